Context: an optimization exercise on an open-source flow, tuned for small area, a short achievable clock period and few clock cycles per item. The choices shown serve that exercise and are no tape-out recipe. RTL that was checked went through simulation tests only; none was proved equivalent to the original. The runs stand in the order in which they began. Some may have run side by side, so a run need not build on the results above it, and the first need not be the original design. Not every run is shown, and edits may drop behaviour that the tests do not exercise. Function not checked in runs 1 to 6, 9, 10, 13 and 15: the RTL went through the layout flow alone. Power is estimated from default activity; no workload was simulated.

## design/flow/config.mk

```make
export PLATFORM = sky130hd
export DESIGN_NAME = fbindct_8bit
export DESIGN_NICKNAME = fbindct_8bit
export VERILOG_FILES = /design/flow/design.v
export SDC_FILE = /design/flow/constraint.sdc
export NUM_CORES = 4
export LEC_CHECK = 0
export CAP_MARGIN = 20
export CORE_MARGIN = 2
export CORE_UTILIZATION = 40
export SLEW_MARGIN = 20
```

## design/flow/constraint.sdc

```tcl
create_clock -name core_clock -period 10.0 [get_ports {clk}]
set_input_delay 2.0000 -clock core_clock [delete_from_list [all_inputs] [get_ports {clk}]]
set_output_delay 2.0000 -clock core_clock [all_outputs]
set_load 0.01 [all_outputs]
```

## design/flow/design.v

```verilog
`timescale 1ns / 1ps
module fbindct_8bit #(
  parameter IN_WIDTH = 8,                                  
  parameter INT_BITS = 6,                                  
  parameter FRAC_BITS = 6,                                 
  parameter INTER_WIDTH = IN_WIDTH + INT_BITS + FRAC_BITS, 
  parameter OUT_WIDTH = 20                                 
)(
  input                                        clk,
  input                                        rst,
  input signed [8*IN_WIDTH-1:0]                x_in,         
  input                                        ready_in,     
  input                                        load,         
  output                                       valid_out,    
  output signed [8*OUT_WIDTH-1:0]              y_out         
);
parameter [1:0] IDLE = 2'b00;
parameter [1:0] WAIT = 2'b01;
parameter [1:0] SEND = 2'b10;
reg [1:0] state;
parameter [1:0] STAGE1 = 2'b00;
parameter [1:0] STAGE2 = 2'b01;
parameter [1:0] STAGE3 = 2'b10;
parameter [1:0] STAGE4 = 2'b11;
reg [1:0] stage;
reg signed [IN_WIDTH-1:0] x_reg_0, x_reg_1, x_reg_2, x_reg_3, x_reg_4, x_reg_5, x_reg_6, x_reg_7;
reg done;
assign valid_out = done;
always @(posedge clk) begin : state_machine
  if (rst) begin
    state <= IDLE;
    stage <= STAGE1;
    done <= 1'b0;
    x_reg_0 <= 0;
    x_reg_1 <= 0;
    x_reg_2 <= 0;
    x_reg_3 <= 0;
    x_reg_4 <= 0;
    x_reg_5 <= 0;
    x_reg_6 <= 0;
    x_reg_7 <= 0;
  end else begin
    case (state)
      IDLE: begin
        if(load) begin
          x_reg_0 <= x_in[1*IN_WIDTH-1:0*IN_WIDTH];
          x_reg_1 <= x_in[2*IN_WIDTH-1:1*IN_WIDTH];
          x_reg_2 <= x_in[3*IN_WIDTH-1:2*IN_WIDTH];
          x_reg_3 <= x_in[4*IN_WIDTH-1:3*IN_WIDTH];
          x_reg_4 <= x_in[5*IN_WIDTH-1:4*IN_WIDTH];
          x_reg_5 <= x_in[6*IN_WIDTH-1:5*IN_WIDTH];
          x_reg_6 <= x_in[7*IN_WIDTH-1:6*IN_WIDTH];
          x_reg_7 <= x_in[8*IN_WIDTH-1:7*IN_WIDTH];
          state <= WAIT;
        end
      end
      WAIT: begin
        case (stage)
          STAGE1: begin 
            stage <= STAGE2;
            done <= 1'b0;
          end
          STAGE2: stage <= STAGE3;
          STAGE3: stage <= STAGE4;
          STAGE4: begin 
            state <= SEND;
            stage <= STAGE1;
            done <= 1'b1;
          end
          default : begin 
            stage <= STAGE1;
          end
        endcase
      end
      SEND: begin
        if(ready_in) begin
          state <= IDLE;
          done <= 1'b0;
        end
      end
      default: state <= IDLE;
    endcase
  end
end
reg signed [INTER_WIDTH-1:0] a_reg_0, a_reg_1, a_reg_2, a_reg_3, a_reg_4, a_reg_5, a_reg_6, a_reg_7;
wire signed [INTER_WIDTH-1:0] a_wire_0, a_wire_1, a_wire_2, a_wire_3, a_wire_4, a_wire_5, a_wire_6, a_wire_7;
assign a_wire_0 = (x_reg_0 + x_reg_7) << FRAC_BITS;
assign a_wire_1 = (x_reg_1 + x_reg_6) << FRAC_BITS;
assign a_wire_2 = (x_reg_2 + x_reg_5) << FRAC_BITS;
assign a_wire_3 = (x_reg_3 + x_reg_4) << FRAC_BITS;
assign a_wire_4 = (x_reg_3 - x_reg_4) << FRAC_BITS;
assign a_wire_5 = (x_reg_2 - x_reg_5) << FRAC_BITS;
assign a_wire_6 = (x_reg_1 - x_reg_6) << FRAC_BITS;
assign a_wire_7 = (x_reg_0 - x_reg_7) << FRAC_BITS;
always @(posedge clk) begin : stage1
  if(rst) begin
    a_reg_0 <= 0;
    a_reg_1 <= 0;
    a_reg_2 <= 0;
    a_reg_3 <= 0;
    a_reg_4 <= 0;
    a_reg_5 <= 0;
    a_reg_6 <= 0;
    a_reg_7 <= 0;
  end else if(stage == STAGE1) begin
    a_reg_0 <= a_wire_0;
    a_reg_1 <= a_wire_1;
    a_reg_2 <= a_wire_2;
    a_reg_3 <= a_wire_3;
    a_reg_4 <= a_wire_4;
    a_reg_5 <= a_wire_5;
    a_reg_6 <= a_wire_6;
    a_reg_7 <= a_wire_7;
  end
end
reg signed [INTER_WIDTH-1:0] b_reg_0, b_reg_1;
wire signed [INTER_WIDTH-1:0] b_wire_0, b_wire_1;
assign b_wire_0 = (a_reg_5>>>2) + (a_reg_5>>>3) + a_reg_6;             
assign b_wire_1 = (b_wire_0>>>1) + (b_wire_0>>>3) - a_reg_5;           
always @(posedge clk) begin : stage2
  if(rst) begin
    b_reg_0 <= 0;
    b_reg_1 <= 0;
  end else if(stage == STAGE2) begin
    b_reg_0 <= b_wire_0;
    b_reg_1 <= b_wire_1;
  end
end
reg signed [INTER_WIDTH-1:0] c_reg_0, c_reg_1, c_reg_2, c_reg_3, c_reg_4, c_reg_5, c_reg_6, c_reg_7;
wire signed [INTER_WIDTH-1:0] c_wire_0, c_wire_1, c_wire_2, c_wire_3, c_wire_4, c_wire_5, c_wire_6, c_wire_7;
assign c_wire_0 = a_reg_0 + a_reg_3;
assign c_wire_1 = a_reg_2 + a_reg_1;
assign c_wire_2 = a_reg_1 - a_reg_2;
assign c_wire_3 = a_reg_0 - a_reg_3;
assign c_wire_4 = a_reg_4 + b_reg_1;
assign c_wire_5 = a_reg_4 - b_reg_1;
assign c_wire_6 = a_reg_7 - b_reg_0;
assign c_wire_7 = b_reg_0 + a_reg_7;
always @(posedge clk) begin : stage3 
  if(rst) begin
    c_reg_0 <= 0;
    c_reg_1 <= 0;
    c_reg_2 <= 0;
    c_reg_3 <= 0;
    c_reg_4 <= 0;
    c_reg_5 <= 0;
    c_reg_6 <= 0;
    c_reg_7 <= 0;
  end else if(stage == STAGE3) begin
    c_reg_0 <= c_wire_0;
    c_reg_1 <= c_wire_1;
    c_reg_2 <= c_wire_2;
    c_reg_3 <= c_wire_3;
    c_reg_4 <= c_wire_4;
    c_reg_5 <= c_wire_5;
    c_reg_6 <= c_wire_6;
    c_reg_7 <= c_wire_7;
  end
end
reg signed [INTER_WIDTH-1:0] d_reg_0, d_reg_1, d_reg_2, d_reg_3, d_reg_4, d_reg_5, d_reg_6;
wire signed [INTER_WIDTH-1:0] d_wire_0, d_wire_1, d_wire_2, d_wire_3, d_wire_4, d_wire_5, d_wire_6;
assign d_wire_0 = c_reg_0 + c_reg_1;                                          
assign d_wire_1 = (d_wire_0>>>1) - c_reg_1;                                   
assign d_wire_2 = c_reg_2 - ((c_reg_3>>>2) + (c_reg_3>>>3));                 
assign d_wire_3 = c_reg_3 + (d_wire_2>>>2) + (d_wire_2>>>3);                 
assign d_wire_4 = c_reg_4 - (c_reg_7>>>3);                                    
assign d_wire_5 = c_reg_5 + (c_reg_6>>>1) + (c_reg_6>>>2) + (c_reg_6>>>3);  
assign d_wire_6 = c_reg_6 - (d_wire_5>>>1);                                   
always @(posedge clk) begin : stage4 
  if(rst) begin
    d_reg_0 <= 0;
    d_reg_1 <= 0;
    d_reg_2 <= 0;
    d_reg_3 <= 0;
    d_reg_4 <= 0;
    d_reg_5 <= 0;
    d_reg_6 <= 0;
  end else if(stage == STAGE4) begin
    d_reg_0 <= d_wire_0;
    d_reg_1 <= d_wire_1;
    d_reg_2 <= d_wire_2;
    d_reg_3 <= d_wire_3;
    d_reg_4 <= d_wire_4;
    d_reg_5 <= d_wire_5;
    d_reg_6 <= d_wire_6;
  end
end
reg [INTER_WIDTH-1:0] c_reg7_delay;
always @(posedge clk) begin : delay_c_reg
  if (rst) begin
    c_reg7_delay <= 1'b0;
  end else begin
    c_reg7_delay <= c_reg_7;
  end
end
assign y_out[1*OUT_WIDTH-1:0*OUT_WIDTH] = d_reg_0;
assign y_out[2*OUT_WIDTH-1:1*OUT_WIDTH] = c_reg7_delay;
assign y_out[3*OUT_WIDTH-1:2*OUT_WIDTH] = d_reg_3;
assign y_out[4*OUT_WIDTH-1:3*OUT_WIDTH] = d_reg_6;
assign y_out[5*OUT_WIDTH-1:4*OUT_WIDTH] = d_reg_1;
assign y_out[6*OUT_WIDTH-1:5*OUT_WIDTH] = d_reg_5;
assign y_out[7*OUT_WIDTH-1:6*OUT_WIDTH] = d_reg_2;
assign y_out[8*OUT_WIDTH-1:7*OUT_WIDTH] = d_reg_4;
endmodule
```

## design/flow/run.sh

```bash
#!/bin/bash
# synth_recipe.tcl (not shown) runs the flow's synth.tcl, then flattens the netlist and writes it again
# the make line also repeats each setting of config.mk as NAME=value (left out here)
make -C /OpenROAD-flow-scripts/flow DESIGN_CONFIG=/design/flow/config.mk WORK_HOME=/design/flow/orfs CLKGATE_MAP_FILE= SYNTH_SCRIPT=/design/flow/synth_recipe.tcl finish
```

==> metrics.cfg, run 1 <==
[synthesis]
ys_warn_count=1
synth_common_cells=nor2_1, dfxtp_1, inv_1
syn_inst=3451
synth_ff_type=dfxtp_1
synth_top_area_cell=dfxtp_1
yosys_register_bits=432
synth_edf_count=0
synth.top_cell.area_share=0.299
ys_types=67
synth_area_mm2=0.0290
avgSynthCellArea_um2=8.39
yosysSeqAreaShare=0.299
yosys-top-cells-area=dfxtp_1, ha_1, nor2_1
async_flop_share=0
synth.most_common_cell=nor2_1

[routing]
via_count=22800
totalWireLength_um=74200
ant_nets=0
drtPass1Iterations=7
viasPerCell=4.98
drc=0
wl_per_cell_um=16.2
drt_iter0_markers=1219

[critical_path]
r2r_end=d_reg_6[18]$_SDFFE_PP0P_
arrival_ns=6.61
endpoint_kind=register
regToRegStartpoint=c_reg_5[1]$_SDFFE_PP0P_
reg2regPathDepth=22
worst-r2r-setup-slack_ns=3.89
crit_slowest_cell=dfxtp_1
crit_type=reg -> reg
crit_required_ns=10.51
cpPeakStageDelay_ns=0.51
cp_common_cell=o21ai_0
path_cells=inv_1, fa_1, fa_1, inv_1, ha_1, o21ai_0, nor2_1, o21ai_0, and2_1, xor2_1, ha_1, o21a_1, o21ai_0, a22oi_1, a31o_2, maj3_1, maj3_1, nand3b_1, and2_1, a2111oi_0, o21ai_0, a311oi_1
startpoint_type=register
path_max_fanout=7

[floorplan]
initial_utilization=0.404
rows=98
dieArea_mm2=0.0746
ioPinCount=229
core_mm2=0.0716
die_w_um=273
die_y_um=273

[timing]
tightest_slew_ns=1.09
slew_viol_final=0
skew_ns=0.0285
rsz0062_at_grt=false
max_freq_mhz=164
fin_tns_setup_ns=0
fin_crit_sh=0.611
min_period_ns=6.11
hold_viol_final=0
maxSlewHeadroom=0.277
setup_viol=0

[hold_path]
min_path_type=reg -> reg
hold-path-endpoint=c_reg7_delay[4]$_SDFF_PP0_
hp-start=c_reg_7[4]$_SDFFE_PP0P_
hold_depth=1

[grt]
track_usage=0.196
grt_overflow=0
antenna_found_initial=0
grt_pass1_vias=21300
grt_max_degree=221
grt_first_pass_wirelength_um=117000

[layout]
fin_nets=4049
fin_util=0.467
drive_gt1_frac=0.0345
area_growth_pct=15.6
n_antenna_cell=0

[clock_network]
clock_sinks=432
htree_levels=2
numCtsBuffers=49
postCtsHoldBufs=0
clkLatencyLatePin_ns=0.60
path_clk_slew_ns=0.06
cts_tree=yes
root_buffer=clkbuf_16
post-cts-setup-buffer-count=0
cts_buffer_depth=3
cts_resized=0

[pwr]
ir_drop_v=0.000214
p_per_area_mw_per_mm2=265
power_leakage_nw=13.7

[placed_design]
routabilityCongestion=0.865
io_buffers=208
hpwl_um=57600

[outcome]
status=finished clean

[run]
cap_viol_max_count=0

registers in the layout (all words and copies together) (netlist names), 9 cells and up:
register,cells
c_reg_1,14
c_reg_7,17
a_reg_1,9
c_reg_0,14
d_reg_4,18
a_reg_2,9
d_reg_1,14
a_reg_0,9
c_reg_5,19
d_reg_2,17
a_reg_3,9
d_reg_3,19
c_reg_3,13
c_reg_4,18
d_reg_6,19
b_reg_1,20
d_reg_5,19
c_reg7_delay,17
c_reg_6,15
d_reg_0,14
c_reg_2,13
b_reg_0,15
cells in the final DEF (no fill, tap or decap), types with 89 or more instances in the layout:
cell type	synthesis	final
dfxtp_1	432	432
fa_1	89	89
xnor2_1	178	178
a21oi_1	263	263
o21ai_0	117	117
inv_1	361	360
clkdlybuf4s50_1	0	207
nor2_1	475	474
mux2i_1	144	144
nand2_1	238	238
a211oi_1	113	113
ha_1	311	307
final cells by class:
| class | instances | area (µm²) |
|---|---|---|
| Timing Repair Buffer | 219 | 2180 |
| Clock inverter | 30 | 405 |
| Clock buffer | 60 | 1320 |
| Inverter | 361 | 1360 |
| Multi-Input combinational cell | 2518 | 18400 |
| Sequential cell | 432 | 8650 |
| Tap cell | 950 | 1190 |
| Fill cell | 7151 | 38100 |
layer usage:
| layer | track usage | vias to the layer above | share of wire |
|---|---|---|---|
| met2 | 0.298 | 412 | 0.42 |
| li1 | - | 11900 | - |
| met5 | 0 | - | 0 |
| met1 | 0.292 | 10400 | 0.52 |
| met4 | 0.0476 | 0 | 0.021 |
| met3 | 0.0257 | 82 | 0.041 |
power by group:
part           switching (mW)  internal, mW  leakage [nW]
sequential              0.159          1.85          3.51
combinational            2.79          2.13          9.39
clock                   0.774          1.15         0.827
total                    3.73          5.13          13.7
metrics by stage:
stage	instance area (µm²)	power, mW	hold WS, ns	setup WS [ns]	instances
final	33500	8.86	0.459	3.89	4570
after global placement	31700	6.92	0.453	4.05	4480
after global routing	33500	9.59	0.495	3.50	4570
after CTS	33500	8.91	0.458	3.90	4570
after detailed placement	31700	6.95	0.460	3.95	4480
after floorplan	29000	5.84	0.429	4.36	3470
how the worst max path moves through the flow:
stage / start / depth (start not counted) / slack, ns / endpoint
finish: c_reg_5[1]$_SDFFE_PP0P_ / 22 / 3.89 / d_reg_6[18]$_SDFFE_PP0P_
global route: c_reg_5[1]$_SDFFE_PP0P_ / 22 / 3.50 / d_reg_6[18]$_SDFFE_PP0P_
CTS: c_reg_5[1]$_SDFFE_PP0P_ / 22 / 3.90 / d_reg_6[18]$_SDFFE_PP0P_
detailed placement: c_reg_5[1]$_SDFFE_PP0P_ / 22 / 3.95 / d_reg_6[18]$_SDFFE_PP0P_
global placement: c_reg_5[1]$_SDFFE_PP0P_ / 22 / 4.05 / d_reg_6[15]$_SDFFE_PP0P_
floorplan: c_reg_5[1]$_SDFFE_PP0P_ / 22 / 4.36 / d_reg_6[15]$_SDFFE_PP0P_
cells by family after synthesis:
| family | share of synthesized area |
|---|---|
| AO/OA/AOI/OAI | 0.168 |
| XOR/XNOR | 0.0726 |
| adder cells (fa/ha/maj) | 0.200 |
| buffers and inverters | 0.0709 |
| flip-flops | 0.299 |
| multiplexers | 0.0510 |
| other | 0.000130 |
| AND/OR/NAND/NOR | 0.139 |
worst max-delay path, delay by kind of cell (launching register included):
kind / cells / cell delay (ns)
adders and majority gates: 6 / 2.42
xor gates and xnor gates: 1 / 0.23
buffers and inverters: 2 / 0.15
AOI/OAI and AO/OA: 9 / 2.04
DFF: 1 / 0.51
and+or+nand+nor: 4 / 0.64
==> inputs of run 2 (changes only) <==
==> design/flow/design.v (replaced) <==
`timescale 1ns / 1ps
module fbindct_8bit #(
  parameter IN_WIDTH = 8,
  parameter INT_BITS = 6,
  parameter FRAC_BITS = 6,
  parameter INTER_WIDTH = IN_WIDTH + INT_BITS + FRAC_BITS,
  parameter OUT_WIDTH = 20
)(
  input                                        clk,
  input                                        rst,
  input signed [8*IN_WIDTH-1:0]                x_in,
  input                                        ready_in,
  input                                        load,
  output                                       valid_out,
  output signed [8*OUT_WIDTH-1:0]              y_out
);
  wire signed [7:0] x0 = x_in[ 7: 0];
  wire signed [7:0] x1 = x_in[15: 8];
  wire signed [7:0] x2 = x_in[23:16];
  wire signed [7:0] x3 = x_in[31:24];
  wire signed [7:0] x4 = x_in[39:32];
  wire signed [7:0] x5 = x_in[47:40];
  wire signed [7:0] x6 = x_in[55:48];
  wire signed [7:0] x7 = x_in[63:56];
  reg signed [8:0] s0, s1, s2, s3, s4, s5, s6, s7;
  reg              vld;
  always @(posedge clk) begin
    if (load) begin
      s0 <= x0 + x7;  s7 <= x0 - x7;
      s1 <= x1 + x6;  s6 <= x1 - x6;
      s2 <= x2 + x5;  s5 <= x2 - x5;
      s3 <= x3 + x4;  s4 <= x3 - x4;
    end
  end
  always @(posedge clk) begin
    if (rst)
      vld <= 1'b0;
    else if (load)
      vld <= 1'b1;
    else if (ready_in)
      vld <= 1'b0;
  end
  assign valid_out = vld;
  wire signed [9:0]  t0 = s0 + s3;
  wire signed [9:0]  t1 = s1 + s2;
  wire signed [9:0]  c3 = s0 - s3;
  wire signed [9:0]  c2 = s1 - s2;
  wire signed [10:0] e0 = t0 + t1;
  wire signed [10:0] e4 = t0 - t1;
  wire signed [11:0] h3 = (c3 <<< 1) + c3;
  wire signed [13:0] e6 = (c2 <<< 3) - h3;
  wire signed [16:0] e2 = (c3 <<< 6) + (e6 <<< 1) + e6;
  wire signed [12:0] u  = (s5 <<< 1) + s5 + (s6 <<< 3);
  wire signed [9:0]  p  = s4 + s5;
  wire signed [9:0]  z  = s4 - s5;
  wire signed [13:0] o1 = u + (s7 <<< 3);
  wire signed [14:0] o7 = (z <<< 4) + u - (s7 <<< 1);
  wire signed [14:0] o5 = (p <<< 4) - (u <<< 1) - u + (s7 <<< 4) - (s7 <<< 1);
  wire signed [14:0] o3 = (s7 <<< 4) + (s7 <<< 1) - (p <<< 4) - u;
  assign y_out[ 19:  0] = {{3{e0[10]}}, e0, 6'b0};
  assign y_out[ 39: 20] = {{3{o1[13]}}, o1, 3'b0};
  assign y_out[ 59: 40] = {{3{e2[16]}}, e2};
  assign y_out[ 79: 60] = {{4{o3[14]}}, o3, 1'b0};
  assign y_out[ 99: 80] = {{4{e4[10]}}, e4, 5'b0};
  assign y_out[119:100] = {{3{o5[14]}}, o5, 2'b0};
  assign y_out[139:120] = {{3{e6[13]}}, e6, 3'b0};
  assign y_out[159:140] = {{3{o7[14]}}, o7, 2'b0};
endmodule
==> metrics.cfg, run 2 <==
[outcome]
status=finished clean

[synthesis]
avgSynthCellArea_um2=8.76
synth_ff_type=edfxtp_1
synth_common_cells=inv_1, ha_1, xnor2_1
synth_edf_count=68
synth.top_cell.area_share=0.226
ys_warn_count=1
yosys_register_bits=69
yosys-top-cells-area=ha_1, edfxtp_1, fa_1
syn_inst=1586
async_flop_share=0
yosysSeqAreaShare=0.148
synth_top_area_cell=ha_1
synth_area_mm2=0.0139
synth.most_common_cell=inv_1
ys_types=69

[clock_network]
path_clk_slew_ns=0.06
root_buffer=clkbuf_16
cts_resized=0
clkLatencyLatePin_ns=0.34
clock_sinks=69
cts_buffer_depth=2
cts_tree=yes
htree_levels=3
numCtsBuffers=9

[floorplan]
ioPinCount=229
rows=68
die_y_um=190
initial_utilization=0.404
dieArea_mm2=0.0362
core_mm2=0.0344
die_w_um=190

[timing]
hold_viol_final=0
skew_ns=0
maxSlewHeadroom=0.360
slew_viol_final=0
min_period_ns=9.44
holdWs_ns=0.507
layout_setup_ws_ns=0.556
tightest_slew_ns=0.960
setup_viol=0
fin_tns_setup_ns=0
fin_crit_sh=0.944
rsz0062_at_grt=false
max_freq_mhz=106

[critical_path]
arrival_ns=7.44
path_max_fanout=7
startpoint_type=register
crit_type=reg -> out
cpPeakStageDelay_ns=0.60
endpoint_kind=primary output
crit_slowest_cell=clkdlybuf4s50_1
cp_common_cell=o21ai_0
crit_required_ns=8.00

[routing]
via_count=11000
wl_per_cell_um=15.3
ant_nets=0
viasPerCell=4.96
totalWireLength_um=33900
drtPass1Iterations=7
drt_iter0_markers=570
drc=0

[placed_design]
routabilityCongestion=0.868
preCtsSetupSlack_ns=0.766
dp.cells=2197
io_buffers=206
hpwl_um=29100

[layout]
area_growth_pct=18.3
regArea_mm2=0.00206
n_fill_cell=3322
drive_gt1_frac=0.0193
stdcell_count=2215
fin_nets=2168
final_cell_mix=inv_1, ha_1, clkdlybuf4s50_1, xnor2_1, nor2_1
n_antenna_cell=0
final_common_cell=inv_1
multiInputGateArea_mm2=0.0104

[grt]
grt_first_pass_wirelength_um=53800
grt_pass1_vias=10600
grt_max_degree=66
track_usage=0.187
grt_overflow=0
antenna_found_initial=0

[hold_path]
min_path_type=reg -> reg

[run]
cap_viol_max_count=0

## run 2: path summary, 6_finish.rpt
path | start | endpoint | slack, ns | cells past startpoint
setup reg to reg | vld$_SDFFE_PP0P_ | vld$_SDFFE_PP0P_ | 9.41 | 2
setup / recovery | s0[0]$_DFFE_PP_ | y_out[58] | 0.56 | 26
hold / removal | vld$_SDFFE_PP0P_ | vld$_SDFFE_PP0P_ | 0.51 | 2
hold reg to reg | vld$_SDFFE_PP0P_ | vld$_SDFFE_PP0P_ | 0.51 | 2
## run 2: what timing repair did
item / 4_1_cts / 5_1_grt
hold buffers: 0 / 0
buffers inserted: 0 / 2
endpoints found under the setup margin: 0 / 4
## run 2: final cells by class
type	instances	area share
Inverter	266	0.0607
Clock inverter	5	0.00312
Timing Repair Buffer	210	0.127
Sequential cell	69	0.125
Tap cell	455	0.0346
Clock buffer	11	0.0142
Multi-Input combinational cell	1199	0.635
## run 2: kinds of logic after synthesis
| family | count (synthesis) | synth area share |
|---|---|---|
| and+or+nand+nor | 308 | 0.109 |
| muxes | 5 | 0.00360 |
| DFF | 69 | 0.148 |
| buffers and inverters | 339 | 0.106 |
| other | 1 | 0.000270 |
| xor gates and xnor gates | 177 | 0.113 |
| AOI/OAI and AO/OA | 342 | 0.159 |
| adders and majority gates | 345 | 0.361 |
## run 2: routing by layer
| layer | track usage | part of all wire | vias up |
|---|---|---|---|
| met5 | 0 | 0 | - |
| met1 | 0.251 | 0.46 | 5125 |
| met2 | 0.322 | 0.48 | 247 |
| met4 | 0.0405 | 0.017 | 0 |
| li1 | - | - | 5583 |
| met3 | 0.0212 | 0.038 | 31 |
## run 2: through the flow
step	instance area, µm²	util
2_1_floorplan	14000	-
3_3_place_gp	16100	0.469
3_5_place_dp	16100	0.469
4_1_cts	16400	0.478
5_1_grt	16400	0.478
6_report	16400	0.478
## run 2: critical path: cells and delay by family (launching register included)
kind,cells,cell delay [ns]
fa+ha+maj,6,2.18
xor+xnor,3,0.76
flops,1,0.40
simple gates,4,0.74
compound gates,9,2.15
buf+inv,4,0.86
Power of run 2 is left out: the tool's default activity adds up to more than one toggle a clock period on the data nets, which glitch-free logic cannot reach.
==> inputs of run 3 (changes only) <==
--- a/design/flow/config.mk
+++ b/design/flow/config.mk
@@ -8,4 +8,5 @@
 export CAP_MARGIN = 20
 export CORE_MARGIN = 2
 export CORE_UTILIZATION = 40
+export SETUP_SLACK_MARGIN = 5
 export SLEW_MARGIN = 20
==> metrics.cfg, run 3 <==
[outcome]
status=finished clean

[critical_path]
critPathBufInv=2
crit_required_ns=8.00
cpPeakStageDelay_ns=0.56
startpoint_type=register
crit_type=reg -> out
cp_common_cell=ha_4
crit_family=adder cells
path_cells=ha_4, fa_2, or2b_1, a21oi_2, o31ai_2, a21oi_2, xnor2_2, inv_1, fa_1, ha_4, a21o_1, a21oi_1, o21ai_1, or3b_4, xor2_4, xor2_1, ha_2, ha_4, or3_1, o221a_4, o21ai_4, xor2_2, buf_2
endpoint_kind=primary output
arrival_ns=6.01
path_max_fanout=6
crit_slowest_cell=fa_1

[synthesis]
synth_edf_count=68
async_flop_share=0
yosysSeqAreaShare=0.148
synth.most_common_cell=inv_1
synth_common_cells=inv_1, ha_1, xnor2_1
ys_types=69
avgSynthCellArea_um2=8.76
synth_area_mm2=0.0139
synth.top_cell.area_share=0.226
yosys-top-cells-area=ha_1, edfxtp_1, fa_1
syn_inst=1586
synth_ff_type=edfxtp_1
ys_warn_count=1
yosys_register_bits=69
synth_top_area_cell=ha_1

[clock_network]
htree_levels=3
clock_sinks=69
path_clk_slew_ns=0.06
root_buffer=clkbuf_16
postCtsHoldBufs=0
clkLatencyLatePin_ns=0.34
numCtsBuffers=9
cts_buffer_depth=2
cts_tree=yes

[run]
cap_viol_max_count=0

[layout]
drive_gt1_frac=0.354
final_common_cell=inv_1
n_fill_cell=2876
regArea_mm2=0.00206
fin_util=0.595
multiInputGateArea_mm2=0.0131
final_cell_mix=inv_1, ha_1, buf_4, buf_6, fa_1
stdcell_count=2415
area_growth_pct=47.2
fin_nets=2366

[timing]
min_period_ns=8.01
max_freq_mhz=125
hold_viol_final=0
tightest_slew_ns=0.923
fin_tns_setup_ns=0
skew_ns=0
layout_setup_ws_ns=1.99
fin_crit_sh=0.801
slew_viol_final=0
setup_viol=0
rsz0062_at_grt=true
maxSlewHeadroom=0.385

[hold_path]
min_path_type=reg -> reg

[floorplan]
dieArea_mm2=0.0362
rows=68
die_y_um=190
die_w_um=190
ioPinCount=229
core_mm2=0.0344
initial_utilization=0.404

[placed_design]
preCtsSetupSlack_ns=1.20
io_buffers=206
routabilityCongestion=0.848
hpwl_um=29800
dp.cells=2197

[routing]
drtPass1Iterations=6
totalWireLength_um=39600
drc=0
ant_nets=0
via_count=12000
wl_per_cell_um=16.4
drt_iter0_markers=446
viasPerCell=4.98

[grt]
grt_first_pass_wirelength_um=61300
grt_pass1_vias=12100
antenna_found_initial=3
grt_max_degree=70
track_usage=0.212
grt_overflow=0

run 3: logic make-up after synthesis:
logic type,synth area share
compound gates,0.159
fa+ha+maj,0.361
xor+xnor,0.113
buf+inv,0.106
flops,0.148
mux,0.00360
other cells,0.000270
simple gates,0.109
run 3: worst register-to-register path, stage by stage (launching register included):
cell	delay (ns)
dfxtp_1	0.31
a21oi_1	0.11
nor2_1	0.05
run 3: area by class of cell:
cell class,instances,share of cell area
repair buffers,408,0.167
well taps,455,0.0278
clock buffers,9,0.0110
clock inverters,7,0.00514
inverters,266,0.0493
flip-flops and latches,69,0.101
diodes,2,0.000245
multi-input cells,1199,0.638
run 3: repair_timing:
item,4_1_cts,5_1_grt
resized for setup,702,159
setup endpoints to repair,122,118
buffers inserted,150,50
pin swaps,178,158
run 3: metal layers:
metal	GRT usage	share of wire
met3	0.0274	0.037
met4	0.0423	0.021
met5	0	0.00023
met1	0.273	0.44
met2	0.379	0.50
run 3: path summary, 6_finish.rpt:
check	startpoint	end	slack, ns	cells past startpoint
min reg2reg	vld$_SDFFE_PP0P_	vld$_SDFFE_PP0P_	0.49	2
max	s4[0]$_DFFE_PP_	y_out[59]	1.99	23
min	vld$_SDFFE_PP0P_	vld$_SDFFE_PP0P_	0.49	2
max reg2reg	vld$_SDFFE_PP0P_	vld$_SDFFE_PP0P_	9.42	2
run 3: per-stage QoR:
step	area (µm²)	hold WS [ns]
4_1_cts	19400	0.500
2_1_floorplan	14900	0.521
3_5_place_dp	17100	0.489
5_1_grt	20500	0.543
3_3_place_gp	17100	0.475
6_report	20500	0.492
Power of run 3 is left out for the same reason.
==> inputs of run 4 (changes only) <==
==> design/flow/design.v (replaced) <==
`timescale 1ns / 1ps
module fbindct_8bit #(
  parameter IN_WIDTH = 8,
  parameter INT_BITS = 6,
  parameter FRAC_BITS = 6,
  parameter INTER_WIDTH = IN_WIDTH + INT_BITS + FRAC_BITS,
  parameter OUT_WIDTH = 20
)(
  input                                        clk,
  input                                        rst,
  input signed [8*IN_WIDTH-1:0]                x_in,
  input                                        ready_in,
  input                                        load,
  output                                       valid_out,
  output signed [8*OUT_WIDTH-1:0]              y_out
);
  wire signed [7:0] x0 = x_in[ 7: 0];
  wire signed [7:0] x1 = x_in[15: 8];
  wire signed [7:0] x2 = x_in[23:16];
  wire signed [7:0] x3 = x_in[31:24];
  wire signed [7:0] x4 = x_in[39:32];
  wire signed [7:0] x5 = x_in[47:40];
  wire signed [7:0] x6 = x_in[55:48];
  wire signed [7:0] x7 = x_in[63:56];
  reg vld;
  always @(posedge clk) begin
    if (rst)
      vld <= 1'b0;
    else if (load)
      vld <= 1'b1;
    else if (ready_in)
      vld <= 1'b0;
  end
  assign valid_out = vld;
  reg [8:0] s0, s1, s2, s3;
  reg [8:1] s4h, s5h, s6h, s7h;
  wire [8:0] n0 = x0 + x7, n1 = x1 + x6, n2 = x2 + x5, n3 = x3 + x4;
  wire [8:0] n4 = x3 - x4, n5 = x2 - x5, n6 = x1 - x6, n7 = x0 - x7;
  always @(posedge clk) begin
    if (load) begin
      s0 <= n0; s1 <= n1; s2 <= n2; s3 <= n3;
      s4h <= n4[8:1]; s5h <= n5[8:1]; s6h <= n6[8:1]; s7h <= n7[8:1];
    end
  end
  wire [8:0] s4 = {s4h, s3[0]}, s5 = {s5h, s2[0]}, s6 = {s6h, s1[0]}, s7 = {s7h, s0[0]};
  wire w1 = s0[0] ^ s1[0];
  wire w2 = s0[0] & s1[0];
  wire w3s, w3c;
  fbd_fa u3 (.a(s0[1]), .b(s1[1]), .c(s2[1]), .s(w3s), .co(w3c));
  wire w4s, w4c;
  fbd_fa u4 (.a(s0[2]), .b(s1[2]), .c(s2[2]), .s(w4s), .co(w4c));
  wire w5s, w5c;
  fbd_fa u5 (.a(s0[3]), .b(s1[3]), .c(s2[3]), .s(w5s), .co(w5c));
  wire w6s, w6c;
  fbd_fa u6 (.a(s0[4]), .b(s1[4]), .c(s2[4]), .s(w6s), .co(w6c));
  wire w7s, w7c;
  fbd_fa u7 (.a(s0[5]), .b(s1[5]), .c(s2[5]), .s(w7s), .co(w7c));
  wire w8s, w8c;
  fbd_fa u8 (.a(s0[6]), .b(s1[6]), .c(s2[6]), .s(w8s), .co(w8c));
  wire w9s, w9c;
  fbd_fa u9 (.a(s0[7]), .b(s1[7]), .c(s2[7]), .s(w9s), .co(w9c));
  wire w10s, w10c;
  fbd_fa u10 (.a(s0[8]), .b(s1[8]), .c(s2[8]), .s(w10s), .co(w10c));
  wire w11 = s2[0] ^ s3[0];
  wire w12 = s2[0] & s3[0];
  wire w13s, w13c;
  fbd_fa u13 (.a(s3[1]), .b(w2), .c(w3s), .s(w13s), .co(w13c));
  wire w14s, w14c;
  fbd_fa u14 (.a(s3[2]), .b(w3c), .c(w4s), .s(w14s), .co(w14c));
  wire w15s, w15c;
  fbd_fa u15 (.a(s3[3]), .b(w4c), .c(w5s), .s(w15s), .co(w15c));
  wire w16s, w16c;
  fbd_fa u16 (.a(s3[4]), .b(w5c), .c(w6s), .s(w16s), .co(w16c));
  wire w17s, w17c;
  fbd_fa u17 (.a(s3[5]), .b(w6c), .c(w7s), .s(w17s), .co(w17c));
  wire w18s, w18c;
  fbd_fa u18 (.a(s3[6]), .b(w7c), .c(w8s), .s(w18s), .co(w18c));
  wire w19s, w19c;
  fbd_fa u19 (.a(s3[7]), .b(w8c), .c(w9s), .s(w19s), .co(w19c));
  wire w20s, w20c;
  fbd_fa u20 (.a(s3[8]), .b(~w9c), .c(w10s), .s(w20s), .co(w20c));
  wire [10:0] e0_a = {1'b1, ~w20c, w19c, w18c, w17c, w16c, w15c, w14c, w13c, w12, w11};
  wire [10:0] e0_b = {1'b0, ~w10c, ~w20s, w19s, w18s, w17s, w16s, w15s, w14s, w13s, w1};
  wire [10:0] e0 = e0_a + e0_b;
  wire w21 = 1'b1 ^ s0[1];
  wire w22 = 1'b1 & s0[1];
  wire w23 = s0[2] ^ ~s1[2];
  wire w24 = s0[2] & ~s1[2];
  wire w25 = s0[3] ^ ~s1[3];
  wire w26 = s0[3] & ~s1[3];
  wire w27 = s0[4] ^ ~s1[4];
  wire w28 = s0[4] & ~s1[4];
  wire w29 = s0[5] ^ ~s1[5];
  wire w30 = s0[5] & ~s1[5];
  wire w31 = s0[6] ^ ~s1[6];
  wire w32 = s0[6] & ~s1[6];
  wire w33 = s0[7] ^ ~s1[7];
  wire w34 = s0[7] & ~s1[7];
  wire w35 = ~s0[8] ^ s1[8];
  wire w36 = ~s0[8] & s1[8];
  wire w37 = s0[0] ^ ~s1[0];
  wire w38 = s0[0] & ~s1[0];
  wire w39s, w39c;
  fbd_fa u39 (.a(s1[1]), .b(s2[1]), .c(~s3[1]), .s(w39s), .co(w39c));
  wire w40s, w40c;
  fbd_fa u40 (.a(~s2[2]), .b(s3[2]), .c(w22), .s(w40s), .co(w40c));
  wire w41s, w41c;
  fbd_fa u41 (.a(~s2[3]), .b(s3[3]), .c(w24), .s(w41s), .co(w41c));
  wire w42s, w42c;
  fbd_fa u42 (.a(~s2[4]), .b(s3[4]), .c(w26), .s(w42s), .co(w42c));
  wire w43s, w43c;
  fbd_fa u43 (.a(~s2[5]), .b(s3[5]), .c(w28), .s(w43s), .co(w43c));
  wire w44s, w44c;
  fbd_fa u44 (.a(~s2[6]), .b(s3[6]), .c(w30), .s(w44s), .co(w44c));
  wire w45s, w45c;
  fbd_fa u45 (.a(~s2[7]), .b(s3[7]), .c(w32), .s(w45s), .co(w45c));
  wire w46s, w46c;
  fbd_fa u46 (.a(s2[8]), .b(w34), .c(w35), .s(w46s), .co(w46c));
  wire w47 = ~s2[0] ^ s3[0];
  wire w48 = ~s2[0] & s3[0];
  wire w49s, w49c;
  fbd_fa u49 (.a(w38), .b(w21), .c(~w39s), .s(w49s), .co(w49c));
  wire w50s, w50c;
  fbd_fa u50 (.a(w23), .b(~w39c), .c(w40s), .s(w50s), .co(w50c));
  wire w51s, w51c;
  fbd_fa u51 (.a(w25), .b(w40c), .c(w41s), .s(w51s), .co(w51c));
  wire w52s, w52c;
  fbd_fa u52 (.a(w27), .b(w41c), .c(w42s), .s(w52s), .co(w52c));
  wire w53s, w53c;
  fbd_fa u53 (.a(w29), .b(w42c), .c(w43s), .s(w53s), .co(w53c));
  wire w54s, w54c;
  fbd_fa u54 (.a(w31), .b(w43c), .c(w44s), .s(w54s), .co(w54c));
  wire w55s, w55c;
  fbd_fa u55 (.a(w33), .b(w44c), .c(w45s), .s(w55s), .co(w55c));
  wire w56s, w56c;
  fbd_fa u56 (.a(~s3[8]), .b(w45c), .c(w46s), .s(w56s), .co(w56c));
  wire w57 = w36 ^ w46c;
  wire w58 = w36 & w46c;
  wire [10:0] e4_a = {w58, w56c, w55c, w54c, w53c, w52c, w51c, w50c, w49c, w48, w47};
  wire [10:0] e4_b = {1'b1, w57, w56s, w55s, w54s, w53s, w52s, w51s, w50s, w49s, w37};
  wire [10:0] e4 = e4_a + e4_b;
  wire w59 = 1'b1 ^ s1[0];
  wire w60 = 1'b1 & s1[0];
  wire w61 = s1[1] ^ ~s2[1];
  wire w62 = s1[1] & ~s2[1];
  wire w63 = s1[2] ^ ~s2[2];
  wire w64 = s1[2] & ~s2[2];
  wire w65 = s1[3] ^ ~s2[3];
  wire w66 = s1[3] & ~s2[3];
  wire w67 = s1[4] ^ ~s2[4];
  wire w68 = s1[4] & ~s2[4];
  wire w69 = s1[5] ^ ~s2[5];
  wire w70 = s1[5] & ~s2[5];
  wire w71 = 1'b1 ^ ~s0[0];
  wire w72 = 1'b1 & ~s0[0];
  wire w73 = ~s0[1] ^ ~s0[2];
  wire w74 = ~s0[1] & ~s0[2];
  wire w75s, w75c;
  fbd_fa u75 (.a(s2[0]), .b(s0[2]), .c(s0[3]), .s(w75s), .co(w75c));
  wire w76 = s3[2] ^ s3[3];
  wire w77 = s3[2] & s3[3];
  wire w78s, w78c;
  fbd_fa u78 (.a(s0[3]), .b(s0[4]), .c(~s3[3]), .s(w78s), .co(w78c));
  wire w79s, w79c;
  fbd_fa u79 (.a(s3[4]), .b(w60), .c(w61), .s(w79s), .co(w79c));
  wire w80s, w80c;
  fbd_fa u80 (.a(s0[4]), .b(s0[5]), .c(~s3[4]), .s(w80s), .co(w80c));
  wire w81s, w81c;
  fbd_fa u81 (.a(s3[5]), .b(w62), .c(w63), .s(w81s), .co(w81c));
  wire w82s, w82c;
  fbd_fa u82 (.a(s0[5]), .b(s0[6]), .c(~s3[5]), .s(w82s), .co(w82c));
  wire w83s, w83c;
  fbd_fa u83 (.a(s3[6]), .b(w64), .c(w65), .s(w83s), .co(w83c));
  wire w84s, w84c;
  fbd_fa u84 (.a(s0[6]), .b(s0[7]), .c(~s3[6]), .s(w84s), .co(w84c));
  wire w85s, w85c;
  fbd_fa u85 (.a(s3[7]), .b(w66), .c(w67), .s(w85s), .co(w85c));
  wire w86s, w86c;
  fbd_fa u86 (.a(~s0[7]), .b(s0[8]), .c(s3[7]), .s(w86s), .co(w86c));
  wire w87s, w87c;
  fbd_fa u87 (.a(~s3[8]), .b(w68), .c(w69), .s(w87s), .co(w87c));
  wire w88 = 1'b1 ^ s1[6] ^ ~s2[6];
  wire w89 = (1'b1 & s1[6]) | (1'b1 & ~s2[6]) | (s1[6] & ~s2[6]);
  wire w90s, w90c;
  fbd_fa u90 (.a(s0[8]), .b(~s3[8]), .c(w70), .s(w90s), .co(w90c));
  wire w91 = ~s0[1] ^ s3[0];
  wire w92 = ~s0[1] & s3[0];
  wire w93s, w93c;
  fbd_fa u93 (.a(s3[1]), .b(s3[2]), .c(w72), .s(w93s), .co(w93c));
  wire w94s, w94c;
  fbd_fa u94 (.a(w74), .b(w76), .c(w59), .s(w94s), .co(w94c));
  wire w95s, w95c;
  fbd_fa u95 (.a(~w77), .b(w75c), .c(w78s), .s(w95s), .co(w95c));
  wire w96s, w96c;
  fbd_fa u96 (.a(w78c), .b(w80s), .c(~w79c), .s(w96s), .co(w96c));
  wire w97s, w97c;
  fbd_fa u97 (.a(w80c), .b(w82s), .c(~w81c), .s(w97s), .co(w97c));
  wire w98s, w98c;
  fbd_fa u98 (.a(w82c), .b(w84s), .c(~w83c), .s(w98s), .co(w98c));
  wire w99s, w99c;
  fbd_fa u99 (.a(~w84c), .b(w86s), .c(w85c), .s(w99s), .co(w99c));
  wire w100s, w100c;
  fbd_fa u100 (.a(w86c), .b(w88), .c(w87c), .s(w100s), .co(w100c));
  wire w101s, w101c;
  fbd_fa u101 (.a(s1[7]), .b(~s2[7]), .c(w89), .s(w101s), .co(w101c));
  wire w102 = 1'b1 ^ ~s1[8];
  wire w103 = 1'b1 & ~s1[8];
  wire w104 = 1'b1 ^ ~s0[0];
  wire w105 = 1'b1 & ~s0[0];
  wire w106s, w106c;
  fbd_fa u106 (.a(s3[1]), .b(w91), .c(w71), .s(w106s), .co(w106c));
  wire w107s, w107c;
  fbd_fa u107 (.a(w92), .b(w73), .c(w93s), .s(w107s), .co(w107c));
  wire w108s, w108c;
  fbd_fa u108 (.a(~w75s), .b(w93c), .c(w94s), .s(w108s), .co(w108c));
  wire w109s, w109c;
  fbd_fa u109 (.a(w94c), .b(w79s), .c(~w95s), .s(w109s), .co(w109c));
  wire w110s, w110c;
  fbd_fa u110 (.a(~w81s), .b(w95c), .c(w96s), .s(w110s), .co(w110c));
  wire w111s, w111c;
  fbd_fa u111 (.a(~w83s), .b(w96c), .c(w97s), .s(w111s), .co(w111c));
  wire w112s, w112c;
  fbd_fa u112 (.a(~w85s), .b(w97c), .c(w98s), .s(w112s), .co(w112c));
  wire w113s, w113c;
  fbd_fa u113 (.a(w87s), .b(~w98c), .c(w99s), .s(w113s), .co(w113c));
  wire w114s, w114c;
  fbd_fa u114 (.a(w90s), .b(w99c), .c(w100s), .s(w114s), .co(w114c));
  wire w115s, w115c;
  fbd_fa u115 (.a(w90c), .b(w101s), .c(w100c), .s(w115s), .co(w115c));
  wire w116s, w116c;
  fbd_fa u116 (.a(s2[8]), .b(w102), .c(w101c), .s(w116s), .co(w116c));
  wire [13:0] e6_a = {1'b1, w116c, w115c, w114c, w113c, ~w112c, ~w111c, ~w110c, w109c, w108c, w107c, w106c, w105, w104};
  wire [13:0] e6_b = {1'b0, w103, w116s, w115s, w114s, w113s, ~w112s, ~w111s, ~w110s, w109s, w108s, w107s, w106s, s3[0]};
  wire [13:0] e6 = e6_a + e6_b;
  wire w117 = 1'b1 ^ s0[0] ^ ~s0[3];
  wire w118 = (1'b1 & s0[0]) | (1'b1 & ~s0[3]) | (s0[0] & ~s0[3]);
  wire w119s, w119c;
  fbd_fa u119 (.a(s0[1]), .b(s3[4]), .c(s3[7]), .s(w119s), .co(w119c));
  wire w120s, w120c;
  fbd_fa u120 (.a(s0[2]), .b(s0[8]), .c(s3[5]), .s(w120s), .co(w120c));
  wire w121 = 1'b1 ^ s0[3];
  wire w122 = 1'b1 & s0[3];
  wire w123 = 1'b1 ^ s0[4];
  wire w124 = 1'b1 & s0[4];
  wire w125 = 1'b1 ^ s0[5];
  wire w126 = 1'b1 & s0[5];
  wire w127s, w127c;
  fbd_fa u127 (.a(s0[1]), .b(s0[4]), .c(s2[0]), .s(w127s), .co(w127c));
  wire w128 = 1'b0 ^ s0[2] ^ s0[5];
  wire w129 = (1'b0 & s0[2]) | (1'b0 & s0[5]) | (s0[2] & s0[5]);
  wire w130s, w130c;
  fbd_fa u130 (.a(s3[2]), .b(s3[5]), .c(s1[1]), .s(w130s), .co(w130c));
  wire w131s, w131c;
  fbd_fa u131 (.a(s0[6]), .b(s3[0]), .c(s2[2]), .s(w131s), .co(w131c));
  wire w132s, w132c;
  fbd_fa u132 (.a(s3[3]), .b(s3[6]), .c(s1[2]), .s(w132s), .co(w132c));
  wire w133 = s1[3] ^ ~s2[3];
  wire w134 = s1[3] & ~s2[3];
  wire w135s, w135c;
  fbd_fa u135 (.a(s0[4]), .b(s0[7]), .c(s3[1]), .s(w135s), .co(w135c));
  wire w136s, w136c;
  fbd_fa u136 (.a(s1[3]), .b(s1[4]), .c(~s2[3]), .s(w136s), .co(w136c));
  wire w137s, w137c;
  fbd_fa u137 (.a(~s2[4]), .b(w119s), .c(w118), .s(w137s), .co(w137c));
  wire w138s, w138c;
  fbd_fa u138 (.a(s0[5]), .b(s3[2]), .c(s3[8]), .s(w138s), .co(w138c));
  wire w139s, w139c;
  fbd_fa u139 (.a(s1[4]), .b(s1[5]), .c(~s2[4]), .s(w139s), .co(w139c));
  wire w140s, w140c;
  fbd_fa u140 (.a(~s2[5]), .b(w119c), .c(w120s), .s(w140s), .co(w140c));
  wire w141s, w141c;
  fbd_fa u141 (.a(s0[6]), .b(s3[3]), .c(s2[5]), .s(w141s), .co(w141c));
  wire w142s, w142c;
  fbd_fa u142 (.a(s3[6]), .b(s1[5]), .c(s1[6]), .s(w142s), .co(w142c));
  wire w143s, w143c;
  fbd_fa u143 (.a(~s2[6]), .b(w121), .c(w120c), .s(w143s), .co(w143c));
  wire w144s, w144c;
  fbd_fa u144 (.a(s0[7]), .b(s3[4]), .c(s2[6]), .s(w144s), .co(w144c));
  wire w145s, w145c;
  fbd_fa u145 (.a(s3[7]), .b(s1[6]), .c(s1[7]), .s(w145s), .co(w145c));
  wire w146s, w146c;
  fbd_fa u146 (.a(~s2[7]), .b(w122), .c(w123), .s(w146s), .co(w146c));
  wire w147s, w147c;
  fbd_fa u147 (.a(s0[8]), .b(s1[7]), .c(s2[8]), .s(w147s), .co(w147c));
  wire w148s, w148c;
  fbd_fa u148 (.a(s3[5]), .b(s3[8]), .c(s1[8]), .s(w148s), .co(w148c));
  wire w149s, w149c;
  fbd_fa u149 (.a(~s2[7]), .b(w124), .c(w125), .s(w149s), .co(w149c));
  wire w150 = 1'b1 ^ s0[6] ^ ~s3[6];
  wire w151 = (1'b1 & s0[6]) | (1'b1 & ~s3[6]) | (s0[6] & ~s3[6]);
  wire w152 = ~s1[8] ^ s2[8];
  wire w153 = ~s1[8] & s2[8];
  wire w154s, w154c;
  fbd_fa u154 (.a(s0[0]), .b(s0[3]), .c(s2[0]), .s(w154s), .co(w154c));
  wire w155s, w155c;
  fbd_fa u155 (.a(s3[1]), .b(s3[4]), .c(s1[0]), .s(w155s), .co(w155c));
  wire w156 = s1[1] ^ ~s2[1];
  wire w157 = s1[1] & ~s2[1];
  wire w158s, w158c;
  fbd_fa u158 (.a(~s1[2]), .b(s2[1]), .c(s2[2]), .s(w158s), .co(w158c));
  wire w159s, w159c;
  fbd_fa u159 (.a(w127c), .b(w128), .c(~w130s), .s(w159s), .co(w159c));
  wire w160s, w160c;
  fbd_fa u160 (.a(w133), .b(w130c), .c(w132s), .s(w160s), .co(w160c));
  wire w161s, w161c;
  fbd_fa u161 (.a(w129), .b(w131s), .c(~w117), .s(w161s), .co(w161c));
  wire w162s, w162c;
  fbd_fa u162 (.a(w134), .b(w132c), .c(w136s), .s(w162s), .co(w162c));
  wire w163s, w163c;
  fbd_fa u163 (.a(w131c), .b(w135s), .c(~w137s), .s(w163s), .co(w163c));
  wire w164s, w164c;
  fbd_fa u164 (.a(w135c), .b(w138s), .c(~w136c), .s(w164s), .co(w164c));
  wire w165s, w165c;
  fbd_fa u165 (.a(w139s), .b(w137c), .c(w140s), .s(w165s), .co(w165c));
  wire w166s, w166c;
  fbd_fa u166 (.a(w138c), .b(w141s), .c(~w142s), .s(w166s), .co(w166c));
  wire w167s, w167c;
  fbd_fa u167 (.a(w139c), .b(w140c), .c(w143s), .s(w167s), .co(w167c));
  wire w168s, w168c;
  fbd_fa u168 (.a(w141c), .b(~w142c), .c(w144s), .s(w168s), .co(w168c));
  wire w169s, w169c;
  fbd_fa u169 (.a(w145s), .b(w146s), .c(w143c), .s(w169s), .co(w169c));
  wire w170s, w170c;
  fbd_fa u170 (.a(~w144c), .b(w145c), .c(w147s), .s(w170s), .co(w170c));
  wire w171s, w171c;
  fbd_fa u171 (.a(~w148s), .b(w146c), .c(w149s), .s(w171s), .co(w171c));
  wire w172s, w172c;
  fbd_fa u172 (.a(w126), .b(w152), .c(w147c), .s(w172s), .co(w172c));
  wire w173s, w173c;
  fbd_fa u173 (.a(~w148c), .b(w150), .c(w149c), .s(w173s), .co(w173c));
  wire w174 = 1'b1 ^ s0[7] ^ ~s3[7];
  wire w175 = (1'b1 & s0[7]) | (1'b1 & ~s3[7]) | (s0[7] & ~s3[7]);
  wire w176 = w153 ^ w151;
  wire w177 = w153 & w151;
  wire w178 = s3[0] ^ s3[3];
  wire w179 = s3[0] & s3[3];
  wire w180s, w180c;
  fbd_fa u180 (.a(w156), .b(~w154c), .c(w155s), .s(w180s), .co(w180c));
  wire w181s, w181c;
  fbd_fa u181 (.a(w157), .b(w155c), .c(~w158s), .s(w181s), .co(w181c));
  wire w182s, w182c;
  fbd_fa u182 (.a(w158c), .b(w159c), .c(w161s), .s(w182s), .co(w182c));
  wire w183s, w183c;
  fbd_fa u183 (.a(w160c), .b(w162s), .c(~w161c), .s(w183s), .co(w183c));
  wire w184s, w184c;
  fbd_fa u184 (.a(w162c), .b(~w164s), .c(w165s), .s(w184s), .co(w184c));
  wire w185s, w185c;
  fbd_fa u185 (.a(w164c), .b(w166s), .c(~w165c), .s(w185s), .co(w185c));
  wire w186s, w186c;
  fbd_fa u186 (.a(w166c), .b(w168s), .c(~w167c), .s(w186s), .co(w186c));
  wire w187s, w187c;
  fbd_fa u187 (.a(~w168c), .b(w170s), .c(w169c), .s(w187s), .co(w187c));
  wire w188s, w188c;
  fbd_fa u188 (.a(w172s), .b(w170c), .c(w171c), .s(w188s), .co(w188c));
  wire w189s, w189c;
  fbd_fa u189 (.a(w174), .b(w176), .c(w172c), .s(w189s), .co(w189c));
  wire w190s, w190c;
  fbd_fa u190 (.a(~s0[8]), .b(s3[8]), .c(w175), .s(w190s), .co(w190c));
  wire w191 = 1'b1 ^ ~s0[0];
  wire w192 = 1'b1 & ~s0[0];
  wire w193 = ~s0[1] ^ s3[1];
  wire w194 = ~s0[1] & s3[1];
  wire w195 = ~s0[2] ^ s3[2];
  wire w196 = ~s0[2] & s3[2];
  wire w197s, w197c;
  fbd_fa u197 (.a(s1[0]), .b(w178), .c(~w154s), .s(w197s), .co(w197c));
  wire w198s, w198c;
  fbd_fa u198 (.a(w179), .b(~w127s), .c(w180s), .s(w198s), .co(w198c));
  wire w199s, w199c;
  fbd_fa u199 (.a(w180c), .b(~w159s), .c(w181s), .s(w199s), .co(w199c));
  wire w200s, w200c;
  fbd_fa u200 (.a(w160s), .b(w181c), .c(~w182s), .s(w200s), .co(w200c));
  wire w201s, w201c;
  fbd_fa u201 (.a(w182c), .b(~w183s), .c(w163s), .s(w201s), .co(w201c));
  wire w202s, w202c;
  fbd_fa u202 (.a(w183c), .b(~w163c), .c(w184s), .s(w202s), .co(w202c));
  wire w203s, w203c;
  fbd_fa u203 (.a(w167s), .b(~w185s), .c(w184c), .s(w203s), .co(w203c));
  wire w204s, w204c;
  fbd_fa u204 (.a(~w169s), .b(w185c), .c(w186s), .s(w204s), .co(w204c));
  wire w205s, w205c;
  fbd_fa u205 (.a(w171s), .b(~w186c), .c(w187s), .s(w205s), .co(w205c));
  wire w206s, w206c;
  fbd_fa u206 (.a(w173s), .b(w188s), .c(w187c), .s(w206s), .co(w206c));
  wire w207s, w207c;
  fbd_fa u207 (.a(w189s), .b(w173c), .c(w188c), .s(w207s), .co(w207c));
  wire w208s, w208c;
  fbd_fa u208 (.a(w177), .b(w190s), .c(w189c), .s(w208s), .co(w208c));
  wire [16:0] e2_a = {1'b1, w208c, w207c, w206c, w205c, ~w204c, w203c, w202c, ~w201c, w200c, w199c, w198c, w197c, w196, w194, w192, w191};
  wire [16:0] e2_b = {1'b0, w190c, w208s, w207s, w206s, w205s, ~w204s, w203s, w202s, ~w201s, w200s, w199s, w198s, w197s, w195, w193, s3[0]};
  wire [16:0] e2 = e2_a + e2_b;
  wire w209 = 1'b1 ^ s5[7];
  wire w210 = 1'b1 & s5[7];
  wire w211 = s5[2] ^ s5[3];
  wire w212 = s5[2] & s5[3];
  wire w213s, w213c;
  fbd_fa u213 (.a(s5[3]), .b(s5[4]), .c(s6[1]), .s(w213s), .co(w213c));
  wire w214s, w214c;
  fbd_fa u214 (.a(s5[4]), .b(s5[5]), .c(s6[2]), .s(w214s), .co(w214c));
  wire w215s, w215c;
  fbd_fa u215 (.a(s5[5]), .b(s5[6]), .c(s6[3]), .s(w215s), .co(w215c));
  wire w216s, w216c;
  fbd_fa u216 (.a(s5[6]), .b(s5[7]), .c(s6[4]), .s(w216s), .co(w216c));
  wire w217s, w217c;
  fbd_fa u217 (.a(~s5[8]), .b(s6[5]), .c(s7[5]), .s(w217s), .co(w217c));
  wire w218s, w218c;
  fbd_fa u218 (.a(~s5[8]), .b(s6[6]), .c(s7[6]), .s(w218s), .co(w218c));
  wire w219 = 1'b1 ^ s6[7];
  wire w220 = 1'b1 & s6[7];
  wire w221 = 1'b1 ^ ~s6[8];
  wire w222 = 1'b1 & ~s6[8];
  wire w223 = s6[0] ^ s7[0];
  wire w224 = s6[0] & s7[0];
  wire w225s, w225c;
  fbd_fa u225 (.a(s7[1]), .b(w212), .c(w213s), .s(w225s), .co(w225c));
  wire w226s, w226c;
  fbd_fa u226 (.a(s7[2]), .b(w213c), .c(w214s), .s(w226s), .co(w226c));
  wire w227s, w227c;
  fbd_fa u227 (.a(s7[3]), .b(w214c), .c(w215s), .s(w227s), .co(w227c));
  wire w228s, w228c;
  fbd_fa u228 (.a(s7[4]), .b(w215c), .c(w216s), .s(w228s), .co(w228c));
  wire w229s, w229c;
  fbd_fa u229 (.a(w209), .b(w216c), .c(w217s), .s(w229s), .co(w229c));
  wire w230s, w230c;
  fbd_fa u230 (.a(w210), .b(w217c), .c(w218s), .s(w230s), .co(w230c));
  wire w231s, w231c;
  fbd_fa u231 (.a(s7[7]), .b(w219), .c(w218c), .s(w231s), .co(w231c));
  wire w232s, w232c;
  fbd_fa u232 (.a(~s7[8]), .b(w220), .c(w221), .s(w232s), .co(w232c));
  wire [13:0] o1_a = {1'b1, w232c, w231c, w230c, w229c, w228c, w227c, w226c, w225c, w224, w223, s5[1], s5[0], s5[0]};
  wire [13:0] o1_b = {1'b0, w222, w232s, w231s, w230s, w229s, w228s, w227s, w226s, w225s, w211, s5[2], s5[1], 1'b0};
  wire [13:0] o1 = o1_a + o1_b;
  wire w233 = 1'b1 ^ s4[0];
  wire w234 = 1'b1 & s4[0];
  wire w235 = s4[1] ^ ~s5[1];
  wire w236 = s4[1] & ~s5[1];
  wire w237 = s4[2] ^ ~s5[2];
  wire w238 = s4[2] & ~s5[2];
  wire w239 = s4[3] ^ ~s5[3];
  wire w240 = s4[3] & ~s5[3];
  wire w241 = 1'b1 ^ s4[4] ^ ~s5[4];
  wire w242 = (1'b1 & s4[4]) | (1'b1 & ~s5[4]) | (s4[4] & ~s5[4]);
  wire w243s, w243c;
  fbd_fa u243 (.a(s5[0]), .b(s5[4]), .c(s7[3]), .s(w243s), .co(w243c));
  wire w244s, w244c;
  fbd_fa u244 (.a(s5[3]), .b(~s5[5]), .c(s6[2]), .s(w244s), .co(w244c));
  wire w245 = ~s7[4] ^ w234;
  wire w246 = ~s7[4] & w234;
  wire w247s, w247c;
  fbd_fa u247 (.a(s5[4]), .b(~s5[6]), .c(s6[3]), .s(w247s), .co(w247c));
  wire w248s, w248c;
  fbd_fa u248 (.a(~s7[5]), .b(w236), .c(w237), .s(w248s), .co(w248c));
  wire w249s, w249c;
  fbd_fa u249 (.a(s5[5]), .b(~s5[7]), .c(s6[4]), .s(w249s), .co(w249c));
  wire w250s, w250c;
  fbd_fa u250 (.a(~s7[6]), .b(w238), .c(w239), .s(w250s), .co(w250c));
  wire w251s, w251c;
  fbd_fa u251 (.a(s5[6]), .b(s5[8]), .c(s6[5]), .s(w251s), .co(w251c));
  wire w252s, w252c;
  fbd_fa u252 (.a(~s7[7]), .b(w240), .c(w241), .s(w252s), .co(w252c));
  wire w253s, w253c;
  fbd_fa u253 (.a(s4[5]), .b(s5[7]), .c(s6[6]), .s(w253s), .co(w253c));
  wire w254s, w254c;
  fbd_fa u254 (.a(~s5[5]), .b(s7[8]), .c(w242), .s(w254s), .co(w254c));
  wire w255s, w255c;
  fbd_fa u255 (.a(~s4[6]), .b(s5[6]), .c(s5[8]), .s(w255s), .co(w255c));
  wire w256 = s5[1] ^ ~s5[3];
  wire w257 = s5[1] & ~s5[3];
  wire w258s, w258c;
  fbd_fa u258 (.a(s5[2]), .b(s6[1]), .c(w233), .s(w258s), .co(w258c));
  wire w259s, w259c;
  fbd_fa u259 (.a(w235), .b(w244s), .c(w245), .s(w259s), .co(w259c));
  wire w260s, w260c;
  fbd_fa u260 (.a(w244c), .b(w246), .c(w247s), .s(w260s), .co(w260c));
  wire w261s, w261c;
  fbd_fa u261 (.a(w247c), .b(w249s), .c(w248c), .s(w261s), .co(w261c));
  wire w262s, w262c;
  fbd_fa u262 (.a(w251s), .b(w249c), .c(w250c), .s(w262s), .co(w262c));
  wire w263s, w263c;
  fbd_fa u263 (.a(w251c), .b(w253s), .c(w252c), .s(w263s), .co(w263c));
  wire w264s, w264c;
  fbd_fa u264 (.a(s6[7]), .b(w253c), .c(~w255s), .s(w264s), .co(w264c));
  wire w265s, w265c;
  fbd_fa u265 (.a(~s4[7]), .b(s5[7]), .c(s6[8]), .s(w265s), .co(w265c));
  wire w266 = 1'b1 ^ ~s4[8];
  wire w267 = 1'b1 & ~s4[8];
  wire w268 = 1'b1 ^ ~s5[1];
  wire w269 = 1'b1 & ~s5[1];
  wire w270s, w270c;
  fbd_fa u270 (.a(~s5[0]), .b(s5[2]), .c(s7[1]), .s(w270s), .co(w270c));
  wire w271s, w271c;
  fbd_fa u271 (.a(s6[0]), .b(~s7[2]), .c(w256), .s(w271s), .co(w271c));
  wire w272s, w272c;
  fbd_fa u272 (.a(w257), .b(~w243s), .c(w258s), .s(w272s), .co(w272c));
  wire w273s, w273c;
  fbd_fa u273 (.a(~w243c), .b(w258c), .c(w259s), .s(w273s), .co(w273c));
  wire w274s, w274c;
  fbd_fa u274 (.a(w248s), .b(w259c), .c(w260s), .s(w274s), .co(w274c));
  wire w275s, w275c;
  fbd_fa u275 (.a(w250s), .b(w260c), .c(w261s), .s(w275s), .co(w275c));
  wire w276s, w276c;
  fbd_fa u276 (.a(w252s), .b(w261c), .c(w262s), .s(w276s), .co(w276c));
  wire w277s, w277c;
  fbd_fa u277 (.a(w254s), .b(w262c), .c(w263s), .s(w277s), .co(w277c));
  wire w278s, w278c;
  fbd_fa u278 (.a(w254c), .b(w264s), .c(w263c), .s(w278s), .co(w278c));
  wire w279s, w279c;
  fbd_fa u279 (.a(w255c), .b(w265s), .c(~w264c), .s(w279s), .co(w279c));
  wire w280s, w280c;
  fbd_fa u280 (.a(s5[8]), .b(w266), .c(~w265c), .s(w280s), .co(w280c));
  wire [14:0] o7_a = {1'b1, w280c, ~w279c, w278c, w277c, w276c, w275c, w274c, w273c, w272c, w271c, ~w270c, w269, w268, 1'b1};
  wire [14:0] o7_b = {1'b0, w267, w280s, ~w279s, w278s, w277s, w276s, w275s, w274s, w273s, w272s, w271s, ~w270s, ~s7[0], ~s5[0]};
  wire [14:0] o7 = o7_a + o7_b;
  wire w281 = 1'b1 ^ s4[1] ^ s5[2];
  wire w282 = (1'b1 & s4[1]) | (1'b1 & s5[2]) | (s4[1] & s5[2]);
  wire w283s, w283c;
  fbd_fa u283 (.a(s4[2]), .b(s5[3]), .c(s6[3]), .s(w283s), .co(w283c));
  wire w284s, w284c;
  fbd_fa u284 (.a(s4[3]), .b(s5[4]), .c(s6[4]), .s(w284s), .co(w284c));
  wire w285 = 1'b1 ^ s4[4] ^ s5[5];
  wire w286 = (1'b1 & s4[4]) | (1'b1 & s5[5]) | (s4[4] & s5[5]);
  wire w287 = s5[8] ^ ~s6[3];
  wire w288 = s5[8] & ~s6[3];
  wire w289s, w289c;
  fbd_fa u289 (.a(s4[5]), .b(s5[6]), .c(s6[6]), .s(w289s), .co(w289c));
  wire w290 = 1'b1 ^ s4[6];
  wire w291 = 1'b1 & s4[6];
  wire w292 = 1'b1 ^ s4[7];
  wire w293 = 1'b1 & s4[7];
  wire w294s, w294c;
  fbd_fa u294 (.a(s4[0]), .b(s5[1]), .c(s6[1]), .s(w294s), .co(w294c));
  wire w295s, w295c;
  fbd_fa u295 (.a(s5[5]), .b(s6[0]), .c(s7[4]), .s(w295s), .co(w295c));
  wire w296 = s6[2] ^ s7[1];
  wire w297 = s6[2] & s7[1];
  wire w298s, w298c;
  fbd_fa u298 (.a(s5[6]), .b(s6[1]), .c(s7[5]), .s(w298s), .co(w298c));
  wire w299s, w299c;
  fbd_fa u299 (.a(s7[2]), .b(w282), .c(w283s), .s(w299s), .co(w299c));
  wire w300s, w300c;
  fbd_fa u300 (.a(s5[7]), .b(s6[2]), .c(s7[6]), .s(w300s), .co(w300c));
  wire w301s, w301c;
  fbd_fa u301 (.a(s7[3]), .b(w283c), .c(w284s), .s(w301s), .co(w301c));
  wire w302s, w302c;
  fbd_fa u302 (.a(s6[5]), .b(s7[4]), .c(~s7[7]), .s(w302s), .co(w302c));
  wire w303s, w303c;
  fbd_fa u303 (.a(w287), .b(w284c), .c(w285), .s(w303s), .co(w303c));
  wire w304s, w304c;
  fbd_fa u304 (.a(~s6[4]), .b(s7[5]), .c(s7[8]), .s(w304s), .co(w304c));
  wire w305s, w305c;
  fbd_fa u305 (.a(w288), .b(w286), .c(w289s), .s(w305s), .co(w305c));
  wire w306s, w306c;
  fbd_fa u306 (.a(s5[7]), .b(s6[7]), .c(s7[6]), .s(w306s), .co(w306c));
  wire w307s, w307c;
  fbd_fa u307 (.a(~s6[5]), .b(w290), .c(w289c), .s(w307s), .co(w307c));
  wire w308s, w308c;
  fbd_fa u308 (.a(s5[8]), .b(s6[6]), .c(s6[8]), .s(w308s), .co(w308c));
  wire w309s, w309c;
  fbd_fa u309 (.a(s7[7]), .b(w291), .c(w292), .s(w309s), .co(w309c));
  wire w310s, w310c;
  fbd_fa u310 (.a(s4[8]), .b(s6[7]), .c(s7[8]), .s(w310s), .co(w310c));
  wire w311 = s5[0] ^ ~s5[3];
  wire w312 = s5[0] & ~s5[3];
  wire w313s, w313c;
  fbd_fa u313 (.a(s5[4]), .b(~s7[0]), .c(s7[3]), .s(w313s), .co(w313c));
  wire w314s, w314c;
  fbd_fa u314 (.a(w296), .b(w294c), .c(w281), .s(w314s), .co(w314c));
  wire w315s, w315c;
  fbd_fa u315 (.a(~w297), .b(w295c), .c(w298s), .s(w315s), .co(w315c));
  wire w316s, w316c;
  fbd_fa u316 (.a(w298c), .b(w300s), .c(~w299c), .s(w316s), .co(w316c));
  wire w317s, w317c;
  fbd_fa u317 (.a(~w300c), .b(w302s), .c(w301c), .s(w317s), .co(w317c));
  wire w318s, w318c;
  fbd_fa u318 (.a(w302c), .b(w304s), .c(w303c), .s(w318s), .co(w318c));
  wire w319s, w319c;
  fbd_fa u319 (.a(w306s), .b(w304c), .c(w305c), .s(w319s), .co(w319c));
  wire w320s, w320c;
  fbd_fa u320 (.a(w306c), .b(w309s), .c(w307c), .s(w320s), .co(w320c));
  wire w321s, w321c;
  fbd_fa u321 (.a(~w293), .b(w308c), .c(w310s), .s(w321s), .co(w321c));
  wire w322 = 1'b1 ^ s6[8];
  wire w323 = 1'b1 & s6[8];
  wire w324 = 1'b1 ^ ~s5[1];
  wire w325 = 1'b1 & ~s5[1];
  wire w326 = ~s5[2] ^ ~s7[1];
  wire w327 = ~s5[2] & ~s7[1];
  wire w328s, w328c;
  fbd_fa u328 (.a(s6[0]), .b(~s7[2]), .c(w311), .s(w328s), .co(w328c));
  wire w329s, w329c;
  fbd_fa u329 (.a(w312), .b(w294s), .c(~w313s), .s(w329s), .co(w329c));
  wire w330s, w330c;
  fbd_fa u330 (.a(w295s), .b(w313c), .c(~w314s), .s(w330s), .co(w330c));
  wire w331s, w331c;
  fbd_fa u331 (.a(w314c), .b(w299s), .c(~w315s), .s(w331s), .co(w331c));
  wire w332s, w332c;
  fbd_fa u332 (.a(~w301s), .b(w315c), .c(w316s), .s(w332s), .co(w332c));
  wire w333s, w333c;
  fbd_fa u333 (.a(w303s), .b(~w316c), .c(w317s), .s(w333s), .co(w333c));
  wire w334s, w334c;
  fbd_fa u334 (.a(w305s), .b(w318s), .c(w317c), .s(w334s), .co(w334c));
  wire w335s, w335c;
  fbd_fa u335 (.a(w307s), .b(w318c), .c(w319s), .s(w335s), .co(w335c));
  wire w336s, w336c;
  fbd_fa u336 (.a(~w308s), .b(w319c), .c(w320s), .s(w336s), .co(w336c));
  wire w337s, w337c;
  fbd_fa u337 (.a(w309c), .b(~w321s), .c(w320c), .s(w337s), .co(w337c));
  wire w338s, w338c;
  fbd_fa u338 (.a(~w322), .b(w310c), .c(w321c), .s(w338s), .co(w338c));
  wire [14:0] o5_a = {~w338c, w337c, w336c, w335c, w334c, w333c, ~w332c, w331c, ~w330c, w329c, w328c, w327, w325, w324, 1'b1};
  wire [14:0] o5_b = {w323, ~w338s, w337s, w336s, w335s, w334s, w333s, ~w332s, w331s, ~w330s, w329s, w328s, w326, ~s7[0], ~s5[0]};
  wire [14:0] o5 = o5_a + o5_b;
  wire w339 = ~s4[0] ^ ~s5[0];
  wire w340 = ~s4[0] & ~s5[0];
  wire w341 = 1'b0 ^ s4[1] ^ s5[1];
  wire w342 = (1'b0 & s4[1]) | (1'b0 & s5[1]) | (s4[1] & s5[1]);
  wire w343 = ~s5[4] ^ ~s5[5];
  wire w344 = ~s5[4] & ~s5[5];
  wire w345s, w345c;
  fbd_fa u345 (.a(s4[2]), .b(s5[2]), .c(s5[5]), .s(w345s), .co(w345c));
  wire w346 = ~s5[6] ^ ~s6[3];
  wire w347 = ~s5[6] & ~s6[3];
  wire w348s, w348c;
  fbd_fa u348 (.a(s4[3]), .b(s5[3]), .c(s5[6]), .s(w348s), .co(w348c));
  wire w349 = ~s5[7] ^ ~s6[4];
  wire w350 = ~s5[7] & ~s6[4];
  wire w351 = 1'b0 ^ s4[4] ^ s5[4];
  wire w352 = (1'b0 & s4[4]) | (1'b0 & s5[4]) | (s4[4] & s5[4]);
  wire w353s, w353c;
  fbd_fa u353 (.a(s5[7]), .b(~s5[8]), .c(s6[5]), .s(w353s), .co(w353c));
  wire w354 = 1'b0 ^ s4[5] ^ s5[5];
  wire w355 = (1'b0 & s4[5]) | (1'b0 & s5[5]) | (s4[5] & s5[5]);
  wire w356 = s5[8] ^ ~s6[6];
  wire w357 = s5[8] & ~s6[6];
  wire w358 = 1'b1 ^ ~s5[2];
  wire w359 = 1'b1 & ~s5[2];
  wire w360s, w360c;
  fbd_fa u360 (.a(s5[3]), .b(s5[4]), .c(s6[1]), .s(w360s), .co(w360c));
  wire w361 = s7[0] ^ s7[3];
  wire w362 = s7[0] & s7[3];
  wire w363s, w363c;
  fbd_fa u363 (.a(~s6[2]), .b(s7[1]), .c(s7[4]), .s(w363s), .co(w363c));
  wire w364s, w364c;
  fbd_fa u364 (.a(w340), .b(w343), .c(~w341), .s(w364s), .co(w364c));
  wire w365s, w365c;
  fbd_fa u365 (.a(s7[2]), .b(s7[5]), .c(w344), .s(w365s), .co(w365c));
  wire w366s, w366c;
  fbd_fa u366 (.a(~w346), .b(w342), .c(w345s), .s(w366s), .co(w366c));
  wire w367s, w367c;
  fbd_fa u367 (.a(s7[3]), .b(s7[6]), .c(w347), .s(w367s), .co(w367c));
  wire w368s, w368c;
  fbd_fa u368 (.a(~w349), .b(w345c), .c(w348s), .s(w368s), .co(w368c));
  wire w369s, w369c;
  fbd_fa u369 (.a(s7[4]), .b(s7[7]), .c(w350), .s(w369s), .co(w369c));
  wire w370s, w370c;
  fbd_fa u370 (.a(w348c), .b(w351), .c(w353s), .s(w370s), .co(w370c));
  wire w371s, w371c;
  fbd_fa u371 (.a(s7[5]), .b(~s7[8]), .c(w356), .s(w371s), .co(w371c));
  wire w372s, w372c;
  fbd_fa u372 (.a(w352), .b(w354), .c(w353c), .s(w372s), .co(w372c));
  wire w373s, w373c;
  fbd_fa u373 (.a(s4[6]), .b(s5[6]), .c(s6[7]), .s(w373s), .co(w373c));
  wire w374s, w374c;
  fbd_fa u374 (.a(s7[6]), .b(w357), .c(~w355), .s(w374s), .co(w374c));
  wire w375s, w375c;
  fbd_fa u375 (.a(s4[7]), .b(s5[7]), .c(~s6[8]), .s(w375s), .co(w375c));
  wire w376 = 1'b1 ^ ~s5[0];
  wire w377 = 1'b1 & ~s5[0];
  wire w378 = ~s5[1] ^ ~s5[2];
  wire w379 = ~s5[1] & ~s5[2];
  wire w380s, w380c;
  fbd_fa u380 (.a(s5[3]), .b(s6[0]), .c(~s7[2]), .s(w380s), .co(w380c));
  wire w381s, w381c;
  fbd_fa u381 (.a(w359), .b(w361), .c(w339), .s(w381s), .co(w381c));
  wire w382s, w382c;
  fbd_fa u382 (.a(w362), .b(~w360c), .c(w363s), .s(w382s), .co(w382c));
  wire w383s, w383c;
  fbd_fa u383 (.a(w363c), .b(w365s), .c(w364c), .s(w383s), .co(w383c));
  wire w384s, w384c;
  fbd_fa u384 (.a(w365c), .b(w367s), .c(~w366c), .s(w384s), .co(w384c));
  wire w385s, w385c;
  fbd_fa u385 (.a(w367c), .b(w369s), .c(~w368c), .s(w385s), .co(w385c));
  wire w386s, w386c;
  fbd_fa u386 (.a(w369c), .b(w371s), .c(~w370c), .s(w386s), .co(w386c));
  wire w387s, w387c;
  fbd_fa u387 (.a(w373s), .b(~w371c), .c(w372c), .s(w387s), .co(w387c));
  wire w388s, w388c;
  fbd_fa u388 (.a(~s7[7]), .b(w373c), .c(w375s), .s(w388s), .co(w388c));
  wire w389s, w389c;
  fbd_fa u389 (.a(s4[8]), .b(s5[8]), .c(~s7[8]), .s(w389s), .co(w389c));
  wire w390 = ~s5[1] ^ s7[0];
  wire w391 = ~s5[1] & s7[0];
  wire w392s, w392c;
  fbd_fa u392 (.a(s7[1]), .b(w377), .c(w378), .s(w392s), .co(w392c));
  wire w393s, w393c;
  fbd_fa u393 (.a(w379), .b(w358), .c(~w380s), .s(w393s), .co(w393c));
  wire w394s, w394c;
  fbd_fa u394 (.a(w360s), .b(w380c), .c(~w381s), .s(w394s), .co(w394c));
  wire w395s, w395c;
  fbd_fa u395 (.a(w381c), .b(w364s), .c(w382s), .s(w395s), .co(w395c));
  wire w396s, w396c;
  fbd_fa u396 (.a(~w366s), .b(w382c), .c(w383s), .s(w396s), .co(w396c));
  wire w397s, w397c;
  fbd_fa u397 (.a(~w368s), .b(w383c), .c(w384s), .s(w397s), .co(w397c));
  wire w398s, w398c;
  fbd_fa u398 (.a(~w370s), .b(w384c), .c(w385s), .s(w398s), .co(w398c));
  wire w399s, w399c;
  fbd_fa u399 (.a(~w372s), .b(w385c), .c(w386s), .s(w399s), .co(w399c));
  wire w400s, w400c;
  fbd_fa u400 (.a(w374s), .b(w386c), .c(~w387s), .s(w400s), .co(w400c));
  wire w401s, w401c;
  fbd_fa u401 (.a(~w374c), .b(w388s), .c(w387c), .s(w401s), .co(w401c));
  wire w402s, w402c;
  fbd_fa u402 (.a(w375c), .b(~w389s), .c(w388c), .s(w402s), .co(w402c));
  wire [14:0] o3_a = {1'b1, ~w402c, ~w401c, w400c, w399c, w398c, w397c, w396c, w395c, ~w394c, w393c, w392c, w391, w390, 1'b1};
  wire [14:0] o3_b = {1'b0, w389c, ~w402s, ~w401s, w400s, w399s, w398s, w397s, w396s, w395s, ~w394s, w393s, w392s, w376, ~s5[0]};
  wire [14:0] o3 = o3_a + o3_b;
  assign y_out[19:0] = {{3{e0[10]}}, e0, 6'b0};
  assign y_out[39:20] = {{3{o1[13]}}, o1, 3'b0};
  assign y_out[59:40] = {{3{e2[16]}}, e2};
  assign y_out[79:60] = {{4{o3[14]}}, o3, 1'b0};
  assign y_out[99:80] = {{4{e4[10]}}, e4, 5'b0};
  assign y_out[119:100] = {{3{o5[14]}}, o5, 2'b0};
  assign y_out[139:120] = {{3{e6[13]}}, e6, 3'b0};
  assign y_out[159:140] = {{3{o7[14]}}, o7, 2'b0};
endmodule
module fbd_fa (
  input  a,
  input  b,
  input  c,
  output s,
  output co
);
  assign s  = a ^ b ^ c;
  assign co = (a & b) | (a & c) | (b & c);
endmodule
==> design/flow/flow/run.sh (new file) <==
#!/bin/bash
# The standard layout, with plain buf_1 cells as the port buffers instead of the
# delay buffers buffer_ports picks by default. Every port still gets its buffer.
set -euo pipefail
bash standard.sh "BUFFER_PORTS_ARGS=-buffer_cell sky130_fd_sc_hd__buf_1" finish > standard_flow.log 2>&1
==> design/flow/standard.sh (new file) <==
#!/bin/bash
# synth_recipe.tcl (not shown) runs the flow's synth.tcl, then flattens the netlist and writes it again
# the make line also repeats each setting of config.mk as NAME=value (left out here)
make -C /OpenROAD-flow-scripts/flow DESIGN_CONFIG=/design/flow/config.mk WORK_HOME=/design/flow/orfs CLKGATE_MAP_FILE= SYNTH_SCRIPT=/design/flow/synth_recipe.tcl "${@:-finish}"
--- a/design/flow/config.mk
+++ b/design/flow/config.mk
@@ -8,5 +8,5 @@
 export CAP_MARGIN = 20
 export CORE_MARGIN = 2
 export CORE_UTILIZATION = 40
-export SETUP_SLACK_MARGIN = 5
 export SLEW_MARGIN = 20
+export SYNTH_HIERARCHICAL = 1
removed: design/flow/run.sh
==> metrics.cfg, run 4 <==
[outcome]
status=finished clean

[clock_network]
clkLatencyLatePin_ns=0.33
cts_resized=0
root_buffer=clkbuf_16
cts_buffer_depth=2
htree_levels=3
post-cts-setup-buffer-count=0
path_clk_slew_ns=0.06
postCtsHoldBufs=0
cts_tree=yes
numCtsBuffers=9
clock_sinks=69

[floorplan]
rows=72
die_w_um=202
core_mm2=0.0387
ioPinCount=229
die_y_um=202
initial_utilization=0.407
dieArea_mm2=0.0410

[critical_path]
crit_required_ns=8.00
arrival_ns=5.38
startpoint_type=register
crit_type=reg -> out
path_max_fanout=10
endpoint_kind=primary output

[layout]
final_cell_mix=inv_1, fa_1, ha_1, buf_1, nor2_1
stdcell_count=2260
drive_gt1_frac=0.0195
fin_util=0.443
fin_nets=2280
area_growth_pct=8.80
final_common_cell=inv_1
n_antenna_cell=0

[routing]
via_count=11400
drt_iter0_markers=687
drc=0
ant_nets=0
drtPass1Iterations=5
viasPerCell=5.05
totalWireLength_um=40700
wl_per_cell_um=18.0

[synthesis]
yosys_register_bits=69
ys_types=69
synth_top_area_cell=fa_1
synth_ff_type=edfxtp_1
synth_area_mm2=0.0158
async_flop_share=0
synth.top_cell.area_share=0.330
yosysSeqAreaShare=0.131
synth_edf_count=68
avgSynthCellArea_um2=10.1
ys_warn_count=7
synth_common_cells=inv_1, fa_1, ha_1
syn_inst=1561
synth.most_common_cell=inv_1
yosys-top-cells-area=fa_1, ha_1, edfxtp_1

[timing]
skew_ns=0
layout_setup_ws_ns=2.62
maxSlewHeadroom=0.380
hold_viol_final=0
tightest_slew_ns=0.929
rsz0062_at_grt=false
fin_tns_setup_ns=0
slew_viol_final=0
min_period_ns=7.38
setup_viol=0
max_freq_mhz=135
fin_crit_sh=0.738

[placed_design]
routabilityCongestion=0.873
dp.cells=2244
io_buffers=206
hpwl_um=35200
preCtsSetupSlack_ns=2.98

[run]
cap_viol_max_count=0

[grt]
grt_pass1_vias=11700
antenna_found_initial=0
grt_first_pass_wirelength_um=64500
grt_max_degree=70
track_usage=0.203
grt_overflow=0

[hold_path]
min_path_type=reg -> reg

## run 4: changes by cell type after synthesis, sizes merged, moves of 8 or more
| cell | delta |
|---|---|
| fa | +166 |
| nor2 | -24 |
| a21oi | -23 |
| ha | -36 |
| a221oi | +10 |
| o21ai | -11 |
| xnor2 | -41 |
| nor2b | +8 |
| nand2 | -10 |
| xor2 | -23 |
| o21bai | -19 |
| nand3 | +15 |
| nor3 | -11 |
## run 4: per-module statistics from Yosys, one instance, submodules excluded
module	cells inside	copies in the design	area, µm²	flip-flops and latches
fbindct_8bit	1315	1	10800	69
fbd_fa	1	246	20.0	0
## run 4: stage by stage
| step | hold WS [ns] | instance area (µm²) |
|---|---|---|
| after detailed placement | 0.500 | 16800 |
| after floorplan | 0.521 | 15800 |
| after global placement | 0.468 | 16800 |
| final | 0.501 | 17100 |
| after global routing | 0.548 | 17100 |
| after CTS | 0.515 | 17100 |
## run 4: path summary, 6_finish.rpt
check | from | to | slack (ns) | cells after the start
max reg2reg | vld$_SDFFE_PP0P_ | vld$_SDFFE_PP0P_ | 9.41 | 2
min reg2reg | vld$_SDFFE_PP0P_ | vld$_SDFFE_PP0P_ | 0.50 | 2
max | s0[0]$_DFFE_PP_ | y_out[55] | 2.62 | 17
min | vld$_SDFFE_PP0P_ | vld$_SDFFE_PP0P_ | 0.50 | 2
## run 4: critical path, cell delays in order (launching register included)
cell and delay (ns):
edfxtp_1 0.65, inv_1 0.42, ha_1 0.23, inv_1 0.06
fa_1 0.39, fa_1 0.39, inv_1 0.08, fa_1 0.40
inv_1 0.09, fa_1 0.43, ha_1 0.40, nand4_1 0.25
nor2_1 0.19, a311oi_2 0.15, and2b_1 0.20, o2111ai_1 0.20
or3b_1 0.37, buf_1 0.13
## run 4: cells by family (layout without fill, tap and decap cells)
group	count (synthesis)	after routing	synth area share
AND/OR/NAND/NOR	280	280	0.0892
AO/OA/AOI/OAI	279	279	0.118
adder cells (fa/ha/maj)	475	475	0.501
multiplexers	8	8	0.00516
other	1	22	0.000238
buffers and inverters	336	496	0.0930
flip-flops	69	69	0.131
XOR/XNOR	113	113	0.0628
## run 4: final cells by class
cell class | count | area, µm²
inverters | 272 | 1020
well taps | 518 | 648
flip-flops and latches | 69 | 2060
multi-input cells | 1177 | 12300
clock buffers | 9 | 225
fillers | 3781 | 21600
repair buffers | 208 | 790
clock inverters | 7 | 88.8
## run 4: metal layers
| layer | GRT usage | routed length [µm] |
|---|---|---|
| met5 | 0 | 0 |
| met4 | 0.0284 | 449 |
| met3 | 0.0260 | 1930 |
| met2 | 0.326 | 18700 |
| met1 | 0.300 | 19600 |
Power of run 4 is left out for the same reason.
==> inputs of run 5 (changes only) <==
==> design/flow/run.sh (new file) <==
#!/bin/bash
# synth_recipe.tcl (not shown) runs the flow's synth.tcl, then flattens the netlist and writes it again
# the make line also repeats each setting of config.mk as NAME=value (left out here)
make -C /OpenROAD-flow-scripts/flow DESIGN_CONFIG=/design/flow/config.mk WORK_HOME=/design/flow/orfs CLKGATE_MAP_FILE= SYNTH_SCRIPT=/design/flow/synth_recipe.tcl finish
removed: design/flow/flow/run.sh
removed: design/flow/standard.sh
==> metrics.cfg, run 5 <==
[floorplan]
ioPinCount=229
die_y_um=202
initial_utilization=0.407
core_mm2=0.0387
rows=72
dieArea_mm2=0.0410
die_w_um=202

[synthesis]
ys_warn_count=7
synth_ff_type=edfxtp_1
ys_types=69
synth_edf_count=68
syn_inst=1561
yosysSeqAreaShare=0.131
yosys_register_bits=69
synth_top_area_cell=fa_1
synth_area_mm2=0.0158
async_flop_share=0
yosys-top-cells-area=fa_1, ha_1, edfxtp_1
synth_common_cells=inv_1, fa_1, ha_1
synth.top_cell.area_share=0.330
avgSynthCellArea_um2=10.1
synth.most_common_cell=inv_1

[layout]
regArea_mm2=0.00206
fin_util=0.476
n_antenna_cell=0
n_fill_cell=3676
drive_gt1_frac=0.0195
multiInputGateArea_mm2=0.0123
fin_nets=2280
final_cell_mix=inv_1, fa_1, ha_1, clkdlybuf4s50_1, nor2_1
area_growth_pct=17.1
final_common_cell=inv_1

[clock_network]
clkLatencyLatePin_ns=0.33
clock_sinks=69
cts_buffer_depth=2
cts_tree=yes
post-cts-setup-buffer-count=0
numCtsBuffers=9
cts_resized=0
path_clk_slew_ns=0.06
htree_levels=3
postCtsHoldBufs=0
root_buffer=clkbuf_16

[timing]
rsz0062_at_grt=false
hold_viol_final=0
slew_viol_final=0
min_period_ns=7.70
fin_tns_setup_ns=0
skew_ns=0
fin_crit_sh=0.770
holdWs_ns=0.495
max_freq_mhz=130
setup_viol=0
tightest_slew_ns=0.897
maxSlewHeadroom=0.402

[routing]
drtPass1Iterations=5
drc=0
via_count=11500
drt_iter0_markers=704
wl_per_cell_um=17.9
viasPerCell=5.07
ant_nets=0
totalWireLength_um=40500

[critical_path]
cpPeakStageDelay_ns=0.64
crit_slowest_cell=edfxtp_1
worst-r2r-setup-slack_ns=9.42
crit_type=reg -> out
arrival_ns=5.70
path_cells=inv_1, ha_1, inv_1, fa_1, fa_1, inv_1, fa_1, inv_1, fa_1, ha_1, nand4_1, nor2_1, a311oi_2, and2b_1, o2111ai_1, or3b_1, clkdlybuf4s50_1
endpoint_kind=primary output
path_max_fanout=10
startpoint_type=register
crit_required_ns=8.00

[grt]
antenna_found_initial=0
grt_overflow=0
grt_first_pass_wirelength_um=64900
grt_pass1_vias=11700
grt_max_degree=70
track_usage=0.203

[placed_design]
routabilityCongestion=0.895
hpwl_um=35100
io_buffers=206

[run]
cap_viol_max_count=0

[hold_path]
min_path_type=reg -> reg

[outcome]
status=finished clean

run 5: cell counts after synthesis:
Identical to the previous run, type by type.
run 5: cell families after synthesis:
logic type | after synthesis | synth area share
xor+xnor | 113 | 0.0628
flops | 69 | 0.131
fa+ha+maj | 475 | 0.501
mux | 8 | 0.00516
buf+inv | 336 | 0.0930
simple gates | 280 | 0.0892
other cells | 1 | 0.000238
compound gates | 279 | 0.118
run 5: worst paths after layout:
check,from,endpoint,cells after the start
setup reg to reg,vld$_SDFFE_PP0P_,vld$_SDFFE_PP0P_,2
hold reg to reg,vld$_SDFFE_PP0P_,vld$_SDFFE_PP0P_,2
hold / removal,vld$_SDFFE_PP0P_,vld$_SDFFE_PP0P_,2
setup / recovery,s0[0]$_DFFE_PP_,y_out[55],17
run 5: metrics by stage:
step	instances	area (µm²)	worst slack (ns)
6_report	2260	18500	2.30
5_1_grt	2260	18500	1.93
4_1_cts	2260	18500	2.27
3_5_place_dp	2244	18100	2.65
3_3_place_gp	2244	18100	2.75
2_1_floorplan	1582	15800	3.65
run 5: metal layers:
metal,up-vias,track usage,part of all wire
met2,323,0.321,0.45
met3,20,0.0300,0.057
li1,5451,-,-
met4,0,0.0240,0.011
met1,5662,0.305,0.48
met5,-,0,0
run 5: per-module statistics from Yosys (local to each module, per instance):
module | flops+latches | cell area [µm²] | cells
fbd_fa | 0 | 20.0 | 1
fbindct_8bit | 69 | 10800 | 1315
run 5: worst max-delay path: cells and delay by family, from the launching register on:
kind	cells	cell delay, ns
flops	1	0.64
fa+ha+maj	6	2.23
compound gates	2	0.32
buf+inv	5	1.13
simple gates	4	1.04
run 5: final cells by class:
cell class | count | area share
Timing Repair Buffer | 208 | 0.112
Clock buffer | 9 | 0.0122
Inverter | 272 | 0.0553
Multi-Input combinational cell | 1177 | 0.667
Tap cell | 518 | 0.0351
Clock inverter | 7 | 0.00617
Sequential cell | 69 | 0.112
Power of run 5 is left out for the same reason.
==> inputs of run 6 (changes only) <==
==> design/flow/design.v (replaced) <==
`timescale 1ns / 1ps
module fbindct_8bit #(
  parameter IN_WIDTH = 8,
  parameter INT_BITS = 6,
  parameter FRAC_BITS = 6,
  parameter INTER_WIDTH = IN_WIDTH + INT_BITS + FRAC_BITS,
  parameter OUT_WIDTH = 20
)(
  input                                        clk,
  input                                        rst,
  input signed [8*IN_WIDTH-1:0]                x_in,
  input                                        ready_in,
  input                                        load,
  output                                       valid_out,
  output signed [8*OUT_WIDTH-1:0]              y_out
);
  wire signed [7:0] x0 = x_in[ 7: 0];
  wire signed [7:0] x1 = x_in[15: 8];
  wire signed [7:0] x2 = x_in[23:16];
  wire signed [7:0] x3 = x_in[31:24];
  wire signed [7:0] x4 = x_in[39:32];
  wire signed [7:0] x5 = x_in[47:40];
  wire signed [7:0] x6 = x_in[55:48];
  wire signed [7:0] x7 = x_in[63:56];
  reg vld;
  always @(posedge clk) begin
    if (rst)
      vld <= 1'b0;
    else if (load)
      vld <= 1'b1;
    else if (ready_in)
      vld <= 1'b0;
  end
  assign valid_out = vld;
  wire signed [8:0] n0 = x0 + x7, n1 = x1 + x6, n2 = x2 + x5, n3 = x3 + x4;
  wire signed [8:0] n4 = x3 - x4, n5 = x2 - x5, n6 = x1 - x6, n7 = x0 - x7;
  wire signed [9:0] nt0 = n0 + n3, nt1 = n1 + n2, nc3 = n0 - n3, nc2 = n1 - n2;
  wire signed [9:0] np = n4 + n5, nz = n4 - n5;
  wire signed [12:0] nu = (n5 <<< 1) + n5 + (n6 <<< 3);
  reg [9:0] t0, t1, p;
  reg [9:1] c3h, c2h, zh;
  reg [12:0] u;
  reg [8:0] s7;
  always @(posedge clk) begin
    if (load) begin
      t0 <= nt0; t1 <= nt1; c3h <= nc3[9:1]; c2h <= nc2[9:1];
      p <= np; zh <= nz[9:1]; u <= nu; s7 <= n7;
    end
  end
  wire [9:0] c3 = {c3h, t0[0]}, c2 = {c2h, t1[0]}, z = {zh, p[0]};
  wire signed [10:0] e0 = + $signed(t0) + $signed(t1);
  wire signed [10:0] e4 = + $signed(t0) - $signed(t1);
  wire w1 = 1'b1 ^ c2[6];
  wire w2 = 1'b1 & c2[6];
  wire w3 = 1'b1 ^ ~c3[0];
  wire w4 = 1'b1 & ~c3[0];
  wire w5 = ~c3[1] ^ ~c3[2];
  wire w6 = ~c3[1] & ~c3[2];
  wire w7s, w7c;
  fbd_fa u7 (.a(~c2[0]), .b(c3[2]), .c(c3[3]), .s(w7s), .co(w7c));
  wire w8s, w8c;
  fbd_fa u8 (.a(~c2[1]), .b(c3[3]), .c(c3[4]), .s(w8s), .co(w8c));
  wire w9s, w9c;
  fbd_fa u9 (.a(~c2[2]), .b(c3[4]), .c(c3[5]), .s(w9s), .co(w9c));
  wire w10s, w10c;
  fbd_fa u10 (.a(~c2[3]), .b(c3[5]), .c(c3[6]), .s(w10s), .co(w10c));
  wire w11s, w11c;
  fbd_fa u11 (.a(~c2[4]), .b(c3[6]), .c(c3[7]), .s(w11s), .co(w11c));
  wire w12s, w12c;
  fbd_fa u12 (.a(~c2[5]), .b(c3[7]), .c(c3[8]), .s(w12s), .co(w12c));
  wire w13s, w13c;
  fbd_fa u13 (.a(~c3[8]), .b(c3[9]), .c(w1), .s(w13s), .co(w13c));
  wire w14s, w14c;
  fbd_fa u14 (.a(c2[7]), .b(c3[9]), .c(w2), .s(w14s), .co(w14c));
  wire w15 = 1'b1 ^ c2[8];
  wire w16 = 1'b1 & c2[8];
  wire [13:0] e6_a = {1'b1, w16, w14c, w13c, ~w12c, ~w11c, ~w10c, ~w9c, ~w8c, ~w7c, w6, w4, w3, 1'b1};
  wire [13:0] e6_b = {1'b0, ~c2[9], w15, w14s, w13s, ~w12s, ~w11s, ~w10s, ~w9s, ~w8s, ~w7s, w5, ~c3[1], ~c3[0]};
  wire [13:0] e6 = e6_a + e6_b;
  wire w17 = c3[0] ^ ~c3[3];
  wire w18 = c3[0] & ~c3[3];
  wire w19s, w19c;
  fbd_fa u19 (.a(c3[1]), .b(c2[3]), .c(c2[4]), .s(w19s), .co(w19c));
  wire w20s, w20c;
  fbd_fa u20 (.a(c3[2]), .b(c2[4]), .c(c2[5]), .s(w20s), .co(w20c));
  wire w21 = 1'b1 ^ c3[3] ^ ~c3[6];
  wire w22 = (1'b1 & c3[3]) | (1'b1 & ~c3[6]) | (c3[3] & ~c3[6]);
  wire w23 = c3[9] ^ c2[5];
  wire w24 = c3[9] & c2[5];
  wire w25 = 1'b1 ^ c3[4] ^ ~c3[7];
  wire w26 = (1'b1 & c3[4]) | (1'b1 & ~c3[7]) | (c3[4] & ~c3[7]);
  wire w27 = c2[6] ^ c2[7];
  wire w28 = c2[6] & c2[7];
  wire w29 = 1'b1 ^ c3[5] ^ ~c3[8];
  wire w30 = (1'b1 & c3[5]) | (1'b1 & ~c3[8]) | (c3[5] & ~c3[8]);
  wire w31 = c2[7] ^ c2[8];
  wire w32 = c2[7] & c2[8];
  wire w33 = 1'b1 ^ c3[6] ^ c3[9];
  wire w34 = (1'b1 & c3[6]) | (1'b1 & c3[9]) | (c3[6] & c3[9]);
  wire w35 = c2[8] ^ ~c2[9];
  wire w36 = c2[8] & ~c2[9];
  wire w37 = 1'b1 ^ c3[7];
  wire w38 = 1'b1 & c3[7];
  wire w39 = 1'b1 ^ ~c3[0];
  wire w40 = 1'b1 & ~c3[0];
  wire w41s, w41c;
  fbd_fa u41 (.a(c3[1]), .b(c3[4]), .c(~c2[0]), .s(w41s), .co(w41c));
  wire w42s, w42c;
  fbd_fa u42 (.a(c3[2]), .b(c3[5]), .c(~c2[1]), .s(w42s), .co(w42c));
  wire w43s, w43c;
  fbd_fa u43 (.a(~c3[6]), .b(c2[2]), .c(c2[3]), .s(w43s), .co(w43c));
  wire w44s, w44c;
  fbd_fa u44 (.a(c3[4]), .b(c3[7]), .c(~w18), .s(w44s), .co(w44c));
  wire w45s, w45c;
  fbd_fa u45 (.a(c3[5]), .b(c3[8]), .c(~w19c), .s(w45s), .co(w45c));
  wire w46s, w46c;
  fbd_fa u46 (.a(c2[6]), .b(w23), .c(w20c), .s(w46s), .co(w46c));
  wire w47s, w47c;
  fbd_fa u47 (.a(w24), .b(w27), .c(w22), .s(w47s), .co(w47c));
  wire w48s, w48c;
  fbd_fa u48 (.a(w28), .b(w31), .c(w26), .s(w48s), .co(w48c));
  wire w49s, w49c;
  fbd_fa u49 (.a(w32), .b(w35), .c(w33), .s(w49s), .co(w49c));
  wire w50s, w50c;
  fbd_fa u50 (.a(~c2[9]), .b(w36), .c(w37), .s(w50s), .co(w50c));
  wire w51 = ~c3[3] ^ c2[0];
  wire w52 = ~c3[3] & c2[0];
  wire w53s, w53c;
  fbd_fa u53 (.a(c2[1]), .b(w40), .c(~w41s), .s(w53s), .co(w53c));
  wire w54s, w54c;
  fbd_fa u54 (.a(~c2[2]), .b(w41c), .c(w42s), .s(w54s), .co(w54c));
  wire w55s, w55c;
  fbd_fa u55 (.a(w17), .b(~w42c), .c(w43s), .s(w55s), .co(w55c));
  wire w56s, w56c;
  fbd_fa u56 (.a(w19s), .b(w43c), .c(~w44s), .s(w56s), .co(w56c));
  wire w57s, w57c;
  fbd_fa u57 (.a(~w20s), .b(w44c), .c(w45s), .s(w57s), .co(w57c));
  wire w58s, w58c;
  fbd_fa u58 (.a(w21), .b(w46s), .c(~w45c), .s(w58s), .co(w58c));
  wire w59s, w59c;
  fbd_fa u59 (.a(w25), .b(w46c), .c(w47s), .s(w59s), .co(w59c));
  wire w60s, w60c;
  fbd_fa u60 (.a(w29), .b(w47c), .c(w48s), .s(w60s), .co(w60c));
  wire w61s, w61c;
  fbd_fa u61 (.a(w30), .b(w48c), .c(w49s), .s(w61s), .co(w61c));
  wire w62s, w62c;
  fbd_fa u62 (.a(w34), .b(w50s), .c(w49c), .s(w62s), .co(w62c));
  wire w63s, w63c;
  fbd_fa u63 (.a(c3[8]), .b(w38), .c(w50c), .s(w63s), .co(w63c));
  wire [16:0] e2_a = {1'b1, w63c, w62c, w61c, w60c, w59c, w58c, ~w57c, w56c, w55c, ~w54c, w53c, w52, w51, ~c3[2], ~c3[1], 1'b1};
  wire [16:0] e2_b = {1'b0, ~c3[9], w63s, w62s, w61s, w60s, w59s, w58s, ~w57s, w56s, w55s, ~w54s, w53s, w39, 1'b0, 1'b0, ~c3[0]};
  wire [16:0] e2 = e2_a + e2_b;
  wire signed [13:0] o1 = + $signed(u) + ($signed(s7) <<< 3);
  wire w64 = 1'b1 ^ z[5];
  wire w65 = 1'b1 & z[5];
  wire w66 = 1'b1 ^ z[6];
  wire w67 = 1'b1 & z[6];
  wire w68 = 1'b1 ^ z[7];
  wire w69 = 1'b1 & z[7];
  wire w70 = 1'b1 ^ u[1];
  wire w71 = 1'b1 & u[1];
  wire w72 = u[2] ^ ~s7[1];
  wire w73 = u[2] & ~s7[1];
  wire w74 = u[3] ^ ~s7[2];
  wire w75 = u[3] & ~s7[2];
  wire w76s, w76c;
  fbd_fa u76 (.a(z[0]), .b(u[4]), .c(~s7[3]), .s(w76s), .co(w76c));
  wire w77s, w77c;
  fbd_fa u77 (.a(z[1]), .b(u[5]), .c(~s7[4]), .s(w77s), .co(w77c));
  wire w78s, w78c;
  fbd_fa u78 (.a(z[2]), .b(u[6]), .c(~s7[5]), .s(w78s), .co(w78c));
  wire w79s, w79c;
  fbd_fa u79 (.a(z[3]), .b(u[7]), .c(~s7[6]), .s(w79s), .co(w79c));
  wire w80s, w80c;
  fbd_fa u80 (.a(z[4]), .b(u[8]), .c(~s7[7]), .s(w80s), .co(w80c));
  wire w81s, w81c;
  fbd_fa u81 (.a(u[9]), .b(s7[8]), .c(w64), .s(w81s), .co(w81c));
  wire w82s, w82c;
  fbd_fa u82 (.a(u[10]), .b(w65), .c(w66), .s(w82s), .co(w82c));
  wire w83s, w83c;
  fbd_fa u83 (.a(u[11]), .b(w67), .c(w68), .s(w83s), .co(w83c));
  wire w84s, w84c;
  fbd_fa u84 (.a(z[8]), .b(~u[12]), .c(w69), .s(w84s), .co(w84c));
  wire [14:0] o7_a = {1'b1, w84c, w83c, w82c, w81c, w80c, w79c, w78c, w77c, w76c, w75, w73, w71, w70, u[0]};
  wire [14:0] o7_b = {1'b0, ~z[9], w84s, w83s, w82s, w81s, w80s, w79s, w78s, w77s, w76s, w74, w72, ~s7[0], 1'b0};
  wire [14:0] o7 = o7_a + o7_b;
  wire w85 = p[0] ^ ~u[3];
  wire w86 = p[0] & ~u[3];
  wire w87s, w87c;
  fbd_fa u87 (.a(~p[1]), .b(u[4]), .c(u[5]), .s(w87s), .co(w87c));
  wire w88s, w88c;
  fbd_fa u88 (.a(~p[2]), .b(u[5]), .c(u[6]), .s(w88s), .co(w88c));
  wire w89s, w89c;
  fbd_fa u89 (.a(~p[3]), .b(u[6]), .c(u[7]), .s(w89s), .co(w89c));
  wire w90s, w90c;
  fbd_fa u90 (.a(~p[4]), .b(u[7]), .c(u[8]), .s(w90s), .co(w90c));
  wire w91 = 1'b1 ^ p[5] ^ ~u[8];
  wire w92 = (1'b1 & p[5]) | (1'b1 & ~u[8]) | (p[5] & ~u[8]);
  wire w93 = ~u[9] ^ s7[5];
  wire w94 = ~u[9] & s7[5];
  wire w95 = 1'b1 ^ p[6] ^ ~u[9];
  wire w96 = (1'b1 & p[6]) | (1'b1 & ~u[9]) | (p[6] & ~u[9]);
  wire w97 = ~u[10] ^ s7[6];
  wire w98 = ~u[10] & s7[6];
  wire w99 = 1'b1 ^ p[7] ^ ~u[10];
  wire w100 = (1'b1 & p[7]) | (1'b1 & ~u[10]) | (p[7] & ~u[10]);
  wire w101 = ~u[11] ^ s7[7];
  wire w102 = ~u[11] & s7[7];
  wire w103 = 1'b1 ^ p[8] ^ ~u[11];
  wire w104 = (1'b1 & p[8]) | (1'b1 & ~u[11]) | (p[8] & ~u[11]);
  wire w105 = u[12] ^ ~s7[8];
  wire w106 = u[12] & ~s7[8];
  wire w107 = 1'b1 ^ ~u[1];
  wire w108 = 1'b1 & ~u[1];
  wire w109 = ~u[2] ^ ~u[3];
  wire w110 = ~u[2] & ~u[3];
  wire w111s, w111c;
  fbd_fa u111 (.a(u[4]), .b(~s7[0]), .c(s7[3]), .s(w111s), .co(w111c));
  wire w112s, w112c;
  fbd_fa u112 (.a(s7[1]), .b(~s7[4]), .c(w86), .s(w112s), .co(w112c));
  wire w113s, w113c;
  fbd_fa u113 (.a(~s7[2]), .b(s7[5]), .c(w87c), .s(w113s), .co(w113c));
  wire w114s, w114c;
  fbd_fa u114 (.a(~s7[3]), .b(s7[6]), .c(w88c), .s(w114s), .co(w114c));
  wire w115s, w115c;
  fbd_fa u115 (.a(~s7[4]), .b(s7[7]), .c(w89c), .s(w115s), .co(w115c));
  wire w116s, w116c;
  fbd_fa u116 (.a(s7[8]), .b(w93), .c(w91), .s(w116s), .co(w116c));
  wire w117s, w117c;
  fbd_fa u117 (.a(w94), .b(w97), .c(w92), .s(w117s), .co(w117c));
  wire w118s, w118c;
  fbd_fa u118 (.a(w98), .b(w101), .c(w96), .s(w118s), .co(w118c));
  wire w119s, w119c;
  fbd_fa u119 (.a(w102), .b(w105), .c(w100), .s(w119s), .co(w119c));
  wire w120s, w120c;
  fbd_fa u120 (.a(~p[9]), .b(u[12]), .c(w106), .s(w120s), .co(w120c));
  wire w121 = ~u[0] ^ ~u[1];
  wire w122 = ~u[0] & ~u[1];
  wire w123s, w123c;
  fbd_fa u123 (.a(u[2]), .b(s7[1]), .c(~w107), .s(w123s), .co(w123c));
  wire w124s, w124c;
  fbd_fa u124 (.a(~s7[2]), .b(w108), .c(w109), .s(w124s), .co(w124c));
  wire w125s, w125c;
  fbd_fa u125 (.a(w110), .b(w85), .c(~w111s), .s(w125s), .co(w125c));
  wire w126s, w126c;
  fbd_fa u126 (.a(w111c), .b(w87s), .c(~w112s), .s(w126s), .co(w126c));
  wire w127s, w127c;
  fbd_fa u127 (.a(w88s), .b(~w112c), .c(w113s), .s(w127s), .co(w127c));
  wire w128s, w128c;
  fbd_fa u128 (.a(w89s), .b(w113c), .c(w114s), .s(w128s), .co(w128c));
  wire w129s, w129c;
  fbd_fa u129 (.a(w90s), .b(w114c), .c(w115s), .s(w129s), .co(w129c));
  wire w130s, w130c;
  fbd_fa u130 (.a(w90c), .b(w115c), .c(~w116s), .s(w130s), .co(w130c));
  wire w131s, w131c;
  fbd_fa u131 (.a(w95), .b(w116c), .c(w117s), .s(w131s), .co(w131c));
  wire w132s, w132c;
  fbd_fa u132 (.a(w99), .b(w117c), .c(w118s), .s(w132s), .co(w132c));
  wire w133s, w133c;
  fbd_fa u133 (.a(w103), .b(w118c), .c(w119s), .s(w133s), .co(w133c));
  wire w134s, w134c;
  fbd_fa u134 (.a(w104), .b(w120s), .c(w119c), .s(w134s), .co(w134c));
  wire [14:0] o5_a = {w134c, w133c, w132c, w131c, ~w130c, ~w129c, ~w128c, ~w127c, ~w126c, w125c, w124c, ~w123c, w122, w121, 1'b1};
  wire [14:0] o5_b = {w120c, w134s, w133s, w132s, w131s, ~w130s, ~w129s, ~w128s, ~w127s, ~w126s, w125s, w124s, ~w123s, ~s7[0], ~u[0]};
  wire [14:0] o5 = o5_a + o5_b;
  wire w135 = 1'b1 ^ ~p[0];
  wire w136 = 1'b1 & ~p[0];
  wire w137 = ~p[1] ^ ~u[5];
  wire w138 = ~p[1] & ~u[5];
  wire w139 = ~p[2] ^ ~u[6];
  wire w140 = ~p[2] & ~u[6];
  wire w141 = ~p[3] ^ ~u[7];
  wire w142 = ~p[3] & ~u[7];
  wire w143 = ~p[4] ^ ~u[8];
  wire w144 = ~p[4] & ~u[8];
  wire w145 = 1'b0 ^ p[5] ^ u[9];
  wire w146 = (1'b0 & p[5]) | (1'b0 & u[9]) | (p[5] & u[9]);
  wire w147 = 1'b1 ^ ~p[6];
  wire w148 = 1'b1 & ~p[6];
  wire w149 = 1'b1 ^ ~p[7];
  wire w150 = 1'b1 & ~p[7];
  wire w151 = 1'b1 ^ ~p[8];
  wire w152 = 1'b1 & ~p[8];
  wire w153 = ~u[4] ^ s7[0];
  wire w154 = ~u[4] & s7[0];
  wire w155s, w155c;
  fbd_fa u155 (.a(s7[1]), .b(s7[4]), .c(w136), .s(w155s), .co(w155c));
  wire w156s, w156c;
  fbd_fa u156 (.a(s7[2]), .b(s7[5]), .c(w138), .s(w156s), .co(w156c));
  wire w157s, w157c;
  fbd_fa u157 (.a(s7[3]), .b(s7[6]), .c(w140), .s(w157s), .co(w157c));
  wire w158s, w158c;
  fbd_fa u158 (.a(s7[4]), .b(s7[7]), .c(w142), .s(w158s), .co(w158c));
  wire w159s, w159c;
  fbd_fa u159 (.a(s7[5]), .b(~s7[8]), .c(w144), .s(w159s), .co(w159c));
  wire w160s, w160c;
  fbd_fa u160 (.a(~u[10]), .b(s7[6]), .c(w147), .s(w160s), .co(w160c));
  wire w161s, w161c;
  fbd_fa u161 (.a(~u[11]), .b(s7[7]), .c(w148), .s(w161s), .co(w161c));
  wire w162s, w162c;
  fbd_fa u162 (.a(u[12]), .b(w150), .c(w151), .s(w162s), .co(w162c));
  wire w163 = 1'b1 ^ p[9];
  wire w164 = 1'b1 & p[9];
  wire w165 = s7[3] ^ w153;
  wire w166 = s7[3] & w153;
  wire w167s, w167c;
  fbd_fa u167 (.a(w154), .b(w137), .c(w155s), .s(w167s), .co(w167c));
  wire w168s, w168c;
  fbd_fa u168 (.a(w139), .b(w155c), .c(w156s), .s(w168s), .co(w168c));
  wire w169s, w169c;
  fbd_fa u169 (.a(w141), .b(w156c), .c(w157s), .s(w169s), .co(w169c));
  wire w170s, w170c;
  fbd_fa u170 (.a(w143), .b(w157c), .c(w158s), .s(w170s), .co(w170c));
  wire w171s, w171c;
  fbd_fa u171 (.a(~w145), .b(w158c), .c(w159s), .s(w171s), .co(w171c));
  wire w172s, w172c;
  fbd_fa u172 (.a(~w146), .b(w159c), .c(w160s), .s(w172s), .co(w172c));
  wire w173s, w173c;
  fbd_fa u173 (.a(w149), .b(w160c), .c(w161s), .s(w173s), .co(w173c));
  wire w174s, w174c;
  fbd_fa u174 (.a(~s7[8]), .b(w161c), .c(w162s), .s(w174s), .co(w174c));
  wire w175s, w175c;
  fbd_fa u175 (.a(w152), .b(w163), .c(w162c), .s(w175s), .co(w175c));
  wire [14:0] o3_a = {w175c, w174c, w173c, w172c, w171c, w170c, w169c, w168c, w167c, w166, w165, ~u[3], ~u[2], ~u[1], 1'b1};
  wire [14:0] o3_b = {w164, w175s, w174s, w173s, w172s, w171s, w170s, w169s, w168s, w167s, w135, s7[2], s7[1], s7[0], ~u[0]};
  wire [14:0] o3 = o3_a + o3_b;
  assign y_out[19:0] = {{3{e0[10]}}, e0, 6'b0};
  assign y_out[39:20] = {{3{o1[13]}}, o1, 3'b0};
  assign y_out[59:40] = {{3{e2[16]}}, e2};
  assign y_out[79:60] = {{4{o3[14]}}, o3, 1'b0};
  assign y_out[99:80] = {{4{e4[10]}}, e4, 5'b0};
  assign y_out[119:100] = {{3{o5[14]}}, o5, 2'b0};
  assign y_out[139:120] = {{3{e6[13]}}, e6, 3'b0};
  assign y_out[159:140] = {{3{o7[14]}}, o7, 2'b0};
endmodule
module fbd_fa (
  input  a,
  input  b,
  input  c,
  output s,
  output co
);
  assign s  = a ^ b ^ c;
  assign co = (a & b) | (a & c) | (b & c);
endmodule
==> design/flow/flow/run.sh (new file) <==
#!/bin/bash
# The standard layout, with plain buf_1 cells as the port buffers instead of the
# delay buffers buffer_ports picks by default. Every port still gets its buffer.
set -euo pipefail
bash standard.sh "BUFFER_PORTS_ARGS=-buffer_cell sky130_fd_sc_hd__buf_1" finish > standard_flow.log 2>&1
==> design/flow/standard.sh (new file) <==
#!/bin/bash
# synth_recipe.tcl (not shown) runs the flow's synth.tcl, then flattens the netlist and writes it again
# the make line also repeats each setting of config.mk as NAME=value (left out here)
make -C /OpenROAD-flow-scripts/flow DESIGN_CONFIG=/design/flow/config.mk WORK_HOME=/design/flow/orfs CLKGATE_MAP_FILE= SYNTH_SCRIPT=/design/flow/synth_recipe.tcl "${@:-finish}"
removed: design/flow/run.sh
==> metrics.cfg, run 6 <==
[outcome]
status=finished clean

[timing]
holdWs_ns=0.500
fin_crit_sh=0.622
setup_viol=0
fin_tns_setup_ns=0
skew_ns=0
slew_viol_final=0
max_freq_mhz=161
maxSlewHeadroom=0.345
tightest_slew_ns=0.982
hold_viol_final=0
min_period_ns=6.22
rsz0062_at_grt=false

[routing]
drtPass1Iterations=5
wl_per_cell_um=15.7
drc=0
drt_iter0_markers=609
totalWireLength_um=35500
via_count=11200
viasPerCell=4.98
ant_nets=0

[synthesis]
synth_edf_count=79
synth_common_cells=inv_1, ha_1, xnor2_1
ys_types=74
synth_top_area_cell=ha_1
syn_inst=1619
yosys-top-cells-area=ha_1, edfxtp_1, fa_1
yosys_register_bits=80
synth.top_cell.area_share=0.219
avgSynthCellArea_um2=9.05
yosysSeqAreaShare=0.163
synth_area_mm2=0.0146
synth.most_common_cell=inv_1
ys_warn_count=7
async_flop_share=0
synth_ff_type=edfxtp_1

[floorplan]
die_w_um=195
ioPinCount=229
die_y_um=195
dieArea_mm2=0.0382
core_mm2=0.0363
initial_utilization=0.403
rows=70

[run]
cap_viol_max_count=0

[hold_path]
hold_depth=2
min_path_type=reg -> reg

[clock_network]
path_clk_slew_ns=0.07
cts_buffer_depth=2
root_buffer=clkbuf_16
numCtsBuffers=9
clock_sinks=80
cts_tree=yes
htree_levels=3
cts_resized=0
clkLatencyLatePin_ns=0.34
post-cts-setup-buffer-count=0
postCtsHoldBufs=0

[grt]
grt_first_pass_wirelength_um=57500
grt_busiest_layer=met2
antenna_found_initial=1
met1_usage=0.263
grtUsageMet2=0.320
met3_usage=0.0235
track_usage=0.189
grt_max_degree=73
grt_pass1_vias=11300
grt_overflow=0

[layout]
n_fill_cell=3642
area_growth_pct=8.41
final_common_cell=inv_1
final_cell_mix=inv_1, ha_1, buf_1, xnor2_1, a21oi_1
regArea_mm2=0.00239
largest_register_ffs=13
multiInputGateArea_mm2=0.0107
fin_nets=2213
drive_gt1_frac=0.0224
largest-register=u

[placed_design]
routabilityCongestion=0.898
io_buffers=206
hpwl_um=30700

[critical_path]
crit_slowest_cell=edfxtp_1
arrival_ns=4.22
crit_required_ns=8.00
cpPeakStageDelay_ns=0.56
endpoint_kind=primary output
crit_type=reg -> out
reg2regPathDepth=2
path_max_fanout=7
startpoint_type=register
path_cells=fa_1, fa_1, fa_1, ha_1, a21o_1, a21o_1, or4_1, a21oi_1, o31ai_1, a21oi_1, buf_1
cp_common_cell=fa_1

[run 6: cell types whose count changed after synthesis, sizes merged, moves of 9 or more]
cell    before  now
xnor2       74  121
nand2b      29   19
edfxtp      68   79
a21o        23   50
nand2       42   57
o31ai        3   17
fa         260  107
nor2b       37   26
a21oi       76  120
o21ai       68   52
o21bai      11   32
nor2        80   71
ha         215  256
inv        272  288
[run 6: modules after synthesis, one instance, submodules excluded]
module	area, µm²	flops+latches
fbindct_8bit	13000	80
fbd_fa	20.0	0
[run 6: cell type report]
class                   count  area share
clock inverters             5     0.00355
inverters                 288      0.0681
repair buffers            207      0.0494
multi-input cells        1196       0.677
clock buffers              11      0.0147
flip-flops and latches     80       0.151
diodes                      1    0.000158
well taps                 468      0.0369
[run 6: per-layer routing]
metal | part of all wire | vias to the layer above | routed length [µm]
met3 | 0.031 | 20 | 1120
met4 | 0.011 | 0 | 399
met2 | 0.47 | 195 | 16800
met5 | 0 | - | 0
met1 | 0.48 | 5337 | 17200
li1 | - | 5692 | -
[run 6: final timing paths]
kind,slack [ns],endpoint,from
setup / recovery,3.78,y_out[57],c3h[2]$_DFFE_PP_
setup reg to reg,9.41,vld$_SDFFE_PP0P_,vld$_SDFFE_PP0P_
hold / removal,0.50,vld$_SDFFE_PP0P_,vld$_SDFFE_PP0P_
hold reg to reg,0.50,vld$_SDFFE_PP0P_,vld$_SDFFE_PP0P_
[run 6: logic make-up after synthesis]
group	synth area share
mux	0.00478
buf+inv	0.109
flops	0.163
compound gates	0.163
xor+xnor	0.0987
other cells	0.000256
fa+ha+maj	0.365
simple gates	0.0962
[run 6: stage by stage]
step | std cells | utilization | worst slack [ns] | area [µm²]
after floorplan | 1640 | - | 4.26 | 14700
after global placement | 2239 | 0.429 | 4.13 | 15600
after detailed placement | 2239 | 0.429 | 4.04 | 15600
after global routing | 2255 | 0.437 | 3.51 | 15900
final | 2256 | 0.437 | 3.78 | 15900
after CTS | 2255 | 0.437 | 3.76 | 15900
[run 6: worst max-delay path: cells and delay by family, from the launching register on]
kind / cells / cell delay, ns
DFF: 1 / 0.56
and+or+nand+nor: 1 / 0.39
adders and majority gates: 4 / 1.81
buffers and inverters: 1 / 0.19
AOI/OAI and AO/OA: 5 / 0.93
Power of run 6 is left out for the same reason.
==> inputs of run 7 (changes only) <==
==> design/flow/design.v (replaced) <==
`timescale 1ns / 1ps
module fbindct_8bit #(
  parameter IN_WIDTH = 8,
  parameter INT_BITS = 6,
  parameter FRAC_BITS = 6,
  parameter INTER_WIDTH = IN_WIDTH + INT_BITS + FRAC_BITS,
  parameter OUT_WIDTH = 20
)(
  input                                        clk,
  input                                        rst,
  input signed [8*IN_WIDTH-1:0]                x_in,
  input                                        ready_in,
  input                                        load,
  output                                       valid_out,
  output signed [8*OUT_WIDTH-1:0]              y_out
);
  wire signed [7:0] x0 = x_in[ 7: 0];
  wire signed [7:0] x1 = x_in[15: 8];
  wire signed [7:0] x2 = x_in[23:16];
  wire signed [7:0] x3 = x_in[31:24];
  wire signed [7:0] x4 = x_in[39:32];
  wire signed [7:0] x5 = x_in[47:40];
  wire signed [7:0] x6 = x_in[55:48];
  wire signed [7:0] x7 = x_in[63:56];
  reg vld;
  always @(posedge clk) begin
    if (rst)
      vld <= 1'b0;
    else if (load)
      vld <= 1'b1;
    else if (ready_in)
      vld <= 1'b0;
  end
  assign valid_out = vld;
  wire signed [8:0] n0 = x0 + x7, n1 = x1 + x6, n2 = x2 + x5, n3 = x3 + x4;
  wire signed [8:0] n4 = x3 - x4, n5 = x2 - x5, n6 = x1 - x6, n7 = x0 - x7;
  wire signed [9:0] nt0 = n0 + n3, nt1 = n1 + n2, nc3 = n0 - n3, nc2 = n1 - n2;
  wire signed [9:0] np = n4 + n5, nz = n4 - n5;
  wire signed [12:0] nu = (n5 <<< 1) + n5 + (n6 <<< 3);
  reg [9:0] t0, t1, p;
  reg [9:1] c3h, c2h, zh;
  reg [12:0] u_n;
  reg [8:0] s7;
  always @(posedge clk) begin
    if (load) begin
      t0 <= nt0; t1 <= nt1; c3h <= ~nc3[9:1]; c2h <= nc2[9:1];
      p <= np; zh <= nz[9:1]; u_n <= ~nu; s7 <= n7;
    end
  end
  wire [9:0] c3_n = {c3h, ~t0[0]}, c2 = {c2h, t1[0]}, z = {zh, p[0]};
  wire [10:0] e0 = + {{1{t0[9]}}, t0} + {{1{t1[9]}}, t1};
  wire [10:0] e4 = + {{1{t0[9]}}, t0} - {{1{t1[9]}}, t1};
  wire w1 = 1'b1 ^ c2[6];
  wire w2 = 1'b1 & c2[6];
  wire w3 = 1'b1 ^ c3_n[0];
  wire w4 = 1'b1 & c3_n[0];
  wire w5 = c3_n[1] ^ c3_n[2];
  wire w6 = c3_n[1] & c3_n[2];
  wire w7s, w7c;
  fbd_fa u7 (.a(c2[0]), .b(c3_n[2]), .c(c3_n[3]), .s(w7s), .co(w7c));
  wire w8s, w8c;
  fbd_fa u8 (.a(c2[1]), .b(c3_n[3]), .c(c3_n[4]), .s(w8s), .co(w8c));
  wire w9s, w9c;
  fbd_fa u9 (.a(c2[2]), .b(c3_n[4]), .c(c3_n[5]), .s(w9s), .co(w9c));
  wire w10s, w10c;
  fbd_fa u10 (.a(c2[3]), .b(c3_n[5]), .c(c3_n[6]), .s(w10s), .co(w10c));
  wire w11s, w11c;
  fbd_fa u11 (.a(c2[4]), .b(c3_n[6]), .c(c3_n[7]), .s(w11s), .co(w11c));
  wire w12s, w12c;
  fbd_fa u12 (.a(c2[5]), .b(c3_n[7]), .c(c3_n[8]), .s(w12s), .co(w12c));
  wire w13s, w13c;
  fbd_fa u13 (.a(c3_n[8]), .b(~c3_n[9]), .c(w1), .s(w13s), .co(w13c));
  wire w14s, w14c;
  fbd_fa u14 (.a(c2[7]), .b(~c3_n[9]), .c(w2), .s(w14s), .co(w14c));
  wire w15 = 1'b1 ^ c2[8];
  wire w16 = 1'b1 & c2[8];
  wire [13:0] e6_a = {1'b1, w16, w14c, w13c, w12c, w11c, w10c, w9c, w8c, w7c, w6, w4, w3, 1'b1};
  wire [13:0] e6_b = {1'b0, ~c2[9], w15, w14s, w13s, w12s, w11s, w10s, w9s, w8s, w7s, w5, c3_n[1], c3_n[0]};
  wire [13:0] e6 = e6_a + e6_b;
  wire w17 = ~c3_n[0] ^ c3_n[3];
  wire w18 = ~c3_n[0] & c3_n[3];
  wire w19s, w19c;
  fbd_fa u19 (.a(~c3_n[1]), .b(c3_n[4]), .c(c3_n[7]), .s(w19s), .co(w19c));
  wire w20s, w20c;
  fbd_fa u20 (.a(~c3_n[2]), .b(c3_n[5]), .c(c3_n[8]), .s(w20s), .co(w20c));
  wire w21 = 1'b1 ^ ~c3_n[3] ^ c3_n[6];
  wire w22 = (1'b1 & ~c3_n[3]) | (1'b1 & c3_n[6]) | (~c3_n[3] & c3_n[6]);
  wire w23 = ~c3_n[9] ^ c2[5];
  wire w24 = ~c3_n[9] & c2[5];
  wire w25 = 1'b1 ^ ~c3_n[4] ^ c3_n[7];
  wire w26 = (1'b1 & ~c3_n[4]) | (1'b1 & c3_n[7]) | (~c3_n[4] & c3_n[7]);
  wire w27 = c2[6] ^ c2[7];
  wire w28 = c2[6] & c2[7];
  wire w29 = 1'b1 ^ ~c3_n[5] ^ c3_n[8];
  wire w30 = (1'b1 & ~c3_n[5]) | (1'b1 & c3_n[8]) | (~c3_n[5] & c3_n[8]);
  wire w31 = c2[7] ^ c2[8];
  wire w32 = c2[7] & c2[8];
  wire w33 = 1'b0 ^ c3_n[6] ^ c3_n[9];
  wire w34 = (1'b0 & c3_n[6]) | (1'b0 & c3_n[9]) | (c3_n[6] & c3_n[9]);
  wire w35 = c2[8] ^ ~c2[9];
  wire w36 = c2[8] & ~c2[9];
  wire w37 = 1'b1 ^ ~c3_n[7];
  wire w38 = 1'b1 & ~c3_n[7];
  wire w39 = 1'b1 ^ c3_n[0];
  wire w40 = 1'b1 & c3_n[0];
  wire w41s, w41c;
  fbd_fa u41 (.a(c3_n[1]), .b(c3_n[4]), .c(c2[0]), .s(w41s), .co(w41c));
  wire w42s, w42c;
  fbd_fa u42 (.a(c3_n[2]), .b(c3_n[5]), .c(c2[1]), .s(w42s), .co(w42c));
  wire w43s, w43c;
  fbd_fa u43 (.a(c3_n[6]), .b(c2[2]), .c(c2[3]), .s(w43s), .co(w43c));
  wire w44s, w44c;
  fbd_fa u44 (.a(c2[3]), .b(c2[4]), .c(w18), .s(w44s), .co(w44c));
  wire w45s, w45c;
  fbd_fa u45 (.a(c2[4]), .b(c2[5]), .c(w19c), .s(w45s), .co(w45c));
  wire w46s, w46c;
  fbd_fa u46 (.a(c2[6]), .b(w23), .c(w20c), .s(w46s), .co(w46c));
  wire w47s, w47c;
  fbd_fa u47 (.a(w24), .b(w27), .c(w22), .s(w47s), .co(w47c));
  wire w48s, w48c;
  fbd_fa u48 (.a(w28), .b(w31), .c(w26), .s(w48s), .co(w48c));
  wire w49s, w49c;
  fbd_fa u49 (.a(w32), .b(w35), .c(w30), .s(w49s), .co(w49c));
  wire w50s, w50c;
  fbd_fa u50 (.a(~c2[9]), .b(w36), .c(w37), .s(w50s), .co(w50c));
  wire w51 = c3_n[3] ^ c2[0];
  wire w52 = c3_n[3] & c2[0];
  wire w53s, w53c;
  fbd_fa u53 (.a(c2[1]), .b(w40), .c(w41s), .s(w53s), .co(w53c));
  wire w54s, w54c;
  fbd_fa u54 (.a(c2[2]), .b(w41c), .c(w42s), .s(w54s), .co(w54c));
  wire w55s, w55c;
  fbd_fa u55 (.a(w17), .b(w42c), .c(w43s), .s(w55s), .co(w55c));
  wire w56s, w56c;
  fbd_fa u56 (.a(w43c), .b(w19s), .c(w44s), .s(w56s), .co(w56c));
  wire w57s, w57c;
  fbd_fa u57 (.a(w20s), .b(w44c), .c(w45s), .s(w57s), .co(w57c));
  wire w58s, w58c;
  fbd_fa u58 (.a(w21), .b(w45c), .c(w46s), .s(w58s), .co(w58c));
  wire w59s, w59c;
  fbd_fa u59 (.a(w25), .b(w46c), .c(w47s), .s(w59s), .co(w59c));
  wire w60s, w60c;
  fbd_fa u60 (.a(w29), .b(w47c), .c(w48s), .s(w60s), .co(w60c));
  wire w61s, w61c;
  fbd_fa u61 (.a(~w33), .b(w48c), .c(w49s), .s(w61s), .co(w61c));
  wire w62s, w62c;
  fbd_fa u62 (.a(~w34), .b(w50s), .c(w49c), .s(w62s), .co(w62c));
  wire w63s, w63c;
  fbd_fa u63 (.a(~c3_n[8]), .b(w38), .c(w50c), .s(w63s), .co(w63c));
  wire [16:0] e2_a = {1'b1, w63c, w62c, w61c, w60c, w59c, w58c, w57c, w56c, w55c, w54c, w53c, w52, w51, c3_n[2], c3_n[1], 1'b1};
  wire [16:0] e2_b = {1'b0, c3_n[9], w63s, w62s, w61s, w60s, w59s, w58s, w57s, w56s, w55s, w54s, w53s, w39, 1'b0, 1'b0, c3_n[0]};
  wire [16:0] e2 = e2_a + e2_b;
  wire w64 = 1'b1 ^ ~u_n[11];
  wire w65 = 1'b1 & ~u_n[11];
  wire [13:0] o1_a = {1'b1, w65, w64, ~u_n[10], ~u_n[9], ~u_n[8], ~u_n[7], ~u_n[6], ~u_n[5], ~u_n[4], ~u_n[3], ~u_n[2], ~u_n[1], ~u_n[0]};
  wire [13:0] o1_b = {1'b0, u_n[12], ~s7[8], s7[7], s7[6], s7[5], s7[4], s7[3], s7[2], s7[1], s7[0], 1'b0, 1'b0, 1'b0};
  wire [13:0] o1 = o1_a + o1_b;
  wire w66 = 1'b1 ^ z[5];
  wire w67 = 1'b1 & z[5];
  wire w68 = 1'b1 ^ z[6];
  wire w69 = 1'b1 & z[6];
  wire w70 = 1'b1 ^ z[7];
  wire w71 = 1'b1 & z[7];
  wire w72 = 1'b1 ^ ~u_n[1];
  wire w73 = 1'b1 & ~u_n[1];
  wire w74 = ~u_n[2] ^ ~s7[1];
  wire w75 = ~u_n[2] & ~s7[1];
  wire w76 = ~u_n[3] ^ ~s7[2];
  wire w77 = ~u_n[3] & ~s7[2];
  wire w78s, w78c;
  fbd_fa u78 (.a(~z[0]), .b(u_n[4]), .c(s7[3]), .s(w78s), .co(w78c));
  wire w79s, w79c;
  fbd_fa u79 (.a(~z[1]), .b(u_n[5]), .c(s7[4]), .s(w79s), .co(w79c));
  wire w80s, w80c;
  fbd_fa u80 (.a(~z[2]), .b(u_n[6]), .c(s7[5]), .s(w80s), .co(w80c));
  wire w81s, w81c;
  fbd_fa u81 (.a(~z[3]), .b(u_n[7]), .c(s7[6]), .s(w81s), .co(w81c));
  wire w82s, w82c;
  fbd_fa u82 (.a(~z[4]), .b(u_n[8]), .c(s7[7]), .s(w82s), .co(w82c));
  wire w83s, w83c;
  fbd_fa u83 (.a(~u_n[9]), .b(s7[8]), .c(w66), .s(w83s), .co(w83c));
  wire w84s, w84c;
  fbd_fa u84 (.a(~u_n[10]), .b(w67), .c(w68), .s(w84s), .co(w84c));
  wire w85s, w85c;
  fbd_fa u85 (.a(~u_n[11]), .b(w69), .c(w70), .s(w85s), .co(w85c));
  wire w86s, w86c;
  fbd_fa u86 (.a(z[8]), .b(u_n[12]), .c(w71), .s(w86s), .co(w86c));
  wire [14:0] o7_a = {1'b1, w86c, w85c, w84c, w83c, ~w82c, ~w81c, ~w80c, ~w79c, ~w78c, w77, w75, w73, w72, ~u_n[0]};
  wire [14:0] o7_b = {1'b0, ~z[9], w86s, w85s, w84s, w83s, ~w82s, ~w81s, ~w80s, ~w79s, ~w78s, w76, w74, ~s7[0], 1'b0};
  wire [14:0] o7 = o7_a + o7_b;
  wire w87 = p[0] ^ u_n[3];
  wire w88 = p[0] & u_n[3];
  wire w89s, w89c;
  fbd_fa u89 (.a(p[1]), .b(u_n[4]), .c(u_n[5]), .s(w89s), .co(w89c));
  wire w90s, w90c;
  fbd_fa u90 (.a(p[2]), .b(u_n[5]), .c(u_n[6]), .s(w90s), .co(w90c));
  wire w91s, w91c;
  fbd_fa u91 (.a(p[3]), .b(u_n[6]), .c(u_n[7]), .s(w91s), .co(w91c));
  wire w92s, w92c;
  fbd_fa u92 (.a(p[4]), .b(u_n[7]), .c(u_n[8]), .s(w92s), .co(w92c));
  wire w93 = 1'b1 ^ p[5] ^ u_n[8];
  wire w94 = (1'b1 & p[5]) | (1'b1 & u_n[8]) | (p[5] & u_n[8]);
  wire w95 = u_n[9] ^ s7[5];
  wire w96 = u_n[9] & s7[5];
  wire w97 = 1'b1 ^ p[6] ^ u_n[9];
  wire w98 = (1'b1 & p[6]) | (1'b1 & u_n[9]) | (p[6] & u_n[9]);
  wire w99 = u_n[10] ^ s7[6];
  wire w100 = u_n[10] & s7[6];
  wire w101 = 1'b1 ^ p[7] ^ u_n[10];
  wire w102 = (1'b1 & p[7]) | (1'b1 & u_n[10]) | (p[7] & u_n[10]);
  wire w103 = u_n[11] ^ s7[7];
  wire w104 = u_n[11] & s7[7];
  wire w105 = 1'b1 ^ p[8] ^ u_n[11];
  wire w106 = (1'b1 & p[8]) | (1'b1 & u_n[11]) | (p[8] & u_n[11]);
  wire w107 = ~u_n[12] ^ ~s7[8];
  wire w108 = ~u_n[12] & ~s7[8];
  wire w109 = 1'b1 ^ u_n[1];
  wire w110 = 1'b1 & u_n[1];
  wire w111 = u_n[2] ^ u_n[3];
  wire w112 = u_n[2] & u_n[3];
  wire w113s, w113c;
  fbd_fa u113 (.a(u_n[4]), .b(s7[0]), .c(~s7[3]), .s(w113s), .co(w113c));
  wire w114s, w114c;
  fbd_fa u114 (.a(s7[1]), .b(w88), .c(w89s), .s(w114s), .co(w114c));
  wire w115s, w115c;
  fbd_fa u115 (.a(s7[2]), .b(w89c), .c(w90s), .s(w115s), .co(w115c));
  wire w116s, w116c;
  fbd_fa u116 (.a(s7[3]), .b(w90c), .c(w91s), .s(w116s), .co(w116c));
  wire w117s, w117c;
  fbd_fa u117 (.a(s7[4]), .b(w91c), .c(w92s), .s(w117s), .co(w117c));
  wire w118s, w118c;
  fbd_fa u118 (.a(s7[8]), .b(w95), .c(w92c), .s(w118s), .co(w118c));
  wire w119s, w119c;
  fbd_fa u119 (.a(w96), .b(w99), .c(w94), .s(w119s), .co(w119c));
  wire w120s, w120c;
  fbd_fa u120 (.a(w100), .b(w103), .c(w98), .s(w120s), .co(w120c));
  wire w121s, w121c;
  fbd_fa u121 (.a(w104), .b(w107), .c(w102), .s(w121s), .co(w121c));
  wire w122s, w122c;
  fbd_fa u122 (.a(p[9]), .b(u_n[12]), .c(~w108), .s(w122s), .co(w122c));
  wire w123 = u_n[0] ^ u_n[1];
  wire w124 = u_n[0] & u_n[1];
  wire w125s, w125c;
  fbd_fa u125 (.a(u_n[2]), .b(~s7[1]), .c(w109), .s(w125s), .co(w125c));
  wire w126s, w126c;
  fbd_fa u126 (.a(~s7[2]), .b(w110), .c(w111), .s(w126s), .co(w126c));
  wire w127s, w127c;
  fbd_fa u127 (.a(w112), .b(w87), .c(w113s), .s(w127s), .co(w127c));
  wire w128s, w128c;
  fbd_fa u128 (.a(~s7[4]), .b(w113c), .c(w114s), .s(w128s), .co(w128c));
  wire w129s, w129c;
  fbd_fa u129 (.a(~s7[5]), .b(w114c), .c(w115s), .s(w129s), .co(w129c));
  wire w130s, w130c;
  fbd_fa u130 (.a(~s7[6]), .b(w115c), .c(w116s), .s(w130s), .co(w130c));
  wire w131s, w131c;
  fbd_fa u131 (.a(~s7[7]), .b(w116c), .c(w117s), .s(w131s), .co(w131c));
  wire w132s, w132c;
  fbd_fa u132 (.a(w93), .b(w117c), .c(w118s), .s(w132s), .co(w132c));
  wire w133s, w133c;
  fbd_fa u133 (.a(w97), .b(w118c), .c(w119s), .s(w133s), .co(w133c));
  wire w134s, w134c;
  fbd_fa u134 (.a(w101), .b(w119c), .c(w120s), .s(w134s), .co(w134c));
  wire w135s, w135c;
  fbd_fa u135 (.a(w105), .b(w120c), .c(w121s), .s(w135s), .co(w135c));
  wire w136s, w136c;
  fbd_fa u136 (.a(w106), .b(~w122s), .c(w121c), .s(w136s), .co(w136c));
  wire [14:0] o5_a = {w136c, w135c, w134c, w133c, w132c, w131c, w130c, w129c, w128c, w127c, w126c, w125c, w124, w123, 1'b1};
  wire [14:0] o5_b = {~w122c, w136s, w135s, w134s, w133s, w132s, w131s, w130s, w129s, w128s, w127s, w126s, w125s, ~s7[0], u_n[0]};
  wire [14:0] o5 = o5_a + o5_b;
  wire w137 = 1'b1 ^ ~p[0];
  wire w138 = 1'b1 & ~p[0];
  wire w139 = ~p[1] ^ u_n[5];
  wire w140 = ~p[1] & u_n[5];
  wire w141 = ~p[2] ^ u_n[6];
  wire w142 = ~p[2] & u_n[6];
  wire w143 = ~p[3] ^ u_n[7];
  wire w144 = ~p[3] & u_n[7];
  wire w145 = ~p[4] ^ u_n[8];
  wire w146 = ~p[4] & u_n[8];
  wire w147 = 1'b1 ^ ~p[5] ^ u_n[9];
  wire w148 = (1'b1 & ~p[5]) | (1'b1 & u_n[9]) | (~p[5] & u_n[9]);
  wire w149 = 1'b1 ^ ~p[6];
  wire w150 = 1'b1 & ~p[6];
  wire w151 = 1'b1 ^ ~p[7];
  wire w152 = 1'b1 & ~p[7];
  wire w153 = 1'b1 ^ ~p[8];
  wire w154 = 1'b1 & ~p[8];
  wire w155 = u_n[4] ^ s7[0];
  wire w156 = u_n[4] & s7[0];
  wire w157s, w157c;
  fbd_fa u157 (.a(s7[1]), .b(s7[4]), .c(w138), .s(w157s), .co(w157c));
  wire w158s, w158c;
  fbd_fa u158 (.a(s7[2]), .b(s7[5]), .c(w140), .s(w158s), .co(w158c));
  wire w159s, w159c;
  fbd_fa u159 (.a(s7[3]), .b(s7[6]), .c(w142), .s(w159s), .co(w159c));
  wire w160s, w160c;
  fbd_fa u160 (.a(s7[4]), .b(s7[7]), .c(w144), .s(w160s), .co(w160c));
  wire w161s, w161c;
  fbd_fa u161 (.a(s7[5]), .b(~s7[8]), .c(w146), .s(w161s), .co(w161c));
  wire w162s, w162c;
  fbd_fa u162 (.a(u_n[10]), .b(s7[6]), .c(w149), .s(w162s), .co(w162c));
  wire w163s, w163c;
  fbd_fa u163 (.a(u_n[11]), .b(s7[7]), .c(w150), .s(w163s), .co(w163c));
  wire w164s, w164c;
  fbd_fa u164 (.a(u_n[12]), .b(s7[8]), .c(~w152), .s(w164s), .co(w164c));
  wire w165 = 1'b1 ^ p[9];
  wire w166 = 1'b1 & p[9];
  wire w167 = s7[3] ^ w155;
  wire w168 = s7[3] & w155;
  wire w169s, w169c;
  fbd_fa u169 (.a(w156), .b(w139), .c(w157s), .s(w169s), .co(w169c));
  wire w170s, w170c;
  fbd_fa u170 (.a(w141), .b(w157c), .c(w158s), .s(w170s), .co(w170c));
  wire w171s, w171c;
  fbd_fa u171 (.a(w143), .b(w158c), .c(w159s), .s(w171s), .co(w171c));
  wire w172s, w172c;
  fbd_fa u172 (.a(w145), .b(w159c), .c(w160s), .s(w172s), .co(w172c));
  wire w173s, w173c;
  fbd_fa u173 (.a(w147), .b(w160c), .c(w161s), .s(w173s), .co(w173c));
  wire w174s, w174c;
  fbd_fa u174 (.a(w148), .b(w161c), .c(w162s), .s(w174s), .co(w174c));
  wire w175s, w175c;
  fbd_fa u175 (.a(w151), .b(w162c), .c(w163s), .s(w175s), .co(w175c));
  wire w176s, w176c;
  fbd_fa u176 (.a(w153), .b(w163c), .c(~w164s), .s(w176s), .co(w176c));
  wire w177s, w177c;
  fbd_fa u177 (.a(w154), .b(w165), .c(~w164c), .s(w177s), .co(w177c));
  wire [14:0] o3_a = {w177c, w176c, w175c, w174c, w173c, w172c, w171c, w170c, w169c, w168, w167, u_n[3], u_n[2], u_n[1], 1'b1};
  wire [14:0] o3_b = {w166, w177s, w176s, w175s, w174s, w173s, w172s, w171s, w170s, w169s, w137, s7[2], s7[1], s7[0], u_n[0]};
  wire [14:0] o3 = o3_a + o3_b;
  assign y_out[19:0] = {{3{e0[10]}}, e0, 6'b0};
  assign y_out[39:20] = {{3{o1[13]}}, o1, 3'b0};
  assign y_out[59:40] = {{3{e2[16]}}, e2};
  assign y_out[79:60] = {{4{o3[14]}}, o3, 1'b0};
  assign y_out[99:80] = {{4{e4[10]}}, e4, 5'b0};
  assign y_out[119:100] = {{3{o5[14]}}, o5, 2'b0};
  assign y_out[139:120] = {{3{e6[13]}}, e6, 3'b0};
  assign y_out[159:140] = {{3{o7[14]}}, o7, 2'b0};
endmodule
module fbd_fa (
  input  a,
  input  b,
  input  c,
  output s,
  output co
);
  assign s  = a ^ b ^ c;
  assign co = (a & b) | (a & c) | (b & c);
endmodule
==> metrics.cfg, run 7 <==
[clock_network]
postCtsHoldBufs=0
post-cts-setup-buffer-count=0
clkLatencyLatePin_ns=0.34
root_buffer=clkbuf_16
clock_sinks=80
cts_buffer_depth=2
cts_tree=yes
numCtsBuffers=9
path_clk_slew_ns=0.07
htree_levels=3
cts_resized=0

[hold_path]
hp-start=vld$_SDFFE_PP0P_
hold_depth=2
min_path_type=reg -> reg

[grt]
grt_busiest_layer=met2
grtUsageMet2=0.318
grt_pass1_vias=10800
antenna_found_initial=3
grt_first_pass_wirelength_um=55900
track_usage=0.186
met3_usage=0.0204
grt_overflow=0
met1_usage=0.252
grt_max_degree=59

[synthesis]
ys_types=70
synth_ff_type=edfxtp_1
yosysSeqAreaShare=0.166
synth_area_mm2=0.0144
yosys_register_bits=80
synth.top_cell.area_share=0.222
ys_warn_count=7
yosys-top-cells-area=ha_1, edfxtp_1, fa_1
synth_common_cells=inv_1, ha_1, xnor2_1
avgSynthCellArea_um2=9.13
synth_top_area_cell=ha_1
synth.most_common_cell=inv_1
async_flop_share=0
syn_inst=1581
synth_edf_count=79

[critical_path]
startpoint=c3h[4]$_DFFE_PP_
regToRegStartpoint=vld$_SDFFE_PP0P_
reg2regPathDepth=2
startpoint_type=register
cp_common_cell=fa_1
path_cells=fa_1, fa_1, fa_1, ha_1, inv_1, o22ai_1, a21oi_1, o21ai_0, a21oi_1, o21ai_0, a31oi_1, buf_1
endpoint_kind=primary output
crit_required_ns=8.00
cpPeakStageDelay_ns=0.57
crit_slowest_cell=edfxtp_1
arrival_ns=4.25
path_max_fanout=5
crit_type=reg -> out

[routing]
drtPass1Iterations=5
wl_per_cell_um=15.8
drt_iter0_markers=456
drc=0
ant_nets=0
viasPerCell=5.03
via_count=11100
totalWireLength_um=35000

[outcome]
status=finished clean

[layout]
fin_nets=2177
largest_register_ffs=13
final_common_cell=inv_1
area_growth_pct=8.69
final_cell_mix=inv_1, ha_1, buf_1, xnor2_1, a21oi_1
largest-register=u_n
drive_gt1_frac=0.0234

[timing]
skew_ns=0
fin_crit_sh=0.625
setup_viol=0
max_freq_mhz=160
hold_viol_final=0
min_period_ns=6.25
slew_viol_final=0
rsz0062_at_grt=false
tightest_slew_ns=0.756
maxSlewHeadroom=0.496
fin_tns_setup_ns=0

[floorplan]
die_y_um=194
ioPinCount=229
dieArea_mm2=0.0376
initial_utilization=0.406
rows=69
core_mm2=0.0356
die_w_um=194

[placed_design]
hpwl_um=30500
io_buffers=206
routabilityCongestion=0.873

[run]
cap_viol_max_count=0

## run 7: changes by cell type after synthesis, moves of 3 or more
cell	before	now
inv_1	288	270
o21ai_1	0	11
o21ai_0	52	42
a31oi_1	4	10
a21o_1	48	43
nor2_1	71	66
a21boi_0	8	4
mux2i_1	7	3
nand3_1	17	13
a211oi_1	5	8
a21boi_1	0	3
a21oi_2	0	3
nand4_1	6	9
xor2_1	44	47
## run 7: path summary, 6_finish.rpt
kind	endpoint	slack [ns]
worst max-delay path	y_out[59]	3.75
worst min register to register	vld$_SDFFE_PP0P_	0.49
worst min-delay path	vld$_SDFFE_PP0P_	0.49
worst max register to register	vld$_SDFFE_PP0P_	9.42
## run 7: area by class of cell
cell class	instances	area, µm²
fill	3566	19900
multi-input combinational	1178	10600
sequential	80	2390
inverter	270	1010
timing repair buffer	207	785
tap	461	577
clock buffer	9	225
clock inverter	7	88.8
antenna	2	5.00
## run 7: logic make-up (layout without fill, tap and decap cells)
| kind of cell | Yosys count | in the layout | share of synthesized area |
|---|---|---|---|
| buffers and inverters | 344 | 493 | 0.105 |
| and+or+nand+nor | 257 | 257 | 0.0885 |
| DFF | 80 | 80 | 0.166 |
| AOI/OAI and AO/OA | 365 | 365 | 0.166 |
| xor gates and xnor gates | 168 | 168 | 0.102 |
| adders and majority gates | 363 | 363 | 0.370 |
| muxes | 3 | 3 | 0.00208 |
| other | 1 | 24 | 0.000260 |
## run 7: metrics by stage
step	cell area (µm²)	cells	setup WS, ns	utilization	hold slack [ns]
after floorplan	14500	1602	4.32	-	0.521
after global placement	15400	2196	3.91	0.432	0.468
after detailed placement	15400	2196	3.85	0.432	0.488
after CTS	15700	2212	3.72	0.441	0.495
after global routing	15700	2213	3.42	0.441	0.566
final	15700	2214	3.75	0.441	0.490
## run 7: critical path: cells and delay by family (launching register included)
| family | cells | cell delay (ns) |
|---|---|---|
| AOI/OAI and AO/OA | 6 | 1.24 |
| buffers and inverters | 2 | 0.32 |
| DFF | 1 | 0.57 |
| adders and majority gates | 4 | 1.77 |
## run 7: metal layers
| layer | part of all wire | routed length (µm) | vias to the layer above |
|---|---|---|---|
| li1 | - | - | 5591 |
| met5 | 0 | 0 | - |
| met4 | 0.017 | 608 | 0 |
| met1 | 0.47 | 16600 | 5328 |
| met2 | 0.48 | 16700 | 195 |
| met3 | 0.032 | 1110 | 28 |
## run 7: Yosys stat by module (local to each module, per instance)
| module | cells inside | times used |
|---|---|---|
| fbindct_8bit | 1498 | 1 |
| fbd_fa | 1 | 83 |
Testbench counts for the RTL of run 7, summed over its fixed seeds: cycles 4,096, rows 2,048.
Power of run 7 is left out for the same reason.
==> inputs of run 8 (changes only) <==
==> design/flow/design.v (replaced) <==
`timescale 1ns / 1ps
module fbindct_8bit #(
  parameter IN_WIDTH = 8,
  parameter INT_BITS = 6,
  parameter FRAC_BITS = 6,
  parameter INTER_WIDTH = IN_WIDTH + INT_BITS + FRAC_BITS,
  parameter OUT_WIDTH = 20
)(
  input                                        clk,
  input                                        rst,
  input signed [8*IN_WIDTH-1:0]                x_in,
  input                                        ready_in,
  input                                        load,
  output                                       valid_out,
  output signed [8*OUT_WIDTH-1:0]              y_out
);
  wire signed [7:0] x0 = x_in[ 7: 0];
  wire signed [7:0] x1 = x_in[15: 8];
  wire signed [7:0] x2 = x_in[23:16];
  wire signed [7:0] x3 = x_in[31:24];
  wire signed [7:0] x4 = x_in[39:32];
  wire signed [7:0] x5 = x_in[47:40];
  wire signed [7:0] x6 = x_in[55:48];
  wire signed [7:0] x7 = x_in[63:56];
  reg vld;
  always @(posedge clk) begin
    if (rst)
      vld <= 1'b0;
    else if (load)
      vld <= 1'b1;
    else if (ready_in)
      vld <= 1'b0;
  end
  assign valid_out = vld;
  wire [8:0] n0_a = {{1{x0[7]}}, x0};
  wire [8:0] n0_b = {{1{x7[7]}}, x7};
  wire [8:0] n0_p = n0_a ^ n0_b;
  wire [8:0] n0_g = n0_a & n0_b;
  wire n0_G1 = n0_g[1] | (n0_p[1] & n0_g[0]);
  wire n0_P1 = n0_p[1] & n0_p[0];
  wire n0_G2 = n0_g[3] | (n0_p[3] & n0_g[2]);
  wire n0_P2 = n0_p[3] & n0_p[2];
  wire n0_G3 = n0_g[5] | (n0_p[5] & n0_g[4]);
  wire n0_P3 = n0_p[5] & n0_p[4];
  wire n0_G4 = n0_g[7] | (n0_p[7] & n0_g[6]);
  wire n0_P4 = n0_p[7] & n0_p[6];
  wire n0_G5 = n0_G2 | (n0_P2 & n0_G1);
  wire n0_P5 = n0_P2 & n0_P1;
  wire n0_G6 = n0_G4 | (n0_P4 & n0_G3);
  wire n0_P6 = n0_P4 & n0_P3;
  wire n0_G7 = n0_G6 | (n0_P6 & n0_G5);
  wire n0_P7 = n0_P6 & n0_P5;
  wire n0_G8 = n0_G3 | (n0_P3 & n0_G5);
  wire n0_P8 = n0_P3 & n0_P5;
  wire n0_G9 = n0_g[2] | (n0_p[2] & n0_G1);
  wire n0_P9 = n0_p[2] & n0_P1;
  wire n0_G10 = n0_g[4] | (n0_p[4] & n0_G5);
  wire n0_P10 = n0_p[4] & n0_P5;
  wire n0_G11 = n0_g[6] | (n0_p[6] & n0_G8);
  wire n0_P11 = n0_p[6] & n0_P8;
  wire n0_G12 = n0_g[8] | (n0_p[8] & n0_G7);
  wire n0_P12 = n0_p[8] & n0_P7;
  wire [8:0] n0 = {n0_p[8] ^ n0_G7, n0_p[7] ^ n0_G11, n0_p[6] ^ n0_G8, n0_p[5] ^ n0_G10, n0_p[4] ^ n0_G5, n0_p[3] ^ n0_G9, n0_p[2] ^ n0_G1, n0_p[1] ^ n0_g[0], n0_p[0]};
  wire [8:0] n7_a = {{1{x0[7]}}, x0};
  wire [8:0] n7_b = ~{{1{x7[7]}}, x7};
  wire [8:0] n7_p = n7_a ^ n7_b;
  wire [8:0] n7_g = n7_a & n7_b;
  wire n7_g0 = n7_a[0] | n7_b[0];
  wire n7_G1 = n7_g[1] | (n7_p[1] & n7_g0);
  wire n7_P1 = n7_p[1] & n7_p[0];
  wire n7_G2 = n7_g[3] | (n7_p[3] & n7_g[2]);
  wire n7_P2 = n7_p[3] & n7_p[2];
  wire n7_G3 = n7_g[5] | (n7_p[5] & n7_g[4]);
  wire n7_P3 = n7_p[5] & n7_p[4];
  wire n7_G4 = n7_g[7] | (n7_p[7] & n7_g[6]);
  wire n7_P4 = n7_p[7] & n7_p[6];
  wire n7_G5 = n7_G2 | (n7_P2 & n7_G1);
  wire n7_P5 = n7_P2 & n7_P1;
  wire n7_G6 = n7_G4 | (n7_P4 & n7_G3);
  wire n7_P6 = n7_P4 & n7_P3;
  wire n7_G7 = n7_G6 | (n7_P6 & n7_G5);
  wire n7_P7 = n7_P6 & n7_P5;
  wire n7_G8 = n7_G3 | (n7_P3 & n7_G5);
  wire n7_P8 = n7_P3 & n7_P5;
  wire n7_G9 = n7_g[2] | (n7_p[2] & n7_G1);
  wire n7_P9 = n7_p[2] & n7_P1;
  wire n7_G10 = n7_g[4] | (n7_p[4] & n7_G5);
  wire n7_P10 = n7_p[4] & n7_P5;
  wire n7_G11 = n7_g[6] | (n7_p[6] & n7_G8);
  wire n7_P11 = n7_p[6] & n7_P8;
  wire n7_G12 = n7_g[8] | (n7_p[8] & n7_G7);
  wire n7_P12 = n7_p[8] & n7_P7;
  wire [8:0] n7 = {n7_p[8] ^ n7_G7, n7_p[7] ^ n7_G11, n7_p[6] ^ n7_G8, n7_p[5] ^ n7_G10, n7_p[4] ^ n7_G5, n7_p[3] ^ n7_G9, n7_p[2] ^ n7_G1, n7_p[1] ^ n7_g0, ~n7_p[0]};
  wire [8:0] n1_a = {{1{x1[7]}}, x1};
  wire [8:0] n1_b = {{1{x6[7]}}, x6};
  wire [8:0] n1_p = n1_a ^ n1_b;
  wire [8:0] n1_g = n1_a & n1_b;
  wire n1_G1 = n1_g[1] | (n1_p[1] & n1_g[0]);
  wire n1_P1 = n1_p[1] & n1_p[0];
  wire n1_G2 = n1_g[3] | (n1_p[3] & n1_g[2]);
  wire n1_P2 = n1_p[3] & n1_p[2];
  wire n1_G3 = n1_g[5] | (n1_p[5] & n1_g[4]);
  wire n1_P3 = n1_p[5] & n1_p[4];
  wire n1_G4 = n1_g[7] | (n1_p[7] & n1_g[6]);
  wire n1_P4 = n1_p[7] & n1_p[6];
  wire n1_G5 = n1_G2 | (n1_P2 & n1_G1);
  wire n1_P5 = n1_P2 & n1_P1;
  wire n1_G6 = n1_G4 | (n1_P4 & n1_G3);
  wire n1_P6 = n1_P4 & n1_P3;
  wire n1_G7 = n1_G6 | (n1_P6 & n1_G5);
  wire n1_P7 = n1_P6 & n1_P5;
  wire n1_G8 = n1_G3 | (n1_P3 & n1_G5);
  wire n1_P8 = n1_P3 & n1_P5;
  wire n1_G9 = n1_g[2] | (n1_p[2] & n1_G1);
  wire n1_P9 = n1_p[2] & n1_P1;
  wire n1_G10 = n1_g[4] | (n1_p[4] & n1_G5);
  wire n1_P10 = n1_p[4] & n1_P5;
  wire n1_G11 = n1_g[6] | (n1_p[6] & n1_G8);
  wire n1_P11 = n1_p[6] & n1_P8;
  wire n1_G12 = n1_g[8] | (n1_p[8] & n1_G7);
  wire n1_P12 = n1_p[8] & n1_P7;
  wire [8:0] n1 = {n1_p[8] ^ n1_G7, n1_p[7] ^ n1_G11, n1_p[6] ^ n1_G8, n1_p[5] ^ n1_G10, n1_p[4] ^ n1_G5, n1_p[3] ^ n1_G9, n1_p[2] ^ n1_G1, n1_p[1] ^ n1_g[0], n1_p[0]};
  wire [8:0] n6_a = {{1{x1[7]}}, x1};
  wire [8:0] n6_b = ~{{1{x6[7]}}, x6};
  wire [8:0] n6_p = n6_a ^ n6_b;
  wire [8:0] n6_g = n6_a & n6_b;
  wire n6_g0 = n6_a[0] | n6_b[0];
  wire n6_G1 = n6_g[1] | (n6_p[1] & n6_g0);
  wire n6_P1 = n6_p[1] & n6_p[0];
  wire n6_G2 = n6_g[3] | (n6_p[3] & n6_g[2]);
  wire n6_P2 = n6_p[3] & n6_p[2];
  wire n6_G3 = n6_g[5] | (n6_p[5] & n6_g[4]);
  wire n6_P3 = n6_p[5] & n6_p[4];
  wire n6_G4 = n6_g[7] | (n6_p[7] & n6_g[6]);
  wire n6_P4 = n6_p[7] & n6_p[6];
  wire n6_G5 = n6_G2 | (n6_P2 & n6_G1);
  wire n6_P5 = n6_P2 & n6_P1;
  wire n6_G6 = n6_G4 | (n6_P4 & n6_G3);
  wire n6_P6 = n6_P4 & n6_P3;
  wire n6_G7 = n6_G6 | (n6_P6 & n6_G5);
  wire n6_P7 = n6_P6 & n6_P5;
  wire n6_G8 = n6_G3 | (n6_P3 & n6_G5);
  wire n6_P8 = n6_P3 & n6_P5;
  wire n6_G9 = n6_g[2] | (n6_p[2] & n6_G1);
  wire n6_P9 = n6_p[2] & n6_P1;
  wire n6_G10 = n6_g[4] | (n6_p[4] & n6_G5);
  wire n6_P10 = n6_p[4] & n6_P5;
  wire n6_G11 = n6_g[6] | (n6_p[6] & n6_G8);
  wire n6_P11 = n6_p[6] & n6_P8;
  wire n6_G12 = n6_g[8] | (n6_p[8] & n6_G7);
  wire n6_P12 = n6_p[8] & n6_P7;
  wire [8:0] n6 = {n6_p[8] ^ n6_G7, n6_p[7] ^ n6_G11, n6_p[6] ^ n6_G8, n6_p[5] ^ n6_G10, n6_p[4] ^ n6_G5, n6_p[3] ^ n6_G9, n6_p[2] ^ n6_G1, n6_p[1] ^ n6_g0, ~n6_p[0]};
  wire [8:0] n2_a = {{1{x2[7]}}, x2};
  wire [8:0] n2_b = {{1{x5[7]}}, x5};
  wire [8:0] n2_p = n2_a ^ n2_b;
  wire [8:0] n2_g = n2_a & n2_b;
  wire n2_G1 = n2_g[1] | (n2_p[1] & n2_g[0]);
  wire n2_P1 = n2_p[1] & n2_p[0];
  wire n2_G2 = n2_g[3] | (n2_p[3] & n2_g[2]);
  wire n2_P2 = n2_p[3] & n2_p[2];
  wire n2_G3 = n2_g[5] | (n2_p[5] & n2_g[4]);
  wire n2_P3 = n2_p[5] & n2_p[4];
  wire n2_G4 = n2_g[7] | (n2_p[7] & n2_g[6]);
  wire n2_P4 = n2_p[7] & n2_p[6];
  wire n2_G5 = n2_G2 | (n2_P2 & n2_G1);
  wire n2_P5 = n2_P2 & n2_P1;
  wire n2_G6 = n2_G4 | (n2_P4 & n2_G3);
  wire n2_P6 = n2_P4 & n2_P3;
  wire n2_G7 = n2_G6 | (n2_P6 & n2_G5);
  wire n2_P7 = n2_P6 & n2_P5;
  wire n2_G8 = n2_G3 | (n2_P3 & n2_G5);
  wire n2_P8 = n2_P3 & n2_P5;
  wire n2_G9 = n2_g[2] | (n2_p[2] & n2_G1);
  wire n2_P9 = n2_p[2] & n2_P1;
  wire n2_G10 = n2_g[4] | (n2_p[4] & n2_G5);
  wire n2_P10 = n2_p[4] & n2_P5;
  wire n2_G11 = n2_g[6] | (n2_p[6] & n2_G8);
  wire n2_P11 = n2_p[6] & n2_P8;
  wire n2_G12 = n2_g[8] | (n2_p[8] & n2_G7);
  wire n2_P12 = n2_p[8] & n2_P7;
  wire [8:0] n2 = {n2_p[8] ^ n2_G7, n2_p[7] ^ n2_G11, n2_p[6] ^ n2_G8, n2_p[5] ^ n2_G10, n2_p[4] ^ n2_G5, n2_p[3] ^ n2_G9, n2_p[2] ^ n2_G1, n2_p[1] ^ n2_g[0], n2_p[0]};
  wire [8:0] n5_a = {{1{x2[7]}}, x2};
  wire [8:0] n5_b = ~{{1{x5[7]}}, x5};
  wire [8:0] n5_p = n5_a ^ n5_b;
  wire [8:0] n5_g = n5_a & n5_b;
  wire n5_g0 = n5_a[0] | n5_b[0];
  wire n5_G1 = n5_g[1] | (n5_p[1] & n5_g0);
  wire n5_P1 = n5_p[1] & n5_p[0];
  wire n5_G2 = n5_g[3] | (n5_p[3] & n5_g[2]);
  wire n5_P2 = n5_p[3] & n5_p[2];
  wire n5_G3 = n5_g[5] | (n5_p[5] & n5_g[4]);
  wire n5_P3 = n5_p[5] & n5_p[4];
  wire n5_G4 = n5_g[7] | (n5_p[7] & n5_g[6]);
  wire n5_P4 = n5_p[7] & n5_p[6];
  wire n5_G5 = n5_G2 | (n5_P2 & n5_G1);
  wire n5_P5 = n5_P2 & n5_P1;
  wire n5_G6 = n5_G4 | (n5_P4 & n5_G3);
  wire n5_P6 = n5_P4 & n5_P3;
  wire n5_G7 = n5_G6 | (n5_P6 & n5_G5);
  wire n5_P7 = n5_P6 & n5_P5;
  wire n5_G8 = n5_G3 | (n5_P3 & n5_G5);
  wire n5_P8 = n5_P3 & n5_P5;
  wire n5_G9 = n5_g[2] | (n5_p[2] & n5_G1);
  wire n5_P9 = n5_p[2] & n5_P1;
  wire n5_G10 = n5_g[4] | (n5_p[4] & n5_G5);
  wire n5_P10 = n5_p[4] & n5_P5;
  wire n5_G11 = n5_g[6] | (n5_p[6] & n5_G8);
  wire n5_P11 = n5_p[6] & n5_P8;
  wire n5_G12 = n5_g[8] | (n5_p[8] & n5_G7);
  wire n5_P12 = n5_p[8] & n5_P7;
  wire [8:0] n5 = {n5_p[8] ^ n5_G7, n5_p[7] ^ n5_G11, n5_p[6] ^ n5_G8, n5_p[5] ^ n5_G10, n5_p[4] ^ n5_G5, n5_p[3] ^ n5_G9, n5_p[2] ^ n5_G1, n5_p[1] ^ n5_g0, ~n5_p[0]};
  wire [8:0] n3_a = {{1{x3[7]}}, x3};
  wire [8:0] n3_b = {{1{x4[7]}}, x4};
  wire [8:0] n3_p = n3_a ^ n3_b;
  wire [8:0] n3_g = n3_a & n3_b;
  wire n3_G1 = n3_g[1] | (n3_p[1] & n3_g[0]);
  wire n3_P1 = n3_p[1] & n3_p[0];
  wire n3_G2 = n3_g[3] | (n3_p[3] & n3_g[2]);
  wire n3_P2 = n3_p[3] & n3_p[2];
  wire n3_G3 = n3_g[5] | (n3_p[5] & n3_g[4]);
  wire n3_P3 = n3_p[5] & n3_p[4];
  wire n3_G4 = n3_g[7] | (n3_p[7] & n3_g[6]);
  wire n3_P4 = n3_p[7] & n3_p[6];
  wire n3_G5 = n3_G2 | (n3_P2 & n3_G1);
  wire n3_P5 = n3_P2 & n3_P1;
  wire n3_G6 = n3_G4 | (n3_P4 & n3_G3);
  wire n3_P6 = n3_P4 & n3_P3;
  wire n3_G7 = n3_G6 | (n3_P6 & n3_G5);
  wire n3_P7 = n3_P6 & n3_P5;
  wire n3_G8 = n3_G3 | (n3_P3 & n3_G5);
  wire n3_P8 = n3_P3 & n3_P5;
  wire n3_G9 = n3_g[2] | (n3_p[2] & n3_G1);
  wire n3_P9 = n3_p[2] & n3_P1;
  wire n3_G10 = n3_g[4] | (n3_p[4] & n3_G5);
  wire n3_P10 = n3_p[4] & n3_P5;
  wire n3_G11 = n3_g[6] | (n3_p[6] & n3_G8);
  wire n3_P11 = n3_p[6] & n3_P8;
  wire n3_G12 = n3_g[8] | (n3_p[8] & n3_G7);
  wire n3_P12 = n3_p[8] & n3_P7;
  wire [8:0] n3 = {n3_p[8] ^ n3_G7, n3_p[7] ^ n3_G11, n3_p[6] ^ n3_G8, n3_p[5] ^ n3_G10, n3_p[4] ^ n3_G5, n3_p[3] ^ n3_G9, n3_p[2] ^ n3_G1, n3_p[1] ^ n3_g[0], n3_p[0]};
  wire [8:0] n4_a = {{1{x3[7]}}, x3};
  wire [8:0] n4_b = ~{{1{x4[7]}}, x4};
  wire [8:0] n4_p = n4_a ^ n4_b;
  wire [8:0] n4_g = n4_a & n4_b;
  wire n4_g0 = n4_a[0] | n4_b[0];
  wire n4_G1 = n4_g[1] | (n4_p[1] & n4_g0);
  wire n4_P1 = n4_p[1] & n4_p[0];
  wire n4_G2 = n4_g[3] | (n4_p[3] & n4_g[2]);
  wire n4_P2 = n4_p[3] & n4_p[2];
  wire n4_G3 = n4_g[5] | (n4_p[5] & n4_g[4]);
  wire n4_P3 = n4_p[5] & n4_p[4];
  wire n4_G4 = n4_g[7] | (n4_p[7] & n4_g[6]);
  wire n4_P4 = n4_p[7] & n4_p[6];
  wire n4_G5 = n4_G2 | (n4_P2 & n4_G1);
  wire n4_P5 = n4_P2 & n4_P1;
  wire n4_G6 = n4_G4 | (n4_P4 & n4_G3);
  wire n4_P6 = n4_P4 & n4_P3;
  wire n4_G7 = n4_G6 | (n4_P6 & n4_G5);
  wire n4_P7 = n4_P6 & n4_P5;
  wire n4_G8 = n4_G3 | (n4_P3 & n4_G5);
  wire n4_P8 = n4_P3 & n4_P5;
  wire n4_G9 = n4_g[2] | (n4_p[2] & n4_G1);
  wire n4_P9 = n4_p[2] & n4_P1;
  wire n4_G10 = n4_g[4] | (n4_p[4] & n4_G5);
  wire n4_P10 = n4_p[4] & n4_P5;
  wire n4_G11 = n4_g[6] | (n4_p[6] & n4_G8);
  wire n4_P11 = n4_p[6] & n4_P8;
  wire n4_G12 = n4_g[8] | (n4_p[8] & n4_G7);
  wire n4_P12 = n4_p[8] & n4_P7;
  wire [8:0] n4 = {n4_p[8] ^ n4_G7, n4_p[7] ^ n4_G11, n4_p[6] ^ n4_G8, n4_p[5] ^ n4_G10, n4_p[4] ^ n4_G5, n4_p[3] ^ n4_G9, n4_p[2] ^ n4_G1, n4_p[1] ^ n4_g0, ~n4_p[0]};
  wire [9:0] nt0_a = {{1{n0[8]}}, n0};
  wire [9:0] nt0_b = {{1{n3[8]}}, n3};
  wire [9:0] nt0_p = nt0_a ^ nt0_b;
  wire [9:0] nt0_g = nt0_a & nt0_b;
  wire nt0_G1 = nt0_g[1] | (nt0_p[1] & nt0_g[0]);
  wire nt0_P1 = nt0_p[1] & nt0_p[0];
  wire nt0_G2 = nt0_g[3] | (nt0_p[3] & nt0_g[2]);
  wire nt0_P2 = nt0_p[3] & nt0_p[2];
  wire nt0_G3 = nt0_g[5] | (nt0_p[5] & nt0_g[4]);
  wire nt0_P3 = nt0_p[5] & nt0_p[4];
  wire nt0_G4 = nt0_g[7] | (nt0_p[7] & nt0_g[6]);
  wire nt0_P4 = nt0_p[7] & nt0_p[6];
  wire nt0_G5 = nt0_g[9] | (nt0_p[9] & nt0_g[8]);
  wire nt0_P5 = nt0_p[9] & nt0_p[8];
  wire nt0_G6 = nt0_G2 | (nt0_P2 & nt0_G1);
  wire nt0_P6 = nt0_P2 & nt0_P1;
  wire nt0_G7 = nt0_G4 | (nt0_P4 & nt0_G3);
  wire nt0_P7 = nt0_P4 & nt0_P3;
  wire nt0_G8 = nt0_G7 | (nt0_P7 & nt0_G6);
  wire nt0_P8 = nt0_P7 & nt0_P6;
  wire nt0_G9 = nt0_G3 | (nt0_P3 & nt0_G6);
  wire nt0_P9 = nt0_P3 & nt0_P6;
  wire nt0_G10 = nt0_G5 | (nt0_P5 & nt0_G8);
  wire nt0_P10 = nt0_P5 & nt0_P8;
  wire nt0_G11 = nt0_g[2] | (nt0_p[2] & nt0_G1);
  wire nt0_P11 = nt0_p[2] & nt0_P1;
  wire nt0_G12 = nt0_g[4] | (nt0_p[4] & nt0_G6);
  wire nt0_P12 = nt0_p[4] & nt0_P6;
  wire nt0_G13 = nt0_g[6] | (nt0_p[6] & nt0_G9);
  wire nt0_P13 = nt0_p[6] & nt0_P9;
  wire nt0_G14 = nt0_g[8] | (nt0_p[8] & nt0_G8);
  wire nt0_P14 = nt0_p[8] & nt0_P8;
  wire [9:0] nt0 = {nt0_p[9] ^ nt0_G14, nt0_p[8] ^ nt0_G8, nt0_p[7] ^ nt0_G13, nt0_p[6] ^ nt0_G9, nt0_p[5] ^ nt0_G12, nt0_p[4] ^ nt0_G6, nt0_p[3] ^ nt0_G11, nt0_p[2] ^ nt0_G1, nt0_p[1] ^ nt0_g[0], nt0_p[0]};
  wire [9:0] nt1_a = {{1{n1[8]}}, n1};
  wire [9:0] nt1_b = {{1{n2[8]}}, n2};
  wire [9:0] nt1_p = nt1_a ^ nt1_b;
  wire [9:0] nt1_g = nt1_a & nt1_b;
  wire nt1_G1 = nt1_g[1] | (nt1_p[1] & nt1_g[0]);
  wire nt1_P1 = nt1_p[1] & nt1_p[0];
  wire nt1_G2 = nt1_g[3] | (nt1_p[3] & nt1_g[2]);
  wire nt1_P2 = nt1_p[3] & nt1_p[2];
  wire nt1_G3 = nt1_g[5] | (nt1_p[5] & nt1_g[4]);
  wire nt1_P3 = nt1_p[5] & nt1_p[4];
  wire nt1_G4 = nt1_g[7] | (nt1_p[7] & nt1_g[6]);
  wire nt1_P4 = nt1_p[7] & nt1_p[6];
  wire nt1_G5 = nt1_g[9] | (nt1_p[9] & nt1_g[8]);
  wire nt1_P5 = nt1_p[9] & nt1_p[8];
  wire nt1_G6 = nt1_G2 | (nt1_P2 & nt1_G1);
  wire nt1_P6 = nt1_P2 & nt1_P1;
  wire nt1_G7 = nt1_G4 | (nt1_P4 & nt1_G3);
  wire nt1_P7 = nt1_P4 & nt1_P3;
  wire nt1_G8 = nt1_G7 | (nt1_P7 & nt1_G6);
  wire nt1_P8 = nt1_P7 & nt1_P6;
  wire nt1_G9 = nt1_G3 | (nt1_P3 & nt1_G6);
  wire nt1_P9 = nt1_P3 & nt1_P6;
  wire nt1_G10 = nt1_G5 | (nt1_P5 & nt1_G8);
  wire nt1_P10 = nt1_P5 & nt1_P8;
  wire nt1_G11 = nt1_g[2] | (nt1_p[2] & nt1_G1);
  wire nt1_P11 = nt1_p[2] & nt1_P1;
  wire nt1_G12 = nt1_g[4] | (nt1_p[4] & nt1_G6);
  wire nt1_P12 = nt1_p[4] & nt1_P6;
  wire nt1_G13 = nt1_g[6] | (nt1_p[6] & nt1_G9);
  wire nt1_P13 = nt1_p[6] & nt1_P9;
  wire nt1_G14 = nt1_g[8] | (nt1_p[8] & nt1_G8);
  wire nt1_P14 = nt1_p[8] & nt1_P8;
  wire [9:0] nt1 = {nt1_p[9] ^ nt1_G14, nt1_p[8] ^ nt1_G8, nt1_p[7] ^ nt1_G13, nt1_p[6] ^ nt1_G9, nt1_p[5] ^ nt1_G12, nt1_p[4] ^ nt1_G6, nt1_p[3] ^ nt1_G11, nt1_p[2] ^ nt1_G1, nt1_p[1] ^ nt1_g[0], nt1_p[0]};
  wire [9:0] nc3_a = {{1{n0[8]}}, n0};
  wire [9:0] nc3_b = ~{{1{n3[8]}}, n3};
  wire [9:0] nc3_p = nc3_a ^ nc3_b;
  wire [9:0] nc3_g = nc3_a & nc3_b;
  wire nc3_g0 = nc3_a[0] | nc3_b[0];
  wire nc3_G1 = nc3_g[1] | (nc3_p[1] & nc3_g0);
  wire nc3_P1 = nc3_p[1] & nc3_p[0];
  wire nc3_G2 = nc3_g[3] | (nc3_p[3] & nc3_g[2]);
  wire nc3_P2 = nc3_p[3] & nc3_p[2];
  wire nc3_G3 = nc3_g[5] | (nc3_p[5] & nc3_g[4]);
  wire nc3_P3 = nc3_p[5] & nc3_p[4];
  wire nc3_G4 = nc3_g[7] | (nc3_p[7] & nc3_g[6]);
  wire nc3_P4 = nc3_p[7] & nc3_p[6];
  wire nc3_G5 = nc3_g[9] | (nc3_p[9] & nc3_g[8]);
  wire nc3_P5 = nc3_p[9] & nc3_p[8];
  wire nc3_G6 = nc3_G2 | (nc3_P2 & nc3_G1);
  wire nc3_P6 = nc3_P2 & nc3_P1;
  wire nc3_G7 = nc3_G4 | (nc3_P4 & nc3_G3);
  wire nc3_P7 = nc3_P4 & nc3_P3;
  wire nc3_G8 = nc3_G7 | (nc3_P7 & nc3_G6);
  wire nc3_P8 = nc3_P7 & nc3_P6;
  wire nc3_G9 = nc3_G3 | (nc3_P3 & nc3_G6);
  wire nc3_P9 = nc3_P3 & nc3_P6;
  wire nc3_G10 = nc3_G5 | (nc3_P5 & nc3_G8);
  wire nc3_P10 = nc3_P5 & nc3_P8;
  wire nc3_G11 = nc3_g[2] | (nc3_p[2] & nc3_G1);
  wire nc3_P11 = nc3_p[2] & nc3_P1;
  wire nc3_G12 = nc3_g[4] | (nc3_p[4] & nc3_G6);
  wire nc3_P12 = nc3_p[4] & nc3_P6;
  wire nc3_G13 = nc3_g[6] | (nc3_p[6] & nc3_G9);
  wire nc3_P13 = nc3_p[6] & nc3_P9;
  wire nc3_G14 = nc3_g[8] | (nc3_p[8] & nc3_G8);
  wire nc3_P14 = nc3_p[8] & nc3_P8;
  wire [9:0] nc3 = {nc3_p[9] ^ nc3_G14, nc3_p[8] ^ nc3_G8, nc3_p[7] ^ nc3_G13, nc3_p[6] ^ nc3_G9, nc3_p[5] ^ nc3_G12, nc3_p[4] ^ nc3_G6, nc3_p[3] ^ nc3_G11, nc3_p[2] ^ nc3_G1, nc3_p[1] ^ nc3_g0, ~nc3_p[0]};
  wire [9:0] nc2_a = {{1{n1[8]}}, n1};
  wire [9:0] nc2_b = ~{{1{n2[8]}}, n2};
  wire [9:0] nc2_p = nc2_a ^ nc2_b;
  wire [9:0] nc2_g = nc2_a & nc2_b;
  wire nc2_g0 = nc2_a[0] | nc2_b[0];
  wire nc2_G1 = nc2_g[1] | (nc2_p[1] & nc2_g0);
  wire nc2_P1 = nc2_p[1] & nc2_p[0];
  wire nc2_G2 = nc2_g[3] | (nc2_p[3] & nc2_g[2]);
  wire nc2_P2 = nc2_p[3] & nc2_p[2];
  wire nc2_G3 = nc2_g[5] | (nc2_p[5] & nc2_g[4]);
  wire nc2_P3 = nc2_p[5] & nc2_p[4];
  wire nc2_G4 = nc2_g[7] | (nc2_p[7] & nc2_g[6]);
  wire nc2_P4 = nc2_p[7] & nc2_p[6];
  wire nc2_G5 = nc2_g[9] | (nc2_p[9] & nc2_g[8]);
  wire nc2_P5 = nc2_p[9] & nc2_p[8];
  wire nc2_G6 = nc2_G2 | (nc2_P2 & nc2_G1);
  wire nc2_P6 = nc2_P2 & nc2_P1;
  wire nc2_G7 = nc2_G4 | (nc2_P4 & nc2_G3);
  wire nc2_P7 = nc2_P4 & nc2_P3;
  wire nc2_G8 = nc2_G7 | (nc2_P7 & nc2_G6);
  wire nc2_P8 = nc2_P7 & nc2_P6;
  wire nc2_G9 = nc2_G3 | (nc2_P3 & nc2_G6);
  wire nc2_P9 = nc2_P3 & nc2_P6;
  wire nc2_G10 = nc2_G5 | (nc2_P5 & nc2_G8);
  wire nc2_P10 = nc2_P5 & nc2_P8;
  wire nc2_G11 = nc2_g[2] | (nc2_p[2] & nc2_G1);
  wire nc2_P11 = nc2_p[2] & nc2_P1;
  wire nc2_G12 = nc2_g[4] | (nc2_p[4] & nc2_G6);
  wire nc2_P12 = nc2_p[4] & nc2_P6;
  wire nc2_G13 = nc2_g[6] | (nc2_p[6] & nc2_G9);
  wire nc2_P13 = nc2_p[6] & nc2_P9;
  wire nc2_G14 = nc2_g[8] | (nc2_p[8] & nc2_G8);
  wire nc2_P14 = nc2_p[8] & nc2_P8;
  wire [9:0] nc2 = {nc2_p[9] ^ nc2_G14, nc2_p[8] ^ nc2_G8, nc2_p[7] ^ nc2_G13, nc2_p[6] ^ nc2_G9, nc2_p[5] ^ nc2_G12, nc2_p[4] ^ nc2_G6, nc2_p[3] ^ nc2_G11, nc2_p[2] ^ nc2_G1, nc2_p[1] ^ nc2_g0, ~nc2_p[0]};
  wire [9:0] np_a = {{1{n4[8]}}, n4};
  wire [9:0] np_b = {{1{n5[8]}}, n5};
  wire [9:0] np_p = np_a ^ np_b;
  wire [9:0] np_g = np_a & np_b;
  wire np_G1 = np_g[1] | (np_p[1] & np_g[0]);
  wire np_P1 = np_p[1] & np_p[0];
  wire np_G2 = np_g[3] | (np_p[3] & np_g[2]);
  wire np_P2 = np_p[3] & np_p[2];
  wire np_G3 = np_g[5] | (np_p[5] & np_g[4]);
  wire np_P3 = np_p[5] & np_p[4];
  wire np_G4 = np_g[7] | (np_p[7] & np_g[6]);
  wire np_P4 = np_p[7] & np_p[6];
  wire np_G5 = np_g[9] | (np_p[9] & np_g[8]);
  wire np_P5 = np_p[9] & np_p[8];
  wire np_G6 = np_G2 | (np_P2 & np_G1);
  wire np_P6 = np_P2 & np_P1;
  wire np_G7 = np_G4 | (np_P4 & np_G3);
  wire np_P7 = np_P4 & np_P3;
  wire np_G8 = np_G7 | (np_P7 & np_G6);
  wire np_P8 = np_P7 & np_P6;
  wire np_G9 = np_G3 | (np_P3 & np_G6);
  wire np_P9 = np_P3 & np_P6;
  wire np_G10 = np_G5 | (np_P5 & np_G8);
  wire np_P10 = np_P5 & np_P8;
  wire np_G11 = np_g[2] | (np_p[2] & np_G1);
  wire np_P11 = np_p[2] & np_P1;
  wire np_G12 = np_g[4] | (np_p[4] & np_G6);
  wire np_P12 = np_p[4] & np_P6;
  wire np_G13 = np_g[6] | (np_p[6] & np_G9);
  wire np_P13 = np_p[6] & np_P9;
  wire np_G14 = np_g[8] | (np_p[8] & np_G8);
  wire np_P14 = np_p[8] & np_P8;
  wire [9:0] np = {np_p[9] ^ np_G14, np_p[8] ^ np_G8, np_p[7] ^ np_G13, np_p[6] ^ np_G9, np_p[5] ^ np_G12, np_p[4] ^ np_G6, np_p[3] ^ np_G11, np_p[2] ^ np_G1, np_p[1] ^ np_g[0], np_p[0]};
  wire [9:0] nz_a = {{1{n4[8]}}, n4};
  wire [9:0] nz_b = ~{{1{n5[8]}}, n5};
  wire [9:0] nz_p = nz_a ^ nz_b;
  wire [9:0] nz_g = nz_a & nz_b;
  wire nz_g0 = nz_a[0] | nz_b[0];
  wire nz_G1 = nz_g[1] | (nz_p[1] & nz_g0);
  wire nz_P1 = nz_p[1] & nz_p[0];
  wire nz_G2 = nz_g[3] | (nz_p[3] & nz_g[2]);
  wire nz_P2 = nz_p[3] & nz_p[2];
  wire nz_G3 = nz_g[5] | (nz_p[5] & nz_g[4]);
  wire nz_P3 = nz_p[5] & nz_p[4];
  wire nz_G4 = nz_g[7] | (nz_p[7] & nz_g[6]);
  wire nz_P4 = nz_p[7] & nz_p[6];
  wire nz_G5 = nz_g[9] | (nz_p[9] & nz_g[8]);
  wire nz_P5 = nz_p[9] & nz_p[8];
  wire nz_G6 = nz_G2 | (nz_P2 & nz_G1);
  wire nz_P6 = nz_P2 & nz_P1;
  wire nz_G7 = nz_G4 | (nz_P4 & nz_G3);
  wire nz_P7 = nz_P4 & nz_P3;
  wire nz_G8 = nz_G7 | (nz_P7 & nz_G6);
  wire nz_P8 = nz_P7 & nz_P6;
  wire nz_G9 = nz_G3 | (nz_P3 & nz_G6);
  wire nz_P9 = nz_P3 & nz_P6;
  wire nz_G10 = nz_G5 | (nz_P5 & nz_G8);
  wire nz_P10 = nz_P5 & nz_P8;
  wire nz_G11 = nz_g[2] | (nz_p[2] & nz_G1);
  wire nz_P11 = nz_p[2] & nz_P1;
  wire nz_G12 = nz_g[4] | (nz_p[4] & nz_G6);
  wire nz_P12 = nz_p[4] & nz_P6;
  wire nz_G13 = nz_g[6] | (nz_p[6] & nz_G9);
  wire nz_P13 = nz_p[6] & nz_P9;
  wire nz_G14 = nz_g[8] | (nz_p[8] & nz_G8);
  wire nz_P14 = nz_p[8] & nz_P8;
  wire [9:0] nz = {nz_p[9] ^ nz_G14, nz_p[8] ^ nz_G8, nz_p[7] ^ nz_G13, nz_p[6] ^ nz_G9, nz_p[5] ^ nz_G12, nz_p[4] ^ nz_G6, nz_p[3] ^ nz_G11, nz_p[2] ^ nz_G1, nz_p[1] ^ nz_g0, ~nz_p[0]};
  wire w10001 = 1'b1 ^ n5[7];
  wire w10002 = 1'b1 & n5[7];
  wire w10003 = n5[2] ^ n5[3];
  wire w10004 = n5[2] & n5[3];
  wire w10005s, w10005c;
  fbd_fa u10005 (.a(n5[3]), .b(n5[4]), .c(n6[1]), .s(w10005s), .co(w10005c));
  wire w10006s, w10006c;
  fbd_fa u10006 (.a(n5[4]), .b(n5[5]), .c(n6[2]), .s(w10006s), .co(w10006c));
  wire w10007s, w10007c;
  fbd_fa u10007 (.a(n5[5]), .b(n5[6]), .c(n6[3]), .s(w10007s), .co(w10007c));
  wire w10008s, w10008c;
  fbd_fa u10008 (.a(n5[6]), .b(n5[7]), .c(n6[4]), .s(w10008s), .co(w10008c));
  wire w10009s, w10009c;
  fbd_fa u10009 (.a(~n5[8]), .b(n6[5]), .c(w10001), .s(w10009s), .co(w10009c));
  wire w10010s, w10010c;
  fbd_fa u10010 (.a(~n5[8]), .b(n6[6]), .c(w10002), .s(w10010s), .co(w10010c));
  wire w10011 = 1'b1 ^ n6[7];
  wire w10012 = 1'b1 & n6[7];
  wire [12:0] nu_a = {1'b1, w10012, w10010c, w10009c, w10008c, w10007c, w10006c, w10005c, w10004, w10003, n5[1], n5[0], n5[0]};
  wire [12:0] nu_b = {1'b0, ~n6[8], w10011, w10010s, w10009s, w10008s, w10007s, w10006s, w10005s, n6[0], n5[2], n5[1], 1'b0};
  wire [12:0] nu_p = nu_a ^ nu_b;
  wire [12:0] nu_g = nu_a & nu_b;
  wire nu_G1 = nu_g[1] | (nu_p[1] & nu_g[0]);
  wire nu_P1 = nu_p[1] & nu_p[0];
  wire nu_G2 = nu_g[3] | (nu_p[3] & nu_g[2]);
  wire nu_P2 = nu_p[3] & nu_p[2];
  wire nu_G3 = nu_g[5] | (nu_p[5] & nu_g[4]);
  wire nu_P3 = nu_p[5] & nu_p[4];
  wire nu_G4 = nu_g[7] | (nu_p[7] & nu_g[6]);
  wire nu_P4 = nu_p[7] & nu_p[6];
  wire nu_G5 = nu_g[9] | (nu_p[9] & nu_g[8]);
  wire nu_P5 = nu_p[9] & nu_p[8];
  wire nu_G6 = nu_g[11] | (nu_p[11] & nu_g[10]);
  wire nu_P6 = nu_p[11] & nu_p[10];
  wire nu_G7 = nu_G2 | (nu_P2 & nu_G1);
  wire nu_P7 = nu_P2 & nu_P1;
  wire nu_G8 = nu_G4 | (nu_P4 & nu_G3);
  wire nu_P8 = nu_P4 & nu_P3;
  wire nu_G9 = nu_G6 | (nu_P6 & nu_G5);
  wire nu_P9 = nu_P6 & nu_P5;
  wire nu_G10 = nu_G8 | (nu_P8 & nu_G7);
  wire nu_P10 = nu_P8 & nu_P7;
  wire nu_G11 = nu_G9 | (nu_P9 & nu_G10);
  wire nu_P11 = nu_P9 & nu_P10;
  wire nu_G12 = nu_G3 | (nu_P3 & nu_G7);
  wire nu_P12 = nu_P3 & nu_P7;
  wire nu_G13 = nu_G5 | (nu_P5 & nu_G10);
  wire nu_P13 = nu_P5 & nu_P10;
  wire nu_G14 = nu_g[2] | (nu_p[2] & nu_G1);
  wire nu_P14 = nu_p[2] & nu_P1;
  wire nu_G15 = nu_g[4] | (nu_p[4] & nu_G7);
  wire nu_P15 = nu_p[4] & nu_P7;
  wire nu_G16 = nu_g[6] | (nu_p[6] & nu_G12);
  wire nu_P16 = nu_p[6] & nu_P12;
  wire nu_G17 = nu_g[8] | (nu_p[8] & nu_G10);
  wire nu_P17 = nu_p[8] & nu_P10;
  wire nu_G18 = nu_g[10] | (nu_p[10] & nu_G13);
  wire nu_P18 = nu_p[10] & nu_P13;
  wire nu_G19 = nu_g[12] | (nu_p[12] & nu_G11);
  wire nu_P19 = nu_p[12] & nu_P11;
  wire [12:0] nu = {nu_p[12] ^ nu_G11, nu_p[11] ^ nu_G18, nu_p[10] ^ nu_G13, nu_p[9] ^ nu_G17, nu_p[8] ^ nu_G10, nu_p[7] ^ nu_G16, nu_p[6] ^ nu_G12, nu_p[5] ^ nu_G15, nu_p[4] ^ nu_G7, nu_p[3] ^ nu_G14, nu_p[2] ^ nu_G1, nu_p[1] ^ nu_g[0], nu_p[0]};
  reg [9:0] t0, t1, p;
  reg [9:1] c3h, c2h, zh;
  reg [12:0] u_n;
  reg [8:0] s7;
  always @(posedge clk) begin
    if (load) begin
      t0 <= nt0; t1 <= nt1; c3h <= ~nc3[9:1]; c2h <= nc2[9:1];
      p <= np; zh <= nz[9:1]; u_n <= ~nu; s7 <= n7;
    end
  end
  wire [9:0] c3_n = {c3h, ~t0[0]}, c2 = {c2h, t1[0]}, z = {zh, p[0]};
  wire [10:0] e0_a = {{1{t0[9]}}, t0};
  wire [10:0] e0_b = {{1{t1[9]}}, t1};
  wire [10:0] e0_p = e0_a ^ e0_b;
  wire [10:0] e0_g = e0_a & e0_b;
  wire e0_G1 = e0_g[1] | (e0_p[1] & e0_g[0]);
  wire e0_P1 = e0_p[1] & e0_p[0];
  wire e0_G2 = e0_g[3] | (e0_p[3] & e0_g[2]);
  wire e0_P2 = e0_p[3] & e0_p[2];
  wire e0_G3 = e0_g[5] | (e0_p[5] & e0_g[4]);
  wire e0_P3 = e0_p[5] & e0_p[4];
  wire e0_G4 = e0_g[7] | (e0_p[7] & e0_g[6]);
  wire e0_P4 = e0_p[7] & e0_p[6];
  wire e0_G5 = e0_g[9] | (e0_p[9] & e0_g[8]);
  wire e0_P5 = e0_p[9] & e0_p[8];
  wire e0_G6 = e0_G2 | (e0_P2 & e0_G1);
  wire e0_P6 = e0_P2 & e0_P1;
  wire e0_G7 = e0_G4 | (e0_P4 & e0_G3);
  wire e0_P7 = e0_P4 & e0_P3;
  wire e0_G8 = e0_G7 | (e0_P7 & e0_G6);
  wire e0_P8 = e0_P7 & e0_P6;
  wire e0_G9 = e0_G3 | (e0_P3 & e0_G6);
  wire e0_P9 = e0_P3 & e0_P6;
  wire e0_G10 = e0_G5 | (e0_P5 & e0_G8);
  wire e0_P10 = e0_P5 & e0_P8;
  wire e0_G11 = e0_g[2] | (e0_p[2] & e0_G1);
  wire e0_P11 = e0_p[2] & e0_P1;
  wire e0_G12 = e0_g[4] | (e0_p[4] & e0_G6);
  wire e0_P12 = e0_p[4] & e0_P6;
  wire e0_G13 = e0_g[6] | (e0_p[6] & e0_G9);
  wire e0_P13 = e0_p[6] & e0_P9;
  wire e0_G14 = e0_g[8] | (e0_p[8] & e0_G8);
  wire e0_P14 = e0_p[8] & e0_P8;
  wire e0_G15 = e0_g[10] | (e0_p[10] & e0_G10);
  wire e0_P15 = e0_p[10] & e0_P10;
  wire [10:0] e0 = {e0_p[10] ^ e0_G10, e0_p[9] ^ e0_G14, e0_p[8] ^ e0_G8, e0_p[7] ^ e0_G13, e0_p[6] ^ e0_G9, e0_p[5] ^ e0_G12, e0_p[4] ^ e0_G6, e0_p[3] ^ e0_G11, e0_p[2] ^ e0_G1, e0_p[1] ^ e0_g[0], e0_p[0]};
  wire [10:0] e4_a = {{1{t0[9]}}, t0};
  wire [10:0] e4_b = ~{{1{t1[9]}}, t1};
  wire [10:0] e4_p = e4_a ^ e4_b;
  wire [10:0] e4_g = e4_a & e4_b;
  wire e4_g0 = e4_a[0] | e4_b[0];
  wire e4_G1 = e4_g[1] | (e4_p[1] & e4_g0);
  wire e4_P1 = e4_p[1] & e4_p[0];
  wire e4_G2 = e4_g[3] | (e4_p[3] & e4_g[2]);
  wire e4_P2 = e4_p[3] & e4_p[2];
  wire e4_G3 = e4_g[5] | (e4_p[5] & e4_g[4]);
  wire e4_P3 = e4_p[5] & e4_p[4];
  wire e4_G4 = e4_g[7] | (e4_p[7] & e4_g[6]);
  wire e4_P4 = e4_p[7] & e4_p[6];
  wire e4_G5 = e4_g[9] | (e4_p[9] & e4_g[8]);
  wire e4_P5 = e4_p[9] & e4_p[8];
  wire e4_G6 = e4_G2 | (e4_P2 & e4_G1);
  wire e4_P6 = e4_P2 & e4_P1;
  wire e4_G7 = e4_G4 | (e4_P4 & e4_G3);
  wire e4_P7 = e4_P4 & e4_P3;
  wire e4_G8 = e4_G7 | (e4_P7 & e4_G6);
  wire e4_P8 = e4_P7 & e4_P6;
  wire e4_G9 = e4_G3 | (e4_P3 & e4_G6);
  wire e4_P9 = e4_P3 & e4_P6;
  wire e4_G10 = e4_G5 | (e4_P5 & e4_G8);
  wire e4_P10 = e4_P5 & e4_P8;
  wire e4_G11 = e4_g[2] | (e4_p[2] & e4_G1);
  wire e4_P11 = e4_p[2] & e4_P1;
  wire e4_G12 = e4_g[4] | (e4_p[4] & e4_G6);
  wire e4_P12 = e4_p[4] & e4_P6;
  wire e4_G13 = e4_g[6] | (e4_p[6] & e4_G9);
  wire e4_P13 = e4_p[6] & e4_P9;
  wire e4_G14 = e4_g[8] | (e4_p[8] & e4_G8);
  wire e4_P14 = e4_p[8] & e4_P8;
  wire e4_G15 = e4_g[10] | (e4_p[10] & e4_G10);
  wire e4_P15 = e4_p[10] & e4_P10;
  wire [10:0] e4 = {e4_p[10] ^ e4_G10, e4_p[9] ^ e4_G14, e4_p[8] ^ e4_G8, e4_p[7] ^ e4_G13, e4_p[6] ^ e4_G9, e4_p[5] ^ e4_G12, e4_p[4] ^ e4_G6, e4_p[3] ^ e4_G11, e4_p[2] ^ e4_G1, e4_p[1] ^ e4_g0, ~e4_p[0]};
  wire w1 = 1'b1 ^ c2[6];
  wire w2 = 1'b1 & c2[6];
  wire w3 = 1'b1 ^ c3_n[0];
  wire w4 = 1'b1 & c3_n[0];
  wire w5 = c3_n[1] ^ c3_n[2];
  wire w6 = c3_n[1] & c3_n[2];
  wire w7s, w7c;
  fbd_fa u7 (.a(c2[0]), .b(c3_n[2]), .c(c3_n[3]), .s(w7s), .co(w7c));
  wire w8s, w8c;
  fbd_fa u8 (.a(c2[1]), .b(c3_n[3]), .c(c3_n[4]), .s(w8s), .co(w8c));
  wire w9s, w9c;
  fbd_fa u9 (.a(c2[2]), .b(c3_n[4]), .c(c3_n[5]), .s(w9s), .co(w9c));
  wire w10s, w10c;
  fbd_fa u10 (.a(c2[3]), .b(c3_n[5]), .c(c3_n[6]), .s(w10s), .co(w10c));
  wire w11s, w11c;
  fbd_fa u11 (.a(c2[4]), .b(c3_n[6]), .c(c3_n[7]), .s(w11s), .co(w11c));
  wire w12s, w12c;
  fbd_fa u12 (.a(c2[5]), .b(c3_n[7]), .c(c3_n[8]), .s(w12s), .co(w12c));
  wire w13s, w13c;
  fbd_fa u13 (.a(c3_n[8]), .b(~c3_n[9]), .c(w1), .s(w13s), .co(w13c));
  wire w14s, w14c;
  fbd_fa u14 (.a(c2[7]), .b(~c3_n[9]), .c(w2), .s(w14s), .co(w14c));
  wire w15 = 1'b1 ^ c2[8];
  wire w16 = 1'b1 & c2[8];
  wire [13:0] e6_a = {1'b1, w16, w14c, w13c, w12c, w11c, w10c, w9c, w8c, w7c, w6, w4, w3, 1'b1};
  wire [13:0] e6_b = {1'b0, ~c2[9], w15, w14s, w13s, w12s, w11s, w10s, w9s, w8s, w7s, w5, c3_n[1], c3_n[0]};
  wire [13:0] e6_p = e6_a ^ e6_b;
  wire [13:0] e6_g = e6_a & e6_b;
  wire e6_G1 = e6_g[1] | (e6_p[1] & e6_g[0]);
  wire e6_P1 = e6_p[1] & e6_p[0];
  wire e6_G2 = e6_g[3] | (e6_p[3] & e6_g[2]);
  wire e6_P2 = e6_p[3] & e6_p[2];
  wire e6_G3 = e6_g[5] | (e6_p[5] & e6_g[4]);
  wire e6_P3 = e6_p[5] & e6_p[4];
  wire e6_G4 = e6_g[7] | (e6_p[7] & e6_g[6]);
  wire e6_P4 = e6_p[7] & e6_p[6];
  wire e6_G5 = e6_g[9] | (e6_p[9] & e6_g[8]);
  wire e6_P5 = e6_p[9] & e6_p[8];
  wire e6_G6 = e6_g[11] | (e6_p[11] & e6_g[10]);
  wire e6_P6 = e6_p[11] & e6_p[10];
  wire e6_G7 = e6_g[13] | (e6_p[13] & e6_g[12]);
  wire e6_P7 = e6_p[13] & e6_p[12];
  wire e6_G8 = e6_G2 | (e6_P2 & e6_G1);
  wire e6_P8 = e6_P2 & e6_P1;
  wire e6_G9 = e6_G4 | (e6_P4 & e6_G3);
  wire e6_P9 = e6_P4 & e6_P3;
  wire e6_G10 = e6_G6 | (e6_P6 & e6_G5);
  wire e6_P10 = e6_P6 & e6_P5;
  wire e6_G11 = e6_G9 | (e6_P9 & e6_G8);
  wire e6_P11 = e6_P9 & e6_P8;
  wire e6_G12 = e6_G10 | (e6_P10 & e6_G11);
  wire e6_P12 = e6_P10 & e6_P11;
  wire e6_G13 = e6_G3 | (e6_P3 & e6_G8);
  wire e6_P13 = e6_P3 & e6_P8;
  wire e6_G14 = e6_G5 | (e6_P5 & e6_G11);
  wire e6_P14 = e6_P5 & e6_P11;
  wire e6_G15 = e6_G7 | (e6_P7 & e6_G12);
  wire e6_P15 = e6_P7 & e6_P12;
  wire e6_G16 = e6_g[2] | (e6_p[2] & e6_G1);
  wire e6_P16 = e6_p[2] & e6_P1;
  wire e6_G17 = e6_g[4] | (e6_p[4] & e6_G8);
  wire e6_P17 = e6_p[4] & e6_P8;
  wire e6_G18 = e6_g[6] | (e6_p[6] & e6_G13);
  wire e6_P18 = e6_p[6] & e6_P13;
  wire e6_G19 = e6_g[8] | (e6_p[8] & e6_G11);
  wire e6_P19 = e6_p[8] & e6_P11;
  wire e6_G20 = e6_g[10] | (e6_p[10] & e6_G14);
  wire e6_P20 = e6_p[10] & e6_P14;
  wire e6_G21 = e6_g[12] | (e6_p[12] & e6_G12);
  wire e6_P21 = e6_p[12] & e6_P12;
  wire [13:0] e6 = {e6_p[13] ^ e6_G21, e6_p[12] ^ e6_G12, e6_p[11] ^ e6_G20, e6_p[10] ^ e6_G14, e6_p[9] ^ e6_G19, e6_p[8] ^ e6_G11, e6_p[7] ^ e6_G18, e6_p[6] ^ e6_G13, e6_p[5] ^ e6_G17, e6_p[4] ^ e6_G8, e6_p[3] ^ e6_G16, e6_p[2] ^ e6_G1, e6_p[1] ^ e6_g[0], e6_p[0]};
  wire w17 = ~c3_n[0] ^ c3_n[3];
  wire w18 = ~c3_n[0] & c3_n[3];
  wire w19s, w19c;
  fbd_fa u19 (.a(~c3_n[1]), .b(c3_n[4]), .c(c3_n[7]), .s(w19s), .co(w19c));
  wire w20s, w20c;
  fbd_fa u20 (.a(~c3_n[2]), .b(c3_n[5]), .c(c3_n[8]), .s(w20s), .co(w20c));
  wire w21 = 1'b1 ^ ~c3_n[3] ^ c3_n[6];
  wire w22 = (1'b1 & ~c3_n[3]) | (1'b1 & c3_n[6]) | (~c3_n[3] & c3_n[6]);
  wire w23 = ~c3_n[9] ^ c2[5];
  wire w24 = ~c3_n[9] & c2[5];
  wire w25 = 1'b1 ^ ~c3_n[4] ^ c3_n[7];
  wire w26 = (1'b1 & ~c3_n[4]) | (1'b1 & c3_n[7]) | (~c3_n[4] & c3_n[7]);
  wire w27 = c2[6] ^ c2[7];
  wire w28 = c2[6] & c2[7];
  wire w29 = 1'b1 ^ ~c3_n[5] ^ c3_n[8];
  wire w30 = (1'b1 & ~c3_n[5]) | (1'b1 & c3_n[8]) | (~c3_n[5] & c3_n[8]);
  wire w31 = c2[7] ^ c2[8];
  wire w32 = c2[7] & c2[8];
  wire w33 = 1'b0 ^ c3_n[6] ^ c3_n[9];
  wire w34 = (1'b0 & c3_n[6]) | (1'b0 & c3_n[9]) | (c3_n[6] & c3_n[9]);
  wire w35 = c2[8] ^ ~c2[9];
  wire w36 = c2[8] & ~c2[9];
  wire w37 = 1'b1 ^ ~c3_n[7];
  wire w38 = 1'b1 & ~c3_n[7];
  wire w39 = 1'b1 ^ c3_n[0];
  wire w40 = 1'b1 & c3_n[0];
  wire w41s, w41c;
  fbd_fa u41 (.a(c3_n[1]), .b(c3_n[4]), .c(c2[0]), .s(w41s), .co(w41c));
  wire w42s, w42c;
  fbd_fa u42 (.a(c3_n[2]), .b(c3_n[5]), .c(c2[1]), .s(w42s), .co(w42c));
  wire w43s, w43c;
  fbd_fa u43 (.a(c3_n[6]), .b(c2[2]), .c(c2[3]), .s(w43s), .co(w43c));
  wire w44s, w44c;
  fbd_fa u44 (.a(c2[3]), .b(c2[4]), .c(w18), .s(w44s), .co(w44c));
  wire w45s, w45c;
  fbd_fa u45 (.a(c2[4]), .b(c2[5]), .c(w19c), .s(w45s), .co(w45c));
  wire w46s, w46c;
  fbd_fa u46 (.a(c2[6]), .b(w23), .c(w20c), .s(w46s), .co(w46c));
  wire w47s, w47c;
  fbd_fa u47 (.a(w24), .b(w27), .c(w22), .s(w47s), .co(w47c));
  wire w48s, w48c;
  fbd_fa u48 (.a(w28), .b(w31), .c(w26), .s(w48s), .co(w48c));
  wire w49s, w49c;
  fbd_fa u49 (.a(w32), .b(w35), .c(w30), .s(w49s), .co(w49c));
  wire w50s, w50c;
  fbd_fa u50 (.a(~c2[9]), .b(w36), .c(w37), .s(w50s), .co(w50c));
  wire w51 = c3_n[3] ^ c2[0];
  wire w52 = c3_n[3] & c2[0];
  wire w53s, w53c;
  fbd_fa u53 (.a(c2[1]), .b(w40), .c(w41s), .s(w53s), .co(w53c));
  wire w54s, w54c;
  fbd_fa u54 (.a(c2[2]), .b(w41c), .c(w42s), .s(w54s), .co(w54c));
  wire w55s, w55c;
  fbd_fa u55 (.a(w17), .b(w42c), .c(w43s), .s(w55s), .co(w55c));
  wire w56s, w56c;
  fbd_fa u56 (.a(w43c), .b(w19s), .c(w44s), .s(w56s), .co(w56c));
  wire w57s, w57c;
  fbd_fa u57 (.a(w20s), .b(w44c), .c(w45s), .s(w57s), .co(w57c));
  wire w58s, w58c;
  fbd_fa u58 (.a(w21), .b(w45c), .c(w46s), .s(w58s), .co(w58c));
  wire w59s, w59c;
  fbd_fa u59 (.a(w25), .b(w46c), .c(w47s), .s(w59s), .co(w59c));
  wire w60s, w60c;
  fbd_fa u60 (.a(w29), .b(w47c), .c(w48s), .s(w60s), .co(w60c));
  wire w61s, w61c;
  fbd_fa u61 (.a(~w33), .b(w48c), .c(w49s), .s(w61s), .co(w61c));
  wire w62s, w62c;
  fbd_fa u62 (.a(~w34), .b(w50s), .c(w49c), .s(w62s), .co(w62c));
  wire w63s, w63c;
  fbd_fa u63 (.a(~c3_n[8]), .b(w38), .c(w50c), .s(w63s), .co(w63c));
  wire [16:0] e2_a = {1'b1, w63c, w62c, w61c, w60c, w59c, w58c, w57c, w56c, w55c, w54c, w53c, w52, w51, c3_n[2], c3_n[1], 1'b1};
  wire [16:0] e2_b = {1'b0, c3_n[9], w63s, w62s, w61s, w60s, w59s, w58s, w57s, w56s, w55s, w54s, w53s, w39, 1'b0, 1'b0, c3_n[0]};
  wire [16:0] e2_p = e2_a ^ e2_b;
  wire [16:0] e2_g = e2_a & e2_b;
  wire e2_G1 = e2_g[1] | (e2_p[1] & e2_g[0]);
  wire e2_P1 = e2_p[1] & e2_p[0];
  wire e2_G2 = e2_g[3] | (e2_p[3] & e2_g[2]);
  wire e2_P2 = e2_p[3] & e2_p[2];
  wire e2_G3 = e2_g[5] | (e2_p[5] & e2_g[4]);
  wire e2_P3 = e2_p[5] & e2_p[4];
  wire e2_G4 = e2_g[7] | (e2_p[7] & e2_g[6]);
  wire e2_P4 = e2_p[7] & e2_p[6];
  wire e2_G5 = e2_g[9] | (e2_p[9] & e2_g[8]);
  wire e2_P5 = e2_p[9] & e2_p[8];
  wire e2_G6 = e2_g[11] | (e2_p[11] & e2_g[10]);
  wire e2_P6 = e2_p[11] & e2_p[10];
  wire e2_G7 = e2_g[13] | (e2_p[13] & e2_g[12]);
  wire e2_P7 = e2_p[13] & e2_p[12];
  wire e2_G8 = e2_g[15] | (e2_p[15] & e2_g[14]);
  wire e2_P8 = e2_p[15] & e2_p[14];
  wire e2_G9 = e2_G2 | (e2_P2 & e2_G1);
  wire e2_P9 = e2_P2 & e2_P1;
  wire e2_G10 = e2_G4 | (e2_P4 & e2_G3);
  wire e2_P10 = e2_P4 & e2_P3;
  wire e2_G11 = e2_G6 | (e2_P6 & e2_G5);
  wire e2_P11 = e2_P6 & e2_P5;
  wire e2_G12 = e2_G8 | (e2_P8 & e2_G7);
  wire e2_P12 = e2_P8 & e2_P7;
  wire e2_G13 = e2_G10 | (e2_P10 & e2_G9);
  wire e2_P13 = e2_P10 & e2_P9;
  wire e2_G14 = e2_G12 | (e2_P12 & e2_G11);
  wire e2_P14 = e2_P12 & e2_P11;
  wire e2_G15 = e2_G14 | (e2_P14 & e2_G13);
  wire e2_P15 = e2_P14 & e2_P13;
  wire e2_G16 = e2_G11 | (e2_P11 & e2_G13);
  wire e2_P16 = e2_P11 & e2_P13;
  wire e2_G17 = e2_G3 | (e2_P3 & e2_G9);
  wire e2_P17 = e2_P3 & e2_P9;
  wire e2_G18 = e2_G5 | (e2_P5 & e2_G13);
  wire e2_P18 = e2_P5 & e2_P13;
  wire e2_G19 = e2_G7 | (e2_P7 & e2_G16);
  wire e2_P19 = e2_P7 & e2_P16;
  wire e2_G20 = e2_g[2] | (e2_p[2] & e2_G1);
  wire e2_P20 = e2_p[2] & e2_P1;
  wire e2_G21 = e2_g[4] | (e2_p[4] & e2_G9);
  wire e2_P21 = e2_p[4] & e2_P9;
  wire e2_G22 = e2_g[6] | (e2_p[6] & e2_G17);
  wire e2_P22 = e2_p[6] & e2_P17;
  wire e2_G23 = e2_g[8] | (e2_p[8] & e2_G13);
  wire e2_P23 = e2_p[8] & e2_P13;
  wire e2_G24 = e2_g[10] | (e2_p[10] & e2_G18);
  wire e2_P24 = e2_p[10] & e2_P18;
  wire e2_G25 = e2_g[12] | (e2_p[12] & e2_G16);
  wire e2_P25 = e2_p[12] & e2_P16;
  wire e2_G26 = e2_g[14] | (e2_p[14] & e2_G19);
  wire e2_P26 = e2_p[14] & e2_P19;
  wire e2_G27 = e2_g[16] | (e2_p[16] & e2_G15);
  wire e2_P27 = e2_p[16] & e2_P15;
  wire [16:0] e2 = {e2_p[16] ^ e2_G15, e2_p[15] ^ e2_G26, e2_p[14] ^ e2_G19, e2_p[13] ^ e2_G25, e2_p[12] ^ e2_G16, e2_p[11] ^ e2_G24, e2_p[10] ^ e2_G18, e2_p[9] ^ e2_G23, e2_p[8] ^ e2_G13, e2_p[7] ^ e2_G22, e2_p[6] ^ e2_G17, e2_p[5] ^ e2_G21, e2_p[4] ^ e2_G9, e2_p[3] ^ e2_G20, e2_p[2] ^ e2_G1, e2_p[1] ^ e2_g[0], e2_p[0]};
  wire [13:0] o1_a = ~{{1{u_n[12]}}, u_n};
  wire [13:0] o1_b = {{2{s7[8]}}, s7, 3'b0};
  wire [13:0] o1_p = o1_a ^ o1_b;
  wire [13:0] o1_g = o1_a & o1_b;
  wire o1_G1 = o1_g[1] | (o1_p[1] & o1_g[0]);
  wire o1_P1 = o1_p[1] & o1_p[0];
  wire o1_G2 = o1_g[3] | (o1_p[3] & o1_g[2]);
  wire o1_P2 = o1_p[3] & o1_p[2];
  wire o1_G3 = o1_g[5] | (o1_p[5] & o1_g[4]);
  wire o1_P3 = o1_p[5] & o1_p[4];
  wire o1_G4 = o1_g[7] | (o1_p[7] & o1_g[6]);
  wire o1_P4 = o1_p[7] & o1_p[6];
  wire o1_G5 = o1_g[9] | (o1_p[9] & o1_g[8]);
  wire o1_P5 = o1_p[9] & o1_p[8];
  wire o1_G6 = o1_g[11] | (o1_p[11] & o1_g[10]);
  wire o1_P6 = o1_p[11] & o1_p[10];
  wire o1_G7 = o1_g[13] | (o1_p[13] & o1_g[12]);
  wire o1_P7 = o1_p[13] & o1_p[12];
  wire o1_G8 = o1_G2 | (o1_P2 & o1_G1);
  wire o1_P8 = o1_P2 & o1_P1;
  wire o1_G9 = o1_G4 | (o1_P4 & o1_G3);
  wire o1_P9 = o1_P4 & o1_P3;
  wire o1_G10 = o1_G6 | (o1_P6 & o1_G5);
  wire o1_P10 = o1_P6 & o1_P5;
  wire o1_G11 = o1_G9 | (o1_P9 & o1_G8);
  wire o1_P11 = o1_P9 & o1_P8;
  wire o1_G12 = o1_G10 | (o1_P10 & o1_G11);
  wire o1_P12 = o1_P10 & o1_P11;
  wire o1_G13 = o1_G3 | (o1_P3 & o1_G8);
  wire o1_P13 = o1_P3 & o1_P8;
  wire o1_G14 = o1_G5 | (o1_P5 & o1_G11);
  wire o1_P14 = o1_P5 & o1_P11;
  wire o1_G15 = o1_G7 | (o1_P7 & o1_G12);
  wire o1_P15 = o1_P7 & o1_P12;
  wire o1_G16 = o1_g[2] | (o1_p[2] & o1_G1);
  wire o1_P16 = o1_p[2] & o1_P1;
  wire o1_G17 = o1_g[4] | (o1_p[4] & o1_G8);
  wire o1_P17 = o1_p[4] & o1_P8;
  wire o1_G18 = o1_g[6] | (o1_p[6] & o1_G13);
  wire o1_P18 = o1_p[6] & o1_P13;
  wire o1_G19 = o1_g[8] | (o1_p[8] & o1_G11);
  wire o1_P19 = o1_p[8] & o1_P11;
  wire o1_G20 = o1_g[10] | (o1_p[10] & o1_G14);
  wire o1_P20 = o1_p[10] & o1_P14;
  wire o1_G21 = o1_g[12] | (o1_p[12] & o1_G12);
  wire o1_P21 = o1_p[12] & o1_P12;
  wire [13:0] o1 = {o1_p[13] ^ o1_G21, o1_p[12] ^ o1_G12, o1_p[11] ^ o1_G20, o1_p[10] ^ o1_G14, o1_p[9] ^ o1_G19, o1_p[8] ^ o1_G11, o1_p[7] ^ o1_G18, o1_p[6] ^ o1_G13, o1_p[5] ^ o1_G17, o1_p[4] ^ o1_G8, o1_p[3] ^ o1_G16, o1_p[2] ^ o1_G1, o1_p[1] ^ o1_g[0], o1_p[0]};
  wire w64 = 1'b1 ^ z[5];
  wire w65 = 1'b1 & z[5];
  wire w66 = 1'b1 ^ z[6];
  wire w67 = 1'b1 & z[6];
  wire w68 = 1'b1 ^ z[7];
  wire w69 = 1'b1 & z[7];
  wire w70 = 1'b1 ^ ~u_n[1];
  wire w71 = 1'b1 & ~u_n[1];
  wire w72 = ~u_n[2] ^ ~s7[1];
  wire w73 = ~u_n[2] & ~s7[1];
  wire w74 = ~u_n[3] ^ ~s7[2];
  wire w75 = ~u_n[3] & ~s7[2];
  wire w76s, w76c;
  fbd_fa u76 (.a(~z[0]), .b(u_n[4]), .c(s7[3]), .s(w76s), .co(w76c));
  wire w77s, w77c;
  fbd_fa u77 (.a(~z[1]), .b(u_n[5]), .c(s7[4]), .s(w77s), .co(w77c));
  wire w78s, w78c;
  fbd_fa u78 (.a(~z[2]), .b(u_n[6]), .c(s7[5]), .s(w78s), .co(w78c));
  wire w79s, w79c;
  fbd_fa u79 (.a(~z[3]), .b(u_n[7]), .c(s7[6]), .s(w79s), .co(w79c));
  wire w80s, w80c;
  fbd_fa u80 (.a(~z[4]), .b(u_n[8]), .c(s7[7]), .s(w80s), .co(w80c));
  wire w81s, w81c;
  fbd_fa u81 (.a(~u_n[9]), .b(s7[8]), .c(w64), .s(w81s), .co(w81c));
  wire w82s, w82c;
  fbd_fa u82 (.a(~u_n[10]), .b(w65), .c(w66), .s(w82s), .co(w82c));
  wire w83s, w83c;
  fbd_fa u83 (.a(~u_n[11]), .b(w67), .c(w68), .s(w83s), .co(w83c));
  wire w84s, w84c;
  fbd_fa u84 (.a(z[8]), .b(u_n[12]), .c(w69), .s(w84s), .co(w84c));
  wire [14:0] o7_a = {1'b1, w84c, w83c, w82c, w81c, ~w80c, ~w79c, ~w78c, ~w77c, ~w76c, w75, w73, w71, w70, ~u_n[0]};
  wire [14:0] o7_b = {1'b0, ~z[9], w84s, w83s, w82s, w81s, ~w80s, ~w79s, ~w78s, ~w77s, ~w76s, w74, w72, ~s7[0], 1'b0};
  wire [14:0] o7_p = o7_a ^ o7_b;
  wire [14:0] o7_g = o7_a & o7_b;
  wire o7_G1 = o7_g[1] | (o7_p[1] & o7_g[0]);
  wire o7_P1 = o7_p[1] & o7_p[0];
  wire o7_G2 = o7_g[3] | (o7_p[3] & o7_g[2]);
  wire o7_P2 = o7_p[3] & o7_p[2];
  wire o7_G3 = o7_g[5] | (o7_p[5] & o7_g[4]);
  wire o7_P3 = o7_p[5] & o7_p[4];
  wire o7_G4 = o7_g[7] | (o7_p[7] & o7_g[6]);
  wire o7_P4 = o7_p[7] & o7_p[6];
  wire o7_G5 = o7_g[9] | (o7_p[9] & o7_g[8]);
  wire o7_P5 = o7_p[9] & o7_p[8];
  wire o7_G6 = o7_g[11] | (o7_p[11] & o7_g[10]);
  wire o7_P6 = o7_p[11] & o7_p[10];
  wire o7_G7 = o7_g[13] | (o7_p[13] & o7_g[12]);
  wire o7_P7 = o7_p[13] & o7_p[12];
  wire o7_G8 = o7_G2 | (o7_P2 & o7_G1);
  wire o7_P8 = o7_P2 & o7_P1;
  wire o7_G9 = o7_G4 | (o7_P4 & o7_G3);
  wire o7_P9 = o7_P4 & o7_P3;
  wire o7_G10 = o7_G6 | (o7_P6 & o7_G5);
  wire o7_P10 = o7_P6 & o7_P5;
  wire o7_G11 = o7_G9 | (o7_P9 & o7_G8);
  wire o7_P11 = o7_P9 & o7_P8;
  wire o7_G12 = o7_G10 | (o7_P10 & o7_G11);
  wire o7_P12 = o7_P10 & o7_P11;
  wire o7_G13 = o7_G3 | (o7_P3 & o7_G8);
  wire o7_P13 = o7_P3 & o7_P8;
  wire o7_G14 = o7_G5 | (o7_P5 & o7_G11);
  wire o7_P14 = o7_P5 & o7_P11;
  wire o7_G15 = o7_G7 | (o7_P7 & o7_G12);
  wire o7_P15 = o7_P7 & o7_P12;
  wire o7_G16 = o7_g[2] | (o7_p[2] & o7_G1);
  wire o7_P16 = o7_p[2] & o7_P1;
  wire o7_G17 = o7_g[4] | (o7_p[4] & o7_G8);
  wire o7_P17 = o7_p[4] & o7_P8;
  wire o7_G18 = o7_g[6] | (o7_p[6] & o7_G13);
  wire o7_P18 = o7_p[6] & o7_P13;
  wire o7_G19 = o7_g[8] | (o7_p[8] & o7_G11);
  wire o7_P19 = o7_p[8] & o7_P11;
  wire o7_G20 = o7_g[10] | (o7_p[10] & o7_G14);
  wire o7_P20 = o7_p[10] & o7_P14;
  wire o7_G21 = o7_g[12] | (o7_p[12] & o7_G12);
  wire o7_P21 = o7_p[12] & o7_P12;
  wire o7_G22 = o7_g[14] | (o7_p[14] & o7_G15);
  wire o7_P22 = o7_p[14] & o7_P15;
  wire [14:0] o7 = {o7_p[14] ^ o7_G15, o7_p[13] ^ o7_G21, o7_p[12] ^ o7_G12, o7_p[11] ^ o7_G20, o7_p[10] ^ o7_G14, o7_p[9] ^ o7_G19, o7_p[8] ^ o7_G11, o7_p[7] ^ o7_G18, o7_p[6] ^ o7_G13, o7_p[5] ^ o7_G17, o7_p[4] ^ o7_G8, o7_p[3] ^ o7_G16, o7_p[2] ^ o7_G1, o7_p[1] ^ o7_g[0], o7_p[0]};
  wire w85 = p[0] ^ u_n[3];
  wire w86 = p[0] & u_n[3];
  wire w87s, w87c;
  fbd_fa u87 (.a(p[1]), .b(u_n[4]), .c(u_n[5]), .s(w87s), .co(w87c));
  wire w88s, w88c;
  fbd_fa u88 (.a(p[2]), .b(u_n[5]), .c(u_n[6]), .s(w88s), .co(w88c));
  wire w89s, w89c;
  fbd_fa u89 (.a(p[3]), .b(u_n[6]), .c(u_n[7]), .s(w89s), .co(w89c));
  wire w90s, w90c;
  fbd_fa u90 (.a(p[4]), .b(u_n[7]), .c(u_n[8]), .s(w90s), .co(w90c));
  wire w91 = 1'b1 ^ p[5] ^ u_n[8];
  wire w92 = (1'b1 & p[5]) | (1'b1 & u_n[8]) | (p[5] & u_n[8]);
  wire w93 = u_n[9] ^ s7[5];
  wire w94 = u_n[9] & s7[5];
  wire w95 = 1'b1 ^ p[6] ^ u_n[9];
  wire w96 = (1'b1 & p[6]) | (1'b1 & u_n[9]) | (p[6] & u_n[9]);
  wire w97 = u_n[10] ^ s7[6];
  wire w98 = u_n[10] & s7[6];
  wire w99 = 1'b1 ^ p[7] ^ u_n[10];
  wire w100 = (1'b1 & p[7]) | (1'b1 & u_n[10]) | (p[7] & u_n[10]);
  wire w101 = u_n[11] ^ s7[7];
  wire w102 = u_n[11] & s7[7];
  wire w103 = 1'b1 ^ p[8] ^ u_n[11];
  wire w104 = (1'b1 & p[8]) | (1'b1 & u_n[11]) | (p[8] & u_n[11]);
  wire w105 = ~u_n[12] ^ ~s7[8];
  wire w106 = ~u_n[12] & ~s7[8];
  wire w107 = 1'b1 ^ u_n[1];
  wire w108 = 1'b1 & u_n[1];
  wire w109 = u_n[2] ^ u_n[3];
  wire w110 = u_n[2] & u_n[3];
  wire w111s, w111c;
  fbd_fa u111 (.a(u_n[4]), .b(s7[0]), .c(~s7[3]), .s(w111s), .co(w111c));
  wire w112s, w112c;
  fbd_fa u112 (.a(s7[1]), .b(w86), .c(w87s), .s(w112s), .co(w112c));
  wire w113s, w113c;
  fbd_fa u113 (.a(s7[2]), .b(w87c), .c(w88s), .s(w113s), .co(w113c));
  wire w114s, w114c;
  fbd_fa u114 (.a(s7[3]), .b(w88c), .c(w89s), .s(w114s), .co(w114c));
  wire w115s, w115c;
  fbd_fa u115 (.a(s7[4]), .b(w89c), .c(w90s), .s(w115s), .co(w115c));
  wire w116s, w116c;
  fbd_fa u116 (.a(s7[8]), .b(w93), .c(w90c), .s(w116s), .co(w116c));
  wire w117s, w117c;
  fbd_fa u117 (.a(w94), .b(w97), .c(w92), .s(w117s), .co(w117c));
  wire w118s, w118c;
  fbd_fa u118 (.a(w98), .b(w101), .c(w96), .s(w118s), .co(w118c));
  wire w119s, w119c;
  fbd_fa u119 (.a(w102), .b(w105), .c(w100), .s(w119s), .co(w119c));
  wire w120s, w120c;
  fbd_fa u120 (.a(p[9]), .b(u_n[12]), .c(~w106), .s(w120s), .co(w120c));
  wire w121 = u_n[0] ^ u_n[1];
  wire w122 = u_n[0] & u_n[1];
  wire w123s, w123c;
  fbd_fa u123 (.a(u_n[2]), .b(~s7[1]), .c(w107), .s(w123s), .co(w123c));
  wire w124s, w124c;
  fbd_fa u124 (.a(~s7[2]), .b(w108), .c(w109), .s(w124s), .co(w124c));
  wire w125s, w125c;
  fbd_fa u125 (.a(w110), .b(w85), .c(w111s), .s(w125s), .co(w125c));
  wire w126s, w126c;
  fbd_fa u126 (.a(~s7[4]), .b(w111c), .c(w112s), .s(w126s), .co(w126c));
  wire w127s, w127c;
  fbd_fa u127 (.a(~s7[5]), .b(w112c), .c(w113s), .s(w127s), .co(w127c));
  wire w128s, w128c;
  fbd_fa u128 (.a(~s7[6]), .b(w113c), .c(w114s), .s(w128s), .co(w128c));
  wire w129s, w129c;
  fbd_fa u129 (.a(~s7[7]), .b(w114c), .c(w115s), .s(w129s), .co(w129c));
  wire w130s, w130c;
  fbd_fa u130 (.a(w91), .b(w115c), .c(w116s), .s(w130s), .co(w130c));
  wire w131s, w131c;
  fbd_fa u131 (.a(w95), .b(w116c), .c(w117s), .s(w131s), .co(w131c));
  wire w132s, w132c;
  fbd_fa u132 (.a(w99), .b(w117c), .c(w118s), .s(w132s), .co(w132c));
  wire w133s, w133c;
  fbd_fa u133 (.a(w103), .b(w118c), .c(w119s), .s(w133s), .co(w133c));
  wire w134s, w134c;
  fbd_fa u134 (.a(w104), .b(~w120s), .c(w119c), .s(w134s), .co(w134c));
  wire [14:0] o5_a = {w134c, w133c, w132c, w131c, w130c, w129c, w128c, w127c, w126c, w125c, w124c, w123c, w122, w121, 1'b1};
  wire [14:0] o5_b = {~w120c, w134s, w133s, w132s, w131s, w130s, w129s, w128s, w127s, w126s, w125s, w124s, w123s, ~s7[0], u_n[0]};
  wire [14:0] o5_p = o5_a ^ o5_b;
  wire [14:0] o5_g = o5_a & o5_b;
  wire o5_G1 = o5_g[1] | (o5_p[1] & o5_g[0]);
  wire o5_P1 = o5_p[1] & o5_p[0];
  wire o5_G2 = o5_g[3] | (o5_p[3] & o5_g[2]);
  wire o5_P2 = o5_p[3] & o5_p[2];
  wire o5_G3 = o5_g[5] | (o5_p[5] & o5_g[4]);
  wire o5_P3 = o5_p[5] & o5_p[4];
  wire o5_G4 = o5_g[7] | (o5_p[7] & o5_g[6]);
  wire o5_P4 = o5_p[7] & o5_p[6];
  wire o5_G5 = o5_g[9] | (o5_p[9] & o5_g[8]);
  wire o5_P5 = o5_p[9] & o5_p[8];
  wire o5_G6 = o5_g[11] | (o5_p[11] & o5_g[10]);
  wire o5_P6 = o5_p[11] & o5_p[10];
  wire o5_G7 = o5_g[13] | (o5_p[13] & o5_g[12]);
  wire o5_P7 = o5_p[13] & o5_p[12];
  wire o5_G8 = o5_G2 | (o5_P2 & o5_G1);
  wire o5_P8 = o5_P2 & o5_P1;
  wire o5_G9 = o5_G4 | (o5_P4 & o5_G3);
  wire o5_P9 = o5_P4 & o5_P3;
  wire o5_G10 = o5_G6 | (o5_P6 & o5_G5);
  wire o5_P10 = o5_P6 & o5_P5;
  wire o5_G11 = o5_G9 | (o5_P9 & o5_G8);
  wire o5_P11 = o5_P9 & o5_P8;
  wire o5_G12 = o5_G10 | (o5_P10 & o5_G11);
  wire o5_P12 = o5_P10 & o5_P11;
  wire o5_G13 = o5_G3 | (o5_P3 & o5_G8);
  wire o5_P13 = o5_P3 & o5_P8;
  wire o5_G14 = o5_G5 | (o5_P5 & o5_G11);
  wire o5_P14 = o5_P5 & o5_P11;
  wire o5_G15 = o5_G7 | (o5_P7 & o5_G12);
  wire o5_P15 = o5_P7 & o5_P12;
  wire o5_G16 = o5_g[2] | (o5_p[2] & o5_G1);
  wire o5_P16 = o5_p[2] & o5_P1;
  wire o5_G17 = o5_g[4] | (o5_p[4] & o5_G8);
  wire o5_P17 = o5_p[4] & o5_P8;
  wire o5_G18 = o5_g[6] | (o5_p[6] & o5_G13);
  wire o5_P18 = o5_p[6] & o5_P13;
  wire o5_G19 = o5_g[8] | (o5_p[8] & o5_G11);
  wire o5_P19 = o5_p[8] & o5_P11;
  wire o5_G20 = o5_g[10] | (o5_p[10] & o5_G14);
  wire o5_P20 = o5_p[10] & o5_P14;
  wire o5_G21 = o5_g[12] | (o5_p[12] & o5_G12);
  wire o5_P21 = o5_p[12] & o5_P12;
  wire o5_G22 = o5_g[14] | (o5_p[14] & o5_G15);
  wire o5_P22 = o5_p[14] & o5_P15;
  wire [14:0] o5 = {o5_p[14] ^ o5_G15, o5_p[13] ^ o5_G21, o5_p[12] ^ o5_G12, o5_p[11] ^ o5_G20, o5_p[10] ^ o5_G14, o5_p[9] ^ o5_G19, o5_p[8] ^ o5_G11, o5_p[7] ^ o5_G18, o5_p[6] ^ o5_G13, o5_p[5] ^ o5_G17, o5_p[4] ^ o5_G8, o5_p[3] ^ o5_G16, o5_p[2] ^ o5_G1, o5_p[1] ^ o5_g[0], o5_p[0]};
  wire w135 = 1'b1 ^ ~p[0];
  wire w136 = 1'b1 & ~p[0];
  wire w137 = ~p[1] ^ u_n[5];
  wire w138 = ~p[1] & u_n[5];
  wire w139 = ~p[2] ^ u_n[6];
  wire w140 = ~p[2] & u_n[6];
  wire w141 = ~p[3] ^ u_n[7];
  wire w142 = ~p[3] & u_n[7];
  wire w143 = ~p[4] ^ u_n[8];
  wire w144 = ~p[4] & u_n[8];
  wire w145 = 1'b1 ^ ~p[5] ^ u_n[9];
  wire w146 = (1'b1 & ~p[5]) | (1'b1 & u_n[9]) | (~p[5] & u_n[9]);
  wire w147 = 1'b1 ^ ~p[6];
  wire w148 = 1'b1 & ~p[6];
  wire w149 = 1'b1 ^ ~p[7];
  wire w150 = 1'b1 & ~p[7];
  wire w151 = 1'b1 ^ ~p[8];
  wire w152 = 1'b1 & ~p[8];
  wire w153 = u_n[4] ^ s7[0];
  wire w154 = u_n[4] & s7[0];
  wire w155s, w155c;
  fbd_fa u155 (.a(s7[1]), .b(s7[4]), .c(w136), .s(w155s), .co(w155c));
  wire w156s, w156c;
  fbd_fa u156 (.a(s7[2]), .b(s7[5]), .c(w138), .s(w156s), .co(w156c));
  wire w157s, w157c;
  fbd_fa u157 (.a(s7[3]), .b(s7[6]), .c(w140), .s(w157s), .co(w157c));
  wire w158s, w158c;
  fbd_fa u158 (.a(s7[4]), .b(s7[7]), .c(w142), .s(w158s), .co(w158c));
  wire w159s, w159c;
  fbd_fa u159 (.a(s7[5]), .b(~s7[8]), .c(w144), .s(w159s), .co(w159c));
  wire w160s, w160c;
  fbd_fa u160 (.a(u_n[10]), .b(s7[6]), .c(w147), .s(w160s), .co(w160c));
  wire w161s, w161c;
  fbd_fa u161 (.a(u_n[11]), .b(s7[7]), .c(w148), .s(w161s), .co(w161c));
  wire w162s, w162c;
  fbd_fa u162 (.a(u_n[12]), .b(s7[8]), .c(~w150), .s(w162s), .co(w162c));
  wire w163 = 1'b1 ^ p[9];
  wire w164 = 1'b1 & p[9];
  wire w165 = s7[3] ^ w153;
  wire w166 = s7[3] & w153;
  wire w167s, w167c;
  fbd_fa u167 (.a(w154), .b(w137), .c(w155s), .s(w167s), .co(w167c));
  wire w168s, w168c;
  fbd_fa u168 (.a(w139), .b(w155c), .c(w156s), .s(w168s), .co(w168c));
  wire w169s, w169c;
  fbd_fa u169 (.a(w141), .b(w156c), .c(w157s), .s(w169s), .co(w169c));
  wire w170s, w170c;
  fbd_fa u170 (.a(w143), .b(w157c), .c(w158s), .s(w170s), .co(w170c));
  wire w171s, w171c;
  fbd_fa u171 (.a(w145), .b(w158c), .c(w159s), .s(w171s), .co(w171c));
  wire w172s, w172c;
  fbd_fa u172 (.a(w146), .b(w159c), .c(w160s), .s(w172s), .co(w172c));
  wire w173s, w173c;
  fbd_fa u173 (.a(w149), .b(w160c), .c(w161s), .s(w173s), .co(w173c));
  wire w174s, w174c;
  fbd_fa u174 (.a(w151), .b(w161c), .c(~w162s), .s(w174s), .co(w174c));
  wire w175s, w175c;
  fbd_fa u175 (.a(w152), .b(w163), .c(~w162c), .s(w175s), .co(w175c));
  wire [14:0] o3_a = {w175c, w174c, w173c, w172c, w171c, w170c, w169c, w168c, w167c, w166, w165, u_n[3], u_n[2], u_n[1], 1'b1};
  wire [14:0] o3_b = {w164, w175s, w174s, w173s, w172s, w171s, w170s, w169s, w168s, w167s, w135, s7[2], s7[1], s7[0], u_n[0]};
  wire [14:0] o3_p = o3_a ^ o3_b;
  wire [14:0] o3_g = o3_a & o3_b;
  wire o3_G1 = o3_g[1] | (o3_p[1] & o3_g[0]);
  wire o3_P1 = o3_p[1] & o3_p[0];
  wire o3_G2 = o3_g[3] | (o3_p[3] & o3_g[2]);
  wire o3_P2 = o3_p[3] & o3_p[2];
  wire o3_G3 = o3_g[5] | (o3_p[5] & o3_g[4]);
  wire o3_P3 = o3_p[5] & o3_p[4];
  wire o3_G4 = o3_g[7] | (o3_p[7] & o3_g[6]);
  wire o3_P4 = o3_p[7] & o3_p[6];
  wire o3_G5 = o3_g[9] | (o3_p[9] & o3_g[8]);
  wire o3_P5 = o3_p[9] & o3_p[8];
  wire o3_G6 = o3_g[11] | (o3_p[11] & o3_g[10]);
  wire o3_P6 = o3_p[11] & o3_p[10];
  wire o3_G7 = o3_g[13] | (o3_p[13] & o3_g[12]);
  wire o3_P7 = o3_p[13] & o3_p[12];
  wire o3_G8 = o3_G2 | (o3_P2 & o3_G1);
  wire o3_P8 = o3_P2 & o3_P1;
  wire o3_G9 = o3_G4 | (o3_P4 & o3_G3);
  wire o3_P9 = o3_P4 & o3_P3;
  wire o3_G10 = o3_G6 | (o3_P6 & o3_G5);
  wire o3_P10 = o3_P6 & o3_P5;
  wire o3_G11 = o3_G9 | (o3_P9 & o3_G8);
  wire o3_P11 = o3_P9 & o3_P8;
  wire o3_G12 = o3_G10 | (o3_P10 & o3_G11);
  wire o3_P12 = o3_P10 & o3_P11;
  wire o3_G13 = o3_G3 | (o3_P3 & o3_G8);
  wire o3_P13 = o3_P3 & o3_P8;
  wire o3_G14 = o3_G5 | (o3_P5 & o3_G11);
  wire o3_P14 = o3_P5 & o3_P11;
  wire o3_G15 = o3_G7 | (o3_P7 & o3_G12);
  wire o3_P15 = o3_P7 & o3_P12;
  wire o3_G16 = o3_g[2] | (o3_p[2] & o3_G1);
  wire o3_P16 = o3_p[2] & o3_P1;
  wire o3_G17 = o3_g[4] | (o3_p[4] & o3_G8);
  wire o3_P17 = o3_p[4] & o3_P8;
  wire o3_G18 = o3_g[6] | (o3_p[6] & o3_G13);
  wire o3_P18 = o3_p[6] & o3_P13;
  wire o3_G19 = o3_g[8] | (o3_p[8] & o3_G11);
  wire o3_P19 = o3_p[8] & o3_P11;
  wire o3_G20 = o3_g[10] | (o3_p[10] & o3_G14);
  wire o3_P20 = o3_p[10] & o3_P14;
  wire o3_G21 = o3_g[12] | (o3_p[12] & o3_G12);
  wire o3_P21 = o3_p[12] & o3_P12;
  wire o3_G22 = o3_g[14] | (o3_p[14] & o3_G15);
  wire o3_P22 = o3_p[14] & o3_P15;
  wire [14:0] o3 = {o3_p[14] ^ o3_G15, o3_p[13] ^ o3_G21, o3_p[12] ^ o3_G12, o3_p[11] ^ o3_G20, o3_p[10] ^ o3_G14, o3_p[9] ^ o3_G19, o3_p[8] ^ o3_G11, o3_p[7] ^ o3_G18, o3_p[6] ^ o3_G13, o3_p[5] ^ o3_G17, o3_p[4] ^ o3_G8, o3_p[3] ^ o3_G16, o3_p[2] ^ o3_G1, o3_p[1] ^ o3_g[0], o3_p[0]};
  assign y_out[19:0] = {{3{e0[10]}}, e0, 6'b0};
  assign y_out[39:20] = {{3{o1[13]}}, o1, 3'b0};
  assign y_out[59:40] = {{3{e2[16]}}, e2};
  assign y_out[79:60] = {{4{o3[14]}}, o3, 1'b0};
  assign y_out[99:80] = {{4{e4[10]}}, e4, 5'b0};
  assign y_out[119:100] = {{3{o5[14]}}, o5, 2'b0};
  assign y_out[139:120] = {{3{e6[13]}}, e6, 3'b0};
  assign y_out[159:140] = {{3{o7[14]}}, o7, 2'b0};
endmodule
module fbd_fa (
  input  a,
  input  b,
  input  c,
  output s,
  output co
);
  assign s  = a ^ b ^ c;
  assign co = (a & b) | (a & c) | (b & c);
endmodule
==> metrics.cfg, run 8 <==
[outcome]
status=finished clean

[critical_path]
endpoint_kind=primary output
startpoint_type=register
cpPeakStageDelay_ns=0.52
critPathBufInv=1
crit_family=adder cells
path_cells=fa_1, fa_1, fa_1, ha_1, a21oi_1, nor2_1, a211oi_1, a211o_1, nand2_1, fa_1, xor2_1, buf_1
crit_type=reg -> out
path_max_fanout=5
cp_common_cell=fa_1
crit_required_ns=8.00
arrival_ns=4.33
crit_slowest_cell=edfxtp_1

[synthesis]
synth_ff_type=edfxtp_1
yosysSeqAreaShare=0.179
synth-simple-area-share=0.0296
ys_warn_count=7
async_flop_share=0
synth-xor-area-share=0.0642
yosys_register_bits=80
syn_inst=1233
synth_adder_area_share=0.519
synth_edf_count=79
synth.top_cell.area_share=0.303
synth.most_common_cell=inv_1
synth_top_area_cell=fa_1
muxShareOfSynthArea=0.00159
ys_types=47
synth_top_family_by_area=adder cells
yosys-top-cells-area=fa_1, ha_1, edfxtp_1
synth_area_mm2=0.0134
synth_compound_area_frac=0.0919
synth_common_cells=inv_1, ha_1, fa_1
avgSynthCellArea_um2=10.8

[clock_network]
clkLatencyLatePin_ns=0.34
cts_resized=0
post-cts-setup-buffer-count=0
postCtsHoldBufs=0
cts_buffer_depth=2
clock_sinks=80
path_clk_slew_ns=0.07
root_buffer=clkbuf_16
numCtsBuffers=9
htree_levels=3
cts_tree=yes

[layout]
design_area_mm2=0.0147
fin_nets=1907
largest-register=u_n
area_growth_pct=9.81
final_cell_mix=inv_1, ha_1, buf_1, fa_1, edfxtp_1
final_common_cell=inv_1
largest_register_ffs=13
drive_gt1_frac=0.0241

[grt]
grt_overflow=0
grt_max_degree=75
grt_first_pass_wirelength_um=46500
antenna_found_initial=6
track_usage=0.169
grt_pass1_vias=9138

[floorplan]
ioPinCount=229
die_w_um=187
initial_utilization=0.409
die_y_um=187
rows=66
dieArea_mm2=0.0349
core_mm2=0.0327

[timing]
skew_ns=0
hold_viol_final=0
holdWs_ns=0.495
setup_viol=0
maxSlewHeadroom=0.356
rsz0062_at_grt=false
slew_viol_final=0
fin_crit_sh=0.633
max_freq_mhz=158
fin_tns_setup_ns=0
tightest_slew_ns=0.965
min_period_ns=6.33

[hold_path]
min_path_type=reg -> reg

[routing]
totalWireLength_um=28000
wl_per_cell_um=15.1
viasPerCell=4.57
drtPass1Iterations=4
drt_iter0_markers=349
ant_nets=0
via_count=8493
drc=0

[run]
cap_viol_max_count=0

[placed_design]
placed_area_mm2=0.0143
io_buffers=206
routabilityCongestion=0.819
hpwl_um=25100

==> run 8: layer usage <==
layer,vias to the layer above,share of wire,track usage
li1,4208,-,-
met4,2,0.0057,0.0259
met1,4113,0.46,0.228
met2,159,0.48,0.287
met3,11,0.048,0.0318
met5,-,0.00039,0
==> run 8: logic make-up after synthesis <==
group           after synthesis
mux                           2
simple gates                 87
compound gates              182
xor+xnor                     98
fa+ha+maj                   433
buf+inv                     350
flops                        80
other cells                   1
==> run 8: metrics by stage <==
step	util	setup WS, ns	cells
3_3_place_gp	0.438	3.54	1837
4_1_cts	0.448	3.62	1853
6_report	0.449	3.67	1858
3_5_place_dp	0.438	3.42	1837
2_1_floorplan	-	3.96	1254
5_1_grt	0.448	3.38	1854
==> run 8: path summary, 6_finish.rpt <==
| path | start | end | slack (ns) | depth (start not counted) |
|---|---|---|---|---|
| max | u_n[4]$_DFFE_PP_ | y_out[115] | 3.67 | 12 |
| min reg2reg | vld$_SDFFE_PP0P_ | vld$_SDFFE_PP0P_ | 0.50 | 2 |
| min | vld$_SDFFE_PP0P_ | vld$_SDFFE_PP0P_ | 0.50 | 2 |
| max reg2reg | vld$_SDFFE_PP0P_ | vld$_SDFFE_PP0P_ | 9.42 | 2 |
==> run 8: final cells by class <==
class / instances / area [µm²]
multi-input cells: 824 / 9520
well taps: 442 / 553
clock inverters: 7 / 120
clock buffers: 9 / 225
fillers: 3150 / 18000
diodes: 5 / 12.5
inverters: 284 / 1070
flip-flops and latches: 80 / 2390
repair buffers: 207 / 785
==> run 8: worst reg2reg max path: cells and delay by family, from the launching register on <==
| kind | cells | cell delay, ns |
|---|---|---|
| AO/OA/AOI/OAI | 1 | 0.12 |
| AND/OR/NAND/NOR | 1 | 0.05 |
| flip-flops | 1 | 0.31 |
==> run 8: per-module statistics from Yosys (local to each module, per instance) <==
| module | times used | area [µm²] | cells inside | flops+latches |
|---|---|---|---|---|
| fbd_fa | 89 | 20.0 | 1 | 0 |
| fbindct_8bit | 1 | 11600 | 1144 | 80 |
Testbench counts for the RTL of run 8, summed over its fixed seeds: cycles 4,096, rows 2,048.
Power of run 8 is left out for the same reason.
==> inputs of run 9 (changes only) <==
--- a/design/flow/design.v
+++ b/design/flow/design.v
@@ -120,36 +120,6 @@
   wire n1_G12 = n1_g[8] | (n1_p[8] & n1_G7);
   wire n1_P12 = n1_p[8] & n1_P7;
   wire [8:0] n1 = {n1_p[8] ^ n1_G7, n1_p[7] ^ n1_G11, n1_p[6] ^ n1_G8, n1_p[5] ^ n1_G10, n1_p[4] ^ n1_G5, n1_p[3] ^ n1_G9, n1_p[2] ^ n1_G1, n1_p[1] ^ n1_g[0], n1_p[0]};
-  wire [8:0] n6_a = {{1{x1[7]}}, x1};
-  wire [8:0] n6_b = ~{{1{x6[7]}}, x6};
-  wire [8:0] n6_p = n6_a ^ n6_b;
-  wire [8:0] n6_g = n6_a & n6_b;
-  wire n6_g0 = n6_a[0] | n6_b[0];
-  wire n6_G1 = n6_g[1] | (n6_p[1] & n6_g0);
-  wire n6_P1 = n6_p[1] & n6_p[0];
-  wire n6_G2 = n6_g[3] | (n6_p[3] & n6_g[2]);
-  wire n6_P2 = n6_p[3] & n6_p[2];
-  wire n6_G3 = n6_g[5] | (n6_p[5] & n6_g[4]);
-  wire n6_P3 = n6_p[5] & n6_p[4];
-  wire n6_G4 = n6_g[7] | (n6_p[7] & n6_g[6]);
-  wire n6_P4 = n6_p[7] & n6_p[6];
-  wire n6_G5 = n6_G2 | (n6_P2 & n6_G1);
-  wire n6_P5 = n6_P2 & n6_P1;
-  wire n6_G6 = n6_G4 | (n6_P4 & n6_G3);
-  wire n6_P6 = n6_P4 & n6_P3;
-  wire n6_G7 = n6_G6 | (n6_P6 & n6_G5);
-  wire n6_P7 = n6_P6 & n6_P5;
-  wire n6_G8 = n6_G3 | (n6_P3 & n6_G5);
-  wire n6_P8 = n6_P3 & n6_P5;
-  wire n6_G9 = n6_g[2] | (n6_p[2] & n6_G1);
-  wire n6_P9 = n6_p[2] & n6_P1;
-  wire n6_G10 = n6_g[4] | (n6_p[4] & n6_G5);
-  wire n6_P10 = n6_p[4] & n6_P5;
-  wire n6_G11 = n6_g[6] | (n6_p[6] & n6_G8);
-  wire n6_P11 = n6_p[6] & n6_P8;
-  wire n6_G12 = n6_g[8] | (n6_p[8] & n6_G7);
-  wire n6_P12 = n6_p[8] & n6_P7;
-  wire [8:0] n6 = {n6_p[8] ^ n6_G7, n6_p[7] ^ n6_G11, n6_p[6] ^ n6_G8, n6_p[5] ^ n6_G10, n6_p[4] ^ n6_G5, n6_p[3] ^ n6_G9, n6_p[2] ^ n6_G1, n6_p[1] ^ n6_g0, ~n6_p[0]};
   wire [8:0] n2_a = {{1{x2[7]}}, x2};
   wire [8:0] n2_b = {{1{x5[7]}}, x5};
   wire [8:0] n2_p = n2_a ^ n2_b;
@@ -469,26 +439,88 @@
   wire nz_G14 = nz_g[8] | (nz_p[8] & nz_G8);
   wire nz_P14 = nz_p[8] & nz_P8;
   wire [9:0] nz = {nz_p[9] ^ nz_G14, nz_p[8] ^ nz_G8, nz_p[7] ^ nz_G13, nz_p[6] ^ nz_G9, nz_p[5] ^ nz_G12, nz_p[4] ^ nz_G6, nz_p[3] ^ nz_G11, nz_p[2] ^ nz_G1, nz_p[1] ^ nz_g0, ~nz_p[0]};
-  wire w10001 = 1'b1 ^ n5[7];
-  wire w10002 = 1'b1 & n5[7];
-  wire w10003 = n5[2] ^ n5[3];
-  wire w10004 = n5[2] & n5[3];
-  wire w10005s, w10005c;
-  fbd_fa u10005 (.a(n5[3]), .b(n5[4]), .c(n6[1]), .s(w10005s), .co(w10005c));
-  wire w10006s, w10006c;
-  fbd_fa u10006 (.a(n5[4]), .b(n5[5]), .c(n6[2]), .s(w10006s), .co(w10006c));
-  wire w10007s, w10007c;
-  fbd_fa u10007 (.a(n5[5]), .b(n5[6]), .c(n6[3]), .s(w10007s), .co(w10007c));
-  wire w10008s, w10008c;
-  fbd_fa u10008 (.a(n5[6]), .b(n5[7]), .c(n6[4]), .s(w10008s), .co(w10008c));
-  wire w10009s, w10009c;
-  fbd_fa u10009 (.a(~n5[8]), .b(n6[5]), .c(w10001), .s(w10009s), .co(w10009c));
-  wire w10010s, w10010c;
-  fbd_fa u10010 (.a(~n5[8]), .b(n6[6]), .c(w10002), .s(w10010s), .co(w10010c));
-  wire w10011 = 1'b1 ^ n6[7];
-  wire w10012 = 1'b1 & n6[7];
-  wire [12:0] nu_a = {1'b1, w10012, w10010c, w10009c, w10008c, w10007c, w10006c, w10005c, w10004, w10003, n5[1], n5[0], n5[0]};
-  wire [12:0] nu_b = {1'b0, ~n6[8], w10011, w10010s, w10009s, w10008s, w10007s, w10006s, w10005s, n6[0], n5[2], n5[1], 1'b0};
+  wire w10001 = 1'b1 ^ x2[2];
+  wire w10002 = 1'b1 & x2[2];
+  wire w10003 = x2[3] ^ x2[4];
+  wire w10004 = x2[3] & x2[4];
+  wire w10005 = x2[4] ^ x2[5];
+  wire w10006 = x2[4] & x2[5];
+  wire w10007 = x2[5] ^ x2[6];
+  wire w10008 = x2[5] & x2[6];
+  wire w10009 = x2[6] ^ ~x2[7];
+  wire w10010 = x2[6] & ~x2[7];
+  wire w10011 = 1'b1 ^ x2[0];
+  wire w10012 = 1'b1 & x2[0];
+  wire w10013 = x2[1] ^ x2[2];
+  wire w10014 = x2[1] & x2[2];
+  wire w10015s, w10015c;
+  fbd_fa u10015 (.a(~x2[3]), .b(x5[2]), .c(x5[3]), .s(w10015s), .co(w10015c));
+  wire w10016 = x1[0] ^ ~x6[0];
+  wire w10017 = x1[0] & ~x6[0];
+  wire w10018s, w10018c;
+  fbd_fa u10018 (.a(x5[3]), .b(x5[4]), .c(x6[1]), .s(w10018s), .co(w10018c));
+  wire w10019s, w10019c;
+  fbd_fa u10019 (.a(x1[1]), .b(w10002), .c(w10003), .s(w10019s), .co(w10019c));
+  wire w10020s, w10020c;
+  fbd_fa u10020 (.a(x5[4]), .b(x5[5]), .c(x6[2]), .s(w10020s), .co(w10020c));
+  wire w10021s, w10021c;
+  fbd_fa u10021 (.a(x1[2]), .b(w10004), .c(w10005), .s(w10021s), .co(w10021c));
+  wire w10022s, w10022c;
+  fbd_fa u10022 (.a(x5[5]), .b(x5[6]), .c(x6[3]), .s(w10022s), .co(w10022c));
+  wire w10023s, w10023c;
+  fbd_fa u10023 (.a(x1[3]), .b(w10006), .c(w10007), .s(w10023s), .co(w10023c));
+  wire w10024s, w10024c;
+  fbd_fa u10024 (.a(~x5[6]), .b(x5[7]), .c(x1[4]), .s(w10024s), .co(w10024c));
+  wire w10025s, w10025c;
+  fbd_fa u10025 (.a(~x6[4]), .b(w10008), .c(w10009), .s(w10025s), .co(w10025c));
+  wire w10026 = 1'b1 ^ ~x2[7] ^ x5[7];
+  wire w10027 = (1'b1 & ~x2[7]) | (1'b1 & x5[7]) | (~x2[7] & x5[7]);
+  wire w10028s, w10028c;
+  fbd_fa u10028 (.a(x1[5]), .b(~x6[5]), .c(w10010), .s(w10028s), .co(w10028c));
+  wire w10029 = x2[1] ^ ~x5[0];
+  wire w10030 = x2[1] & ~x5[0];
+  wire w10031s, w10031c;
+  fbd_fa u10031 (.a(x5[1]), .b(x5[2]), .c(~w10012), .s(w10031s), .co(w10031c));
+  wire w10032s, w10032c;
+  fbd_fa u10032 (.a(w10014), .b(w10016), .c(w10001), .s(w10032s), .co(w10032c));
+  wire w10033s, w10033c;
+  fbd_fa u10033 (.a(~w10017), .b(w10018s), .c(w10015c), .s(w10033s), .co(w10033c));
+  wire w10034s, w10034c;
+  fbd_fa u10034 (.a(w10018c), .b(w10020s), .c(~w10019c), .s(w10034s), .co(w10034c));
+  wire w10035s, w10035c;
+  fbd_fa u10035 (.a(w10020c), .b(w10022s), .c(~w10021c), .s(w10035s), .co(w10035c));
+  wire w10036s, w10036c;
+  fbd_fa u10036 (.a(~w10022c), .b(w10024s), .c(w10023c), .s(w10036s), .co(w10036c));
+  wire w10037s, w10037c;
+  fbd_fa u10037 (.a(w10024c), .b(w10026), .c(w10025c), .s(w10037s), .co(w10037c));
+  wire w10038s, w10038c;
+  fbd_fa u10038 (.a(x1[6]), .b(~x6[6]), .c(w10027), .s(w10038s), .co(w10038c));
+  wire w10039 = 1'b1 ^ ~x1[7];
+  wire w10040 = 1'b1 & ~x1[7];
+  wire w10041 = 1'b1 ^ x2[0];
+  wire w10042 = 1'b1 & x2[0];
+  wire w10043s, w10043c;
+  fbd_fa u10043 (.a(~x5[1]), .b(w10029), .c(w10011), .s(w10043s), .co(w10043c));
+  wire w10044s, w10044c;
+  fbd_fa u10044 (.a(w10030), .b(w10013), .c(~w10031s), .s(w10044s), .co(w10044c));
+  wire w10045s, w10045c;
+  fbd_fa u10045 (.a(w10015s), .b(w10031c), .c(~w10032s), .s(w10045s), .co(w10045c));
+  wire w10046s, w10046c;
+  fbd_fa u10046 (.a(w10032c), .b(w10019s), .c(~w10033s), .s(w10046s), .co(w10046c));
+  wire w10047s, w10047c;
+  fbd_fa u10047 (.a(~w10021s), .b(w10033c), .c(w10034s), .s(w10047s), .co(w10047c));
+  wire w10048s, w10048c;
+  fbd_fa u10048 (.a(~w10023s), .b(w10034c), .c(w10035s), .s(w10048s), .co(w10048c));
+  wire w10049s, w10049c;
+  fbd_fa u10049 (.a(w10025s), .b(~w10035c), .c(w10036s), .s(w10049s), .co(w10049c));
+  wire w10050s, w10050c;
+  fbd_fa u10050 (.a(w10028s), .b(w10036c), .c(w10037s), .s(w10050s), .co(w10050c));
+  wire w10051s, w10051c;
+  fbd_fa u10051 (.a(w10028c), .b(w10038s), .c(w10037c), .s(w10051s), .co(w10051c));
+  wire w10052s, w10052c;
+  fbd_fa u10052 (.a(x6[7]), .b(w10039), .c(w10038c), .s(w10052s), .co(w10052c));
+  wire [12:0] nu_a = {1'b1, w10052c, w10051c, w10050c, w10049c, ~w10048c, ~w10047c, w10046c, ~w10045c, w10044c, w10043c, w10042, w10041};
+  wire [12:0] nu_b = {1'b0, w10040, w10052s, w10051s, w10050s, w10049s, ~w10048s, ~w10047s, w10046s, ~w10045s, w10044s, w10043s, ~x5[0]};
   wire [12:0] nu_p = nu_a ^ nu_b;
   wire [12:0] nu_g = nu_a & nu_b;
   wire nu_G1 = nu_g[1] | (nu_p[1] & nu_g[0]);
--- a/design/flow/config.mk
+++ b/design/flow/config.mk
@@ -8,5 +8,6 @@
 export CAP_MARGIN = 20
 export CORE_MARGIN = 2
 export CORE_UTILIZATION = 40
+export SETUP_SLACK_MARGIN = 4.2
 export SLEW_MARGIN = 20
 export SYNTH_HIERARCHICAL = 1
==> metrics.cfg, run 9 <==
[routing]
ant_nets=0
met3_length_um=1490
viasPerCell=4.54
drtPass1Iterations=5
wl_per_cell_um=15.5
via_count=8734
totalWireLength_um=29900
drc=0
drt_iter0_markers=327
wl_met1_um=13600
topRoutingLayerUsed=met5
met2_length_um=14500

[grt]
grt_max_degree=80
antenna_found_initial=7
grt_pass1_vias=9431
grt_first_pass_wirelength_um=48700
track_usage=0.174
grt_overflow=0

[critical_path]
cp_common_cell=fa_1
startpoint_type=register
crit_slowest_cell=fa_1
endpoint_kind=primary output
path_cells=fa_1, fa_1, fa_1, ha_4, nand4_1, a211oi_2, o21bai_2, a211o_1, nand2_1, fa_2, buf_2
crit_required_ns=8.00
path_max_fanout=4
cpPeakStageDelay_ns=0.53
crit_type=reg -> out
arrival_ns=4.03

[synthesis]
yosysSeqAreaShare=0.175
synth.most_common_cell=inv_1
syn_inst=1253
synth_common_cells=inv_1, ha_1, fa_1
synth.top_cell.area_share=0.322
yosys-top-cells-area=fa_1, ha_1, edfxtp_1
synth_edf_count=79
ys_warn_count=7
synth_top_area_cell=fa_1
async_flop_share=0
avgSynthCellArea_um2=10.9
synth_area_mm2=0.0137
ys_types=49
yosys_register_bits=80
synth_ff_type=edfxtp_1

[layout]
drive_gt1_frac=0.106
fin_util=0.467
final_cell_mix=inv_1, ha_1, fa_1, buf_1, edfxtp_1
n_fill_cell=3183
largest_register_ffs=13
final_common_cell=inv_1
area_growth_pct=14.6
fin_nets=1982
largest-register=u_n

[clock_network]
root_buffer=clkbuf_16
cts_tree=yes
numCtsBuffers=9
htree_levels=3
cts_buffer_depth=2
path_clk_slew_ns=0.07
postCtsHoldBufs=0
clock_sinks=80
clkLatencyLatePin_ns=0.34

[timing]
slew_viol_final=0
min_period_ns=6.03
holdWs_ns=0.495
rsz0062_at_grt=true
hold_viol_final=0
setup_viol=0
max_freq_mhz=166
tightest_slew_ns=1.06
maxSlewHeadroom=0.293
fin_crit_sh=0.603
fin_tns_setup_ns=0
skew_ns=0

[floorplan]
core_mm2=0.0336
die_y_um=189
dieArea_mm2=0.0357
die_w_um=189
initial_utilization=0.407
ioPinCount=229
rows=67

[placed_design]
routabilityCongestion=0.809
io_buffers=206
hpwl_um=26000

[run]
cap_viol_max_count=0

[outcome]
status=finished clean

[hold_path]
min_path_type=reg -> reg

-- run 9: path summary, 6_finish.rpt --
path,startpoint,end,slack (ns),depth (start not counted)
worst min-delay path,vld$_SDFFE_PP0P_,vld$_SDFFE_PP0P_,0.49,2
worst max register to register,vld$_SDFFE_PP0P_,vld$_SDFFE_PP0P_,9.43,2
worst min register to register,vld$_SDFFE_PP0P_,vld$_SDFFE_PP0P_,0.49,2
worst max-delay path,u_n[5]$_DFFE_PP_,y_out[114],3.97,11
-- run 9: Yosys stat by module (local to each module, per instance) --
module	area [µm²]	copies in the design	flip-flops and latches	cells inside
fbindct_8bit	11500	1	80	1142
fbd_fa	20.0	111	0	1
-- run 9: worst max-delay path: cells and delay by family (launching register included) --
kind / cells / cell delay [ns]
AOI/OAI and AO/OA: 3 / 0.68
adders and majority gates: 5 / 2.19
DFF: 1 / 0.47
buffers and inverters: 1 / 0.15
and+or+nand+nor: 2 / 0.20
-- run 9: area by class of cell --
class,instances,area [µm²],area share
Clock buffer,9,225,0.0144
Clock inverter,7,96.3,0.00614
Timing Repair Buffer,242,1100,0.0703
Multi-Input combinational cell,828,10200,0.648
Antenna cell,5,12.5,0.000798
Tap cell,448,561,0.0357
Inverter,303,1140,0.0725
Sequential cell,80,2390,0.153
-- run 9: logic make-up (layout without fill, tap and decap cells) --
| kind of cell | Yosys count | after routing | synth area share |
|---|---|---|---|
| fa+ha+maj | 450 | 450 | 0.532 |
| buf+inv | 366 | 561 | 0.116 |
| compound gates | 177 | 177 | 0.0881 |
| xor+xnor | 95 | 95 | 0.0608 |
| simple gates | 83 | 83 | 0.0275 |
| flops | 80 | 80 | 0.175 |
| other cells | 1 | 27 | 0.000274 |
| mux | 1 | 1 | 0.000731 |
-- run 9: repair_timing --
action,in CTS,in global routing
endpoints found under the setup margin,33,31
resized for setup,52,53
pin swaps,18,22
setup buffers,28,7
gates cloned,0,0
-- run 9: metal layers --
metal,track usage,vias up
met1,0.236,4243
met3,0.0335,17
met5,0,-
met2,0.296,151
li1,-,4319
met4,0.0264,4
-- run 9: metrics by stage --
step           cell area (µm²)  worst slack, ns  std cells
3_5_place_dp             14700             4.05       1866
6_report                 15700             3.97       1922
4_1_cts                  15400             3.98       1910
2_1_floorplan            13800             4.32       1274
3_3_place_gp             14700             4.11       1866
5_1_grt                  15700             3.75       1919
Power of run 9 is left out for the same reason.
==> inputs of run 10 (changes only) <==
--- a/design/flow/config.mk
+++ b/design/flow/config.mk
@@ -8,6 +8,5 @@
 export CAP_MARGIN = 20
 export CORE_MARGIN = 2
 export CORE_UTILIZATION = 40
-export SETUP_SLACK_MARGIN = 4.2
 export SLEW_MARGIN = 20
 export SYNTH_HIERARCHICAL = 1
==> metrics.cfg, run 10 <==
[timing]
rsz0062_at_grt=false
skew_ns=0
setup_viol=0
fin_crit_sh=0.633
holdWs_ns=0.495
maxSlewHeadroom=0.286
slew_viol_final=0
fin_tns_setup_ns=0
max_freq_mhz=158
hold_viol_final=0
tightest_slew_ns=1.07
min_period_ns=6.33

[grt]
grt_pass1_vias=9242
grt_overflow=0
antenna_found_initial=7
grt_max_degree=80
track_usage=0.170
grt_first_pass_wirelength_um=47500

[floorplan]
initial_utilization=0.407
rows=67
die_y_um=189
dieArea_mm2=0.0357
ioPinCount=229
die_w_um=189
core_mm2=0.0336

[outcome]
status=finished clean

[hold_path]
hold-path-endpoint=vld$_SDFFE_PP0P_
hp-start=vld$_SDFFE_PP0P_
min_path_type=reg -> reg
hold_depth=2

[layout]
area_growth_pct=9.55
largest_register_ffs=13
n_fill_cell=3238
final_common_cell=inv_1
largest-register=u_n
fin_nets=1947
drive_gt1_frac=0.0272
final_cell_mix=inv_1, ha_1, fa_1, buf_1, edfxtp_1

[clock_network]
numCtsBuffers=9
clock_sinks=80
cts_buffer_depth=2
postCtsHoldBufs=0
htree_levels=3
cts_resized=0
root_buffer=clkbuf_16
post-cts-setup-buffer-count=0
cts_tree=yes
clkLatencyLatePin_ns=0.34
path_clk_slew_ns=0.07

[placed_design]
routabilityCongestion=0.809
io_buffers=206
hpwl_um=26000

[synthesis]
synth_common_cells=inv_1, ha_1, fa_1
synth_edf_count=79
ys_warn_count=7
synth_ff_type=edfxtp_1
synth.most_common_cell=inv_1
syn_inst=1253
yosys-top-cells-area=fa_1, ha_1, edfxtp_1
synth_compound_area_frac=0.0881
synth.top_cell.area_share=0.322
synth_top_area_cell=fa_1
async_flop_share=0
synth-simple-area-share=0.0275
yosys_register_bits=80
muxShareOfSynthArea=0.000731
synth-xor-area-share=0.0608
synth_area_mm2=0.0137
synth_top_family_by_area=adder cells
synth_adder_area_share=0.532
yosysSeqAreaShare=0.175
ys_types=49
avgSynthCellArea_um2=10.9

[routing]
drt_iter0_markers=319
drc=0
via_count=8540
totalWireLength_um=28800
drtPass1Iterations=4
wl_per_cell_um=15.3
ant_nets=0
viasPerCell=4.53

[critical_path]
r2r_end=vld$_SDFFE_PP0P_
endpoint_kind=primary output
reg2regPathDepth=2
cpPeakStageDelay_ns=0.52
cp_common_cell=fa_1
crit_type=reg -> out
crit_required_ns=8.00
path_cells=fa_1, fa_1, fa_1, ha_1, a21oi_1, nor2_1, a211oi_1, and2_1, o21ai_0, fa_1, xor2_1, buf_1
path_max_fanout=5
arrival_ns=4.33
startpoint_type=register
worst-r2r-setup-slack_ns=9.43
regToRegStartpoint=vld$_SDFFE_PP0P_
crit_slowest_cell=edfxtp_1

[run]
cap_viol_max_count=0

==> run 10: cell counts after synthesis <==
No cell type changed its count.
==> run 10: routing by layer <==
metal | GRT usage | vias up | share of wire | routed length [µm]
met3 | 0.0335 | 14 | 0.053 | 1530
met1 | 0.230 | 4129 | 0.46 | 13200
met5 | 0 | - | 0.00083 | 24
met2 | 0.287 | 146 | 0.48 | 13800
li1 | - | 4247 | - | -
met4 | 0.0264 | 4 | 0.0077 | 221
==> run 10: logic make-up after synthesis <==
logic type | count (synthesis)
muxes | 1
other | 1
DFF | 80
adders and majority gates | 450
and+or+nand+nor | 83
xor gates and xnor gates | 95
buffers and inverters | 366
AOI/OAI and AO/OA | 177
==> run 10: metrics by stage <==
stage | cell area, µm² | setup slack [ns] | util | std cells
global route | 15000 | 3.36 | 0.446 | 1884
floorplan | 13800 | 4.32 | - | 1274
CTS | 15000 | 3.66 | 0.446 | 1882
detailed placement | 14700 | 4.05 | 0.436 | 1866
finish | 15000 | 3.67 | 0.446 | 1887
global placement | 14700 | 4.11 | 0.436 | 1866
==> run 10: worst max-delay path by stage <==
stage | startpoint | endpoint | slack, ns | cells past startpoint
2_1_floorplan | u_n[4]$_DFFE_PP_ | y_out[117] | 4.32 | 11
3_3_place_gp | u_n[4]$_DFFE_PP_ | y_out[113] | 4.11 | 12
3_5_place_dp | u_n[4]$_DFFE_PP_ | y_out[113] | 4.05 | 12
4_1_cts | u_n[4]$_DFFE_PP_ | y_out[113] | 3.66 | 12
5_1_grt | u_n[4]$_DFFE_PP_ | y_out[113] | 3.36 | 12
6_report | u_n[4]$_DFFE_PP_ | y_out[113] | 3.67 | 12
==> run 10: area by class of cell <==
class | count | area (µm²) | area share
inverter | 303 | 1140 | 0.0758
clock inverter | 7 | 96.3 | 0.00642
clock buffer | 9 | 225 | 0.0150
antenna | 5 | 12.5 | 0.000834
tap | 448 | 561 | 0.0374
multi-input combinational | 828 | 9790 | 0.653
timing repair buffer | 207 | 785 | 0.0523
sequential | 80 | 2390 | 0.160
==> run 10: critical path: cells and delay by family (launching register included) <==
kind            cells  cell delay [ns]
buf+inv             1             0.16
compound gates      3             0.69
fa+ha+maj           5             2.17
flops               1             0.52
simple gates        2             0.28
xor+xnor            1             0.16
==> run 10: Yosys stat by module, one instance, submodules excluded <==
| module | times used | cells | flops+latches |
|---|---|---|---|
| fbd_fa | 111 | 1 | 0 |
| fbindct_8bit | 1 | 1142 | 80 |
Power of run 10 is left out for the same reason.
==> inputs of run 11 (changes only) <==
==> design/flow/design.v: back to that of run 8 <==
--- a/design/flow/config.mk
+++ b/design/flow/config.mk
@@ -7,6 +7,7 @@
 export LEC_CHECK = 0
 export CAP_MARGIN = 20
 export CORE_MARGIN = 2
-export CORE_UTILIZATION = 40
+export CORE_UTILIZATION = 65
+export PLACE_DENSITY = 0.8
 export SLEW_MARGIN = 20
 export SYNTH_HIERARCHICAL = 1
==> metrics.cfg, run 11 <==
[synthesis]
async_flop_share=0
yosys_register_bits=80
synth_area_mm2=0.0134
synth_edf_count=79
synth_ff_type=edfxtp_1
synth_common_cells=inv_1, ha_1, fa_1
yosys-top-cells-area=fa_1, ha_1, edfxtp_1
yosysSeqAreaShare=0.179
ys_warn_count=7
ys_types=47
synth_top_area_cell=fa_1
synth.top_cell.area_share=0.303
synth.most_common_cell=inv_1
syn_inst=1233
avgSynthCellArea_um2=10.8

[hold_path]
min_path_type=reg -> reg

[routing]
via_count=8675
drc=0
wl_per_cell_um=15.7
ant_nets=0
drtPass1Iterations=5
totalWireLength_um=26400
drt_iter0_markers=368
viasPerCell=5.16

[clock_network]
path_clk_slew_ns=0.06
clkLatencyLatePin_ns=0.34
cts_tree=yes
clock_sinks=80
cts_resized=0
cts_buffer_depth=2
numCtsBuffers=9
root_buffer=clkbuf_16
htree_levels=3
postCtsHoldBufs=0
post-cts-setup-buffer-count=0

[critical_path]
endpoint_kind=primary output
path_cells=fa_1, fa_1, fa_1, ha_1, a21oi_1, nor2_1, a211oi_1, a211o_1, nand2_1, fa_1, xor2_1, buf_1
cpPeakStageDelay_ns=0.53
crit_type=reg -> out
path_max_fanout=5
cp_common_cell=fa_1
startpoint_type=register
arrival_ns=4.36
crit_slowest_cell=fa_1
crit_required_ns=8.00

[layout]
area_growth_pct=7.42
largest_register_ffs=13
drive_gt1_frac=0.0206
largest-register=u_n
fin_nets=1906
final_cell_mix=inv_1, ha_1, buf_1, fa_1, edfxtp_1
final_common_cell=inv_1

[timing]
maxSlewHeadroom=0.303
max_freq_mhz=157
slew_viol_final=0
hold_viol_final=0
fin_tns_setup_ns=0
fin_crit_sh=0.636
setup_viol=0
rsz0062_at_grt=false
min_period_ns=6.36
tightest_slew_ns=1.05
skew_ns=0
holdWs_ns=0.512

[placed_design]
io_buffers=206
routabilityCongestion=0.891
hpwl_um=23300

[floorplan]
die_w_um=147
die_y_um=147
rows=52
core_mm2=0.0202
dieArea_mm2=0.0217
ioPinCount=229
initial_utilization=0.660

[grt]
grt_overflow=0
grt_pass1_vias=9123
track_usage=0.254
grt_first_pass_wirelength_um=43300
antenna_found_initial=2
grt_max_degree=81

[run]
cap_viol_max_count=0

[outcome]
status=finished clean

## run 11: changes by cell type after synthesis, moves of 3 or more
cell / delta
xnor2_1: -3
xor2_1: +6
a31oi_1: +3
nor2b_1: +5
fa_1: -18
inv_1: -19
o21bai_1: +3
a21o_1: +3
## run 11: logic make-up after synthesis
family | count (synthesis) | share of synthesized area
and+or+nand+nor | 87 | 0.0296
AOI/OAI and AO/OA | 182 | 0.0919
buffers and inverters | 350 | 0.114
muxes | 2 | 0.00159
adders and majority gates | 433 | 0.519
xor gates and xnor gates | 98 | 0.0642
DFF | 80 | 0.179
other | 1 | 0.000281
## run 11: path summary, 6_finish.rpt
path / from / to / slack (ns) / cells past startpoint
setup / recovery: u_n[4]$_DFFE_PP_ / y_out[115] / 3.64 / 12
setup reg to reg: vld$_SDFFE_PP0P_ / vld$_SDFFE_PP0P_ / 9.41 / 2
hold reg to reg: vld$_SDFFE_PP0P_ / vld$_SDFFE_PP0P_ / 0.51 / 2
hold / removal: vld$_SDFFE_PP0P_ / vld$_SDFFE_PP0P_ / 0.51 / 2
## run 11: area by class of cell
type,count,area [µm²]
Inverter,284,1070
Multi-Input combinational cell,824,9520
Clock inverter,4,21.3
Timing Repair Buffer,206,777
Antenna cell,1,2.50
Tap cell,270,338
Sequential cell,80,2390
Fill cell,1536,5880
Clock buffer,12,236
## run 11: critical path, delay by kind of cell, from the launching register on
kind | cells | cell delay (ns)
adders and majority gates | 5 | 2.20
AOI/OAI and AO/OA | 3 | 0.78
DFF | 1 | 0.52
xor gates and xnor gates | 1 | 0.19
buffers and inverters | 1 | 0.18
and+or+nand+nor | 2 | 0.15
## run 11: stage by stage
| stage | setup slack (ns) | area, µm² | util | instances |
|---|---|---|---|---|
| detailed placement | 3.42 | 14100 | 0.696 | 1664 |
| floorplan | 3.96 | 13400 | - | 1254 |
| global placement | 3.50 | 14100 | 0.696 | 1664 |
| CTS | 3.61 | 14400 | 0.709 | 1680 |
| global route | 3.40 | 14400 | 0.709 | 1681 |
| finish | 3.64 | 14400 | 0.709 | 1681 |
## run 11: metal layers
metal	vias to the layer above	wire length, µm	GRT usage	part of all wire
met5	-	16	0	0.00061
met4	2	439	0.0577	0.017
met3	32	1310	0.0417	0.049
met2	213	13000	0.431	0.49
met1	4239	11700	0.348	0.44
li1	4189	-	-	-
## run 11: modules after synthesis, one instance, submodules excluded
module        flops+latches  copies in the design
fbindct_8bit             80                     1
fbd_fa                    0                    89
Testbench counts for the RTL of run 11, summed over its fixed seeds: cycles 4,096, rows 2,048.
Power of run 11 is left out for the same reason.
==> inputs of run 12 (changes only) <==
--- a/design/flow/config.mk
+++ b/design/flow/config.mk
@@ -5,9 +5,9 @@
 export SDC_FILE = /design/flow/constraint.sdc
 export NUM_CORES = 4
 export LEC_CHECK = 0
+export ABC_AREA = 1
 export CAP_MARGIN = 20
 export CORE_MARGIN = 2
-export CORE_UTILIZATION = 65
-export PLACE_DENSITY = 0.8
+export CORE_UTILIZATION = 40
 export SLEW_MARGIN = 20
 export SYNTH_HIERARCHICAL = 1
==> metrics.cfg, run 12 <==
[critical_path]
r2r_end=vld$_SDFFE_PP0P_
path_max_fanout=8
worst-r2r-setup-slack_ns=9.39
crit_required_ns=8.00
regToRegStartpoint=vld$_SDFFE_PP0P_
crit_type=reg -> out
startpoint_type=register
reg2regPathDepth=2
arrival_ns=4.06
endpoint_kind=primary output

[synthesis]
synth_top_area_cell=fa_1
avgSynthCellArea_um2=10.2
yosys-top-cells-area=fa_1, ha_1, edfxtp_1
async_flop_share=0
synth_area_mm2=0.0137
synth_ff_type=edfxtp_1
synth.most_common_cell=inv_1
synth_edf_count=79
synth.top_cell.area_share=0.295
yosys_register_bits=80
ys_warn_count=7
ys_types=41
syn_inst=1350
synth_common_cells=inv_1, ha_1, fa_1
yosysSeqAreaShare=0.174

[routing]
viasPerCell=4.60
drc=0
via_count=9085
drtPass1Iterations=4
drt_iter0_markers=301
totalWireLength_um=30200
ant_nets=0
wl_per_cell_um=15.3

[grt]
antenna_found_initial=4
grt_max_degree=70
grt_overflow=0
met3_usage=0.0261
track_usage=0.178
grtUsageMet2=0.302
met1_usage=0.246
grt_busiest_layer=met2
grt_first_pass_wirelength_um=49600
grt_pass1_vias=9594

[clock_network]
root_buffer=clkbuf_16
clkLatencyLatePin_ns=0.35
post-cts-setup-buffer-count=0
clock_sinks=80
path_clk_slew_ns=0.06
postCtsHoldBufs=0
cts_tree=yes
htree_levels=3
cts_buffer_depth=2
numCtsBuffers=9
cts_resized=0

[placed_design]
hpwl_um=26800
routabilityCongestion=0.873
placed_area_mm2=0.0146
io_buffers=206
dp.cells=1957

[layout]
n_fill_cell=3259
final_common_cell=inv_1
largest_register_ffs=13
drive_gt1_frac=0.0334
area_growth_pct=8.90
final_cell_mix=inv_1, ha_1, buf_1, fa_1, nand2_1
design_area_mm2=0.0149
regArea_mm2=0.00239
stdcell_count=1975
multiInputGateArea_mm2=0.00967
fin_nets=2021
largest-register=u_n

[floorplan]
die_w_um=189
initial_utilization=0.408
rows=67
ioPinCount=229
core_mm2=0.0336
dieArea_mm2=0.0358
die_y_um=189

[hold_path]
hold-path-endpoint=vld$_SDFFE_PP0P_
min_path_type=reg -> reg
hp-start=vld$_SDFFE_PP0P_
hold_depth=2

[timing]
min_period_ns=6.06
fin_tns_setup_ns=0
maxSlewHeadroom=0.384
max_freq_mhz=165
hold_viol_final=0
setup_viol=0
slew_viol_final=0
skew_ns=0
fin_crit_sh=0.606
rsz0062_at_grt=false
tightest_slew_ns=0.924

[run]
cap_viol_max_count=0

[outcome]
status=finished clean

## run 12: cell types whose count changed in the layout (fill, tap and decap cells not counted), sizes merged, moves of 5 or more
cell and delta:
nand2 +96, inv +45, nand3 +27, o21ai -12, a21o -10, nand4 +10, nand2b -9, nor2b -7
o21bai -6, a21boi +5, o21a -5
## run 12: area by class of cell
| class | count | share of cell area |
|---|---|---|
| inverters | 329 | 0.0827 |
| multi-input cells | 893 | 0.647 |
| repair buffers | 207 | 0.0525 |
| clock buffers | 10 | 0.0153 |
| clock inverters | 6 | 0.00394 |
| diodes | 2 | 0.000335 |
| flip-flops and latches | 80 | 0.160 |
| well taps | 448 | 0.0375 |
## run 12: worst max-delay path, stage by stage, from the launching register on
cell	delay (ns)
edfxtp_1	0.58
inv_1	0.12
fa_1	0.46
fa_1	0.51
fa_1	0.41
ha_1	0.33
a21o_1	0.20
nand3_1	0.06
nand2_1	0.05
inv_1	0.05
nand2_1	0.11
nand3_1	0.09
nand2_1	0.06
fa_1	0.37
xor2_1	0.15
buf_1	0.17
## run 12: cells by family (layout without fill, tap and decap cells)
family                   Yosys count  in the layout  synth area share
adder cells (fa/ha/maj)          433            433             0.506
buffers and inverters            398            552             0.126
AND/OR/NAND/NOR                  204            204            0.0644
AO/OA/AOI/OAI                    136            136            0.0662
XOR/XNOR                          98             98            0.0626
flip-flops                        80             80             0.174
other                              1             24          0.000273
## run 12: worst max path at each step
| stage | slack, ns | endpoint | depth (start not counted) | from |
|---|---|---|---|---|
| finish | 3.94 | y_out[55] | 15 | c3h[2]$_DFFE_PP_ |
| global route | 3.68 | y_out[55] | 15 | c3h[2]$_DFFE_PP_ |
| CTS | 3.89 | y_out[55] | 15 | c3h[2]$_DFFE_PP_ |
| detailed placement | 3.79 | u_n[11]$_DFFE_PP_ | 20 | x_in[16] |
| global placement | 3.84 | u_n[11]$_DFFE_PP_ | 20 | x_in[16] |
| floorplan | 4.26 | u_n[11]$_DFFE_PP_ | 19 | x_in[16] |
## run 12: stage by stage
stage / hold slack (ns) / setup WS [ns] / util
CTS: 0.555 / 3.89 / 0.444
detailed placement: 0.537 / 3.79 / 0.435
finish: 0.532 / 3.94 / 0.444
floorplan: 0.524 / 4.26 / -
global placement: 0.478 / 3.84 / 0.435
global route: 0.601 / 3.68 / 0.444
## run 12: modules after synthesis, one instance, submodules excluded
module,flip-flops and latches,times used,cells
fbindct_8bit,80,1,1261
fbd_fa,0,89,1
## run 12: layer usage
layer	wire length (µm)	vias up
met5	27	-
met4	264	4
met3	1440	16
met2	14200	205
met1	14200	4390
li1	-	4470
Power of run 12 is left out for the same reason.
==> inputs of run 13 (changes only) <==
==> design/flow/design.v: back to that of run 9 <==
==> metrics.cfg, run 13 <==
[synthesis]
ys_types=41
avgSynthCellArea_um2=10.3
syn_inst=1364
synth.most_common_cell=inv_1
synth.top_cell.area_share=0.314
yosys-top-cells-area=fa_1, ha_1, edfxtp_1
synth_common_cells=inv_1, ha_1, fa_1
synth_edf_count=79
synth_top_area_cell=fa_1
synth_ff_type=edfxtp_1
ys_warn_count=7
synth_area_mm2=0.0140
yosys_register_bits=80
yosysSeqAreaShare=0.171
async_flop_share=0

[clock_network]
root_buffer=clkbuf_16
cts_tree=yes
clkLatencyLatePin_ns=0.34
postCtsHoldBufs=0
htree_levels=3
cts_buffer_depth=2
clock_sinks=80
cts_resized=0
path_clk_slew_ns=0.07
post-cts-setup-buffer-count=0
numCtsBuffers=9

[grt]
antenna_found_initial=5
grt_overflow=0
track_usage=0.171
grt_first_pass_wirelength_um=48200
grt_max_degree=72
grt_pass1_vias=9446

[timing]
tightest_slew_ns=0.939
min_period_ns=6.04
rsz0062_at_grt=false
setup_viol=0
fin_tns_setup_ns=0
maxSlewHeadroom=0.374
max_freq_mhz=166
slew_viol_final=0
skew_ns=0
hold_viol_final=0
fin_crit_sh=0.604

[placed_design]
hpwl_um=27400
routabilityCongestion=0.853
io_buffers=206
placed_area_mm2=0.0150
dp.cells=1981

[critical_path]
path_cells=inv_1, fa_1, fa_1, fa_1, ha_1, a21o_1, nand3_1, nand2_1, inv_1, nand2_1, nand3_1, nand2_1, fa_1, xor2_1, buf_1
reg2regPathDepth=2
endpoint_kind=primary output
arrival_ns=4.04
startpoint=c3h[2]$_DFFE_PP_
path_max_fanout=8
worst-r2r-setup-slack_ns=9.39
r2r_end=vld$_SDFFE_PP0P_
crit_slowest_cell=edfxtp_1
regToRegStartpoint=vld$_SDFFE_PP0P_
crit_required_ns=8.00
cpPeakStageDelay_ns=0.56
critPathCapture=y_out[55]
cp_common_cell=fa_1
startpoint_type=register
crit_type=reg -> out

[floorplan]
die_w_um=191
core_mm2=0.0345
rows=68
initial_utilization=0.405
dieArea_mm2=0.0365
die_y_um=191
ioPinCount=229

[routing]
viasPerCell=4.60
totalWireLength_um=30200
drc=0
drtPass1Iterations=4
via_count=9189
ant_nets=0
drt_iter0_markers=333
wl_per_cell_um=15.1

[hold_path]
min_path_type=reg -> reg

[outcome]
status=finished clean

[layout]
area_growth_pct=9.26
stdcell_count=1999
largest_register_ffs=13
drive_gt1_frac=0.0389
largest-register=u_n
final_cell_mix=inv_1, ha_1, fa_1, buf_1, nand2_1
design_area_mm2=0.0153
fin_nets=2055
fin_util=0.443
final_common_cell=inv_1

[run]
cap_viol_max_count=0

[run 13: logic make-up (layout without fill, tap and decap cells)]
kind of cell               Yosys count  count (layout)  share of synthesized area
and+or+nand+nor                    200             200                     0.0631
DFF                                 80              80                      0.171
xor gates and xnor gates            95              95                     0.0594
buffers and inverters              410             567                      0.126
other                                1              24                   0.000268
AOI/OAI and AO/OA                  128             128                     0.0602
adders and majority gates          450             450                      0.520
[run 13: metrics by stage]
stage | worst slack, ns | hold WS [ns]
2_1_floorplan | 4.62 | 0.524
3_3_place_gp | 4.36 | 0.473
3_5_place_dp | 4.27 | 0.491
4_1_cts | 3.92 | 0.506
5_1_grt | 3.71 | 0.553
6_report | 3.96 | 0.504
[run 13: cell type report]
cell class | count | area [µm²]
Antenna cell | 2 | 5.00
Clock buffer | 11 | 253
Clock inverter | 5 | 86.3
Fill cell | 3393 | 19200
Inverter | 344 | 1290
Multi-Input combinational cell | 895 | 9920
Sequential cell | 80 | 2390
Tap cell | 455 | 569
Timing Repair Buffer | 207 | 785
[run 13: metal layers]
layer | track usage | part of all wire | vias to the layer above
met5 | 0 | 0.0015 | -
met3 | 0.0226 | 0.041 | 28
met1 | 0.230 | 0.46 | 4458
met4 | 0.0361 | 0.014 | 6
li1 | - | - | 4505
met2 | 0.295 | 0.48 | 192
[run 13: worst max-delay path, delay by kind of cell (launching register included)]
kind | cells | cell delay [ns]
fa+ha+maj | 5 | 2.09
flops | 1 | 0.56
buf+inv | 3 | 0.35
simple gates | 5 | 0.34
compound gates | 1 | 0.20
xor+xnor | 1 | 0.15
[run 13: modules after synthesis, one instance, submodules excluded]
module / copies in the design / flip-flops and latches
fbd_fa: 111 / 0
fbindct_8bit: 1 / 80
[run 13: worst min-delay path by stage]
| stage | endpoint | from | cells past startpoint | slack [ns] |
|---|---|---|---|---|
| global route | vld$_SDFFE_PP0P_ | vld$_SDFFE_PP0P_ | 2 | 0.55 |
| detailed placement | vld$_SDFFE_PP0P_ | vld$_SDFFE_PP0P_ | 2 | 0.49 |
| finish | vld$_SDFFE_PP0P_ | vld$_SDFFE_PP0P_ | 2 | 0.50 |
| CTS | vld$_SDFFE_PP0P_ | vld$_SDFFE_PP0P_ | 2 | 0.51 |
| global placement | vld$_SDFFE_PP0P_ | vld$_SDFFE_PP0P_ | 2 | 0.47 |
| floorplan | vld$_SDFFE_PP0P_ | vld$_SDFFE_PP0P_ | 2 | 0.52 |
Power of run 13 is left out for the same reason.
==> inputs of run 14 (changes only) <==
==> design/flow/design.v: back to that of run 8 <==
--- a/design/flow/config.mk
+++ b/design/flow/config.mk
@@ -9,5 +9,6 @@
 export CAP_MARGIN = 20
 export CORE_MARGIN = 2
 export CORE_UTILIZATION = 40
+export CTS_BUF_LIST = sky130_fd_sc_hd__clkbuf_4 sky130_fd_sc_hd__clkbuf_8
 export SLEW_MARGIN = 20
 export SYNTH_HIERARCHICAL = 1
==> metrics.cfg, run 14 <==
[grt]
met1_usage=0.246
grt_overflow=0
grt_first_pass_wirelength_um=49600
grt_busiest_layer=met2
grt_max_degree=70
grtUsageMet2=0.303
track_usage=0.178
grt_pass1_vias=9608
antenna_found_initial=4
met3_usage=0.0239

[floorplan]
rows=67
dieArea_mm2=0.0358
ioPinCount=229
die_y_um=189
die_w_um=189
initial_utilization=0.408
core_mm2=0.0336

[critical_path]
cp_common_cell=fa_1
r2r_end=vld$_SDFFE_PP0P_
worst-r2r-setup-slack_ns=9.39
crit_required_ns=8.00
crit_slowest_cell=edfxtp_1
startpoint_type=register
regToRegStartpoint=vld$_SDFFE_PP0P_
cpPeakStageDelay_ns=0.59
critPathBufInv=3
crit_family=adder cells
arrival_ns=4.10
crit_type=reg -> out
endpoint_kind=primary output
path_cells=inv_1, fa_1, fa_1, fa_1, ha_1, a21o_1, nand3_1, nand2_1, inv_1, nand2_1, nand3_1, nand2_1, fa_1, xor2_1, buf_1
cp.depth=15
reg2regPathDepth=2
path_max_fanout=8

[synthesis]
synth.top_cell.area_share=0.295
synth.most_common_cell=inv_1
synth_ff_type=edfxtp_1
yosys-top-cells-area=fa_1, ha_1, edfxtp_1
synth_area_mm2=0.0137
ys_types=41
synth_common_cells=inv_1, ha_1, fa_1
yosysSeqAreaShare=0.174
yosys_register_bits=80
synth_top_area_cell=fa_1
synth_edf_count=79
async_flop_share=0
syn_inst=1350
avgSynthCellArea_um2=10.2
ys_warn_count=7

[hold_path]
hold-path-endpoint=vld$_SDFFE_PP0P_
hold_depth=2
hp-start=vld$_SDFFE_PP0P_
min_path_type=reg -> reg

[outcome]
status=finished clean

[timing]
skew_ns=0
fin_crit_sh=0.610
max_freq_mhz=164
hold_viol_final=0
setup_viol=0
fin_tns_setup_ns=0
maxSlewHeadroom=0.378
min_period_ns=6.10
rsz0062_at_grt=false
slew_viol_final=0
tightest_slew_ns=0.933

[clock_network]
cts_tree=yes
numCtsBuffers=9
cts_resized=0
postCtsHoldBufs=0
cts_buffer_depth=2
path_clk_slew_ns=0.09
clock_sinks=80
htree_levels=3
clkLatencyLatePin_ns=0.37
root_buffer=clkbuf_8
post-cts-setup-buffer-count=0

[layout]
largest_register_ffs=13
final_common_cell=inv_1
largest-register=u_n
n_fill_cell=3272
area_growth_pct=8.17
fin_nets=2021
drive_gt1_frac=0.0341
final_cell_mix=inv_1, ha_1, buf_1, fa_1, nand2_1

[placed_design]
routabilityCongestion=0.873
hpwl_um=26800
io_buffers=206

[routing]
viasPerCell=4.61
drt_iter0_markers=301
drc=0
via_count=9107
drtPass1Iterations=6
wl_per_cell_um=15.3
totalWireLength_um=30200
ant_nets=0

[run]
cap_viol_max_count=0

run 14: area by class of cell:
| cell class | count | area [µm²] | area share |
|---|---|---|---|
| sequential | 80 | 2390 | 0.161 |
| inverter | 329 | 1230 | 0.0833 |
| timing repair buffer | 207 | 785 | 0.0529 |
| clock buffer | 10 | 131 | 0.00886 |
| tap | 448 | 561 | 0.0378 |
| clock inverter | 6 | 58.8 | 0.00396 |
| multi-input combinational | 893 | 9670 | 0.652 |
| antenna | 1 | 2.50 | 0.000169 |
run 14: cell families (layout without fill, tap and decap cells):
logic type,Yosys count,count (layout),share of synthesized area
other cells,1,23,0.000273
flops,80,80,0.174
xor+xnor,98,98,0.0626
buf+inv,398,552,0.126
compound gates,136,136,0.0662
simple gates,204,204,0.0644
fa+ha+maj,433,433,0.506
run 14: per-module statistics from Yosys, one instance, submodules excluded:
module	copies in the design	cells	flops+latches	cell area (µm²)
fbindct_8bit	1	1261	80	11900
fbd_fa	89	1	0	20.0
run 14: tightest hold or removal path, cell delays in order (launching register included):
cell and delay (ns):
dfxtp_1 0.34, a21oi_1 0.07, nor2_1 0.09
run 14: through the flow:
step / area, µm² / utilization / setup WS, ns / cells / hold WS (ns)
floorplan: 13800 / - / 4.26 / 1371 / 0.524
global placement: 14600 / 0.435 / 3.84 / 1957 / 0.478
detailed placement: 14600 / 0.435 / 3.79 / 1957 / 0.537
CTS: 14800 / 0.441 / 3.85 / 1973 / 0.560
global route: 14800 / 0.441 / 3.63 / 1973 / 0.608
finish: 14800 / 0.441 / 3.90 / 1974 / 0.540
run 14: worst max path at each step:
stage / startpoint / slack (ns) / endpoint
after detailed placement: x_in[16] / 3.79 / u_n[11]$_DFFE_PP_
after global routing: c3h[2]$_DFFE_PP_ / 3.63 / y_out[55]
after global placement: x_in[16] / 3.84 / u_n[11]$_DFFE_PP_
final: c3h[2]$_DFFE_PP_ / 3.90 / y_out[55]
after CTS: c3h[2]$_DFFE_PP_ / 3.85 / y_out[55]
after floorplan: x_in[16] / 4.26 / u_n[11]$_DFFE_PP_
run 14: routing by layer:
layer,vias to the layer above,routed length [µm]
met5,-,41
met4,6,332
met3,24,1440
met2,203,14200
met1,4407,14200
li1,4467,-
Testbench counts for the RTL of run 14, summed over its fixed seeds: cycles 4,096, rows 2,048.
Power of run 14 is left out for the same reason.
==> inputs of run 15 (changes only) <==
==> design/flow/design.v (replaced) <==
`timescale 1ns / 1ps
module fbindct_8bit #(
  parameter IN_WIDTH = 8,
  parameter INT_BITS = 6,
  parameter FRAC_BITS = 6,
  parameter INTER_WIDTH = IN_WIDTH + INT_BITS + FRAC_BITS,
  parameter OUT_WIDTH = 20
)(
  input                                        clk,
  input                                        rst,
  input signed [8*IN_WIDTH-1:0]                x_in,
  input                                        ready_in,
  input                                        load,
  output                                       valid_out,
  output signed [8*OUT_WIDTH-1:0]              y_out
);
  wire signed [7:0] x0 = x_in[ 7: 0];
  wire signed [7:0] x1 = x_in[15: 8];
  wire signed [7:0] x2 = x_in[23:16];
  wire signed [7:0] x3 = x_in[31:24];
  wire signed [7:0] x4 = x_in[39:32];
  wire signed [7:0] x5 = x_in[47:40];
  wire signed [7:0] x6 = x_in[55:48];
  wire signed [7:0] x7 = x_in[63:56];
  reg vld;
  always @(posedge clk) begin
    if (rst)
      vld <= 1'b0;
    else if (load)
      vld <= 1'b1;
    else if (ready_in)
      vld <= 1'b0;
  end
  assign valid_out = vld;
  wire [8:0] n0_a = {{1{x0[7]}}, x0};
  wire [8:0] n0_b = {{1{x7[7]}}, x7};
  wire [8:0] n0_p = n0_a ^ n0_b;
  wire [8:0] n0_g = n0_a & n0_b;
  wire n0_G1 = n0_g[1] | (n0_p[1] & n0_g[0]);
  wire n0_G2 = n0_g[2] | (n0_p[2] & n0_G1);
  wire n0_G3 = n0_g[3] | (n0_p[3] & n0_G2);
  wire n0_G4 = n0_g[4] | (n0_p[4] & n0_G3);
  wire n0_G5 = n0_g[5] | (n0_p[5] & n0_G4);
  wire n0_P5 = n0_p[5] & 1'b0;
  wire n0_G6 = n0_g[7] | (n0_p[7] & n0_g[6]);
  wire n0_P6 = n0_p[7] & n0_p[6];
  wire n0_G7 = n0_G6 | (n0_P6 & n0_G5);
  wire n0_P7 = n0_P6 & n0_P5;
  wire n0_G8 = n0_g[6] | (n0_p[6] & n0_G5);
  wire n0_P8 = n0_p[6] & n0_P5;
  wire n0_G9 = n0_g[8] | (n0_p[8] & n0_G7);
  wire n0_P9 = n0_p[8] & n0_P7;
  wire [8:0] n0 = {n0_p[8] ^ n0_G7, n0_p[7] ^ n0_G8, n0_p[6] ^ n0_G5, n0_p[5] ^ n0_G4, n0_p[4] ^ n0_G3, n0_p[3] ^ n0_G2, n0_p[2] ^ n0_G1, n0_p[1] ^ n0_g[0], n0_p[0]};
  wire [8:0] n7_a = {{1{x0[7]}}, x0};
  wire [8:0] n7_b = ~{{1{x7[7]}}, x7};
  wire [8:0] n7_p = n7_a ^ n7_b;
  wire [8:0] n7_g = n7_a & n7_b;
  wire n7_g0 = n7_a[0] | n7_b[0];
  wire n7_G1 = n7_g[1] | (n7_p[1] & n7_g0);
  wire n7_G2 = n7_g[2] | (n7_p[2] & n7_G1);
  wire n7_G3 = n7_g[3] | (n7_p[3] & n7_G2);
  wire n7_G4 = n7_g[4] | (n7_p[4] & n7_G3);
  wire n7_G5 = n7_g[5] | (n7_p[5] & n7_G4);
  wire n7_P5 = n7_p[5] & 1'b0;
  wire n7_G6 = n7_g[7] | (n7_p[7] & n7_g[6]);
  wire n7_P6 = n7_p[7] & n7_p[6];
  wire n7_G7 = n7_G6 | (n7_P6 & n7_G5);
  wire n7_P7 = n7_P6 & n7_P5;
  wire n7_G8 = n7_g[6] | (n7_p[6] & n7_G5);
  wire n7_P8 = n7_p[6] & n7_P5;
  wire n7_G9 = n7_g[8] | (n7_p[8] & n7_G7);
  wire n7_P9 = n7_p[8] & n7_P7;
  wire [8:0] n7 = {n7_p[8] ^ n7_G7, n7_p[7] ^ n7_G8, n7_p[6] ^ n7_G5, n7_p[5] ^ n7_G4, n7_p[4] ^ n7_G3, n7_p[3] ^ n7_G2, n7_p[2] ^ n7_G1, n7_p[1] ^ n7_g0, ~n7_p[0]};
  wire [8:0] n1_a = {{1{x1[7]}}, x1};
  wire [8:0] n1_b = {{1{x6[7]}}, x6};
  wire [8:0] n1_p = n1_a ^ n1_b;
  wire [8:0] n1_g = n1_a & n1_b;
  wire n1_G1 = n1_g[1] | (n1_p[1] & n1_g[0]);
  wire n1_G2 = n1_g[2] | (n1_p[2] & n1_G1);
  wire n1_G3 = n1_g[3] | (n1_p[3] & n1_G2);
  wire n1_G4 = n1_g[4] | (n1_p[4] & n1_G3);
  wire n1_G5 = n1_g[5] | (n1_p[5] & n1_G4);
  wire n1_P5 = n1_p[5] & 1'b0;
  wire n1_G6 = n1_g[7] | (n1_p[7] & n1_g[6]);
  wire n1_P6 = n1_p[7] & n1_p[6];
  wire n1_G7 = n1_G6 | (n1_P6 & n1_G5);
  wire n1_P7 = n1_P6 & n1_P5;
  wire n1_G8 = n1_g[6] | (n1_p[6] & n1_G5);
  wire n1_P8 = n1_p[6] & n1_P5;
  wire n1_G9 = n1_g[8] | (n1_p[8] & n1_G7);
  wire n1_P9 = n1_p[8] & n1_P7;
  wire [8:0] n1 = {n1_p[8] ^ n1_G7, n1_p[7] ^ n1_G8, n1_p[6] ^ n1_G5, n1_p[5] ^ n1_G4, n1_p[4] ^ n1_G3, n1_p[3] ^ n1_G2, n1_p[2] ^ n1_G1, n1_p[1] ^ n1_g[0], n1_p[0]};
  wire [8:0] n6_a = {{1{x1[7]}}, x1};
  wire [8:0] n6_b = ~{{1{x6[7]}}, x6};
  wire [8:0] n6_p = n6_a ^ n6_b;
  wire [8:0] n6_g = n6_a & n6_b;
  wire n6_g0 = n6_a[0] | n6_b[0];
  wire n6_G1 = n6_g[1] | (n6_p[1] & n6_g0);
  wire n6_P1 = n6_p[1] & n6_p[0];
  wire n6_G2 = n6_g[3] | (n6_p[3] & n6_g[2]);
  wire n6_P2 = n6_p[3] & n6_p[2];
  wire n6_G3 = n6_g[5] | (n6_p[5] & n6_g[4]);
  wire n6_P3 = n6_p[5] & n6_p[4];
  wire n6_G4 = n6_g[7] | (n6_p[7] & n6_g[6]);
  wire n6_P4 = n6_p[7] & n6_p[6];
  wire n6_G5 = n6_G2 | (n6_P2 & n6_G1);
  wire n6_P5 = n6_P2 & n6_P1;
  wire n6_G6 = n6_G4 | (n6_P4 & n6_G3);
  wire n6_P6 = n6_P4 & n6_P3;
  wire n6_G7 = n6_G6 | (n6_P6 & n6_G5);
  wire n6_P7 = n6_P6 & n6_P5;
  wire n6_G8 = n6_G3 | (n6_P3 & n6_G5);
  wire n6_P8 = n6_P3 & n6_P5;
  wire n6_G9 = n6_g[2] | (n6_p[2] & n6_G1);
  wire n6_P9 = n6_p[2] & n6_P1;
  wire n6_G10 = n6_g[4] | (n6_p[4] & n6_G5);
  wire n6_P10 = n6_p[4] & n6_P5;
  wire n6_G11 = n6_g[6] | (n6_p[6] & n6_G8);
  wire n6_P11 = n6_p[6] & n6_P8;
  wire n6_G12 = n6_g[8] | (n6_p[8] & n6_G7);
  wire n6_P12 = n6_p[8] & n6_P7;
  wire [8:0] n6 = {n6_p[8] ^ n6_G7, n6_p[7] ^ n6_G11, n6_p[6] ^ n6_G8, n6_p[5] ^ n6_G10, n6_p[4] ^ n6_G5, n6_p[3] ^ n6_G9, n6_p[2] ^ n6_G1, n6_p[1] ^ n6_g0, ~n6_p[0]};
  wire [8:0] n2_a = {{1{x2[7]}}, x2};
  wire [8:0] n2_b = {{1{x5[7]}}, x5};
  wire [8:0] n2_p = n2_a ^ n2_b;
  wire [8:0] n2_g = n2_a & n2_b;
  wire n2_G1 = n2_g[1] | (n2_p[1] & n2_g[0]);
  wire n2_G2 = n2_g[2] | (n2_p[2] & n2_G1);
  wire n2_G3 = n2_g[3] | (n2_p[3] & n2_G2);
  wire n2_G4 = n2_g[4] | (n2_p[4] & n2_G3);
  wire n2_G5 = n2_g[5] | (n2_p[5] & n2_G4);
  wire n2_P5 = n2_p[5] & 1'b0;
  wire n2_G6 = n2_g[7] | (n2_p[7] & n2_g[6]);
  wire n2_P6 = n2_p[7] & n2_p[6];
  wire n2_G7 = n2_G6 | (n2_P6 & n2_G5);
  wire n2_P7 = n2_P6 & n2_P5;
  wire n2_G8 = n2_g[6] | (n2_p[6] & n2_G5);
  wire n2_P8 = n2_p[6] & n2_P5;
  wire n2_G9 = n2_g[8] | (n2_p[8] & n2_G7);
  wire n2_P9 = n2_p[8] & n2_P7;
  wire [8:0] n2 = {n2_p[8] ^ n2_G7, n2_p[7] ^ n2_G8, n2_p[6] ^ n2_G5, n2_p[5] ^ n2_G4, n2_p[4] ^ n2_G3, n2_p[3] ^ n2_G2, n2_p[2] ^ n2_G1, n2_p[1] ^ n2_g[0], n2_p[0]};
  wire [8:0] n5_a = {{1{x2[7]}}, x2};
  wire [8:0] n5_b = ~{{1{x5[7]}}, x5};
  wire [8:0] n5_p = n5_a ^ n5_b;
  wire [8:0] n5_g = n5_a & n5_b;
  wire n5_g0 = n5_a[0] | n5_b[0];
  wire n5_G1 = n5_g[1] | (n5_p[1] & n5_g0);
  wire n5_P1 = n5_p[1] & n5_p[0];
  wire n5_G2 = n5_g[3] | (n5_p[3] & n5_g[2]);
  wire n5_P2 = n5_p[3] & n5_p[2];
  wire n5_G3 = n5_g[5] | (n5_p[5] & n5_g[4]);
  wire n5_P3 = n5_p[5] & n5_p[4];
  wire n5_G4 = n5_g[7] | (n5_p[7] & n5_g[6]);
  wire n5_P4 = n5_p[7] & n5_p[6];
  wire n5_G5 = n5_G2 | (n5_P2 & n5_G1);
  wire n5_P5 = n5_P2 & n5_P1;
  wire n5_G6 = n5_G4 | (n5_P4 & n5_G3);
  wire n5_P6 = n5_P4 & n5_P3;
  wire n5_G7 = n5_G6 | (n5_P6 & n5_G5);
  wire n5_P7 = n5_P6 & n5_P5;
  wire n5_G8 = n5_G3 | (n5_P3 & n5_G5);
  wire n5_P8 = n5_P3 & n5_P5;
  wire n5_G9 = n5_g[2] | (n5_p[2] & n5_G1);
  wire n5_P9 = n5_p[2] & n5_P1;
  wire n5_G10 = n5_g[4] | (n5_p[4] & n5_G5);
  wire n5_P10 = n5_p[4] & n5_P5;
  wire n5_G11 = n5_g[6] | (n5_p[6] & n5_G8);
  wire n5_P11 = n5_p[6] & n5_P8;
  wire n5_G12 = n5_g[8] | (n5_p[8] & n5_G7);
  wire n5_P12 = n5_p[8] & n5_P7;
  wire [8:0] n5 = {n5_p[8] ^ n5_G7, n5_p[7] ^ n5_G11, n5_p[6] ^ n5_G8, n5_p[5] ^ n5_G10, n5_p[4] ^ n5_G5, n5_p[3] ^ n5_G9, n5_p[2] ^ n5_G1, n5_p[1] ^ n5_g0, ~n5_p[0]};
  wire [8:0] n3_a = {{1{x3[7]}}, x3};
  wire [8:0] n3_b = {{1{x4[7]}}, x4};
  wire [8:0] n3_p = n3_a ^ n3_b;
  wire [8:0] n3_g = n3_a & n3_b;
  wire n3_G1 = n3_g[1] | (n3_p[1] & n3_g[0]);
  wire n3_G2 = n3_g[2] | (n3_p[2] & n3_G1);
  wire n3_G3 = n3_g[3] | (n3_p[3] & n3_G2);
  wire n3_G4 = n3_g[4] | (n3_p[4] & n3_G3);
  wire n3_G5 = n3_g[5] | (n3_p[5] & n3_G4);
  wire n3_P5 = n3_p[5] & 1'b0;
  wire n3_G6 = n3_g[7] | (n3_p[7] & n3_g[6]);
  wire n3_P6 = n3_p[7] & n3_p[6];
  wire n3_G7 = n3_G6 | (n3_P6 & n3_G5);
  wire n3_P7 = n3_P6 & n3_P5;
  wire n3_G8 = n3_g[6] | (n3_p[6] & n3_G5);
  wire n3_P8 = n3_p[6] & n3_P5;
  wire n3_G9 = n3_g[8] | (n3_p[8] & n3_G7);
  wire n3_P9 = n3_p[8] & n3_P7;
  wire [8:0] n3 = {n3_p[8] ^ n3_G7, n3_p[7] ^ n3_G8, n3_p[6] ^ n3_G5, n3_p[5] ^ n3_G4, n3_p[4] ^ n3_G3, n3_p[3] ^ n3_G2, n3_p[2] ^ n3_G1, n3_p[1] ^ n3_g[0], n3_p[0]};
  wire [8:0] n4_a = {{1{x3[7]}}, x3};
  wire [8:0] n4_b = ~{{1{x4[7]}}, x4};
  wire [8:0] n4_p = n4_a ^ n4_b;
  wire [8:0] n4_g = n4_a & n4_b;
  wire n4_g0 = n4_a[0] | n4_b[0];
  wire n4_G1 = n4_g[1] | (n4_p[1] & n4_g0);
  wire n4_G2 = n4_g[2] | (n4_p[2] & n4_G1);
  wire n4_G3 = n4_g[3] | (n4_p[3] & n4_G2);
  wire n4_G4 = n4_g[4] | (n4_p[4] & n4_G3);
  wire n4_G5 = n4_g[5] | (n4_p[5] & n4_G4);
  wire n4_P5 = n4_p[5] & 1'b0;
  wire n4_G6 = n4_g[7] | (n4_p[7] & n4_g[6]);
  wire n4_P6 = n4_p[7] & n4_p[6];
  wire n4_G7 = n4_G6 | (n4_P6 & n4_G5);
  wire n4_P7 = n4_P6 & n4_P5;
  wire n4_G8 = n4_g[6] | (n4_p[6] & n4_G5);
  wire n4_P8 = n4_p[6] & n4_P5;
  wire n4_G9 = n4_g[8] | (n4_p[8] & n4_G7);
  wire n4_P9 = n4_p[8] & n4_P7;
  wire [8:0] n4 = {n4_p[8] ^ n4_G7, n4_p[7] ^ n4_G8, n4_p[6] ^ n4_G5, n4_p[5] ^ n4_G4, n4_p[4] ^ n4_G3, n4_p[3] ^ n4_G2, n4_p[2] ^ n4_G1, n4_p[1] ^ n4_g0, ~n4_p[0]};
  wire [9:0] nt0_a = {{1{n0[8]}}, n0};
  wire [9:0] nt0_b = {{1{n3[8]}}, n3};
  wire [9:0] nt0_p = nt0_a ^ nt0_b;
  wire [9:0] nt0_g = nt0_a & nt0_b;
  wire nt0_G1 = nt0_g[1] | (nt0_p[1] & nt0_g[0]);
  wire nt0_G2 = nt0_g[2] | (nt0_p[2] & nt0_G1);
  wire nt0_G3 = nt0_g[3] | (nt0_p[3] & nt0_G2);
  wire nt0_G4 = nt0_g[4] | (nt0_p[4] & nt0_G3);
  wire nt0_G5 = nt0_g[5] | (nt0_p[5] & nt0_G4);
  wire nt0_P5 = nt0_p[5] & 1'b0;
  wire nt0_G6 = nt0_g[7] | (nt0_p[7] & nt0_g[6]);
  wire nt0_P6 = nt0_p[7] & nt0_p[6];
  wire nt0_G7 = nt0_g[9] | (nt0_p[9] & nt0_g[8]);
  wire nt0_P7 = nt0_p[9] & nt0_p[8];
  wire nt0_G8 = nt0_G6 | (nt0_P6 & nt0_G5);
  wire nt0_P8 = nt0_P6 & nt0_P5;
  wire nt0_G9 = nt0_G7 | (nt0_P7 & nt0_G8);
  wire nt0_P9 = nt0_P7 & nt0_P8;
  wire nt0_G10 = nt0_g[6] | (nt0_p[6] & nt0_G5);
  wire nt0_P10 = nt0_p[6] & nt0_P5;
  wire nt0_G11 = nt0_g[8] | (nt0_p[8] & nt0_G8);
  wire nt0_P11 = nt0_p[8] & nt0_P8;
  wire [9:0] nt0 = {nt0_p[9] ^ nt0_G11, nt0_p[8] ^ nt0_G8, nt0_p[7] ^ nt0_G10, nt0_p[6] ^ nt0_G5, nt0_p[5] ^ nt0_G4, nt0_p[4] ^ nt0_G3, nt0_p[3] ^ nt0_G2, nt0_p[2] ^ nt0_G1, nt0_p[1] ^ nt0_g[0], nt0_p[0]};
  wire [9:0] nt1_a = {{1{n1[8]}}, n1};
  wire [9:0] nt1_b = {{1{n2[8]}}, n2};
  wire [9:0] nt1_p = nt1_a ^ nt1_b;
  wire [9:0] nt1_g = nt1_a & nt1_b;
  wire nt1_G1 = nt1_g[1] | (nt1_p[1] & nt1_g[0]);
  wire nt1_G2 = nt1_g[2] | (nt1_p[2] & nt1_G1);
  wire nt1_G3 = nt1_g[3] | (nt1_p[3] & nt1_G2);
  wire nt1_G4 = nt1_g[4] | (nt1_p[4] & nt1_G3);
  wire nt1_G5 = nt1_g[5] | (nt1_p[5] & nt1_G4);
  wire nt1_P5 = nt1_p[5] & 1'b0;
  wire nt1_G6 = nt1_g[7] | (nt1_p[7] & nt1_g[6]);
  wire nt1_P6 = nt1_p[7] & nt1_p[6];
  wire nt1_G7 = nt1_g[9] | (nt1_p[9] & nt1_g[8]);
  wire nt1_P7 = nt1_p[9] & nt1_p[8];
  wire nt1_G8 = nt1_G6 | (nt1_P6 & nt1_G5);
  wire nt1_P8 = nt1_P6 & nt1_P5;
  wire nt1_G9 = nt1_G7 | (nt1_P7 & nt1_G8);
  wire nt1_P9 = nt1_P7 & nt1_P8;
  wire nt1_G10 = nt1_g[6] | (nt1_p[6] & nt1_G5);
  wire nt1_P10 = nt1_p[6] & nt1_P5;
  wire nt1_G11 = nt1_g[8] | (nt1_p[8] & nt1_G8);
  wire nt1_P11 = nt1_p[8] & nt1_P8;
  wire [9:0] nt1 = {nt1_p[9] ^ nt1_G11, nt1_p[8] ^ nt1_G8, nt1_p[7] ^ nt1_G10, nt1_p[6] ^ nt1_G5, nt1_p[5] ^ nt1_G4, nt1_p[4] ^ nt1_G3, nt1_p[3] ^ nt1_G2, nt1_p[2] ^ nt1_G1, nt1_p[1] ^ nt1_g[0], nt1_p[0]};
  wire [9:0] nc3_a = {{1{n0[8]}}, n0};
  wire [9:0] nc3_b = ~{{1{n3[8]}}, n3};
  wire [9:0] nc3_p = nc3_a ^ nc3_b;
  wire [9:0] nc3_g = nc3_a & nc3_b;
  wire nc3_g0 = nc3_a[0] | nc3_b[0];
  wire nc3_G1 = nc3_g[1] | (nc3_p[1] & nc3_g0);
  wire nc3_G2 = nc3_g[2] | (nc3_p[2] & nc3_G1);
  wire nc3_G3 = nc3_g[3] | (nc3_p[3] & nc3_G2);
  wire nc3_G4 = nc3_g[4] | (nc3_p[4] & nc3_G3);
  wire nc3_G5 = nc3_g[5] | (nc3_p[5] & nc3_G4);
  wire nc3_P5 = nc3_p[5] & 1'b0;
  wire nc3_G6 = nc3_g[7] | (nc3_p[7] & nc3_g[6]);
  wire nc3_P6 = nc3_p[7] & nc3_p[6];
  wire nc3_G7 = nc3_g[9] | (nc3_p[9] & nc3_g[8]);
  wire nc3_P7 = nc3_p[9] & nc3_p[8];
  wire nc3_G8 = nc3_G6 | (nc3_P6 & nc3_G5);
  wire nc3_P8 = nc3_P6 & nc3_P5;
  wire nc3_G9 = nc3_G7 | (nc3_P7 & nc3_G8);
  wire nc3_P9 = nc3_P7 & nc3_P8;
  wire nc3_G10 = nc3_g[6] | (nc3_p[6] & nc3_G5);
  wire nc3_P10 = nc3_p[6] & nc3_P5;
  wire nc3_G11 = nc3_g[8] | (nc3_p[8] & nc3_G8);
  wire nc3_P11 = nc3_p[8] & nc3_P8;
  wire [9:0] nc3 = {nc3_p[9] ^ nc3_G11, nc3_p[8] ^ nc3_G8, nc3_p[7] ^ nc3_G10, nc3_p[6] ^ nc3_G5, nc3_p[5] ^ nc3_G4, nc3_p[4] ^ nc3_G3, nc3_p[3] ^ nc3_G2, nc3_p[2] ^ nc3_G1, nc3_p[1] ^ nc3_g0, ~nc3_p[0]};
  wire [9:0] nc2_a = {{1{n1[8]}}, n1};
  wire [9:0] nc2_b = ~{{1{n2[8]}}, n2};
  wire [9:0] nc2_p = nc2_a ^ nc2_b;
  wire [9:0] nc2_g = nc2_a & nc2_b;
  wire nc2_g0 = nc2_a[0] | nc2_b[0];
  wire nc2_G1 = nc2_g[1] | (nc2_p[1] & nc2_g0);
  wire nc2_G2 = nc2_g[2] | (nc2_p[2] & nc2_G1);
  wire nc2_G3 = nc2_g[3] | (nc2_p[3] & nc2_G2);
  wire nc2_G4 = nc2_g[4] | (nc2_p[4] & nc2_G3);
  wire nc2_G5 = nc2_g[5] | (nc2_p[5] & nc2_G4);
  wire nc2_P5 = nc2_p[5] & 1'b0;
  wire nc2_G6 = nc2_g[7] | (nc2_p[7] & nc2_g[6]);
  wire nc2_P6 = nc2_p[7] & nc2_p[6];
  wire nc2_G7 = nc2_g[9] | (nc2_p[9] & nc2_g[8]);
  wire nc2_P7 = nc2_p[9] & nc2_p[8];
  wire nc2_G8 = nc2_G6 | (nc2_P6 & nc2_G5);
  wire nc2_P8 = nc2_P6 & nc2_P5;
  wire nc2_G9 = nc2_G7 | (nc2_P7 & nc2_G8);
  wire nc2_P9 = nc2_P7 & nc2_P8;
  wire nc2_G10 = nc2_g[6] | (nc2_p[6] & nc2_G5);
  wire nc2_P10 = nc2_p[6] & nc2_P5;
  wire nc2_G11 = nc2_g[8] | (nc2_p[8] & nc2_G8);
  wire nc2_P11 = nc2_p[8] & nc2_P8;
  wire [9:0] nc2 = {nc2_p[9] ^ nc2_G11, nc2_p[8] ^ nc2_G8, nc2_p[7] ^ nc2_G10, nc2_p[6] ^ nc2_G5, nc2_p[5] ^ nc2_G4, nc2_p[4] ^ nc2_G3, nc2_p[3] ^ nc2_G2, nc2_p[2] ^ nc2_G1, nc2_p[1] ^ nc2_g0, ~nc2_p[0]};
  wire [9:0] np_a = {{1{n4[8]}}, n4};
  wire [9:0] np_b = {{1{n5[8]}}, n5};
  wire [9:0] np_p = np_a ^ np_b;
  wire [9:0] np_g = np_a & np_b;
  wire np_G1 = np_g[1] | (np_p[1] & np_g[0]);
  wire np_G2 = np_g[2] | (np_p[2] & np_G1);
  wire np_G3 = np_g[3] | (np_p[3] & np_G2);
  wire np_G4 = np_g[4] | (np_p[4] & np_G3);
  wire np_G5 = np_g[5] | (np_p[5] & np_G4);
  wire np_P5 = np_p[5] & 1'b0;
  wire np_G6 = np_g[7] | (np_p[7] & np_g[6]);
  wire np_P6 = np_p[7] & np_p[6];
  wire np_G7 = np_g[9] | (np_p[9] & np_g[8]);
  wire np_P7 = np_p[9] & np_p[8];
  wire np_G8 = np_G6 | (np_P6 & np_G5);
  wire np_P8 = np_P6 & np_P5;
  wire np_G9 = np_G7 | (np_P7 & np_G8);
  wire np_P9 = np_P7 & np_P8;
  wire np_G10 = np_g[6] | (np_p[6] & np_G5);
  wire np_P10 = np_p[6] & np_P5;
  wire np_G11 = np_g[8] | (np_p[8] & np_G8);
  wire np_P11 = np_p[8] & np_P8;
  wire [9:0] np = {np_p[9] ^ np_G11, np_p[8] ^ np_G8, np_p[7] ^ np_G10, np_p[6] ^ np_G5, np_p[5] ^ np_G4, np_p[4] ^ np_G3, np_p[3] ^ np_G2, np_p[2] ^ np_G1, np_p[1] ^ np_g[0], np_p[0]};
  wire [9:0] nz_a = {{1{n4[8]}}, n4};
  wire [9:0] nz_b = ~{{1{n5[8]}}, n5};
  wire [9:0] nz_p = nz_a ^ nz_b;
  wire [9:0] nz_g = nz_a & nz_b;
  wire nz_g0 = nz_a[0] | nz_b[0];
  wire nz_G1 = nz_g[1] | (nz_p[1] & nz_g0);
  wire nz_G2 = nz_g[2] | (nz_p[2] & nz_G1);
  wire nz_G3 = nz_g[3] | (nz_p[3] & nz_G2);
  wire nz_G4 = nz_g[4] | (nz_p[4] & nz_G3);
  wire nz_G5 = nz_g[5] | (nz_p[5] & nz_G4);
  wire nz_P5 = nz_p[5] & 1'b0;
  wire nz_G6 = nz_g[7] | (nz_p[7] & nz_g[6]);
  wire nz_P6 = nz_p[7] & nz_p[6];
  wire nz_G7 = nz_g[9] | (nz_p[9] & nz_g[8]);
  wire nz_P7 = nz_p[9] & nz_p[8];
  wire nz_G8 = nz_G6 | (nz_P6 & nz_G5);
  wire nz_P8 = nz_P6 & nz_P5;
  wire nz_G9 = nz_G7 | (nz_P7 & nz_G8);
  wire nz_P9 = nz_P7 & nz_P8;
  wire nz_G10 = nz_g[6] | (nz_p[6] & nz_G5);
  wire nz_P10 = nz_p[6] & nz_P5;
  wire nz_G11 = nz_g[8] | (nz_p[8] & nz_G8);
  wire nz_P11 = nz_p[8] & nz_P8;
  wire [9:0] nz = {nz_p[9] ^ nz_G11, nz_p[8] ^ nz_G8, nz_p[7] ^ nz_G10, nz_p[6] ^ nz_G5, nz_p[5] ^ nz_G4, nz_p[4] ^ nz_G3, nz_p[3] ^ nz_G2, nz_p[2] ^ nz_G1, nz_p[1] ^ nz_g0, ~nz_p[0]};
  wire w10001 = 1'b1 ^ n5[7];
  wire w10002 = 1'b1 & n5[7];
  wire w10003 = n5[2] ^ n5[3];
  wire w10004 = n5[2] & n5[3];
  wire w10005s, w10005c;
  fbd_fa u10005 (.a(n5[3]), .b(n5[4]), .c(n6[1]), .s(w10005s), .co(w10005c));
  wire w10006s, w10006c;
  fbd_fa u10006 (.a(n5[4]), .b(n5[5]), .c(n6[2]), .s(w10006s), .co(w10006c));
  wire w10007s, w10007c;
  fbd_fa u10007 (.a(n5[5]), .b(n5[6]), .c(n6[3]), .s(w10007s), .co(w10007c));
  wire w10008s, w10008c;
  fbd_fa u10008 (.a(n5[6]), .b(n5[7]), .c(n6[4]), .s(w10008s), .co(w10008c));
  wire w10009s, w10009c;
  fbd_fa u10009 (.a(~n5[8]), .b(n6[5]), .c(w10001), .s(w10009s), .co(w10009c));
  wire w10010s, w10010c;
  fbd_fa u10010 (.a(~n5[8]), .b(n6[6]), .c(w10002), .s(w10010s), .co(w10010c));
  wire w10011 = 1'b1 ^ n6[7];
  wire w10012 = 1'b1 & n6[7];
  wire [12:0] nu_a = {1'b1, w10012, w10010c, w10009c, w10008c, w10007c, w10006c, w10005c, w10004, w10003, n5[1], n5[0], n5[0]};
  wire [12:0] nu_b = {1'b0, ~n6[8], w10011, w10010s, w10009s, w10008s, w10007s, w10006s, w10005s, n6[0], n5[2], n5[1], 1'b0};
  wire [12:0] nu_p = nu_a ^ nu_b;
  wire [12:0] nu_g = nu_a & nu_b;
  wire nu_G1 = nu_g[1] | (nu_p[1] & nu_g[0]);
  wire nu_P1 = nu_p[1] & nu_p[0];
  wire nu_G2 = nu_g[3] | (nu_p[3] & nu_g[2]);
  wire nu_P2 = nu_p[3] & nu_p[2];
  wire nu_G3 = nu_g[5] | (nu_p[5] & nu_g[4]);
  wire nu_P3 = nu_p[5] & nu_p[4];
  wire nu_G4 = nu_g[7] | (nu_p[7] & nu_g[6]);
  wire nu_P4 = nu_p[7] & nu_p[6];
  wire nu_G5 = nu_g[9] | (nu_p[9] & nu_g[8]);
  wire nu_P5 = nu_p[9] & nu_p[8];
  wire nu_G6 = nu_g[11] | (nu_p[11] & nu_g[10]);
  wire nu_P6 = nu_p[11] & nu_p[10];
  wire nu_G7 = nu_G2 | (nu_P2 & nu_G1);
  wire nu_P7 = nu_P2 & nu_P1;
  wire nu_G8 = nu_G4 | (nu_P4 & nu_G3);
  wire nu_P8 = nu_P4 & nu_P3;
  wire nu_G9 = nu_G6 | (nu_P6 & nu_G5);
  wire nu_P9 = nu_P6 & nu_P5;
  wire nu_G10 = nu_G8 | (nu_P8 & nu_G7);
  wire nu_P10 = nu_P8 & nu_P7;
  wire nu_G11 = nu_G9 | (nu_P9 & nu_G10);
  wire nu_P11 = nu_P9 & nu_P10;
  wire nu_G12 = nu_G3 | (nu_P3 & nu_G7);
  wire nu_P12 = nu_P3 & nu_P7;
  wire nu_G13 = nu_G5 | (nu_P5 & nu_G10);
  wire nu_P13 = nu_P5 & nu_P10;
  wire nu_G14 = nu_g[2] | (nu_p[2] & nu_G1);
  wire nu_P14 = nu_p[2] & nu_P1;
  wire nu_G15 = nu_g[4] | (nu_p[4] & nu_G7);
  wire nu_P15 = nu_p[4] & nu_P7;
  wire nu_G16 = nu_g[6] | (nu_p[6] & nu_G12);
  wire nu_P16 = nu_p[6] & nu_P12;
  wire nu_G17 = nu_g[8] | (nu_p[8] & nu_G10);
  wire nu_P17 = nu_p[8] & nu_P10;
  wire nu_G18 = nu_g[10] | (nu_p[10] & nu_G13);
  wire nu_P18 = nu_p[10] & nu_P13;
  wire nu_G19 = nu_g[12] | (nu_p[12] & nu_G11);
  wire nu_P19 = nu_p[12] & nu_P11;
  wire [12:0] nu = {nu_p[12] ^ nu_G11, nu_p[11] ^ nu_G18, nu_p[10] ^ nu_G13, nu_p[9] ^ nu_G17, nu_p[8] ^ nu_G10, nu_p[7] ^ nu_G16, nu_p[6] ^ nu_G12, nu_p[5] ^ nu_G15, nu_p[4] ^ nu_G7, nu_p[3] ^ nu_G14, nu_p[2] ^ nu_G1, nu_p[1] ^ nu_g[0], nu_p[0]};
  reg [9:0] t0, t1, p;
  reg [9:1] c3h, c2h, zh;
  reg [12:0] u_n;
  reg [8:0] s7;
  always @(posedge clk) begin
    if (load) begin
      t0 <= nt0; t1 <= nt1; c3h <= ~nc3[9:1]; c2h <= nc2[9:1];
      p <= np; zh <= nz[9:1]; u_n <= ~nu; s7 <= n7;
    end
  end
  wire [9:0] c3_n = {c3h, ~t0[0]}, c2 = {c2h, t1[0]}, z = {zh, p[0]};
  wire [10:0] e0_a = {{1{t0[9]}}, t0};
  wire [10:0] e0_b = {{1{t1[9]}}, t1};
  wire [10:0] e0_p = e0_a ^ e0_b;
  wire [10:0] e0_g = e0_a & e0_b;
  wire e0_G1 = e0_g[1] | (e0_p[1] & e0_g[0]);
  wire e0_G2 = e0_g[2] | (e0_p[2] & e0_G1);
  wire e0_G3 = e0_g[3] | (e0_p[3] & e0_G2);
  wire e0_G4 = e0_g[4] | (e0_p[4] & e0_G3);
  wire e0_G5 = e0_g[5] | (e0_p[5] & e0_G4);
  wire e0_P5 = e0_p[5] & 1'b0;
  wire e0_G6 = e0_g[7] | (e0_p[7] & e0_g[6]);
  wire e0_P6 = e0_p[7] & e0_p[6];
  wire e0_G7 = e0_g[9] | (e0_p[9] & e0_g[8]);
  wire e0_P7 = e0_p[9] & e0_p[8];
  wire e0_G8 = e0_G6 | (e0_P6 & e0_G5);
  wire e0_P8 = e0_P6 & e0_P5;
  wire e0_G9 = e0_G7 | (e0_P7 & e0_G8);
  wire e0_P9 = e0_P7 & e0_P8;
  wire e0_G10 = e0_g[6] | (e0_p[6] & e0_G5);
  wire e0_P10 = e0_p[6] & e0_P5;
  wire e0_G11 = e0_g[8] | (e0_p[8] & e0_G8);
  wire e0_P11 = e0_p[8] & e0_P8;
  wire e0_G12 = e0_g[10] | (e0_p[10] & e0_G9);
  wire e0_P12 = e0_p[10] & e0_P9;
  wire [10:0] e0 = {e0_p[10] ^ e0_G9, e0_p[9] ^ e0_G11, e0_p[8] ^ e0_G8, e0_p[7] ^ e0_G10, e0_p[6] ^ e0_G5, e0_p[5] ^ e0_G4, e0_p[4] ^ e0_G3, e0_p[3] ^ e0_G2, e0_p[2] ^ e0_G1, e0_p[1] ^ e0_g[0], e0_p[0]};
  wire [10:0] e4_a = {{1{t0[9]}}, t0};
  wire [10:0] e4_b = ~{{1{t1[9]}}, t1};
  wire [10:0] e4_p = e4_a ^ e4_b;
  wire [10:0] e4_g = e4_a & e4_b;
  wire e4_g0 = e4_a[0] | e4_b[0];
  wire e4_G1 = e4_g[1] | (e4_p[1] & e4_g0);
  wire e4_G2 = e4_g[2] | (e4_p[2] & e4_G1);
  wire e4_G3 = e4_g[3] | (e4_p[3] & e4_G2);
  wire e4_G4 = e4_g[4] | (e4_p[4] & e4_G3);
  wire e4_P4 = e4_p[4] & 1'b0;
  wire e4_G5 = e4_g[6] | (e4_p[6] & e4_g[5]);
  wire e4_P5 = e4_p[6] & e4_p[5];
  wire e4_G6 = e4_g[8] | (e4_p[8] & e4_g[7]);
  wire e4_P6 = e4_p[8] & e4_p[7];
  wire e4_G7 = e4_g[10] | (e4_p[10] & e4_g[9]);
  wire e4_P7 = e4_p[10] & e4_p[9];
  wire e4_G8 = e4_G5 | (e4_P5 & e4_G4);
  wire e4_P8 = e4_P5 & e4_P4;
  wire e4_G9 = e4_G7 | (e4_P7 & e4_G6);
  wire e4_P9 = e4_P7 & e4_P6;
  wire e4_G10 = e4_G9 | (e4_P9 & e4_G8);
  wire e4_P10 = e4_P9 & e4_P8;
  wire e4_G11 = e4_G6 | (e4_P6 & e4_G8);
  wire e4_P11 = e4_P6 & e4_P8;
  wire e4_G12 = e4_g[5] | (e4_p[5] & e4_G4);
  wire e4_P12 = e4_p[5] & e4_P4;
  wire e4_G13 = e4_g[7] | (e4_p[7] & e4_G8);
  wire e4_P13 = e4_p[7] & e4_P8;
  wire e4_G14 = e4_g[9] | (e4_p[9] & e4_G11);
  wire e4_P14 = e4_p[9] & e4_P11;
  wire [10:0] e4 = {e4_p[10] ^ e4_G14, e4_p[9] ^ e4_G11, e4_p[8] ^ e4_G13, e4_p[7] ^ e4_G8, e4_p[6] ^ e4_G12, e4_p[5] ^ e4_G4, e4_p[4] ^ e4_G3, e4_p[3] ^ e4_G2, e4_p[2] ^ e4_G1, e4_p[1] ^ e4_g0, ~e4_p[0]};
  wire w1 = 1'b1 ^ c2[6];
  wire w2 = 1'b1 & c2[6];
  wire w3 = 1'b1 ^ c3_n[0];
  wire w4 = 1'b1 & c3_n[0];
  wire w5 = c3_n[1] ^ c3_n[2];
  wire w6 = c3_n[1] & c3_n[2];
  wire w7s, w7c;
  fbd_fa u7 (.a(c2[0]), .b(c3_n[2]), .c(c3_n[3]), .s(w7s), .co(w7c));
  wire w8s, w8c;
  fbd_fa u8 (.a(c2[1]), .b(c3_n[3]), .c(c3_n[4]), .s(w8s), .co(w8c));
  wire w9s, w9c;
  fbd_fa u9 (.a(c2[2]), .b(c3_n[4]), .c(c3_n[5]), .s(w9s), .co(w9c));
  wire w10s, w10c;
  fbd_fa u10 (.a(c2[3]), .b(c3_n[5]), .c(c3_n[6]), .s(w10s), .co(w10c));
  wire w11s, w11c;
  fbd_fa u11 (.a(c2[4]), .b(c3_n[6]), .c(c3_n[7]), .s(w11s), .co(w11c));
  wire w12s, w12c;
  fbd_fa u12 (.a(c2[5]), .b(c3_n[7]), .c(c3_n[8]), .s(w12s), .co(w12c));
  wire w13s, w13c;
  fbd_fa u13 (.a(c3_n[8]), .b(~c3_n[9]), .c(w1), .s(w13s), .co(w13c));
  wire w14s, w14c;
  fbd_fa u14 (.a(c2[7]), .b(~c3_n[9]), .c(w2), .s(w14s), .co(w14c));
  wire w15 = 1'b1 ^ c2[8];
  wire w16 = 1'b1 & c2[8];
  wire [13:0] e6_a = {1'b1, w16, w14c, w13c, w12c, w11c, w10c, w9c, w8c, w7c, w6, w4, w3, 1'b1};
  wire [13:0] e6_b = {1'b0, ~c2[9], w15, w14s, w13s, w12s, w11s, w10s, w9s, w8s, w7s, w5, c3_n[1], c3_n[0]};
  wire [13:0] e6_p = e6_a ^ e6_b;
  wire [13:0] e6_g = e6_a & e6_b;
  wire e6_G1 = e6_g[1] | (e6_p[1] & e6_g[0]);
  wire e6_G2 = e6_g[2] | (e6_p[2] & e6_G1);
  wire e6_G3 = e6_g[3] | (e6_p[3] & e6_G2);
  wire e6_G4 = e6_g[4] | (e6_p[4] & e6_G3);
  wire e6_G5 = e6_g[5] | (e6_p[5] & e6_G4);
  wire e6_P5 = e6_p[5] & 1'b0;
  wire e6_G6 = e6_g[7] | (e6_p[7] & e6_g[6]);
  wire e6_P6 = e6_p[7] & e6_p[6];
  wire e6_G7 = e6_g[9] | (e6_p[9] & e6_g[8]);
  wire e6_P7 = e6_p[9] & e6_p[8];
  wire e6_G8 = e6_g[11] | (e6_p[11] & e6_g[10]);
  wire e6_P8 = e6_p[11] & e6_p[10];
  wire e6_G9 = e6_g[13] | (e6_p[13] & e6_g[12]);
  wire e6_P9 = e6_p[13] & e6_p[12];
  wire e6_G10 = e6_G6 | (e6_P6 & e6_G5);
  wire e6_P10 = e6_P6 & e6_P5;
  wire e6_G11 = e6_G8 | (e6_P8 & e6_G7);
  wire e6_P11 = e6_P8 & e6_P7;
  wire e6_G12 = e6_G11 | (e6_P11 & e6_G10);
  wire e6_P12 = e6_P11 & e6_P10;
  wire e6_G13 = e6_G7 | (e6_P7 & e6_G10);
  wire e6_P13 = e6_P7 & e6_P10;
  wire e6_G14 = e6_G9 | (e6_P9 & e6_G12);
  wire e6_P14 = e6_P9 & e6_P12;
  wire e6_G15 = e6_g[6] | (e6_p[6] & e6_G5);
  wire e6_P15 = e6_p[6] & e6_P5;
  wire e6_G16 = e6_g[8] | (e6_p[8] & e6_G10);
  wire e6_P16 = e6_p[8] & e6_P10;
  wire e6_G17 = e6_g[10] | (e6_p[10] & e6_G13);
  wire e6_P17 = e6_p[10] & e6_P13;
  wire e6_G18 = e6_g[12] | (e6_p[12] & e6_G12);
  wire e6_P18 = e6_p[12] & e6_P12;
  wire [13:0] e6 = {e6_p[13] ^ e6_G18, e6_p[12] ^ e6_G12, e6_p[11] ^ e6_G17, e6_p[10] ^ e6_G13, e6_p[9] ^ e6_G16, e6_p[8] ^ e6_G10, e6_p[7] ^ e6_G15, e6_p[6] ^ e6_G5, e6_p[5] ^ e6_G4, e6_p[4] ^ e6_G3, e6_p[3] ^ e6_G2, e6_p[2] ^ e6_G1, e6_p[1] ^ e6_g[0], e6_p[0]};
  wire w17 = ~c3_n[0] ^ c3_n[3];
  wire w18 = ~c3_n[0] & c3_n[3];
  wire w19s, w19c;
  fbd_fa u19 (.a(~c3_n[1]), .b(c3_n[4]), .c(c3_n[7]), .s(w19s), .co(w19c));
  wire w20s, w20c;
  fbd_fa u20 (.a(~c3_n[2]), .b(c3_n[5]), .c(c3_n[8]), .s(w20s), .co(w20c));
  wire w21 = 1'b1 ^ ~c3_n[3] ^ c3_n[6];
  wire w22 = (1'b1 & ~c3_n[3]) | (1'b1 & c3_n[6]) | (~c3_n[3] & c3_n[6]);
  wire w23 = ~c3_n[9] ^ c2[5];
  wire w24 = ~c3_n[9] & c2[5];
  wire w25 = 1'b1 ^ ~c3_n[4] ^ c3_n[7];
  wire w26 = (1'b1 & ~c3_n[4]) | (1'b1 & c3_n[7]) | (~c3_n[4] & c3_n[7]);
  wire w27 = c2[6] ^ c2[7];
  wire w28 = c2[6] & c2[7];
  wire w29 = 1'b1 ^ ~c3_n[5] ^ c3_n[8];
  wire w30 = (1'b1 & ~c3_n[5]) | (1'b1 & c3_n[8]) | (~c3_n[5] & c3_n[8]);
  wire w31 = c2[7] ^ c2[8];
  wire w32 = c2[7] & c2[8];
  wire w33 = 1'b0 ^ c3_n[6] ^ c3_n[9];
  wire w34 = (1'b0 & c3_n[6]) | (1'b0 & c3_n[9]) | (c3_n[6] & c3_n[9]);
  wire w35 = c2[8] ^ ~c2[9];
  wire w36 = c2[8] & ~c2[9];
  wire w37 = 1'b1 ^ ~c3_n[7];
  wire w38 = 1'b1 & ~c3_n[7];
  wire w39 = 1'b1 ^ c3_n[0];
  wire w40 = 1'b1 & c3_n[0];
  wire w41s, w41c;
  fbd_fa u41 (.a(c3_n[1]), .b(c3_n[4]), .c(c2[0]), .s(w41s), .co(w41c));
  wire w42s, w42c;
  fbd_fa u42 (.a(c3_n[2]), .b(c3_n[5]), .c(c2[1]), .s(w42s), .co(w42c));
  wire w43s, w43c;
  fbd_fa u43 (.a(c3_n[6]), .b(c2[2]), .c(c2[3]), .s(w43s), .co(w43c));
  wire w44s, w44c;
  fbd_fa u44 (.a(c2[3]), .b(c2[4]), .c(w18), .s(w44s), .co(w44c));
  wire w45s, w45c;
  fbd_fa u45 (.a(c2[4]), .b(c2[5]), .c(w19c), .s(w45s), .co(w45c));
  wire w46s, w46c;
  fbd_fa u46 (.a(c2[6]), .b(w23), .c(w20c), .s(w46s), .co(w46c));
  wire w47s, w47c;
  fbd_fa u47 (.a(w24), .b(w27), .c(w22), .s(w47s), .co(w47c));
  wire w48s, w48c;
  fbd_fa u48 (.a(w28), .b(w31), .c(w26), .s(w48s), .co(w48c));
  wire w49s, w49c;
  fbd_fa u49 (.a(w32), .b(w35), .c(w30), .s(w49s), .co(w49c));
  wire w50s, w50c;
  fbd_fa u50 (.a(~c2[9]), .b(w36), .c(w37), .s(w50s), .co(w50c));
  wire w51 = c3_n[3] ^ c2[0];
  wire w52 = c3_n[3] & c2[0];
  wire w53s, w53c;
  fbd_fa u53 (.a(c2[1]), .b(w40), .c(w41s), .s(w53s), .co(w53c));
  wire w54s, w54c;
  fbd_fa u54 (.a(c2[2]), .b(w41c), .c(w42s), .s(w54s), .co(w54c));
  wire w55s, w55c;
  fbd_fa u55 (.a(w17), .b(w42c), .c(w43s), .s(w55s), .co(w55c));
  wire w56s, w56c;
  fbd_fa u56 (.a(w43c), .b(w19s), .c(w44s), .s(w56s), .co(w56c));
  wire w57s, w57c;
  fbd_fa u57 (.a(w20s), .b(w44c), .c(w45s), .s(w57s), .co(w57c));
  wire w58s, w58c;
  fbd_fa u58 (.a(w21), .b(w45c), .c(w46s), .s(w58s), .co(w58c));
  wire w59s, w59c;
  fbd_fa u59 (.a(w25), .b(w46c), .c(w47s), .s(w59s), .co(w59c));
  wire w60s, w60c;
  fbd_fa u60 (.a(w29), .b(w47c), .c(w48s), .s(w60s), .co(w60c));
  wire w61s, w61c;
  fbd_fa u61 (.a(~w33), .b(w48c), .c(w49s), .s(w61s), .co(w61c));
  wire w62s, w62c;
  fbd_fa u62 (.a(~w34), .b(w50s), .c(w49c), .s(w62s), .co(w62c));
  wire w63s, w63c;
  fbd_fa u63 (.a(~c3_n[8]), .b(w38), .c(w50c), .s(w63s), .co(w63c));
  wire [16:0] e2_a = {1'b1, w63c, w62c, w61c, w60c, w59c, w58c, w57c, w56c, w55c, w54c, w53c, w52, w51, c3_n[2], c3_n[1], 1'b1};
  wire [16:0] e2_b = {1'b0, c3_n[9], w63s, w62s, w61s, w60s, w59s, w58s, w57s, w56s, w55s, w54s, w53s, w39, 1'b0, 1'b0, c3_n[0]};
  wire [16:0] e2_p = e2_a ^ e2_b;
  wire [16:0] e2_g = e2_a & e2_b;
  wire e2_G1 = e2_g[1] | (e2_p[1] & e2_g[0]);
  wire e2_P1 = e2_p[1] & e2_p[0];
  wire e2_G2 = e2_g[3] | (e2_p[3] & e2_g[2]);
  wire e2_P2 = e2_p[3] & e2_p[2];
  wire e2_G3 = e2_g[5] | (e2_p[5] & e2_g[4]);
  wire e2_P3 = e2_p[5] & e2_p[4];
  wire e2_G4 = e2_g[7] | (e2_p[7] & e2_g[6]);
  wire e2_P4 = e2_p[7] & e2_p[6];
  wire e2_G5 = e2_g[9] | (e2_p[9] & e2_g[8]);
  wire e2_P5 = e2_p[9] & e2_p[8];
  wire e2_G6 = e2_g[11] | (e2_p[11] & e2_g[10]);
  wire e2_P6 = e2_p[11] & e2_p[10];
  wire e2_G7 = e2_g[13] | (e2_p[13] & e2_g[12]);
  wire e2_P7 = e2_p[13] & e2_p[12];
  wire e2_G8 = e2_g[15] | (e2_p[15] & e2_g[14]);
  wire e2_P8 = e2_p[15] & e2_p[14];
  wire e2_G9 = e2_G2 | (e2_P2 & e2_G1);
  wire e2_P9 = e2_P2 & e2_P1;
  wire e2_G10 = e2_G4 | (e2_P4 & e2_G3);
  wire e2_P10 = e2_P4 & e2_P3;
  wire e2_G11 = e2_G6 | (e2_P6 & e2_G5);
  wire e2_P11 = e2_P6 & e2_P5;
  wire e2_G12 = e2_G8 | (e2_P8 & e2_G7);
  wire e2_P12 = e2_P8 & e2_P7;
  wire e2_G13 = e2_G10 | (e2_P10 & e2_G9);
  wire e2_P13 = e2_P10 & e2_P9;
  wire e2_G14 = e2_G12 | (e2_P12 & e2_G11);
  wire e2_P14 = e2_P12 & e2_P11;
  wire e2_G15 = e2_G14 | (e2_P14 & e2_G13);
  wire e2_P15 = e2_P14 & e2_P13;
  wire e2_G16 = e2_G11 | (e2_P11 & e2_G13);
  wire e2_P16 = e2_P11 & e2_P13;
  wire e2_G17 = e2_G3 | (e2_P3 & e2_G9);
  wire e2_P17 = e2_P3 & e2_P9;
  wire e2_G18 = e2_G5 | (e2_P5 & e2_G13);
  wire e2_P18 = e2_P5 & e2_P13;
  wire e2_G19 = e2_G7 | (e2_P7 & e2_G16);
  wire e2_P19 = e2_P7 & e2_P16;
  wire e2_G20 = e2_g[2] | (e2_p[2] & e2_G1);
  wire e2_P20 = e2_p[2] & e2_P1;
  wire e2_G21 = e2_g[4] | (e2_p[4] & e2_G9);
  wire e2_P21 = e2_p[4] & e2_P9;
  wire e2_G22 = e2_g[6] | (e2_p[6] & e2_G17);
  wire e2_P22 = e2_p[6] & e2_P17;
  wire e2_G23 = e2_g[8] | (e2_p[8] & e2_G13);
  wire e2_P23 = e2_p[8] & e2_P13;
  wire e2_G24 = e2_g[10] | (e2_p[10] & e2_G18);
  wire e2_P24 = e2_p[10] & e2_P18;
  wire e2_G25 = e2_g[12] | (e2_p[12] & e2_G16);
  wire e2_P25 = e2_p[12] & e2_P16;
  wire e2_G26 = e2_g[14] | (e2_p[14] & e2_G19);
  wire e2_P26 = e2_p[14] & e2_P19;
  wire e2_G27 = e2_g[16] | (e2_p[16] & e2_G15);
  wire e2_P27 = e2_p[16] & e2_P15;
  wire [16:0] e2 = {e2_p[16] ^ e2_G15, e2_p[15] ^ e2_G26, e2_p[14] ^ e2_G19, e2_p[13] ^ e2_G25, e2_p[12] ^ e2_G16, e2_p[11] ^ e2_G24, e2_p[10] ^ e2_G18, e2_p[9] ^ e2_G23, e2_p[8] ^ e2_G13, e2_p[7] ^ e2_G22, e2_p[6] ^ e2_G17, e2_p[5] ^ e2_G21, e2_p[4] ^ e2_G9, e2_p[3] ^ e2_G20, e2_p[2] ^ e2_G1, e2_p[1] ^ e2_g[0], e2_p[0]};
  wire [13:0] o1_a = ~{{1{u_n[12]}}, u_n};
  wire [13:0] o1_b = {{2{s7[8]}}, s7, 3'b0};
  wire [13:0] o1_p = o1_a ^ o1_b;
  wire [13:0] o1_g = o1_a & o1_b;
  wire o1_G1 = o1_g[1] | (o1_p[1] & o1_g[0]);
  wire o1_G2 = o1_g[2] | (o1_p[2] & o1_G1);
  wire o1_G3 = o1_g[3] | (o1_p[3] & o1_G2);
  wire o1_G4 = o1_g[4] | (o1_p[4] & o1_G3);
  wire o1_G5 = o1_g[5] | (o1_p[5] & o1_G4);
  wire o1_G6 = o1_g[6] | (o1_p[6] & o1_G5);
  wire o1_G7 = o1_g[7] | (o1_p[7] & o1_G6);
  wire o1_G8 = o1_g[8] | (o1_p[8] & o1_G7);
  wire o1_P8 = o1_p[8] & 1'b0;
  wire o1_G9 = o1_g[10] | (o1_p[10] & o1_g[9]);
  wire o1_P9 = o1_p[10] & o1_p[9];
  wire o1_G10 = o1_g[12] | (o1_p[12] & o1_g[11]);
  wire o1_P10 = o1_p[12] & o1_p[11];
  wire o1_G11 = o1_G9 | (o1_P9 & o1_G8);
  wire o1_P11 = o1_P9 & o1_P8;
  wire o1_G12 = o1_G10 | (o1_P10 & o1_G11);
  wire o1_P12 = o1_P10 & o1_P11;
  wire o1_G13 = o1_g[9] | (o1_p[9] & o1_G8);
  wire o1_P13 = o1_p[9] & o1_P8;
  wire o1_G14 = o1_g[11] | (o1_p[11] & o1_G11);
  wire o1_P14 = o1_p[11] & o1_P11;
  wire o1_G15 = o1_g[13] | (o1_p[13] & o1_G12);
  wire o1_P15 = o1_p[13] & o1_P12;
  wire [13:0] o1 = {o1_p[13] ^ o1_G12, o1_p[12] ^ o1_G14, o1_p[11] ^ o1_G11, o1_p[10] ^ o1_G13, o1_p[9] ^ o1_G8, o1_p[8] ^ o1_G7, o1_p[7] ^ o1_G6, o1_p[6] ^ o1_G5, o1_p[5] ^ o1_G4, o1_p[4] ^ o1_G3, o1_p[3] ^ o1_G2, o1_p[2] ^ o1_G1, o1_p[1] ^ o1_g[0], o1_p[0]};
  wire w64 = 1'b1 ^ z[5];
  wire w65 = 1'b1 & z[5];
  wire w66 = 1'b1 ^ z[6];
  wire w67 = 1'b1 & z[6];
  wire w68 = 1'b1 ^ z[7];
  wire w69 = 1'b1 & z[7];
  wire w70 = 1'b1 ^ ~u_n[1];
  wire w71 = 1'b1 & ~u_n[1];
  wire w72 = ~u_n[2] ^ ~s7[1];
  wire w73 = ~u_n[2] & ~s7[1];
  wire w74 = ~u_n[3] ^ ~s7[2];
  wire w75 = ~u_n[3] & ~s7[2];
  wire w76s, w76c;
  fbd_fa u76 (.a(~z[0]), .b(u_n[4]), .c(s7[3]), .s(w76s), .co(w76c));
  wire w77s, w77c;
  fbd_fa u77 (.a(~z[1]), .b(u_n[5]), .c(s7[4]), .s(w77s), .co(w77c));
  wire w78s, w78c;
  fbd_fa u78 (.a(~z[2]), .b(u_n[6]), .c(s7[5]), .s(w78s), .co(w78c));
  wire w79s, w79c;
  fbd_fa u79 (.a(~z[3]), .b(u_n[7]), .c(s7[6]), .s(w79s), .co(w79c));
  wire w80s, w80c;
  fbd_fa u80 (.a(~z[4]), .b(u_n[8]), .c(s7[7]), .s(w80s), .co(w80c));
  wire w81s, w81c;
  fbd_fa u81 (.a(~u_n[9]), .b(s7[8]), .c(w64), .s(w81s), .co(w81c));
  wire w82s, w82c;
  fbd_fa u82 (.a(~u_n[10]), .b(w65), .c(w66), .s(w82s), .co(w82c));
  wire w83s, w83c;
  fbd_fa u83 (.a(~u_n[11]), .b(w67), .c(w68), .s(w83s), .co(w83c));
  wire w84s, w84c;
  fbd_fa u84 (.a(z[8]), .b(u_n[12]), .c(w69), .s(w84s), .co(w84c));
  wire [14:0] o7_a = {1'b1, w84c, w83c, w82c, w81c, ~w80c, ~w79c, ~w78c, ~w77c, ~w76c, w75, w73, w71, w70, ~u_n[0]};
  wire [14:0] o7_b = {1'b0, ~z[9], w84s, w83s, w82s, w81s, ~w80s, ~w79s, ~w78s, ~w77s, ~w76s, w74, w72, ~s7[0], 1'b0};
  wire [14:0] o7_p = o7_a ^ o7_b;
  wire [14:0] o7_g = o7_a & o7_b;
  wire o7_G1 = o7_g[1] | (o7_p[1] & o7_g[0]);
  wire o7_G2 = o7_g[2] | (o7_p[2] & o7_G1);
  wire o7_G3 = o7_g[3] | (o7_p[3] & o7_G2);
  wire o7_G4 = o7_g[4] | (o7_p[4] & o7_G3);
  wire o7_G5 = o7_g[5] | (o7_p[5] & o7_G4);
  wire o7_P5 = o7_p[5] & 1'b0;
  wire o7_G6 = o7_g[7] | (o7_p[7] & o7_g[6]);
  wire o7_P6 = o7_p[7] & o7_p[6];
  wire o7_G7 = o7_g[9] | (o7_p[9] & o7_g[8]);
  wire o7_P7 = o7_p[9] & o7_p[8];
  wire o7_G8 = o7_g[11] | (o7_p[11] & o7_g[10]);
  wire o7_P8 = o7_p[11] & o7_p[10];
  wire o7_G9 = o7_g[13] | (o7_p[13] & o7_g[12]);
  wire o7_P9 = o7_p[13] & o7_p[12];
  wire o7_G10 = o7_G6 | (o7_P6 & o7_G5);
  wire o7_P10 = o7_P6 & o7_P5;
  wire o7_G11 = o7_G8 | (o7_P8 & o7_G7);
  wire o7_P11 = o7_P8 & o7_P7;
  wire o7_G12 = o7_G11 | (o7_P11 & o7_G10);
  wire o7_P12 = o7_P11 & o7_P10;
  wire o7_G13 = o7_G7 | (o7_P7 & o7_G10);
  wire o7_P13 = o7_P7 & o7_P10;
  wire o7_G14 = o7_G9 | (o7_P9 & o7_G12);
  wire o7_P14 = o7_P9 & o7_P12;
  wire o7_G15 = o7_g[6] | (o7_p[6] & o7_G5);
  wire o7_P15 = o7_p[6] & o7_P5;
  wire o7_G16 = o7_g[8] | (o7_p[8] & o7_G10);
  wire o7_P16 = o7_p[8] & o7_P10;
  wire o7_G17 = o7_g[10] | (o7_p[10] & o7_G13);
  wire o7_P17 = o7_p[10] & o7_P13;
  wire o7_G18 = o7_g[12] | (o7_p[12] & o7_G12);
  wire o7_P18 = o7_p[12] & o7_P12;
  wire o7_G19 = o7_g[14] | (o7_p[14] & o7_G14);
  wire o7_P19 = o7_p[14] & o7_P14;
  wire [14:0] o7 = {o7_p[14] ^ o7_G14, o7_p[13] ^ o7_G18, o7_p[12] ^ o7_G12, o7_p[11] ^ o7_G17, o7_p[10] ^ o7_G13, o7_p[9] ^ o7_G16, o7_p[8] ^ o7_G10, o7_p[7] ^ o7_G15, o7_p[6] ^ o7_G5, o7_p[5] ^ o7_G4, o7_p[4] ^ o7_G3, o7_p[3] ^ o7_G2, o7_p[2] ^ o7_G1, o7_p[1] ^ o7_g[0], o7_p[0]};
  wire w85 = p[0] ^ u_n[3];
  wire w86 = p[0] & u_n[3];
  wire w87s, w87c;
  fbd_fa u87 (.a(p[1]), .b(u_n[4]), .c(u_n[5]), .s(w87s), .co(w87c));
  wire w88s, w88c;
  fbd_fa u88 (.a(p[2]), .b(u_n[5]), .c(u_n[6]), .s(w88s), .co(w88c));
  wire w89s, w89c;
  fbd_fa u89 (.a(p[3]), .b(u_n[6]), .c(u_n[7]), .s(w89s), .co(w89c));
  wire w90s, w90c;
  fbd_fa u90 (.a(p[4]), .b(u_n[7]), .c(u_n[8]), .s(w90s), .co(w90c));
  wire w91 = 1'b1 ^ p[5] ^ u_n[8];
  wire w92 = (1'b1 & p[5]) | (1'b1 & u_n[8]) | (p[5] & u_n[8]);
  wire w93 = u_n[9] ^ s7[5];
  wire w94 = u_n[9] & s7[5];
  wire w95 = 1'b1 ^ p[6] ^ u_n[9];
  wire w96 = (1'b1 & p[6]) | (1'b1 & u_n[9]) | (p[6] & u_n[9]);
  wire w97 = u_n[10] ^ s7[6];
  wire w98 = u_n[10] & s7[6];
  wire w99 = 1'b1 ^ p[7] ^ u_n[10];
  wire w100 = (1'b1 & p[7]) | (1'b1 & u_n[10]) | (p[7] & u_n[10]);
  wire w101 = u_n[11] ^ s7[7];
  wire w102 = u_n[11] & s7[7];
  wire w103 = 1'b1 ^ p[8] ^ u_n[11];
  wire w104 = (1'b1 & p[8]) | (1'b1 & u_n[11]) | (p[8] & u_n[11]);
  wire w105 = ~u_n[12] ^ ~s7[8];
  wire w106 = ~u_n[12] & ~s7[8];
  wire w107 = 1'b1 ^ u_n[1];
  wire w108 = 1'b1 & u_n[1];
  wire w109 = u_n[2] ^ u_n[3];
  wire w110 = u_n[2] & u_n[3];
  wire w111s, w111c;
  fbd_fa u111 (.a(u_n[4]), .b(s7[0]), .c(~s7[3]), .s(w111s), .co(w111c));
  wire w112s, w112c;
  fbd_fa u112 (.a(s7[1]), .b(w86), .c(w87s), .s(w112s), .co(w112c));
  wire w113s, w113c;
  fbd_fa u113 (.a(s7[2]), .b(w87c), .c(w88s), .s(w113s), .co(w113c));
  wire w114s, w114c;
  fbd_fa u114 (.a(s7[3]), .b(w88c), .c(w89s), .s(w114s), .co(w114c));
  wire w115s, w115c;
  fbd_fa u115 (.a(s7[4]), .b(w89c), .c(w90s), .s(w115s), .co(w115c));
  wire w116s, w116c;
  fbd_fa u116 (.a(s7[8]), .b(w93), .c(w90c), .s(w116s), .co(w116c));
  wire w117s, w117c;
  fbd_fa u117 (.a(w94), .b(w97), .c(w92), .s(w117s), .co(w117c));
  wire w118s, w118c;
  fbd_fa u118 (.a(w98), .b(w101), .c(w96), .s(w118s), .co(w118c));
  wire w119s, w119c;
  fbd_fa u119 (.a(w102), .b(w105), .c(w100), .s(w119s), .co(w119c));
  wire w120s, w120c;
  fbd_fa u120 (.a(p[9]), .b(u_n[12]), .c(~w106), .s(w120s), .co(w120c));
  wire w121 = u_n[0] ^ u_n[1];
  wire w122 = u_n[0] & u_n[1];
  wire w123s, w123c;
  fbd_fa u123 (.a(u_n[2]), .b(~s7[1]), .c(w107), .s(w123s), .co(w123c));
  wire w124s, w124c;
  fbd_fa u124 (.a(~s7[2]), .b(w108), .c(w109), .s(w124s), .co(w124c));
  wire w125s, w125c;
  fbd_fa u125 (.a(w110), .b(w85), .c(w111s), .s(w125s), .co(w125c));
  wire w126s, w126c;
  fbd_fa u126 (.a(~s7[4]), .b(w111c), .c(w112s), .s(w126s), .co(w126c));
  wire w127s, w127c;
  fbd_fa u127 (.a(~s7[5]), .b(w112c), .c(w113s), .s(w127s), .co(w127c));
  wire w128s, w128c;
  fbd_fa u128 (.a(~s7[6]), .b(w113c), .c(w114s), .s(w128s), .co(w128c));
  wire w129s, w129c;
  fbd_fa u129 (.a(~s7[7]), .b(w114c), .c(w115s), .s(w129s), .co(w129c));
  wire w130s, w130c;
  fbd_fa u130 (.a(w91), .b(w115c), .c(w116s), .s(w130s), .co(w130c));
  wire w131s, w131c;
  fbd_fa u131 (.a(w95), .b(w116c), .c(w117s), .s(w131s), .co(w131c));
  wire w132s, w132c;
  fbd_fa u132 (.a(w99), .b(w117c), .c(w118s), .s(w132s), .co(w132c));
  wire w133s, w133c;
  fbd_fa u133 (.a(w103), .b(w118c), .c(w119s), .s(w133s), .co(w133c));
  wire w134s, w134c;
  fbd_fa u134 (.a(w104), .b(~w120s), .c(w119c), .s(w134s), .co(w134c));
  wire [14:0] o5_a = {w134c, w133c, w132c, w131c, w130c, w129c, w128c, w127c, w126c, w125c, w124c, w123c, w122, w121, 1'b1};
  wire [14:0] o5_b = {~w120c, w134s, w133s, w132s, w131s, w130s, w129s, w128s, w127s, w126s, w125s, w124s, w123s, ~s7[0], u_n[0]};
  wire [14:0] o5_p = o5_a ^ o5_b;
  wire [14:0] o5_g = o5_a & o5_b;
  wire o5_G1 = o5_g[1] | (o5_p[1] & o5_g[0]);
  wire o5_P1 = o5_p[1] & o5_p[0];
  wire o5_G2 = o5_g[3] | (o5_p[3] & o5_g[2]);
  wire o5_P2 = o5_p[3] & o5_p[2];
  wire o5_G3 = o5_g[5] | (o5_p[5] & o5_g[4]);
  wire o5_P3 = o5_p[5] & o5_p[4];
  wire o5_G4 = o5_g[7] | (o5_p[7] & o5_g[6]);
  wire o5_P4 = o5_p[7] & o5_p[6];
  wire o5_G5 = o5_g[9] | (o5_p[9] & o5_g[8]);
  wire o5_P5 = o5_p[9] & o5_p[8];
  wire o5_G6 = o5_g[11] | (o5_p[11] & o5_g[10]);
  wire o5_P6 = o5_p[11] & o5_p[10];
  wire o5_G7 = o5_g[13] | (o5_p[13] & o5_g[12]);
  wire o5_P7 = o5_p[13] & o5_p[12];
  wire o5_G8 = o5_G2 | (o5_P2 & o5_G1);
  wire o5_P8 = o5_P2 & o5_P1;
  wire o5_G9 = o5_G4 | (o5_P4 & o5_G3);
  wire o5_P9 = o5_P4 & o5_P3;
  wire o5_G10 = o5_G6 | (o5_P6 & o5_G5);
  wire o5_P10 = o5_P6 & o5_P5;
  wire o5_G11 = o5_G9 | (o5_P9 & o5_G8);
  wire o5_P11 = o5_P9 & o5_P8;
  wire o5_G12 = o5_G10 | (o5_P10 & o5_G11);
  wire o5_P12 = o5_P10 & o5_P11;
  wire o5_G13 = o5_G3 | (o5_P3 & o5_G8);
  wire o5_P13 = o5_P3 & o5_P8;
  wire o5_G14 = o5_G5 | (o5_P5 & o5_G11);
  wire o5_P14 = o5_P5 & o5_P11;
  wire o5_G15 = o5_G7 | (o5_P7 & o5_G12);
  wire o5_P15 = o5_P7 & o5_P12;
  wire o5_G16 = o5_g[2] | (o5_p[2] & o5_G1);
  wire o5_P16 = o5_p[2] & o5_P1;
  wire o5_G17 = o5_g[4] | (o5_p[4] & o5_G8);
  wire o5_P17 = o5_p[4] & o5_P8;
  wire o5_G18 = o5_g[6] | (o5_p[6] & o5_G13);
  wire o5_P18 = o5_p[6] & o5_P13;
  wire o5_G19 = o5_g[8] | (o5_p[8] & o5_G11);
  wire o5_P19 = o5_p[8] & o5_P11;
  wire o5_G20 = o5_g[10] | (o5_p[10] & o5_G14);
  wire o5_P20 = o5_p[10] & o5_P14;
  wire o5_G21 = o5_g[12] | (o5_p[12] & o5_G12);
  wire o5_P21 = o5_p[12] & o5_P12;
  wire o5_G22 = o5_g[14] | (o5_p[14] & o5_G15);
  wire o5_P22 = o5_p[14] & o5_P15;
  wire [14:0] o5 = {o5_p[14] ^ o5_G15, o5_p[13] ^ o5_G21, o5_p[12] ^ o5_G12, o5_p[11] ^ o5_G20, o5_p[10] ^ o5_G14, o5_p[9] ^ o5_G19, o5_p[8] ^ o5_G11, o5_p[7] ^ o5_G18, o5_p[6] ^ o5_G13, o5_p[5] ^ o5_G17, o5_p[4] ^ o5_G8, o5_p[3] ^ o5_G16, o5_p[2] ^ o5_G1, o5_p[1] ^ o5_g[0], o5_p[0]};
  wire w135 = 1'b1 ^ ~p[0];
  wire w136 = 1'b1 & ~p[0];
  wire w137 = ~p[1] ^ u_n[5];
  wire w138 = ~p[1] & u_n[5];
  wire w139 = ~p[2] ^ u_n[6];
  wire w140 = ~p[2] & u_n[6];
  wire w141 = ~p[3] ^ u_n[7];
  wire w142 = ~p[3] & u_n[7];
  wire w143 = ~p[4] ^ u_n[8];
  wire w144 = ~p[4] & u_n[8];
  wire w145 = 1'b1 ^ ~p[5] ^ u_n[9];
  wire w146 = (1'b1 & ~p[5]) | (1'b1 & u_n[9]) | (~p[5] & u_n[9]);
  wire w147 = 1'b1 ^ ~p[6];
  wire w148 = 1'b1 & ~p[6];
  wire w149 = 1'b1 ^ ~p[7];
  wire w150 = 1'b1 & ~p[7];
  wire w151 = 1'b1 ^ ~p[8];
  wire w152 = 1'b1 & ~p[8];
  wire w153 = u_n[4] ^ s7[0];
  wire w154 = u_n[4] & s7[0];
  wire w155s, w155c;
  fbd_fa u155 (.a(s7[1]), .b(s7[4]), .c(w136), .s(w155s), .co(w155c));
  wire w156s, w156c;
  fbd_fa u156 (.a(s7[2]), .b(s7[5]), .c(w138), .s(w156s), .co(w156c));
  wire w157s, w157c;
  fbd_fa u157 (.a(s7[3]), .b(s7[6]), .c(w140), .s(w157s), .co(w157c));
  wire w158s, w158c;
  fbd_fa u158 (.a(s7[4]), .b(s7[7]), .c(w142), .s(w158s), .co(w158c));
  wire w159s, w159c;
  fbd_fa u159 (.a(s7[5]), .b(~s7[8]), .c(w144), .s(w159s), .co(w159c));
  wire w160s, w160c;
  fbd_fa u160 (.a(u_n[10]), .b(s7[6]), .c(w147), .s(w160s), .co(w160c));
  wire w161s, w161c;
  fbd_fa u161 (.a(u_n[11]), .b(s7[7]), .c(w148), .s(w161s), .co(w161c));
  wire w162s, w162c;
  fbd_fa u162 (.a(u_n[12]), .b(s7[8]), .c(~w150), .s(w162s), .co(w162c));
  wire w163 = 1'b1 ^ p[9];
  wire w164 = 1'b1 & p[9];
  wire w165 = s7[3] ^ w153;
  wire w166 = s7[3] & w153;
  wire w167s, w167c;
  fbd_fa u167 (.a(w154), .b(w137), .c(w155s), .s(w167s), .co(w167c));
  wire w168s, w168c;
  fbd_fa u168 (.a(w139), .b(w155c), .c(w156s), .s(w168s), .co(w168c));
  wire w169s, w169c;
  fbd_fa u169 (.a(w141), .b(w156c), .c(w157s), .s(w169s), .co(w169c));
  wire w170s, w170c;
  fbd_fa u170 (.a(w143), .b(w157c), .c(w158s), .s(w170s), .co(w170c));
  wire w171s, w171c;
  fbd_fa u171 (.a(w145), .b(w158c), .c(w159s), .s(w171s), .co(w171c));
  wire w172s, w172c;
  fbd_fa u172 (.a(w146), .b(w159c), .c(w160s), .s(w172s), .co(w172c));
  wire w173s, w173c;
  fbd_fa u173 (.a(w149), .b(w160c), .c(w161s), .s(w173s), .co(w173c));
  wire w174s, w174c;
  fbd_fa u174 (.a(w151), .b(w161c), .c(~w162s), .s(w174s), .co(w174c));
  wire w175s, w175c;
  fbd_fa u175 (.a(w152), .b(w163), .c(~w162c), .s(w175s), .co(w175c));
  wire [14:0] o3_a = {w175c, w174c, w173c, w172c, w171c, w170c, w169c, w168c, w167c, w166, w165, u_n[3], u_n[2], u_n[1], 1'b1};
  wire [14:0] o3_b = {w164, w175s, w174s, w173s, w172s, w171s, w170s, w169s, w168s, w167s, w135, s7[2], s7[1], s7[0], u_n[0]};
  wire [14:0] o3_p = o3_a ^ o3_b;
  wire [14:0] o3_g = o3_a & o3_b;
  wire o3_G1 = o3_g[1] | (o3_p[1] & o3_g[0]);
  wire o3_G2 = o3_g[2] | (o3_p[2] & o3_G1);
  wire o3_G3 = o3_g[3] | (o3_p[3] & o3_G2);
  wire o3_P3 = o3_p[3] & 1'b0;
  wire o3_G4 = o3_g[5] | (o3_p[5] & o3_g[4]);
  wire o3_P4 = o3_p[5] & o3_p[4];
  wire o3_G5 = o3_g[7] | (o3_p[7] & o3_g[6]);
  wire o3_P5 = o3_p[7] & o3_p[6];
  wire o3_G6 = o3_g[9] | (o3_p[9] & o3_g[8]);
  wire o3_P6 = o3_p[9] & o3_p[8];
  wire o3_G7 = o3_g[11] | (o3_p[11] & o3_g[10]);
  wire o3_P7 = o3_p[11] & o3_p[10];
  wire o3_G8 = o3_g[13] | (o3_p[13] & o3_g[12]);
  wire o3_P8 = o3_p[13] & o3_p[12];
  wire o3_G9 = o3_G4 | (o3_P4 & o3_G3);
  wire o3_P9 = o3_P4 & o3_P3;
  wire o3_G10 = o3_G6 | (o3_P6 & o3_G5);
  wire o3_P10 = o3_P6 & o3_P5;
  wire o3_G11 = o3_G8 | (o3_P8 & o3_G7);
  wire o3_P11 = o3_P8 & o3_P7;
  wire o3_G12 = o3_G10 | (o3_P10 & o3_G9);
  wire o3_P12 = o3_P10 & o3_P9;
  wire o3_G13 = o3_G11 | (o3_P11 & o3_G12);
  wire o3_P13 = o3_P11 & o3_P12;
  wire o3_G14 = o3_G5 | (o3_P5 & o3_G9);
  wire o3_P14 = o3_P5 & o3_P9;
  wire o3_G15 = o3_G7 | (o3_P7 & o3_G12);
  wire o3_P15 = o3_P7 & o3_P12;
  wire o3_G16 = o3_g[4] | (o3_p[4] & o3_G3);
  wire o3_P16 = o3_p[4] & o3_P3;
  wire o3_G17 = o3_g[6] | (o3_p[6] & o3_G9);
  wire o3_P17 = o3_p[6] & o3_P9;
  wire o3_G18 = o3_g[8] | (o3_p[8] & o3_G14);
  wire o3_P18 = o3_p[8] & o3_P14;
  wire o3_G19 = o3_g[10] | (o3_p[10] & o3_G12);
  wire o3_P19 = o3_p[10] & o3_P12;
  wire o3_G20 = o3_g[12] | (o3_p[12] & o3_G15);
  wire o3_P20 = o3_p[12] & o3_P15;
  wire o3_G21 = o3_g[14] | (o3_p[14] & o3_G13);
  wire o3_P21 = o3_p[14] & o3_P13;
  wire [14:0] o3 = {o3_p[14] ^ o3_G13, o3_p[13] ^ o3_G20, o3_p[12] ^ o3_G15, o3_p[11] ^ o3_G19, o3_p[10] ^ o3_G12, o3_p[9] ^ o3_G18, o3_p[8] ^ o3_G14, o3_p[7] ^ o3_G17, o3_p[6] ^ o3_G9, o3_p[5] ^ o3_G16, o3_p[4] ^ o3_G3, o3_p[3] ^ o3_G2, o3_p[2] ^ o3_G1, o3_p[1] ^ o3_g[0], o3_p[0]};
  assign y_out[19:0] = {{3{e0[10]}}, e0, 6'b0};
  assign y_out[39:20] = {{3{o1[13]}}, o1, 3'b0};
  assign y_out[59:40] = {{3{e2[16]}}, e2};
  assign y_out[79:60] = {{4{o3[14]}}, o3, 1'b0};
  assign y_out[99:80] = {{4{e4[10]}}, e4, 5'b0};
  assign y_out[119:100] = {{3{o5[14]}}, o5, 2'b0};
  assign y_out[139:120] = {{3{e6[13]}}, e6, 3'b0};
  assign y_out[159:140] = {{3{o7[14]}}, o7, 2'b0};
endmodule
module fbd_fa (
  input  a,
  input  b,
  input  c,
  output s,
  output co
);
  assign s  = a ^ b ^ c;
  assign co = (a & b) | (a & c) | (b & c);
endmodule
--- a/design/flow/config.mk
+++ b/design/flow/config.mk
@@ -9,6 +9,5 @@
 export CAP_MARGIN = 20
 export CORE_MARGIN = 2
 export CORE_UTILIZATION = 40
-export CTS_BUF_LIST = sky130_fd_sc_hd__clkbuf_4 sky130_fd_sc_hd__clkbuf_8
 export SLEW_MARGIN = 20
 export SYNTH_HIERARCHICAL = 1
==> metrics.cfg, run 15 <==
[floorplan]
die_w_um=181
die_y_um=181
core_mm2=0.0307
rows=64
dieArea_mm2=0.0326
ioPinCount=229
initial_utilization=0.406

[clock_network]
clock_sinks=80
htree_levels=3
numCtsBuffers=9
postCtsHoldBufs=0
path_clk_slew_ns=0.06
clkLatencyLatePin_ns=0.34
root_buffer=clkbuf_16
cts_tree=yes
cts_resized=0
cts_buffer_depth=2
post-cts-setup-buffer-count=0

[critical_path]
arrival_ns=4.18
startpoint_type=register
crit_type=reg -> out
crit_required_ns=8.00
startpoint=s7[1]$_DFFE_PP_
regToRegStartpoint=vld$_SDFFE_PP0P_
endpoint_kind=primary output
path_max_fanout=5

[timing]
fin_tns_setup_ns=0
setup_viol=0
tightest_slew_ns=0.979
max_freq_mhz=162
fin_crit_sh=0.618
slew_viol_final=0
min_period_ns=6.18
rsz0062_at_grt=false
skew_ns=0
maxSlewHeadroom=0.348
holdWs_ns=0.500
hold_viol_final=0

[layout]
drive_gt1_frac=0.0272
design_area_mm2=0.0137
fin_util=0.447
fin_nets=1785
largest-register=u_n
area_growth_pct=10.1
largest_register_ffs=13
final_common_cell=inv_1
final_cell_mix=inv_1, fa_1, buf_1, ha_1, edfxtp_1

[synthesis]
syn_inst=1137
synth_edf_count=79
synth_ff_type=edfxtp_1
synth_area_mm2=0.0125
yosys-top-cells-area=fa_1, edfxtp_1, ha_1
synth.top_cell.area_share=0.382
yosysSeqAreaShare=0.192
synth.most_common_cell=inv_1
synth_common_cells=inv_1, fa_1, ha_1
avgSynthCellArea_um2=11.0
yosys_register_bits=80
async_flop_share=0
ys_warn_count=7
synth_top_area_cell=fa_1
ys_types=36

[grt]
grt_pass1_vias=8120
grt_max_degree=74
antenna_found_initial=2
grt_overflow=0
track_usage=0.165
grt_first_pass_wirelength_um=41800

[placed_design]
routabilityCongestion=0.897
placed_area_mm2=0.0134
io_buffers=206
hpwl_um=23600

[routing]
drtPass1Iterations=4
viasPerCell=4.45
drc=0
ant_nets=0
wl_per_cell_um=15.0
drt_iter0_markers=344
via_count=7649
totalWireLength_um=25700

[run]
cap_viol_max_count=0

[outcome]
status=finished clean

[hold_path]
min_path_type=reg -> reg
hp-start=vld$_SDFFE_PP0P_

[run 15: cell count changes after synthesis, moves of 8 or more]
cell      change
xor2_1       -22
nand2_1      -40
inv_2        -10
o21bai_1      -8
nor2_1       -12
a21oi_1      -23
ha_1         -69
xnor2_1      -14
fa_1         +36
inv_1        +10
o21ai_0       +8
a21o_1       -14
[run 15: cell type report]
| cell class | instances | area, µm² |
|---|---|---|
| inverter | 328 | 1230 |
| timing repair buffer | 207 | 785 |
| tap | 396 | 495 |
| fill | 2960 | 17000 |
| sequential | 80 | 2390 |
| clock buffer | 10 | 239 |
| multi-input combinational | 691 | 8480 |
| antenna | 1 | 2.50 |
| clock inverter | 6 | 91.3 |
[run 15: metrics by stage]
stage | setup WS [ns] | instances
after floorplan | 4.16 | 1158
after global placement | 3.85 | 1702
after detailed placement | 3.72 | 1702
after CTS | 3.74 | 1718
after global routing | 3.53 | 1719
final | 3.82 | 1719
[run 15: worst max-delay path, stage by stage, from the launching register on]
cell,delay (ns)
edfxtp_1,0.55
inv_1,0.14
ha_1,0.30
inv_1,0.05
fa_1,0.40
fa_1,0.39
fa_1,0.41
fa_1,0.42
nand3b_1,0.18
nand3_1,0.14
nand4_1,0.10
nand3_1,0.16
fa_1,0.46
buf_1,0.14
[run 15: metal layers]
metal,GRT usage,share of wire
met1,0.224,0.45
met2,0.278,0.49
met3,0.0342,0.049
met4,0.0271,0.0091
met5,0,0.00047
[run 15: final timing paths]
| check | slack (ns) | cells past startpoint | end |
|---|---|---|---|
| worst max-delay path | 3.82 | 13 | y_out[154] |
| worst min-delay path | 0.50 | 2 | vld$_SDFFE_PP0P_ |
| worst max register to register | 9.41 | 2 | vld$_SDFFE_PP0P_ |
| worst min register to register | 0.50 | 2 | vld$_SDFFE_PP0P_ |
[run 15: cell families (layout without fill, tap and decap cells)]
group           after synthesis  count (layout)  synth area share
buf+inv                     387             551             0.134
other cells                   1              23          0.000301
fa+ha+maj                   400             400             0.545
compound gates               76              76            0.0389
flops                        80              80             0.192
simple gates                131             131            0.0464
xor+xnor                     62              62            0.0436
[run 15: Yosys stat by module, one instance, submodules excluded]
module        flops+latches  cell area (µm²)  copies in the design
fbd_fa                    0             20.0                    89
fbindct_8bit             80            10700                     1
Power of run 15 is left out for the same reason.
==> inputs of run 16 (changes only) <==
--- a/design/flow/design.v
+++ b/design/flow/design.v
@@ -41,16 +41,10 @@
   wire n0_G3 = n0_g[3] | (n0_p[3] & n0_G2);
   wire n0_G4 = n0_g[4] | (n0_p[4] & n0_G3);
   wire n0_G5 = n0_g[5] | (n0_p[5] & n0_G4);
-  wire n0_P5 = n0_p[5] & 1'b0;
-  wire n0_G6 = n0_g[7] | (n0_p[7] & n0_g[6]);
-  wire n0_P6 = n0_p[7] & n0_p[6];
-  wire n0_G7 = n0_G6 | (n0_P6 & n0_G5);
-  wire n0_P7 = n0_P6 & n0_P5;
-  wire n0_G8 = n0_g[6] | (n0_p[6] & n0_G5);
-  wire n0_P8 = n0_p[6] & n0_P5;
-  wire n0_G9 = n0_g[8] | (n0_p[8] & n0_G7);
-  wire n0_P9 = n0_p[8] & n0_P7;
-  wire [8:0] n0 = {n0_p[8] ^ n0_G7, n0_p[7] ^ n0_G8, n0_p[6] ^ n0_G5, n0_p[5] ^ n0_G4, n0_p[4] ^ n0_G3, n0_p[3] ^ n0_G2, n0_p[2] ^ n0_G1, n0_p[1] ^ n0_g[0], n0_p[0]};
+  wire n0_G6 = n0_g[6] | (n0_p[6] & n0_G5);
+  wire n0_G7 = n0_g[7] | (n0_p[7] & n0_G6);
+  wire n0_G8 = n0_g[8] | (n0_p[8] & n0_G7);
+  wire [8:0] n0 = {n0_p[8] ^ n0_G7, n0_p[7] ^ n0_G6, n0_p[6] ^ n0_G5, n0_p[5] ^ n0_G4, n0_p[4] ^ n0_G3, n0_p[3] ^ n0_G2, n0_p[2] ^ n0_G1, n0_p[1] ^ n0_g[0], n0_p[0]};
   wire [8:0] n7_a = {{1{x0[7]}}, x0};
   wire [8:0] n7_b = ~{{1{x7[7]}}, x7};
   wire [8:0] n7_p = n7_a ^ n7_b;
@@ -61,16 +55,10 @@
   wire n7_G3 = n7_g[3] | (n7_p[3] & n7_G2);
   wire n7_G4 = n7_g[4] | (n7_p[4] & n7_G3);
   wire n7_G5 = n7_g[5] | (n7_p[5] & n7_G4);
-  wire n7_P5 = n7_p[5] & 1'b0;
-  wire n7_G6 = n7_g[7] | (n7_p[7] & n7_g[6]);
-  wire n7_P6 = n7_p[7] & n7_p[6];
-  wire n7_G7 = n7_G6 | (n7_P6 & n7_G5);
-  wire n7_P7 = n7_P6 & n7_P5;
-  wire n7_G8 = n7_g[6] | (n7_p[6] & n7_G5);
-  wire n7_P8 = n7_p[6] & n7_P5;
-  wire n7_G9 = n7_g[8] | (n7_p[8] & n7_G7);
-  wire n7_P9 = n7_p[8] & n7_P7;
-  wire [8:0] n7 = {n7_p[8] ^ n7_G7, n7_p[7] ^ n7_G8, n7_p[6] ^ n7_G5, n7_p[5] ^ n7_G4, n7_p[4] ^ n7_G3, n7_p[3] ^ n7_G2, n7_p[2] ^ n7_G1, n7_p[1] ^ n7_g0, ~n7_p[0]};
+  wire n7_G6 = n7_g[6] | (n7_p[6] & n7_G5);
+  wire n7_G7 = n7_g[7] | (n7_p[7] & n7_G6);
+  wire n7_G8 = n7_g[8] | (n7_p[8] & n7_G7);
+  wire [8:0] n7 = {n7_p[8] ^ n7_G7, n7_p[7] ^ n7_G6, n7_p[6] ^ n7_G5, n7_p[5] ^ n7_G4, n7_p[4] ^ n7_G3, n7_p[3] ^ n7_G2, n7_p[2] ^ n7_G1, n7_p[1] ^ n7_g0, ~n7_p[0]};
   wire [8:0] n1_a = {{1{x1[7]}}, x1};
   wire [8:0] n1_b = {{1{x6[7]}}, x6};
   wire [8:0] n1_p = n1_a ^ n1_b;
@@ -80,16 +68,10 @@
   wire n1_G3 = n1_g[3] | (n1_p[3] & n1_G2);
   wire n1_G4 = n1_g[4] | (n1_p[4] & n1_G3);
   wire n1_G5 = n1_g[5] | (n1_p[5] & n1_G4);
-  wire n1_P5 = n1_p[5] & 1'b0;
-  wire n1_G6 = n1_g[7] | (n1_p[7] & n1_g[6]);
-  wire n1_P6 = n1_p[7] & n1_p[6];
-  wire n1_G7 = n1_G6 | (n1_P6 & n1_G5);
-  wire n1_P7 = n1_P6 & n1_P5;
-  wire n1_G8 = n1_g[6] | (n1_p[6] & n1_G5);
-  wire n1_P8 = n1_p[6] & n1_P5;
-  wire n1_G9 = n1_g[8] | (n1_p[8] & n1_G7);
-  wire n1_P9 = n1_p[8] & n1_P7;
-  wire [8:0] n1 = {n1_p[8] ^ n1_G7, n1_p[7] ^ n1_G8, n1_p[6] ^ n1_G5, n1_p[5] ^ n1_G4, n1_p[4] ^ n1_G3, n1_p[3] ^ n1_G2, n1_p[2] ^ n1_G1, n1_p[1] ^ n1_g[0], n1_p[0]};
+  wire n1_G6 = n1_g[6] | (n1_p[6] & n1_G5);
+  wire n1_G7 = n1_g[7] | (n1_p[7] & n1_G6);
+  wire n1_G8 = n1_g[8] | (n1_p[8] & n1_G7);
+  wire [8:0] n1 = {n1_p[8] ^ n1_G7, n1_p[7] ^ n1_G6, n1_p[6] ^ n1_G5, n1_p[5] ^ n1_G4, n1_p[4] ^ n1_G3, n1_p[3] ^ n1_G2, n1_p[2] ^ n1_G1, n1_p[1] ^ n1_g[0], n1_p[0]};
   wire [8:0] n6_a = {{1{x1[7]}}, x1};
   wire [8:0] n6_b = ~{{1{x6[7]}}, x6};
   wire [8:0] n6_p = n6_a ^ n6_b;
@@ -129,16 +111,10 @@
   wire n2_G3 = n2_g[3] | (n2_p[3] & n2_G2);
   wire n2_G4 = n2_g[4] | (n2_p[4] & n2_G3);
   wire n2_G5 = n2_g[5] | (n2_p[5] & n2_G4);
-  wire n2_P5 = n2_p[5] & 1'b0;
-  wire n2_G6 = n2_g[7] | (n2_p[7] & n2_g[6]);
-  wire n2_P6 = n2_p[7] & n2_p[6];
-  wire n2_G7 = n2_G6 | (n2_P6 & n2_G5);
-  wire n2_P7 = n2_P6 & n2_P5;
-  wire n2_G8 = n2_g[6] | (n2_p[6] & n2_G5);
-  wire n2_P8 = n2_p[6] & n2_P5;
-  wire n2_G9 = n2_g[8] | (n2_p[8] & n2_G7);
-  wire n2_P9 = n2_p[8] & n2_P7;
-  wire [8:0] n2 = {n2_p[8] ^ n2_G7, n2_p[7] ^ n2_G8, n2_p[6] ^ n2_G5, n2_p[5] ^ n2_G4, n2_p[4] ^ n2_G3, n2_p[3] ^ n2_G2, n2_p[2] ^ n2_G1, n2_p[1] ^ n2_g[0], n2_p[0]};
+  wire n2_G6 = n2_g[6] | (n2_p[6] & n2_G5);
+  wire n2_G7 = n2_g[7] | (n2_p[7] & n2_G6);
+  wire n2_G8 = n2_g[8] | (n2_p[8] & n2_G7);
+  wire [8:0] n2 = {n2_p[8] ^ n2_G7, n2_p[7] ^ n2_G6, n2_p[6] ^ n2_G5, n2_p[5] ^ n2_G4, n2_p[4] ^ n2_G3, n2_p[3] ^ n2_G2, n2_p[2] ^ n2_G1, n2_p[1] ^ n2_g[0], n2_p[0]};
   wire [8:0] n5_a = {{1{x2[7]}}, x2};
   wire [8:0] n5_b = ~{{1{x5[7]}}, x5};
   wire [8:0] n5_p = n5_a ^ n5_b;
@@ -178,16 +154,10 @@
   wire n3_G3 = n3_g[3] | (n3_p[3] & n3_G2);
   wire n3_G4 = n3_g[4] | (n3_p[4] & n3_G3);
   wire n3_G5 = n3_g[5] | (n3_p[5] & n3_G4);
-  wire n3_P5 = n3_p[5] & 1'b0;
-  wire n3_G6 = n3_g[7] | (n3_p[7] & n3_g[6]);
-  wire n3_P6 = n3_p[7] & n3_p[6];
-  wire n3_G7 = n3_G6 | (n3_P6 & n3_G5);
-  wire n3_P7 = n3_P6 & n3_P5;
-  wire n3_G8 = n3_g[6] | (n3_p[6] & n3_G5);
-  wire n3_P8 = n3_p[6] & n3_P5;
-  wire n3_G9 = n3_g[8] | (n3_p[8] & n3_G7);
-  wire n3_P9 = n3_p[8] & n3_P7;
-  wire [8:0] n3 = {n3_p[8] ^ n3_G7, n3_p[7] ^ n3_G8, n3_p[6] ^ n3_G5, n3_p[5] ^ n3_G4, n3_p[4] ^ n3_G3, n3_p[3] ^ n3_G2, n3_p[2] ^ n3_G1, n3_p[1] ^ n3_g[0], n3_p[0]};
+  wire n3_G6 = n3_g[6] | (n3_p[6] & n3_G5);
+  wire n3_G7 = n3_g[7] | (n3_p[7] & n3_G6);
+  wire n3_G8 = n3_g[8] | (n3_p[8] & n3_G7);
+  wire [8:0] n3 = {n3_p[8] ^ n3_G7, n3_p[7] ^ n3_G6, n3_p[6] ^ n3_G5, n3_p[5] ^ n3_G4, n3_p[4] ^ n3_G3, n3_p[3] ^ n3_G2, n3_p[2] ^ n3_G1, n3_p[1] ^ n3_g[0], n3_p[0]};
   wire [8:0] n4_a = {{1{x3[7]}}, x3};
   wire [8:0] n4_b = ~{{1{x4[7]}}, x4};
   wire [8:0] n4_p = n4_a ^ n4_b;
@@ -198,16 +168,10 @@
   wire n4_G3 = n4_g[3] | (n4_p[3] & n4_G2);
   wire n4_G4 = n4_g[4] | (n4_p[4] & n4_G3);
   wire n4_G5 = n4_g[5] | (n4_p[5] & n4_G4);
-  wire n4_P5 = n4_p[5] & 1'b0;
-  wire n4_G6 = n4_g[7] | (n4_p[7] & n4_g[6]);
-  wire n4_P6 = n4_p[7] & n4_p[6];
-  wire n4_G7 = n4_G6 | (n4_P6 & n4_G5);
-  wire n4_P7 = n4_P6 & n4_P5;
-  wire n4_G8 = n4_g[6] | (n4_p[6] & n4_G5);
-  wire n4_P8 = n4_p[6] & n4_P5;
-  wire n4_G9 = n4_g[8] | (n4_p[8] & n4_G7);
-  wire n4_P9 = n4_p[8] & n4_P7;
-  wire [8:0] n4 = {n4_p[8] ^ n4_G7, n4_p[7] ^ n4_G8, n4_p[6] ^ n4_G5, n4_p[5] ^ n4_G4, n4_p[4] ^ n4_G3, n4_p[3] ^ n4_G2, n4_p[2] ^ n4_G1, n4_p[1] ^ n4_g0, ~n4_p[0]};
+  wire n4_G6 = n4_g[6] | (n4_p[6] & n4_G5);
+  wire n4_G7 = n4_g[7] | (n4_p[7] & n4_G6);
+  wire n4_G8 = n4_g[8] | (n4_p[8] & n4_G7);
+  wire [8:0] n4 = {n4_p[8] ^ n4_G7, n4_p[7] ^ n4_G6, n4_p[6] ^ n4_G5, n4_p[5] ^ n4_G4, n4_p[4] ^ n4_G3, n4_p[3] ^ n4_G2, n4_p[2] ^ n4_G1, n4_p[1] ^ n4_g0, ~n4_p[0]};
   wire [9:0] nt0_a = {{1{n0[8]}}, n0};
   wire [9:0] nt0_b = {{1{n3[8]}}, n3};
   wire [9:0] nt0_p = nt0_a ^ nt0_b;
==> metrics.cfg, run 16 <==
[routing]
drt_iter0_markers=391
drtPass1Iterations=4
totalWireLength_um=25400
via_count=7516
ant_nets=0
wl_per_cell_um=15.0
viasPerCell=4.44
drc=0

[synthesis]
yosysSeqAreaShare=0.194
async_flop_share=0
synth_edf_count=79
syn_inst=1105
synth_top_area_cell=fa_1
synth_common_cells=inv_1, fa_1, ha_1
yosys-top-cells-area=fa_1, edfxtp_1, ha_1
synth.top_cell.area_share=0.399
avgSynthCellArea_um2=11.2
synth_ff_type=edfxtp_1
synth.most_common_cell=inv_1
synth_area_mm2=0.0123
ys_warn_count=7
ys_types=39
yosys_register_bits=80

[grt]
track_usage=0.170
grt_max_degree=78
grt_pass1_vias=8415
grt_overflow=0
antenna_found_initial=5
grt_first_pass_wirelength_um=43300

[critical_path]
worst-r2r-setup-slack_ns=9.39
regToRegStartpoint=vld$_SDFFE_PP0P_
path_max_fanout=5
crit_required_ns=8.00
reg2regPathDepth=2
crit_type=reg -> out
r2r_end=vld$_SDFFE_PP0P_
endpoint_kind=primary output
startpoint_type=register
arrival_ns=4.19

[floorplan]
ioPinCount=229
dieArea_mm2=0.0323
die_y_um=180
die_w_um=180
core_mm2=0.0305
rows=64
initial_utilization=0.405

[clock_network]
htree_levels=3
clkLatencyLatePin_ns=0.35
numCtsBuffers=9
cts_buffer_depth=2
postCtsHoldBufs=0
post-cts-setup-buffer-count=0
cts_resized=0
cts_tree=yes
path_clk_slew_ns=0.06
clock_sinks=80
root_buffer=clkbuf_16

[placed_design]
routabilityCongestion=0.815
hpwl_um=23300
io_buffers=206

[timing]
max_freq_mhz=162
rsz0062_at_grt=false
hold_viol_final=0
fin_tns_setup_ns=0
holdWs_ns=0.504
tightest_slew_ns=1.03
min_period_ns=6.19
setup_viol=0
fin_crit_sh=0.619
skew_ns=0
maxSlewHeadroom=0.310
slew_viol_final=0

[hold_path]
hold-path-endpoint=vld$_SDFFE_PP0P_
hold_depth=2
hp-start=vld$_SDFFE_PP0P_
min_path_type=reg -> reg

[layout]
drive_gt1_frac=0.0294
fin_nets=1751
largest-register=u_n
largest_register_ffs=13
area_growth_pct=9.97
final_common_cell=inv_1
final_cell_mix=inv_1, fa_1, buf_1, ha_1, edfxtp_1

[run]
cap_viol_max_count=0

[outcome]
status=finished clean

[run 16: cell types whose count changed after synthesis, sizes merged, moves of 5 or more]
| cell | previous run | this run |
|---|---|---|
| o21ai | 14 | 3 |
| nand3 | 20 | 15 |
| xor2 | 37 | 32 |
| fa | 238 | 246 |
| ha | 162 | 150 |
[run 16: per-module statistics from Yosys, one instance, submodules excluded]
module	cell area [µm²]	flops+latches
fbindct_8bit	10600	80
fbd_fa	20.0	0
[run 16: metrics by stage]
stage	setup WS (ns)	instances	util	cell area [µm²]
after floorplan	4.03	1126	-	12400
after global placement	3.72	1672	0.435	13300
after detailed placement	3.60	1672	0.435	13300
after CTS	3.71	1688	0.445	13600
after global routing	3.50	1690	0.445	13600
final	3.81	1693	0.445	13600
[run 16: how the worst max path moves through the flow]
stage                    start              end  slack, ns  depth (start not counted)
2_1_floorplan         x_in[24]  zh[8]$_DFFE_PP_       4.03                         17
3_3_place_gp          x_in[24]  zh[8]$_DFFE_PP_       3.72                         18
3_5_place_dp          x_in[32]  t0[8]$_DFFE_PP_       3.60                         15
4_1_cts        s7[1]$_DFFE_PP_       y_out[155]       3.71                         14
5_1_grt        s7[1]$_DFFE_PP_       y_out[154]       3.50                         13
6_report       s7[1]$_DFFE_PP_       y_out[154]       3.81                         13
[run 16: critical path: stages, from the launching register on]
cell and delay (ns):
edfxtp_1 0.57, inv_1 0.14, ha_1 0.31, inv_1 0.05, fa_1 0.40, fa_1 0.38
fa_1 0.39, fa_1 0.41, nand3b_1 0.17, nand3_1 0.14, nand4_1 0.11, nand3_1 0.16
fa_1 0.43, buf_1 0.16
[run 16: cell type report]
type                    count  area, µm²
inverters                 331       1240
repair buffers            207        785
fillers                  2932      16900
well taps                 396        495
clock buffers               9        225
multi-input cells         658       8360
diodes                      5       12.5
flip-flops and latches     80       2390
clock inverters             7       62.6
[run 16: metal layers]
metal,routed length (µm),global-route usage,share of wire
met1,11700,0.232,0.46
met2,12100,0.282,0.47
met3,1370,0.0375,0.054
met4,316,0.0322,0.012
met5,13,0,0.00051
[run 16: logic make-up after synthesis]
group / share of synthesized area
other cells: 0.000304
flops: 0.194
fa+ha+maj: 0.551
xor+xnor: 0.0390
compound gates: 0.0369
buf+inv: 0.135
simple gates: 0.0436
Testbench counts for the RTL of run 16, summed over its fixed seeds: cycles 4,096, rows 2,048.
Power of run 16 is left out for the same reason.
==> inputs of run 17 (changes only) <==
--- a/design/flow/config.mk
+++ b/design/flow/config.mk
@@ -9,5 +9,6 @@
 export CAP_MARGIN = 20
 export CORE_MARGIN = 2
 export CORE_UTILIZATION = 40
+export CTS_BUF_LIST = sky130_fd_sc_hd__clkbuf_4 sky130_fd_sc_hd__clkbuf_8
 export SLEW_MARGIN = 20
 export SYNTH_HIERARCHICAL = 1
==> metrics.cfg, run 17 <==
[timing]
hold_viol_final=0
setup_viol=0
fin_tns_setup_ns=0
min_period_ns=6.22
tightest_slew_ns=1.05
rsz0062_at_grt=false
maxSlewHeadroom=0.302
slew_viol_final=0
max_freq_mhz=161
fin_crit_sh=0.622
skew_ns=0

[floorplan]
core_mm2=0.0305
rows=64
dieArea_mm2=0.0323
ioPinCount=229
initial_utilization=0.405
die_y_um=180
die_w_um=180

[clock_network]
numCtsBuffers=9
post-cts-setup-buffer-count=0
path_clk_slew_ns=0.09
cts_resized=0
cts_buffer_depth=2
clkLatencyLatePin_ns=0.37
htree_levels=3
postCtsHoldBufs=0
cts_tree=yes
root_buffer=clkbuf_8
clock_sinks=80

[placed_design]
routabilityCongestion=0.815
io_buffers=206
hpwl_um=23300

[synthesis]
synth.top_cell.area_share=0.399
syn_inst=1105
synth_edf_count=79
ys_types=39
yosysSeqAreaShare=0.194
synth_common_cells=inv_1, fa_1, ha_1
avgSynthCellArea_um2=11.2
yosys-top-cells-area=fa_1, edfxtp_1, ha_1
ys_warn_count=7
yosys_register_bits=80
synth_ff_type=edfxtp_1
async_flop_share=0
synth.most_common_cell=inv_1
synth_top_area_cell=fa_1
synth_area_mm2=0.0123

[hold_path]
hp-start=vld$_SDFFE_PP0P_
hold_depth=2
hold-path-endpoint=vld$_SDFFE_PP0P_
min_path_type=reg -> reg

[layout]
fin_nets=1751
final_cell_mix=inv_1, fa_1, buf_1, ha_1, edfxtp_1
largest-register=u_n
largest_register_ffs=13
drive_gt1_frac=0.0294
final_common_cell=inv_1
n_fill_cell=2934
area_growth_pct=9.15

[critical_path]
reg2regPathDepth=2
startpoint_type=register
path_max_fanout=5
startpoint=s7[1]$_DFFE_PP_
regToRegStartpoint=vld$_SDFFE_PP0P_
crit_type=reg -> out
worst-r2r-setup-slack_ns=9.38
r2r_end=vld$_SDFFE_PP0P_
endpoint_kind=primary output
arrival_ns=4.22
crit_required_ns=8.00

[grt]
grt_overflow=0
grt_max_degree=78
track_usage=0.170
grt_pass1_vias=8381
grt_first_pass_wirelength_um=43200
antenna_found_initial=5

[routing]
drt_iter0_markers=337
via_count=7507
drc=0
ant_nets=0
wl_per_cell_um=15.0
viasPerCell=4.43
drtPass1Iterations=4
totalWireLength_um=25500

[outcome]
status=finished clean

[run]
cap_viol_max_count=0

run 17: worst max-delay path, stage by stage, from the launching register on:
cell and delay (ns):
edfxtp_1 0.58, inv_1 0.14, ha_1 0.31, inv_1 0.05, fa_1 0.40, fa_1 0.38, fa_1 0.39, fa_1 0.41
nand3b_1 0.17, nand3_1 0.14, nand4_1 0.11, nand3_1 0.16, fa_1 0.43, buf_1 0.16
run 17: per-module statistics from Yosys, one instance, submodules excluded:
| module | flip-flops and latches | copies in the design | cell area [µm²] | cells |
|---|---|---|---|---|
| fbindct_8bit | 80 | 1 | 10600 | 1016 |
| fbd_fa | 0 | 89 | 20.0 | 1 |
run 17: per-stage QoR:
step / cell area (µm²) / hold slack (ns) / utilization / cells / worst slack, ns
3_5_place_dp: 13300 / 0.495 / 0.435 / 1672 / 3.60
6_report: 13500 / 0.510 / 0.442 / 1693 / 3.78
5_1_grt: 13500 / 0.565 / 0.441 / 1690 / 3.46
3_3_place_gp: 13300 / 0.473 / 0.435 / 1672 / 3.72
4_1_cts: 13500 / 0.516 / 0.441 / 1688 / 3.66
2_1_floorplan: 12400 / 0.524 / - / 1126 / 4.03
run 17: worst max path at each step:
stage,to,slack (ns),cells past startpoint
floorplan,zh[8]$_DFFE_PP_,4.03,17
global placement,zh[8]$_DFFE_PP_,3.72,18
detailed placement,t0[8]$_DFFE_PP_,3.60,15
CTS,y_out[155],3.66,14
global route,y_out[154],3.46,13
finish,y_out[154],3.78,13
run 17: kinds of logic (layout without fill, tap and decap cells):
logic type	after synthesis	count (layout)	synth area share
xor+xnor	55	55	0.0390
buf+inv	388	554	0.135
flops	80	80	0.194
simple gates	120	120	0.0436
compound gates	65	65	0.0369
other cells	1	27	0.000304
fa+ha+maj	396	396	0.551
run 17: area by class of cell:
type / instances / area [µm²] / area share
multi-input cells: 658 / 8360 / 0.620
flip-flops and latches: 80 / 2390 / 0.178
inverters: 331 / 1240 / 0.0922
repair buffers: 207 / 785 / 0.0582
well taps: 396 / 495 / 0.0368
clock buffers: 9 / 124 / 0.00919
clock inverters: 7 / 62.6 / 0.00464
diodes: 5 / 12.5 / 0.000929
run 17: routing by layer:
layer | GRT usage | vias up | part of all wire
li1 | - | 3607 | -
met1 | 0.233 | 3698 | 0.46
met2 | 0.281 | 178 | 0.47
met3 | 0.0338 | 22 | 0.055
met4 | 0.0332 | 2 | 0.013
met5 | 0 | - | 0.00051
Power of run 17 is left out for the same reason.
==> inputs of run 18 (changes only) <==
--- a/design/flow/config.mk
+++ b/design/flow/config.mk
@@ -10,5 +10,6 @@
 export CORE_MARGIN = 2
 export CORE_UTILIZATION = 40
 export CTS_BUF_LIST = sky130_fd_sc_hd__clkbuf_4 sky130_fd_sc_hd__clkbuf_8
+export SETUP_SLACK_MARGIN = 4.3
 export SLEW_MARGIN = 20
 export SYNTH_HIERARCHICAL = 1
==> metrics.cfg, run 18 <==
[synthesis]
ys_types=39
yosys_register_bits=80
synth_top_area_cell=fa_1
yosys-top-cells-area=fa_1, edfxtp_1, ha_1
synth.most_common_cell=inv_1
synth_area_mm2=0.0123
synth_common_cells=inv_1, fa_1, ha_1
yosysSeqAreaShare=0.194
syn_inst=1105
synth.top_cell.area_share=0.399
ys_warn_count=7
async_flop_share=0
synth_edf_count=79
synth_ff_type=edfxtp_1
avgSynthCellArea_um2=11.2

[grt]
grt_overflow=0
grt_pass1_vias=8746
grt_max_degree=81
grt_first_pass_wirelength_um=44300
track_usage=0.175
antenna_found_initial=4

[critical_path]
crit_slowest_cell=fa_2
reg2regPathDepth=2
path_cells=buf_6, fa_1, fa_2, fa_2, ha_4, nand2_4, nor2_4, nor2_4, nand2_4, a31o_1, fa_2, buf_6
r2r_end=vld$_SDFFE_PP0P_
crit_type=reg -> out
crit_required_ns=8.00
endpoint_kind=primary output
startpoint_type=register
path_max_fanout=3
regToRegStartpoint=vld$_SDFFE_PP0P_
worst-r2r-setup-slack_ns=9.39
cpPeakStageDelay_ns=0.59
arrival_ns=3.91
cp_common_cell=fa_2

[layout]
largest-register=u_n
largest_register_ffs=13
fin_util=0.501
stdcell_count=1765
drive_gt1_frac=0.276
area_growth_pct=23.7
final_common_cell=inv_1
fin_nets=1827
final_cell_mix=inv_1, fa_1, buf_1, ha_1, fa_2

[floorplan]
ioPinCount=229
initial_utilization=0.405
dieArea_mm2=0.0323
die_w_um=180
core_mm2=0.0305
rows=64
die_y_um=180

[timing]
min_period_ns=5.91
rsz0062_at_grt=true
fin_tns_setup_ns=0
setup_viol=0
max_freq_mhz=169
layout_setup_ws_ns=4.09
slew_viol_final=0
fin_crit_sh=0.591
tightest_slew_ns=1.08
hold_viol_final=0
skew_ns=0
maxSlewHeadroom=0.280

[routing]
wl_met1_um=11900
wl_per_cell_um=15.4
viasPerCell=4.48
ant_nets=0
drt_iter0_markers=267
drtPass1Iterations=4
via_count=7912
drc=0
met2_length_um=13500
topRoutingLayerUsed=met5
totalWireLength_um=27100
met3_length_um=1430

[placed_design]
hpwl_um=23100
dp.cells=1672
preCtsSetupSlack_ns=3.70
io_buffers=206
routabilityCongestion=0.844

[clock_network]
cts_buffer_depth=2
clock_sinks=80
clkLatencyLatePin_ns=0.37
htree_levels=3
root_buffer=clkbuf_8
cts_tree=yes
path_clk_slew_ns=0.08
postCtsHoldBufs=0
numCtsBuffers=9

[hold_path]
hold_depth=2
hold-path-endpoint=vld$_SDFFE_PP0P_
min_path_type=reg -> reg
hp-start=vld$_SDFFE_PP0P_

[outcome]
status=finished clean

[run]
cap_viol_max_count=0

==> run 18: cell types whose count changed in the layout (fill, tap and decap cells not counted), moves of 17 or more <==
cell,change
fa_1,-88
ha_1,-26
buf_2,+26
buf_4,+55
inv_1,-26
fa_2,+88
nand2_1,-17
buf_1,-67
ha_4,+23
buf_6,+48
inv_2,+23
==> run 18: what timing repair did <==
item	4_1_cts	5_1_grt
setup buffers	52	24
cloned	0	0
endpoints found under the setup margin	72	86
resized for setup	134	202
pin swaps	57	81
==> run 18: layout make-up <==
cell class / instances / area [µm²]
flip-flops and latches: 80 / 2390
well taps: 396 / 495
repair buffers: 283 / 1700
diodes: 1 / 2.50
multi-input cells: 658 / 9220
clock buffers: 11 / 139
inverters: 331 / 1250
fillers: 2786 / 15200
clock inverters: 5 / 81.3
==> run 18: per-module statistics from Yosys, one instance, submodules excluded <==
module / flops+latches / cells / copies in the design
fbindct_8bit: 80 / 1016 / 1
fbd_fa: 0 / 1 / 89
==> run 18: worst max-delay path by stage <==
stage / start / endpoint / cells past startpoint
finish: u_n[5]$_DFFE_PP_ / y_out[112] / 12
global route: t1[0]$_DFFE_PP_ / y_out[135] / 14
CTS: p[3]$_DFFE_PP_ / y_out[112] / 10
detailed placement: x_in[16] / u_n[11]$_DFFE_PP_ / 21
global placement: x_in[16] / u_n[10]$_DFFE_PP_ / 21
floorplan: x_in[24] / zh[8]$_DFFE_PP_ / 17
==> run 18: kinds of logic after synthesis <==
family | share of synthesized area
compound gates | 0.0369
xor+xnor | 0.0390
fa+ha+maj | 0.551
buf+inv | 0.135
flops | 0.194
other cells | 0.000304
simple gates | 0.0436
==> run 18: critical path: cells and delay by family, from the launching register on <==
kind,cells,cell delay [ns]
adder cells (fa/ha/maj),5,2.33
buffers and inverters,2,0.26
AO/OA/AOI/OAI,1,0.19
flip-flops,1,0.47
AND/OR/NAND/NOR,4,0.30
==> run 18: layer usage <==
metal,up-vias,GRT usage
li1,3741,-
met1,3971,0.231
met2,167,0.297
met3,27,0.0405
met4,6,0.0328
met5,-,0
==> run 18: stage by stage <==
stage / hold slack (ns) / cell area (µm²)
2_1_floorplan: 0.524 / 12500
3_3_place_gp: 0.475 / 13400
3_5_place_dp: 0.497 / 13400
4_1_cts: 0.515 / 14500
5_1_grt: 0.565 / 15300
6_report: 0.505 / 15300
Power of run 18 is left out for the same reason.
==> inputs of run 19 (changes only) <==
--- a/design/flow/config.mk
+++ b/design/flow/config.mk
@@ -10,6 +10,6 @@
 export CORE_MARGIN = 2
 export CORE_UTILIZATION = 40
 export CTS_BUF_LIST = sky130_fd_sc_hd__clkbuf_4 sky130_fd_sc_hd__clkbuf_8
-export SETUP_SLACK_MARGIN = 4.3
+export SETUP_SLACK_MARGIN = 4.6
 export SLEW_MARGIN = 20
 export SYNTH_HIERARCHICAL = 1
==> metrics.cfg, run 19 <==
[timing]
setup_viol=0
max_freq_mhz=169
maxSlewHeadroom=0.330
tightest_slew_ns=1.00
slew_viol_final=0
min_period_ns=5.91
rsz0062_at_grt=true
skew_ns=0
hold_viol_final=0
fin_crit_sh=0.591
fin_tns_setup_ns=0

[layout]
regArea_mm2=0.00239
n_fill_cell=2699
final_cell_mix=inv_1, fa_1, ha_1, buf_1, fa_2
multiInputGateArea_mm2=0.00937
fin_util=0.516
drive_gt1_frac=0.334
area_growth_pct=27.6
fin_nets=1849
largest_register_ffs=13
stdcell_count=1793
design_area_mm2=0.0158
final_common_cell=inv_1
largest-register=u_n

[floorplan]
rows=64
initial_utilization=0.405
die_w_um=180
die_y_um=180
dieArea_mm2=0.0323
ioPinCount=229
core_mm2=0.0305

[clock_network]
cts_buffer_depth=2
htree_levels=3
numCtsBuffers=9
path_clk_slew_ns=0.08
clkLatencyLatePin_ns=0.38
clock_sinks=80
cts_tree=yes
root_buffer=clkbuf_8

[synthesis]
synth.most_common_cell=inv_1
synth_common_cells=inv_1, fa_1, ha_1
yosysSeqAreaShare=0.194
syn_inst=1105
synth_edf_count=79
synth_area_mm2=0.0123
synth_ff_type=edfxtp_1
avgSynthCellArea_um2=11.2
synth_top_area_cell=fa_1
yosys_register_bits=80
synth.top_cell.area_share=0.399
async_flop_share=0
ys_types=39
ys_warn_count=7
yosys-top-cells-area=fa_1, edfxtp_1, ha_1

[routing]
ant_nets=0
via_count=7932
drtPass1Iterations=4
totalWireLength_um=27400
wl_per_cell_um=15.3
viasPerCell=4.42
drt_iter0_markers=266
drc=0

[hold_path]
min_path_type=reg -> reg
hold_depth=2

[grt]
grt_max_degree=79
grt_busiest_layer=met2
track_usage=0.175
grt_pass1_vias=8702
grt_overflow=0
grt_first_pass_wirelength_um=44200
met1_usage=0.226
grtUsageMet2=0.299
antenna_found_initial=9
met3_usage=0.0440

[placed_design]
io_buffers=206
routabilityCongestion=0.847
placed_area_mm2=0.0136
hpwl_um=23100
dp.cells=1672

[critical_path]
reg2regPathDepth=2
path_max_fanout=2
arrival_ns=3.91
startpoint_type=register
crit_type=reg -> out
worst-r2r-setup-slack_ns=9.41
crit_required_ns=8.00
endpoint_kind=primary output

[outcome]
status=finished clean

[run]
cap_viol_max_count=0

run 19: cell counts after synthesis:
Identical to the previous run, type by type.
run 19: metal layers:
| layer | share of wire | up-vias |
|---|---|---|
| li1 | - | 3797 |
| met1 | 0.42 | 3956 |
| met2 | 0.51 | 154 |
| met3 | 0.053 | 23 |
| met4 | 0.015 | 2 |
| met5 | 0.00058 | - |
run 19: cells by family (layout without fill, tap and decap cells):
family | count (synthesis) | after routing | synth area share
adder cells (fa/ha/maj) | 396 | 396 | 0.551
other | 1 | 29 | 0.000304
XOR/XNOR | 55 | 55 | 0.0390
buffers and inverters | 388 | 652 | 0.135
flip-flops | 80 | 80 | 0.194
AO/OA/AOI/OAI | 65 | 65 | 0.0369
AND/OR/NAND/NOR | 120 | 120 | 0.0436
run 19: critical path, cell delays in order, from the launching register on:
cell and delay (ns):
edfxtp_1 0.40, buf_6 0.14, fa_1 0.50, fa_2 0.38, fa_2 0.35, fa_2 0.36, a21oi_2 0.14, inv_1 0.06
a21oi_2 0.18, o21ai_2 0.09, nand2_1 0.08, nand2_1 0.07, a21oi_2 0.17, fa_2 0.46, inv_1 0.06, buf_2 0.12
run 19: path summary, 6_finish.rpt:
path,start,to
setup / recovery,c3h[3]$_DFFE_PP_,y_out[135]
hold / removal,vld$_SDFFE_PP0P_,vld$_SDFFE_PP0P_
setup reg to reg,vld$_SDFFE_PP0P_,vld$_SDFFE_PP0P_
hold reg to reg,vld$_SDFFE_PP0P_,vld$_SDFFE_PP0P_
run 19: area by class of cell:
type                            instances  area share
Clock buffer                           10     0.00834
Sequential cell                        80       0.152
Clock inverter                          6     0.00318
Timing Repair Buffer                  305       0.128
Antenna cell                            7     0.00111
Tap cell                              396      0.0315
Inverter                              331      0.0811
Multi-Input combinational cell        658       0.595
run 19: per-module statistics from Yosys, one instance, submodules excluded:
| module | flip-flops and latches | times used | cell area [µm²] | cells |
|---|---|---|---|---|
| fbd_fa | 0 | 89 | 20.0 | 1 |
| fbindct_8bit | 80 | 1 | 10600 | 1016 |
run 19: what timing repair did:
action | 4_1_cts | 5_1_grt
buffers inserted | 66 | 32
gates resized for setup | 246 | 123
pin swaps | 50 | 58
setup endpoints to repair | 106 | 102
cloned | 0 | 0
hold buffers | 0 | 0
run 19: metrics by stage:
step	hold WS (ns)	setup WS (ns)
2_1_floorplan	0.524	4.27
5_1_grt	0.543	3.90
4_1_cts	0.510	4.08
3_5_place_dp	0.490	3.64
6_report	0.501	4.09
3_3_place_gp	0.472	3.66
Power of run 19 is left out for the same reason.
==> inputs of run 20 (changes only) <==
--- a/design/flow/config.mk
+++ b/design/flow/config.mk
@@ -10,6 +10,6 @@
 export CORE_MARGIN = 2
 export CORE_UTILIZATION = 40
 export CTS_BUF_LIST = sky130_fd_sc_hd__clkbuf_4 sky130_fd_sc_hd__clkbuf_8
-export SETUP_SLACK_MARGIN = 4.6
+export SETUP_SLACK_MARGIN = 4.0
 export SLEW_MARGIN = 20
 export SYNTH_HIERARCHICAL = 1
==> metrics.cfg, run 20 <==
[layout]
largest_register_ffs=13
area_growth_pct=13.4
drive_gt1_frac=0.108
fin_nets=1783
largest-register=u_n
final_common_cell=inv_1
stdcell_count=1724
final_cell_mix=inv_1, fa_1, buf_1, ha_1, edfxtp_1
fin_util=0.459

[timing]
hold_viol_final=0
fin_tns_setup_ns=0
max_freq_mhz=170
skew_ns=0
min_period_ns=5.90
setup_viol=0
maxSlewHeadroom=0.302
holdWs_ns=0.509
rsz0062_at_grt=true
slew_viol_final=0
fin_crit_sh=0.590
tightest_slew_ns=1.05

[synthesis]
synth_top_area_cell=fa_1
synth_common_cells=inv_1, fa_1, ha_1
synth_area_mm2=0.0123
ys_warn_count=7
ys_types=39
synth.top_cell.area_share=0.399
synth_edf_count=79
avgSynthCellArea_um2=11.2
yosys_register_bits=80
syn_inst=1105
synth_ff_type=edfxtp_1
yosys-top-cells-area=fa_1, edfxtp_1, ha_1
yosysSeqAreaShare=0.194
synth.most_common_cell=inv_1
async_flop_share=0

[critical_path]
r2r_end=vld$_SDFFE_PP0P_
arrival_ns=3.90
crit_type=reg -> out
startpoint_type=register
worst-r2r-setup-slack_ns=9.38
crit_required_ns=8.00
regToRegStartpoint=vld$_SDFFE_PP0P_
critPathCapture=y_out[15]
reg2regPathDepth=2
endpoint_kind=primary output
startpoint=t1[0]$_DFFE_PP_
path_max_fanout=3

[grt]
grt_first_pass_wirelength_um=43700
grt_max_degree=78
grt_overflow=0
grt_pass1_vias=8503
track_usage=0.171
antenna_found_initial=5

[clock_network]
htree_levels=3
cts_tree=yes
clkLatencyLatePin_ns=0.37
clock_sinks=80
root_buffer=clkbuf_8
path_clk_slew_ns=0.09
numCtsBuffers=9
postCtsHoldBufs=0
cts_buffer_depth=2

[routing]
wl_per_cell_um=15.2
totalWireLength_um=26300
drtPass1Iterations=4
via_count=7673
viasPerCell=4.45
drt_iter0_markers=330
ant_nets=0
drc=0

[placed_design]
io_buffers=206
dp.cells=1672
routabilityCongestion=0.815
hpwl_um=23300

[floorplan]
die_w_um=180
initial_utilization=0.405
core_mm2=0.0305
dieArea_mm2=0.0323
ioPinCount=229
rows=64
die_y_um=180

[outcome]
status=finished clean

[hold_path]
min_path_type=reg -> reg

[run]
cap_viol_max_count=0

run 20: cell type report:
| cell class | count | area [µm²] |
|---|---|---|
| Fill cell | 2894 | 16500 |
| Multi-Input combinational cell | 658 | 8620 |
| Sequential cell | 80 | 2390 |
| Inverter | 331 | 1240 |
| Timing Repair Buffer | 239 | 1050 |
| Tap cell | 396 | 495 |
| Clock buffer | 9 | 124 |
| Clock inverter | 7 | 62.6 |
| Antenna cell | 4 | 10.0 |
run 20: routing by layer:
| metal | vias up | track usage | routed length, µm |
|---|---|---|---|
| li1 | 3672 | - | - |
| met1 | 3785 | 0.234 | 11700 |
| met2 | 191 | 0.286 | 12700 |
| met3 | 23 | 0.0338 | 1510 |
| met4 | 2 | 0.0332 | 344 |
| met5 | - | 0 | 13 |
run 20: metrics by stage:
step | setup WS, ns | area [µm²]
floorplan | 4.03 | 12400
global placement | 3.72 | 13300
detailed placement | 3.60 | 13300
CTS | 3.97 | 13600
global route | 3.91 | 14000
finish | 4.10 | 14000
run 20: worst min path at each step:
| stage | startpoint | to | slack, ns | cells past startpoint |
|---|---|---|---|---|
| final | vld$_SDFFE_PP0P_ | vld$_SDFFE_PP0P_ | 0.51 | 2 |
| after global routing | vld$_SDFFE_PP0P_ | vld$_SDFFE_PP0P_ | 0.57 | 2 |
| after CTS | vld$_SDFFE_PP0P_ | vld$_SDFFE_PP0P_ | 0.52 | 2 |
| after detailed placement | vld$_SDFFE_PP0P_ | vld$_SDFFE_PP0P_ | 0.50 | 2 |
| after global placement | vld$_SDFFE_PP0P_ | vld$_SDFFE_PP0P_ | 0.47 | 2 |
| after floorplan | vld$_SDFFE_PP0P_ | vld$_SDFFE_PP0P_ | 0.52 | 2 |
run 20: what timing repair did:
item / CTS / global route
setup buffers: 17 / 15
pin swaps: 1 / 30
endpoints found under the setup margin: 30 / 42
endpoints found under the hold margin: 0 / 0
gates resized for setup: 10 / 68
run 20: kinds of logic after synthesis:
logic type,after synthesis,synth area share
flops,80,0.194
other cells,1,0.000304
xor+xnor,55,0.0390
simple gates,120,0.0436
buf+inv,388,0.135
compound gates,65,0.0369
fa+ha+maj,396,0.551
run 20: worst max-delay path, cell delays in order (launching register included):
cell and delay (ns):
edfxtp_1 0.47, ha_2 0.20, inv_1 0.06, fa_1 0.15, inv_1 0.05, fa_2 0.34, fa_2 0.43, fa_2 0.43
fa_2 0.42, a21oi_2 0.17, o21bai_2 0.10, fa_2 0.39, xnor2_2 0.17, buf_2 0.15
run 20: modules after synthesis, one instance, submodules excluded:
module / flip-flops and latches / cell area, µm² / cells
fbindct_8bit: 80 / 10600 / 1016
fbd_fa: 0 / 20.0 / 1
Power of run 20 is left out for the same reason.
==> inputs of run 21 (changes only) <==
--- a/design/flow/config.mk
+++ b/design/flow/config.mk
@@ -8,8 +8,9 @@
 export ABC_AREA = 1
 export CAP_MARGIN = 20
 export CORE_MARGIN = 2
-export CORE_UTILIZATION = 40
+export CORE_UTILIZATION = 60
 export CTS_BUF_LIST = sky130_fd_sc_hd__clkbuf_4 sky130_fd_sc_hd__clkbuf_8
+export PLACE_DENSITY = 0.75
 export SETUP_SLACK_MARGIN = 4.0
 export SLEW_MARGIN = 20
 export SYNTH_HIERARCHICAL = 1
==> metrics.cfg, run 21 <==
[critical_path]
path_max_fanout=3
reg2regPathDepth=2
startpoint_type=register
crit_type=reg -> out
cpPeakStageDelay_ns=0.52
r2r_end=vld$_SDFFE_PP0P_
crit_slowest_cell=fa_1
crit_required_ns=8.00
endpoint_kind=primary output
regToRegStartpoint=vld$_SDFFE_PP0P_
path_cells=buf_4, fa_1, fa_2, fa_2, fa_2, a21oi_2, inv_1, a21oi_2, o21ai_2, nand2_1, nand2_1, a21oi_2, fa_1, inv_1, clkbuf_2
worst-r2r-setup-slack_ns=9.40
arrival_ns=3.95

[synthesis]
synth_ff_type=edfxtp_1
synth_area_mm2=0.0123
synth_top_area_cell=fa_1
yosys-top-cells-area=fa_1, edfxtp_1, ha_1
yosysSeqAreaShare=0.194
yosys_register_bits=80
synth_common_cells=inv_1, fa_1, ha_1
async_flop_share=0
ys_warn_count=7
syn_inst=1105
synth.top_cell.area_share=0.399
ys_types=39
synth.most_common_cell=inv_1
synth_edf_count=79
avgSynthCellArea_um2=11.2

[floorplan]
core_mm2=0.0202
initial_utilization=0.610
dieArea_mm2=0.0217
ioPinCount=229
rows=52
die_y_um=147
die_w_um=147

[clock_network]
clkLatencyLatePin_ns=0.37
numCtsBuffers=9
root_buffer=clkbuf_8
cts_tree=yes
clock_sinks=80
cts_buffer_depth=2
path_clk_slew_ns=0.08
htree_levels=3

[routing]
via_count=7744
ant_nets=0
drtPass1Iterations=4
drt_iter0_markers=340
totalWireLength_um=24800
drc=0
wl_per_cell_um=15.5
viasPerCell=4.85

[timing]
maxSlewHeadroom=0.302
skew_ns=0
setup_viol=0
max_freq_mhz=168
layout_setup_ws_ns=4.05
tightest_slew_ns=1.05
fin_tns_setup_ns=0
fin_crit_sh=0.595
min_period_ns=5.95
hold_viol_final=0
rsz0062_at_grt=true
slew_viol_final=0

[hold_path]
hold_depth=2
hp-start=vld$_SDFFE_PP0P_
min_path_type=reg -> reg
hold-path-endpoint=vld$_SDFFE_PP0P_

[placed_design]
hpwl_um=21800
routabilityCongestion=0.873
io_buffers=206
preCtsSetupSlack_ns=3.61
dp.cells=1546

[run]
cap_viol_max_count=0

[layout]
largest_register_ffs=13
largest-register=u_n
stdcell_count=1597
area_growth_pct=11.5
fin_nets=1782
n_fill_cell=1561
drive_gt1_frac=0.0922
final_common_cell=inv_1
final_cell_mix=inv_1, fa_1, buf_1, ha_1, edfxtp_1

[grt]
grt_first_pass_wirelength_um=40200
antenna_found_initial=3
grt_overflow=0
grt_pass1_vias=8244
grt_max_degree=81
track_usage=0.240

[outcome]
status=finished clean

==> run 21: cell counts after synthesis <==
Identical to the previous run, type by type.
==> run 21: layout make-up <==
class / instances / area [µm²] / area share
Timing Repair Buffer: 238 / 1040 / 0.0753
Multi-Input combinational cell: 658 / 8560 / 0.622
Tap cell: 270 / 338 / 0.0245
Clock inverter: 6 / 50.0 / 0.00364
Inverter: 331 / 1240 / 0.0903
Antenna cell: 4 / 10.0 / 0.000727
Clock buffer: 10 / 131 / 0.00954
Sequential cell: 80 / 2390 / 0.174
==> run 21: critical path: cells and delay by family, from the launching register on <==
kind	cells	cell delay [ns]
compound gates	4	0.56
fa+ha+maj	5	2.04
buf+inv	4	0.40
flops	1	0.43
simple gates	2	0.13
==> run 21: through the flow <==
step / instance area, µm² / hold WS [ns] / utilization
final: 13800 / 0.499 / 0.680
after floorplan: 12400 / 0.524 / -
after global placement: 13100 / 0.473 / 0.648
after global routing: 13800 / 0.536 / 0.680
after detailed placement: 13100 / 0.489 / 0.648
after CTS: 13500 / 0.508 / 0.667
==> run 21: per-module statistics from Yosys, one instance, submodules excluded <==
module / cell area [µm²] / cells / flops+latches / copies in the design
fbindct_8bit: 10600 / 1016 / 80 / 1
fbd_fa: 20.0 / 1 / 0 / 89
==> run 21: cell families after synthesis <==
group           synth area share
compound gates            0.0369
xor+xnor                  0.0390
fa+ha+maj                  0.551
buf+inv                    0.135
flops                      0.194
other cells             0.000304
simple gates              0.0436
==> run 21: how the worst max path moves through the flow <==
| stage | start | to | slack [ns] | depth (start not counted) |
|---|---|---|---|---|
| floorplan | x_in[24] | zh[8]$_DFFE_PP_ | 4.03 | 17 |
| global placement | x_in[16] | c2h[8]$_DFFE_PP_ | 3.71 | 16 |
| detailed placement | x_in[16] | c2h[8]$_DFFE_PP_ | 3.61 | 16 |
| CTS | c3h[2]$_DFFE_PP_ | y_out[55] | 4.00 | 16 |
| global route | c3h[2]$_DFFE_PP_ | y_out[135] | 3.88 | 15 |
| finish | c3h[2]$_DFFE_PP_ | y_out[135] | 4.05 | 15 |
==> run 21: routing by layer <==
metal / track usage / part of all wire / routed length (µm)
met1: 0.329 / 0.43 / 10700
met2: 0.405 / 0.50 / 12400
met3: 0.0525 / 0.059 / 1460
met4: 0.0433 / 0.014 / 346
met5: 0 / 0 / 0
==> run 21: repair_timing <==
action,in CTS,in global routing
hold buffers,0,0
pin swaps,1,11
setup buffers,17,14
setup endpoints to repair,31,35
resized for setup,16,41
Power of run 21 is left out for the same reason.
==> inputs of run 22 (changes only) <==
--- a/design/flow/config.mk
+++ b/design/flow/config.mk
@@ -8,9 +8,9 @@
 export ABC_AREA = 1
 export CAP_MARGIN = 20
 export CORE_MARGIN = 2
-export CORE_UTILIZATION = 60
+export CORE_UTILIZATION = 40
 export CTS_BUF_LIST = sky130_fd_sc_hd__clkbuf_4 sky130_fd_sc_hd__clkbuf_8
-export PLACE_DENSITY = 0.75
 export SETUP_SLACK_MARGIN = 4.0
 export SLEW_MARGIN = 20
 export SYNTH_HIERARCHICAL = 1
+export TNS_END_PERCENT = 20
==> metrics.cfg, run 22 <==
[synthesis]
avgSynthCellArea_um2=11.2
synth_edf_count=79
synth_top_area_cell=fa_1
synth_common_cells=inv_1, fa_1, ha_1
ys_warn_count=7
yosysSeqAreaShare=0.194
synth_ff_type=edfxtp_1
yosys-top-cells-area=fa_1, edfxtp_1, ha_1
syn_inst=1105
synth.top_cell.area_share=0.399
synth.most_common_cell=inv_1
async_flop_share=0
yosys_register_bits=80
synth_area_mm2=0.0123
ys_types=39

[layout]
final_common_cell=inv_1
area_growth_pct=12.9
largest_register_ffs=13
n_fill_cell=2902
largest-register=u_n
regArea_mm2=0.00239
fin_nets=1786
drive_gt1_frac=0.0912
multiInputGateArea_mm2=0.00855
final_cell_mix=inv_1, fa_1, buf_1, ha_1, edfxtp_1

[routing]
totalWireLength_um=26100
wl_per_cell_um=15.1
via_count=7676
viasPerCell=4.44
drt_iter0_markers=315
ant_nets=0
drtPass1Iterations=4
drc=0

[timing]
maxSlewHeadroom=0.308
max_freq_mhz=169
min_period_ns=5.93
setup_viol=0
rsz0062_at_grt=true
tightest_slew_ns=1.04
skew_ns=0
hold_viol_final=0
fin_crit_sh=0.593
slew_viol_final=0
fin_tns_setup_ns=0

[hold_path]
hold-path-endpoint=vld$_SDFFE_PP0P_
hp-start=vld$_SDFFE_PP0P_
min_path_type=reg -> reg
hold_depth=2

[critical_path]
path_cells=fa_1, fa_1, fa_2, ha_4, a21o_1, nor2_4, nand2_4, a31o_1, fa_1, xor2_1, clkbuf_2
crit_slowest_cell=fa_2
startpoint_type=register
crit_required_ns=8.00
endpoint_kind=primary output
cpPeakStageDelay_ns=0.59
crit_type=reg -> out
reg2regPathDepth=2
arrival_ns=3.93
r2r_end=vld$_SDFFE_PP0P_
worst-r2r-setup-slack_ns=9.39
regToRegStartpoint=vld$_SDFFE_PP0P_
path_max_fanout=5
cp_common_cell=fa_1

[grt]
track_usage=0.171
grt_overflow=0
grt_pass1_vias=8445
grt_first_pass_wirelength_um=43500
antenna_found_initial=5
grt_max_degree=78

[floorplan]
ioPinCount=229
rows=64
initial_utilization=0.405
die_y_um=180
die_w_um=180
dieArea_mm2=0.0323
core_mm2=0.0305

[clock_network]
postCtsHoldBufs=0
path_clk_slew_ns=0.08
cts_tree=yes
htree_levels=3
numCtsBuffers=9
cts_buffer_depth=2
clkLatencyLatePin_ns=0.37
root_buffer=clkbuf_8
clock_sinks=80

[run]
cap_viol_max_count=0

[placed_design]
io_buffers=206
hpwl_um=23300
routabilityCongestion=0.815

[outcome]
status=finished clean

-- run 22: logic make-up after synthesis --
family          Yosys count  synth area share
compound gates           65            0.0369
xor+xnor                 55            0.0390
fa+ha+maj               396             0.551
buf+inv                 388             0.135
flops                    80             0.194
other cells               1          0.000304
simple gates            120            0.0436
-- run 22: worst max-delay path: cells and delay by family, from the launching register on --
kind,cells,cell delay [ns]
adder cells (fa/ha/maj),5,2.17
flip-flops,1,0.51
AO/OA/AOI/OAI,2,0.39
AND/OR/NAND/NOR,2,0.20
buffers and inverters,1,0.15
XOR/XNOR,1,0.14
-- run 22: worst max path at each step --
| stage | startpoint | end | cells after the start |
|---|---|---|---|
| floorplan | x_in[24] | zh[8]$_DFFE_PP_ | 17 |
| global placement | x_in[24] | zh[8]$_DFFE_PP_ | 18 |
| detailed placement | x_in[32] | t0[8]$_DFFE_PP_ | 15 |
| CTS | u_n[6]$_DFFE_PP_ | y_out[113] | 11 |
| global route | x_in[16] | c2h[8]$_DFFE_PP_ | 16 |
| finish | u_n[6]$_DFFE_PP_ | y_out[113] | 11 |
-- run 22: what timing repair did --
item	4_1_cts	5_1_grt
endpoints found under the setup margin	30	46
gates resized for setup	8	43
setup buffers	9	26
pin swaps	1	16
-- run 22: Yosys stat by module (local to each module, per instance) --
module	cell area [µm²]	times used	cells inside
fbindct_8bit	10600	1	1016
fbd_fa	20.0	89	1
-- run 22: routing by layer --
layer  GRT usage  up-vias  share of wire
met1       0.234     3799           0.46
met5           0        -        0.00050
met2       0.284      175           0.48
met4      0.0332        2          0.014
li1            -     3677              -
met3      0.0338       23          0.051
-- run 22: layout make-up --
cell class / count / area share
multi-input cells: 658 / 0.613
flip-flops and latches: 80 / 0.172
inverters: 331 / 0.0891
repair buffers: 242 / 0.0762
well taps: 396 / 0.0355
clock buffers: 9 / 0.00889
clock inverters: 7 / 0.00449
diodes: 5 / 0.000898
-- run 22: through the flow --
stage	cell area (µm²)	cells	hold WS, ns	utilization	setup WS (ns)
final	13900	1728	0.509	0.457	4.07
after global routing	13900	1725	0.565	0.457	3.89
after CTS	13600	1697	0.516	0.444	3.95
after detailed placement	13300	1672	0.495	0.435	3.60
after global placement	13300	1672	0.473	0.435	3.72
after floorplan	12400	1126	0.524	-	4.03
Power of run 22 is left out for the same reason.
==> inputs of run 23 (changes only) <==
--- a/design/flow/config.mk
+++ b/design/flow/config.mk
@@ -13,4 +13,4 @@
 export SETUP_SLACK_MARGIN = 4.0
 export SLEW_MARGIN = 20
 export SYNTH_HIERARCHICAL = 1
-export TNS_END_PERCENT = 20
+export TNS_END_PERCENT = 50
==> metrics.cfg, run 23 <==
[floorplan]
dieArea_mm2=0.0323
initial_utilization=0.405
ioPinCount=229
die_y_um=180
core_mm2=0.0305
rows=64
die_w_um=180

[placed_design]
io_buffers=206
placed_area_mm2=0.0133
hpwl_um=23300
routabilityCongestion=0.815
dp.cells=1672

[routing]
drc=0
drt_iter0_markers=308
wl_per_cell_um=15.1
wl_met1_um=11800
met3_length_um=1390
ant_nets=0
via_count=7673
topRoutingLayerUsed=met5
met2_length_um=12600
totalWireLength_um=26100
viasPerCell=4.43
drtPass1Iterations=4

[synthesis]
synth_common_cells=inv_1, fa_1, ha_1
yosys-top-cells-area=fa_1, edfxtp_1, ha_1
synth_edf_count=79
async_flop_share=0
yosys_register_bits=80
synth_area_mm2=0.0123
yosysSeqAreaShare=0.194
ys_warn_count=7
synth_ff_type=edfxtp_1
avgSynthCellArea_um2=11.2
synth_top_area_cell=fa_1
syn_inst=1105
synth.top_cell.area_share=0.399
ys_types=39
synth.most_common_cell=inv_1

[layout]
design_area_mm2=0.0140
n_fill_cell=2894
final_common_cell=inv_1
multiInputGateArea_mm2=0.00859
drive_gt1_frac=0.107
largest_register_ffs=13
fin_util=0.459
fin_nets=1789
final_cell_mix=inv_1, fa_1, buf_1, ha_1, edfxtp_1
area_growth_pct=13.5
largest-register=u_n
stdcell_count=1731
regArea_mm2=0.00239

[clock_network]
postCtsHoldBufs=0
htree_levels=3
clkLatencyLatePin_ns=0.37
numCtsBuffers=9
cts_tree=yes
clock_sinks=80
path_clk_slew_ns=0.08
root_buffer=clkbuf_8
cts_buffer_depth=2

[timing]
min_period_ns=5.91
max_freq_mhz=169
tightest_slew_ns=1.04
fin_crit_sh=0.591
hold_viol_final=0
slew_viol_final=0
setup_viol=0
maxSlewHeadroom=0.304
fin_tns_setup_ns=0
skew_ns=0
rsz0062_at_grt=true

[grt]
antenna_found_initial=5
track_usage=0.171
grt_first_pass_wirelength_um=43600
grt_overflow=0
grt_pass1_vias=8455
grt_max_degree=78

[critical_path]
arrival_ns=3.91
crit_type=reg -> out
path_max_fanout=5
endpoint_kind=primary output
startpoint_type=register
crit_required_ns=8.00

[hold_path]
min_path_type=reg -> reg

[run]
cap_viol_max_count=0

[outcome]
status=finished clean

[run 23: cell types whose count changed in the layout (fill, tap and decap cells not counted), moves of 3 or more]
cell | previous run | this run
ha_1 | 143 | 140
fa_2 | 17 | 25
buf_1 | 196 | 192
fa_1 | 229 | 221
buf_4 | 35 | 38
[run 23: layout make-up]
| class | count | area share |
|---|---|---|
| Inverter | 331 | 0.0887 |
| Clock buffer | 9 | 0.00884 |
| Tap cell | 396 | 0.0354 |
| Timing Repair Buffer | 245 | 0.0778 |
| Clock inverter | 7 | 0.00447 |
| Sequential cell | 80 | 0.171 |
| Antenna cell | 5 | 0.000893 |
| Multi-Input combinational cell | 658 | 0.613 |
[run 23: final timing paths]
check	cells after the start	from	to	slack (ns)
hold / removal	2	vld$_SDFFE_PP0P_	vld$_SDFFE_PP0P_	0.51
setup reg to reg	2	vld$_SDFFE_PP0P_	vld$_SDFFE_PP0P_	9.38
setup / recovery	11	u_n[6]$_DFFE_PP_	y_out[113]	4.09
hold reg to reg	2	vld$_SDFFE_PP0P_	vld$_SDFFE_PP0P_	0.51
[run 23: logic make-up (layout without fill, tap and decap cells)]
kind of cell	after synthesis	after routing	share of synthesized area
simple gates	120	120	0.0436
fa+ha+maj	396	396	0.551
other cells	1	27	0.000304
compound gates	65	65	0.0369
xor+xnor	55	55	0.0390
buf+inv	388	592	0.135
flops	80	80	0.194
[run 23: critical path, stage by stage, from the launching register on]
cell	delay, ns
edfxtp_1	0.51
fa_1	0.56
fa_1	0.43
fa_2	0.59
ha_4	0.22
a21o_1	0.20
nor2_4	0.12
nand2_4	0.07
a31o_1	0.18
fa_1	0.37
xor2_1	0.14
clkbuf_2	0.15
[run 23: metrics by stage]
step                      hold slack (ns)  worst slack, ns
after floorplan                     0.524             4.03
after global placement              0.473             3.72
after detailed placement            0.495             3.60
after CTS                           0.516             3.95
after global routing                0.565             3.90
final                               0.509             4.09
[run 23: Yosys stat by module, one instance, submodules excluded]
module | cells inside | flops+latches
fbd_fa | 1 | 0
fbindct_8bit | 1016 | 80
[run 23: metal layers]
metal	global-route usage	vias to the layer above
met5	0	-
met4	0.0332	2
met3	0.0338	23
met2	0.285	175
met1	0.234	3787
li1	-	3686
[run 23: what timing repair did]
item                       CTS  global route
gates resized for setup     10            60
setup endpoints to repair   30            46
pin swaps                    1            22
buffers inserted             9            29
Power of run 23 is left out for the same reason.
==> inputs of run 24 (changes only) <==
--- a/design/flow/config.mk
+++ b/design/flow/config.mk
@@ -5,7 +5,7 @@
 export SDC_FILE = /design/flow/constraint.sdc
 export NUM_CORES = 4
 export LEC_CHECK = 0
-export ABC_AREA = 1
+export ABC_AREA = 0
 export CAP_MARGIN = 20
 export CORE_MARGIN = 2
 export CORE_UTILIZATION = 40
@@ -13,4 +13,3 @@
 export SETUP_SLACK_MARGIN = 4.0
 export SLEW_MARGIN = 20
 export SYNTH_HIERARCHICAL = 1
-export TNS_END_PERCENT = 50
==> metrics.cfg, run 24 <==
[synthesis]
synth.most_common_cell=inv_1
async_flop_share=0
avgSynthCellArea_um2=11.7
syn_inst=1041
synth_area_mm2=0.0121
ys_warn_count=7
synth.top_cell.area_share=0.406
yosys-top-cells-area=fa_1, edfxtp_1, ha_1
synth_ff_type=edfxtp_1
synth_top_area_cell=fa_1
synth_common_cells=inv_1, fa_1, ha_1
ys_types=38
yosys_register_bits=80
yosysSeqAreaShare=0.197
synth_edf_count=79

[placed_design]
io_buffers=206
placed_area_mm2=0.0131
hpwl_um=22400
preCtsSetupSlack_ns=3.58
routabilityCongestion=0.850

[timing]
tightest_slew_ns=1.06
setup_viol=0
maxSlewHeadroom=0.293
slew_viol_final=0
rsz0062_at_grt=true
max_freq_mhz=165
holdWs_ns=0.507
hold_viol_final=0
layout_setup_ws_ns=3.93
fin_crit_sh=0.607
skew_ns=0
min_period_ns=6.07
fin_tns_setup_ns=0

[clock_network]
clkLatencyLatePin_ns=0.37
root_buffer=clkbuf_8
clock_sinks=80
htree_levels=3
numCtsBuffers=9
cts_buffer_depth=2
postCtsHoldBufs=0
path_clk_slew_ns=0.08
cts_tree=yes

[layout]
largest-register=u_n
fin_nets=1746
final_cell_mix=inv_1, fa_1, buf_1, ha_1, edfxtp_1
final_common_cell=inv_1
drive_gt1_frac=0.170
design_area_mm2=0.0143
area_growth_pct=17.7
largest_register_ffs=13

[grt]
track_usage=0.166
antenna_found_initial=3
grt_max_degree=81
grt_overflow=0
grt_pass1_vias=7866
grt_first_pass_wirelength_um=39800

[floorplan]
ioPinCount=229
die_w_um=178
core_mm2=0.0298
dieArea_mm2=0.0318
initial_utilization=0.407
rows=63
die_y_um=178

[outcome]
status=finished clean

[run]
cap_viol_max_count=0

[routing]
ant_nets=0
drc=0
totalWireLength_um=25700
viasPerCell=4.45
drt_iter0_markers=268
wl_per_cell_um=15.3
drtPass1Iterations=4
via_count=7473

[critical_path]
endpoint_kind=primary output
critPathBufInv=3
startpoint_type=register
crit_family=adder cells
crit_slowest_cell=fa_2
crit_type=reg -> out
crit_required_ns=8.00
cpPeakStageDelay_ns=0.55
path_max_fanout=3
arrival_ns=4.07
path_cells=buf_6, fa_1, fa_2, fa_2, ha_4, and3_4, a31oi_4, buf_6, o31ai_4, fa_2, buf_6

[hold_path]
min_path_type=reg -> reg

-- run 24: cell types whose count changed after synthesis, sizes merged, moves of 6 or more --
| cell | before | now |
|---|---|---|
| nand2b | 0 | 6 |
| o21ai | 3 | 10 |
| inv | 330 | 311 |
| a21o | 12 | 33 |
| nand3 | 15 | 1 |
| nand2 | 75 | 13 |
-- run 24: path summary, 6_finish.rpt --
kind	start	endpoint	slack, ns	cells past startpoint
max reg2reg	vld$_SDFFE_PP0P_	vld$_SDFFE_PP0P_	9.40	2
max	u_n[5]$_DFFE_PP_	y_out[114]	3.93	11
min reg2reg	vld$_SDFFE_PP0P_	vld$_SDFFE_PP0P_	0.51	2
min	vld$_SDFFE_PP0P_	vld$_SDFFE_PP0P_	0.51	2
-- run 24: final cells by class --
class,instances,area [µm²]
Inverter,311,1170
Sequential cell,80,2390
Fill cell,2741,15500
Antenna cell,2,5.00
Timing Repair Buffer,266,1360
Tap cell,390,488
Multi-Input combinational cell,614,8700
Clock inverter,7,48.8
Clock buffer,9,124
-- run 24: per-stage QoR --
step                utilization  cells
floorplan                     -   1062
global placement          0.439   1602
detailed placement        0.439   1602
CTS                       0.459   1651
global route              0.479   1677
finish                    0.479   1679
-- run 24: kinds of logic after synthesis --
group	Yosys count	share of synthesized area
multiplexers	1	0.000825
other	1	0.000309
AND/OR/NAND/NOR	43	0.0168
XOR/XNOR	56	0.0404
flip-flops	80	0.197
adder cells (fa/ha/maj)	396	0.560
buffers and inverters	368	0.131
AO/OA/AOI/OAI	96	0.0529
-- run 24: worst reg2reg max path: stages, from the launching register on --
cell and delay (ns):
dfxtp_1 0.32, a21oi_1 0.12, nor2_1 0.06
-- run 24: what timing repair did --
action	in CTS	in global routing
buffers inserted	33	26
setup endpoints to repair	49	64
pin swaps	29	58
endpoints found under the hold margin	0	0
gates cloned	0	0
gates resized for setup	49	134
-- run 24: per-layer routing --
metal,routed length (µm),global-route usage,up-vias,share of wire
li1,-,-,3558,-
met1,11400,0.226,3729,0.44
met2,12400,0.271,167,0.48
met3,1700,0.0437,17,0.066
met4,198,0.0261,2,0.0077
met5,13,0,-,0.00051
-- run 24: per-module statistics from Yosys (local to each module, per instance) --
module,cells,flip-flops and latches,area [µm²]
fbindct_8bit,952,80,10400
fbd_fa,1,0,20.0
Power of run 24 is left out for the same reason.

static timing again, ports no longer ideal:
The flow's constraints put no driver on any port. The routed layouts listed below were extracted and timed again, unchanged, in two steps. Step 1, drivers: a clkbuf_16 drives clk and a buf_2 each remaining input, both assumed. Step 2 times the ports against the registers' clock, not the clock port: input delays grow and output delays shrink by t, the midpoint of the rising clock arrivals with the driver on. Slacks: no drivers / after step 1 / after step 2; pairs: no drivers / after step 1.
run	shift t [ns]	slack for setup (ns)	hold WS [ns]
run 1	0.643	3.895 / 3.895 / 3.895	0.459 / 0.459 / 0.459
run 2	0.382	0.556 / 0.506 / 0.888	0.507 / 0.507 / 0.507
run 3	0.378	1.989 / 1.945 / 2.323	0.492 / 0.492 / 0.492
run 4	0.367	2.619 / 2.579 / 2.946	0.501 / 0.501 / 0.501
run 5	0.366	2.304 / 2.263 / 2.629	0.495 / 0.495 / 0.495
run 6	0.393	3.776 / 3.728 / 3.998	0.500 / 0.500 / 0.500
run 7	0.391	3.746 / 3.700 / 3.859	0.490 / 0.490 / 0.490
run 8	0.391	3.672 / 3.626 / 3.421	0.495 / 0.495 / 0.495
run 9	0.384	3.968 / 3.924 / 4.229	0.495 / 0.495 / 0.495
run 10	0.385	3.672 / 3.627 / 4.012	0.495 / 0.495 / 0.495
run 11	0.383	3.641 / 3.599 / 3.397	0.512 / 0.512 / 0.512
run 12	0.389	3.942 / 3.896 / 3.826	0.532 / 0.532 / 0.532
run 13	0.382	3.962 / 3.917 / 4.239	0.504 / 0.504 / 0.504
run 14	0.411	3.899 / 3.857 / 3.798	0.540 / 0.540 / 0.540
run 15	0.389	3.816 / 3.771 / 3.711	0.500 / 0.500 / 0.500
run 16	0.390	3.813 / 3.768 / 3.652	0.504 / 0.504 / 0.504
run 17	0.406	3.784 / 3.746 / 3.652	0.510 / 0.510 / 0.510
run 18	0.408	4.091 / 4.052 / 3.943	0.505 / 0.505 / 0.505
run 19	0.408	4.085 / 4.046 / 3.977	0.501 / 0.501 / 0.501
run 20	0.405	4.101 / 4.063 / 3.771	0.509 / 0.509 / 0.509
run 21	0.399	4.053 / 4.020 / 3.742	0.499 / 0.499 / 0.499
run 22	0.405	4.072 / 4.034 / 3.695	0.509 / 0.509 / 0.509
run 23	0.402	4.085 / 4.047 / 3.716	0.509 / 0.509 / 0.509
run 24	0.412	3.930 / 3.893 / 3.761	0.507 / 0.507 / 0.507
After both steps setup and hold are still met in every run listed. For run 22, which loses most, drivers alone change the setup slack by -0.038 ns; drivers and shift together by -0.377 ns.
